What follows belongs to an exercise in optimizing a design on an open flow for small area, a short achievable clock period and few clock cycles; a production flow would make more cautious choices. At most, simulation tests tie the RTL to the original design; equivalence was not proved. Order is by start time. A run may have started before the one above it ended, and the first run may already hold edits. Some runs may be left out. An edit can pass the tests and still lose a function that they never use. Function not checked in runs 16, 17 and 25: the RTL went through the layout flow alone. Power figures rest on the tool's default switching activity, not on a simulated workload.

--- run.sh ---
#!/bin/bash
# synth_recipe.tcl (not shown) runs the flow's synth.tcl, then flattens the netlist and writes it again
# the make line also repeats each setting of config.mk as NAME=value (left out here)
make -C /OpenROAD-flow-scripts/flow DESIGN_CONFIG=/design/flow/config.mk WORK_HOME=/design/flow/orfs CLKGATE_MAP_FILE= SYNTH_SCRIPT=/design/flow/synth_recipe.tcl finish
--- config.mk ---
export PLATFORM = sky130hd
export DESIGN_NAME = elc3_core
export DESIGN_NICKNAME = elc3_core
export VERILOG_FILES = /design/flow/design.v
export SDC_FILE = /design/flow/constraint.sdc
export NUM_CORES = 4
export LEC_CHECK = 0
export CAP_MARGIN = 20
export CORE_MARGIN = 2
export CORE_UTILIZATION = 40
export PLACE_DENSITY = 0.6
export SLEW_MARGIN = 20
--- constraint.sdc ---
create_clock -name core_clock -period 10.0 [get_ports {clk}]
set_input_delay 2.0000 -clock core_clock [delete_from_list [all_inputs] [get_ports {clk}]]
set_output_delay 2.0000 -clock core_clock [all_outputs]
set_load 0.01 [all_outputs]
--- design.v ---
module Register #(N = 16)
(
    input   logic           Clk, Reset,
    input   logic           Load,
    input   logic   [N-1:0] In,
    output  logic   [N-1:0] Out
);
    logic   [N-1:0] Next;
    always_ff @(posedge Clk) begin
        Out <= Next;
    end
    always_comb begin
        Next = Out;
        if (Reset)
            Next = {N{1'b0}};
        else if (Load)
            Next = In;
    end
endmodule
module RShiftRegister #(N = 16)
(
    input   logic           Clk, Reset,
    input   logic           Load,
    input   logic           ShiftEnable,
    input   logic           ShiftIn,
    input   logic   [N-1:0] In,
    output  logic           ShiftOut,
    output  logic   [N-1:0] Out
);
    logic   [N-1:0] Next;
    always_ff @(posedge Clk) begin
        Out <= Next;
    end
    always_comb begin
        Next = Out;
        if (Reset)
            Next = {N{1'b0}};
        else if (Load)
            Next = In;
        else if (ShiftEnable)
            Next = { ShiftIn, Out[N-1:1] };
    end
    assign ShiftOut = Out[0];
endmodule
module Mux_2to1 #(N = 16)
(
    input   logic           Select,
    input   logic   [N-1:0] In0, In1,
    output  logic   [N-1:0] Out
);
    always_comb begin
        case (Select)
            1'b0:   Out = In0;
            1'b1:   Out = In1;
        endcase
    end
endmodule
module Mux_4to1 #(N = 16)
(
    input   logic   [1:0]   Select,
    input   logic   [N-1:0] In0, In1, In2, In3,
    output  logic   [N-1:0] Out
);
    always_comb begin
        case (Select)
            2'b00:  Out = In0;
            2'b01:  Out = In1;
            2'b10:  Out = In2;
            2'b11:  Out = In3;
        endcase
    end
endmodule
module Mux_8to1 #(N = 16)
(
    input   logic   [2:0]   Select,
    input   logic   [N-1:0] In0, In1, In2, In3, In4, In5, In6, In7,
    output  logic   [N-1:0] Out
);
    always_comb begin
        case (Select)
            3'b000: Out = In0;
            3'b001: Out = In1;
            3'b010: Out = In2;
            3'b011: Out = In3;
            3'b100: Out = In4;
            3'b101: Out = In5;
            3'b110: Out = In6;
            3'b111: Out = In7;
        endcase
    end
endmodule
module DeMux_1to8 #(N = 16)
(
    input   logic   [2:0]   Select,
    input   logic   [N-1:0] In,
    output  logic   [N-1:0] Out0, Out1, Out2, Out3, Out4, Out5, Out6, Out7
);
    always_comb begin
        Out0 = {N{1'b0}};
        Out1 = {N{1'b0}};
        Out2 = {N{1'b0}};
        Out3 = {N{1'b0}};
        Out4 = {N{1'b0}};
        Out5 = {N{1'b0}};
        Out6 = {N{1'b0}};
        Out7 = {N{1'b0}};
        case (Select)
            3'b000: Out0 = In;
            3'b001: Out1 = In;
            3'b010: Out2 = In;
            3'b011: Out3 = In;
            3'b100: Out4 = In;
            3'b101: Out5 = In;
            3'b110: Out6 = In;
            3'b111: Out7 = In;
        endcase
    end
endmodule
module MuxOneHot_5to1 #(N = 16)
(
    input   logic   [4:0]   Select,
    input   logic   [N-1:0] In0, In1, In2, In3, In4,
    output  logic   [N-1:0] Out
);
    always_comb begin
        unique case (Select)
            5'b00001:   Out = In0;
            5'b00010:   Out = In1;
            5'b00100:   Out = In2;
            5'b01000:   Out = In3;
            5'b10000:   Out = In4;
            default:    Out = {N{1'b0}};
        endcase
    end
endmodule
module ALU
(
    input   logic   [1:0]   Fn,
    input   logic   [15:0]  A, B,
    output  logic   [15:0]  Out
);
    always_comb begin
        case (Fn)
            2'b00:  Out = A + B;     
            2'b01:  Out = A & B;     
            2'b10:  Out = ~A;        
            2'b11:  Out = A;         
        endcase
    end
endmodule
module RegisterFile
(
    input   logic           Clk, Reset,
    input   logic           LD_REG,              
    input   logic   [2:0]   DR, SR1, SR2,        
    input   logic   [15:0]  In,                  
    output  logic   [15:0]  SR1_Out, SR2_Out     
);
    logic           R0_Ld,  R1_Ld,  R2_Ld,  R3_Ld,  R4_Ld,  R5_Ld,  R6_Ld,  R7_Ld;
    logic   [15:0]  R0_In,  R1_In,  R2_In,  R3_In,  R4_In,  R5_In,  R6_In,  R7_In;
    logic   [15:0]  R0_Out, R1_Out, R2_Out, R3_Out, R4_Out, R5_Out, R6_Out, R7_Out;
    Register        _R0(.Clk(Clk), .Reset(Reset), .In(R0_In), .Out(R0_Out), .Load(R0_Ld));
    Register        _R1(.Clk(Clk), .Reset(Reset), .In(R1_In), .Out(R1_Out), .Load(R1_Ld));
    Register        _R2(.Clk(Clk), .Reset(Reset), .In(R2_In), .Out(R2_Out), .Load(R2_Ld));
    Register        _R3(.Clk(Clk), .Reset(Reset), .In(R3_In), .Out(R3_Out), .Load(R3_Ld));
    Register        _R4(.Clk(Clk), .Reset(Reset), .In(R4_In), .Out(R4_Out), .Load(R4_Ld));
    Register        _R5(.Clk(Clk), .Reset(Reset), .In(R5_In), .Out(R5_Out), .Load(R5_Ld));
    Register        _R6(.Clk(Clk), .Reset(Reset), .In(R6_In), .Out(R6_Out), .Load(R6_Ld));
    Register        _R7(.Clk(Clk), .Reset(Reset), .In(R7_In), .Out(R7_Out), .Load(R7_Ld));
    DeMux_1to8      _DRSelect
    (
        .In(In),
        .Out0(R0_In),
        .Out1(R1_In),
        .Out2(R2_In),
        .Out3(R3_In),
        .Out4(R4_In),
        .Out5(R5_In),
        .Out6(R6_In),
        .Out7(R7_In),
        .Select(DR)
    );
    DeMux_1to8 #(1) _LDSelect
    (
        .In(LD_REG),
        .Out0(R0_Ld),
        .Out1(R1_Ld),
        .Out2(R2_Ld),
        .Out3(R3_Ld),
        .Out4(R4_Ld),
        .Out5(R5_Ld),
        .Out6(R6_Ld),
        .Out7(R7_Ld),
        .Select(DR)
    );
    Mux_8to1        _SR1_OutMux
    (
        .In0(R0_Out),
        .In1(R1_Out),
        .In2(R2_Out),
        .In3(R3_Out),
        .In4(R4_Out),
        .In5(R5_Out),
        .In6(R6_Out),
        .In7(R7_Out),
        .Out(SR1_Out),
        .Select(SR1)
    );
    Mux_8to1        _SR2_OutMux
    (
        .In0(R0_Out),
        .In1(R1_Out),
        .In2(R2_Out),
        .In3(R3_Out),
        .In4(R4_Out),
        .In5(R5_Out),
        .In6(R6_Out),
        .In7(R7_Out),
        .Out(SR2_Out),
        .Select(SR2)
    );
endmodule
module Multiplier
(
    input   logic           Clk, Reset,
    input   logic           Run,
    input   logic   [7:0]   A, B,
    output  logic           Ready,
    output  logic   [15:0]  Out
);
    logic   [8:0]   Sum;             
    logic   [8:0]   MUL;             
    logic   [7:0]   A_Out, B_Out;    
    logic   [8:0]   A_Out_SEXT;      
    logic   [7:0]   AMUX_Out;        
    logic           A0;              
    logic           X;               
    logic           M;               
    logic           LD_A;            
    logic           LD_B;            
    logic           LD_MUL;          
    logic           LD_X;            
    logic           CLR_A;           
    logic           SH;              
    logic           AMUX;            
    logic           ADDMUX;          
    assign LD_X = M & LD_A;          
    assign AMUX = M;                 
    assign Out = { A_Out, B_Out };   
    RShiftRegister #(8) _A
    (
        .Clk(Clk),
        .Reset(Reset | CLR_A),   
        .In(AMUX_Out),
        .Out(A_Out),
        .Load(LD_A),             
        .ShiftIn(X),
        .ShiftOut(A0),
        .ShiftEnable(SH)
    );
    RShiftRegister #(8) _B
    (
        .Clk(Clk),
        .Reset(Reset),
        .In(B),
        .Out(B_Out),
        .Load(LD_B),             
        .ShiftIn(A0),
        .ShiftOut(M),
        .ShiftEnable(SH)
    );
    Register #(9)       _MUL
    (
        .Clk(Clk),
        .Reset(Reset),
        .In({ {1{A[7]}}, A }),    
        .Out(MUL),
        .Load(LD_MUL)
    );
    Register #(1)       _X
    (
        .Clk(Clk),
        .Reset(Reset | CLR_A),   
        .In(Sum[8]),
        .Out(X),
        .Load(LD_X)
    );
    Mux_2to1 #(8)       _AMUX
    (
        .In0(A_Out),
        .In1(Sum[7:0]),
        .Out(AMUX_Out),
        .Select(AMUX)
    );
    assign A_Out_SEXT = { {1{A_Out[7]}}, A_Out };    
    Mux_2to1 #(9)       _ADDMUX
    (
        .In0(A_Out_SEXT + MUL),  
        .In1(A_Out_SEXT - MUL),  
        .Out(Sum),
        .Select(ADDMUX)
    );
    logic   [3:0]   Counter, Counter_Next;
    logic           Done;
    enum logic [1:0]
    {
        Wait,
        Load,
        Multiply,
        Halt
    } State, Next_State;
    always_ff @(posedge Clk) begin
        if (Reset) begin
            Counter <= 4'h0;
            State <= Wait;
        end
        else begin
            Counter <= Counter_Next;
            State <= Next_State;
        end
    end
    always_comb begin
        Next_State = State;
        case (State)
            Wait:       Next_State = (Run) ? Load : Wait;
            Load:       Next_State = Multiply;
            Multiply:   Next_State = (Done) ? Halt : Multiply;
            Halt:       Next_State = Wait;
        endcase
    end
    always_comb begin
        CLR_A = 1'b0;
        LD_A = 1'b0;
        LD_B = 1'b0;
        LD_MUL = 1'b0;
        ADDMUX = 1'b0;
        SH = 1'b0;
        Ready = 1'b0;
        Done = 1'b0;
        Counter_Next = Counter;
        case (State)
            Wait: begin
            end
            Load: begin
                CLR_A = 1'b1;
                LD_B = 1'b1;
                LD_MUL = 1'b1;
                Counter_Next = 4'h0;
            end
            Multiply: begin
                if (Counter == 4'hE) begin
                    ADDMUX = 1'b1;
                end
                if (Counter == 4'hF) begin
                    Done = 1'b1;
                    SH = 1'b1;
                end
                else begin
                    Counter_Next = Counter + 4'h1;
                    if (Counter % 2 == 0)
                        LD_A = 1'b1;
                    else
                        SH = 1'b1;
                end
            end
            Halt: begin
                Ready = 1'b1;
            end
        endcase
    end
endmodule
module Datapath
(
    input   logic           Clk, Reset,
    input   logic   [15:0]  In,                                                   
    input   logic           LD_MAR, LD_MDR, LD_IR, LD_BEN, LD_REG, LD_CC, LD_PC,  
    input   logic           GatePC, GateMDR, GateMUL, GateALU, GateMARMUX,        
    input   logic           ADDR1MUX,                                             
    input   logic   [1:0]   ADDR2MUX, PCMUX, DRMUX, SR1MUX,                       
    input   logic           SR2MUX, MARMUX,                                       
    input   logic   [1:0]   ALUK,                                                 
    input   logic           MIO_EN,                                               
    input   logic           MUL_EN,                                               
    output  logic   [15:0]  Out,                                                  
    output  logic   [15:0]  Address,                                              
    output  logic           MUL_R,                                                
    output  logic           BEN,                                                  
    output  logic           IR_5,                                                 
	output  logic           IR_11,												  
    output  logic   [3:0]   IR_15_12,                                             
    output  logic   [15:0]  PC, IR,  
    input   logic   [15:0]  PC_In    
);
    logic   [15:0]  Bus;                                 
    logic   [3:0]   Gate;                                
    logic   [15:0]  MAR, MDR ;                    
    logic   [2:0]   SR1MUX_Out, DRMUX_Out;               
    logic   [15:0]  SR2MUX_Out;                          
    logic   [15:0]  MARMUX_Out, MDRMUX_Out, PCMUX_Out;   
    logic   [15:0]  ADDR1MUX_Out, ADDR2MUX_Out;          
    logic   [15:0]  ALU;                                 
    logic   [15:0]  MUL;                                 
    logic   [15:0]  SR1, SR2;                            
    logic           BEN_In;                              
    logic           N, Z, P;                             
    logic           N_In, Z_In, P_In;                    
    assign IR_5     = IR[5];
	assign IR_11	= IR[11];
    assign IR_15_12 = IR[15:12];
    assign Out      = MDR;                               
    assign Address  = MAR;                               
    assign N_In = Bus[15];
    assign Z_In = (Bus == 16'h0000) ? 1'b1 : 1'b0;
    assign P_In = ~N_In & ~Z_In;
    assign BEN_In = (IR[11] & N) | (IR[10] & Z) | (IR[9] & P);
    Register        _MAR
    (
        .Clk(Clk),
        .Reset(Reset),
        .In(Bus),
        .Out(MAR),
        .Load(LD_MAR)
    );
    Register        _MDR
    (
        .Clk(Clk),
        .Reset(Reset),
        .In(MDRMUX_Out),
        .Out(MDR),
        .Load(LD_MDR)
    );
    Register        _IR
    (
        .Clk(Clk),
        .Reset(Reset),
        .In(Bus),
        .Out(IR),
        .Load(LD_IR)
    );
    Register        _PC
    (
        .Clk(Clk),
        .Reset(Reset),
        .In(PCMUX_Out),
        .Out(PC),
        .Load(LD_PC)
    );
    Register #(1)   _BEN
    (
        .Clk(Clk),
        .Reset(Reset),
        .In(BEN_In),
        .Out(BEN),
        .Load(LD_BEN)
    );
    Register #(1)   _N
    (
        .Clk(Clk),
        .Reset(Reset),
        .In(N_In),
        .Out(N),
        .Load(LD_CC)
    );
    Register #(1)   _Z
    (
        .Clk(Clk),
        .Reset(Reset),
        .In(Z_In),
        .Out(Z),
        .Load(LD_CC)
    );
    Register #(1)   _P
    (
        .Clk(Clk),
        .Reset(Reset),
        .In(P_In),
        .Out(P),
        .Load(LD_CC)
    );
    RegisterFile    _GenPurposeRegs
    (
        .Clk(Clk),
        .Reset(Reset),
        .In(Bus),
        .LD_REG(LD_REG),
        .DR(DRMUX_Out),
        .SR1(SR1MUX_Out),
        .SR2(IR[2:0]),
        .SR1_Out(SR1),
        .SR2_Out(SR2)
    );
    ALU             _ALU
    (
        .A(SR1),
        .B(SR2MUX_Out),
        .Fn(ALUK),
        .Out(ALU)
    );
    Multiplier      _MUL
    (
        .Clk(Clk),
        .Reset(Reset),
        .A(SR1[7:0]),
        .B(SR2MUX_Out[7:0]),
        .Out(MUL),
        .Run(MUL_EN),
        .Ready(MUL_R)
    );
    Mux_4to1 #(3)   _DRMUX
    (
        .In0(IR[11:9]),
        .In1(3'b111),
        .In2(3'b110),
        .In3(3'b000),    
        .Out(DRMUX_Out),
        .Select(DRMUX)
    );
    Mux_4to1 #(3)   _SR1MUX
    (
        .In0(IR[11:9]),
        .In1(IR[8:6]),
        .In2(3'b110),
        .In3(3'b000),    
        .Out(SR1MUX_Out),
        .Select(SR1MUX)
    );
    Mux_2to1        _SR2MUX
    (
        .In0(SR2),
        .In1({ {11{IR[4]}}, IR[4:0] }),  
        .Out(SR2MUX_Out),
        .Select(SR2MUX)
    );
    Mux_4to1        _PCMUX
    (
        .In0(PC + 16'd1),
        .In1(Bus),
        .In2(ADDR1MUX_Out + ADDR2MUX_Out),
        .In3(PC_In),      
        .Out(PCMUX_Out),
        .Select(PCMUX)
    );
    Mux_2to1        _ADDR1MUX
    (
        .In0(PC),
        .In1(SR1),
        .Out(ADDR1MUX_Out),
        .Select(ADDR1MUX)
    );
    Mux_4to1        _ADDR2MUX
    (
        .In0(16'h0000),
        .In1({ {10{IR[ 5]}}, IR[ 5:0] }),    
        .In2({ { 7{IR[ 8]}}, IR[ 8:0] }),    
        .In3({ { 5{IR[10]}}, IR[10:0] }),    
        .Out(ADDR2MUX_Out),
        .Select(ADDR2MUX)
    );
    Mux_2to1        _MARMUX
    (
        .In0({ {8{1'b0}}, IR[7:0] }),        
        .In1(ADDR1MUX_Out + ADDR2MUX_Out),
        .Out(MARMUX_Out),
        .Select(MARMUX)
    );
    Mux_2to1        _MDRMUX
    (
        .In0(Bus),
        .In1(In),
        .Out(MDRMUX_Out),
        .Select(MIO_EN)
    );
    MuxOneHot_5to1  _GateMux
    (
        .In0(MARMUX_Out),
        .In1(ALU),
        .In2(MUL),
        .In3(MDR),
        .In4(PC),
        .Out(Bus),
        .Select({ GatePC, GateMDR, GateMUL, GateALU, GateMARMUX })
    );
endmodule
module ControlUnit
(
    input   logic           Clk, Reset,
    input   logic           Run, Continue, Step,
    input   logic           DoHalt,
    input   logic           MUL_R,
    input   logic           BEN,
    input   logic           IR_5,
    input   logic           IR_11,
    input   logic   [3:0]   IR_15_12,
    output  logic           LD_MAR, LD_MDR, LD_IR, LD_BEN, LD_REG, LD_CC, LD_PC,
    output  logic           GatePC, GateMDR, GateMUL, GateALU, GateMARMUX,
    output  logic           ADDR1MUX,
    output  logic   [1:0]   ADDR2MUX, PCMUX, DRMUX, SR1MUX,
    output  logic           SR2MUX, MARMUX,
    output  logic   [1:0]   ALUK,
    output  logic           MIO_EN, R_W,
    output  logic           MUL_EN,
    output  logic           Halted, Paused, InvalidOp,   
    output  logic   [3:0]   Opcode   
);
    assign Opcode = IR_15_12;
    assign SR2MUX = IR_5;
    enum logic [7:0]
    {
        State_00        = 8'd0,
        State_01        = 8'd1,
        State_02        = 8'd2,
        State_03        = 8'd3,
        State_04        = 8'd4,
        State_05        = 8'd5,
        State_06        = 8'd6,
        State_07        = 8'd7,
        State_09        = 8'd9,
        State_10        = 8'd10,
        State_11        = 8'd11,
        State_12        = 8'd12,
        State_13        = 8'd013,
        State_13_nR     = 8'd113,
        State_13_R      = 8'd213,
        State_14        = 8'd14,
        State_15        = 8'd15,
        State_16_nR1    = 8'd016,    
        State_16_nR2    = 8'd116,
        State_16_R      = 8'd216,    
        State_18        = 8'd18,
        State_20        = 8'd20,
        State_21        = 8'd21,
        State_22        = 8'd22,
        State_23        = 8'd23,
        State_24_nR1    = 8'd024,
        State_24_nR2    = 8'd124,
        State_24_R      = 8'd224,
        State_25_nR1    = 8'd025,
        State_25_nR2    = 8'd125,
        State_25_R      = 8'd225,
        State_26        = 8'd26,
        State_27        = 8'd27,
        State_28_nR1    = 8'd028,
        State_28_nR2    = 8'd128,
        State_28_R      = 8'd228,
        State_29_nR1    = 8'd029,
        State_29_nR2    = 8'd129,
        State_29_R      = 8'd229,
        State_30        = 8'd30,
        State_31        = 8'd31,
        State_32        = 8'd32,
        State_33_nR1    = 8'd033,
        State_33_nR2    = 8'd133,
        State_33_R      = 8'd233,
        State_35        = 8'd35,
        INVALID         = 8'd253,
        START           = 8'd254,
        HALT            = 8'd255
    } State, Next_State;
    always_ff @(posedge Clk) begin
        if (Reset || DoHalt)
            State <= HALT;
        else
            State <= Next_State;
    end
    always_comb begin
        Next_State = State;      
        case (State)
            State_18:       Next_State = State_33_nR1;
            State_33_nR1:   Next_State = State_33_nR2;
            State_33_nR2:   Next_State = State_33_R;
            State_33_R:     Next_State = State_35;
            State_35: begin
                if (Step && ~Continue)
                    Next_State = State_35;
                else
                    Next_State = State_32;
            end
            State_32: begin
                if (Step && Continue)
                    Next_State = State_32;
                else begin
                    case (Opcode)
                        4'b0000:    Next_State = State_00;       
                        4'b0001:    Next_State = State_01;       
                        4'b0010:    Next_State = State_02;       
                        4'b0011:    Next_State = State_03;       
                        4'b0100:    Next_State = State_04;       
                        4'b0101:    Next_State = State_05;       
                        4'b0110:    Next_State = State_06;       
                        4'b0111:    Next_State = State_07;       
                        4'b1001:    Next_State = State_09;       
                        4'b1010:    Next_State = State_10;       
                        4'b1011:    Next_State = State_11;       
                        4'b1100:    Next_State = State_12;       
                        4'b1101:    Next_State = State_13;       
                        4'b1110:    Next_State = State_14;       
                        4'b1111:    Next_State = State_15;       
                        default:    Next_State = INVALID;        
                    endcase
                end
            end
            State_00:       Next_State = (BEN) ? State_22 : State_18;    
            State_22:       Next_State = State_18;
            State_01:       Next_State = State_18;
            State_02:       Next_State = State_25_nR1;
            State_03:       Next_State = State_23;
            State_04:       Next_State = (IR_11) ? State_21 : State_20;  
            State_20:       Next_State = State_18;
            State_21:       Next_State = State_18;
            State_05:       Next_State = State_18;
            State_06:       Next_State = State_25_nR1;
            State_07:       Next_State = State_23;
            State_09:       Next_State = State_18;
            State_10:       Next_State = State_24_nR1;
            State_24_nR1:   Next_State = State_24_nR2;
            State_24_nR2:   Next_State = State_24_R;
            State_24_R:     Next_State = State_26;
            State_26:       Next_State = State_25_nR1;
            State_11:       Next_State = State_29_nR1;
            State_29_nR1:   Next_State = State_29_nR2;
            State_29_nR2:   Next_State = State_29_R;
            State_29_R:     Next_State = State_31;
            State_31:       Next_State = State_23;
            State_12:       Next_State = State_18;
            State_13:       Next_State = State_13_nR;
            State_13_nR:    Next_State = (MUL_R) ? State_13_R : State_13_nR;
            State_13_R:     Next_State = State_18;
            State_14:       Next_State = State_18;
            State_15:       Next_State = State_28_nR1;
            State_28_nR1:   Next_State = State_28_nR2;
            State_28_nR2:   Next_State = State_28_R;
            State_28_R:     Next_State = State_30;
            State_30:       Next_State = State_18;
            State_23:       Next_State = State_16_nR1;
            State_16_nR1:   Next_State = State_16_nR2;
            State_16_nR2:   Next_State = State_16_R;
            State_16_R:     Next_State = State_18;
            State_25_nR1:   Next_State = State_25_nR2;
            State_25_nR2:   Next_State = State_25_R;
            State_25_R:     Next_State = State_27;
            State_27:       Next_State = State_18;
            INVALID: begin
                if (Continue)
                    Next_State = HALT;
                else
                    Next_State = INVALID;
            end
            START: begin
                if (~Run)
                    Next_State = State_18;
                else
                    Next_State = START;
            end
            HALT: begin
                if (Run)
                    Next_State = START;
                else
                    Next_State = HALT;
            end
        endcase
    end
    always_comb begin
        LD_MAR      = 1'b0;
        LD_MDR      = 1'b0;
        LD_IR       = 1'b0;
        LD_BEN      = 1'b0;
        LD_REG      = 1'b0;
        LD_CC       = 1'b0;
        LD_PC       = 1'b0;
        GatePC      = 1'b0;
        GateMDR     = 1'b0;
        GateMUL     = 1'b0;
        GateALU     = 1'b0;
        GateMARMUX  = 1'b0;
        ADDR1MUX    = 1'b0;
        ADDR2MUX    = 2'b00;
        PCMUX       = 2'b00;
        DRMUX       = 2'b00;
        SR1MUX      = 2'b00;
        MARMUX      = 1'b0;
        ALUK        = 2'b00;
        MIO_EN      = 1'b0;
        R_W         = 1'b0;
        MUL_EN      = 1'b0;
        Halted      = 1'b0;
        Paused      = 1'b0;
        InvalidOp   = 1'b0;
        case (State)
            State_18: begin 
                GatePC = 1'b1;       
                LD_MAR = 1'b1;       
                PCMUX = 2'b00;       
                LD_PC = 1'b1;        
            end
            State_33_nR1:
                MIO_EN = 1'b1;       
            State_33_nR2:
                MIO_EN = 1'b1;       
            State_33_R: begin 
                MIO_EN = 1'b1;       
                LD_MDR = 1'b1;       
            end
            State_35: begin 
                GateMDR = 1'b1;      
                LD_IR = 1'b1;        
                Paused = 1'b1;
            end
            State_32:
                LD_BEN = 1'b1;       
            State_00: begin
            end
            State_22: begin
                ADDR1MUX = 1'b0;
                ADDR2MUX = 2'b10;
                PCMUX = 2'b10;
                LD_PC = 1'b1;
            end
            State_01: begin
                DRMUX = 2'b00;
                SR1MUX = 2'b01;
                ALUK = 2'b00;
                GateALU = 1'b1;
                LD_REG = 1'b1;
                LD_CC = 1'b1;
            end
            State_02: begin
                ADDR1MUX = 1'b0;
                ADDR2MUX = 2'b10;
                MARMUX = 1'b1;
                GateMARMUX = 1'b1;
                LD_MAR = 1'b1;
            end
            State_03: begin
                ADDR1MUX = 1'b0;
                ADDR2MUX = 2'b10;
                MARMUX = 1'b1;
                GateMARMUX = 1'b1;
                LD_MAR = 1'b1;
            end
            State_04: begin
                DRMUX = 2'b01;
                GatePC = 1'b1;
                LD_REG = 1'b1;
            end
            State_20: begin
                SR1MUX = 2'b01;
                ADDR1MUX = 1'b1;
                ADDR2MUX = 2'b00;
                PCMUX = 2'b10;
                LD_PC = 1'b1;
            end
            State_21: begin
                PCMUX = 2'b10;
                ADDR1MUX = 1'b0;
                ADDR2MUX = 2'b11;
                LD_PC = 1'b1;
            end
            State_05: begin
                DRMUX = 2'b00;
                SR1MUX = 2'b01;
                ALUK = 2'b01;
                GateALU = 1'b1;
                LD_REG = 1'b1;
                LD_CC = 1'b1;
            end
            State_06: begin
                SR1MUX = 2'b01;
                ADDR1MUX = 1'b1;
                ADDR2MUX = 2'b01;
                MARMUX = 1'b1;
                GateMARMUX = 1'b1;
                LD_MAR = 1'b1;
            end
            State_07: begin
                SR1MUX = 2'b01;
                ADDR1MUX = 1'b1;
                ADDR2MUX = 2'b01;
                MARMUX = 1'b1;
                GateMARMUX = 1'b1;
                LD_MAR = 1'b1;
            end
            State_09: begin
                DRMUX = 2'b00;
                SR1MUX = 2'b01;
                ALUK = 2'b10;
                GateALU = 1'b1;
                LD_REG = 1'b1;
                LD_CC = 1'b1;
            end
            State_10: begin
                ADDR1MUX = 1'b0;
                ADDR2MUX = 2'b10;
                MARMUX = 1'b1;
                GateMARMUX = 1'b1;
                LD_MAR = 1'b1;
            end
            State_24_nR1: begin
                MIO_EN = 1'b1;
            end
            State_24_nR2: begin
                MIO_EN = 1'b1;
            end
            State_24_R: begin
                MIO_EN = 1'b1;
                LD_MDR = 1'b1;
            end
            State_26: begin
                GateMDR = 1'b1;
                LD_MAR = 1'b1;
            end
            State_11: begin
                ADDR1MUX = 1'b0;
                ADDR2MUX = 2'b10;
                MARMUX = 1'b1;
                GateMARMUX = 1'b1;
                LD_MAR = 1'b1;
            end
            State_29_nR1: begin
                MIO_EN = 1'b1;
            end
            State_29_nR2: begin
                MIO_EN = 1'b1;
            end
            State_29_R: begin
                MIO_EN = 1'b1;
                LD_MDR = 1'b1;
            end
            State_31: begin
                LD_MAR = 1'b1;
                GateMDR = 1'b1;
            end
            State_12: begin
                SR1MUX = 2'b01;
                ADDR1MUX = 1'b1;
                ADDR2MUX = 2'b00;
                PCMUX = 2'b10;
                LD_PC = 1'b1;
            end
            State_13: begin
                SR1MUX = 2'b01;
                MUL_EN = 1'b1;
            end
            State_13_nR: begin
                SR1MUX = 2'b01;
            end
            State_13_R: begin
                DRMUX = 2'b00;
                GateMUL = 1'b1;
                LD_REG = 1'b1;
                LD_CC = 1'b1;
            end
            State_14: begin
                DRMUX = 2'b00;
                ADDR1MUX = 1'b0;
                ADDR2MUX = 2'b10;
                MARMUX = 1'b1;
                GateMARMUX = 1'b1;
                LD_REG = 1'b1;
                LD_CC = 1'b1;
            end
            State_15: begin
                MARMUX = 1'b0;
                GateMARMUX = 1'b1;
                LD_MAR = 1'b1;
            end
            State_28_nR1: begin
                MIO_EN = 1'b1;
                DRMUX = 2'b01;
                GatePC = 1'b1;
                LD_REG = 1'b1;
            end
            State_28_nR2: begin
                MIO_EN = 1'b1;
                DRMUX = 2'b01;
                GatePC = 1'b1;
                LD_REG = 1'b1;
            end
            State_28_R: begin
                MIO_EN = 1'b1;
                DRMUX = 2'b01;
                GatePC = 1'b1;
                LD_REG = 1'b1;
                LD_MDR = 1'b1;
            end
            State_30: begin
                GateMDR = 1'b1;
                PCMUX = 2'b01;
                LD_PC = 1'b1;
            end
            State_23: begin
                SR1MUX = 2'b00;
                ALUK = 2'b11;
                GateALU = 1'b1;
                LD_MDR = 1'b1;
            end
            State_16_nR1: begin
                MIO_EN = 1'b1;
                R_W = 1'b1;
            end
            State_16_nR2: begin
                MIO_EN = 1'b1;
                R_W = 1'b1;
            end
            State_16_R: begin
                MIO_EN = 1'b0;
                R_W = 1'b0;
            end
            State_25_nR1: begin
                MIO_EN = 1'b1;
            end
            State_25_nR2: begin
                MIO_EN = 1'b1;
            end
            State_25_R: begin
                MIO_EN = 1'b1;
                LD_MDR = 1'b1;
            end
            State_27: begin
                GateMDR = 1'b1;
                LD_REG = 1'b1;
                LD_CC = 1'b1;
            end
            INVALID:
                InvalidOp = 1'b1;
            HALT: begin
                Halted = 1'b1;
                PCMUX = 2'b11;   
                LD_PC = 1'b1;
                LD_CC = 1'b1;
            end
        endcase
    end
endmodule
module MemoryControlUnit
(
    input   logic           Clk, Reset,
    input   logic           MIO_EN,
    input   logic           R_W,
    input   logic   [15:0]  Address,
    input   logic   [15:0]  Data_FromSRAM,
    input   logic   [15:0]  Data_FromCPU,
    input   logic   [15:0]  Data_FromKeyboard,
    input   logic           Keypress,
    input   logic           DisplayReady,
    output  logic           DisplayWE,
    output  logic           Mem_CE, Mem_OE, Mem_WE,
    output  logic           Mem_LB, Mem_UB,
    output  logic           DoHalt,
    output  logic   [15:0]  Data_ToSRAM,
    output  logic   [15:0]  Data_ToCPU,
    output  logic   [15:0]  Data_ToVideo
);
    logic           LD_KBSR;
    logic           LD_DDR;
    logic           LD_DSR;
    logic           CLR_KBSR;
    logic           CLR_DSR;
    logic   [15:0]  KBDR, KBSR;
    logic   [15:0]  DDR, DSR;
    logic           DisplayWE_Out;
    assign LD_KBSR = Keypress && Data_FromKeyboard != 16'h0000;
    assign LD_DSR = DisplayReady;
    logic   [1:0]   INMUX;
    assign Data_ToSRAM = Data_FromCPU;
    assign Data_ToVideo = DDR;
    assign Mem_CE = 1'b1;
    assign Mem_LB = 1'b1;
    assign Mem_UB = 1'b1;
    always_ff @(posedge Clk) begin
        if (Reset)
            DisplayWE <= 1'b0;
        else
            DisplayWE <= DisplayWE_Out;
    end
    always_comb begin
        CLR_KBSR        = 1'b0;
        CLR_DSR         = 1'b0;
        LD_DDR          = 1'b0;
        INMUX           = 2'b00;
        Mem_OE          = 1'b0;
        Mem_WE          = 1'b0;
        DisplayWE_Out   = 1'b0;
        DoHalt          = 1'b0;
        unique case (Address)
            16'hFE00: begin
                if (MIO_EN) begin
                    INMUX = 2'b01;
                end
            end
            16'hFE02: begin
                if (MIO_EN && !R_W) begin
                    INMUX = 2'b10;
                    CLR_KBSR = 1'b1;
                end
            end
            16'hFE04: begin
                if (MIO_EN && !R_W) begin
                    INMUX = 2'b11;
                end
            end
            16'hFE06: begin
                if (MIO_EN && R_W) begin
                    LD_DDR = 1'b1;
                    CLR_DSR = 1'b1;
                    DisplayWE_Out = 1'b1;
                end
            end
            16'hFFFF: begin
                if (MIO_EN && R_W)
                    DoHalt = 1'b1;
            end
            default : begin
                if (MIO_EN) begin
                    if (R_W)
                        Mem_WE = 1'b1;
                    else begin
                        Mem_OE = 1'b1;
                        INMUX = 2'b00;
                    end
                end
            end
        endcase
    end
    Register        _KBDR
    (
        .Clk(Clk),
        .Reset(Reset),
        .In(Data_FromKeyboard),
        .Out(KBDR),
        .Load(~KBSR[15])
    );
    Register        _KBSR
    (
        .Clk(Clk),
        .Reset(Reset | CLR_KBSR),
        .In(16'h8000),
        .Out(KBSR),
        .Load(LD_KBSR)
    );
    Register        _DDR
    (
        .Clk(Clk),
        .Reset(Reset),
        .In(Data_FromCPU),
        .Out(DDR),
        .Load(LD_DDR)
    );
    Register        _DSR
    (
        .Clk(Clk),
        .Reset(Reset | CLR_DSR),
        .In(16'h8000),
        .Out(DSR),
        .Load(LD_DSR)
    );
    Mux_4to1        _INMUX
    (
        .In0(Data_FromSRAM),
        .In1(KBSR),
        .In2(KBDR),
        .In3(DSR),
        .Out(Data_ToCPU),
        .Select(INMUX)
    );
endmodule
module Synchronizer #(N = 1)
(
    input   logic           Clk,
    input   logic   [N-1:0] In,
    output  logic   [N-1:0] Out
);
    always_ff @(posedge Clk) begin
        Out <= In;
    end
endmodule
module elc3_core
(
    input   logic           clk,
    input   logic           reset,           
    input   logic           run,             
    input   logic           cont,            
    input   logic           step,            
    input   logic   [15:0]  start_pc,        
    output  logic           halted,          
    output  logic           paused,          
    output  logic           invalid_op,      
    output  logic   [15:0]  pc,              
    output  logic   [15:0]  ir,              
    output  logic   [15:0]  mem_addr,
    output  logic           mem_oe,          
    output  logic           mem_we,          
    output  logic   [15:0]  mem_wdata,
    input   logic   [15:0]  mem_rdata,
    input   logic   [7:0]   key_data,
    input   logic           key_valid,
    input   logic           disp_ready,
    output  logic           disp_we,
    output  logic   [7:0]   disp_data
);
    logic           Reset, Run, Continue, Step;
    logic           DoHalt;
    logic   [3:0]   Opcode;
    logic           LD_MAR, LD_MDR, LD_IR, LD_BEN, LD_REG, LD_CC, LD_PC;
    logic           GatePC, GateMDR, GateMUL, GateALU, GateMARMUX;
    logic           ADDR1MUX;
    logic   [1:0]   ADDR2MUX, PCMUX, DRMUX, SR1MUX;
    logic           SR2MUX, MARMUX;
    logic   [1:0]   ALUK;
    logic           MIO_EN, R_W;
    logic           MUL_EN;
    logic           MUL_R;
    logic           BEN;
    logic           IR_5;
    logic           IR_11;
    logic   [3:0]   IR_15_12;
    logic   [15:0]  Address;
    logic           Mem_CE, Mem_OE, Mem_WE, Mem_LB, Mem_UB;
    logic   [15:0]  Data_FromCPU, Data_ToCPU;
    logic   [15:0]  Data_FromSRAM, Data_ToSRAM;
    logic   [15:0]  Data_ToVideo;
    logic           DisplayWE;
    assign Step      = step;
    assign mem_addr  = Address;
    assign disp_data = Data_ToVideo[7:0];
    assign disp_we   = DisplayWE;
    Datapath dp
    (
        .Clk(clk),
        .Reset(Reset),
        .In(Data_ToCPU),
        .LD_MAR(LD_MAR), .LD_MDR(LD_MDR), .LD_IR(LD_IR), .LD_BEN(LD_BEN),
        .LD_REG(LD_REG), .LD_CC(LD_CC), .LD_PC(LD_PC),
        .GatePC(GatePC), .GateMDR(GateMDR), .GateMUL(GateMUL),
        .GateALU(GateALU), .GateMARMUX(GateMARMUX),
        .ADDR1MUX(ADDR1MUX), .ADDR2MUX(ADDR2MUX), .PCMUX(PCMUX),
        .DRMUX(DRMUX), .SR1MUX(SR1MUX), .SR2MUX(SR2MUX), .MARMUX(MARMUX),
        .ALUK(ALUK),
        .MIO_EN(MIO_EN),
        .MUL_EN(MUL_EN),
        .Out(Data_FromCPU),
        .Address(Address),
        .MUL_R(MUL_R),
        .BEN(BEN),
        .IR_5(IR_5),
        .IR_11(IR_11),
        .IR_15_12(IR_15_12),
        .PC(pc),
        .IR(ir),
        .PC_In(start_pc)
    );
    ControlUnit ctl
    (
        .Clk(clk),
        .Reset(Reset),
        .Run(Run), .Continue(Continue), .Step(Step),
        .DoHalt(DoHalt),
        .MUL_R(MUL_R),
        .BEN(BEN),
        .IR_5(IR_5),
        .IR_11(IR_11),
        .IR_15_12(IR_15_12),
        .LD_MAR(LD_MAR), .LD_MDR(LD_MDR), .LD_IR(LD_IR), .LD_BEN(LD_BEN),
        .LD_REG(LD_REG), .LD_CC(LD_CC), .LD_PC(LD_PC),
        .GatePC(GatePC), .GateMDR(GateMDR), .GateMUL(GateMUL),
        .GateALU(GateALU), .GateMARMUX(GateMARMUX),
        .ADDR1MUX(ADDR1MUX), .ADDR2MUX(ADDR2MUX), .PCMUX(PCMUX),
        .DRMUX(DRMUX), .SR1MUX(SR1MUX), .SR2MUX(SR2MUX), .MARMUX(MARMUX),
        .ALUK(ALUK),
        .MIO_EN(MIO_EN), .R_W(R_W),
        .MUL_EN(MUL_EN),
        .Halted(halted), .Paused(paused), .InvalidOp(invalid_op),
        .Opcode(Opcode)
    );
    MemoryControlUnit memCtl
    (
        .Clk(clk),
        .Reset(Reset),
        .MIO_EN(MIO_EN),
        .R_W(R_W),
        .Address(Address),
        .Data_FromSRAM(Data_FromSRAM),
        .Data_FromCPU(Data_FromCPU),
        .Data_FromKeyboard({ 8'h00, key_data }),
        .Keypress(key_valid),
        .DisplayReady(disp_ready),
        .DisplayWE(DisplayWE),
        .Mem_CE(Mem_CE), .Mem_OE(Mem_OE), .Mem_WE(Mem_WE),
        .Mem_LB(Mem_LB), .Mem_UB(Mem_UB),
        .DoHalt(DoHalt),
        .Data_ToSRAM(Data_ToSRAM),
        .Data_ToCPU(Data_ToCPU),
        .Data_ToVideo(Data_ToVideo)
    );
    logic   [15:0]  DataIn_Buffer, DataOut_Buffer;
    always_ff @(posedge clk) begin
        DataIn_Buffer  <= mem_rdata;
        DataOut_Buffer <= Data_ToSRAM;
    end
    assign Data_FromSRAM = DataIn_Buffer;
    assign mem_wdata     = DataOut_Buffer;
    Synchronizer syncReset(.Clk(clk), .In(reset), .Out(Reset));
    Synchronizer syncRun(.Clk(clk), .In(run), .Out(Run));
    Synchronizer syncContinue(.Clk(clk), .In(cont), .Out(Continue));
    Synchronizer syncOE(.Clk(clk), .In(Mem_OE), .Out(mem_oe));
    Synchronizer syncWE(.Clk(clk), .In(Mem_WE), .Out(mem_we));
endmodule
==> impl_metrics.env, run 1 <==
export IMPL_syn_avg_cell_area_um2=7.81
export IMPL_finalNetCount=2479
export IMPL_setup_viol=0
export IMPL_crit_type="reg -> reg"
export IMPL_design_area_um2=21300
export IMPL_synthFlopType="dfxtp_1"
export IMPL_post_cts_buffers=0
export IMPL_synth_edff_count=0
export IMPL_dieArea_um2=47300
export IMPL_tightest_slew_ns=1.16
export IMPL_die_y_um=217
export IMPL_ctsResizeCount=0
export IMPL_finish_utilization_pct=47.2
export IMPL_whs_ns=0.375
export IMPL_hp_class="reg -> reg"
export IMPL_power_density_nw_per_um2=178
export IMPL_pin_count=125
export IMPL_multi_input_area_um2=11500
export IMPL_pwr_share_seq_pct=36.1
export IMPL_cts_sinks=296
export IMPL_finalWorstSetupSlack_ns=2.16
export IMPL_period_needed_ns=7.84
export IMPL_area_growth_pct=17.1
export IMPL_endpoint_kind="flop"
export IMPL_crit_required_ns=10.49
export IMPL_r2r_setup_slack_ns=2.16
export IMPL_met1_usage_pct=45.3
export IMPL_vias=19040
export IMPL_fin_setup_tns_ns=0
export IMPL_ant_nets=0
export IMPL_clkLatencyLatePin_ns=0.57
export IMPL_cp_data_arrival_time_ns=8.33
export IMPL_grt_pass1_wl_um=119000
export IMPL_overflow=0
export IMPL_power_switching_mw=1.33
export IMPL_synthesis_nets=2431
export IMPL_grt_busiest_layer="met2"
export IMPL_core_region_area_um2=45200
export IMPL_portBuffers=124
export IMPL_synth_cell_types=99
export IMPL_ir_drop_mv=0.150
export IMPL_die_width_um=217
export IMPL_synthCells=2334
export IMPL_tritoncts="done"
export IMPL_clkTransAtPathRegs_ns=0.07
export IMPL_drt_iter0_drc=2301
export IMPL_drv_cap=0
export IMPL_pwr_share_clk_pct=37.2
export IMPL_hold_buffers=0
export IMPL_async_reset_ff_share_pct=0
export IMPL_comb_power_share_pct=26.8
export IMPL_cts_root_buf="clkbuf_16"
export IMPL_max_freq_mhz=127
export IMPL_placed_area_um2=20100
export IMPL_htreeDepth=2
export IMPL_n_fill_cell=4420
export IMPL_fin_cells=3009
export IMPL_grt_pass1_vias=17783
export IMPL_status="complete, no violations"
export IMPL_slew_headroom_pct=22.4
export IMPL_switching_share_pct=35.0
export IMPL_routabilityCongestion=1.02
export IMPL_cts_buffers=36
export IMPL_startpoint="ctl.State[2]$_SDFFE_PP1P_"
export IMPL_dp_cells=2944
export IMPL_grt_max_degree=98
export IMPL_drv_slew=0
export IMPL_r2r_start="ctl.State[2]$_SDFFE_PP1P_"
export IMPL_start_util_pct=40.3
export IMPL_syn_cell_area_um2=18200
export IMPL_via_per_inst=6.33
export IMPL_power_total_mw=3.79
export IMPL_dp_hpwl_um=59300
export IMPL_antenna_found_initial=0
export IMPL_place_ws_ns=2.52
export IMPL_crit_fanout=39
export IMPL_groute_usage_overall_pct=33.4
export IMPL_drc_errors=0
export IMPL_synth_seq_cells=296
export IMPL_drive_gt1_share_pct=8.18
export IMPL_clockBufferDepth=3
export IMPL_use_met2_pct=52.2
export IMPL_p_leak_nw=7.45
export IMPL_register_area_um2=5930
export IMPL_yosysSeqAreaShare_pct=32.5
export IMPL_rsz0062_at_grt="no"
export IMPL_internal_power_mw=2.46
export IMPL_grtUsageMet3_pct=5.23
export IMPL_drt_wl_total_um=80500
export IMPL_skew_ns=0.0272
export IMPL_hold_viol=0
export IMPL_placementRows=78
export IMPL_ys_warnings_count=19
export IMPL_r2r_cells=20
export IMPL_wl_per_cell_um=26.8
export IMPL_drtPass1Iterations=8
export IMPL_final_period_utilization_pct=78.4
export IMPL_setup_worst_path_start_class="flop"
==> worst max-delay path, cell delays in order (launching register included) <==
cell	delay (ns)
dfxtp_1	0.31
buf_4	0.35
or4b_1	0.84
o21ai_2	0.83
a32o_1	0.66
a221oi_1	0.23
a31oi_1	0.83
ha_1	0.38
nor2_1	0.08
o2111ai_1	0.17
a41oi_1	0.25
nand2b_1	0.25
or4_1	0.43
o22ai_2	0.24
o21ai_0	0.16
and3_1	0.17
nor4_1	0.66
a211oi_2	0.10
buf_4	0.25
or3_1	0.39
a21oi_1	0.15
==> area by class of cell <==
cell class | count | area share (%)
Multi-Input combinational cell | 1810 | 53.8
Sequential cell | 296 | 27.8
Timing Repair Buffer | 187 | 8.03
Clock buffer | 48 | 4.76
Tap cell | 600 | 3.52
Clock inverter | 16 | 1.19
Inverter | 51 | 0.897
Antenna cell | 1 | 0.0117
==> placed cells by master (no fill, tap or decap), drive strengths merged, types with 23 or more instances in the layout <==
cell           instances
a211oi               142
a21oi                143
a221oi                38
a22oi                 32
and3                  31
buf                   63
clkbuf                48
clkdlybuf4s50        124
dfxtp                296
ha                    47
inv                   53
mux2i                102
nand2                199
nand3                 66
nor2                 360
nor2b                 23
nor3                  53
o21ai                152
o22ai                 25
xnor2                 30
==> worst min path at each step <==
| stage | start | end | cells after the start | slack (ns) |
|---|---|---|---|---|
| 2_1_floorplan | dp._MDR.Out[12]$_SDFFE_PP0P_ | DataOut_Buffer[12]$_DFF_P_ | 0 | 0.35 |
| 3_3_place_gp | dp._MDR.Out[8]$_SDFFE_PP0P_ | DataOut_Buffer[8]$_DFF_P_ | 0 | 0.38 |
| 3_5_place_dp | dp._MDR.Out[8]$_SDFFE_PP0P_ | DataOut_Buffer[8]$_DFF_P_ | 0 | 0.37 |
| 4_1_cts | dp._MDR.Out[8]$_SDFFE_PP0P_ | DataOut_Buffer[8]$_DFF_P_ | 0 | 0.37 |
| 5_1_grt | dp._MDR.Out[8]$_SDFFE_PP0P_ | DataOut_Buffer[8]$_DFF_P_ | 0 | 0.38 |
| 6_report | dp._MDR.Out[8]$_SDFFE_PP0P_ | DataOut_Buffer[8]$_DFF_P_ | 0 | 0.37 |
==> metal layers <==
layer | wire [um] | vias up | share of wire (%)
li1 | - | 8738 | -
met1 | 34100 | 9190 | 42
met2 | 35800 | 933 | 44
met3 | 6800 | 179 | 8.4
met4 | 3850 | 0 | 4.8
met5 | 0 | - | 0
==> power groups by stage <==
stage / clock network, mW / logic (mW) / registers (mW)
after floorplan: 0 / 0.673 / 1.33
after detailed placement: 0 / 0.983 / 1.39
after CTS: 1.44 / 0.989 / 1.36
after global placement: 0 / 1.00 / 1.39
final: 1.41 / 1.02 / 1.37
after global routing: 1.48 / 1.10 / 1.37
==> cells in the mapped netlist (16+ instances only) <==
cell | number | area share, %
nor2_1 | 360 | 7.4
dfxtp_1 | 296 | 33
nand2_1 | 199 | 4.1
o21ai_0 | 144 | 4.0
a21oi_1 | 142 | 3.9
a211oi_1 | 141 | 5.8
clkbuf_1 | 138 | 2.8
mux2i_1 | 102 | 5.6
nand3_1 | 66 | 1.8
nor3_1 | 52 | 1.4
inv_1 | 49 | 1.0
ha_1 | 47 | 3.2
a221oi_1 | 38 | 1.8
a22oi_1 | 31 | 1.3
and3_1 | 31 | 1.1
xnor2_1 | 30 | 1.4
nor2b_1 | 23 | 0.79
o22ai_1 | 23 | 0.79
a21o_1 | 19 | 0.78
nand2b_1 | 19 | 0.65
a21boi_0 | 16 | 0.66
a31oi_1 | 16 | 0.55
==> cell families after synthesis <==
kind of cell	synth area share [%]
flops	32.5
buf+inv	5.09
xor+xnor	1.92
compound gates	29.4
fa+ha+maj	3.56
mux	6.53
simple gates	21.0
Testbench counts, summed over its fixed seeds: cycles 1,307,949.
==> inputs of run 2 (changes only) <==
--- a/design.v
+++ b/design.v
@@ -1177,17 +1177,17 @@
 (
     input   logic           clk,
-    input   logic           reset,           
-    input   logic           run,             
-    input   logic           cont,            
-    input   logic           step,            
-    input   logic   [15:0]  start_pc,        
-    output  logic           halted,          
-    output  logic           paused,          
-    output  logic           invalid_op,      
-    output  logic   [15:0]  pc,              
-    output  logic   [15:0]  ir,              
+    input   logic           reset,
+    input   logic           run,
+    input   logic           cont,
+    input   logic           step,
+    input   logic   [15:0]  start_pc,
+    output  logic           halted,
+    output  logic           paused,
+    output  logic           invalid_op,
+    output  logic   [15:0]  pc,
+    output  logic   [15:0]  ir,
     output  logic   [15:0]  mem_addr,
-    output  logic           mem_oe,          
-    output  logic           mem_we,          
+    output  logic           mem_oe,
+    output  logic           mem_we,
     output  logic   [15:0]  mem_wdata,
     input   logic   [15:0]  mem_rdata,
@@ -1198,109 +1198,227 @@
     output  logic   [7:0]   disp_data
 );
-    logic           Reset, Run, Continue, Step;
-    logic           DoHalt;
-    logic   [3:0]   Opcode;
-    logic           LD_MAR, LD_MDR, LD_IR, LD_BEN, LD_REG, LD_CC, LD_PC;
-    logic           GatePC, GateMDR, GateMUL, GateALU, GateMARMUX;
-    logic           ADDR1MUX;
-    logic   [1:0]   ADDR2MUX, PCMUX, DRMUX, SR1MUX;
-    logic           SR2MUX, MARMUX;
-    logic   [1:0]   ALUK;
-    logic           MIO_EN, R_W;
-    logic           MUL_EN;
-    logic           MUL_R;
-    logic           BEN;
-    logic           IR_5;
-    logic           IR_11;
-    logic   [3:0]   IR_15_12;
-    logic   [15:0]  Address;
-    logic           Mem_CE, Mem_OE, Mem_WE, Mem_LB, Mem_UB;
-    logic   [15:0]  Data_FromCPU, Data_ToCPU;
-    logic   [15:0]  Data_FromSRAM, Data_ToSRAM;
-    logic   [15:0]  Data_ToVideo;
-    logic           DisplayWE;
-    assign Step      = step;
-    assign mem_addr  = Address;
-    assign disp_data = Data_ToVideo[7:0];
-    assign disp_we   = DisplayWE;
-    Datapath dp
-    (
-        .Clk(clk),
-        .Reset(Reset),
-        .In(Data_ToCPU),
-        .LD_MAR(LD_MAR), .LD_MDR(LD_MDR), .LD_IR(LD_IR), .LD_BEN(LD_BEN),
-        .LD_REG(LD_REG), .LD_CC(LD_CC), .LD_PC(LD_PC),
-        .GatePC(GatePC), .GateMDR(GateMDR), .GateMUL(GateMUL),
-        .GateALU(GateALU), .GateMARMUX(GateMARMUX),
-        .ADDR1MUX(ADDR1MUX), .ADDR2MUX(ADDR2MUX), .PCMUX(PCMUX),
-        .DRMUX(DRMUX), .SR1MUX(SR1MUX), .SR2MUX(SR2MUX), .MARMUX(MARMUX),
-        .ALUK(ALUK),
-        .MIO_EN(MIO_EN),
-        .MUL_EN(MUL_EN),
-        .Out(Data_FromCPU),
-        .Address(Address),
-        .MUL_R(MUL_R),
-        .BEN(BEN),
-        .IR_5(IR_5),
-        .IR_11(IR_11),
-        .IR_15_12(IR_15_12),
-        .PC(pc),
-        .IR(ir),
-        .PC_In(start_pc)
-    );
-    ControlUnit ctl
-    (
-        .Clk(clk),
-        .Reset(Reset),
-        .Run(Run), .Continue(Continue), .Step(Step),
-        .DoHalt(DoHalt),
-        .MUL_R(MUL_R),
-        .BEN(BEN),
-        .IR_5(IR_5),
-        .IR_11(IR_11),
-        .IR_15_12(IR_15_12),
-        .LD_MAR(LD_MAR), .LD_MDR(LD_MDR), .LD_IR(LD_IR), .LD_BEN(LD_BEN),
-        .LD_REG(LD_REG), .LD_CC(LD_CC), .LD_PC(LD_PC),
-        .GatePC(GatePC), .GateMDR(GateMDR), .GateMUL(GateMUL),
-        .GateALU(GateALU), .GateMARMUX(GateMARMUX),
-        .ADDR1MUX(ADDR1MUX), .ADDR2MUX(ADDR2MUX), .PCMUX(PCMUX),
-        .DRMUX(DRMUX), .SR1MUX(SR1MUX), .SR2MUX(SR2MUX), .MARMUX(MARMUX),
-        .ALUK(ALUK),
-        .MIO_EN(MIO_EN), .R_W(R_W),
-        .MUL_EN(MUL_EN),
-        .Halted(halted), .Paused(paused), .InvalidOp(invalid_op),
-        .Opcode(Opcode)
-    );
-    MemoryControlUnit memCtl
-    (
-        .Clk(clk),
-        .Reset(Reset),
-        .MIO_EN(MIO_EN),
-        .R_W(R_W),
-        .Address(Address),
-        .Data_FromSRAM(Data_FromSRAM),
-        .Data_FromCPU(Data_FromCPU),
-        .Data_FromKeyboard({ 8'h00, key_data }),
-        .Keypress(key_valid),
-        .DisplayReady(disp_ready),
-        .DisplayWE(DisplayWE),
-        .Mem_CE(Mem_CE), .Mem_OE(Mem_OE), .Mem_WE(Mem_WE),
-        .Mem_LB(Mem_LB), .Mem_UB(Mem_UB),
-        .DoHalt(DoHalt),
-        .Data_ToSRAM(Data_ToSRAM),
-        .Data_ToCPU(Data_ToCPU),
-        .Data_ToVideo(Data_ToVideo)
-    );
-    logic   [15:0]  DataIn_Buffer, DataOut_Buffer;
+    logic s_halt, s_f, s_e, s_p, s_ml, s_ms, s_mi, s_mt, s_inv;
+    logic n_halt, n_f, n_e, n_p, n_ml, n_ms, n_mi, n_mt, n_inv;
+    logic [15:0] PC, A, IR, WD;
+    logic [7:0][15:0] R;
+    logic N, Z, P;
+    logic [2:0] pdr;         
+    logic       pst;         
+    logic       oe, we, dwe, haltf;
+    logic [1:0] rsel;        
+    logic       kbsr, dsr;
+    assign halted     = s_halt;
+    assign paused     = s_p;
+    assign invalid_op = s_inv;
+    assign pc         = PC;
+    assign ir         = IR;
+    assign mem_addr   = A;
+    assign mem_oe     = oe;
+    assign mem_we     = we;
+    assign mem_wdata  = WD;
+    assign disp_we    = dwe;
+    assign disp_data  = WD[7:0];
+    logic [15:0] mem_in;
+    always_comb begin
+        case (rsel)
+            2'd0: mem_in = mem_rdata;
+            2'd1: mem_in = {kbsr, 15'd0};
+            2'd2: mem_in = {8'd0, key_data};
+            default: mem_in = {dsr, 15'd0};
+        endcase
+    end
+    logic [3:0] op;
+    assign op = IR[15:12];
+    logic o_br, o_add, o_ld, o_st, o_jsr, o_and, o_ldr, o_str, o_rti, o_not,
+          o_ldi, o_sti, o_jmp, o_mul, o_lea, o_trap;
+    assign o_br   = op == 4'd0;
+    assign o_add  = op == 4'd1;
+    assign o_ld   = op == 4'd2;
+    assign o_st   = op == 4'd3;
+    assign o_jsr  = op == 4'd4;
+    assign o_and  = op == 4'd5;
+    assign o_ldr  = op == 4'd6;
+    assign o_str  = op == 4'd7;
+    assign o_rti  = op == 4'd8;
+    assign o_not  = op == 4'd9;
+    assign o_ldi  = op == 4'd10;
+    assign o_sti  = op == 4'd11;
+    assign o_jmp  = op == 4'd12;
+    assign o_mul  = op == 4'd13;
+    assign o_lea  = op == 4'd14;
+    assign o_trap = op == 4'd15;
+    logic [2:0]  sr2a;
+    logic [15:0] sr1, sr2, op2;
+    assign sr2a = (op[1] & op[0]) ? IR[11:9] : IR[2:0];
+    assign sr1  = R[IR[8:6]];
+    assign sr2  = R[sr2a];
+    assign op2  = IR[5] ? {{11{IR[4]}}, IR[4:0]} : sr2;
+    logic        base_sr1;
+    logic [15:0] base, offs, sum;
+    assign base_sr1 = o_add | o_ldr | o_str | o_jmp | (o_jsr & ~IR[11]);
+    always_comb begin
+        if (o_add)               offs = op2;
+        else if (o_ldr | o_str)  offs = {{10{IR[5]}}, IR[5:0]};
+        else if (o_jsr)          offs = IR[11] ? {{5{IR[10]}}, IR[10:0]} : 16'd0;
+        else if (o_jmp)          offs = 16'd0;
+        else                     offs = {{7{IR[8]}}, IR[8:0]};
+    end
+    assign base = base_sr1 ? sr1 : PC;
+    assign sum  = base + offs;
+    logic signed [7:0]  ma, mb;
+    logic signed [15:0] prod;
+    assign ma   = sr1[7:0];
+    assign mb   = op2[7:0];
+    assign prod = ma * mb;
+    logic [15:0] eres;
+    always_comb begin
+        if (o_and)                  eres = sr1 & op2;
+        else if (o_not)             eres = ~sr1;
+        else if (o_mul)             eres = prod;
+        else if (o_jsr | o_trap)    eres = PC;
+        else                        eres = sum;      
+    end
+    logic ben;
+    assign ben = (IR[11] & N) | (IR[10] & Z) | (IR[9] & P);
+    logic e_mem, e_redirect, e_wr, e_cc;
+    assign e_mem      = o_ld | o_st | o_ldr | o_str | o_ldi | o_sti;
+    assign e_redirect = (o_br & ben) | o_jmp | (o_jsr & (IR[11] | IR[8:6] != 3'd7));
+    assign e_wr       = o_add | o_and | o_not | o_mul | o_lea | o_jsr | o_trap;
+    assign e_cc       = o_add | o_and | o_not | o_mul | o_lea;
+    logic        wr_en, cc_en;
+    logic [2:0]  wr_a;
+    logic [15:0] wr_d;
+    assign wr_en = (s_e & e_wr) | s_ml;
+    assign cc_en = (s_e & e_cc) | s_ml;
+    assign wr_a  = s_ml ? pdr : ((o_jsr | o_trap) ? 3'd7 : IR[11:9]);
+    assign wr_d  = s_ml ? mem_in : eres;
+    logic [15:0] PC1;
+    assign PC1 = PC + 16'd1;
+    logic [15:0] nA, nPC;
+    logic        ld_ir, ld_pc;
+    always_comb begin
+        n_halt = 1'b0; n_f = 1'b0; n_e = 1'b0; n_p = 1'b0; n_ml = 1'b0;
+        n_ms = 1'b0; n_mi = 1'b0; n_mt = 1'b0; n_inv = 1'b0;
+        nA = A;
+        nPC = PC1;
+        ld_ir = 1'b0;
+        ld_pc = 1'b0;
+        if (s_halt) begin
+            nA = start_pc; nPC = start_pc; ld_pc = 1'b1;
+            if (run) n_f = 1'b1; else n_halt = 1'b1;
+        end
+        if (s_f) begin
+            ld_ir = 1'b1;
+            if (run) n_f = 1'b1;
+            else begin
+                nA = PC1; ld_pc = 1'b1;
+                if (step) n_p = 1'b1; else n_e = 1'b1;
+            end
+        end
+        if (s_p) begin
+            if (cont) n_e = 1'b1; else n_p = 1'b1;
+        end
+        if (s_e) begin
+            if (o_rti) n_inv = 1'b1;
+            else if (o_trap) begin
+                nA = {8'd0, IR[7:0]};
+                n_mt = 1'b1;
+            end else if (e_mem) begin
+                nA = sum;
+                ld_ir = 1'b1;
+                if (o_ldi | o_sti) n_mi = 1'b1;
+                else if (o_ld | o_ldr) n_ml = 1'b1;
+                else n_ms = 1'b1;
+            end else if (e_redirect) begin
+                nA = sum; nPC = sum; ld_pc = 1'b1;
+                n_f = 1'b1;
+            end else begin
+                nA = PC1; ld_pc = 1'b1; ld_ir = 1'b1;
+                if (step) n_p = 1'b1; else n_e = 1'b1;
+            end
+        end
+        if (s_ml) begin
+            nA = PC1; ld_pc = 1'b1;
+            if (step) n_p = 1'b1; else n_e = 1'b1;
+        end
+        if (s_ms) begin
+            if (haltf) n_halt = 1'b1;
+            else if (A == PC) begin
+                nA = PC;     
+                n_f = 1'b1;
+            end else begin
+                nA = PC1; ld_pc = 1'b1;
+                if (step) n_p = 1'b1; else n_e = 1'b1;
+            end
+        end
+        if (s_mi) begin
+            nA = mem_in;
+            if (pst) n_ms = 1'b1; else n_ml = 1'b1;
+        end
+        if (s_mt) begin
+            nA = mem_in; nPC = mem_in; ld_pc = 1'b1;
+            n_f = 1'b1;
+        end
+        if (s_inv) begin
+            if (cont) n_halt = 1'b1; else n_inv = 1'b1;
+        end
+    end
+    logic io_kbsr, io_kbdr, io_dsr, io_ddr, io_halt, io_any;
+    assign io_kbsr = nA == 16'hFE00;
+    assign io_kbdr = nA == 16'hFE02;
+    assign io_dsr  = nA == 16'hFE04;
+    assign io_ddr  = nA == 16'hFE06;
+    assign io_halt = nA == 16'hFFFF;
+    assign io_any  = io_kbsr | io_kbdr | io_dsr | io_ddr | io_halt;
+    always_ff @(posedge clk) begin
+        if (reset) begin
+            s_halt <= 1'b1; s_f <= 1'b0; s_e <= 1'b0; s_p <= 1'b0; s_ml <= 1'b0;
+            s_ms <= 1'b0; s_mi <= 1'b0; s_mt <= 1'b0; s_inv <= 1'b0;
+            we <= 1'b0; dwe <= 1'b0;
+        end else begin
+            s_halt <= n_halt; s_f <= n_f; s_e <= n_e; s_p <= n_p; s_ml <= n_ml;
+            s_ms <= n_ms; s_mi <= n_mi; s_mt <= n_mt; s_inv <= n_inv;
+            we  <= n_ms & ~io_any;
+            dwe <= n_ms & io_ddr;
+        end
+        oe    <= ~n_ms & ~io_any;
+        haltf <= io_halt;
+        rsel  <= io_kbdr ? 2'd2 : io_dsr ? 2'd3 : (io_kbsr | io_ddr | io_halt) ? 2'd1 : 2'd0;
+        A <= nA;
+        if (ld_pc) PC <= nPC;
+        if (ld_ir) IR <= mem_in;
+        if (s_e & e_mem) begin
+            pdr <= IR[11:9];
+            pst <= o_sti;
+            WD  <= sr2;
+        end
+    end
+    always_ff @(posedge clk) begin
+        if (s_halt) begin
+            N <= 1'b0; Z <= 1'b1; P <= 1'b0;
+        end else if (cc_en) begin
+            N <= wr_d[15];
+            Z <= wr_d == 16'd0;
+            P <= ~wr_d[15] & (wr_d != 16'd0);
+        end
+    end
+    logic [15:0] wr_d0;
+    assign wr_d0 = reset ? 16'd0 : wr_d;
+    genvar gi;
+    generate
+        for (gi = 0; gi < 8; gi++) begin : g_r
+            always_ff @(posedge clk)
+                if (reset | (wr_en & wr_a == gi)) R[gi] <= wr_d0;
+        end
+    endgenerate
     always_ff @(posedge clk) begin
-        DataIn_Buffer  <= mem_rdata;
-        DataOut_Buffer <= Data_ToSRAM;
+        if (reset | (s_mi | s_ml | s_mt | s_f | s_e) & rsel == 2'd2)
+            kbsr <= 1'b0;
+        else if (key_valid && key_data != 8'd0)
+            kbsr <= 1'b1;
+        if (reset | dwe)
+            dsr <= 1'b0;
+        else if (disp_ready)
+            dsr <= 1'b1;
     end
-    assign Data_FromSRAM = DataIn_Buffer;
-    assign mem_wdata     = DataOut_Buffer;
-    Synchronizer syncReset(.Clk(clk), .In(reset), .Out(Reset));
-    Synchronizer syncRun(.Clk(clk), .In(run), .Out(Run));
-    Synchronizer syncContinue(.Clk(clk), .In(cont), .Out(Continue));
-    Synchronizer syncOE(.Clk(clk), .In(Mem_OE), .Out(mem_oe));
-    Synchronizer syncWE(.Clk(clk), .In(Mem_WE), .Out(mem_we));
 endmodule
==> impl_metrics.env, run 2 <==
export IMPL_post_cts_buffers=0
export IMPL_synth_cell_types=94
export IMPL_synth_top_cells_by_count="nor2_1 (182), edfxtp_1 (180), nand2_1 (163)"
export IMPL_area_growth_pct=15.2
export IMPL_syn_avg_cell_area_um2=9.59
export IMPL_drt_wl_total_um=64100
export IMPL_setup_worst_path_start_class="flop"
export IMPL_drive_gt1_share_pct=9.66
export IMPL_diodes=0
export IMPL_synthCells=1728
export IMPL_htreeDepth=1
export IMPL_start_util_pct=40.6
export IMPL_async_reset_ff_share_pct=0
export IMPL_dp_hpwl_um=47500
export IMPL_whs_ns=0.418
export IMPL_synth_area_leaders="edfxtp_1 (33%), fa_1 (6.8%), mux4_2 (4.5%), dfxtp_1 (4.3%), nor2_1 (4.1%)"
export IMPL_drv_cap=0
export IMPL_pin_count=125
export IMPL_ir_drop_mv=0.318
export IMPL_design_area_um2=19100
export IMPL_yosysSeqAreaShare_pct=37.0
export IMPL_synthesis_nets=1876
export IMPL_placementRows=74
export IMPL_ys_warnings_count=1
export IMPL_cp_top_family="compound AO/OA/AOI/OAI gates"
export IMPL_portBuffers=124
export IMPL_cts_buffers=24
export IMPL_max_freq_mhz=117
export IMPL_power_total_mw=4.89
export IMPL_overflow=0
export IMPL_via_per_inst=6.31
export IMPL_grt_pass1_vias=14584
export IMPL_highest_layer="met4"
export IMPL_syn_cell_area_um2=16600
export IMPL_cts_sinks=216
export IMPL_p_leak_nw=7.40
export IMPL_hold_buffers=0
export IMPL_synth_edff_count=180
export IMPL_fin_setup_tns_ns=0
export IMPL_dr_wl_met2_um=27800
export IMPL_ant_nets=0
export IMPL_drtPass1Iterations=6
export IMPL_period_needed_ns=8.55
export IMPL_status="complete, no violations"
export IMPL_clockBufferDepth=3
export IMPL_endpoint_kind="flop"
export IMPL_tightest_slew_ns=1.18
export IMPL_clkTransAtPathRegs_ns=0.06
export IMPL_routabilityCongestion=0.952
export IMPL_groute_usage_overall_pct=29.3
export IMPL_cts_root_buf="clkbuf_16"
export IMPL_placed_area_um2=18300
export IMPL_crit_type="reg -> reg"
export IMPL_die_width_um=208
export IMPL_critPathSlowestCell="a21boi_1"
export IMPL_hp_class="reg -> reg"
export IMPL_cp_data_arrival_time_ns=9.00
export IMPL_mostFrequentLayoutCell="nor2_1"
export IMPL_vias=14914
export IMPL_drt_iter0_drc=1805
export IMPL_crit_required_ns=10.44
export IMPL_skew_ns=0.0172
export IMPL_grt_pass1_wl_um=95400
export IMPL_ctsResizeCount=0
export IMPL_n_fill_cell=3802
export IMPL_clkLatencyLatePin_ns=0.56
export IMPL_r2r_setup_slack_ns=1.45
export IMPL_final_cell_mix="nor2_1 (181), edfxtp_1 (180), nand2_1 (163)"
export IMPL_drc_errors=0
export IMPL_wl_per_cell_um=27.1
export IMPL_yosysTopAreaCell="edfxtp_1"
export IMPL_netlist_area_leader_share_pct=32.6
export IMPL_synth_seq_cells=216
export IMPL_finish_utilization_pct=46.8
export IMPL_power_density_nw_per_um2=256
export IMPL_die_y_um=208
export IMPL_crit_fanout=14
export IMPL_dieArea_um2=43100
export IMPL_rsz0062_at_grt="no"
export IMPL_slew_headroom_pct=20.8
export IMPL_finalNetCount=1962
export IMPL_hold_viol=0
export IMPL_setup_viol=0
export IMPL_cpPeakStageDelay_ns=0.72
export IMPL_met3_wirelength_um=6760
export IMPL_synthFlopType="edfxtp_1"
export IMPL_final_period_utilization_pct=85.5
export IMPL_antenna_found_initial=0
export IMPL_core_region_area_um2=40800
export IMPL_drv_slew=0
export IMPL_largest_register="R"
export IMPL_path_common_cell="inv_1"
export IMPL_grt_max_degree=39
export IMPL_wl_met1_um=27100
export IMPL_synth_most_common_cell="nor2_1"
export IMPL_crit_buf_inv=6
export IMPL_largest_reg_flops=128
export IMPL_tritoncts="done"
## run 2: cell count changes in the layout (fill, tap and decap cells not counted), sizes merged, moves of 70 or more
| cell | before | now |
|---|---|---|
| o21ai | 152 | 82 |
| a211oi | 142 | 28 |
| dfxtp | 296 | 36 |
| edfxtp | 0 | 180 |
| nor2 | 360 | 186 |
| inv | 53 | 129 |
## run 2: final timing paths
path                                          to  cells after the start             from
worst max-delay path              P$_SDFFE_PP0P_                     27  IR[0]$_DFFE_PP_
worst min-delay path            dsr$_SDFFE_PP0P_                      1   dwe$_SDFF_PP0_
worst max register to register    P$_SDFFE_PP0P_                     27  IR[0]$_DFFE_PP_
worst min register to register  dsr$_SDFFE_PP0P_                      1   dwe$_SDFF_PP0_
## run 2: worst reg2reg max path: stages, from the launching register on
cell	delay (ns)
edfxtp_1	0.63
a21bo_1	0.33
nand2_1	0.30
buf_4	0.32
nor2_1	0.48
o21ai_0	0.18
and3_1	0.29
a21boi_1	0.72
inv_1	0.19
fa_1	0.52
inv_1	0.06
fa_1	0.50
inv_1	0.05
fa_1	0.54
inv_1	0.06
fa_1	0.48
inv_1	0.04
ha_1	0.35
nand3_1	0.09
o22ai_1	0.29
o211ai_1	0.20
xnor2_1	0.21
a22oi_1	0.18
nor3_1	0.07
a311oi_1	0.41
nand4b_1	0.16
or4_1	0.52
a32o_1	0.29
## run 2: final cells by class
| cell class | instances | area (um^2) | share of cell area (%) |
|---|---|---|---|
| clock buffers | 33 | 654 | 3.43 |
| clock inverters | 11 | 118 | 0.616 |
| inverters | 131 | 492 | 2.58 |
| multi-input cells | 1268 | 9430 | 49.4 |
| flip-flops and latches | 216 | 6130 | 32.1 |
| well taps | 532 | 666 | 3.49 |
| repair buffers | 173 | 1610 | 8.41 |
## run 2: kinds of logic (layout without fill, tap and decap cells)
logic type | count (synthesis) | in the layout | share of synthesized area, %
simple gates | 556 | 556 | 15.6
compound gates | 427 | 427 | 17.6
buf+inv | 244 | 348 | 6.31
flops | 216 | 216 | 37.0
mux | 114 | 114 | 9.55
fa+ha+maj | 101 | 101 | 10.2
xor+xnor | 70 | 70 | 3.78
## run 2: layer usage
metal  global-route usage [%]  up-vias
met3                     5.52      170
li1                         -     6489
met2                     43.9      861
met1                     42.2     7394
met4                     10.7        0
met5                        0        -
## run 2: through the flow
stage	setup slack (ns)	cells
floorplan	3.14	1728
global placement	1.76	2319
detailed placement	1.68	2320
CTS	1.61	2364
global route	1.17	2364
finish	1.45	2364
## run 2: power by group
group / internal (mW) / switching, mW / leakage (nW)
registers: 1.17 / 0.115 / 2.09
logic: 1.04 / 1.67 / 4.94
clock network: 0.510 / 0.383 / 0.370
Testbench counts for the RTL of run 2, summed over its fixed seeds: cycles 216,384.
==> inputs of run 3 (changes only) <==
--- a/design.v
+++ b/design.v
@@ -1207,4 +1207,17 @@
     logic       oe, we, dwe, haltf;
     logic [1:0] rsel;        
+    logic io_hi, io_kbsr, io_kbdr, io_dsr, io_ddr, io_halt, io_any;
+    assign io_hi   = A[15:9] == 7'h7F;
+    assign io_kbsr = io_hi & A[8:0] == 9'h000;
+    assign io_kbdr = io_hi & A[8:0] == 9'h002;
+    assign io_dsr  = io_hi & A[8:0] == 9'h004;
+    assign io_ddr  = io_hi & A[8:0] == 9'h006;
+    assign io_halt = io_hi & A[8:0] == 9'h1FF;
+    assign io_any  = io_hi & ((A[8:3] == 6'd0 & ~A[0]) | A[8:0] == 9'h1FF);
+    assign oe    = ~s_ms & ~io_any;
+    assign we    = s_ms & ~io_any;
+    assign dwe   = s_ms & io_ddr;
+    assign haltf = io_halt;
+    assign rsel  = io_kbdr ? 2'd2 : io_dsr ? 2'd3 : (io_kbsr | io_ddr | io_halt) ? 2'd1 : 2'd0;
     logic       kbsr, dsr;
     assign halted     = s_halt;
@@ -1265,10 +1278,28 @@
     end
     assign base = base_sr1 ? sr1 : PC;
-    assign sum  = base + offs;
-    logic signed [7:0]  ma, mb;
-    logic signed [15:0] prod;
-    assign ma   = sr1[7:0];
-    assign mb   = op2[7:0];
-    assign prod = ma * mb;
+    add16 u_add (.a(base), .b(offs), .s(sum));
+    logic [1:0]  mcnt;
+    logic        mlast;
+    logic [2:0]  mdig;
+    logic        b_one, b_two, b_neg;
+    logic [9:0]  mh, mpp, mhn;
+    logic [15:0] prod;
+    assign mlast = mcnt == 2'd3;
+    always_comb begin
+        case (mcnt)
+            2'd0: mdig = {op2[1:0], 1'b0};
+            2'd1: mdig = op2[3:1];
+            2'd2: mdig = op2[5:3];
+            default: mdig = op2[7:5];
+        endcase
+    end
+    assign b_one = mdig[1] ^ mdig[0];
+    assign b_two = (mdig[2] & ~mdig[1] & ~mdig[0]) | (~mdig[2] & mdig[1] & mdig[0]);
+    assign b_neg = mdig[2] & ~(mdig[1] & mdig[0]);
+    assign mh    = (mcnt == 2'd0) ? 10'd0 : WD[15:6];
+    assign mpp   = ((b_one ? {{2{sr1[7]}}, sr1[7:0]} : 10'd0) |
+                    (b_two ? {sr1[7], sr1[7:0], 1'b0} : 10'd0)) ^ {10{b_neg}};
+    add10 u_madd (.a(mh), .b(mpp), .cin(b_neg), .s(mhn));
+    assign prod  = {mhn, WD[5:0]};
     logic [15:0] eres;
     always_comb begin
@@ -1289,10 +1320,10 @@
     logic [2:0]  wr_a;
     logic [15:0] wr_d;
-    assign wr_en = (s_e & e_wr) | s_ml;
-    assign cc_en = (s_e & e_cc) | s_ml;
+    assign wr_en = (s_e & e_wr & (~o_mul | mlast)) | s_ml;
+    assign cc_en = (s_e & e_cc & (~o_mul | mlast)) | s_ml;
     assign wr_a  = s_ml ? pdr : ((o_jsr | o_trap) ? 3'd7 : IR[11:9]);
     assign wr_d  = s_ml ? mem_in : eres;
     logic [15:0] PC1;
-    assign PC1 = PC + 16'd1;
+    inc16 u_inc (.a(PC), .s(PC1));
     logic [15:0] nA, nPC;
     logic        ld_ir, ld_pc;
@@ -1333,4 +1364,6 @@
                 nA = sum; nPC = sum; ld_pc = 1'b1;
                 n_f = 1'b1;
+            end else if (o_mul & ~mlast) begin
+                n_e = 1'b1;
             end else begin
                 nA = PC1; ld_pc = 1'b1; ld_ir = 1'b1;
@@ -1364,25 +1397,12 @@
         end
     end
-    logic io_kbsr, io_kbdr, io_dsr, io_ddr, io_halt, io_any;
-    assign io_kbsr = nA == 16'hFE00;
-    assign io_kbdr = nA == 16'hFE02;
-    assign io_dsr  = nA == 16'hFE04;
-    assign io_ddr  = nA == 16'hFE06;
-    assign io_halt = nA == 16'hFFFF;
-    assign io_any  = io_kbsr | io_kbdr | io_dsr | io_ddr | io_halt;
     always_ff @(posedge clk) begin
         if (reset) begin
             s_halt <= 1'b1; s_f <= 1'b0; s_e <= 1'b0; s_p <= 1'b0; s_ml <= 1'b0;
             s_ms <= 1'b0; s_mi <= 1'b0; s_mt <= 1'b0; s_inv <= 1'b0;
-            we <= 1'b0; dwe <= 1'b0;
         end else begin
             s_halt <= n_halt; s_f <= n_f; s_e <= n_e; s_p <= n_p; s_ml <= n_ml;
             s_ms <= n_ms; s_mi <= n_mi; s_mt <= n_mt; s_inv <= n_inv;
-            we  <= n_ms & ~io_any;
-            dwe <= n_ms & io_ddr;
         end
-        oe    <= ~n_ms & ~io_any;
-        haltf <= io_halt;
-        rsel  <= io_kbdr ? 2'd2 : io_dsr ? 2'd3 : (io_kbsr | io_ddr | io_halt) ? 2'd1 : 2'd0;
         A <= nA;
         if (ld_pc) PC <= nPC;
@@ -1391,6 +1411,10 @@
             pdr <= IR[11:9];
             pst <= o_sti;
-            WD  <= sr2;
         end
+        if (s_e & e_mem)
+            WD <= sr2;
+        else if (s_e & o_mul)
+            WD <= {mhn[9], mhn[9], mhn[9:2], mhn[1:0], WD[5:2]};
+        mcnt <= (s_e & o_mul) ? mcnt + 2'd1 : 2'd0;
     end
     always_ff @(posedge clk) begin
@@ -1423,2 +1447,50 @@
     end
 endmodule
+module add16
+(
+    input   logic   [15:0]  a, b,
+    output  logic   [15:0]  s
+);
+    logic [15:0] g0, p0, g1, p1, g2, p2, g3, p3, g4;
+    assign g0 = a & b;
+    assign p0 = a ^ b;
+    assign g1 = g0 | (p0 & {g0[14:0], 1'b0});
+    assign p1 = p0 & {p0[14:0], 1'b0};
+    assign g2 = g1 | (p1 & {g1[13:0], 2'b0});
+    assign p2 = p1 & {p1[13:0], 2'b0};
+    assign g3 = g2 | (p2 & {g2[11:0], 4'b0});
+    assign p3 = p2 & {p2[11:0], 4'b0};
+    assign g4 = g3 | (p3 & {g3[7:0], 8'b0});
+    assign s  = p0 ^ {g4[14:0], 1'b0};
+endmodule
+module add10
+(
+    input   logic   [9:0]   a, b,
+    input   logic           cin,
+    output  logic   [9:0]   s
+);
+    logic [10:0] g0, p0, g1, p1, g2, p2, g3, p3, g4;
+    assign g0 = {a & b, cin};
+    assign p0 = {a ^ b, 1'b0};
+    assign g1 = g0 | (p0 & {g0[9:0], 1'b0});
+    assign p1 = p0 & {p0[9:0], 1'b0};
+    assign g2 = g1 | (p1 & {g1[8:0], 2'b0});
+    assign p2 = p1 & {p1[8:0], 2'b0};
+    assign g3 = g2 | (p2 & {g2[6:0], 4'b0});
+    assign p3 = p2 & {p2[6:0], 4'b0};
+    assign g4 = g3 | (p3 & {g3[2:0], 8'b0});
+    assign s  = p0[10:1] ^ g4[9:0];
+endmodule
+module inc16
+(
+    input   logic   [15:0]  a,
+    output  logic   [15:0]  s
+);
+    logic [15:0] c;
+    always_comb begin
+        c[0] = 1'b1;
+        for (int i = 1; i < 16; i++)
+            c[i] = c[i-1] & a[i-1];
+    end
+    assign s = a ^ c;
+endmodule
--- a/config.mk
+++ b/config.mk
@@ -6,4 +6,5 @@
 export NUM_CORES = 4
 export LEC_CHECK = 0
+export ABC_AREA = 1
 export CAP_MARGIN = 20
 export CORE_MARGIN = 2
==> impl_metrics.env, run 3 <==
export IMPL_status="complete, no violations"
export IMPL_placementRows=71
export IMPL_synth_cell_types=55
export IMPL_n_fill_cell=3840
export IMPL_cts_root_buf="clkbuf_16"
export IMPL_routabilityCongestion=1.01
export IMPL_synth_top_cells_by_count="nand2_1 (514), inv_1 (195), a21oi_1 (181)"
export IMPL_async_reset_ff_share_pct=0
export IMPL_met3_wirelength_um=5850
export IMPL_ys_warnings_count=2
export IMPL_yosysSeqAreaShare_pct=39.9
export IMPL_p_leak_nw=7.38
export IMPL_rsz0062_at_grt="no"
export IMPL_whs_ns=0.479
export IMPL_largest_reg_flops=128
export IMPL_synth_area_leaders="edfxtp_1 (36%), nand2_1 (13%), a21oi_1 (6.0%), o21ai_0 (5.7%), nand3_1 (5.5%)"
export IMPL_wl_per_cell_um=23.2
export IMPL_cts_sinks=212
export IMPL_setup_worst_path_start_class="flop"
export IMPL_drive_gt1_share_pct=6.76
export IMPL_path_common_cell="nand2_1"
export IMPL_dp_hpwl_um=43600
export IMPL_design_area_um2=17700
export IMPL_hp_class="reg -> reg"
export IMPL_drt_iter0_drc=2146
export IMPL_cpPeakStageDelay_ns=0.58
export IMPL_final_cell_mix="nand2_1 (514), inv_1 (195), a21oi_1 (181)"
export IMPL_clkTransAtPathRegs_ns=0.06
export IMPL_power_density_nw_per_um2=182
export IMPL_syn_cell_area_um2=15100
export IMPL_core_region_area_um2=37500
export IMPL_synth_most_common_cell="nand2_1"
export IMPL_crit_fanout=54
export IMPL_portBuffers=124
export IMPL_period_needed_ns=6.29
export IMPL_pin_count=125
export IMPL_drv_cap=0
export IMPL_highest_layer="met4"
export IMPL_yosysTopAreaCell="edfxtp_1"
export IMPL_drtPass1Iterations=5
export IMPL_finalWorstSetupSlack_ns=3.71
export IMPL_area_growth_pct=16.8
export IMPL_max_freq_mhz=159
export IMPL_slew_headroom_pct=22.3
export IMPL_critPathSlowestCell="buf_4"
export IMPL_vias=15596
export IMPL_synthCells=2023
export IMPL_dp_cells=2581
export IMPL_r2r_setup_slack_ns=3.71
export IMPL_synthFlopType="edfxtp_1"
export IMPL_synth_seq_cells=212
export IMPL_cp_data_arrival_time_ns=6.59
export IMPL_wl_met1_um=25800
export IMPL_post_cts_buffers=0
export IMPL_dieArea_um2=39400
export IMPL_tightest_slew_ns=1.16
export IMPL_hold_viol=0
export IMPL_dr_wl_met2_um=27100
export IMPL_endpoint_kind="flop"
export IMPL_r2r_cells=34
export IMPL_tritoncts="done"
export IMPL_final_period_utilization_pct=62.9
export IMPL_hold_path_depth=1
export IMPL_crit_required_ns=10.30
export IMPL_die_width_um=199
export IMPL_syn_avg_cell_area_um2=7.49
export IMPL_skew_ns=0.0102
export IMPL_fin_setup_tns_ns=0
export IMPL_clkLatencyLatePin_ns=0.56
export IMPL_drv_slew=0
export IMPL_htreeDepth=1
export IMPL_synthesis_nets=2114
export IMPL_die_y_um=199
export IMPL_netlist_area_leader_share_pct=35.7
export IMPL_groute_usage_overall_pct=30.6
export IMPL_clockBufferDepth=3
export IMPL_cts_buffers=25
export IMPL_ctsResizeCount=0
export IMPL_ir_drop_mv=0.158
export IMPL_mostFrequentLayoutCell="nand2_1"
export IMPL_synth_edff_count=180
export IMPL_fin_cells=2627
export IMPL_overflow=0
export IMPL_start_util_pct=40.4
export IMPL_largest_register="R"
export IMPL_crit_type="reg -> reg"
export IMPL_diodes=0
export IMPL_grt_pass1_wl_um=90200
export IMPL_place_ws_ns=3.91
export IMPL_hold_buffers=0
export IMPL_setup_viol=0
export IMPL_grt_pass1_vias=14559
export IMPL_antenna_found_initial=0
export IMPL_drt_wl_total_um=60900
export IMPL_placed_area_um2=16800
export IMPL_grt_max_degree=55
export IMPL_drc_errors=0
export IMPL_ant_nets=0
export IMPL_finalNetCount=2188
export IMPL_via_per_inst=5.94
[run 3: cell count changes in the layout (fill, tap and decap cells not counted), moves of 55 or more]
cell,previous run,this run
fa_1,56,1
inv_1,129,195
mux2i_1,66,0
nand3_1,44,166
nand2_1,163,514
o21ai_0,81,165
a21oi_1,115,181
nor2_1,181,124
[run 3: worst paths after layout]
| check | from | end |
|---|---|---|
| hold / removal | mcnt[0]$_SDFF_PN0_ | mcnt[0]$_SDFF_PN0_ |
| setup reg to reg | IR[13]$_DFFE_PP_ | R[126]$_DFFE_PP_ |
| setup / recovery | IR[13]$_DFFE_PP_ | R[126]$_DFFE_PP_ |
| hold reg to reg | mcnt[0]$_SDFF_PN0_ | mcnt[0]$_SDFF_PN0_ |
[run 3: critical path: cells and delay by family (launching register included)]
family                   cells  cell delay, ns
AND/OR/NAND/NOR             24            3.57
buffers and inverters        7            1.15
adder cells (fa/ha/maj)      2            0.59
flip-flops                   1            0.50
AO/OA/AOI/OAI                1            0.22
[run 3: cells by family after synthesis]
family	share of synthesized area (%)
AO/OA/AOI/OAI	20.0
XOR/XNOR	2.08
adder cells (fa/ha/maj)	3.68
buffers and inverters	8.74
flip-flops	39.9
AND/OR/NAND/NOR	25.6
[run 3: layer usage]
metal	vias to the layer above	GRT usage, %
li1	7126	-
met4	0	10.3
met1	7438	43.9
met2	902	47.7
met5	-	0
met3	130	3.78
[run 3: layout make-up]
cell class | instances | area, um^2 | share of cell area (%)
Multi-Input combinational cell | 1492 | 7790 | 44.0
Inverter | 206 | 776 | 4.38
Tap cell | 511 | 639 | 3.61
Timing Repair Buffer | 160 | 1510 | 8.54
Sequential cell | 212 | 6050 | 34.2
Clock buffer | 33 | 716 | 4.05
Clock inverter | 13 | 216 | 1.22
[run 3: power breakdown]
part	switching (mW)	leakage [nW]	internal [mW]
Clock	0.393	0.451	0.636
Sequential	0.0907	2.06	1.12
Combinational	0.641	4.86	0.332
Total	1.12	7.38	2.09
[run 3: through the flow]
stage / power, mW / utilization, %
after floorplan: 1.83 / -
after global placement: 2.17 / 44.7
after detailed placement: 2.18 / 44.7
after CTS: 3.20 / 47.2
after global routing: 3.37 / 47.2
final: 3.21 / 47.2
Testbench counts for the RTL of run 3, summed over its fixed seeds: cycles 232,092.
==> inputs of run 4 (changes only) <==
--- a/design.v
+++ b/design.v
@@ -1203,4 +1203,5 @@
     logic [7:0][15:0] R;
     logic N, Z, P;
+    assign P = ~N & ~Z;
     logic [2:0] pdr;         
     logic       pst;         
@@ -1261,22 +1262,22 @@
     assign o_lea  = op == 4'd14;
     assign o_trap = op == 4'd15;
-    logic [2:0]  sr2a;
+    logic [2:0]  sr2a;       
     logic [15:0] sr1, sr2, op2;
-    assign sr2a = (op[1] & op[0]) ? IR[11:9] : IR[2:0];
     assign sr1  = R[IR[8:6]];
     assign sr2  = R[sr2a];
     assign op2  = IR[5] ? {{11{IR[4]}}, IR[4:0]} : sr2;
-    logic        base_sr1;
-    logic [15:0] base, offs, sum;
-    assign base_sr1 = o_add | o_ldr | o_str | o_jmp | (o_jsr & ~IR[11]);
-    always_comb begin
-        if (o_add)               offs = op2;
-        else if (o_ldr | o_str)  offs = {{10{IR[5]}}, IR[5:0]};
-        else if (o_jsr)          offs = IR[11] ? {{5{IR[10]}}, IR[10:0]} : 16'd0;
-        else if (o_jmp)          offs = 16'd0;
-        else                     offs = {{7{IR[8]}}, IR[8:0]};
-    end
-    assign base = base_sr1 ? sr1 : PC;
+    logic        pd_base_sr1, pd_sr2;
+    logic [15:0] base, offs, immv, sum;
+    logic [3:0]  pd_imm;     
+    assign immv = ({16{pd_imm[0]}} & {{11{IR[4]}}, IR[4:0]}) |
+                  ({16{pd_imm[1]}} & {{10{IR[5]}}, IR[5:0]}) |
+                  ({16{pd_imm[2]}} & {{7{IR[8]}}, IR[8:0]}) |
+                  ({16{pd_imm[3]}} & {{5{IR[10]}}, IR[10:0]});
+    assign offs = pd_sr2 ? sr2 : immv;
+    assign base = pd_base_sr1 ? sr1 : PC;
     add16 u_add (.a(base), .b(offs), .s(sum));
+    logic [15:0] a_xor_b, a_or_b;
+    assign a_xor_b = base ^ offs;
+    assign a_or_b  = base | offs;
     logic [1:0]  mcnt;
     logic        mlast;
@@ -1302,12 +1303,18 @@
     add10 u_madd (.a(mh), .b(mpp), .cin(b_neg), .s(mhn));
     assign prod  = {mhn, WD[5:0]};
-    logic [15:0] eres;
-    always_comb begin
-        if (o_and)                  eres = sr1 & op2;
-        else if (o_not)             eres = ~sr1;
-        else if (o_mul)             eres = prod;
-        else if (o_jsr | o_trap)    eres = PC;
-        else                        eres = sum;      
-    end
+    logic [15:0] eres, andv;
+    logic        sel_sum, sel_and, sel_not, sel_mul, sel_pc, sel_ld;
+    assign andv    = sr1 & op2;
+    assign sel_ld  = s_ml & ~reset;
+    assign sel_and = s_e & o_and & ~reset;
+    assign sel_not = s_e & o_not & ~reset;
+    assign sel_mul = s_e & o_mul & ~reset;
+    assign sel_pc  = s_e & (o_jsr | o_trap) & ~reset;
+    assign sel_sum = s_e & (o_add | o_lea) & ~reset;
+    assign eres = ({16{sel_and}} & andv) | ({16{sel_not}} & ~sr1) |
+                  ({16{sel_mul}} & prod) | ({16{sel_pc}} & PC);
+    logic z_sum, z_oth;
+    assign z_sum = &(~(a_xor_b ^ {a_or_b[14:0], 1'b0}));    
+    assign z_oth = ~|(eres | ({16{sel_ld}} & mem_in));
     logic ben;
     assign ben = (IR[11] & N) | (IR[10] & Z) | (IR[9] & P);
@@ -1323,5 +1330,5 @@
     assign cc_en = (s_e & e_cc & (~o_mul | mlast)) | s_ml;
     assign wr_a  = s_ml ? pdr : ((o_jsr | o_trap) ? 3'd7 : IR[11:9]);
-    assign wr_d  = s_ml ? mem_in : eres;
+    assign wr_d  = eres | ({16{sel_ld}} & mem_in) | ({16{sel_sum}} & sum);
     logic [15:0] PC1;
     inc16 u_inc (.a(PC), .s(PC1));
@@ -1407,5 +1414,18 @@
         A <= nA;
         if (ld_pc) PC <= nPC;
-        if (ld_ir) IR <= mem_in;
+        if (ld_ir) begin
+            IR   <= mem_in;
+            sr2a <= (mem_in[13] & mem_in[12]) ? mem_in[11:9] : mem_in[2:0];
+            pd_sr2 <= mem_in[15:12] == 4'd1 && !mem_in[5];
+            pd_imm[0] <= mem_in[15:12] == 4'd1;
+            pd_imm[1] <= mem_in[15:12] == 4'd6 || mem_in[15:12] == 4'd7;
+            pd_imm[2] <= mem_in[15:12] != 4'd1 && mem_in[15:12] != 4'd6 &&
+                         mem_in[15:12] != 4'd7 && mem_in[15:12] != 4'd4 &&
+                         mem_in[15:12] != 4'd12;
+            pd_imm[3] <= mem_in[15:12] == 4'd4 && mem_in[11];
+            pd_base_sr1 <= mem_in[15:12] == 4'd1 || mem_in[15:12] == 4'd6 ||
+                           mem_in[15:12] == 4'd7 || mem_in[15:12] == 4'd12 ||
+                           (mem_in[15:12] == 4'd4 && !mem_in[11]);
+        end
         if (s_e & e_mem) begin
             pdr <= IR[11:9];
@@ -1420,13 +1440,12 @@
     always_ff @(posedge clk) begin
         if (s_halt) begin
-            N <= 1'b0; Z <= 1'b1; P <= 1'b0;
+            N <= 1'b0; Z <= 1'b1;
         end else if (cc_en) begin
             N <= wr_d[15];
-            Z <= wr_d == 16'd0;
-            P <= ~wr_d[15] & (wr_d != 16'd0);
+            Z <= sel_sum ? z_sum : z_oth;
         end
     end
     logic [15:0] wr_d0;
-    assign wr_d0 = reset ? 16'd0 : wr_d;
+    assign wr_d0 = wr_d;     
     genvar gi;
     generate
@@ -1487,10 +1506,9 @@
     output  logic   [15:0]  s
 );
-    logic [15:0] c;
-    always_comb begin
-        c[0] = 1'b1;
-        for (int i = 1; i < 16; i++)
-            c[i] = c[i-1] & a[i-1];
-    end
-    assign s = a ^ c;
+    logic [15:0] c1, c2, c4, c8;
+    assign c1 = {a[14:0], 1'b1};
+    assign c2 = c1 & {c1[14:0], 1'b1};
+    assign c4 = c2 & {c2[13:0], 2'b11};
+    assign c8 = c4 & {c4[11:0], 4'hF};
+    assign s  = a ^ (c8 & {c8[7:0], 8'hFF});
 endmodule
==> impl_metrics.env, run 4 <==
export IMPL_hold_viol=0
export IMPL_diodes=0
export IMPL_power_density_nw_per_um2=156
export IMPL_final_cell_mix="nand2_1 (465), inv_1 (305), o21ai_0 (243)"
export IMPL_setup_worst_path_start_class="flop"
export IMPL_clockBufferDepth=3
export IMPL_slew_headroom_pct=18.4
export IMPL_wl_per_cell_um=22.3
export IMPL_syn_cell_area_um2=15700
export IMPL_skew_ns=0.0295
export IMPL_mostFrequentLayoutCell="nand2_1"
export IMPL_ir_drop_mv=0.123
export IMPL_final_period_utilization_pct=56.7
export IMPL_groute_usage_overall_pct=29.4
export IMPL_cts_root_buf="clkbuf_16"
export IMPL_htreeDepth=1
export IMPL_drv_slew=0
export IMPL_largest_register="R"
export IMPL_placementRows=72
export IMPL_routabilityCongestion=0.981
export IMPL_clkLatencyLatePin_ns=0.59
export IMPL_cts_sinks=220
export IMPL_whs_ns=0.477
export IMPL_overflow=0
export IMPL_clkTransAtPathRegs_ns=0.06
export IMPL_die_width_um=202
export IMPL_drv_cap=0
export IMPL_hold_buffers=0
export IMPL_drive_gt1_share_pct=5.45
export IMPL_largest_reg_flops=128
export IMPL_grt_pass1_wl_um=91300
export IMPL_crit_type="reg -> out"
export IMPL_endpoint_kind="output port"
export IMPL_drc_errors=0
export IMPL_core_region_area_um2=38700
export IMPL_dieArea_um2=40900
export IMPL_setup_viol=0
export IMPL_syn_avg_cell_area_um2=7.35
export IMPL_max_freq_mhz=176
export IMPL_rsz0062_at_grt="no"
export IMPL_grt_max_degree=80
export IMPL_cts_buffers=27
export IMPL_drt_iter0_drc=1850
export IMPL_antenna_found_initial=0
export IMPL_synth_edff_count=189
export IMPL_period_needed_ns=5.67
export IMPL_fin_setup_tns_ns=0
export IMPL_crit_required_ns=8.00
export IMPL_synthFlopType="edfxtp_1"
export IMPL_vias=15996
export IMPL_finalNetCount=2312
export IMPL_synthesis_nets=2233
export IMPL_place_ws_ns=4.64
export IMPL_tritoncts="done"
export IMPL_dp_hpwl_um=45500
export IMPL_synth_most_common_cell="nand2_1"
export IMPL_synth_seq_cells=220
export IMPL_yosysTopAreaCell="edfxtp_1"
export IMPL_crit_fanout=13
export IMPL_yosysSeqAreaShare_pct=40.0
export IMPL_post_cts_buffers=0
export IMPL_netlist_area_leader_share_pct=36.1
export IMPL_portBuffers=124
export IMPL_ys_warnings_count=1
export IMPL_drt_wl_total_um=61600
export IMPL_finalWorstSetupSlack_ns=4.33
export IMPL_grt_pass1_vias=14741
export IMPL_synth_area_leaders="edfxtp_1 (36%), nand2_1 (11%), o21ai_0 (8.0%), inv_1 (7.3%), nand3_1 (5.1%)"
export IMPL_synth_cell_types=54
export IMPL_p_leak_nw=7.90
export IMPL_area_growth_pct=16.1
export IMPL_start_util_pct=40.6
export IMPL_hp_class="reg -> reg"
export IMPL_die_y_um=202
export IMPL_synthCells=2140
export IMPL_via_per_inst=5.80
export IMPL_tightest_slew_ns=1.21
export IMPL_ctsResizeCount=0
export IMPL_async_reset_ff_share_pct=0
export IMPL_status="complete, no violations"
export IMPL_pin_count=125
export IMPL_cp_data_arrival_time_ns=3.67
export IMPL_ant_nets=0
export IMPL_drtPass1Iterations=6
export IMPL_synth_top_cells_by_count="nand2_1 (465), inv_1 (305), o21ai_0 (253)"
[run 4: final timing paths]
kind	start	to	slack [ns]	cells past startpoint
worst max-delay path	A[13]$_DFF_P_	mem_we	4.33	10
worst min-delay path	mcnt[0]$_SDFF_PN0_	mcnt[0]$_SDFF_PN0_	0.48	1
worst max register to register	sr2a[0]$_DFFE_PP_	R[10]$_DFFE_PP_	4.42	22
worst min register to register	mcnt[0]$_SDFF_PN0_	mcnt[0]$_SDFF_PN0_	0.48	1
[run 4: layout make-up]
| class | count | area (um^2) |
|---|---|---|
| Fill cell | 3934 | 20500 |
| Inverter | 317 | 1190 |
| Timing Repair Buffer | 157 | 1490 |
| Tap cell | 518 | 648 |
| Clock inverter | 21 | 180 |
| Clock buffer | 29 | 683 |
| Multi-Input combinational cell | 1496 | 7780 |
| Sequential cell | 220 | 6300 |
[run 4: routing by layer]
metal  vias to the layer above  global-route usage [%]  part of all wire [%]
met5                         -                       0                     0
met4                         0                    8.26                   2.6
met3                       110                    4.32                    10
met2                       925                    45.2                    44
met1                      7580                    43.0                    43
li1                       7381                       -                     -
[run 4: kinds of logic after synthesis]
group | synth area share [%]
simple gates | 23.1
compound gates | 19.7
buf+inv | 10.9
flops | 40.0
xor+xnor | 2.67
fa+ha+maj | 3.71
[run 4: power breakdown]
part | leakage [nW] | switching (mW) | total [mW] | internal (mW)
combinational | 5.32 | 0.504 | 0.761 | 0.256
clock | 0.421 | 0.421 | 0.970 | 0.549
sequential | 2.16 | 0.0584 | 1.11 | 1.05
[run 4: critical path, stage by stage, from the launching register on]
cell and delay [ns]:
dfxtp_1 0.34, inv_1 0.13, nor2_1 0.08, nand2_1 0.17, inv_1 0.09, nand2_1 0.16, inv_1 0.07, nor2_1 0.66
inv_1 0.57, nor2_1 0.24, clkdlybuf4s50_1 0.56
[run 4: per-stage QoR]
step	total power, mW	area, um^2	util (%)	std cells
after CTS	2.84	18300	47.1	2758
after global routing	2.97	18300	47.2	2758
after floorplan	1.58	15700	-	2140
after detailed placement	1.87	17400	44.9	2708
after global placement	1.87	17400	44.9	2708
final	2.84	18300	47.2	2758
Testbench counts for the RTL of run 4, summed over its fixed seeds: cycles 232,092.
==> inputs of run 5 (changes only) <==
--- a/config.mk
+++ b/config.mk
@@ -11,3 +11,5 @@
 export CORE_UTILIZATION = 40
 export PLACE_DENSITY = 0.6
+export SETUP_SLACK_MARGIN = 5
 export SLEW_MARGIN = 20
+export TNS_END_PERCENT = 100
==> impl_metrics.env, run 5 <==
export IMPL_hp_class="reg -> reg"
export IMPL_skew_ns=0.0283
export IMPL_switching_share_pct=34.7
export IMPL_synth_area_leaders="edfxtp_1 (36%), nand2_1 (11%), o21ai_0 (8.0%), inv_1 (7.3%), nand3_1 (5.1%)"
export IMPL_largest_register="R"
export IMPL_die_width_um=202
export IMPL_hold_buffers=0
export IMPL_via_per_inst=5.84
export IMPL_max_freq_mhz=207
export IMPL_wl_per_cell_um=22.5
export IMPL_drt_wl_total_um=62300
export IMPL_clockBufferDepth=3
export IMPL_drc_errors=0
export IMPL_start_util_pct=40.6
export IMPL_portBuffers=124
export IMPL_largest_reg_flops=128
export IMPL_synthCells=2140
export IMPL_syn_cell_area_um2=15700
export IMPL_overflow=0
export IMPL_async_reset_ff_share_pct=0
export IMPL_grt_pass1_wl_um=91400
export IMPL_drv_slew=0
export IMPL_crit_required_ns=8.00
export IMPL_cp_top_family="buffers and inverters"
export IMPL_period_needed_ns=4.84
export IMPL_n_fill_cell=3925
export IMPL_finalWorstSetupSlack_ns=5.16
export IMPL_critical_path_depth=10
export IMPL_cts_sinks=220
export IMPL_critPathSlowestCell="clkdlybuf4s50_1"
export IMPL_r2r_cells=26
export IMPL_cts_root_buf="clkbuf_16"
export IMPL_drive_gt1_share_pct=6.27
export IMPL_comb_power_share_pct=27.0
export IMPL_pin_count=125
export IMPL_pwr_share_clk_pct=34.0
export IMPL_synth_most_common_cell="nand2_1"
export IMPL_yosysTopAreaCell="edfxtp_1"
export IMPL_path_cells="inv_1 > nor2_1 > nand2_1 > inv_1 > nand2_1 > inv_1 > nor2_4 > clkinvlp_4 > nor2_1 > clkdlybuf4s50_1"
export IMPL_power_density_nw_per_um2=155
export IMPL_mostFrequentLayoutCell="nand2_1"
export IMPL_worstHoldEndpoint="mcnt[0]$_SDFF_PN0_"
export IMPL_synth_edff_count=189
export IMPL_cpPeakStageDelay_ns=0.55
export IMPL_routabilityCongestion=0.981
export IMPL_crit_buf_inv=5
export IMPL_path_common_cell="inv_1"
export IMPL_design_area_um2=18500
export IMPL_clkTransAtPathRegs_ns=0.06
export IMPL_fin_setup_tns_ns=0
export IMPL_final_cell_mix="nand2_1 (464), inv_1 (302), o21ai_0 (242)"
export IMPL_dp_hpwl_um=45500
export IMPL_setup_worst_path_start_class="flop"
export IMPL_yosysSeqAreaShare_pct=40.0
export IMPL_synthFlopType="edfxtp_1"
export IMPL_ys_warnings_count=1
export IMPL_drtPass1Iterations=13
export IMPL_status="complete, no violations"
export IMPL_power_switching_mw=0.991
export IMPL_synth_top_cells_by_count="nand2_1 (465), inv_1 (305), o21ai_0 (253)"
export IMPL_cp_data_arrival_time_ns=2.84
export IMPL_r2r_setup_slack_ns=5.24
export IMPL_crit_type="reg -> out"
export IMPL_cts_buffers=27
export IMPL_finalNetCount=2322
export IMPL_reg2reg_to="R[62]$_DFFE_PP_"
export IMPL_endpoint_kind="output port"
export IMPL_setup_viol=0
export IMPL_hold_path_depth=1
export IMPL_hold_viol=0
export IMPL_tritoncts="done"
export IMPL_crit_fanout=7
export IMPL_rsz0062_at_grt="yes"
export IMPL_grt_max_degree=80
export IMPL_syn_avg_cell_area_um2=7.35
export IMPL_netlist_area_leader_share_pct=36.1
export IMPL_r2r_start="sr2a[2]$_DFFE_PP_"
export IMPL_placed_area_um2=17400
export IMPL_placementRows=72
export IMPL_worstHoldStart="mcnt[0]$_SDFF_PN0_"
export IMPL_ir_drop_mv=0.124
export IMPL_internal_power_mw=1.87
export IMPL_final_period_utilization_pct=48.4
export IMPL_p_leak_nw=7.97
export IMPL_pwr_share_seq_pct=39.0
export IMPL_groute_usage_overall_pct=29.4
export IMPL_synth_seq_cells=220
export IMPL_clkLatencyLatePin_ns=0.59
export IMPL_synth_cell_types=54
export IMPL_slew_headroom_pct=14.1
export IMPL_dieArea_um2=40900
export IMPL_core_region_area_um2=38700
export IMPL_antenna_found_initial=0
export IMPL_synthesis_nets=2233
export IMPL_area_growth_pct=17.3
export IMPL_tightest_slew_ns=1.28
export IMPL_ant_nets=0
export IMPL_drv_cap=0
export IMPL_die_y_um=202
export IMPL_drt_iter0_drc=1940
export IMPL_vias=16168
export IMPL_htreeDepth=1
export IMPL_grt_pass1_vias=14715
export IMPL_place_ws_ns=4.64
## run 5: cell count changes in the layout (fill, tap and decap cells not counted), moves of 2 or more
cell	delta
a21oi_1	-2
a21oi_2	+2
buf_4	+3
buf_6	+5
clkinvlp_4	+3
inv_1	-3
inv_2	-2
inv_6	+2
## run 5: timing repair
item / 4_1_cts / 5_1_grt
setup endpoints to repair: 70 / 85
gates resized for setup: 9 / 24
setup buffers: 1 / 7
pin swaps: 0 / 3
gates cloned: 0 / 2
## run 5: final cells by class
class / instances / area (um^2) / area share, %
diodes: 1 / 2.50 / 0.0136
inverters: 317 / 1240 / 6.72
clock inverters: 21 / 180 / 0.976
clock buffers: 29 / 683 / 3.70
flip-flops and latches: 220 / 6300 / 34.1
multi-input cells: 1496 / 7800 / 42.3
well taps: 518 / 648 / 3.51
repair buffers: 167 / 1610 / 8.71
## run 5: worst reg2reg max path, cell delays in order (launching register included)
cell	delay [ns]
edfxtp_1	0.33
buf_4	0.30
clkinvlp_4	0.36
buf_4	0.27
nand3_1	0.08
nand2_1	0.12
nand2_1	0.09
nand2_1	0.08
nand2_1	0.06
o21ai_1	0.09
inv_1	0.07
ha_1	0.13
inv_1	0.09
nand2_4	0.13
clkinv_2	0.20
xor2_1	0.22
ha_1	0.38
a21oi_2	0.22
nor2_1	0.06
a211oi_1	0.25
nand2_1	0.21
nand2_1	0.13
nand3b_1	0.10
nand3_1	0.11
nand2_1	0.05
inv_1	0.08
nand2_1	0.22
## run 5: how the worst max path moves through the flow
stage / start / end / slack (ns)
after global routing: IR[7]$_DFFE_PP_ / A[11]$_DFF_P_ / 4.91
after floorplan: sr2a[0]$_DFFE_PP_ / R[111]$_DFFE_PP_ / 6.14
final: A[13]$_DFF_P_ / mem_we / 5.16
after CTS: A[13]$_DFF_P_ / mem_we / 5.01
after detailed placement: sr2a[0]$_DFFE_PP_ / R[127]$_DFFE_PP_ / 4.64
after global placement: reset / Z$_SDFFE_PP1P_ / 4.70
## run 5: cells by family (layout without fill, tap and decap cells)
logic type | Yosys count | after routing | share of synthesized area, %
simple gates | 853 | 853 | 23.1
compound gates | 549 | 549 | 19.7
buf+inv | 424 | 534 | 10.9
flops | 220 | 220 | 40.0
xor+xnor | 48 | 48 | 2.67
fa+ha+maj | 46 | 46 | 3.71
other cells | 0 | 1 | 0
## run 5: routing by layer
layer  GRT usage [%]  share of wire (%)  vias to the layer above
li1                -                  -                     7409
met1            43.1                 44                     7715
met2            45.1                 44                      931
met3            4.29                 10                      113
met4            8.29                2.6                        0
met5               0                  0                        -
## run 5: power by group through the flow
stage / Sequential, mW / Clock, mW / Combinational [mW]
final: 1.11 / 0.972 / 0.771
after global routing: 1.12 / 1.02 / 0.839
after CTS: 1.11 / 0.984 / 0.744
after detailed placement: 1.13 / 0 / 0.739
after global placement: 1.13 / 0 / 0.739
after floorplan: 1.12 / 0 / 0.462
## run 5: per-stage QoR
step	hold WS [ns]	utilization (%)	std cells	power (mW)
3_3_place_gp	0.448	44.9	2708	1.87
3_5_place_dp	0.467	44.9	2708	1.87
2_1_floorplan	0.433	-	2140	1.58
6_report	0.479	47.6	2769	2.86
5_1_grt	0.501	47.6	2768	2.98
4_1_cts	0.473	47.2	2759	2.84
==> inputs of run 6 (changes only) <==
--- a/design.v
+++ b/design.v
@@ -1262,8 +1262,14 @@
     assign o_lea  = op == 4'd14;
     assign o_trap = op == 4'd15;
-    logic [2:0]  sr2a;       
+    logic [7:0]  sr1h, sr2h;     
     logic [15:0] sr1, sr2, op2;
-    assign sr1  = R[IR[8:6]];
-    assign sr2  = R[sr2a];
+    always_comb begin
+        sr1 = 16'd0;
+        sr2 = 16'd0;
+        for (int i = 0; i < 8; i++) begin
+            sr1 = sr1 | ({16{sr1h[i]}} & R[i]);
+            sr2 = sr2 | ({16{sr2h[i]}} & R[i]);
+        end
+    end
     assign op2  = IR[5] ? {{11{IR[4]}}, IR[4:0]} : sr2;
     logic        pd_base_sr1, pd_sr2;
@@ -1314,7 +1320,17 @@
     assign eres = ({16{sel_and}} & andv) | ({16{sel_not}} & ~sr1) |
                   ({16{sel_mul}} & prod) | ({16{sel_pc}} & PC);
-    logic z_sum, z_oth;
+    logic z_sum, z_and, z_not, z_mul, z_ld, z_n;
     assign z_sum = &(~(a_xor_b ^ {a_or_b[14:0], 1'b0}));    
-    assign z_oth = ~|(eres | ({16{sel_ld}} & mem_in));
+    assign z_and = ~|andv;
+    assign z_not = &sr1;
+    assign z_mul = ~|prod;
+    assign z_ld  = ~|mem_in;
+    always_comb begin
+        if (s_ml)                   z_n = z_ld;
+        else if (o_and)             z_n = z_and;
+        else if (o_not)             z_n = z_not;
+        else if (o_mul)             z_n = z_mul;
+        else                        z_n = z_sum;
+    end
     logic ben;
     assign ben = (IR[11] & N) | (IR[10] & Z) | (IR[9] & P);
@@ -1416,5 +1432,6 @@
         if (ld_ir) begin
             IR   <= mem_in;
-            sr2a <= (mem_in[13] & mem_in[12]) ? mem_in[11:9] : mem_in[2:0];
+            sr1h <= 8'd1 << mem_in[8:6];
+            sr2h <= 8'd1 << ((mem_in[13] & mem_in[12]) ? mem_in[11:9] : mem_in[2:0]);
             pd_sr2 <= mem_in[15:12] == 4'd1 && !mem_in[5];
             pd_imm[0] <= mem_in[15:12] == 4'd1;
@@ -1443,5 +1460,5 @@
         end else if (cc_en) begin
             N <= wr_d[15];
-            Z <= sel_sum ? z_sum : z_oth;
+            Z <= z_n;
         end
     end
==> impl_metrics.env, run 6 <==
export IMPL_status="complete, no violations"
export IMPL_critPathSlowestCell="dfxtp_1"
export IMPL_placementRows=73
export IMPL_period_needed_ns=4.84
export IMPL_drc_errors=0
export IMPL_endpoint_kind="output port"
export IMPL_rsz0062_at_grt="no"
export IMPL_area_growth_pct=18.8
export IMPL_grt_busiest_layer="met2"
export IMPL_pwr_share_seq_pct=38.2
export IMPL_n_fill_cell=3868
export IMPL_synthFlopType="edfxtp_1"
export IMPL_place_ws_ns=4.43
export IMPL_clkTransAtPathRegs_ns=0.07
export IMPL_pin_count=125
export IMPL_finalNetCount=2234
export IMPL_drt_iter0_drc=1881
export IMPL_skew_ns=0.0211
export IMPL_synth_seq_cells=233
export IMPL_synth_cell_types=62
export IMPL_dieArea_um2=41400
export IMPL_groute_usage_overall_pct=31.4
export IMPL_r2r_cells=23
export IMPL_use_met2_pct=49.3
export IMPL_power_switching_mw=1.06
export IMPL_setup_viol=0
export IMPL_mostFrequentLayoutCell="nand2_1"
export IMPL_drtPass1Iterations=6
export IMPL_ant_nets=0
export IMPL_drt_wl_total_um=65800
export IMPL_start_util_pct=40.3
export IMPL_yosysTopAreaCell="edfxtp_1"
export IMPL_met1_usage_pct=41.7
export IMPL_design_area_um2=18900
export IMPL_largest_reg_flops=128
export IMPL_syn_cell_area_um2=15900
export IMPL_dp_hpwl_um=48400
export IMPL_grt_max_degree=45
export IMPL_hold_buffers=0
export IMPL_hp_class="reg -> reg"
export IMPL_ir_drop_mv=0.114
export IMPL_finalWorstSetupSlack_ns=5.16
export IMPL_cpPeakStageDelay_ns=0.55
export IMPL_max_freq_mhz=207
export IMPL_overflow=0
export IMPL_crit_required_ns=8.00
export IMPL_ys_warnings_count=1
export IMPL_p_leak_nw=8.04
export IMPL_die_y_um=203
export IMPL_clockBufferDepth=3
export IMPL_crit_fanout=9
export IMPL_drv_slew=0
export IMPL_hold_viol=0
export IMPL_final_period_utilization_pct=48.4
export IMPL_clkLatencyLatePin_ns=0.59
export IMPL_synthesis_nets=2113
export IMPL_fin_cells=2690
export IMPL_drive_gt1_share_pct=9.06
export IMPL_synthCells=2020
export IMPL_slew_headroom_pct=33.3
export IMPL_setup_worst_path_start_class="flop"
export IMPL_yosysSeqAreaShare_pct=42.0
export IMPL_cts_root_buf="clkbuf_16"
export IMPL_internal_power_mw=2.06
export IMPL_cts_buffers=28
export IMPL_whs_ns=0.477
export IMPL_pwr_share_clk_pct=35.4
export IMPL_core_region_area_um2=39500
export IMPL_placed_area_um2=17600
export IMPL_final_cell_mix="nand2_1 (497), inv_1 (263), edfxtp_1 (202)"
export IMPL_portBuffers=124
export IMPL_fin_setup_tns_ns=0
export IMPL_dp_cells=2614
export IMPL_syn_avg_cell_area_um2=7.88
export IMPL_path_common_cell="inv_1"
export IMPL_power_density_nw_per_um2=165
export IMPL_hold_path_depth=1
export IMPL_synth_top_cells_by_count="nand2_1 (497), inv_1 (265), edfxtp_1 (202)"
export IMPL_via_per_inst=5.92
export IMPL_path_cells="inv_1 > nor4_1 > nand2_1 > inv_1 > nor2_1 > buf_4 > clkinvlp_4 > a21oi_1 > clkdlybuf4s50_1"
export IMPL_drv_cap=0
export IMPL_tritoncts="done"
export IMPL_power_total_mw=3.12
export IMPL_synth_edff_count=202
export IMPL_antenna_found_initial=1
export IMPL_switching_share_pct=34.0
export IMPL_netlist_area_leader_share_pct=38.1
export IMPL_async_reset_ff_share_pct=0
export IMPL_synth_most_common_cell="nand2_1"
export IMPL_grt_pass1_vias=15059
export IMPL_crit_type="reg -> out"
export IMPL_vias=15932
export IMPL_comb_power_share_pct=26.4
export IMPL_cp_data_arrival_time_ns=2.84
export IMPL_tightest_slew_ns=1.00
export IMPL_routabilityCongestion=1.04
export IMPL_synth_area_leaders="edfxtp_1 (38%), nand2_1 (12%), inv_1 (6.3%), o21ai_0 (5.4%), dfxtp_1 (3.9%)"
export IMPL_grt_pass1_wl_um=96000
export IMPL_largest_register="R"
export IMPL_grtUsageMet3_pct=6.01
export IMPL_cts_sinks=233
export IMPL_die_width_um=203
export IMPL_wl_per_cell_um=24.5
export IMPL_htreeDepth=1
export IMPL_finish_utilization_pct=47.9
==> run 6: cell types whose count changed in the layout (fill, tap and decap cells not counted), moves of 26 or more <==
cell / delta
nand3_1: -86
inv_1: -39
a22o_1: +26
o21ai_0: -81
o21ai_1: +30
a221oi_1: +34
nand2_1: +33
a21oi_1: -62
==> run 6: final timing paths <==
path,slack [ns],to,startpoint
worst max-delay path,5.16,mem_we,A[8]$_DFF_P_
worst min-delay path,0.48,mcnt[0]$_SDFF_PN0_,mcnt[0]$_SDFF_PN0_
worst max register to register,5.26,R[28]$_DFFE_PP_,sr2h[4]$_SDFFCE_PN0P_
worst min register to register,0.48,mcnt[0]$_SDFF_PN0_,mcnt[0]$_SDFF_PN0_
==> run 6: cell families (layout without fill, tap and decap cells) <==
family	count (synthesis)	in the layout	share of synthesized area [%]
and+or+nand+nor	835	835	22.9
AOI/OAI and AO/OA	490	490	19.0
buffers and inverters	372	515	9.95
DFF	233	233	42.0
adders and majority gates	46	46	3.66
xor gates and xnor gates	44	44	2.47
other	0	2	0
==> run 6: critical path: cells and delay by family, from the launching register on <==
family,cells,cell delay [ns]
AOI/OAI and AO/OA,1,0.05
and+or+nand+nor,3,0.53
buffers and inverters,5,1.13
DFF,1,0.55
==> run 6: what timing repair did <==
| action | 4_1_cts | 5_1_grt |
|---|---|---|
| gates cloned | 0 | 0 |
| pin swaps | 0 | 3 |
| endpoints found under the setup margin | 2 | 120 |
| buffers inserted | 10 | 12 |
| endpoints found under the hold margin | 0 | 0 |
| resized for setup | 1 | 17 |
==> run 6: final cells by class <==
type	count	area, um^2	share of cell area, %
tap	525	657	3.47
multi-input combinational	1415	7750	41.0
sequential	233	6690	35.4
antenna	2	5.00	0.0265
timing repair buffer	183	1760	9.30
clock buffer	32	716	3.78
clock inverter	20	285	1.51
inverter	280	1060	5.60
==> run 6: power by group through the flow <==
stage | combinational [mW] | clock [mW] | sequential, mW
2_1_floorplan | 0.462 | 0 | 1.19
3_3_place_gp | 0.765 | 0 | 1.22
3_5_place_dp | 0.768 | 0 | 1.22
4_1_cts | 0.783 | 1.11 | 1.19
5_1_grt | 0.885 | 1.16 | 1.20
6_report | 0.823 | 1.10 | 1.19
==> run 6: metal layers <==
| metal | part of all wire [%] | wire length [um] |
|---|---|---|
| met4 | 5.4 | 3530 |
| met1 | 40 | 26000 |
| met3 | 11 | 6930 |
| met5 | 0 | 0 |
| met2 | 45 | 29300 |
Testbench counts for the RTL of run 6, summed over its fixed seeds: cycles 232,092.
==> inputs of run 7 (changes only) <==
==> flow/run.sh (new file) <==
#!/bin/bash
set -euo pipefail
export SETUP_SLACK_MARGIN=6.5
export BUFFER_PORTS_ARGS="-buffer_cell sky130_fd_sc_hd__buf_4"
bash standard.sh > standard.log 2>&1
==> standard.sh (new file) <==
#!/bin/bash
# synth_recipe.tcl (not shown) runs the flow's synth.tcl, then flattens the netlist and writes it again
# the make line also repeats each setting of config.mk as NAME=value (left out here)
make -C /OpenROAD-flow-scripts/flow DESIGN_CONFIG=/design/flow/config.mk WORK_HOME=/design/flow/orfs CLKGATE_MAP_FILE= SYNTH_SCRIPT=/design/flow/synth_recipe.tcl "${@:-finish}"
--- a/config.mk
+++ b/config.mk
@@ -11,5 +11,4 @@
 export CORE_UTILIZATION = 40
 export PLACE_DENSITY = 0.6
-export SETUP_SLACK_MARGIN = 5
 export SLEW_MARGIN = 20
 export TNS_END_PERCENT = 100
removed: run.sh
==> impl_metrics.env, run 7 <==
export IMPL_status="complete, no violations"
export IMPL_place_ws_ns=5.09
export IMPL_core_region_area_um2=39500
export IMPL_path_common_cell="nand2_1"
export IMPL_finalNetCount=2495
export IMPL_dieArea_um2=41400
export IMPL_routabilityCongestion=1.00
export IMPL_clkTransAtPathRegs_ns=0.07
export IMPL_die_y_um=203
export IMPL_die_width_um=203
export IMPL_dp_cells=2605
export IMPL_largest_reg_flops=128
export IMPL_n_fill_cell=3429
export IMPL_crit_required_ns=10.52
export IMPL_worstHoldStart="mcnt[0]$_SDFF_PN0_"
export IMPL_cts_sinks=233
export IMPL_portBuffers=124
export IMPL_crit_fanout=7
export IMPL_finalWorstSetupSlack_ns=5.76
export IMPL_mostFrequentLayoutCell="nand2_1"
export IMPL_period_needed_ns=4.24
export IMPL_power_density_nw_per_um2=152
export IMPL_final_period_utilization_pct=42.4
export IMPL_fin_cells=2950
export IMPL_hp_class="reg -> reg"
export IMPL_max_freq_mhz=236
export IMPL_crit_type="reg -> reg"
export IMPL_dp_hpwl_um=48600
export IMPL_synth_edff_count=202
export IMPL_drive_gt1_share_pct=37.9
export IMPL_via_per_inst=5.96
export IMPL_ir_drop_mv=0.109
export IMPL_yosysSeqAreaShare_pct=42.0
export IMPL_syn_cell_area_um2=15900
export IMPL_synth_cell_types=62
export IMPL_hold_buffers=0
export IMPL_cpPeakStageDelay_ns=0.52
export IMPL_vias=17581
export IMPL_yosysTopAreaCell="edfxtp_1"
export IMPL_overflow=0
export IMPL_grt_pass1_vias=16388
export IMPL_endpoint_kind="flop"
export IMPL_r2r_start="sr2h[3]$_SDFFCE_PP0P_"
export IMPL_netlist_area_leader_share_pct=38.1
export IMPL_ys_warnings_count=1
export IMPL_critPathSlowestCell="edfxtp_1"
export IMPL_placementRows=73
export IMPL_hold_viol=0
export IMPL_skew_ns=0.0158
export IMPL_syn_avg_cell_area_um2=7.88
export IMPL_fin_setup_tns_ns=0
export IMPL_drt_iter0_drc=2315
export IMPL_final_cell_mix="nand2_1 (431), buf_4 (347), inv_1 (219)"
export IMPL_cts_buffers=27
export IMPL_drv_cap=0
export IMPL_grt_pass1_wl_um=103000
export IMPL_groute_usage_overall_pct=33.8
export IMPL_wl_per_cell_um=24.9
export IMPL_grt_max_degree=44
export IMPL_startpoint="sr2h[3]$_SDFFCE_PP0P_"
export IMPL_synthesis_nets=2113
export IMPL_area_growth_pct=43.7
export IMPL_tightest_slew_ns=1.17
export IMPL_synthCells=2020
export IMPL_cts_root_buf="clkbuf_16"
export IMPL_async_reset_ff_share_pct=0
export IMPL_setup_worst_path_start_class="flop"
export IMPL_whs_ns=0.476
export IMPL_synth_area_leaders="edfxtp_1 (38%), nand2_1 (12%), inv_1 (6.3%), o21ai_0 (5.4%), dfxtp_1 (3.9%)"
export IMPL_drtPass1Iterations=6
export IMPL_finish_utilization_pct=58.0
export IMPL_antenna_found_initial=3
export IMPL_pin_count=125
export IMPL_p_leak_nw=9.84
export IMPL_synthFlopType="edfxtp_1"
export IMPL_synth_seq_cells=233
export IMPL_clkLatencyLatePin_ns=0.58
export IMPL_synth_most_common_cell="nand2_1"
export IMPL_htreeDepth=1
export IMPL_ant_nets=0
export IMPL_cp_data_arrival_time_ns=4.76
export IMPL_clockBufferDepth=3
export IMPL_drc_errors=0
export IMPL_drt_wl_total_um=73400
export IMPL_drv_slew=0
export IMPL_start_util_pct=40.3
export IMPL_tritoncts="done"
export IMPL_rsz0062_at_grt="yes"
export IMPL_synth_top_cells_by_count="nand2_1 (497), inv_1 (265), edfxtp_1 (202)"
export IMPL_slew_headroom_pct=21.7
export IMPL_setup_viol=0
export IMPL_largest_register="R"
[run 7: cell types whose count changed in the layout (fill, tap and decap cells not counted), sizes merged]
cell,change
buf,+382
bufinv,-4
clkbuf,-3
clkdlybuf4s50,-124
clkinv,-2
clkinvlp,+11
inv,-1
nor2,+1
[run 7: per-layer routing]
metal | routed length, um | global-route usage (%)
met5 | 15 | 0
met4 | 4860 | 18.7
met3 | 8690 | 7.70
met2 | 32100 | 51.7
met1 | 27800 | 44.2
[run 7: final cells by class]
cell class	instances	area [um^2]	area share [%]
Sequential cell	233	6720	29.4
Tap cell	525	657	2.87
Timing Repair inverter	3	23.8	0.104
Timing Repair Buffer	441	3780	16.5
Clock inverter	21	205	0.897
Inverter	280	1120	4.89
Multi-Input combinational cell	1416	9690	42.3
Antenna cell	2	5.00	0.0219
Clock buffer	29	683	2.99
[run 7: worst max-delay path, delay by kind of cell (launching register included)]
kind,cells,cell delay (ns)
simple gates,24,1.93
fa+ha+maj,2,0.61
compound gates,3,0.54
flops,1,0.52
buf+inv,3,0.33
xor+xnor,1,0.21
[run 7: what timing repair did]
item	CTS	global route
pin swaps	86	129
cloned	2	2
resized for setup	279	303
endpoints found under the setup margin	187	248
endpoints found under the hold margin	0	0
setup buffers	198	91
[run 7: power by group]
group | leakage [nW] | internal (mW) | total (mW) | switching (mW)
Sequential | 2.29 | 1.12 | 1.19 | 0.0675
Clock | 0.426 | 0.557 | 1.01 | 0.448
Combinational | 7.13 | 0.524 | 1.28 | 0.752
Total | 9.84 | 2.20 | 3.47 | 1.27
[run 7: path summary, 6_finish.rpt]
kind	endpoint	slack [ns]	depth (start not counted)
setup reg to reg	Z$_SDFFE_PP1P_	5.76	33
hold reg to reg	mcnt[0]$_SDFF_PN0_	0.48	1
hold / removal	mcnt[0]$_SDFF_PN0_	0.48	1
setup / recovery	Z$_SDFFE_PP1P_	5.76	33
[run 7: metrics by stage]
step           area (um^2)  total power, mW
6_report             22900             3.47
2_1_floorplan        16000             1.66
4_1_cts              20900             3.19
3_5_place_dp         17300             1.96
3_3_place_gp         17300             1.96
5_1_grt              22900             3.58
[run 7: kinds of logic after synthesis]
group / Yosys count / share of synthesized area, %
flops: 233 / 42.0
fa+ha+maj: 46 / 3.66
simple gates: 835 / 22.9
compound gates: 490 / 19.0
xor+xnor: 44 / 2.47
buf+inv: 372 / 9.95
==> inputs of run 8 (changes only) <==
--- a/design.v
+++ b/design.v
@@ -1262,14 +1262,8 @@
     assign o_lea  = op == 4'd14;
     assign o_trap = op == 4'd15;
-    logic [7:0]  sr1h, sr2h;     
+    logic [2:0]  sr2a;       
     logic [15:0] sr1, sr2, op2;
-    always_comb begin
-        sr1 = 16'd0;
-        sr2 = 16'd0;
-        for (int i = 0; i < 8; i++) begin
-            sr1 = sr1 | ({16{sr1h[i]}} & R[i]);
-            sr2 = sr2 | ({16{sr2h[i]}} & R[i]);
-        end
-    end
+    assign sr1  = R[IR[8:6]];
+    assign sr2  = R[sr2a];
     assign op2  = IR[5] ? {{11{IR[4]}}, IR[4:0]} : sr2;
     logic        pd_base_sr1, pd_sr2;
@@ -1320,17 +1314,7 @@
     assign eres = ({16{sel_and}} & andv) | ({16{sel_not}} & ~sr1) |
                   ({16{sel_mul}} & prod) | ({16{sel_pc}} & PC);
-    logic z_sum, z_and, z_not, z_mul, z_ld, z_n;
+    logic z_sum, z_oth;
     assign z_sum = &(~(a_xor_b ^ {a_or_b[14:0], 1'b0}));    
-    assign z_and = ~|andv;
-    assign z_not = &sr1;
-    assign z_mul = ~|prod;
-    assign z_ld  = ~|mem_in;
-    always_comb begin
-        if (s_ml)                   z_n = z_ld;
-        else if (o_and)             z_n = z_and;
-        else if (o_not)             z_n = z_not;
-        else if (o_mul)             z_n = z_mul;
-        else                        z_n = z_sum;
-    end
+    assign z_oth = ~|(eres | ({16{sel_ld}} & mem_in));
     logic ben;
     assign ben = (IR[11] & N) | (IR[10] & Z) | (IR[9] & P);
@@ -1432,6 +1416,5 @@
         if (ld_ir) begin
             IR   <= mem_in;
-            sr1h <= 8'd1 << mem_in[8:6];
-            sr2h <= 8'd1 << ((mem_in[13] & mem_in[12]) ? mem_in[11:9] : mem_in[2:0]);
+            sr2a <= (mem_in[13] & mem_in[12]) ? mem_in[11:9] : mem_in[2:0];
             pd_sr2 <= mem_in[15:12] == 4'd1 && !mem_in[5];
             pd_imm[0] <= mem_in[15:12] == 4'd1;
@@ -1460,5 +1443,5 @@
         end else if (cc_en) begin
             N <= wr_d[15];
-            Z <= z_n;
+            Z <= sel_sum ? z_sum : z_oth;
         end
     end
==> flow/run.sh (replaced) <==
#!/bin/bash
set -euo pipefail
export SETUP_SLACK_MARGIN=5
export BUFFER_PORTS_ARGS="-buffer_cell sky130_fd_sc_hd__buf_2"
bash standard.sh > standard.log 2>&1
==> impl_metrics.env, run 8 <==
export IMPL_status="complete, no violations"
export IMPL_grt_pass1_wl_um=90800
export IMPL_largest_reg_flops=128
export IMPL_finalNetCount=2319
export IMPL_path_common_cell="o21ai_0"
export IMPL_cts_root_buf="clkbuf_16"
export IMPL_groute_usage_overall_pct=29.4
export IMPL_synthCells=2140
export IMPL_pin_count=125
export IMPL_tightest_slew_ns=1.12
export IMPL_p_leak_nw=7.98
export IMPL_place_ws_ns=4.66
export IMPL_synth_area_leaders="edfxtp_1 (36%), nand2_1 (11%), o21ai_0 (8.0%), inv_1 (7.3%), nand3_1 (5.1%)"
export IMPL_start_util_pct=40.6
export IMPL_skew_ns=0.0189
export IMPL_period_needed_ns=4.67
export IMPL_netlist_area_leader_share_pct=36.1
export IMPL_grt_max_degree=80
export IMPL_final_period_utilization_pct=46.7
export IMPL_antenna_found_initial=0
export IMPL_fin_cells=2762
export IMPL_die_width_um=202
export IMPL_clkLatencyLatePin_ns=0.57
export IMPL_htreeDepth=1
export IMPL_pwr_share_clk_pct=34.6
export IMPL_hp_class="reg -> reg"
export IMPL_drtPass1Iterations=5
export IMPL_rsz0062_at_grt="no"
export IMPL_power_density_nw_per_um2=159
export IMPL_vias=15790
export IMPL_hold_buffers=0
export IMPL_placed_area_um2=16800
export IMPL_cts_sinks=220
export IMPL_ir_drop_mv=0.105
export IMPL_use_met2_pct=44.1
export IMPL_power_total_mw=2.82
export IMPL_drive_gt1_share_pct=11.4
export IMPL_clockBufferDepth=3
export IMPL_core_region_area_um2=38700
export IMPL_via_per_inst=5.72
export IMPL_mostFrequentLayoutCell="nand2_1"
export IMPL_synthesis_nets=2233
export IMPL_slew_headroom_pct=24.4
export IMPL_ant_nets=0
export IMPL_tritoncts="done"
export IMPL_max_freq_mhz=214
export IMPL_finalWorstSetupSlack_ns=5.33
export IMPL_yosysTopAreaCell="edfxtp_1"
export IMPL_synth_edff_count=189
export IMPL_grt_busiest_layer="met2"
export IMPL_ys_warnings_count=1
export IMPL_endpoint_kind="flop"
export IMPL_internal_power_mw=1.85
export IMPL_pwr_share_seq_pct=39.4
export IMPL_drt_iter0_drc=1699
export IMPL_clkTransAtPathRegs_ns=0.06
export IMPL_placementRows=72
export IMPL_syn_avg_cell_area_um2=7.35
export IMPL_grt_pass1_vias=14751
export IMPL_crit_required_ns=10.40
export IMPL_syn_cell_area_um2=15700
export IMPL_switching_share_pct=34.3
export IMPL_design_area_um2=17800
export IMPL_async_reset_ff_share_pct=0
export IMPL_grtUsageMet3_pct=4.00
export IMPL_drc_errors=0
export IMPL_dp_cells=2708
export IMPL_setup_viol=0
export IMPL_hold_viol=0
export IMPL_critPathSlowestCell="nor3_1"
export IMPL_met1_usage_pct=43.9
export IMPL_crit_type="reg -> reg"
export IMPL_diodes=0
export IMPL_cpPeakStageDelay_ns=0.64
export IMPL_setup_worst_path_start_class="flop"
export IMPL_largest_register="R"
export IMPL_synth_top_cells_by_count="nand2_1 (465), inv_1 (305), o21ai_0 (253)"
export IMPL_finish_utilization_pct=45.9
export IMPL_cts_buffers=27
export IMPL_fin_setup_tns_ns=0
export IMPL_comb_power_share_pct=26.0
export IMPL_drv_slew=0
export IMPL_final_cell_mix="nand2_1 (465), inv_1 (303), o21ai_0 (242)"
export IMPL_dieArea_um2=40900
export IMPL_dp_hpwl_um=45300
export IMPL_area_growth_pct=13.1
export IMPL_yosysSeqAreaShare_pct=40.0
export IMPL_whs_ns=0.480
export IMPL_n_fill_cell=3955
export IMPL_cp_data_arrival_time_ns=5.07
export IMPL_die_y_um=202
export IMPL_drv_cap=0
export IMPL_power_switching_mw=0.969
export IMPL_synth_most_common_cell="nand2_1"
export IMPL_portBuffers=124
export IMPL_drt_wl_total_um=61800
export IMPL_wl_per_cell_um=22.4
export IMPL_synth_cell_types=54
export IMPL_synthFlopType="edfxtp_1"
export IMPL_crit_fanout=5
export IMPL_synth_seq_cells=220
export IMPL_overflow=0
export IMPL_path_cells="nor2_1 > inv_1 > nor3_1 > nor2_1 > o21ai_0 > inv_1 > ha_1 > fa_1 > nand3_1 > nand2_1 > nand3_1 > o2111ai_1 > xnor2_1 > o22ai_1 > a22oi_1 > o21ai_0 > o21ai_0 > o21ai_0"
export IMPL_routabilityCongestion=0.974
==> run 8: routing by layer <==
metal / share of wire [%] / wire length (um)
met1: 46 / 28300
met2: 43 / 26500
met3: 8.3 / 5140
met4: 3.0 / 1830
met5: 0 / 0
==> run 8: area by class of cell <==
class / instances / area (um^2) / share of cell area (%)
Timing Repair Buffer: 164 / 973 / 5.47
Tap cell: 518 / 648 / 3.64
Clock inverter: 12 / 139 / 0.781
Inverter: 317 / 1230 / 6.93
Sequential cell: 220 / 6300 / 35.4
Clock buffer: 35 / 706 / 3.97
Multi-Input combinational cell: 1496 / 7790 / 43.8
==> run 8: worst paths after layout <==
kind,end,startpoint,cells past startpoint,slack (ns)
worst max-delay path,A[12]$_DFF_P_,pd_imm[3]$_DFFE_PP_,18,5.33
worst max register to register,A[12]$_DFF_P_,pd_imm[3]$_DFFE_PP_,18,5.33
worst min-delay path,mcnt[0]$_SDFF_PN0_,mcnt[0]$_SDFF_PN0_,1,0.48
worst min register to register,mcnt[0]$_SDFF_PN0_,mcnt[0]$_SDFF_PN0_,1,0.48
==> run 8: what timing repair did <==
action                                 in CTS  in global routing
gates cloned                                0                  2
resized for setup                           9                 20
setup endpoints to repair                  76                 80
endpoints found under the hold margin       0                  0
pin swaps                                   0                  1
buffers inserted                            0                  5
==> run 8: critical path: cells and delay by family (launching register included) <==
family	cells	cell delay [ns]
xor+xnor	1	0.59
simple gates	6	1.39
fa+ha+maj	2	0.71
compound gates	7	1.16
flops	1	0.40
buf+inv	2	0.24
==> run 8: cells by family (layout without fill, tap and decap cells) <==
group | after synthesis | in the layout | share of synthesized area (%)
xor+xnor | 48 | 48 | 2.67
fa+ha+maj | 46 | 46 | 3.71
buf+inv | 424 | 528 | 10.9
flops | 220 | 220 | 40.0
compound gates | 549 | 549 | 19.7
simple gates | 853 | 853 | 23.1
==> run 8: power groups by stage <==
| stage | Combinational (mW) | Sequential [mW] | Clock [mW] |
|---|---|---|---|
| after CTS | 0.711 | 1.11 | 0.984 |
| final | 0.735 | 1.11 | 0.976 |
| after global placement | 0.704 | 1.13 | 0 |
| after detailed placement | 0.706 | 1.13 | 0 |
| after floorplan | 0.462 | 1.12 | 0 |
| after global routing | 0.804 | 1.12 | 1.02 |
Testbench counts for the RTL of run 8, summed over its fixed seeds: cycles 232,092.
==> inputs of run 9 (changes only) <==
==> flow/run.sh (replaced) <==
#!/bin/bash
set -euo pipefail
export SETUP_SLACK_MARGIN=5.6
export BUFFER_PORTS_ARGS="-buffer_cell sky130_fd_sc_hd__buf_2"
bash standard.sh > standard.log 2>&1
==> impl_metrics.env, run 9 <==
export IMPL_drv_cap=0
export IMPL_fin_setup_tns_ns=0
export IMPL_internal_power_mw=1.88
export IMPL_ant_nets=0
export IMPL_cpPeakStageDelay_ns=0.47
export IMPL_area_growth_pct=16.2
export IMPL_groute_usage_overall_pct=29.6
export IMPL_via_per_inst=5.76
export IMPL_grt_max_degree=67
export IMPL_async_reset_ff_share_pct=0
export IMPL_hp_class="reg -> reg"
export IMPL_setup_worst_path_start_class="flop"
export IMPL_synth_seq_cells=220
export IMPL_clkTransAtPathRegs_ns=0.06
export IMPL_final_period_utilization_pct=44.0
export IMPL_status="complete, no violations"
export IMPL_syn_cell_area_um2=15700
export IMPL_rsz0062_at_grt="yes"
export IMPL_synth_area_leaders="edfxtp_1 (36%), nand2_1 (11%), o21ai_0 (8.0%), inv_1 (7.3%), nand3_1 (5.1%)"
export IMPL_final_cell_mix="nand2_1 (453), inv_1 (299), o21ai_0 (231)"
export IMPL_die_y_um=202
export IMPL_drt_wl_total_um=62800
export IMPL_hold_viol=0
export IMPL_period_needed_ns=4.40
export IMPL_placementRows=72
export IMPL_routabilityCongestion=0.974
export IMPL_n_fill_cell=3922
export IMPL_comb_power_share_pct=27.2
export IMPL_synthFlopType="edfxtp_1"
export IMPL_ys_warnings_count=1
export IMPL_antenna_found_initial=1
export IMPL_htreeDepth=1
export IMPL_hold_buffers=0
export IMPL_drc_errors=0
export IMPL_pin_count=125
export IMPL_vias=16024
export IMPL_p_leak_nw=8.16
export IMPL_switching_share_pct=34.5
export IMPL_slew_headroom_pct=21.6
export IMPL_synthCells=2140
export IMPL_placed_area_um2=16800
export IMPL_critPathSlowestCell="edfxtp_1"
export IMPL_design_area_um2=18300
export IMPL_yosysSeqAreaShare_pct=40.0
export IMPL_tightest_slew_ns=1.16
export IMPL_grt_pass1_wl_um=91300
export IMPL_grt_pass1_vias=14779
export IMPL_max_freq_mhz=227
export IMPL_yosysTopAreaCell="edfxtp_1"
export IMPL_mostFrequentLayoutCell="nand2_1"
export IMPL_die_width_um=202
export IMPL_synth_edff_count=189
export IMPL_clkLatencyLatePin_ns=0.57
export IMPL_pwr_share_clk_pct=34.0
export IMPL_tritoncts="done"
export IMPL_crit_required_ns=10.46
export IMPL_synthesis_nets=2233
export IMPL_cts_sinks=220
export IMPL_setup_viol=0
export IMPL_drv_slew=0
export IMPL_cts_root_buf="clkbuf_16"
export IMPL_drt_iter0_drc=1762
export IMPL_diodes=0
export IMPL_register_area_um2=6300
export IMPL_wl_per_cell_um=22.6
export IMPL_drive_gt1_share_pct=14.1
export IMPL_cp_data_arrival_time_ns=4.86
export IMPL_path_common_cell="nand2_1"
export IMPL_drtPass1Iterations=6
export IMPL_power_switching_mw=0.989
export IMPL_endpoint_kind="flop"
export IMPL_power_density_nw_per_um2=157
export IMPL_cts_buffers=27
export IMPL_skew_ns=0.0166
export IMPL_overflow=0
export IMPL_crit_fanout=25
export IMPL_dieArea_um2=40900
export IMPL_finalNetCount=2339
export IMPL_netlist_area_leader_share_pct=36.1
export IMPL_synth_top_cells_by_count="nand2_1 (465), inv_1 (305), o21ai_0 (253)"
export IMPL_pwr_share_seq_pct=38.8
export IMPL_synth_cell_types=54
export IMPL_crit_type="reg -> reg"
export IMPL_start_util_pct=40.6
export IMPL_multi_input_area_um2=7980
export IMPL_ir_drop_mv=0.115
export IMPL_syn_avg_cell_area_um2=7.35
export IMPL_clockBufferDepth=3
export IMPL_core_region_area_um2=38700
export IMPL_synth_most_common_cell="nand2_1"
export IMPL_dp_hpwl_um=45300
export IMPL_largest_reg_flops=128
export IMPL_largest_register="R"
export IMPL_portBuffers=124
[run 9: cell counts after synthesis]
Identical to the previous run, type by type.
[run 9: cells by family after synthesis]
family	synth area share, %
fa+ha+maj	3.71
simple gates	23.1
xor+xnor	2.67
buf+inv	10.9
flops	40.0
compound gates	19.7
[run 9: final timing paths]
path	start	to	slack (ns)	cells past startpoint
hold reg to reg	mcnt[0]$_SDFF_PN0_	mcnt[0]$_SDFF_PN0_	0.48	1
hold / removal	mcnt[0]$_SDFF_PN0_	mcnt[0]$_SDFF_PN0_	0.48	1
setup / recovery	sr2a[0]$_DFFE_PP_	Z$_SDFFE_PP1P_	5.60	32
setup reg to reg	sr2a[0]$_DFFE_PP_	Z$_SDFFE_PP1P_	5.60	32
[run 9: metal layers]
| metal | vias to the layer above | wire [um] | global-route usage [%] |
|---|---|---|---|
| li1 | 7444 | - | - |
| met2 | 841 | 27000 | 44.1 |
| met1 | 7616 | 28200 | 44.2 |
| met3 | 123 | 5720 | 3.98 |
| met5 | - | 0 | 0 |
| met4 | 0 | 1940 | 9.05 |
[run 9: per-stage QoR]
stage,cells,hold WS [ns],utilization [%],power [mW],worst slack (ns)
finish,2782,0.475,47.2,2.87,5.60
global route,2782,0.507,47.2,2.99,5.43
CTS,2762,0.484,46.1,2.82,5.62
detailed placement,2708,0.474,43.3,1.83,4.66
global placement,2708,0.450,43.3,1.83,4.73
floorplan,2140,0.433,-,1.58,6.14
[run 9: area by class of cell]
cell class | instances | area share [%]
clock buffers | 35 | 3.86
clock inverters | 12 | 0.760
multi-input cells | 1496 | 43.6
flip-flops and latches | 220 | 34.4
repair buffers | 183 | 6.81
well taps | 518 | 3.55
repair inverters | 1 | 0.110
inverters | 317 | 6.82
[run 9: power groups by stage]
stage | clock network [mW] | registers [mW] | logic [mW]
after floorplan | 0 | 1.12 | 0.462
after global placement | 0 | 1.13 | 0.704
after global routing | 1.02 | 1.12 | 0.851
after detailed placement | 0 | 1.13 | 0.706
after CTS | 0.984 | 1.11 | 0.724
final | 0.977 | 1.11 | 0.781
[run 9: worst max-delay path, delay by kind of cell, from the launching register on]
kind	cells	cell delay (ns)
buffers and inverters	4	0.50
xor gates and xnor gates	2	0.49
and+or+nand+nor	20	1.72
AOI/OAI and AO/OA	5	0.75
adders and majority gates	1	0.34
DFF	1	0.47
[run 9: what timing repair did]
item | in CTS | in global routing
endpoints found under the hold margin | 0 | 0
pin swaps | 2 | 11
setup endpoints to repair | 130 | 93
cloned | 2 | 5
resized for setup | 36 | 68
buffers inserted | 5 | 15
==> inputs of run 10 (changes only) <==
==> design.v: back to that of run 3 <==
==> impl_metrics.env, run 10 <==
export IMPL_tritoncts="done"
export IMPL_core_region_area_um2=37500
export IMPL_crit_type="reg -> reg"
export IMPL_routabilityCongestion=0.965
export IMPL_switching_share_pct=36.6
export IMPL_hold_viol=0
export IMPL_final_cell_mix="nand2_1 (467), inv_1 (185), edfxtp_1 (180)"
export IMPL_die_y_um=199
export IMPL_syn_cell_area_um2=15100
export IMPL_power_total_mw=3.38
export IMPL_period_needed_ns=4.79
export IMPL_final_period_utilization_pct=47.9
export IMPL_endpoint_kind="flop"
export IMPL_start_util_pct=40.4
export IMPL_finalNetCount=2307
export IMPL_slew_headroom_pct=31.1
export IMPL_cts_buffers=24
export IMPL_die_width_um=199
export IMPL_skew_ns=0.0254
export IMPL_pin_count=125
export IMPL_critPathSlowestCell="edfxtp_1"
export IMPL_htreeDepth=1
export IMPL_synthFlopType="edfxtp_1"
export IMPL_drt_wl_total_um=64700
export IMPL_diodes=0
export IMPL_ys_warnings_count=2
export IMPL_groute_usage_overall_pct=31.9
export IMPL_pwr_share_clk_pct=28.6
export IMPL_via_per_inst=5.95
export IMPL_crit_fanout=6
export IMPL_drt_iter0_drc=2052
export IMPL_synth_edff_count=180
export IMPL_netlist_area_leader_share_pct=35.7
export IMPL_placementRows=71
export IMPL_clkTransAtPathRegs_ns=0.06
export IMPL_largest_register="R"
export IMPL_grt_pass1_wl_um=93800
export IMPL_cts_sinks=212
export IMPL_synth_most_common_cell="nand2_1"
export IMPL_synthesis_nets=2114
export IMPL_internal_power_mw=2.14
export IMPL_wl_per_cell_um=23.6
export IMPL_drv_slew=0
export IMPL_drv_cap=0
export IMPL_synth_area_leaders="edfxtp_1 (36%), nand2_1 (13%), a21oi_1 (6.0%), o21ai_0 (5.7%), nand3_1 (5.5%)"
export IMPL_hold_buffers=0
export IMPL_syn_avg_cell_area_um2=7.49
export IMPL_setup_viol=0
export IMPL_power_density_nw_per_um2=176
export IMPL_yosysTopAreaCell="edfxtp_1"
export IMPL_synth_seq_cells=212
export IMPL_tightest_slew_ns=1.03
export IMPL_rsz0062_at_grt="yes"
export IMPL_drc_errors=0
export IMPL_area_growth_pct=26.6
export IMPL_vias=16330
export IMPL_pwr_share_seq_pct=35.9
export IMPL_async_reset_ff_share_pct=0
export IMPL_status="complete, no violations"
export IMPL_overflow=0
export IMPL_setup_worst_path_start_class="flop"
export IMPL_grt_pass1_vias=15085
export IMPL_p_leak_nw=8.21
export IMPL_clockBufferDepth=3
export IMPL_synth_cell_types=55
export IMPL_drtPass1Iterations=6
export IMPL_yosysSeqAreaShare_pct=39.9
export IMPL_cts_root_buf="clkbuf_16"
export IMPL_comb_power_share_pct=35.5
export IMPL_grt_max_degree=77
export IMPL_cp_data_arrival_time_ns=5.23
export IMPL_synthCells=2023
export IMPL_antenna_found_initial=2
export IMPL_dieArea_um2=39400
export IMPL_fin_setup_tns_ns=0
export IMPL_portBuffers=124
export IMPL_cpPeakStageDelay_ns=0.47
export IMPL_ant_nets=0
export IMPL_ir_drop_mv=0.131
export IMPL_fin_cells=2743
export IMPL_clkLatencyLatePin_ns=0.58
export IMPL_whs_ns=0.480
export IMPL_largest_reg_flops=128
export IMPL_dp_cells=2579
export IMPL_drive_gt1_share_pct=24.8
export IMPL_path_common_cell="nand2_1"
export IMPL_hp_class="reg -> reg"
export IMPL_crit_required_ns=10.44
export IMPL_dp_hpwl_um=43000
export IMPL_power_switching_mw=1.24
export IMPL_mostFrequentLayoutCell="nand2_1"
export IMPL_max_freq_mhz=209
export IMPL_synth_top_cells_by_count="nand2_1 (514), inv_1 (195), a21oi_1 (181)"
==> run 10: cell types whose count changed after synthesis, moves of 9 or more <==
| cell | change |
|---|---|
| inv_1 | -110 |
| o21ai_0 | -80 |
| nand2_1 | +49 |
| a21oi_1 | +32 |
| nor2_1 | -20 |
| o211ai_1 | -18 |
| clkbuf_1 | +13 |
| nand3_2 | +12 |
| a31oi_1 | +11 |
| a32o_1 | +11 |
| buf_2 | -11 |
| edfxtp_1 | -9 |
| o21ai_1 | -9 |
==> run 10: path summary, 6_finish.rpt <==
path                    start              to  slack, ns  cells past startpoint
max reg2reg  IR[12]$_DFFE_PP_  P$_SDFFE_PP0P_       5.21                     37
min reg2reg    Z$_SDFFE_PP1P_  Z$_SDFFE_PP1P_       0.48                      2
max          IR[12]$_DFFE_PP_  P$_SDFFE_PP0P_       5.21                     37
min            Z$_SDFFE_PP1P_  Z$_SDFFE_PP1P_       0.48                      2
==> run 10: power groups by stage <==
stage          Combinational, mW  Sequential, mW  Clock, mW
2_1_floorplan              0.620            1.21          0
3_3_place_gp               0.904            1.23          0
3_5_place_dp               0.910            1.23          0
4_1_cts                     1.06            1.21      0.978
5_1_grt                     1.29            1.22       1.01
6_report                    1.20            1.21      0.967
==> run 10: routing by layer <==
metal	wire [um]	GRT usage [%]
met2	28400	49.2
met1	26300	44.1
met4	2640	12.1
met3	7330	6.65
met5	12	0
==> run 10: cell families (layout without fill, tap and decap cells) <==
| family | after synthesis | count (layout) | share of synthesized area [%] |
|---|---|---|---|
| and+or+nand+nor | 898 | 902 | 25.6 |
| AOI/OAI and AO/OA | 514 | 515 | 20.0 |
| buffers and inverters | 319 | 523 | 8.74 |
| DFF | 212 | 212 | 39.9 |
| adders and majority gates | 44 | 44 | 3.68 |
| xor gates and xnor gates | 36 | 36 | 2.08 |
==> run 10: area by class of cell <==
cell class | instances | area [um^2]
Inverter | 206 | 807
Fill cell | 3641 | 18300
Clock buffer | 26 | 608
Clock inverter | 16 | 240
Sequential cell | 212 | 6050
Multi-Input combinational cell | 1497 | 8740
Tap cell | 511 | 639
Timing Repair Buffer | 275 | 2090
==> run 10: repair_timing <==
action | in CTS | in global routing
pin swaps | 45 | 67
setup endpoints to repair | 173 | 125
buffers inserted | 82 | 29
resized for setup | 145 | 115
cloned | 11 | 0
==> run 10: metrics by stage <==
step                      utilization, %  worst slack (ns)  instance area, um^2
after floorplan                        -              5.70                15100
after global placement              43.1              3.69                16100
after detailed placement            43.1              3.64                16100
after CTS                           49.3              5.29                18500
after global routing                51.2              4.99                19200
final                               51.2              5.21                19200
==> run 10: critical path: cells and delay by family, from the launching register on <==
| family | cells | cell delay [ns] |
|---|---|---|
| simple gates | 25 | 2.46 |
| fa+ha+maj | 2 | 0.57 |
| buf+inv | 7 | 0.76 |
| compound gates | 2 | 0.22 |
| flops | 1 | 0.47 |
| xor+xnor | 1 | 0.19 |
Testbench counts for the RTL of run 10, summed over its fixed seeds: cycles 232,092.
==> inputs of run 11 (changes only) <==
--- a/design.v
+++ b/design.v
@@ -1203,4 +1203,5 @@
     logic [7:0][15:0] R;
     logic N, Z, P;
+    assign P = ~N & ~Z;
     logic [2:0] pdr;         
     logic       pst;         
@@ -1261,22 +1262,22 @@
     assign o_lea  = op == 4'd14;
     assign o_trap = op == 4'd15;
-    logic [2:0]  sr2a;
+    logic [2:0]  sr2a;       
     logic [15:0] sr1, sr2, op2;
-    assign sr2a = (op[1] & op[0]) ? IR[11:9] : IR[2:0];
     assign sr1  = R[IR[8:6]];
     assign sr2  = R[sr2a];
     assign op2  = IR[5] ? {{11{IR[4]}}, IR[4:0]} : sr2;
-    logic        base_sr1;
-    logic [15:0] base, offs, sum;
-    assign base_sr1 = o_add | o_ldr | o_str | o_jmp | (o_jsr & ~IR[11]);
-    always_comb begin
-        if (o_add)               offs = op2;
-        else if (o_ldr | o_str)  offs = {{10{IR[5]}}, IR[5:0]};
-        else if (o_jsr)          offs = IR[11] ? {{5{IR[10]}}, IR[10:0]} : 16'd0;
-        else if (o_jmp)          offs = 16'd0;
-        else                     offs = {{7{IR[8]}}, IR[8:0]};
-    end
-    assign base = base_sr1 ? sr1 : PC;
+    logic        pd_base_sr1, pd_sr2;
+    logic [15:0] base, offs, immv, sum;
+    logic [3:0]  pd_imm;     
+    assign immv = ({16{pd_imm[0]}} & {{11{IR[4]}}, IR[4:0]}) |
+                  ({16{pd_imm[1]}} & {{10{IR[5]}}, IR[5:0]}) |
+                  ({16{pd_imm[2]}} & {{7{IR[8]}}, IR[8:0]}) |
+                  ({16{pd_imm[3]}} & {{5{IR[10]}}, IR[10:0]});
+    assign offs = pd_sr2 ? sr2 : immv;
+    assign base = pd_base_sr1 ? sr1 : PC;
     add16 u_add (.a(base), .b(offs), .s(sum));
+    logic [15:0] a_xor_b, a_or_b;
+    assign a_xor_b = base ^ offs;
+    assign a_or_b  = base | offs;
     logic [1:0]  mcnt;
     logic        mlast;
@@ -1302,12 +1303,18 @@
     add10 u_madd (.a(mh), .b(mpp), .cin(b_neg), .s(mhn));
     assign prod  = {mhn, WD[5:0]};
-    logic [15:0] eres;
-    always_comb begin
-        if (o_and)                  eres = sr1 & op2;
-        else if (o_not)             eres = ~sr1;
-        else if (o_mul)             eres = prod;
-        else if (o_jsr | o_trap)    eres = PC;
-        else                        eres = sum;      
-    end
+    logic [15:0] eres, andv;
+    logic        sel_sum, sel_and, sel_not, sel_mul, sel_pc, sel_ld;
+    assign andv    = sr1 & op2;
+    assign sel_ld  = s_ml & ~reset;
+    assign sel_and = s_e & o_and & ~reset;
+    assign sel_not = s_e & o_not & ~reset;
+    assign sel_mul = s_e & o_mul & ~reset;
+    assign sel_pc  = s_e & (o_jsr | o_trap) & ~reset;
+    assign sel_sum = s_e & (o_add | o_lea) & ~reset;
+    assign eres = ({16{sel_and}} & andv) | ({16{sel_not}} & ~sr1) |
+                  ({16{sel_mul}} & prod) | ({16{sel_pc}} & PC);
+    logic z_sum, z_oth;
+    assign z_sum = &(~(a_xor_b ^ {a_or_b[14:0], 1'b0}));    
+    assign z_oth = ~|(eres | ({16{sel_ld}} & mem_in));
     logic ben;
     assign ben = (IR[11] & N) | (IR[10] & Z) | (IR[9] & P);
@@ -1323,18 +1330,32 @@
     assign cc_en = (s_e & e_cc & (~o_mul | mlast)) | s_ml;
     assign wr_a  = s_ml ? pdr : ((o_jsr | o_trap) ? 3'd7 : IR[11:9]);
-    assign wr_d  = s_ml ? mem_in : eres;
+    assign wr_d  = eres | ({16{sel_ld}} & mem_in) | ({16{sel_sum}} & sum);
     logic [15:0] PC1;
     inc16 u_inc (.a(PC), .s(PC1));
     logic [15:0] nA, nPC;
+    logic refetch;
+    logic a_start, a_pc1, a_sum, a_pc, a_min, a_vect, a_hold;
+    assign refetch = A == PC;
+    assign a_start = s_halt;
+    assign a_pc1   = (s_f & ~run) | s_ml | (s_ms & ~haltf & ~refetch) |
+                     (s_e & ~o_rti & ~o_trap & ~e_mem & ~e_redirect & (~o_mul | mlast));
+    assign a_sum   = s_e & ~o_rti & ~o_trap & (e_mem | e_redirect);
+    assign a_pc    = s_ms & ~haltf & refetch;
+    assign a_min   = s_mi | s_mt;
+    assign a_vect  = s_e & o_trap;
+    assign a_hold  = ~(a_start | a_pc1 | a_sum | a_pc | a_min | a_vect);
+    assign nPC = ({16{a_start}} & start_pc) | ({16{a_pc1}} & PC1) |
+                 ({16{a_sum & e_redirect}} & sum) | ({16{s_mt}} & mem_in);
+    assign nA = ({16{a_start}} & start_pc) | ({16{a_pc1}} & PC1) | ({16{a_sum}} & sum) |
+                ({16{a_pc}} & PC) | ({16{a_min}} & mem_in) | ({16{a_vect}} & {8'd0, IR[7:0]}) |
+                ({16{a_hold}} & A);
     logic        ld_ir, ld_pc;
     always_comb begin
         n_halt = 1'b0; n_f = 1'b0; n_e = 1'b0; n_p = 1'b0; n_ml = 1'b0;
         n_ms = 1'b0; n_mi = 1'b0; n_mt = 1'b0; n_inv = 1'b0;
-        nA = A;
-        nPC = PC1;
         ld_ir = 1'b0;
         ld_pc = 1'b0;
         if (s_halt) begin
-            nA = start_pc; nPC = start_pc; ld_pc = 1'b1;
+            ld_pc = 1'b1;
             if (run) n_f = 1'b1; else n_halt = 1'b1;
         end
@@ -1343,5 +1364,5 @@
             if (run) n_f = 1'b1;
             else begin
-                nA = PC1; ld_pc = 1'b1;
+                ld_pc = 1'b1;
                 if (step) n_p = 1'b1; else n_e = 1'b1;
             end
@@ -1353,8 +1374,6 @@
             if (o_rti) n_inv = 1'b1;
             else if (o_trap) begin
-                nA = {8'd0, IR[7:0]};
                 n_mt = 1'b1;
             end else if (e_mem) begin
-                nA = sum;
                 ld_ir = 1'b1;
                 if (o_ldi | o_sti) n_mi = 1'b1;
@@ -1362,33 +1381,31 @@
                 else n_ms = 1'b1;
             end else if (e_redirect) begin
-                nA = sum; nPC = sum; ld_pc = 1'b1;
+                ld_pc = 1'b1;
                 n_f = 1'b1;
             end else if (o_mul & ~mlast) begin
                 n_e = 1'b1;
             end else begin
-                nA = PC1; ld_pc = 1'b1; ld_ir = 1'b1;
+                ld_pc = 1'b1; ld_ir = 1'b1;
                 if (step) n_p = 1'b1; else n_e = 1'b1;
             end
         end
         if (s_ml) begin
-            nA = PC1; ld_pc = 1'b1;
+            ld_pc = 1'b1;
             if (step) n_p = 1'b1; else n_e = 1'b1;
         end
         if (s_ms) begin
             if (haltf) n_halt = 1'b1;
-            else if (A == PC) begin
-                nA = PC;     
-                n_f = 1'b1;
+            else if (refetch) begin
+                n_f = 1'b1;      
             end else begin
-                nA = PC1; ld_pc = 1'b1;
+                ld_pc = 1'b1;
                 if (step) n_p = 1'b1; else n_e = 1'b1;
             end
         end
         if (s_mi) begin
-            nA = mem_in;
             if (pst) n_ms = 1'b1; else n_ml = 1'b1;
         end
         if (s_mt) begin
-            nA = mem_in; nPC = mem_in; ld_pc = 1'b1;
+            ld_pc = 1'b1;
             n_f = 1'b1;
         end
@@ -1407,5 +1424,18 @@
         A <= nA;
         if (ld_pc) PC <= nPC;
-        if (ld_ir) IR <= mem_in;
+        if (ld_ir) begin
+            IR   <= mem_in;
+            sr2a <= (mem_in[13] & mem_in[12]) ? mem_in[11:9] : mem_in[2:0];
+            pd_sr2 <= mem_in[15:12] == 4'd1 && !mem_in[5];
+            pd_imm[0] <= mem_in[15:12] == 4'd1;
+            pd_imm[1] <= mem_in[15:12] == 4'd6 || mem_in[15:12] == 4'd7;
+            pd_imm[2] <= mem_in[15:12] != 4'd1 && mem_in[15:12] != 4'd6 &&
+                         mem_in[15:12] != 4'd7 && mem_in[15:12] != 4'd4 &&
+                         mem_in[15:12] != 4'd12;
+            pd_imm[3] <= mem_in[15:12] == 4'd4 && mem_in[11];
+            pd_base_sr1 <= mem_in[15:12] == 4'd1 || mem_in[15:12] == 4'd6 ||
+                           mem_in[15:12] == 4'd7 || mem_in[15:12] == 4'd12 ||
+                           (mem_in[15:12] == 4'd4 && !mem_in[11]);
+        end
         if (s_e & e_mem) begin
             pdr <= IR[11:9];
@@ -1420,13 +1450,12 @@
     always_ff @(posedge clk) begin
         if (s_halt) begin
-            N <= 1'b0; Z <= 1'b1; P <= 1'b0;
+            N <= 1'b0; Z <= 1'b1;
         end else if (cc_en) begin
             N <= wr_d[15];
-            Z <= wr_d == 16'd0;
-            P <= ~wr_d[15] & (wr_d != 16'd0);
+            Z <= sel_sum ? z_sum : z_oth;
         end
     end
     logic [15:0] wr_d0;
-    assign wr_d0 = reset ? 16'd0 : wr_d;
+    assign wr_d0 = wr_d;     
     genvar gi;
     generate
@@ -1487,10 +1516,9 @@
     output  logic   [15:0]  s
 );
-    logic [15:0] c;
-    always_comb begin
-        c[0] = 1'b1;
-        for (int i = 1; i < 16; i++)
-            c[i] = c[i-1] & a[i-1];
-    end
-    assign s = a ^ c;
+    logic [15:0] c1, c2, c4, c8;
+    assign c1 = {a[14:0], 1'b1};
+    assign c2 = c1 & {c1[14:0], 1'b1};
+    assign c4 = c2 & {c2[13:0], 2'b11};
+    assign c8 = c4 & {c4[11:0], 4'hF};
+    assign s  = a ^ (c8 & {c8[7:0], 8'hFF});
 endmodule
==> flow/run.sh (replaced) <==
#!/bin/bash
set -euo pipefail
export SETUP_SLACK_MARGIN=6.0
export BUFFER_PORTS_ARGS="-buffer_cell sky130_fd_sc_hd__buf_2"
bash standard.sh > standard.log 2>&1
==> impl_metrics.env, run 11 <==
export IMPL_status="complete, no violations"
export IMPL_finalNetCount=2184
export IMPL_drt_wl_total_um=58900
export IMPL_portBuffers=124
export IMPL_area_growth_pct=24.3
export IMPL_drv_slew=0
export IMPL_synth_top_cells_by_count="nand2_1 (388), inv_1 (291), edfxtp_1 (189)"
export IMPL_largest_register="R"
export IMPL_power_density_nw_per_um2=155
export IMPL_synth_seq_cells=220
export IMPL_synth_fa_ha_area_share_pct=3.94
export IMPL_worstHoldEndpoint="kbsr$_SDFFE_PP0P_"
export IMPL_setup_viol=0
export IMPL_synth_cell_types=60
export IMPL_skew_ns=0.0155
export IMPL_largest_reg_flops=128
export IMPL_synth_top_family_by_area="simple AND/OR/NAND/NOR gates"
export IMPL_hold_buffers=0
export IMPL_syn_cell_area_um2=14800
export IMPL_cts_root_buf="clkbuf_16"
export IMPL_cp_data_arrival_time_ns=4.74
export IMPL_crit_type="reg -> reg"
export IMPL_synth_simple_area_share_pct=21.6
export IMPL_cts_sinks=220
export IMPL_cpPeakStageDelay_ns=0.52
export IMPL_drc_errors=0
export IMPL_tightest_slew_ns=0.991
export IMPL_power_total_mw=2.85
export IMPL_drv_cap=0
export IMPL_via_per_inst=5.84
export IMPL_start_util_pct=40.5
export IMPL_synthCells=1916
export IMPL_hold_path_depth=2
export IMPL_rsz0062_at_grt="yes"
export IMPL_clkTransAtPathRegs_ns=0.06
export IMPL_clkLatencyLatePin_ns=0.55
export IMPL_endpoint_kind="flop"
export IMPL_synth_area_leaders="edfxtp_1 (38%), nand2_1 (9.8%), inv_1 (7.4%), o21ai_0 (5.8%), a21oi_1 (5.1%)"
export IMPL_hold_viol=0
export IMPL_routabilityCongestion=0.968
export IMPL_period_needed_ns=4.25
export IMPL_placed_area_um2=15800
export IMPL_synthFlopType="edfxtp_1"
export IMPL_pin_count=125
export IMPL_groute_usage_overall_pct=29.2
export IMPL_dp_hpwl_um=39900
export IMPL_overflow=0
export IMPL_grt_max_degree=47
export IMPL_drtPass1Iterations=8
export IMPL_mostFrequentLayoutCell="nand2_1"
export IMPL_design_area_um2=18400
export IMPL_max_freq_mhz=235
export IMPL_r2r_setup_slack_ns=5.75
export IMPL_setup_worst_path_start_class="flop"
export IMPL_core_region_area_um2=36500
export IMPL_yosysSeqAreaShare_pct=42.5
export IMPL_ant_nets=0
export IMPL_slew_headroom_pct=32.2
export IMPL_crit_required_ns=10.49
export IMPL_async_reset_ff_share_pct=0
export IMPL_synth_compound_area_share_pct=18.8
export IMPL_fin_setup_tns_ns=0
export IMPL_whs_ns=0.473
export IMPL_p_leak_nw=8.11
export IMPL_netlist_area_leader_share_pct=38.3
export IMPL_final_period_utilization_pct=42.5
export IMPL_placementRows=70
export IMPL_r2r_cells=31
export IMPL_drt_iter0_drc=1829
export IMPL_synth_most_common_cell="nand2_1"
export IMPL_startpoint="sr2a[0]$_DFFE_PP_"
export IMPL_clockBufferDepth=3
export IMPL_final_cell_mix="nand2_1 (344), inv_1 (280), edfxtp_1 (189)"
export IMPL_ys_warnings_count=1
export IMPL_synth_xor_area_share_pct=2.43
export IMPL_synth_mux_area_share_pct=0
export IMPL_die_y_um=196
export IMPL_diodes=0
export IMPL_finish_utilization_pct=50.4
export IMPL_dieArea_um2=38600
export IMPL_tritoncts="done"
export IMPL_critPathSlowestCell="edfxtp_1"
export IMPL_wl_per_cell_um=22.8
export IMPL_grt_pass1_vias=13692
export IMPL_ir_drop_mv=0.120
export IMPL_reg2reg_to="Z$_SDFFE_PP1P_"
export IMPL_yosysTopAreaCell="edfxtp_1"
export IMPL_crit_fanout=19
export IMPL_hp_class="reg -> reg"
export IMPL_cts_buffers=26
export IMPL_synth_edff_count=189
export IMPL_die_width_um=196
export IMPL_vias=15072
export IMPL_synthesis_nets=2009
export IMPL_syn_avg_cell_area_um2=7.73
export IMPL_r2r_start="sr2a[0]$_DFFE_PP_"
export IMPL_path_common_cell="nand2_1"
export IMPL_grt_pass1_wl_um=84400
export IMPL_worstHoldStart="kbsr$_SDFFE_PP0P_"
export IMPL_drive_gt1_share_pct=22.8
export IMPL_htreeDepth=1
export IMPL_antenna_found_initial=0
==> run 11: cell count changes in the layout (fill, tap and decap cells not counted), moves of 9 or more <==
cell / delta
a31oi_1: -17
nand2_1: -123
o21ai_2: +10
a21oi_1: -27
buf_4: -41
edfxtp_1: +9
a32o_1: -11
nor2_1: +32
nand3_1: -9
inv_1: +95
nand3_2: -23
==> run 11: metrics by stage <==
step	instances	setup slack, ns
after floorplan	1916	6.18
after global placement	2450	4.70
after detailed placement	2450	4.56
after CTS	2537	5.98
after global routing	2579	5.51
final	2579	5.75
==> run 11: area by class of cell <==
cell class / count / area [um^2]
flip-flops and latches: 220 / 6310
inverters: 304 / 1220
repair inverters: 2 / 20.0
clock inverters: 19 / 176
fillers: 3452 / 18100
multi-input cells: 1307 / 7600
repair buffers: 230 / 1810
clock buffers: 29 / 683
well taps: 468 / 586
==> run 11: worst max-delay path, delay by kind of cell, from the launching register on <==
| kind | cells | cell delay, ns |
|---|---|---|
| fa+ha+maj | 2 | 0.59 |
| buf+inv | 5 | 0.49 |
| simple gates | 20 | 1.82 |
| compound gates | 3 | 0.56 |
| xor+xnor | 1 | 0.17 |
| flops | 1 | 0.52 |
==> run 11: routing by layer <==
metal | track usage, % | wire length, um
met5 | 0 | 0
met1 | 42.4 | 24700
met4 | 9.82 | 2420
met2 | 44.1 | 25300
met3 | 4.69 | 6550
==> run 11: cell families after synthesis <==
family,count (synthesis)
compound gates,472
simple gates,748
xor+xnor,41
flops,220
buf+inv,389
fa+ha+maj,46
==> run 11: where the power goes <==
group | leakage, nW | internal (mW) | total (mW) | switching, mW
Combinational | 5.53 | 0.279 | 0.781 | 0.502
Sequential | 2.16 | 1.05 | 1.11 | 0.0535
Clock | 0.420 | 0.568 | 0.967 | 0.399
==> run 11: what timing repair did <==
action                                  CTS  global route
gates cloned                             11             5
resized for setup                       116           130
pin swaps                                19            75
endpoints found under the setup margin  158           132
hold endpoints to repair                  0             0
setup buffers                            28            37
==> run 11: worst max path at each step <==
stage | end | slack [ns] | cells after the start
after floorplan | R[111]$_DFFE_PP_ | 6.18 | 24
after global placement | R[108]$_DFFE_PP_ | 4.70 | 27
after detailed placement | R[60]$_DFFE_PP_ | 4.56 | 27
after CTS | R[28]$_DFFE_PP_ | 5.98 | 28
after global routing | Z$_SDFFE_PP1P_ | 5.51 | 31
final | Z$_SDFFE_PP1P_ | 5.75 | 31
Testbench counts for the RTL of run 11, summed over its fixed seeds: cycles 232,092.
==> inputs of run 12 (changes only) <==
==> flow/run.sh (replaced) <==
#!/bin/bash
set -euo pipefail
export SETUP_SLACK_MARGIN=5.6
export BUFFER_PORTS_ARGS="-buffer_cell sky130_fd_sc_hd__buf_2"
bash standard.sh > standard.log 2>&1
==> impl_metrics.env, run 12 <==
export IMPL_hold_viol=0
export IMPL_wl_per_cell_um=22.5
export IMPL_yosysTopAreaCell="edfxtp_1"
export IMPL_synth_cell_types=60
export IMPL_drive_gt1_share_pct=18.2
export IMPL_start_util_pct=40.5
export IMPL_finish_utilization_pct=48.5
export IMPL_p_leak_nw=7.82
export IMPL_routabilityCongestion=0.968
export IMPL_netlist_area_leader_share_pct=38.3
export IMPL_dp_hpwl_um=39900
export IMPL_yosysSeqAreaShare_pct=42.5
export IMPL_async_reset_ff_share_pct=0
export IMPL_groute_usage_overall_pct=28.0
export IMPL_clockBufferDepth=3
export IMPL_synth_most_common_cell="nand2_1"
export IMPL_grt_max_degree=76
export IMPL_crit_required_ns=10.49
export IMPL_syn_cell_area_um2=14800
export IMPL_crit_buf_inv=2
export IMPL_hp_class="reg -> reg"
export IMPL_cpPeakStageDelay_ns=0.84
export IMPL_synth_area_leaders="edfxtp_1 (38%), nand2_1 (9.8%), inv_1 (7.4%), o21ai_0 (5.8%), a21oi_1 (5.1%)"
export IMPL_cp_top_family="compound AO/OA/AOI/OAI gates"
export IMPL_path_cells="clkbuf_16 > buf_4 > a21oi_1 > o21ai_0 > nand3_1 > nand2_2 > o21ai_0 > ha_2 > nand2_1 > o211ai_1 > a2111oi_0 > nand4_1 > nor2_1 > nand3_1 > nand2_1 > nand2_1 > nand2_1"
export IMPL_fin_setup_tns_ns=0
export IMPL_critPathSlowestCell="a2111oi_0"
export IMPL_clkLatencyLatePin_ns=0.55
export IMPL_placementRows=70
export IMPL_tightest_slew_ns=1.15
export IMPL_cts_root_buf="clkbuf_16"
export IMPL_synthesis_nets=2009
export IMPL_grt_pass1_wl_um=81100
export IMPL_vias=14727
export IMPL_drtPass1Iterations=7
export IMPL_overflow=0
export IMPL_portBuffers=124
export IMPL_die_width_um=196
export IMPL_rsz0062_at_grt="yes"
export IMPL_power_density_nw_per_um2=157
export IMPL_largest_register="R"
export IMPL_diodes=0
export IMPL_syn_avg_cell_area_um2=7.73
export IMPL_whs_ns=0.476
export IMPL_ir_drop_mv=0.120
export IMPL_slew_headroom_pct=22.2
export IMPL_antenna_found_initial=1
export IMPL_largest_reg_flops=128
export IMPL_final_period_utilization_pct=42.8
export IMPL_drt_wl_total_um=57200
export IMPL_crit_fanout=16
export IMPL_setup_viol=0
export IMPL_synth_edff_count=189
export IMPL_finalNetCount=2148
export IMPL_drt_iter0_drc=1744
export IMPL_synth_seq_cells=220
export IMPL_htreeDepth=1
export IMPL_design_area_um2=17700
export IMPL_crit_type="reg -> reg"
export IMPL_synthCells=1916
export IMPL_period_needed_ns=4.28
export IMPL_cts_buffers=26
export IMPL_drv_cap=0
export IMPL_die_y_um=196
export IMPL_mostFrequentLayoutCell="nand2_1"
export IMPL_cts_sinks=220
export IMPL_cp_data_arrival_time_ns=4.77
export IMPL_endpoint_kind="flop"
export IMPL_placed_area_um2=15800
export IMPL_max_freq_mhz=234
export IMPL_synth_top_cells_by_count="nand2_1 (388), inv_1 (291), edfxtp_1 (189)"
export IMPL_drc_errors=0
export IMPL_grt_pass1_vias=13310
export IMPL_status="complete, no violations"
export IMPL_final_cell_mix="nand2_1 (362), inv_1 (283), edfxtp_1 (189)"
export IMPL_pin_count=125
export IMPL_skew_ns=0.0136
export IMPL_synthFlopType="edfxtp_1"
export IMPL_path_common_cell="nand2_1"
export IMPL_via_per_inst=5.79
export IMPL_tritoncts="done"
export IMPL_area_growth_pct=19.7
export IMPL_drv_slew=0
export IMPL_core_region_area_um2=36500
export IMPL_ant_nets=0
export IMPL_setup_worst_path_start_class="flop"
export IMPL_ys_warnings_count=1
export IMPL_clkTransAtPathRegs_ns=0.06
export IMPL_dieArea_um2=38600
==> run 12: cell counts after synthesis <==
Identical to the previous run, type by type.
==> run 12: per-stage QoR <==
step                      total power [mW]  instances  setup slack (ns)
final                                 2.78       2543              5.72
after CTS                             2.70       2506              5.61
after floorplan                       1.51       1916              6.18
after global routing                  2.89       2543              5.55
after detailed placement              1.73       2450              4.56
after global placement                1.72       2450              4.70
==> run 12: cells by family (layout without fill, tap and decap cells) <==
kind of cell    Yosys count  in the layout  share of synthesized area, %
fa+ha+maj                46             46                          3.94
simple gates            748            749                          21.6
compound gates          472            472                          18.8
xor+xnor                 41             41                          2.43
flops                   220            220                          42.5
buf+inv                 389            547                          10.7
==> run 12: metal layers <==
metal | vias to the layer above | GRT usage [%] | wire length [um]
met5 | - | 0 | 0
met4 | 0 | 9.62 | 1990
met3 | 130 | 4.71 | 6080
met2 | 865 | 41.9 | 24600
met1 | 6962 | 40.8 | 24500
li1 | 6770 | - | -
==> run 12: worst register-to-register path, stage by stage, from the launching register on <==
cell	delay, ns
edfxtp_1	0.54
clkbuf_16	0.25
buf_4	0.19
a21oi_1	0.15
o21ai_0	0.10
nand3_1	0.09
nand2_2	0.16
o21ai_0	0.29
ha_2	0.38
nand2_1	0.14
o211ai_1	0.11
a2111oi_0	0.84
nand4_1	0.36
nor2_1	0.29
nand3_1	0.14
nand2_1	0.10
nand2_1	0.05
nand2_1	0.05
==> run 12: path summary, 6_finish.rpt <==
check | start | to | slack, ns | cells past startpoint
worst max-delay path | IR[6]$_DFFE_PP_ | Z$_SDFFE_PP1P_ | 5.72 | 17
worst min-delay path | kbsr$_SDFFE_PP0P_ | kbsr$_SDFFE_PP0P_ | 0.48 | 2
worst max register to register | IR[6]$_DFFE_PP_ | Z$_SDFFE_PP1P_ | 5.72 | 17
worst min register to register | kbsr$_SDFFE_PP0P_ | kbsr$_SDFFE_PP0P_ | 0.48 | 2
==> run 12: cell type report <==
type                            instances  area (um^2)
Timing Repair Buffer                  194         1390
Tap cell                              468          586
Clock buffer                           29          683
Fill cell                            3522        18800
Multi-Input combinational cell       1308         7360
Sequential cell                       220         6300
Clock inverter                         19          176
Inverter                              304         1230
Timing Repair inverter                  1         11.3
==> run 12: power breakdown <==
group	switching [mW]	internal (mW)
Clock	0.395	0.568
Combinational	0.475	0.236
Sequential	0.0539	1.05
==> run 12: repair_timing <==
item,CTS,global route
setup buffers,7,26
pin swaps,1,41
setup endpoints to repair,140,89
resized for setup,49,107
cloned,1,11
hold buffers,0,0
==> inputs of run 13 (changes only) <==
--- a/config.mk
+++ b/config.mk
@@ -10,4 +10,5 @@
 export CORE_MARGIN = 2
 export CORE_UTILIZATION = 40
+export CTS_BUF_LIST = sky130_fd_sc_hd__clkbuf_4
 export PLACE_DENSITY = 0.6
 export SLEW_MARGIN = 20
==> impl_metrics.env, run 13 <==
export IMPL_synth_edff_count=189
export IMPL_placementRows=70
export IMPL_crit_type="reg -> reg"
export IMPL_pwr_share_seq_pct=41.3
export IMPL_die_y_um=196
export IMPL_cts_root_buf="clkbuf_4"
export IMPL_crit_required_ns=10.46
export IMPL_fin_setup_tns_ns=0
export IMPL_register_area_um2=6300
export IMPL_place_ws_ns=4.56
export IMPL_drtPass1Iterations=6
export IMPL_grtUsageMet3_pct=5.54
export IMPL_area_growth_pct=19.2
export IMPL_whs_ns=0.474
export IMPL_power_density_nw_per_um2=152
export IMPL_mostFrequentLayoutCell="nand2_1"
export IMPL_grt_max_degree=76
export IMPL_p_leak_nw=7.87
export IMPL_synth_cell_types=60
export IMPL_yosysSeqAreaShare_pct=42.5
export IMPL_drv_cap=0
export IMPL_dp_hpwl_um=39900
export IMPL_rsz0062_at_grt="no"
export IMPL_worstHoldStart="kbsr$_SDFFE_PP0P_"
export IMPL_placed_area_um2=15800
export IMPL_tritoncts="done"
export IMPL_drc_errors=0
export IMPL_synth_seq_cells=220
export IMPL_critPathSlowestCell="edfxtp_1"
export IMPL_synth_area_leaders="edfxtp_1 (38%), nand2_1 (9.8%), inv_1 (7.4%), o21ai_0 (5.8%), a21oi_1 (5.1%)"
export IMPL_switching_share_pct=34.9
export IMPL_met1_usage_pct=41.0
export IMPL_ir_drop_mv=0.0757
export IMPL_path_common_cell="nand2_2"
export IMPL_startpoint="sr2a[0]$_DFFE_PP_"
export IMPL_finalNetCount=2183
export IMPL_r2r_cells=25
export IMPL_yosysTopAreaCell="edfxtp_1"
export IMPL_finish_utilization_pct=48.3
export IMPL_syn_avg_cell_area_um2=7.73
export IMPL_grt_pass1_vias=13700
export IMPL_finalWorstSetupSlack_ns=5.70
export IMPL_groute_usage_overall_pct=28.4
export IMPL_start_util_pct=40.5
export IMPL_largest_register="R"
export IMPL_period_needed_ns=4.30
export IMPL_grt_busiest_layer="met2"
export IMPL_ant_nets=0
export IMPL_final_cell_mix="nand2_1 (359), inv_1 (284), edfxtp_1 (189)"
export IMPL_use_met2_pct=42.7
export IMPL_final_period_utilization_pct=43.0
export IMPL_skew_ns=0.0474
export IMPL_hold_path_depth=2
export IMPL_worstHoldEndpoint="kbsr$_SDFFE_PP0P_"
export IMPL_synthesis_nets=2009
export IMPL_setup_worst_path_start_class="flop"
export IMPL_cp_top_family="simple AND/OR/NAND/NOR gates"
export IMPL_cp_data_arrival_time_ns=4.76
export IMPL_cts_buffers=60
export IMPL_power_switching_mw=0.932
export IMPL_wl_per_cell_um=22.1
export IMPL_synthCells=1916
export IMPL_synthFlopType="edfxtp_1"
export IMPL_design_area_um2=17600
export IMPL_cts_sinks=220
export IMPL_crit_fanout=11
export IMPL_die_width_um=196
export IMPL_fin_cells=2604
export IMPL_drive_gt1_share_pct=20.3
export IMPL_overflow=0
export IMPL_clockBufferDepth=3
export IMPL_async_reset_ff_share_pct=0
export IMPL_core_region_area_um2=36500
export IMPL_via_per_inst=5.76
export IMPL_ys_warnings_count=1
export IMPL_vias=14994
export IMPL_r2r_start="sr2a[0]$_DFFE_PP_"
export IMPL_dieArea_um2=38600
export IMPL_cpPeakStageDelay_ns=0.50
export IMPL_clkLatencyLatePin_ns=0.77
export IMPL_routabilityCongestion=0.968
export IMPL_max_freq_mhz=233
export IMPL_status="complete, no violations"
export IMPL_drt_wl_total_um=57600
export IMPL_multi_input_area_um2=7330
export IMPL_netlist_area_leader_share_pct=38.3
export IMPL_drt_iter0_drc=1893
export IMPL_power_total_mw=2.67
export IMPL_synth_top_cells_by_count="nand2_1 (388), inv_1 (291), edfxtp_1 (189)"
export IMPL_crit_buf_inv=4
export IMPL_setup_viol=0
export IMPL_comb_power_share_pct=26.8
export IMPL_n_fill_cell=3586
export IMPL_synth_most_common_cell="nand2_1"
export IMPL_hold_buffers=0
export IMPL_internal_power_mw=1.74
export IMPL_largest_reg_flops=128
export IMPL_slew_headroom_pct=24.5
export IMPL_grt_pass1_wl_um=82500
export IMPL_portBuffers=124
export IMPL_pwr_share_clk_pct=31.9
export IMPL_htreeDepth=2
export IMPL_dp_cells=2450
export IMPL_endpoint_kind="flop"
export IMPL_drv_slew=0
export IMPL_hold_viol=0
export IMPL_hp_class="reg -> reg"
export IMPL_reg2reg_to="R[15]$_DFFE_PP_"
export IMPL_antenna_found_initial=2
export IMPL_r2r_setup_slack_ns=5.70
export IMPL_syn_cell_area_um2=14800
export IMPL_clkTransAtPathRegs_ns=0.06
export IMPL_pin_count=125
export IMPL_tightest_slew_ns=1.12
## run 13: cell type report
type                       instances  share of cell area, %
antenna                            1                 0.0142
clock buffer                      94                   4.00
clock inverter                    13                  0.475
inverter                         304                   6.92
multi-input combinational       1308                   41.6
sequential                       220                   35.7
tap                              468                   3.32
timing repair buffer             195                   7.95
timing repair inverter             1                 0.0638
## run 13: worst min-delay path, stage by stage (launching register included)
cell and delay [ns]:
dfxtp_1 0.31, inv_1 0.05, a221oi_1 0.06
## run 13: cells by family after synthesis
family | synth area share, %
fa+ha+maj | 3.94
xor+xnor | 2.43
simple gates | 21.6
flops | 42.5
buf+inv | 10.7
compound gates | 18.8
## run 13: power by group through the flow
stage	clock, mW	combinational (mW)	sequential [mW]
2_1_floorplan	0	0.399	1.11
3_3_place_gp	0	0.603	1.12
3_5_place_dp	0	0.607	1.12
4_1_cts	0.861	0.629	1.10
5_1_grt	0.910	0.772	1.11
6_report	0.852	0.718	1.10
## run 13: worst max path at each step
stage	end	slack [ns]	cells past startpoint
6_report	R[15]$_DFFE_PP_	5.70	25
5_1_grt	R[15]$_DFFE_PP_	5.51	28
4_1_cts	Z$_SDFFE_PP1P_	5.60	32
3_5_place_dp	R[60]$_DFFE_PP_	4.56	27
3_3_place_gp	R[108]$_DFFE_PP_	4.70	27
2_1_floorplan	R[111]$_DFFE_PP_	6.18	24
## run 13: timing repair
item | in CTS | in global routing
setup endpoints to repair | 132 | 97
buffers inserted | 6 | 28
resized for setup | 53 | 98
gates cloned | 2 | 10
pin swaps | 1 | 51
## run 13: per-layer routing
metal  vias to the layer above  share of wire, %
met1                      7070                43
met3                       127                11
li1                       6886                 -
met2                       911                43
met4                         0               2.8
met5                         -                 0
==> inputs of run 14 (changes only) <==
--- a/config.mk
+++ b/config.mk
@@ -10,5 +10,5 @@
 export CORE_MARGIN = 2
 export CORE_UTILIZATION = 40
-export CTS_BUF_LIST = sky130_fd_sc_hd__clkbuf_4
+export CTS_BUF_LIST = sky130_fd_sc_hd__clkbuf_8
 export PLACE_DENSITY = 0.6
 export SLEW_MARGIN = 20
==> impl_metrics.env, run 14 <==
export IMPL_fin_cells=2558
export IMPL_routabilityCongestion=0.968
export IMPL_syn_cell_area_um2=14800
export IMPL_clkLatencyLatePin_ns=0.58
export IMPL_ant_nets=0
export IMPL_pwr_share_seq_pct=41.6
export IMPL_drt_iter0_drc=1728
export IMPL_path_cells="clkbuf_16 > buf_4 > a21oi_1 > o21ai_0 > nand3_1 > nand2_2 > o21ai_0 > ha_2 > nand2_1 > o211ai_1 > a2111oi_0 > nand4_1 > nor2_1 > nand3_1 > nand2_1 > nand2_1 > nand2_1"
export IMPL_power_density_nw_per_um2=152
export IMPL_p_leak_nw=7.77
export IMPL_die_width_um=196
export IMPL_clkTransAtPathRegs_ns=0.07
export IMPL_cts_sinks=220
export IMPL_crit_type="reg -> reg"
export IMPL_start_util_pct=40.5
export IMPL_worstHoldEndpoint="kbsr$_SDFFE_PP0P_"
export IMPL_grt_pass1_vias=13470
export IMPL_drive_gt1_share_pct=17.3
export IMPL_antenna_found_initial=1
export IMPL_rsz0062_at_grt="yes"
export IMPL_dieArea_um2=38600
export IMPL_path_common_cell="nand2_1"
export IMPL_drt_wl_total_um=56800
export IMPL_worstHoldStart="kbsr$_SDFFE_PP0P_"
export IMPL_period_needed_ns=4.28
export IMPL_synth_top_cells_by_count="nand2_1 (388), inv_1 (291), edfxtp_1 (189)"
export IMPL_die_y_um=196
export IMPL_switching_share_pct=34.4
export IMPL_yosysTopAreaCell="edfxtp_1"
export IMPL_whs_ns=0.472
export IMPL_cts_root_buf="clkbuf_8"
export IMPL_synth_edff_count=189
export IMPL_synthFlopType="edfxtp_1"
export IMPL_hold_viol=0
export IMPL_r2r_cells=17
export IMPL_area_growth_pct=18.1
export IMPL_via_per_inst=5.75
export IMPL_dp_hpwl_um=39900
export IMPL_placementRows=70
export IMPL_wl_per_cell_um=22.2
export IMPL_placed_area_um2=15800
export IMPL_drv_cap=0
export IMPL_design_area_um2=17500
export IMPL_portBuffers=124
export IMPL_diodes=0
export IMPL_core_region_area_um2=36500
export IMPL_power_switching_mw=0.914
export IMPL_cpPeakStageDelay_ns=0.85
export IMPL_hp_class="reg -> reg"
export IMPL_syn_avg_cell_area_um2=7.73
export IMPL_final_cell_mix="nand2_1 (370), inv_1 (297), edfxtp_1 (189)"
export IMPL_synth_area_leaders="edfxtp_1 (38%), nand2_1 (9.8%), inv_1 (7.4%), o21ai_0 (5.8%), a21oi_1 (5.1%)"
export IMPL_status="complete, no violations"
export IMPL_overflow=0
export IMPL_vias=14708
export IMPL_largest_reg_flops=128
export IMPL_htreeDepth=2
export IMPL_grt_max_degree=76
export IMPL_synthCells=1916
export IMPL_r2r_setup_slack_ns=5.72
export IMPL_critPathSlowestCell="a2111oi_0"
export IMPL_cp_data_arrival_time_ns=4.79
export IMPL_clockBufferDepth=3
export IMPL_grt_pass1_wl_um=81500
export IMPL_hold_buffers=0
export IMPL_mostFrequentLayoutCell="nand2_1"
export IMPL_synthesis_nets=2009
export IMPL_reg2reg_to="Z$_SDFFE_PP1P_"
export IMPL_slew_headroom_pct=25.4
export IMPL_hold_path_depth=2
export IMPL_tightest_slew_ns=1.11
export IMPL_drv_slew=0
export IMPL_synth_most_common_cell="nand2_1"
export IMPL_max_freq_mhz=234
export IMPL_internal_power_mw=1.74
export IMPL_largest_register="R"
export IMPL_pwr_share_clk_pct=31.8
export IMPL_setup_viol=0
export IMPL_endpoint_kind="flop"
export IMPL_groute_usage_overall_pct=28.2
export IMPL_ir_drop_mv=0.0828
export IMPL_async_reset_ff_share_pct=0
export IMPL_power_total_mw=2.66
export IMPL_place_ws_ns=4.56
export IMPL_crit_fanout=16
export IMPL_skew_ns=0.0264
export IMPL_finish_utilization_pct=47.9
export IMPL_drc_errors=0
export IMPL_r2r_start="IR[6]$_DFFE_PP_"
export IMPL_netlist_area_leader_share_pct=38.3
export IMPL_n_fill_cell=3541
export IMPL_comb_power_share_pct=26.6
export IMPL_crit_required_ns=10.51
export IMPL_fin_setup_tns_ns=0
export IMPL_ys_warnings_count=1
export IMPL_finalNetCount=2153
export IMPL_dp_cells=2450
export IMPL_pin_count=125
export IMPL_setup_worst_path_start_class="flop"
export IMPL_synth_seq_cells=220
export IMPL_drtPass1Iterations=5
export IMPL_synth_cell_types=60
export IMPL_final_period_utilization_pct=42.8
export IMPL_yosysSeqAreaShare_pct=42.5
export IMPL_finalWorstSetupSlack_ns=5.72
export IMPL_tritoncts="done"
export IMPL_cts_buffers=40
## run 14: power groups by stage
stage	clock network (mW)	logic (mW)	registers (mW)
3_3_place_gp	0	0.603	1.12
5_1_grt	0.900	0.761	1.11
3_5_place_dp	0	0.607	1.12
6_report	0.845	0.707	1.10
2_1_floorplan	0	0.399	1.11
4_1_cts	0.856	0.628	1.10
## run 14: cells by family after synthesis
group                      Yosys count  synth area share (%)
AOI/OAI and AO/OA                  472                  18.8
xor gates and xnor gates            41                  2.43
adders and majority gates           46                  3.94
buffers and inverters              389                  10.7
DFF                                220                  42.5
and+or+nand+nor                    748                  21.6
## run 14: how the worst max path moves through the flow
stage                                 start  cells after the start               end  slack (ns)
final                       IR[6]$_DFFE_PP_                     17    Z$_SDFFE_PP1P_        5.72
after global routing      sr2a[0]$_DFFE_PP_                     29    N$_SDFFE_PP0P_        5.54
after CTS                   IR[6]$_DFFE_PP_                     24  R[111]$_DFFE_PP_        5.61
after detailed placement  sr2a[0]$_DFFE_PP_                     27   R[60]$_DFFE_PP_        4.56
after global placement    sr2a[0]$_DFFE_PP_                     27  R[108]$_DFFE_PP_        4.70
after floorplan           sr2a[0]$_DFFE_PP_                     24  R[111]$_DFFE_PP_        6.18
## run 14: worst max-delay path, delay by kind of cell (launching register included)
family | cells | cell delay (ns)
AO/OA/AOI/OAI | 5 | 1.50
flip-flops | 1 | 0.54
AND/OR/NAND/NOR | 9 | 1.35
adder cells (fa/ha/maj) | 1 | 0.38
buffers and inverters | 2 | 0.42
## run 14: metal layers
metal,vias to the layer above,global-route usage [%],wire (um)
li1,6780,-,-
met1,6911,40.5,24300
met2,883,42.1,24200
met3,134,5.39,6260
met4,0,10.7,2000
met5,-,0,0
## run 14: area by class of cell
cell class | instances | area, um^2 | share of cell area, %
multi-input cells | 1307 | 7270 | 41.6
flip-flops and latches | 220 | 6300 | 36.0
repair buffers | 186 | 1330 | 7.60
inverters | 304 | 1230 | 7.01
clock buffers | 44 | 606 | 3.46
well taps | 468 | 586 | 3.35
clock inverters | 28 | 170 | 0.973
repair inverters | 1 | 6.26 | 0.0358
## run 14: what timing repair did
item,CTS,global route
pin swaps,1,21
endpoints found under the setup margin,132,89
setup buffers,7,20
gates resized for setup,50,80
gates cloned,1,8
==> inputs of run 15 (changes only) <==
==> flow/run.sh (replaced) <==
#!/bin/bash
set -euo pipefail
export SETUP_SLACK_MARGIN=5.3
export BUFFER_PORTS_ARGS="-buffer_cell sky130_fd_sc_hd__buf_2"
bash standard.sh > standard.log 2>&1
--- a/config.mk
+++ b/config.mk
@@ -10,5 +10,5 @@
 export CORE_MARGIN = 2
 export CORE_UTILIZATION = 40
-export CTS_BUF_LIST = sky130_fd_sc_hd__clkbuf_8
+export CTS_BUF_LIST = sky130_fd_sc_hd__clkbuf_4
 export PLACE_DENSITY = 0.6
 export SLEW_MARGIN = 20
==> impl_metrics.env, run 15 <==
export IMPL_hp_class="reg -> reg"
export IMPL_hold_buffers=0
export IMPL_rsz0062_at_grt="no"
export IMPL_synth_top_cells_by_count="nand2_1 (388), inv_1 (291), edfxtp_1 (189)"
export IMPL_portBuffers=124
export IMPL_pin_count=125
export IMPL_r2r_start="pd_sr2$_DFFE_PP_"
export IMPL_dp_hpwl_um=39900
export IMPL_syn_avg_cell_area_um2=7.73
export IMPL_cp_data_arrival_time_ns=5.04
export IMPL_synthFlopType="edfxtp_1"
export IMPL_hold_path_depth=2
export IMPL_drt_iter0_drc=1769
export IMPL_reg2reg_to="R[31]$_DFFE_PP_"
export IMPL_final_period_utilization_pct=44.8
export IMPL_crit_required_ns=10.55
export IMPL_die_width_um=196
export IMPL_p_leak_nw=7.61
export IMPL_finalNetCount=2154
export IMPL_max_freq_mhz=223
export IMPL_worstHoldStart="kbsr$_SDFFE_PP0P_"
export IMPL_worstHoldEndpoint="kbsr$_SDFFE_PP0P_"
export IMPL_finish_utilization_pct=46.5
export IMPL_syn_cell_area_um2=14800
export IMPL_drv_cap=0
export IMPL_area_growth_pct=14.7
export IMPL_async_reset_ff_share_pct=0
export IMPL_synthesis_nets=2009
export IMPL_grtUsageMet3_pct=5.72
export IMPL_drtPass1Iterations=5
export IMPL_slew_headroom_pct=27.0
export IMPL_met1_usage_pct=40.4
export IMPL_netlist_area_leader_share_pct=38.3
export IMPL_clkTransAtPathRegs_ns=0.08
export IMPL_period_needed_ns=4.48
export IMPL_synthCells=1916
export IMPL_wl_per_cell_um=21.7
export IMPL_synth_seq_cells=220
export IMPL_r2r_setup_slack_ns=5.52
export IMPL_start_util_pct=40.5
export IMPL_status="complete, no violations"
export IMPL_drive_gt1_share_pct=16.7
export IMPL_power_density_nw_per_um2=154
export IMPL_placementRows=70
export IMPL_setup_viol=0
export IMPL_htreeDepth=2
export IMPL_groute_usage_overall_pct=28.1
export IMPL_cts_root_buf="clkbuf_4"
export IMPL_drc_errors=0
export IMPL_drt_wl_total_um=55800
export IMPL_synth_edff_count=189
export IMPL_vias=14731
export IMPL_largest_register="R"
export IMPL_clkLatencyLatePin_ns=0.77
export IMPL_grt_max_degree=93
export IMPL_overflow=0
export IMPL_fin_setup_tns_ns=0
export IMPL_die_y_um=196
export IMPL_clockBufferDepth=3
export IMPL_grt_busiest_layer="met2"
export IMPL_r2r_cells=21
export IMPL_mostFrequentLayoutCell="nand2_1"
export IMPL_crit_type="reg -> reg"
export IMPL_use_met2_pct=42.0
export IMPL_tritoncts="done"
export IMPL_endpoint_kind="flop"
export IMPL_synth_area_leaders="edfxtp_1 (38%), nand2_1 (9.8%), inv_1 (7.4%), o21ai_0 (5.8%), a21oi_1 (5.1%)"
export IMPL_dieArea_um2=38600
export IMPL_setup_worst_path_start_class="flop"
export IMPL_crit_fanout=13
export IMPL_ir_drop_mv=0.0755
export IMPL_cts_sinks=220
export IMPL_via_per_inst=5.72
export IMPL_synth_most_common_cell="nand2_1"
export IMPL_largest_reg_flops=128
export IMPL_ys_warnings_count=1
export IMPL_ant_nets=0
export IMPL_grt_pass1_vias=13588
export IMPL_yosysTopAreaCell="edfxtp_1"
export IMPL_antenna_found_initial=2
export IMPL_yosysSeqAreaShare_pct=42.5
export IMPL_cts_buffers=60
export IMPL_grt_pass1_wl_um=81400
export IMPL_hold_viol=0
export IMPL_tightest_slew_ns=1.08
export IMPL_core_region_area_um2=36500
export IMPL_routabilityCongestion=0.968
export IMPL_synth_cell_types=60
export IMPL_skew_ns=0.0464
export IMPL_drv_slew=0
export IMPL_final_cell_mix="nand2_1 (380), inv_1 (286), edfxtp_1 (189)"
[run 15: cell types whose count changed in the layout (fill, tap and decap cells not counted), sizes merged]
cell / before / now
bufinv: 2 / 1
clkinvlp: 3 / 2
bufbuf: 1 / 0
buf: 179 / 164
inv: 312 / 299
clkinv: 16 / 15
diode: 0 / 1
clkbuf: 50 / 98
[run 15: power breakdown]
| group | internal, mW | switching, mW |
|---|---|---|
| Clock | 0.449 | 0.404 |
| Sequential | 1.05 | 0.0529 |
| Combinational | 0.205 | 0.449 |
[run 15: how the worst max path moves through the flow]
stage / start / end / slack, ns / cells after the start
3_5_place_dp: sr2a[0]$_DFFE_PP_ / R[60]$_DFFE_PP_ / 4.56 / 27
4_1_cts: sr2a[0]$_DFFE_PP_ / R[111]$_DFFE_PP_ / 5.31 / 26
3_3_place_gp: sr2a[0]$_DFFE_PP_ / R[108]$_DFFE_PP_ / 4.70 / 27
2_1_floorplan: sr2a[0]$_DFFE_PP_ / R[111]$_DFFE_PP_ / 6.18 / 24
6_report: pd_sr2$_DFFE_PP_ / R[31]$_DFFE_PP_ / 5.52 / 21
5_1_grt: sr2a[0]$_DFFE_PP_ / R[31]$_DFFE_PP_ / 5.30 / 26
[run 15: critical path, cell delays in order, from the launching register on]
cell and delay, ns:
edfxtp_1 0.63, a21oi_1 0.21, inv_1 0.08, a21oi_1 0.41
inv_1 0.11, a21oi_1 0.15, a21oi_1 0.08, ha_1 0.43
inv_2 0.09, nor3_1 0.20, nand2_1 0.08, o211ai_1 0.16
a21oi_1 0.12, o21ai_1 0.26, a21boi_2 0.12, o21ai_1 0.28
nand2_1 0.10, nand2_1 0.08, a21oi_1 0.09, xor2_2 0.27
nand2_1 0.14, nand2_2 0.19
[run 15: timing repair]
action	in CTS	in global routing
resized for setup	22	53
gates cloned	0	5
endpoints found under the setup margin	99	89
pin swaps	0	2
buffers inserted	3	9
[run 15: per-stage QoR]
stage                     area [um^2]  cells  setup slack, ns  power [mW]  hold slack, ns
after floorplan                 14800   1916             6.18        1.51           0.433
after global placement          15800   2450             4.70        1.72           0.445
after detailed placement        15800   2450             4.56        1.73           0.462
after CTS                       16700   2560             5.31        2.58           0.475
after global routing            17000   2575             5.30        2.73           0.515
final                           17000   2575             5.52        2.61           0.472
[run 15: cells by family after synthesis]
logic type	Yosys count	synth area share, %
AOI/OAI and AO/OA	472	18.8
buffers and inverters	389	10.7
DFF	220	42.5
xor gates and xnor gates	41	2.43
and+or+nand+nor	748	21.6
adders and majority gates	46	3.94
[run 15: layer usage]
layer	wire length (um)	share of wire [%]	vias up
met2	24200	43	856
li1	-	-	6813
met3	5880	11	113
met1	24000	43	6949
met4	1680	3.0	0
met5	0	0	-
[run 15: final cells by class]
type / instances / area [um^2]
Fill cell: 3633 / 19500
Multi-Input combinational cell: 1307 / 7040
Sequential cell: 220 / 6300
Inverter: 304 / 1200
Timing Repair Buffer: 168 / 1070
Clock buffer: 94 / 706
Tap cell: 468 / 586
Clock inverter: 13 / 83.8
Antenna cell: 1 / 2.50
==> inputs of run 16 (changes only) <==
--- a/design.v
+++ b/design.v
@@ -1200,5 +1200,6 @@
     logic s_halt, s_f, s_e, s_p, s_ml, s_ms, s_mi, s_mt, s_inv;
     logic n_halt, n_f, n_e, n_p, n_ml, n_ms, n_mi, n_mt, n_inv;
-    logic [15:0] PC, A, IR, WD;
+    logic [15:0] PC, IR, WD;     
+    logic        ud;             
     logic [7:0][15:0] R;
     logic N, Z, P;
@@ -1209,11 +1210,27 @@
     logic [1:0] rsel;        
     logic io_hi, io_kbsr, io_kbdr, io_dsr, io_ddr, io_halt, io_any;
-    assign io_hi   = A[15:9] == 7'h7F;
-    assign io_kbsr = io_hi & A[8:0] == 9'h000;
-    assign io_kbdr = io_hi & A[8:0] == 9'h002;
-    assign io_dsr  = io_hi & A[8:0] == 9'h004;
-    assign io_ddr  = io_hi & A[8:0] == 9'h006;
-    assign io_halt = io_hi & A[8:0] == 9'h1FF;
-    assign io_any  = io_hi & ((A[8:3] == 6'd0 & ~A[0]) | A[8:0] == 9'h1FF);
+    logic [15:0] A;
+    assign A = ud ? WD : PC;
+    logic [15:0] dA;             
+    logic wh, wl0, wl2, wl4, wl6, wlf, ph, pl0, pl2, pl4, pl6, plf;
+    assign wh  = WD[15:9] == 7'h7F;
+    assign wl0 = WD[8:0] == 9'h000;
+    assign wl2 = WD[8:0] == 9'h002;
+    assign wl4 = WD[8:0] == 9'h004;
+    assign wl6 = WD[8:0] == 9'h006;
+    assign wlf = WD[8:0] == 9'h1FF;
+    assign ph  = PC[15:9] == 7'h7F;
+    assign pl0 = PC[8:0] == 9'h000;
+    assign pl2 = PC[8:0] == 9'h002;
+    assign pl4 = PC[8:0] == 9'h004;
+    assign pl6 = PC[8:0] == 9'h006;
+    assign plf = PC[8:0] == 9'h1FF;
+    assign io_hi   = ud ? wh : ph;
+    assign io_kbsr = io_hi & (ud ? wl0 : pl0);
+    assign io_kbdr = io_hi & (ud ? wl2 : pl2);
+    assign io_dsr  = io_hi & (ud ? wl4 : pl4);
+    assign io_ddr  = io_hi & (ud ? wl6 : pl6);
+    assign io_halt = io_hi & (ud ? wlf : plf);
+    assign io_any  = io_kbsr | io_kbdr | io_dsr | io_ddr | io_halt;
     assign oe    = ~s_ms & ~io_any;
     assign we    = s_ms & ~io_any;
@@ -1222,4 +1239,6 @@
     assign rsel  = io_kbdr ? 2'd2 : io_dsr ? 2'd3 : (io_kbsr | io_ddr | io_halt) ? 2'd1 : 2'd0;
     logic       kbsr, dsr;
+    logic [2:0]  sr2a;       
+    logic [15:0] sr1, sr2;
     assign halted     = s_halt;
     assign paused     = s_p;
@@ -1230,7 +1249,7 @@
     assign mem_oe     = oe;
     assign mem_we     = we;
-    assign mem_wdata  = WD;
+    assign mem_wdata  = sr2;     
     assign disp_we    = dwe;
-    assign disp_data  = WD[7:0];
+    assign disp_data  = sr2[7:0];
     logic [15:0] mem_in;
     always_comb begin
@@ -1262,6 +1281,5 @@
     assign o_lea  = op == 4'd14;
     assign o_trap = op == 4'd15;
-    logic [2:0]  sr2a;       
-    logic [15:0] sr1, sr2, op2;
+    logic [15:0] op2;
     assign sr1  = R[IR[8:6]];
     assign sr2  = R[sr2a];
@@ -1333,21 +1351,23 @@
     logic [15:0] PC1;
     inc16 u_inc (.a(PC), .s(PC1));
-    logic [15:0] nA, nPC;
+    logic [15:0] nPC;
     logic refetch;
-    logic a_start, a_pc1, a_sum, a_pc, a_min, a_vect, a_hold;
-    assign refetch = A == PC;
+    logic a_start, a_pc1, a_sum;
+    assign refetch = WD == PC;
     assign a_start = s_halt;
     assign a_pc1   = (s_f & ~run) | s_ml | (s_ms & ~haltf & ~refetch) |
                      (s_e & ~o_rti & ~o_trap & ~e_mem & ~e_redirect & (~o_mul | mlast));
     assign a_sum   = s_e & ~o_rti & ~o_trap & (e_mem | e_redirect);
-    assign a_pc    = s_ms & ~haltf & refetch;
-    assign a_min   = s_mi | s_mt;
-    assign a_vect  = s_e & o_trap;
-    assign a_hold  = ~(a_start | a_pc1 | a_sum | a_pc | a_min | a_vect);
     assign nPC = ({16{a_start}} & start_pc) | ({16{a_pc1}} & PC1) |
                  ({16{a_sum & e_redirect}} & sum) | ({16{s_mt}} & mem_in);
-    assign nA = ({16{a_start}} & start_pc) | ({16{a_pc1}} & PC1) | ({16{a_sum}} & sum) |
-                ({16{a_pc}} & PC) | ({16{a_min}} & mem_in) | ({16{a_vect}} & {8'd0, IR[7:0]}) |
-                ({16{a_hold}} & A);
+    logic w_sum, w_min, w_vect, w_mul, w_ld;
+    logic [15:0] nWD;
+    assign w_sum  = s_e & e_mem;
+    assign w_vect = s_e & o_trap;
+    assign w_mul  = s_e & o_mul;
+    assign w_min  = s_mi;
+    assign w_ld   = w_sum | w_vect | w_mul | w_min;
+    assign nWD = ({16{w_sum}} & sum) | ({16{w_vect}} & {8'd0, IR[7:0]}) | ({16{w_min}} & mem_in) |
+                 ({16{w_mul}} & {mhn[9], mhn[9], mhn[9:2], mhn[1:0], WD[5:2]});
     logic        ld_ir, ld_pc;
     always_comb begin
@@ -1422,9 +1442,10 @@
             s_ms <= n_ms; s_mi <= n_mi; s_mt <= n_mt; s_inv <= n_inv;
         end
-        A <= nA;
+        if (reset) ud <= 1'b0;
+        else       ud <= n_ml | n_ms | n_mi | n_mt;
+        if (w_ld) WD <= nWD;
         if (ld_pc) PC <= nPC;
         if (ld_ir) begin
             IR   <= mem_in;
-            sr2a <= (mem_in[13] & mem_in[12]) ? mem_in[11:9] : mem_in[2:0];
             pd_sr2 <= mem_in[15:12] == 4'd1 && !mem_in[5];
             pd_imm[0] <= mem_in[15:12] == 4'd1;
@@ -1442,8 +1463,10 @@
             pst <= o_sti;
         end
-        if (s_e & e_mem)
-            WD <= sr2;
-        else if (s_e & o_mul)
-            WD <= {mhn[9], mhn[9], mhn[9:2], mhn[1:0], WD[5:2]};
+        if (s_e & (o_st | o_str | o_sti))
+            sr2a <= IR[11:9];
+        else if (s_ms)
+            sr2a <= (IR[13] & IR[12]) ? IR[11:9] : IR[2:0];
+        else if (ld_ir)
+            sr2a <= (mem_in[13] & mem_in[12]) ? mem_in[11:9] : mem_in[2:0];
         mcnt <= (s_e & o_mul) ? mcnt + 2'd1 : 2'd0;
     end
@@ -1453,5 +1476,5 @@
         end else if (cc_en) begin
             N <= wr_d[15];
-            Z <= sel_sum ? z_sum : z_oth;
+            Z <= ~|wr_d;
         end
     end
==> flow/run.sh (replaced) <==
#!/bin/bash
set -euo pipefail
export SETUP_SLACK_MARGIN=5.6
export BUFFER_PORTS_ARGS="-buffer_cell sky130_fd_sc_hd__buf_2"
bash standard.sh > standard.log 2>&1
==> impl_metrics.env, run 16 <==
export IMPL_synth_edff_count=189
export IMPL_finalNetCount=2186
export IMPL_hold_viol=0
export IMPL_placed_area_um2=15100
export IMPL_drc_errors=0
export IMPL_drv_cap=0
export IMPL_synth_top_cells_by_count="nand2_1 (406), inv_1 (249), edfxtp_1 (189)"
export IMPL_drive_gt1_share_pct=26.9
export IMPL_vias=15190
export IMPL_via_per_inst=5.81
export IMPL_largest_register="R"
export IMPL_power_density_nw_per_um2=143
export IMPL_tritoncts="done"
export IMPL_n_fill_cell=3317
export IMPL_htreeDepth=2
export IMPL_groute_usage_overall_pct=31.0
export IMPL_comb_power_share_pct=29.8
export IMPL_setup_worst_path_start_class="flop"
export IMPL_design_area_um2=18200
export IMPL_cp_data_arrival_time_ns=2.52
export IMPL_fin_setup_tns_ns=0
export IMPL_area_growth_pct=29.1
export IMPL_rsz0062_at_grt="yes"
export IMPL_power_switching_mw=0.925
export IMPL_crit_required_ns=8.00
export IMPL_clockBufferDepth=3
export IMPL_ir_drop_mv=0.0717
export IMPL_largest_reg_flops=128
export IMPL_cts_buffers=59
export IMPL_portBuffers=124
export IMPL_start_util_pct=40.7
export IMPL_dieArea_um2=36800
export IMPL_skew_ns=0.0551
export IMPL_antenna_found_initial=1
export IMPL_drtPass1Iterations=5
export IMPL_period_needed_ns=4.52
export IMPL_max_freq_mhz=221
export IMPL_hold_buffers=0
export IMPL_dp_hpwl_um=39400
export IMPL_syn_avg_cell_area_um2=7.63
export IMPL_cts_root_buf="clkbuf_4"
export IMPL_synth_most_common_cell="nand2_1"
export IMPL_async_reset_ff_share_pct=0
export IMPL_finish_utilization_pct=52.6
export IMPL_grt_pass1_vias=13835
export IMPL_placementRows=68
export IMPL_cts_sinks=205
export IMPL_netlist_area_leader_share_pct=40.3
export IMPL_path_cells="buf_12 > buf_16 > o21ai_4 > nand3_2 > nor2_4 > nand2_4 > nand2_2 > nor2_4 > nand2_8 > nor2_1 > buf_2"
export IMPL_grt_pass1_wl_um=84400
export IMPL_drt_iter0_drc=2033
export IMPL_wl_per_cell_um=22.9
export IMPL_pin_count=125
export IMPL_yosysTopAreaCell="edfxtp_1"
export IMPL_switching_share_pct=35.5
export IMPL_final_cell_mix="nand2_1 (370), inv_1 (227), edfxtp_1 (189)"
export IMPL_crit_type="reg -> out"
export IMPL_drt_wl_total_um=59800
export IMPL_setup_viol=0
export IMPL_synthesis_nets=1927
export IMPL_grt_max_degree=53
export IMPL_die_width_um=192
export IMPL_tightest_slew_ns=1.11
export IMPL_syn_cell_area_um2=14100
export IMPL_ant_nets=0
export IMPL_final_period_utilization_pct=45.2
export IMPL_clkTransAtPathRegs_ns=0.07
export IMPL_endpoint_kind="output port"
export IMPL_cpPeakStageDelay_ns=0.41
export IMPL_crit_fanout=7
export IMPL_path_common_cell="nor2_4"
export IMPL_synth_area_leaders="edfxtp_1 (40%), nand2_1 (11%), inv_1 (6.6%), o21ai_0 (5.9%), nand3_1 (5.2%)"
export IMPL_routabilityCongestion=1.02
export IMPL_ys_warnings_count=1
export IMPL_pwr_share_clk_pct=31.5
export IMPL_critPathSlowestCell="dfxtp_4"
export IMPL_status="complete, no violations"
export IMPL_clkLatencyLatePin_ns=0.83
export IMPL_p_leak_nw=7.92
export IMPL_hp_class="reg -> reg"
export IMPL_pwr_share_seq_pct=38.7
export IMPL_core_region_area_um2=34600
export IMPL_synth_cell_types=59
export IMPL_overflow=0
export IMPL_synth_seq_cells=205
export IMPL_yosysSeqAreaShare_pct=42.5
export IMPL_synthFlopType="edfxtp_1"
export IMPL_internal_power_mw=1.68
export IMPL_drv_slew=0
export IMPL_mostFrequentLayoutCell="nand2_1"
export IMPL_die_y_um=192
export IMPL_synthCells=1847
export IMPL_slew_headroom_pct=25.1
run 16: cell type report:
cell class                      instances  area (um^2)  area share (%)
Multi-Input combinational cell       1299         7470            41.1
Sequential cell                       205         6000            33.0
Timing Repair Buffer                  281         2340            12.8
Inverter                              258         1020            5.62
Clock buffer                           77          578            3.18
Tap cell                              455          569            3.13
Clock inverter                         33          198            1.09
Timing Repair inverter                  2         12.5          0.0687
Antenna cell                            4         10.0          0.0550
run 16: kinds of logic after synthesis:
family	Yosys count	share of synthesized area, %
compound gates	423	17.5
buf+inv	344	10.3
simple gates	810	24.7
fa+ha+maj	33	2.98
flops	205	42.5
xor+xnor	32	1.99
run 16: per-stage QoR:
step | hold WS, ns | instances | setup WS, ns | power [mW]
finish | 0.471 | 2614 | 5.48 | 2.61
global route | 0.476 | 2611 | 5.36 | 2.72
CTS | 0.470 | 2564 | 5.51 | 2.50
detailed placement | 0.463 | 2370 | 4.41 | 1.59
global placement | 0.451 | 2370 | 4.45 | 1.59
floorplan | 0.433 | 1847 | 6.08 | 1.39
run 16: worst paths after layout:
path / slack [ns] / endpoint / cells after the start / start
worst max-delay path: 5.48 / mem_we / 11 / ud$_SDFF_PP0_
worst min register to register: 0.47 / mcnt[0]$_SDFF_PN0_ / 1 / mcnt[0]$_SDFF_PN0_
worst min-delay path: 0.47 / mcnt[0]$_SDFF_PN0_ / 1 / mcnt[0]$_SDFF_PN0_
worst max register to register: 5.56 / Z$_SDFFE_PP1P_ / 25 / IR[6]$_DFFE_PP_
run 16: power groups by stage:
| stage | Combinational [mW] | Sequential, mW | Clock (mW) |
|---|---|---|---|
| 2_1_floorplan | 0.366 | 1.02 | 0 |
| 3_3_place_gp | 0.555 | 1.04 | 0 |
| 3_5_place_dp | 0.555 | 1.04 | 0 |
| 4_1_cts | 0.654 | 1.01 | 0.835 |
| 5_1_grt | 0.829 | 1.01 | 0.879 |
| 6_report | 0.777 | 1.01 | 0.820 |
run 16: repair_timing:
action	in CTS	in global routing
pin swaps	34	54
resized for setup	134	156
endpoints found under the setup margin	146	102
cloned	8	10
buffers inserted	76	35
run 16: critical path, delay by kind of cell, from the launching register on:
kind / cells / cell delay (ns)
AO/OA/AOI/OAI: 1 / 0.26
AND/OR/NAND/NOR: 7 / 0.63
flip-flops: 1 / 0.41
buffers and inverters: 3 / 0.43
run 16: metal layers:
layer  global-route usage [%]  vias to the layer above  part of all wire, %  wire length [um]
met1                     43.1                     7147                   41             24600
met5                        0                        -                    0                 0
li1                         -                     6863                    -                 -
met4                     12.4                        0                  4.3              2560
met3                     6.25                      196                   11              6350
met2                     47.2                      984                   44             26300
==> inputs of run 17 (changes only) <==
--- a/design.v
+++ b/design.v
@@ -1476,5 +1476,5 @@
         end else if (cc_en) begin
             N <= wr_d[15];
-            Z <= ~|wr_d;
+            Z <= sel_sum ? z_sum : z_oth;
         end
     end
--- a/config.mk
+++ b/config.mk
@@ -9,7 +9,7 @@
 export CAP_MARGIN = 20
 export CORE_MARGIN = 2
-export CORE_UTILIZATION = 40
+export CORE_UTILIZATION = 55
 export CTS_BUF_LIST = sky130_fd_sc_hd__clkbuf_4
-export PLACE_DENSITY = 0.6
+export PLACE_DENSITY = 0.72
 export SLEW_MARGIN = 20
 export TNS_END_PERCENT = 100
==> impl_metrics.env, run 17 <==
export IMPL_synthesis_nets=1995
export IMPL_area_growth_pct=22.8
export IMPL_power_total_mw=2.56
export IMPL_overflow=0
export IMPL_yosysTopAreaCell="edfxtp_1"
export IMPL_endpoint_kind="output port"
export IMPL_grt_max_degree=49
export IMPL_largest_register="R"
export IMPL_hold_buffers=0
export IMPL_power_density_nw_per_um2=143
export IMPL_drtPass1Iterations=6
export IMPL_setup_viol=0
export IMPL_portBuffers=124
export IMPL_final_cell_mix="nand2_1 (366), inv_1 (270), edfxtp_1 (189)"
export IMPL_crit_required_ns=8.00
export IMPL_period_needed_ns=4.57
export IMPL_dieArea_um2=27700
export IMPL_ir_drop_mv=0.135
export IMPL_dp_hpwl_um=37600
export IMPL_synth_mux_area_share_pct=0
export IMPL_core_region_area_um2=26000
export IMPL_pin_count=125
export IMPL_drt_wl_total_um=55100
export IMPL_synth_top_family_by_area="simple AND/OR/NAND/NOR gates"
export IMPL_slew_headroom_pct=27.5
export IMPL_synth_edff_count=189
export IMPL_cts_sinks=205
export IMPL_register_area_um2=6000
export IMPL_drive_gt1_share_pct=23.9
export IMPL_synthCells=1901
export IMPL_max_freq_mhz=219
export IMPL_cts_root_buf="clkbuf_4"
export IMPL_syn_avg_cell_area_um2=7.63
export IMPL_drt_iter0_drc=2093
export IMPL_htreeDepth=2
export IMPL_fin_cells=2482
export IMPL_ant_nets=0
export IMPL_synth_seq_cells=205
export IMPL_synth_simple_area_share_pct=22.6
export IMPL_antenna_found_initial=1
export IMPL_synth_xor_area_share_pct=2.60
export IMPL_hp_class="reg -> reg"
export IMPL_cts_buffers=56
export IMPL_die_y_um=166
export IMPL_skew_ns=0.0419
export IMPL_hold_viol=0
export IMPL_whs_ns=0.477
export IMPL_synth_cell_types=57
export IMPL_cp_data_arrival_time_ns=2.57
export IMPL_placementRows=59
export IMPL_clockBufferDepth=3
export IMPL_status="complete, no violations"
export IMPL_mostFrequentLayoutCell="nand2_1"
export IMPL_grt_pass1_vias=13859
export IMPL_drv_slew=0
export IMPL_die_width_um=166
export IMPL_synthFlopType="edfxtp_1"
export IMPL_start_util_pct=55.8
export IMPL_setup_worst_path_start_class="flop"
export IMPL_vias=15257
export IMPL_groute_usage_overall_pct=37.3
export IMPL_drc_errors=0
export IMPL_multi_input_area_um2=7660
export IMPL_tritoncts="done"
export IMPL_rsz0062_at_grt="yes"
export IMPL_tightest_slew_ns=1.08
export IMPL_p_leak_nw=7.94
export IMPL_yosysSeqAreaShare_pct=41.3
export IMPL_synth_top_cells_by_count="nand2_1 (401), inv_1 (289), edfxtp_1 (189)"
export IMPL_final_period_utilization_pct=45.7
export IMPL_netlist_area_leader_share_pct=39.1
export IMPL_design_area_um2=17800
export IMPL_placed_area_um2=15300
export IMPL_grt_pass1_wl_um=79800
export IMPL_crit_type="reg -> out"
export IMPL_drv_cap=0
export IMPL_clkTransAtPathRegs_ns=0.07
export IMPL_finalNetCount=2197
export IMPL_clkLatencyLatePin_ns=0.72
export IMPL_largest_reg_flops=128
export IMPL_crit_fanout=6
export IMPL_ys_warnings_count=1
export IMPL_synth_fa_ha_area_share_pct=4.10
export IMPL_routabilityCongestion=0.999
export IMPL_syn_cell_area_um2=14500
export IMPL_async_reset_ff_share_pct=0
export IMPL_dp_cells=2297
export IMPL_fin_setup_tns_ns=0
export IMPL_synth_area_leaders="edfxtp_1 (39%), nand2_1 (10%), inv_1 (7.5%), o21ai_0 (6.3%), nand3_1 (4.9%)"
export IMPL_synth_most_common_cell="nand2_1"
export IMPL_n_fill_cell=2201
export IMPL_synth_compound_area_share_pct=18.8
export IMPL_wl_per_cell_um=22.2
export IMPL_via_per_inst=6.15
[run 17: cell families (layout without fill, tap and decap cells)]
kind of cell | after synthesis | count (layout)
buffers and inverters | 386 | 631
AO/OA/AOI/OAI | 460 | 460
adder cells (fa/ha/maj) | 47 | 47
flip-flops | 205 | 205
XOR/XNOR | 43 | 43
AND/OR/NAND/NOR | 760 | 760
other | 0 | 1
[run 17: cell type report]
class | instances | share of cell area (%)
Antenna cell | 1 | 0.0140
Clock buffer | 73 | 3.08
Clock inverter | 28 | 1.03
Inverter | 299 | 6.74
Multi-Input combinational cell | 1310 | 43.0
Sequential cell | 205 | 33.7
Tap cell | 335 | 2.35
Timing Repair Buffer | 227 | 9.84
Timing Repair inverter | 4 | 0.316
[run 17: worst paths after layout]
check                                         from            endpoint  slack (ns)  cells after the start
worst min-delay path            mcnt[0]$_SDFF_PN0_  mcnt[0]$_SDFF_PN0_        0.48                      1
worst max register to register   sr2a[0]$_DFFE_PP_    R[111]$_DFFE_PP_        5.71                     29
worst max-delay path                 ud$_SDFF_PP0_              mem_oe        5.43                     13
worst min register to register  mcnt[0]$_SDFF_PN0_  mcnt[0]$_SDFF_PN0_        0.48                      1
[run 17: routing by layer]
layer	part of all wire, %	vias up	global-route usage (%)
met5	0	-	0
met1	40	7105	52.3
met2	44	1068	57.2
met3	11	193	6.06
li1	-	6891	-
met4	4.7	0	17.1
[run 17: critical path, stage by stage (launching register included)]
cell        delay (ns)
dfxtp_4           0.36
buf_12            0.14
clkinvlp_4        0.15
buf_6             0.13
nand2_4           0.05
nand2_4           0.09
inv_2             0.04
nor2_2            0.10
nand3_2           0.11
nor3_4            0.31
nor2_4            0.10
nand2_8           0.09
nor2_4            0.04
buf_6             0.13
[run 17: power breakdown]
| part | leakage [nW] | total, mW | internal, mW | switching (mW) |
|---|---|---|---|---|
| sequential | 2.04 | 1.01 | 0.976 | 0.0348 |
| combinational | 5.47 | 0.755 | 0.267 | 0.487 |
| clock | 0.436 | 0.790 | 0.400 | 0.391 |
[run 17: what timing repair did]
item,4_1_cts,5_1_grt
pin swaps,25,65
resized for setup,96,156
setup endpoints to repair,170,94
buffers inserted,30,39
gates cloned,4,9
[run 17: metrics by stage]
stage	setup WS, ns	util (%)
global route	5.40	68.6
global placement	4.53	59.0
floorplan	6.11	-
finish	5.43	68.6
detailed placement	4.42	59.1
CTS	5.48	64.3
==> inputs of run 18 (changes only) <==
==> design.v: back to that of run 11 <==
--- a/config.mk
+++ b/config.mk
@@ -10,5 +10,4 @@
 export CORE_MARGIN = 2
 export CORE_UTILIZATION = 55
-export CTS_BUF_LIST = sky130_fd_sc_hd__clkbuf_4
 export PLACE_DENSITY = 0.72
 export SLEW_MARGIN = 20
==> impl_metrics.env, run 18 <==
export IMPL_die_width_um=168
export IMPL_drt_wl_total_um=52900
export IMPL_core_region_area_um2=26700
export IMPL_dieArea_um2=28200
export IMPL_largest_reg_flops=128
export IMPL_status="complete, no violations"
export IMPL_cp_data_arrival_time_ns=4.77
export IMPL_drt_iter0_drc=2209
export IMPL_max_freq_mhz=232
export IMPL_htreeDepth=1
export IMPL_async_reset_ff_share_pct=0
export IMPL_area_growth_pct=15.0
export IMPL_crit_fanout=11
export IMPL_ant_nets=0
export IMPL_cts_buffers=25
export IMPL_drv_cap=0
export IMPL_pin_count=125
export IMPL_synth_most_common_cell="nand2_1"
export IMPL_worstHoldStart="mcnt[0]$_SDFF_PN0_"
export IMPL_portBuffers=124
export IMPL_crit_required_ns=10.45
export IMPL_r2r_cells=28
export IMPL_crit_type="in -> reg"
export IMPL_endpoint_kind="flop"
export IMPL_finalNetCount=2128
export IMPL_start_util_pct=55.4
export IMPL_clkLatencyLatePin_ns=0.57
export IMPL_finalWorstSetupSlack_ns=5.69
export IMPL_power_switching_mw=0.889
export IMPL_placed_area_um2=15600
export IMPL_synth_cell_types=60
export IMPL_internal_power_mw=1.75
export IMPL_diodes=0
export IMPL_switching_share_pct=33.6
export IMPL_synth_top_cells_by_count="nand2_1 (388), inv_1 (291), edfxtp_1 (189)"
export IMPL_die_y_um=168
export IMPL_multi_input_area_um2=7160
export IMPL_syn_cell_area_um2=14800
export IMPL_ir_drop_mv=0.123
export IMPL_drc_errors=0
export IMPL_synth_edff_count=189
export IMPL_final_period_utilization_pct=43.1
export IMPL_finish_utilization_pct=63.7
export IMPL_tritoncts="done"
export IMPL_cts_sinks=220
export IMPL_grt_pass1_wl_um=75800
export IMPL_yosysTopAreaCell="edfxtp_1"
export IMPL_mostFrequentLayoutCell="nand2_1"
export IMPL_clkTransAtPathRegs_ns=0.06
export IMPL_wl_per_cell_um=22.1
export IMPL_grt_pass1_vias=13127
export IMPL_syn_avg_cell_area_um2=7.73
export IMPL_synthesis_nets=2009
export IMPL_placementRows=60
export IMPL_setup_viol=0
export IMPL_design_area_um2=17000
export IMPL_pwr_share_seq_pct=41.9
export IMPL_final_cell_mix="nand2_1 (373), inv_1 (285), edfxtp_1 (189)"
export IMPL_antenna_found_initial=2
export IMPL_hold_viol=0
export IMPL_largest_register="R"
export IMPL_hold_path_depth=1
export IMPL_worstHoldEndpoint="mcnt[0]$_SDFF_PN0_"
export IMPL_drive_gt1_share_pct=15.7
export IMPL_synthCells=1916
export IMPL_fin_setup_tns_ns=0
export IMPL_synth_area_leaders="edfxtp_1 (38%), nand2_1 (9.8%), inv_1 (7.4%), o21ai_0 (5.8%), a21oi_1 (5.1%)"
export IMPL_place_ws_ns=4.59
export IMPL_vias=14862
export IMPL_grt_max_degree=93
export IMPL_rsz0062_at_grt="yes"
export IMPL_ys_warnings_count=1
export IMPL_via_per_inst=6.21
export IMPL_setup_worst_path_start_class="primary input"
export IMPL_drtPass1Iterations=6
export IMPL_groute_usage_overall_pct=35.2
export IMPL_hp_class="reg -> reg"
export IMPL_reg2reg_to="Z$_SDFFE_PP1P_"
export IMPL_synth_seq_cells=220
export IMPL_power_density_nw_per_um2=155
export IMPL_r2r_start="sr2a[2]$_DFFE_PP_"
export IMPL_p_leak_nw=7.60
export IMPL_routabilityCongestion=1.04
export IMPL_hold_buffers=0
export IMPL_drv_slew=0
export IMPL_tightest_slew_ns=1.23
export IMPL_pwr_share_clk_pct=32.9
export IMPL_register_area_um2=6300
export IMPL_n_fill_cell=2371
export IMPL_dp_hpwl_um=36600
export IMPL_skew_ns=0.0202
export IMPL_slew_headroom_pct=17.3
export IMPL_r2r_setup_slack_ns=5.73
export IMPL_cts_root_buf="clkbuf_16"
export IMPL_comb_power_share_pct=25.2
export IMPL_yosysSeqAreaShare_pct=42.5
export IMPL_power_total_mw=2.64
export IMPL_synthFlopType="edfxtp_1"
export IMPL_overflow=0
export IMPL_clockBufferDepth=3
export IMPL_period_needed_ns=4.31
export IMPL_netlist_area_leader_share_pct=38.3
run 18: cell types whose count changed in the layout (fill, tap and decap cells not counted), moves of 15 or more:
cell / delta
a21oi_1: +20
clkbuf_4: -73
dfxtp_1: +16
nor2_1: +27
clkbuf_16: +24
buf_4: -37
inv_1: +15
run 18: routing by layer:
| metal | GRT usage (%) | up-vias | wire length, um |
|---|---|---|---|
| met4 | 13.1 | 2 | 2260 |
| met5 | 0 | - | 13 |
| met3 | 7.92 | 169 | 6890 |
| li1 | - | 6726 | - |
| met1 | 49.8 | 6919 | 20800 |
| met2 | 53.0 | 1046 | 22900 |
run 18: logic make-up after synthesis:
logic type / share of synthesized area, %
adders and majority gates: 3.94
xor gates and xnor gates: 2.43
buffers and inverters: 10.7
DFF: 42.5
AOI/OAI and AO/OA: 18.8
and+or+nand+nor: 21.6
run 18: area by class of cell:
class	instances	area share, %
clock inverters	15	0.639
repair inverters	2	0.103
repair buffers	175	6.83
flip-flops and latches	220	37.0
inverters	304	7.12
multi-input cells	1307	42.0
clock buffers	31	3.81
well taps	341	2.51
run 18: repair_timing:
item                       in CTS  in global routing
gates cloned                    0                  9
pin swaps                       0                 17
gates resized for setup        36                 69
buffers inserted                4                 19
setup endpoints to repair     130                 81
run 18: worst max path at each step:
stage                      startpoint               end  slack [ns]  depth (start not counted)
finish                          reset    Z$_SDFFE_PP1P_        5.69                         23
global route        sr2a[0]$_DFFE_PP_    Z$_SDFFE_PP1P_        5.50                         31
CTS                   IR[7]$_DFFE_PP_   R[29]$_DFFE_PP_        5.61                         20
detailed placement  sr2a[0]$_DFFE_PP_  R[108]$_DFFE_PP_        4.59                         27
global placement    sr2a[0]$_DFFE_PP_  R[108]$_DFFE_PP_        4.69                         27
floorplan           sr2a[0]$_DFFE_PP_  R[111]$_DFFE_PP_        6.18                         24
run 18: critical path: stages:
cell and delay, ns:
buf_2 0.19, nor2_2 0.25, nand2_1 0.12, nor2_2 0.28, inv_1 0.23, nor2_4 0.24
inv_1 0.20, nor3b_1 0.31, nor2_1 0.10, nand2_1 0.07, nor2_1 0.04, nand2_1 0.05
nor2_1 0.07, nand3_1 0.08, nor2_1 0.05, nand2_1 0.07, nor2_1 0.06, nand3_1 0.08
nor2_1 0.05, nand2_1 0.06, nand2_1 0.06, nand2_1 0.05, nand2_1 0.04
run 18: power groups by stage:
stage                     Sequential (mW)  Combinational [mW]  Clock, mW
final                                1.11               0.666      0.869
after global routing                 1.11               0.717      0.908
after CTS                            1.10               0.599      0.867
after detailed placement             1.12               0.585          0
after global placement               1.12               0.579          0
after floorplan                      1.11               0.399          0
run 18: per-stage QoR:
step | cells | hold slack (ns)
floorplan | 1916 | 0.433
global placement | 2316 | 0.447
detailed placement | 2316 | 0.463
CTS | 2366 | 0.475
global route | 2395 | 0.485
finish | 2395 | 0.465
Testbench counts for the RTL of run 18, summed over its fixed seeds: cycles 232,092.
==> inputs of run 19 (changes only) <==
--- a/config.mk
+++ b/config.mk
@@ -9,6 +9,6 @@
 export CAP_MARGIN = 20
 export CORE_MARGIN = 2
-export CORE_UTILIZATION = 55
-export PLACE_DENSITY = 0.72
+export CORE_UTILIZATION = 70
+export PLACE_DENSITY = 0.85
 export SLEW_MARGIN = 20
 export TNS_END_PERCENT = 100
==> impl_metrics.env, run 19 <==
export IMPL_syn_avg_cell_area_um2=7.73
export IMPL_clockBufferDepth=3
export IMPL_hp_class="reg -> reg"
export IMPL_skew_ns=0.0203
export IMPL_crit_type="reg -> reg"
export IMPL_htreeDepth=1
export IMPL_path_common_cell="nand2_1"
export IMPL_placementRows=53
export IMPL_cp_data_arrival_time_ns=5.11
export IMPL_yosysTopAreaCell="edfxtp_1"
export IMPL_finalNetCount=2161
export IMPL_synth_area_leaders="edfxtp_1 (38%), nand2_1 (9.8%), inv_1 (7.4%), o21ai_0 (5.8%), a21oi_1 (5.1%)"
export IMPL_placed_area_um2=15500
export IMPL_core_region_area_um2=20900
export IMPL_synth_edff_count=189
export IMPL_setup_viol=0
export IMPL_ant_nets=0
export IMPL_grt_pass1_vias=14731
export IMPL_clkTransAtPathRegs_ns=0.07
export IMPL_rsz0062_at_grt="yes"
export IMPL_grt_max_degree=58
export IMPL_critPathSlowestCell="edfxtp_1"
export IMPL_die_y_um=149
export IMPL_die_width_um=149
export IMPL_area_growth_pct=17.5
export IMPL_clkLatencyLatePin_ns=0.55
export IMPL_cts_sinks=220
export IMPL_synthCells=1916
export IMPL_dieArea_um2=22300
export IMPL_drt_wl_total_um=60700
export IMPL_n_fill_cell=1273
export IMPL_drive_gt1_share_pct=17.9
export IMPL_async_reset_ff_share_pct=0
export IMPL_largest_register="R"
export IMPL_portBuffers=124
export IMPL_cts_root_buf="clkbuf_16"
export IMPL_tritoncts="done"
export IMPL_place_ws_ns=4.62
export IMPL_max_freq_mhz=217
export IMPL_synth_cell_types=60
export IMPL_status="complete, no violations"
export IMPL_p_leak_nw=7.82
export IMPL_cts_buffers=25
export IMPL_grt_pass1_wl_um=80800
export IMPL_syn_cell_area_um2=14800
export IMPL_power_total_mw=2.78
export IMPL_cpPeakStageDelay_ns=0.52
export IMPL_ir_drop_mv=0.216
export IMPL_endpoint_kind="flop"
export IMPL_ys_warnings_count=1
export IMPL_antenna_found_initial=0
export IMPL_drt_iter0_drc=3522
export IMPL_synth_most_common_cell="nand2_1"
export IMPL_routabilityCongestion=1.06
export IMPL_setup_worst_path_start_class="flop"
export IMPL_synth_seq_cells=220
export IMPL_power_density_nw_per_um2=160
export IMPL_finalWorstSetupSlack_ns=5.38
export IMPL_period_needed_ns=4.62
export IMPL_synth_top_cells_by_count="nand2_1 (388), inv_1 (291), edfxtp_1 (189)"
export IMPL_dp_hpwl_um=37500
export IMPL_synthFlopType="edfxtp_1"
export IMPL_crit_fanout=8
export IMPL_pin_count=125
export IMPL_tightest_slew_ns=1.43
export IMPL_overflow=0
export IMPL_mostFrequentLayoutCell="nand2_1"
export IMPL_largest_reg_flops=128
export IMPL_cp_top_family="simple AND/OR/NAND/NOR gates"
export IMPL_groute_usage_overall_pct=47.9
export IMPL_slew_headroom_pct=3.84
export IMPL_synthesis_nets=2009
export IMPL_drv_slew=0
export IMPL_drv_cap=0
export IMPL_final_period_utilization_pct=46.2
export IMPL_crit_buf_inv=3
export IMPL_yosysSeqAreaShare_pct=42.5
export IMPL_via_per_inst=7.02
export IMPL_drtPass1Iterations=10
export IMPL_hold_viol=0
export IMPL_vias=16571
export IMPL_wl_per_cell_um=25.7
export IMPL_drc_errors=0
export IMPL_start_util_pct=70.9
export IMPL_design_area_um2=17400
export IMPL_crit_required_ns=10.49
export IMPL_final_cell_mix="nand2_1 (367), inv_1 (284), edfxtp_1 (189)"
export IMPL_netlist_area_leader_share_pct=38.3
export IMPL_fin_setup_tns_ns=0
run 19: cell counts after synthesis:
No cell type changed its count.
run 19: final timing paths:
path,to,startpoint,cells past startpoint,slack [ns]
max,Z$_SDFFE_PP1P_,sr2a[0]$_DFFE_PP_,32,5.38
min,mcnt[0]$_SDFF_PN0_,mcnt[0]$_SDFF_PN0_,1,0.48
max reg2reg,Z$_SDFFE_PP1P_,sr2a[0]$_DFFE_PP_,32,5.38
min reg2reg,mcnt[0]$_SDFF_PN0_,mcnt[0]$_SDFF_PN0_,1,0.48
run 19: power breakdown:
group          total, mW  switching (mW)  internal, mW  leakage, nW
Combinational      0.746           0.502         0.244         5.28
Sequential          1.11          0.0572          1.05         2.16
Clock              0.922           0.413         0.509        0.379
Total               2.78           0.972          1.80         7.82
run 19: metal layers:
layer	up-vias	GRT usage, %	part of all wire (%)
met5	-	0	0
met4	0	27.2	9.4
met3	579	12.2	18
met2	1909	73.7	41
met1	7284	61.8	31
li1	6799	-	-
run 19: layout make-up:
cell class | count | area [um^2] | area share (%)
Multi-Input combinational cell | 1307 | 7260 | 41.7
Sequential cell | 220 | 6300 | 36.2
Inverter | 304 | 1220 | 7.00
Clock buffer | 27 | 633 | 3.64
Tap cell | 275 | 344 | 1.98
Timing Repair Buffer | 208 | 1490 | 8.54
Timing Repair inverter | 2 | 17.5 | 0.101
Antenna cell | 1 | 2.50 | 0.0144
Clock inverter | 18 | 144 | 0.827
run 19: cell families after synthesis:
group,count (synthesis),share of synthesized area [%]
simple gates,748,21.6
compound gates,472,18.8
buf+inv,389,10.7
flops,220,42.5
fa+ha+maj,46,3.94
xor+xnor,41,2.43
run 19: what timing repair did:
action / 4_1_cts / 5_1_grt
setup endpoints to repair: 131 / 79
buffers inserted: 5 / 45
hold buffers: 0 / 0
resized for setup: 44 / 90
pin swaps: 1 / 45
gates cloned: 2 / 10
run 19: through the flow:
step / instances / hold slack (ns) / util (%)
floorplan: 1916 / 0.433 / -
global placement: 2253 / 0.447 / 74.2
detailed placement: 2254 / 0.461 / 74.3
CTS: 2306 / 0.473 / 79.3
global route: 2361 / 0.499 / 83.3
finish: 2362 / 0.475 / 83.3
==> inputs of run 20 (changes only) <==
--- a/config.mk
+++ b/config.mk
@@ -9,6 +9,8 @@
 export CAP_MARGIN = 20
 export CORE_MARGIN = 2
-export CORE_UTILIZATION = 70
-export PLACE_DENSITY = 0.85
+export CORE_UTILIZATION = 55
+export CTS_CLUSTER_DIAMETER = 60
+export CTS_CLUSTER_SIZE = 32
+export PLACE_DENSITY = 0.72
 export SLEW_MARGIN = 20
 export TNS_END_PERCENT = 100
==> impl_metrics.env, run 20 <==
export IMPL_drt_wl_total_um=53400
export IMPL_pin_count=125
export IMPL_design_area_um2=17100
export IMPL_worstHoldStart="mcnt[0]$_SDFF_PN0_"
export IMPL_largest_reg_flops=128
export IMPL_diodes=0
export IMPL_fin_setup_tns_ns=0
export IMPL_yosysSeqAreaShare_pct=42.5
export IMPL_ir_drop_mv=0.117
export IMPL_via_per_inst=6.26
export IMPL_synthCells=1916
export IMPL_setup_worst_path_start_class="flop"
export IMPL_area_growth_pct=15.7
export IMPL_final_period_utilization_pct=43.7
export IMPL_antenna_found_initial=2
export IMPL_finalNetCount=2132
export IMPL_path_common_cell="nand2_1"
export IMPL_die_y_um=168
export IMPL_synth_edff_count=189
export IMPL_status="complete, no violations"
export IMPL_p_leak_nw=7.64
export IMPL_hold_buffers=0
export IMPL_core_region_area_um2=26700
export IMPL_tightest_slew_ns=1.20
export IMPL_largest_register="R"
export IMPL_vias=15005
export IMPL_clkTransAtPathRegs_ns=0.07
export IMPL_syn_avg_cell_area_um2=7.73
export IMPL_start_util_pct=55.4
export IMPL_cts_buffers=22
export IMPL_htreeDepth=1
export IMPL_grt_max_degree=93
export IMPL_tritoncts="done"
export IMPL_portBuffers=124
export IMPL_placed_area_um2=15600
export IMPL_crit_type="reg -> reg"
export IMPL_groute_usage_overall_pct=35.1
export IMPL_mostFrequentLayoutCell="nand2_1"
export IMPL_drc_errors=0
export IMPL_cp_data_arrival_time_ns=4.85
export IMPL_crit_fanout=18
export IMPL_grt_pass1_wl_um=76000
export IMPL_synthesis_nets=2009
export IMPL_drv_cap=0
export IMPL_routabilityCongestion=1.04
export IMPL_synth_top_cells_by_count="nand2_1 (388), inv_1 (291), edfxtp_1 (189)"
export IMPL_hold_viol=0
export IMPL_startpoint="sr2a[0]$_DFFE_PP_"
export IMPL_crit_required_ns=10.49
export IMPL_final_cell_mix="nand2_1 (370), inv_1 (284), edfxtp_1 (189)"
export IMPL_async_reset_ff_share_pct=0
export IMPL_slew_headroom_pct=18.9
export IMPL_cts_root_buf="clkbuf_16"
export IMPL_setup_viol=0
export IMPL_ys_warnings_count=1
export IMPL_skew_ns=0.0170
export IMPL_synthFlopType="edfxtp_1"
export IMPL_die_width_um=168
export IMPL_synth_cell_types=60
export IMPL_power_total_mw=2.65
export IMPL_drt_iter0_drc=2272
export IMPL_max_freq_mhz=229
export IMPL_drv_slew=0
export IMPL_rsz0062_at_grt="no"
export IMPL_drive_gt1_share_pct=16.6
export IMPL_grt_pass1_vias=13145
export IMPL_cts_sinks=220
export IMPL_netlist_area_leader_share_pct=38.3
export IMPL_dieArea_um2=28200
export IMPL_ant_nets=0
export IMPL_synth_seq_cells=220
export IMPL_hp_class="reg -> reg"
export IMPL_clockBufferDepth=3
export IMPL_r2r_start="sr2a[0]$_DFFE_PP_"
export IMPL_clkLatencyLatePin_ns=0.54
export IMPL_power_density_nw_per_um2=155
export IMPL_dp_hpwl_um=36600
export IMPL_synth_area_leaders="edfxtp_1 (38%), nand2_1 (9.8%), inv_1 (7.4%), o21ai_0 (5.8%), a21oi_1 (5.1%)"
export IMPL_cpPeakStageDelay_ns=0.50
export IMPL_endpoint_kind="flop"
export IMPL_synth_most_common_cell="nand2_1"
export IMPL_drtPass1Iterations=5
export IMPL_syn_cell_area_um2=14800
export IMPL_wl_per_cell_um=22.3
export IMPL_yosysTopAreaCell="edfxtp_1"
export IMPL_critPathSlowestCell="edfxtp_1"
export IMPL_period_needed_ns=4.37
export IMPL_overflow=0
export IMPL_placementRows=60
[run 20: worst paths after layout]
path                            cells past startpoint                  to  slack (ns)
worst min register to register                      1  mcnt[0]$_SDFF_PN0_        0.48
worst min-delay path                                1  mcnt[0]$_SDFF_PN0_        0.48
worst max register to register                     30      Z$_SDFFE_PP1P_        5.63
worst max-delay path                               30      Z$_SDFFE_PP1P_        5.63
[run 20: final cells by class]
class                   count  area (um^2)
multi-input cells        1307         7180
flip-flops and latches    220         6300
fillers                  2332         9590
well taps                 341          427
clock buffers              24          568
repair buffers            182         1240
inverters                 304         1210
clock inverters            16          186
repair inverters            2         17.5
[run 20: metal layers]
| metal | global-route usage (%) | vias up | part of all wire [%] |
|---|---|---|---|
| met5 | 0 | - | 0.024 |
| met4 | 12.2 | 2 | 3.9 |
| met3 | 7.59 | 162 | 13 |
| met2 | 53.6 | 1135 | 44 |
| met1 | 49.8 | 6973 | 39 |
| li1 | - | 6733 | - |
[run 20: kinds of logic (layout without fill, tap and decap cells)]
logic type	after synthesis	in the layout	share of synthesized area (%)
AOI/OAI and AO/OA	472	472	18.8
xor gates and xnor gates	41	41	2.43
adders and majority gates	46	46	3.94
buffers and inverters	389	528	10.7
DFF	220	220	42.5
and+or+nand+nor	748	748	21.6
[run 20: timing repair]
| item | CTS | global route |
|---|---|---|
| hold endpoints to repair | 0 | 0 |
| gates resized for setup | 36 | 78 |
| cloned | 0 | 11 |
| buffers inserted | 5 | 23 |
| pin swaps | 0 | 19 |
| setup endpoints to repair | 130 | 81 |
[run 20: where the power goes]
part           switching, mW  internal, mW  leakage (nW)  total (mW)
logic                  0.452         0.219          5.11       0.670
registers             0.0566          1.05          2.16        1.11
clock network          0.412         0.462         0.365       0.873
[run 20: through the flow]
stage | utilization (%) | hold WS (ns) | cells | setup slack [ns]
floorplan | - | 0.433 | 1916 | 6.18
global placement | 58.4 | 0.447 | 2316 | 4.69
detailed placement | 58.4 | 0.463 | 2316 | 4.59
CTS | 61.7 | 0.478 | 2361 | 5.59
global route | 64.1 | 0.487 | 2396 | 5.40
finish | 64.1 | 0.477 | 2396 | 5.63
[run 20: critical path, delay by kind of cell (launching register included)]
| family | cells | cell delay [ns] |
|---|---|---|
| simple gates | 17 | 1.51 |
| compound gates | 5 | 1.07 |
| buf+inv | 6 | 0.68 |
| flops | 1 | 0.50 |
| fa+ha+maj | 1 | 0.32 |
| xor+xnor | 1 | 0.24 |
==> inputs of run 21 (changes only) <==
--- a/config.mk
+++ b/config.mk
@@ -10,6 +10,5 @@
 export CORE_MARGIN = 2
 export CORE_UTILIZATION = 55
-export CTS_CLUSTER_DIAMETER = 60
-export CTS_CLUSTER_SIZE = 32
+export GPL_TIMING_DRIVEN = 1
 export PLACE_DENSITY = 0.72
 export SLEW_MARGIN = 20
==> impl_metrics.env, run 21 <==
export IMPL_synth_mux_area_share_pct=0
export IMPL_drtPass1Iterations=6
export IMPL_drt_iter0_drc=2209
export IMPL_final_period_utilization_pct=43.1
export IMPL_synth_area_leaders="edfxtp_1 (38%), nand2_1 (9.8%), inv_1 (7.4%), o21ai_0 (5.8%), a21oi_1 (5.1%)"
export IMPL_htreeDepth=1
export IMPL_drt_wl_total_um=52900
export IMPL_die_y_um=168
export IMPL_synthesis_nets=2009
export IMPL_setup_viol=0
export IMPL_grt_max_degree=93
export IMPL_slew_headroom_pct=17.3
export IMPL_cts_buffers=25
export IMPL_netlist_area_leader_share_pct=38.3
export IMPL_area_growth_pct=15.0
export IMPL_mostFrequentLayoutCell="nand2_1"
export IMPL_core_region_area_um2=26700
export IMPL_r2r_cells=28
export IMPL_synth_top_family_by_area="simple AND/OR/NAND/NOR gates"
export IMPL_synth_edff_count=189
export IMPL_hold_viol=0
export IMPL_drv_slew=0
export IMPL_skew_ns=0.0202
export IMPL_tritoncts="done"
export IMPL_synthCells=1916
export IMPL_drv_cap=0
export IMPL_syn_avg_cell_area_um2=7.73
export IMPL_overflow=0
export IMPL_clkLatencyLatePin_ns=0.57
export IMPL_ir_drop_mv=0.123
export IMPL_syn_cell_area_um2=14800
export IMPL_grt_pass1_wl_um=75800
export IMPL_antenna_found_initial=2
export IMPL_yosysSeqAreaShare_pct=42.5
export IMPL_vias=14862
export IMPL_n_fill_cell=2371
export IMPL_finalNetCount=2128
export IMPL_synth_cell_types=60
export IMPL_status="complete, no violations"
export IMPL_clkTransAtPathRegs_ns=0.06
export IMPL_reg2reg_to="Z$_SDFFE_PP1P_"
export IMPL_clockBufferDepth=3
export IMPL_placed_area_um2=15600
export IMPL_die_width_um=168
export IMPL_hold_path_depth=1
export IMPL_routabilityCongestion=1.04
export IMPL_hp_class="reg -> reg"
export IMPL_synth_compound_area_share_pct=18.8
export IMPL_max_freq_mhz=232
export IMPL_drc_errors=0
export IMPL_cts_root_buf="clkbuf_16"
export IMPL_synth_top_cells_by_count="nand2_1 (388), inv_1 (291), edfxtp_1 (189)"
export IMPL_yosysTopAreaCell="edfxtp_1"
export IMPL_dp_hpwl_um=36600
export IMPL_final_cell_mix="nand2_1 (373), inv_1 (285), edfxtp_1 (189)"
export IMPL_crit_required_ns=10.45
export IMPL_portBuffers=124
export IMPL_grt_pass1_vias=13127
export IMPL_design_area_um2=17000
export IMPL_groute_usage_overall_pct=35.2
export IMPL_crit_fanout=11
export IMPL_tightest_slew_ns=1.23
export IMPL_drive_gt1_share_pct=15.7
export IMPL_pin_count=125
export IMPL_p_leak_nw=7.60
export IMPL_cts_sinks=220
export IMPL_largest_register="R"
export IMPL_worstHoldStart="mcnt[0]$_SDFF_PN0_"
export IMPL_period_needed_ns=4.31
export IMPL_diodes=0
export IMPL_whs_ns=0.465
export IMPL_wl_per_cell_um=22.1
export IMPL_r2r_start="sr2a[2]$_DFFE_PP_"
export IMPL_dieArea_um2=28200
export IMPL_start_util_pct=55.4
export IMPL_rsz0062_at_grt="yes"
export IMPL_via_per_inst=6.21
export IMPL_ys_warnings_count=1
export IMPL_endpoint_kind="flop"
export IMPL_synthFlopType="edfxtp_1"
export IMPL_ant_nets=0
export IMPL_synth_fa_ha_area_share_pct=3.94
export IMPL_fin_setup_tns_ns=0
export IMPL_async_reset_ff_share_pct=0
export IMPL_synth_simple_area_share_pct=21.6
export IMPL_synth_most_common_cell="nand2_1"
export IMPL_power_density_nw_per_um2=155
export IMPL_synth_seq_cells=220
export IMPL_r2r_setup_slack_ns=5.73
export IMPL_worstHoldEndpoint="mcnt[0]$_SDFF_PN0_"
export IMPL_placementRows=60
export IMPL_synth_xor_area_share_pct=2.43
export IMPL_largest_reg_flops=128
export IMPL_setup_worst_path_start_class="primary input"
export IMPL_crit_type="in -> reg"
export IMPL_cp_data_arrival_time_ns=4.77
-- run 21: cell counts after synthesis --
Identical to the previous run, type by type.
-- run 21: stage by stage --
stage	setup WS, ns	util [%]	instances	power [mW]
4_1_cts	5.61	61.7	2366	2.57
5_1_grt	5.50	63.7	2395	2.74
6_report	5.69	63.7	2395	2.64
3_5_place_dp	4.59	58.4	2316	1.71
2_1_floorplan	6.18	-	1916	1.51
3_3_place_gp	4.69	58.4	2316	1.70
-- run 21: worst max path at each step --
stage | start | endpoint | slack (ns) | cells after the start
floorplan | sr2a[0]$_DFFE_PP_ | R[111]$_DFFE_PP_ | 6.18 | 24
global placement | sr2a[0]$_DFFE_PP_ | R[108]$_DFFE_PP_ | 4.69 | 27
CTS | IR[7]$_DFFE_PP_ | R[29]$_DFFE_PP_ | 5.61 | 20
detailed placement | sr2a[0]$_DFFE_PP_ | R[108]$_DFFE_PP_ | 4.59 | 27
global route | sr2a[0]$_DFFE_PP_ | Z$_SDFFE_PP1P_ | 5.50 | 31
finish | reset | Z$_SDFFE_PP1P_ | 5.69 | 23
-- run 21: where the power goes --
part	switching, mW	internal [mW]
Combinational	0.450	0.216
Clock	0.383	0.487
Sequential	0.0558	1.05
-- run 21: worst max-delay path, cell delays in order --
cell     delay, ns
buf_2         0.19
nor2_2        0.25
nand2_1       0.12
nor2_2        0.28
inv_1         0.23
nor2_4        0.24
inv_1         0.20
nor3b_1       0.31
nor2_1        0.10
nand2_1       0.07
nor2_1        0.04
nand2_1       0.05
nor2_1        0.07
nand3_1       0.08
nor2_1        0.05
nand2_1       0.07
nor2_1        0.06
nand3_1       0.08
nor2_1        0.05
nand2_1       0.06
nand2_1       0.06
nand2_1       0.05
nand2_1       0.04
-- run 21: area by class of cell --
type                            count  area (um^2)  area share (%)
Multi-Input combinational cell   1307         7160            42.0
Sequential cell                   220         6300            37.0
Inverter                          304         1210            7.12
Timing Repair Buffer              175         1160            6.83
Clock buffer                       31          648            3.81
Tap cell                          341          427            2.51
Clock inverter                     15          109           0.639
Timing Repair inverter              2         17.5           0.103
-- run 21: kinds of logic after synthesis --
family,count (synthesis)
flops,220
compound gates,472
xor+xnor,41
fa+ha+maj,46
buf+inv,389
simple gates,748
-- run 21: what timing repair did --
item / in CTS / in global routing
endpoints found under the setup margin: 130 / 81
pin swaps: 0 / 17
cloned: 0 / 9
resized for setup: 36 / 69
setup buffers: 4 / 19
endpoints found under the hold margin: 0 / 0
hold buffers: 0 / 0
-- run 21: routing by layer --
layer	GRT usage, %	wire (um)	part of all wire, %
met3	7.92	6890	13
met2	53.0	22900	43
met4	13.1	2260	4.3
met1	49.8	20800	39
met5	0	13	0.025
==> inputs of run 22 (changes only) <==
==> flow/run.sh (replaced) <==
#!/bin/bash
set -euo pipefail
export SETUP_SLACK_MARGIN=5.8
export BUFFER_PORTS_ARGS="-buffer_cell sky130_fd_sc_hd__buf_2"
bash standard.sh > standard.log 2>&1
--- a/config.mk
+++ b/config.mk
@@ -10,5 +10,4 @@
 export CORE_MARGIN = 2
 export CORE_UTILIZATION = 55
-export GPL_TIMING_DRIVEN = 1
 export PLACE_DENSITY = 0.72
 export SLEW_MARGIN = 20
==> impl_metrics.env, run 22 <==
export IMPL_cp_data_arrival_time_ns=4.65
export IMPL_final_cell_mix="nand2_1 (352), inv_1 (281), edfxtp_1 (189)"
export IMPL_drt_iter0_drc=2343
export IMPL_overflow=0
export IMPL_core_region_area_um2=26700
export IMPL_skew_ns=0.0114
export IMPL_synth_compound_area_share_pct=18.8
export IMPL_period_needed_ns=4.20
export IMPL_die_y_um=168
export IMPL_final_period_utilization_pct=42.0
export IMPL_tightest_slew_ns=1.18
export IMPL_vias=15200
export IMPL_largest_register="R"
export IMPL_p_leak_nw=7.84
export IMPL_synth_area_leaders="edfxtp_1 (38%), nand2_1 (9.8%), inv_1 (7.4%), o21ai_0 (5.8%), a21oi_1 (5.1%)"
export IMPL_yosysTopAreaCell="edfxtp_1"
export IMPL_power_density_nw_per_um2=153
export IMPL_switching_share_pct=34.0
export IMPL_dieArea_um2=28200
export IMPL_pin_count=125
export IMPL_placementRows=60
export IMPL_drt_wl_total_um=54900
export IMPL_cp_top_family="simple AND/OR/NAND/NOR gates"
export IMPL_mostFrequentLayoutCell="nand2_1"
export IMPL_crit_fanout=9
export IMPL_drtPass1Iterations=7
export IMPL_wl_per_cell_um=22.7
export IMPL_synth_top_cells_by_count="nand2_1 (388), inv_1 (291), edfxtp_1 (189)"
export IMPL_power_total_mw=2.70
export IMPL_pwr_share_seq_pct=40.9
export IMPL_routabilityCongestion=1.04
export IMPL_cts_buffers=25
export IMPL_tritoncts="done"
export IMPL_yosysSeqAreaShare_pct=42.5
export IMPL_drv_slew=0
export IMPL_diodes=0
export IMPL_slew_headroom_pct=20.8
export IMPL_drv_cap=0
export IMPL_ir_drop_mv=0.125
export IMPL_crit_type="reg -> reg"
export IMPL_clockBufferDepth=3
export IMPL_finish_utilization_pct=66.1
export IMPL_crit_buf_inv=5
export IMPL_largest_reg_flops=128
export IMPL_synth_fa_ha_area_share_pct=3.94
export IMPL_endpoint_kind="flop"
export IMPL_syn_cell_area_um2=14800
export IMPL_synth_cell_types=60
export IMPL_cpPeakStageDelay_ns=0.45
export IMPL_grt_max_degree=76
export IMPL_synth_xor_area_share_pct=2.43
export IMPL_hold_buffers=0
export IMPL_crit_required_ns=10.46
export IMPL_synth_top_family_by_area="simple AND/OR/NAND/NOR gates"
export IMPL_start_util_pct=55.4
export IMPL_die_width_um=168
export IMPL_via_per_inst=6.28
export IMPL_setup_worst_path_start_class="flop"
export IMPL_cts_root_buf="clkbuf_16"
export IMPL_ys_warnings_count=1
export IMPL_area_growth_pct=19.2
export IMPL_finalNetCount=2154
export IMPL_drive_gt1_share_pct=19.8
export IMPL_ant_nets=0
export IMPL_cts_sinks=220
export IMPL_synthesis_nets=2009
export IMPL_rsz0062_at_grt="yes"
export IMPL_synth_simple_area_share_pct=21.6
export IMPL_grt_pass1_vias=13211
export IMPL_async_reset_ff_share_pct=0
export IMPL_path_common_cell="nand2_1"
export IMPL_setup_viol=0
export IMPL_portBuffers=124
export IMPL_clkLatencyLatePin_ns=0.56
export IMPL_hp_class="reg -> reg"
export IMPL_comb_power_share_pct=26.7
export IMPL_power_switching_mw=0.919
export IMPL_synth_edff_count=189
export IMPL_netlist_area_leader_share_pct=38.3
export IMPL_synth_mux_area_share_pct=0
export IMPL_internal_power_mw=1.79
export IMPL_clkTransAtPathRegs_ns=0.06
export IMPL_synth_seq_cells=220
export IMPL_dp_hpwl_um=36600
export IMPL_htreeDepth=1
export IMPL_drc_errors=0
export IMPL_antenna_found_initial=2
export IMPL_status="complete, no violations"
export IMPL_synth_most_common_cell="nand2_1"
export IMPL_fin_setup_tns_ns=0
export IMPL_syn_avg_cell_area_um2=7.73
export IMPL_max_freq_mhz=238
export IMPL_critPathSlowestCell="edfxtp_1"
export IMPL_synthCells=1916
export IMPL_grt_pass1_wl_um=76700
export IMPL_hold_viol=0
export IMPL_synthFlopType="edfxtp_1"
export IMPL_pwr_share_clk_pct=32.3
export IMPL_groute_usage_overall_pct=35.6
-- run 22: cell types whose count changed in the layout (fill, tap and decap cells not counted), sizes merged --
cell and delta:
inv -1, nand2 +1, buf +19, clkinv +2
clkbuf +3, bufbuf +2
-- run 22: power by group through the flow --
stage,Clock [mW],Combinational [mW],Sequential (mW)
after floorplan,0,0.399,1.11
after global placement,0,0.579,1.12
after detailed placement,0,0.585,1.12
after CTS,0.867,0.616,1.10
after global routing,0.910,0.773,1.11
final,0.875,0.723,1.11
-- run 22: layout make-up --
| class | instances | area [um^2] |
|---|---|---|
| repair buffers | 199 | 1460 |
| multi-input cells | 1308 | 7460 |
| clock inverters | 15 | 109 |
| flip-flops and latches | 220 | 6300 |
| clock buffers | 31 | 648 |
| fillers | 2270 | 9070 |
| inverters | 304 | 1230 |
| repair inverters | 3 | 33.8 |
| well taps | 341 | 427 |
-- run 22: metal layers --
| layer | wire length, um | part of all wire, % | track usage, % |
|---|---|---|---|
| met5 | 13 | 0.024 | 0 |
| met3 | 7090 | 13 | 7.71 |
| met2 | 23700 | 43 | 53.8 |
| met4 | 2560 | 4.7 | 13.3 |
| met1 | 21600 | 39 | 50.6 |
-- run 22: through the flow --
| step | area [um^2] | hold WS (ns) | instances | setup slack (ns) |
|---|---|---|---|---|
| detailed placement | 15600 | 0.463 | 2316 | 4.59 |
| global placement | 15600 | 0.447 | 2316 | 4.69 |
| CTS | 16700 | 0.475 | 2374 | 5.79 |
| floorplan | 14800 | 0.433 | 1916 | 6.18 |
| global route | 17700 | 0.485 | 2421 | 5.58 |
| finish | 17700 | 0.470 | 2421 | 5.80 |
-- run 22: final timing paths --
path	slack, ns	to	cells past startpoint	from
setup / recovery	5.80	Z$_SDFFE_PP1P_	33	sr2a[0]$_DFFE_PP_
hold / removal	0.47	mcnt[0]$_SDFF_PN0_	1	mcnt[0]$_SDFF_PN0_
setup reg to reg	5.80	Z$_SDFFE_PP1P_	33	sr2a[0]$_DFFE_PP_
hold reg to reg	0.47	mcnt[0]$_SDFF_PN0_	1	mcnt[0]$_SDFF_PN0_
-- run 22: cells by family (layout without fill, tap and decap cells) --
kind of cell	after synthesis	in the layout
adders and majority gates	46	46
AOI/OAI and AO/OA	472	472
DFF	220	220
buffers and inverters	389	552
and+or+nand+nor	748	749
xor gates and xnor gates	41	41
-- run 22: what timing repair did --
item | CTS | global route
setup buffers | 9 | 32
gates cloned | 3 | 13
setup endpoints to repair | 151 | 97
pin swaps | 2 | 51
gates resized for setup | 57 | 138
-- run 22: worst reg2reg max path: cells and delay by family (launching register included) --
kind	cells	cell delay (ns)
buf+inv	5	0.55
xor+xnor	1	0.20
simple gates	22	1.75
flops	1	0.45
fa+ha+maj	2	0.55
compound gates	3	0.56
==> inputs of run 23 (changes only) <==
==> flow/run.sh (replaced) <==
#!/bin/bash
set -euo pipefail
export SETUP_SLACK_MARGIN=5.6
export BUFFER_PORTS_ARGS="-buffer_cell sky130_fd_sc_hd__buf_2"
bash standard.sh > standard.log 2>&1
--- a/config.mk
+++ b/config.mk
@@ -7,8 +7,8 @@
 export LEC_CHECK = 0
 export ABC_AREA = 1
-export CAP_MARGIN = 20
+export CAP_MARGIN = 5
 export CORE_MARGIN = 2
 export CORE_UTILIZATION = 55
 export PLACE_DENSITY = 0.72
-export SLEW_MARGIN = 20
+export SLEW_MARGIN = 5
 export TNS_END_PERCENT = 100
==> impl_metrics.env, run 23 <==
export IMPL_yosysSeqAreaShare_pct=42.5
export IMPL_cp_data_arrival_time_ns=4.75
export IMPL_grt_pass1_vias=13127
export IMPL_mostFrequentLayoutCell="nand2_1"
export IMPL_hp_class="reg -> reg"
export IMPL_antenna_found_initial=2
export IMPL_dieArea_um2=28200
export IMPL_fin_setup_tns_ns=0
export IMPL_synth_most_common_cell="nand2_1"
export IMPL_tritoncts="done"
export IMPL_synth_seq_cells=220
export IMPL_die_width_um=168
export IMPL_portBuffers=124
export IMPL_vias=14943
export IMPL_die_y_um=168
export IMPL_critPathSlowestCell="nor3b_1"
export IMPL_cts_buffers=25
export IMPL_drt_iter0_drc=2392
export IMPL_grt_pass1_wl_um=75800
export IMPL_overflow=0
export IMPL_netlist_area_leader_share_pct=38.3
export IMPL_core_region_area_um2=26700
export IMPL_async_reset_ff_share_pct=0
export IMPL_crit_fanout=11
export IMPL_synthFlopType="edfxtp_1"
export IMPL_placementRows=60
export IMPL_clkLatencyLatePin_ns=0.57
export IMPL_grt_busiest_layer="met2"
export IMPL_max_freq_mhz=233
export IMPL_diodes=0
export IMPL_path_common_cell="nand2_1"
export IMPL_hold_buffers=0
export IMPL_largest_reg_flops=128
export IMPL_synth_cell_types=60
export IMPL_drv_cap=0
export IMPL_hold_viol=0
export IMPL_syn_cell_area_um2=14800
export IMPL_htreeDepth=1
export IMPL_dp_hpwl_um=36600
export IMPL_clkTransAtPathRegs_ns=0.06
export IMPL_setup_worst_path_start_class="primary input"
export IMPL_drive_gt1_share_pct=15.6
export IMPL_crit_buf_inv=3
export IMPL_ir_drop_mv=0.122
export IMPL_crit_required_ns=10.45
export IMPL_path_cells="buf_2 > nor2_2 > nand2_1 > nor2_2 > inv_1 > nor2_4 > inv_1 > nor3b_1 > nor2_1 > nand2_1 > nor2_1 > nand2_1 > nor2_1 > nand3_1 > nor2_1 > nand2_1 > nor2_1 > nand3_1 > nor2_1 > nand2_1 > nand2_1 > nand2_1 > nand2_1"
export IMPL_drt_wl_total_um=53100
export IMPL_largest_register="R"
export IMPL_cp_top_family="simple AND/OR/NAND/NOR gates"
export IMPL_final_cell_mix="nand2_1 (373), inv_1 (285), edfxtp_1 (189)"
export IMPL_met1_usage_pct=49.8
export IMPL_power_density_nw_per_um2=155
export IMPL_drc_errors=0
export IMPL_slew_headroom_pct=12.8
export IMPL_synth_top_cells_by_count="nand2_1 (388), inv_1 (291), edfxtp_1 (189)"
export IMPL_yosysTopAreaCell="edfxtp_1"
export IMPL_final_period_utilization_pct=43.0
export IMPL_routabilityCongestion=1.04
export IMPL_area_growth_pct=14.9
export IMPL_cpPeakStageDelay_ns=0.31
export IMPL_use_met2_pct=53.0
export IMPL_rsz0062_at_grt="yes"
export IMPL_grt_max_degree=93
export IMPL_ys_warnings_count=1
export IMPL_synthesis_nets=2009
export IMPL_ant_nets=0
export IMPL_grtUsageMet3_pct=7.92
export IMPL_start_util_pct=55.4
export IMPL_drtPass1Iterations=6
export IMPL_clockBufferDepth=3
export IMPL_syn_avg_cell_area_um2=7.73
export IMPL_crit_type="in -> reg"
export IMPL_synth_area_leaders="edfxtp_1 (38%), nand2_1 (9.8%), inv_1 (7.4%), o21ai_0 (5.8%), a21oi_1 (5.1%)"
export IMPL_via_per_inst=6.24
export IMPL_period_needed_ns=4.30
export IMPL_power_total_mw=2.64
export IMPL_drv_slew=0
export IMPL_synth_edff_count=189
export IMPL_synthCells=1916
export IMPL_endpoint_kind="flop"
export IMPL_setup_viol=0
export IMPL_finalNetCount=2127
export IMPL_wl_per_cell_um=22.2
export IMPL_cts_root_buf="clkbuf_16"
export IMPL_p_leak_nw=7.60
export IMPL_cts_sinks=220
export IMPL_tightest_slew_ns=1.29
export IMPL_skew_ns=0.0188
export IMPL_pin_count=125
export IMPL_status="complete, no violations"
export IMPL_n_fill_cell=2373
export IMPL_groute_usage_overall_pct=35.2
run 23: cell counts after synthesis:
No cell type changed its count.
run 23: layer usage:
layer / part of all wire, % / routed length [um] / up-vias
met4: 4.1 / 2180 / 2
met1: 40 / 21200 / 6996
li1: - / - / 6717
met3: 12 / 6620 / 170
met2: 43 / 23000 / 1058
met5: 0.025 / 13 / -
run 23: final timing paths:
kind / startpoint / slack, ns / cells past startpoint / endpoint
setup / recovery: reset / 5.70 / 23 / Z$_SDFFE_PP1P_
hold / removal: mcnt[0]$_SDFF_PN0_ / 0.47 / 1 / mcnt[0]$_SDFF_PN0_
setup reg to reg: sr2a[2]$_DFFE_PP_ / 5.71 / 26 / Z$_SDFFE_PP1P_
hold reg to reg: mcnt[0]$_SDFF_PN0_ / 0.47 / 1 / mcnt[0]$_SDFF_PN0_
run 23: cell type report:
class                           count  area (um^2)  area share, %
Multi-Input combinational cell   1307         7160           42.1
Sequential cell                   220         6300           37.0
Inverter                          304         1210           7.12
Timing Repair Buffer              174         1150           6.76
Clock buffer                       31          648           3.81
Tap cell                          341          427           2.51
Clock inverter                     15          109          0.640
Timing Repair inverter              2         17.5          0.103
run 23: cell families (layout without fill, tap and decap cells):
kind of cell,count (synthesis),after routing,synth area share (%)
buffers and inverters,389,526,10.7
AOI/OAI and AO/OA,472,472,18.8
xor gates and xnor gates,41,41,2.43
and+or+nand+nor,748,748,21.6
adders and majority gates,46,46,3.94
DFF,220,220,42.5
run 23: per-stage QoR:
stage	worst slack (ns)	hold WS (ns)	instances	util, %	area, um^2
6_report	5.70	0.467	2394	63.7	17000
5_1_grt	5.42	0.485	2394	63.7	17000
3_5_place_dp	4.59	0.463	2316	58.4	15600
2_1_floorplan	6.18	0.433	1916	-	14800
3_3_place_gp	4.69	0.447	2316	58.4	15600
4_1_cts	5.61	0.475	2366	61.7	16500
run 23: where the power goes:
part	switching [mW]	internal [mW]	total, mW
Sequential	0.0561	1.05	1.11
Clock	0.384	0.487	0.871
Combinational	0.450	0.216	0.666
run 23: timing repair:
| item | in CTS | in global routing |
|---|---|---|
| buffers inserted | 4 | 19 |
| cloned | 0 | 9 |
| resized for setup | 36 | 69 |
| setup endpoints to repair | 130 | 81 |
| pin swaps | 0 | 17 |
==> inputs of run 24 (changes only) <==
--- a/config.mk
+++ b/config.mk
@@ -7,8 +7,8 @@
 export LEC_CHECK = 0
 export ABC_AREA = 1
-export CAP_MARGIN = 5
+export CAP_MARGIN = 20
 export CORE_MARGIN = 2
-export CORE_UTILIZATION = 55
-export PLACE_DENSITY = 0.72
-export SLEW_MARGIN = 5
+export CORE_UTILIZATION = 60
+export PLACE_DENSITY = 0.75
+export SLEW_MARGIN = 20
 export TNS_END_PERCENT = 100
==> impl_metrics.env, run 24 <==
export IMPL_die_width_um=161
export IMPL_groute_usage_overall_pct=38.9
export IMPL_r2r_start="sr2a[0]$_DFFE_PP_"
export IMPL_drv_cap=0
export IMPL_dp_hpwl_um=36900
export IMPL_fin_setup_tns_ns=0
export IMPL_switching_share_pct=34.2
export IMPL_ant_nets=0
export IMPL_synth_cell_types=60
export IMPL_drt_iter0_drc=2354
export IMPL_max_freq_mhz=232
export IMPL_drc_errors=0
export IMPL_hold_viol=0
export IMPL_finish_utilization_pct=71.6
export IMPL_yosysSeqAreaShare_pct=42.5
export IMPL_drtPass1Iterations=8
export IMPL_finalWorstSetupSlack_ns=5.68
export IMPL_crit_fanout=8
export IMPL_hold_path_depth=1
export IMPL_core_region_area_um2=24200
export IMPL_skew_ns=0.0199
export IMPL_area_growth_pct=17.3
export IMPL_synthFlopType="edfxtp_1"
export IMPL_n_fill_cell=1950
export IMPL_overflow=0
export IMPL_largest_reg_flops=128
export IMPL_ys_warnings_count=1
export IMPL_drive_gt1_share_pct=17.7
export IMPL_grt_pass1_vias=13549
export IMPL_start_util_pct=61.1
export IMPL_ir_drop_mv=0.131
export IMPL_final_period_utilization_pct=43.2
export IMPL_period_needed_ns=4.32
export IMPL_r2r_cells=35
export IMPL_cp_data_arrival_time_ns=4.80
export IMPL_slew_headroom_pct=12.4
export IMPL_crit_type="reg -> reg"
export IMPL_clockBufferDepth=3
export IMPL_r2r_setup_slack_ns=5.68
export IMPL_dieArea_um2=26000
export IMPL_place_ws_ns=4.62
export IMPL_tritoncts="done"
export IMPL_largest_register="R"
export IMPL_die_y_um=161
export IMPL_vias=15162
export IMPL_internal_power_mw=1.74
export IMPL_status="complete, no violations"
export IMPL_portBuffers=124
export IMPL_mostFrequentLayoutCell="nand2_1"
export IMPL_worstHoldStart="mcnt[0]$_SDFF_PN0_"
export IMPL_synth_top_cells_by_count="nand2_1 (388), inv_1 (291), edfxtp_1 (189)"
export IMPL_reg2reg_to="Z$_SDFFE_PP1P_"
export IMPL_power_density_nw_per_um2=152
export IMPL_cts_buffers=25
export IMPL_clkTransAtPathRegs_ns=0.06
export IMPL_startpoint="sr2a[0]$_DFFE_PP_"
export IMPL_grt_max_degree=93
export IMPL_worstHoldEndpoint="mcnt[0]$_SDFF_PN0_"
export IMPL_wl_per_cell_um=22.7
export IMPL_crit_required_ns=10.48
export IMPL_placementRows=57
export IMPL_synth_edff_count=189
export IMPL_via_per_inst=6.34
export IMPL_clkLatencyLatePin_ns=0.55
export IMPL_whs_ns=0.467
export IMPL_pwr_share_seq_pct=41.7
export IMPL_power_switching_mw=0.906
export IMPL_rsz0062_at_grt="yes"
export IMPL_syn_avg_cell_area_um2=7.73
export IMPL_async_reset_ff_share_pct=0
export IMPL_drv_slew=0
export IMPL_cts_sinks=220
export IMPL_tightest_slew_ns=1.30
export IMPL_synth_seq_cells=220
export IMPL_synthesis_nets=2009
export IMPL_synth_area_leaders="edfxtp_1 (38%), nand2_1 (9.8%), inv_1 (7.4%), o21ai_0 (5.8%), a21oi_1 (5.1%)"
export IMPL_drt_wl_total_um=54300
export IMPL_endpoint_kind="flop"
export IMPL_pwr_share_clk_pct=31.8
export IMPL_comb_power_share_pct=26.5
export IMPL_synth_most_common_cell="nand2_1"
export IMPL_setup_worst_path_start_class="flop"
export IMPL_htreeDepth=1
export IMPL_pin_count=125
export IMPL_finalNetCount=2144
export IMPL_antenna_found_initial=2
export IMPL_syn_cell_area_um2=14800
export IMPL_cts_root_buf="clkbuf_16"
export IMPL_hp_class="reg -> reg"
export IMPL_critPathSlowestCell="edfxtp_1"
export IMPL_final_cell_mix="nand2_1 (359), inv_1 (283), edfxtp_1 (189)"
export IMPL_yosysTopAreaCell="edfxtp_1"
export IMPL_cpPeakStageDelay_ns=0.47
export IMPL_setup_viol=0
export IMPL_netlist_area_leader_share_pct=38.3
export IMPL_synthCells=1916
export IMPL_path_common_cell="nand2_1"
export IMPL_grt_pass1_wl_um=77600
export IMPL_routabilityCongestion=1.05
export IMPL_p_leak_nw=7.70
==> run 24: critical path: cells and delay by family (launching register included) <==
family	cells	cell delay [ns]
flops	1	0.47
buf+inv	5	0.65
simple gates	28	2.65
fa+ha+maj	2	0.46
==> run 24: cells by family after synthesis <==
family	synth area share, %
xor gates and xnor gates	2.43
AOI/OAI and AO/OA	18.8
DFF	42.5
adders and majority gates	3.94
buffers and inverters	10.7
and+or+nand+nor	21.6
==> run 24: area by class of cell <==
class | count | area, um^2 | area share (%)
antenna | 1 | 2.50 | 0.0144
clock buffer | 29 | 641 | 3.69
clock inverter | 15 | 88.8 | 0.511
inverter | 304 | 1220 | 7.05
multi-input combinational | 1308 | 7370 | 42.4
sequential | 220 | 6300 | 36.2
tap | 324 | 405 | 2.33
timing repair buffer | 190 | 1310 | 7.53
timing repair inverter | 2 | 32.5 | 0.187
==> run 24: repair_timing <==
action,in CTS,in global routing
buffers inserted,4,32
pin swaps,1,39
gates resized for setup,36,124
setup endpoints to repair,146,72
hold buffers,0,0
cloned,0,11
==> run 24: worst max-delay path by stage <==
stage	end	slack, ns	cells past startpoint
2_1_floorplan	R[111]$_DFFE_PP_	6.18	24
3_3_place_gp	R[76]$_DFFE_PP_	4.73	27
3_5_place_dp	R[92]$_DFFE_PP_	4.62	27
4_1_cts	Z$_SDFFE_PP1P_	5.61	32
5_1_grt	N$_SDFFE_PP0P_	5.39	28
6_report	Z$_SDFFE_PP1P_	5.68	35
==> run 24: power groups by stage <==
stage / sequential, mW / clock, mW / combinational (mW)
floorplan: 1.11 / 0 / 0.399
global placement: 1.12 / 0 / 0.584
detailed placement: 1.12 / 0 / 0.592
CTS: 1.10 / 0.838 / 0.605
global route: 1.11 / 0.876 / 0.746
finish: 1.10 / 0.843 / 0.702
==> run 24: per-layer routing <==
layer  vias to the layer above  wire length [um]  GRT usage [%]
met5                         -                 0              0
met4                         0              3000           17.0
met3                       221              7770           9.58
met2                      1181             23800           60.4
met1                      7002             19700           52.2
li1                       6758                 -              -
==> run 24: stage by stage <==
step                power (mW)  area (um^2)  instances
floorplan                 1.51        14800       1916
global placement          1.70        15600       2301
detailed placement        1.71        15600       2301
CTS                       2.54        16500       2349
global route              2.73        17400       2392
finish                    2.65        17400       2393
==> inputs of run 25 (changes only) <==
--- a/design.v
+++ b/design.v
@@ -1280,27 +1280,31 @@
     assign a_xor_b = base ^ offs;
     assign a_or_b  = base | offs;
-    logic [1:0]  mcnt;
+    logic        mcnt;
     logic        mlast;
-    logic [2:0]  mdig;
-    logic        b_one, b_two, b_neg;
-    logic [9:0]  mh, mpp, mhn;
+    logic [2:0]  mdl, mdh;
+    logic        l_one, l_two, l_neg, h_one, h_two, h_neg;
+    logic [9:0]  ppl, pph;
+    logic [11:0] ma, mb, mc, ms, mcy, mx;
     logic [15:0] prod;
-    assign mlast = mcnt == 2'd3;
-    always_comb begin
-        case (mcnt)
-            2'd0: mdig = {op2[1:0], 1'b0};
-            2'd1: mdig = op2[3:1];
-            2'd2: mdig = op2[5:3];
-            default: mdig = op2[7:5];
-        endcase
-    end
-    assign b_one = mdig[1] ^ mdig[0];
-    assign b_two = (mdig[2] & ~mdig[1] & ~mdig[0]) | (~mdig[2] & mdig[1] & mdig[0]);
-    assign b_neg = mdig[2] & ~(mdig[1] & mdig[0]);
-    assign mh    = (mcnt == 2'd0) ? 10'd0 : WD[15:6];
-    assign mpp   = ((b_one ? {{2{sr1[7]}}, sr1[7:0]} : 10'd0) |
-                    (b_two ? {sr1[7], sr1[7:0], 1'b0} : 10'd0)) ^ {10{b_neg}};
-    add10 u_madd (.a(mh), .b(mpp), .cin(b_neg), .s(mhn));
-    assign prod  = {mhn, WD[5:0]};
+    assign mlast = mcnt;
+    assign mdl = mcnt ? op2[5:3] : {op2[1:0], 1'b0};
+    assign mdh = mcnt ? op2[7:5] : op2[3:1];
+    assign l_one = mdl[1] ^ mdl[0];
+    assign l_two = (mdl[2] & ~mdl[1] & ~mdl[0]) | (~mdl[2] & mdl[1] & mdl[0]);
+    assign l_neg = mdl[2] & ~(mdl[1] & mdl[0]);
+    assign h_one = mdh[1] ^ mdh[0];
+    assign h_two = (mdh[2] & ~mdh[1] & ~mdh[0]) | (~mdh[2] & mdh[1] & mdh[0]);
+    assign h_neg = mdh[2] & ~(mdh[1] & mdh[0]);
+    assign ppl = ((l_one ? {{2{sr1[7]}}, sr1[7:0]} : 10'd0) |
+                  (l_two ? {sr1[7], sr1[7:0], 1'b0} : 10'd0)) ^ {10{l_neg}};
+    assign pph = ((h_one ? {{2{sr1[7]}}, sr1[7:0]} : 10'd0) |
+                  (h_two ? {sr1[7], sr1[7:0], 1'b0} : 10'd0)) ^ {10{h_neg}};
+    assign ma  = mcnt ? {{4{WD[11]}}, WD[11:4]} : 12'd0;
+    assign mb  = {{2{ppl[9]}}, ppl};
+    assign mc  = {pph, h_neg, l_neg};
+    assign ms  = ma ^ mb ^ mc;
+    assign mcy = {(ma[10:0] & mb[10:0]) | (ma[10:0] & mc[10:0]) | (mb[10:0] & mc[10:0]), h_neg};
+    add12 u_madd (.a(ms), .b(mcy), .cin(h_neg), .s(mx));
+    assign prod  = {mx, WD[3:0]};
     logic [15:0] eres, andv;
     logic        sel_sum, sel_and, sel_not, sel_mul, sel_pc, sel_ld;
@@ -1445,6 +1449,6 @@
             WD <= sr2;
         else if (s_e & o_mul)
-            WD <= {mhn[9], mhn[9], mhn[9:2], mhn[1:0], WD[5:2]};
-        mcnt <= (s_e & o_mul) ? mcnt + 2'd1 : 2'd0;
+            WD <= {4'd0, mx};
+        mcnt <= s_e & o_mul & ~mcnt;
     end
     always_ff @(posedge clk) begin
@@ -1493,4 +1497,22 @@
     assign s  = p0 ^ {g4[14:0], 1'b0};
 endmodule
+module add12
+(
+    input   logic   [11:0]  a, b,
+    input   logic           cin,
+    output  logic   [11:0]  s
+);
+    logic [12:0] g0, p0, g1, p1, g2, p2, g3, p3, g4;
+    assign g0 = {a & b, cin};
+    assign p0 = {a ^ b, 1'b0};
+    assign g1 = g0 | (p0 & {g0[11:0], 1'b0});
+    assign p1 = p0 & {p0[11:0], 1'b0};
+    assign g2 = g1 | (p1 & {g1[10:0], 2'b0});
+    assign p2 = p1 & {p1[10:0], 2'b0};
+    assign g3 = g2 | (p2 & {g2[8:0], 4'b0});
+    assign p3 = p2 & {p2[8:0], 4'b0};
+    assign g4 = g3 | (p3 & {g3[4:0], 8'b0});
+    assign s  = p0[12:1] ^ g4[11:0];
+endmodule
 module add10
 (
--- a/config.mk
+++ b/config.mk
@@ -9,6 +9,6 @@
 export CAP_MARGIN = 20
 export CORE_MARGIN = 2
-export CORE_UTILIZATION = 60
-export PLACE_DENSITY = 0.75
+export CORE_UTILIZATION = 55
+export PLACE_DENSITY = 0.72
 export SLEW_MARGIN = 20
 export TNS_END_PERCENT = 100
==> impl_metrics.env, run 25 <==
export IMPL_status="complete, no violations"
export IMPL_worstHoldStart="kbsr$_SDFFE_PP0P_"
export IMPL_drt_iter0_drc=2256
export IMPL_rsz0062_at_grt="yes"
export IMPL_clkTransAtPathRegs_ns=0.06
export IMPL_drt_wl_total_um=56200
export IMPL_critPathSlowestCell="fa_1"
export IMPL_largest_reg_flops=128
export IMPL_reg2reg_to="Z$_SDFFE_PP1P_"
export IMPL_crit_required_ns=10.43
export IMPL_wl_per_cell_um=22.2
export IMPL_r2r_setup_slack_ns=5.12
export IMPL_synthesis_nets=2071
export IMPL_die_y_um=171
export IMPL_dp_hpwl_um=39100
export IMPL_synth_top_cells_by_count="nand2_1 (439), inv_1 (275), edfxtp_1 (189)"
export IMPL_pwr_share_seq_pct=32.0
export IMPL_cpPeakStageDelay_ns=0.60
export IMPL_yosysTopAreaCell="edfxtp_1"
export IMPL_internal_power_mw=2.18
export IMPL_drv_cap=0
export IMPL_routabilityCongestion=0.993
export IMPL_grt_max_degree=53
export IMPL_syn_cell_area_um2=15300
export IMPL_synth_seq_cells=219
export IMPL_crit_fanout=11
export IMPL_power_switching_mw=1.29
export IMPL_pwr_share_clk_pct=28.2
export IMPL_cp_data_arrival_time_ns=5.31
export IMPL_core_region_area_um2=27600
export IMPL_placementRows=61
export IMPL_switching_share_pct=37.2
export IMPL_netlist_area_leader_share_pct=37.1
export IMPL_start_util_pct=55.5
export IMPL_vias=15394
export IMPL_skew_ns=0.0259
export IMPL_setup_worst_path_start_class="flop"
export IMPL_drv_slew=0
export IMPL_yosysSeqAreaShare_pct=41.1
export IMPL_overflow=0
export IMPL_slew_headroom_pct=25.8
export IMPL_placed_area_um2=16100
export IMPL_setup_viol=0
export IMPL_comb_power_share_pct=39.9
export IMPL_antenna_found_initial=1
export IMPL_crit_type="reg -> reg"
export IMPL_crit_buf_inv=5
export IMPL_r2r_start="sr2a[0]$_DFFE_PP_"
export IMPL_cts_root_buf="clkbuf_16"
export IMPL_power_density_nw_per_um2=184
export IMPL_ys_warnings_count=1
export IMPL_fin_setup_tns_ns=0
export IMPL_p_leak_nw=8.22
export IMPL_finalNetCount=2233
export IMPL_final_cell_mix="nand2_1 (407), inv_1 (257), edfxtp_1 (189)"
export IMPL_via_per_inst=6.09
export IMPL_synthFlopType="edfxtp_1"
export IMPL_cts_buffers=25
export IMPL_async_reset_ff_share_pct=0
export IMPL_synth_most_common_cell="nand2_1"
export IMPL_whs_ns=0.482
export IMPL_design_area_um2=18900
export IMPL_dp_cells=2408
export IMPL_groute_usage_overall_pct=37.7
export IMPL_syn_avg_cell_area_um2=7.77
export IMPL_tightest_slew_ns=1.11
export IMPL_ant_nets=0
export IMPL_drc_errors=0
export IMPL_path_common_cell="nand2_1"
export IMPL_dieArea_um2=29100
export IMPL_hold_path_depth=2
export IMPL_htreeDepth=1
export IMPL_synth_cell_types=65
export IMPL_ir_drop_mv=0.205
export IMPL_synth_area_leaders="edfxtp_1 (37%), nand2_1 (11%), inv_1 (6.8%), o21ai_0 (5.8%), nand3_1 (5.5%)"
export IMPL_pin_count=125
export IMPL_largest_register="R"
export IMPL_clockBufferDepth=3
export IMPL_cts_sinks=219
export IMPL_drive_gt1_share_pct=22.2
export IMPL_final_period_utilization_pct=48.8
export IMPL_hp_class="reg -> reg"
export IMPL_fin_cells=2528
export IMPL_grt_pass1_wl_um=82500
export IMPL_tritoncts="done"
export IMPL_synthCells=1968
export IMPL_cp_top_family="simple AND/OR/NAND/NOR gates"
export IMPL_portBuffers=124
export IMPL_synth_edff_count=189
export IMPL_max_freq_mhz=205
export IMPL_endpoint_kind="flop"
export IMPL_worstHoldEndpoint="kbsr$_SDFFE_PP0P_"
export IMPL_mostFrequentLayoutCell="nand2_1"
export IMPL_period_needed_ns=4.88
export IMPL_n_fill_cell=2262
export IMPL_die_width_um=171
export IMPL_drtPass1Iterations=6
export IMPL_r2r_cells=32
export IMPL_hold_viol=0
export IMPL_power_total_mw=3.48
export IMPL_area_growth_pct=23.5
export IMPL_grt_pass1_vias=14077
export IMPL_clkLatencyLatePin_ns=0.55
run 25: metal layers:
| layer | wire length (um) | GRT usage (%) |
|---|---|---|
| met1 | 21400 | 49.1 |
| met2 | 25800 | 60.1 |
| met3 | 5790 | 6.18 |
| met4 | 3180 | 20.3 |
| met5 | 12 | 1.74 |
run 25: power groups by stage:
stage	logic, mW	registers, mW	clock network (mW)
4_1_cts	1.15	1.11	0.978
5_1_grt	1.49	1.12	1.01
3_5_place_dp	0.931	1.13	0
3_3_place_gp	0.935	1.13	0
6_report	1.39	1.11	0.979
2_1_floorplan	0.638	1.12	0
run 25: timing repair:
item	CTS	global route
cloned	6	0
resized for setup	162	132
hold buffers	0	0
setup buffers	39	27
setup endpoints to repair	113	107
hold endpoints to repair	0	0
pin swaps	56	37
run 25: final cells by class:
cell class | count | area (um^2) | area share (%)
inverter | 293 | 1180 | 6.27
multi-input combinational | 1371 | 8520 | 45.1
clock inverter | 13 | 206 | 1.09
sequential | 219 | 6280 | 33.2
timing repair buffer | 219 | 1550 | 8.21
tap | 378 | 473 | 2.51
timing repair inverter | 1 | 8.76 | 0.0464
clock buffer | 33 | 656 | 3.47
antenna | 1 | 2.50 | 0.0133
run 25: worst max-delay path by stage:
stage	startpoint	end	slack, ns	depth (start not counted)
after floorplan	sr2a[1]$_DFFE_PP_	N$_SDFFE_PP0P_	5.62	26
after global placement	sr2a[1]$_DFFE_PP_	N$_SDFFE_PP0P_	4.25	27
after detailed placement	sr2a[1]$_DFFE_PP_	N$_SDFFE_PP0P_	4.14	27
after CTS	sr2a[0]$_DFFE_PP_	R[110]$_DFFE_PP_	5.25	26
after global routing	sr2a[0]$_DFFE_PP_	Z$_SDFFE_PP1P_	4.97	32
final	sr2a[0]$_DFFE_PP_	Z$_SDFFE_PP1P_	5.12	32
run 25: through the flow:
stage / worst slack, ns / utilization (%)
2_1_floorplan: 5.62 / -
3_3_place_gp: 4.25 / 58.5
3_5_place_dp: 4.14 / 58.5
4_1_cts: 5.25 / 65.6
5_1_grt: 4.97 / 68.5
6_report: 5.12 / 68.5
run 25: cell families after synthesis:
kind of cell    after synthesis  synth area share (%)
simple gates                811                  23.2
compound gates              454                  17.2
buf+inv                     379                  10.5
flops                       219                  41.1
fa+ha+maj                    56                  5.12
xor+xnor                     49                  2.86
run 25: worst register-to-register path: cells and delay by family, from the launching register on:
| kind | cells | cell delay [ns] |
|---|---|---|
| buf+inv | 5 | 0.71 |
| flops | 1 | 0.42 |
| simple gates | 19 | 1.82 |
| fa+ha+maj | 2 | 0.83 |
| compound gates | 5 | 0.89 |
| xor+xnor | 1 | 0.12 |
==> inputs of run 26 (changes only) <==
==> design.v: back to that of run 11 <==
--- a/config.mk
+++ b/config.mk
@@ -12,3 +12,3 @@
 export PLACE_DENSITY = 0.72
 export SLEW_MARGIN = 20
-export TNS_END_PERCENT = 100
+export TNS_END_PERCENT = 25
==> impl_metrics.env, run 26 <==
export IMPL_crit_required_ns=10.45
export IMPL_setup_worst_path_start_class="primary input"
export IMPL_r2r_setup_slack_ns=5.73
export IMPL_vias=14862
export IMPL_met1_usage_pct=49.8
export IMPL_grt_busiest_layer="met2"
export IMPL_area_growth_pct=15.0
export IMPL_hold_path_depth=1
export IMPL_synth_edff_count=189
export IMPL_design_area_um2=17000
export IMPL_drv_slew=0
export IMPL_ant_nets=0
export IMPL_slew_headroom_pct=17.3
export IMPL_final_period_utilization_pct=43.1
export IMPL_clkLatencyLatePin_ns=0.57
export IMPL_critPathSlowestCell="nor3b_1"
export IMPL_mostFrequentLayoutCell="nand2_1"
export IMPL_grtUsageMet3_pct=7.92
export IMPL_finalNetCount=2128
export IMPL_worstHoldStart="mcnt[0]$_SDFF_PN0_"
export IMPL_hold_viol=0
export IMPL_dp_hpwl_um=36600
export IMPL_crit_fanout=11
export IMPL_synth_cell_types=60
export IMPL_tritoncts="done"
export IMPL_r2r_start="sr2a[2]$_DFFE_PP_"
export IMPL_synthFlopType="edfxtp_1"
export IMPL_synth_seq_cells=220
export IMPL_use_met2_pct=53.0
export IMPL_power_density_nw_per_um2=155
export IMPL_syn_cell_area_um2=14800
export IMPL_hold_buffers=0
export IMPL_clkTransAtPathRegs_ns=0.06
export IMPL_die_width_um=168
export IMPL_yosysTopAreaCell="edfxtp_1"
export IMPL_synthesis_nets=2009
export IMPL_skew_ns=0.0202
export IMPL_drtPass1Iterations=6
export IMPL_period_needed_ns=4.31
export IMPL_htreeDepth=1
export IMPL_grt_pass1_vias=13127
export IMPL_placementRows=60
export IMPL_drive_gt1_share_pct=15.7
export IMPL_hp_class="reg -> reg"
export IMPL_tightest_slew_ns=1.23
export IMPL_wl_per_cell_um=22.1
export IMPL_ys_warnings_count=1
export IMPL_dieArea_um2=28200
export IMPL_drt_wl_total_um=52900
export IMPL_setup_viol=0
export IMPL_reg2reg_to="Z$_SDFFE_PP1P_"
export IMPL_cts_sinks=220
export IMPL_diodes=0
export IMPL_largest_reg_flops=128
export IMPL_cpPeakStageDelay_ns=0.31
export IMPL_synthCells=1916
export IMPL_drv_cap=0
export IMPL_drc_errors=0
export IMPL_die_y_um=168
export IMPL_syn_avg_cell_area_um2=7.73
export IMPL_pin_count=125
export IMPL_synth_top_cells_by_count="nand2_1 (388), inv_1 (291), edfxtp_1 (189)"
export IMPL_worstHoldEndpoint="mcnt[0]$_SDFF_PN0_"
export IMPL_netlist_area_leader_share_pct=38.3
export IMPL_rsz0062_at_grt="yes"
export IMPL_crit_type="in -> reg"
export IMPL_r2r_cells=28
export IMPL_async_reset_ff_share_pct=0
export IMPL_antenna_found_initial=2
export IMPL_overflow=0
export IMPL_final_cell_mix="nand2_1 (373), inv_1 (285), edfxtp_1 (189)"
export IMPL_grt_max_degree=93
export IMPL_whs_ns=0.465
export IMPL_portBuffers=124
export IMPL_drt_iter0_drc=2209
export IMPL_status="complete, no violations"
export IMPL_cp_data_arrival_time_ns=4.77
export IMPL_path_common_cell="nand2_1"
export IMPL_routabilityCongestion=1.04
export IMPL_p_leak_nw=7.60
export IMPL_max_freq_mhz=232
export IMPL_groute_usage_overall_pct=35.2
export IMPL_n_fill_cell=2371
export IMPL_synth_most_common_cell="nand2_1"
export IMPL_cts_root_buf="clkbuf_16"
export IMPL_endpoint_kind="flop"
export IMPL_path_cells="buf_2 > nor2_2 > nand2_1 > nor2_2 > inv_1 > nor2_4 > inv_1 > nor3b_1 > nor2_1 > nand2_1 > nor2_1 > nand2_1 > nor2_1 > nand3_1 > nor2_1 > nand2_1 > nor2_1 > nand3_1 > nor2_1 > nand2_1 > nand2_1 > nand2_1 > nand2_1"
export IMPL_grt_pass1_wl_um=75800
export IMPL_yosysSeqAreaShare_pct=42.5
export IMPL_ir_drop_mv=0.123
export IMPL_fin_setup_tns_ns=0
export IMPL_via_per_inst=6.21
export IMPL_clockBufferDepth=3
export IMPL_cts_buffers=25
export IMPL_start_util_pct=55.4
export IMPL_core_region_area_um2=26700
export IMPL_synth_area_leaders="edfxtp_1 (38%), nand2_1 (9.8%), inv_1 (7.4%), o21ai_0 (5.8%), a21oi_1 (5.1%)"
export IMPL_largest_register="R"
export IMPL_placed_area_um2=15600
[run 26: cell types whose count changed in the layout (fill, tap and decap cells not counted), moves of 13 or more]
cell and change:
a21oi_1 +23, nor2_1 +41, nand3_2 -13, buf_4 -35
inv_1 +28, nand2_1 -34, nand3_4 -13
[run 26: cell families (layout without fill, tap and decap cells)]
group	count (synthesis)	count (layout)	share of synthesized area, %
flops	220	220	42.5
xor+xnor	41	41	2.43
simple gates	748	748	21.6
buf+inv	389	527	10.7
compound gates	472	472	18.8
fa+ha+maj	46	46	3.94
[run 26: critical path, delay by kind of cell]
kind	cells	cell delay, ns
simple gates	20	2.13
buf+inv	3	0.62
[run 26: final cells by class]
cell class                      count  area (um^2)  area share, %
Clock buffer                       31          648           3.81
Clock inverter                     15          109          0.639
Inverter                          304         1210           7.12
Multi-Input combinational cell   1307         7160           42.0
Sequential cell                   220         6300           37.0
Tap cell                          341          427           2.51
Timing Repair Buffer              175         1160           6.83
Timing Repair inverter              2         17.5          0.103
[run 26: worst max-delay path by stage]
stage                           start          endpoint  slack (ns)
finish                          reset    Z$_SDFFE_PP1P_        5.69
global route        sr2a[0]$_DFFE_PP_    Z$_SDFFE_PP1P_        5.50
CTS                   IR[7]$_DFFE_PP_   R[29]$_DFFE_PP_        5.61
detailed placement  sr2a[0]$_DFFE_PP_  R[108]$_DFFE_PP_        4.59
global placement    sr2a[0]$_DFFE_PP_  R[108]$_DFFE_PP_        4.69
floorplan           sr2a[0]$_DFFE_PP_  R[111]$_DFFE_PP_        6.18
[run 26: routing by layer]
| layer | routed length, um | vias up |
|---|---|---|
| met2 | 22900 | 1046 |
| met1 | 20800 | 6919 |
| met5 | 13 | - |
| met3 | 6890 | 169 |
| li1 | - | 6726 |
| met4 | 2260 | 2 |
[run 26: what timing repair did]
action	CTS	global route
gates resized for setup	36	69
setup buffers	4	19
cloned	0	9
endpoints found under the setup margin	130	81
pin swaps	0	17
[run 26: where the power goes]
| group | total, mW | internal, mW | switching [mW] |
|---|---|---|---|
| combinational | 0.666 | 0.216 | 0.450 |
| sequential | 1.11 | 1.05 | 0.0558 |
| clock | 0.869 | 0.487 | 0.383 |
| total | 2.64 | 1.75 | 0.889 |
[run 26: per-stage QoR]
step | cells | worst slack (ns) | utilization, % | total power, mW
after global placement | 2316 | 4.69 | 58.4 | 1.70
after global routing | 2395 | 5.50 | 63.7 | 2.74
after CTS | 2366 | 5.61 | 61.7 | 2.57
after floorplan | 1916 | 6.18 | - | 1.51
final | 2395 | 5.69 | 63.7 | 2.64
after detailed placement | 2316 | 4.59 | 58.4 | 1.71
Testbench counts for the RTL of run 26, summed over its fixed seeds: cycles 232,092.
==> inputs of run 27 (changes only) <==
--- a/config.mk
+++ b/config.mk
@@ -12,3 +12,3 @@
 export PLACE_DENSITY = 0.72
 export SLEW_MARGIN = 20
-export TNS_END_PERCENT = 25
+export TNS_END_PERCENT = 0
==> impl_metrics.env, run 27 <==
export IMPL_overflow=0
export IMPL_async_reset_ff_share_pct=0
export IMPL_setup_viol=0
export IMPL_vias=14884
export IMPL_final_cell_mix="nand2_1 (370), inv_1 (284), edfxtp_1 (189)"
export IMPL_p_leak_nw=7.62
export IMPL_crit_type="in -> reg"
export IMPL_synth_edff_count=189
export IMPL_ant_nets=0
export IMPL_dp_hpwl_um=36600
export IMPL_syn_avg_cell_area_um2=7.73
export IMPL_drtPass1Iterations=6
export IMPL_drive_gt1_share_pct=16.1
export IMPL_via_per_inst=6.21
export IMPL_routabilityCongestion=1.04
export IMPL_die_y_um=168
export IMPL_hold_buffers=0
export IMPL_synth_seq_cells=220
export IMPL_synthFlopType="edfxtp_1"
export IMPL_synth_top_cells_by_count="nand2_1 (388), inv_1 (291), edfxtp_1 (189)"
export IMPL_switching_share_pct=33.6
export IMPL_yosysSeqAreaShare_pct=42.5
export IMPL_max_freq_mhz=233
export IMPL_final_period_utilization_pct=42.9
export IMPL_rsz0062_at_grt="yes"
export IMPL_groute_usage_overall_pct=35.2
export IMPL_area_growth_pct=15.3
export IMPL_pin_count=125
export IMPL_synth_area_leaders="edfxtp_1 (38%), nand2_1 (9.8%), inv_1 (7.4%), o21ai_0 (5.8%), a21oi_1 (5.1%)"
export IMPL_dieArea_um2=28200
export IMPL_cts_root_buf="clkbuf_16"
export IMPL_largest_reg_flops=128
export IMPL_drv_cap=0
export IMPL_largest_register="R"
export IMPL_clockBufferDepth=3
export IMPL_tightest_slew_ns=1.25
export IMPL_crit_required_ns=10.45
export IMPL_tritoncts="done"
export IMPL_fin_cells=2396
export IMPL_antenna_found_initial=2
export IMPL_diodes=0
export IMPL_pwr_share_seq_pct=41.9
export IMPL_status="complete, no violations"
export IMPL_skew_ns=0.0226
export IMPL_start_util_pct=55.4
export IMPL_pwr_share_clk_pct=32.8
export IMPL_cts_sinks=220
export IMPL_syn_cell_area_um2=14800
export IMPL_hold_viol=0
export IMPL_setup_worst_path_start_class="primary input"
export IMPL_placed_area_um2=15600
export IMPL_synth_most_common_cell="nand2_1"
export IMPL_die_width_um=168
export IMPL_grt_pass1_wl_um=75700
export IMPL_synthesis_nets=2009
export IMPL_clkLatencyLatePin_ns=0.56
export IMPL_ir_drop_mv=0.120
export IMPL_drv_slew=0
export IMPL_clkTransAtPathRegs_ns=0.06
export IMPL_grt_pass1_vias=13126
export IMPL_power_total_mw=2.64
export IMPL_htreeDepth=1
export IMPL_comb_power_share_pct=25.2
export IMPL_synthCells=1916
export IMPL_wl_per_cell_um=22.2
export IMPL_power_switching_mw=0.886
export IMPL_dp_cells=2316
export IMPL_finalNetCount=2129
export IMPL_endpoint_kind="flop"
export IMPL_yosysTopAreaCell="edfxtp_1"
export IMPL_design_area_um2=17100
export IMPL_drc_errors=0
export IMPL_netlist_area_leader_share_pct=38.3
export IMPL_drt_iter0_drc=2142
export IMPL_fin_setup_tns_ns=0
export IMPL_period_needed_ns=4.29
export IMPL_ys_warnings_count=1
export IMPL_hp_class="reg -> reg"
export IMPL_portBuffers=124
export IMPL_cts_buffers=25
export IMPL_mostFrequentLayoutCell="nand2_1"
export IMPL_drt_wl_total_um=53300
export IMPL_crit_fanout=11
export IMPL_power_density_nw_per_um2=155
export IMPL_grt_max_degree=93
export IMPL_synth_cell_types=60
export IMPL_internal_power_mw=1.75
export IMPL_slew_headroom_pct=16.0
export IMPL_cp_data_arrival_time_ns=4.74
export IMPL_placementRows=60
export IMPL_core_region_area_um2=26700
==> run 27: cells by family after synthesis <==
kind of cell | after synthesis | synth area share [%]
AO/OA/AOI/OAI | 472 | 18.8
XOR/XNOR | 41 | 2.43
adder cells (fa/ha/maj) | 46 | 3.94
buffers and inverters | 389 | 10.7
flip-flops | 220 | 42.5
AND/OR/NAND/NOR | 748 | 21.6
==> run 27: final timing paths <==
path | startpoint | end | slack, ns | cells after the start
min reg2reg | mcnt[0]$_SDFF_PN0_ | mcnt[0]$_SDFF_PN0_ | 0.47 | 1
max reg2reg | sr2a[0]$_DFFE_PP_ | Z$_SDFFE_PP1P_ | 5.74 | 34
min | mcnt[0]$_SDFF_PN0_ | mcnt[0]$_SDFF_PN0_ | 0.47 | 1
max | reset | Z$_SDFFE_PP1P_ | 5.71 | 23
==> run 27: stage by stage <==
stage	setup slack (ns)	hold slack (ns)	util (%)
floorplan	6.18	0.433	-
detailed placement	4.59	0.463	58.4
global route	5.53	0.485	63.9
finish	5.71	0.468	63.9
CTS	5.53	0.475	61.7
global placement	4.69	0.447	58.4
==> run 27: power by group through the flow <==
stage | clock network [mW] | registers [mW] | logic [mW]
6_report | 0.867 | 1.11 | 0.666
5_1_grt | 0.908 | 1.11 | 0.718
4_1_cts | 0.867 | 1.10 | 0.598
3_5_place_dp | 0 | 1.12 | 0.585
3_3_place_gp | 0 | 1.12 | 0.579
2_1_floorplan | 0 | 1.11 | 0.399
==> run 27: final cells by class <==
type                    count  area [um^2]
clock inverters            15          109
well taps                 341          427
repair buffers            177         1180
flip-flops and latches    220         6300
fillers                  2353         9660
clock buffers              31          648
multi-input cells        1307         7190
inverters                 304         1210
repair inverters            1         11.3
==> run 27: per-layer routing <==
layer	vias up	GRT usage, %	part of all wire (%)
met5	-	0	0.024
li1	6725	-	-
met3	158	7.92	13
met1	6980	49.8	40
met4	2	13.1	3.8
met2	1019	53.0	44
==> run 27: what timing repair did <==
action | in CTS | in global routing
resized for setup | 30 | 85
pin swaps | 0 | 22
buffers inserted | 4 | 20
cloned | 0 | 9
setup endpoints to repair | 130 | 89
endpoints found under the hold margin | 0 | 0
==> run 27: worst max-delay path, stage by stage <==
cell,delay (ns)
buf_2,0.19
nor2_2,0.25
nand2_1,0.11
nor2_2,0.27
inv_1,0.23
nor2_4,0.24
inv_1,0.20
nor3b_1,0.31
nor2_1,0.10
nand2_1,0.07
nor2_1,0.04
nand2_1,0.05
nor2_1,0.07
nand3_1,0.07
nor2_1,0.05
nand2_1,0.07
nor2_1,0.07
nand3_1,0.09
nor2_1,0.05
nand2_1,0.06
nand2_1,0.05
nand2_1,0.05
nand2_1,0.04
==> inputs of run 28 (changes only) <==
--- a/config.mk
+++ b/config.mk
@@ -10,5 +10,7 @@
 export CORE_MARGIN = 2
 export CORE_UTILIZATION = 55
+export CTS_CLUSTER_DIAMETER = 100
+export CTS_CLUSTER_SIZE = 18
 export PLACE_DENSITY = 0.72
 export SLEW_MARGIN = 20
-export TNS_END_PERCENT = 0
+export TNS_END_PERCENT = 100
==> impl_metrics.env, run 28 <==
export IMPL_setup_viol=0
export IMPL_clkTransAtPathRegs_ns=0.09
export IMPL_start_util_pct=55.4
export IMPL_cts_sinks=220
export IMPL_portBuffers=124
export IMPL_critPathSlowestCell="edfxtp_1"
export IMPL_cpPeakStageDelay_ns=0.51
export IMPL_clkLatencyLatePin_ns=0.52
export IMPL_die_y_um=168
export IMPL_cts_buffers=16
export IMPL_grt_max_degree=93
export IMPL_synth_seq_cells=220
export IMPL_power_total_mw=2.46
export IMPL_core_region_area_um2=26700
export IMPL_ys_warnings_count=1
export IMPL_drtPass1Iterations=7
export IMPL_async_reset_ff_share_pct=0
export IMPL_grt_pass1_vias=12920
export IMPL_synth_top_cells_by_count="nand2_1 (388), inv_1 (291), edfxtp_1 (189)"
export IMPL_setup_worst_path_start_class="flop"
export IMPL_ir_drop_mv=0.115
export IMPL_via_per_inst=6.21
export IMPL_synthCells=1916
export IMPL_clockBufferDepth=3
export IMPL_max_freq_mhz=231
export IMPL_status="complete, no violations"
export IMPL_skew_ns=0.0294
export IMPL_vias=14815
export IMPL_pwr_share_clk_pct=27.5
export IMPL_routabilityCongestion=1.04
export IMPL_drt_wl_total_um=53100
export IMPL_dp_hpwl_um=36600
export IMPL_slew_headroom_pct=12.0
export IMPL_placementRows=60
export IMPL_power_switching_mw=0.842
export IMPL_synth_cell_types=60
export IMPL_synthFlopType="edfxtp_1"
export IMPL_rsz0062_at_grt="no"
export IMPL_comb_power_share_pct=27.5
export IMPL_largest_register="R"
export IMPL_hold_viol=0
export IMPL_period_needed_ns=4.33
export IMPL_htreeDepth=1
export IMPL_ant_nets=0
export IMPL_final_cell_mix="nand2_1 (371), inv_1 (283), edfxtp_1 (189)"
export IMPL_finalNetCount=2127
export IMPL_hp_class="reg -> reg"
export IMPL_cp_data_arrival_time_ns=4.77
export IMPL_synth_area_leaders="edfxtp_1 (38%), nand2_1 (9.8%), inv_1 (7.4%), o21ai_0 (5.8%), a21oi_1 (5.1%)"
export IMPL_endpoint_kind="flop"
export IMPL_die_width_um=168
export IMPL_p_leak_nw=7.51
export IMPL_tightest_slew_ns=1.31
export IMPL_drt_iter0_drc=2178
export IMPL_drive_gt1_share_pct=15.9
export IMPL_syn_avg_cell_area_um2=7.73
export IMPL_synth_most_common_cell="nand2_1"
export IMPL_syn_cell_area_um2=14800
export IMPL_path_common_cell="nand2_1"
export IMPL_tritoncts="done"
export IMPL_groute_usage_overall_pct=35.0
export IMPL_dieArea_um2=28200
export IMPL_cts_root_buf="clkbuf_16"
export IMPL_drv_slew=0
export IMPL_synthesis_nets=2009
export IMPL_drc_errors=0
export IMPL_final_period_utilization_pct=43.3
export IMPL_yosysTopAreaCell="edfxtp_1"
export IMPL_mostFrequentLayoutCell="nand2_1"
export IMPL_synth_edff_count=189
export IMPL_crit_required_ns=10.44
export IMPL_crit_fanout=23
export IMPL_wl_per_cell_um=22.2
export IMPL_power_density_nw_per_um2=145
export IMPL_pin_count=125
export IMPL_pwr_share_seq_pct=45.0
export IMPL_largest_reg_flops=128
export IMPL_grt_pass1_wl_um=75600
export IMPL_antenna_found_initial=2
export IMPL_netlist_area_leader_share_pct=38.3
export IMPL_switching_share_pct=34.3
export IMPL_crit_type="reg -> reg"
export IMPL_internal_power_mw=1.62
export IMPL_fin_setup_tns_ns=0
export IMPL_yosysSeqAreaShare_pct=42.5
export IMPL_area_growth_pct=14.2
export IMPL_drv_cap=0
export IMPL_overflow=0
-- run 28: cell counts after synthesis --
Identical to the previous run, type by type.
-- run 28: routing by layer --
| metal | share of wire, % | routed length, um | GRT usage [%] | vias up |
|---|---|---|---|---|
| li1 | - | - | - | 6711 |
| met1 | 39 | 20800 | 50.5 | 6878 |
| met2 | 43 | 22800 | 53.0 | 1042 |
| met3 | 13 | 6950 | 6.68 | 182 |
| met4 | 4.7 | 2510 | 12.4 | 2 |
| met5 | 0.024 | 13 | 0 | - |
-- run 28: layout make-up --
class	count	area (um^2)
Fill cell	2368	9820
Multi-Input combinational cell	1307	7210
Sequential cell	220	6300
Timing Repair Buffer	184	1250
Inverter	304	1210
Clock buffer	25	455
Tap cell	341	427
Clock inverter	3	43.8
Timing Repair inverter	1	11.3
Antenna cell	2	5.00
-- run 28: path summary, 6_finish.rpt --
path,slack (ns),to,start,depth (start not counted)
worst min register to register,0.47,mcnt[0]$_SDFF_PN0_,mcnt[0]$_SDFF_PN0_,1
worst min-delay path,0.47,mcnt[0]$_SDFF_PN0_,mcnt[0]$_SDFF_PN0_,1
worst max register to register,5.67,Z$_SDFFE_PP1P_,sr2a[0]$_DFFE_PP_,28
worst max-delay path,5.67,Z$_SDFFE_PP1P_,sr2a[0]$_DFFE_PP_,28
-- run 28: critical path: cells and delay by family, from the launching register on --
kind / cells / cell delay (ns)
XOR/XNOR: 1 / 0.23
AND/OR/NAND/NOR: 15 / 1.45
buffers and inverters: 6 / 0.79
AO/OA/AOI/OAI: 4 / 0.77
flip-flops: 1 / 0.51
adder cells (fa/ha/maj): 2 / 0.51
-- run 28: repair_timing --
| item | in CTS | in global routing |
|---|---|---|
| buffers inserted | 5 | 26 |
| resized for setup | 37 | 79 |
| gates cloned | 0 | 9 |
| pin swaps | 0 | 27 |
| hold buffers | 0 | 0 |
| endpoints found under the setup margin | 130 | 81 |
-- run 28: cell families after synthesis --
kind of cell,synth area share (%)
AOI/OAI and AO/OA,18.8
xor gates and xnor gates,2.43
adders and majority gates,3.94
buffers and inverters,10.7
DFF,42.5
and+or+nand+nor,21.6
-- run 28: metrics by stage --
stage          instance area, um^2  instances  worst slack [ns]  hold WS (ns)  utilization, %
2_1_floorplan                14800       1916              6.18         0.433               -
3_3_place_gp                 15600       2316              4.69         0.447            58.4
3_5_place_dp                 15600       2316              4.59         0.463            58.4
4_1_cts                      16200       2349              5.59         0.479            60.8
5_1_grt                      16900       2385              5.43         0.489            63.3
6_report                     16900       2387              5.67         0.470            63.3
-- run 28: power groups by stage --
| stage | logic [mW] | registers, mW | clock network (mW) |
|---|---|---|---|
| floorplan | 0.399 | 1.11 | 0 |
| CTS | 0.600 | 1.10 | 0.674 |
| global route | 0.728 | 1.11 | 0.704 |
| detailed placement | 0.585 | 1.12 | 0 |
| finish | 0.676 | 1.11 | 0.677 |
| global placement | 0.579 | 1.12 | 0 |
==> inputs of run 29 (changes only) <==
--- a/config.mk
+++ b/config.mk
@@ -10,6 +10,6 @@
 export CORE_MARGIN = 2
 export CORE_UTILIZATION = 55
-export CTS_CLUSTER_DIAMETER = 100
-export CTS_CLUSTER_SIZE = 18
+export CTS_CLUSTER_DIAMETER = 80
+export CTS_CLUSTER_SIZE = 24
 export PLACE_DENSITY = 0.72
 export SLEW_MARGIN = 20
==> impl_metrics.env, run 29 <==
export IMPL_slew_headroom_pct=18.4
export IMPL_synth_area_leaders="edfxtp_1 (38%), nand2_1 (9.8%), inv_1 (7.4%), o21ai_0 (5.8%), a21oi_1 (5.1%)"
export IMPL_finalNetCount=2122
export IMPL_design_area_um2=16800
export IMPL_syn_cell_area_um2=14800
export IMPL_drv_cap=0
export IMPL_fin_setup_tns_ns=0
export IMPL_cts_root_buf="clkbuf_16"
export IMPL_max_freq_mhz=234
export IMPL_tightest_slew_ns=1.21
export IMPL_crit_type="reg -> reg"
export IMPL_hold_path_depth=1
export IMPL_n_fill_cell=2370
export IMPL_status="complete, no violations"
export IMPL_fin_cells=2378
export IMPL_area_growth_pct=13.6
export IMPL_largest_register="R"
export IMPL_r2r_cells=33
export IMPL_dp_hpwl_um=36600
export IMPL_synth_top_cells_by_count="nand2_1 (388), inv_1 (291), edfxtp_1 (189)"
export IMPL_drive_gt1_share_pct=15.9
export IMPL_crit_required_ns=10.41
export IMPL_period_needed_ns=4.27
export IMPL_dp_cells=2316
export IMPL_grt_max_degree=93
export IMPL_grt_pass1_wl_um=75300
export IMPL_synthesis_nets=2009
export IMPL_r2r_start="sr2a[0]$_DFFE_PP_"
export IMPL_pin_count=125
export IMPL_antenna_found_initial=2
export IMPL_async_reset_ff_share_pct=0
export IMPL_setup_worst_path_start_class="flop"
export IMPL_power_density_nw_per_um2=142
export IMPL_clockBufferDepth=3
export IMPL_cp_data_arrival_time_ns=4.68
export IMPL_placementRows=60
export IMPL_yosysSeqAreaShare_pct=42.5
export IMPL_die_width_um=168
export IMPL_setup_viol=0
export IMPL_drt_wl_total_um=52900
export IMPL_via_per_inst=6.24
export IMPL_ys_warnings_count=1
export IMPL_hold_viol=0
export IMPL_critPathSlowestCell="edfxtp_1"
export IMPL_tritoncts="done"
export IMPL_clkLatencyLatePin_ns=0.50
export IMPL_netlist_area_leader_share_pct=38.3
export IMPL_groute_usage_overall_pct=34.9
export IMPL_skew_ns=0.0247
export IMPL_ir_drop_mv=0.0861
export IMPL_grtUsageMet3_pct=6.93
export IMPL_worstHoldEndpoint="mcnt[0]$_SDFF_PN0_"
export IMPL_synth_edff_count=189
export IMPL_p_leak_nw=7.47
export IMPL_worstHoldStart="mcnt[0]$_SDFF_PN0_"
export IMPL_power_total_mw=2.39
export IMPL_largest_reg_flops=128
export IMPL_portBuffers=124
export IMPL_cpPeakStageDelay_ns=0.51
export IMPL_synth_cell_types=60
export IMPL_syn_avg_cell_area_um2=7.73
export IMPL_final_period_utilization_pct=42.7
export IMPL_drtPass1Iterations=6
export IMPL_dieArea_um2=28200
export IMPL_grt_busiest_layer="met2"
export IMPL_ant_nets=0
export IMPL_r2r_setup_slack_ns=5.73
export IMPL_vias=14849
export IMPL_finish_utilization_pct=62.9
export IMPL_endpoint_kind="flop"
export IMPL_cts_buffers=14
export IMPL_routabilityCongestion=1.04
export IMPL_rsz0062_at_grt="yes"
export IMPL_diodes=0
export IMPL_path_common_cell="nand2_1"
export IMPL_wl_per_cell_um=22.2
export IMPL_synth_seq_cells=220
export IMPL_placed_area_um2=15600
export IMPL_mostFrequentLayoutCell="nand2_1"
export IMPL_grt_pass1_vias=12961
export IMPL_synth_most_common_cell="nand2_1"
export IMPL_drt_iter0_drc=2176
export IMPL_cts_sinks=220
export IMPL_drv_slew=0
export IMPL_synthFlopType="edfxtp_1"
export IMPL_core_region_area_um2=26700
export IMPL_overflow=0
export IMPL_yosysTopAreaCell="edfxtp_1"
export IMPL_use_met2_pct=53.3
export IMPL_hp_class="reg -> reg"
export IMPL_met1_usage_pct=49.9
export IMPL_final_cell_mix="nand2_1 (370), inv_1 (283), edfxtp_1 (189)"
export IMPL_htreeDepth=1
export IMPL_die_y_um=168
export IMPL_drc_errors=0
export IMPL_start_util_pct=55.4
export IMPL_reg2reg_to="Z$_SDFFE_PP1P_"
export IMPL_synthCells=1916
export IMPL_clkTransAtPathRegs_ns=0.09
export IMPL_crit_fanout=18
run 29: report_power, final:
group          internal [mW]  switching, mW  leakage, nW
Sequential              1.05         0.0565         2.16
Combinational          0.222          0.454         5.10
Clock                  0.283          0.322        0.209
Total                   1.55          0.833         7.47
run 29: through the flow:
stage          setup slack, ns  hold slack [ns]
3_3_place_gp              4.69            0.447
4_1_cts                   5.61            0.478
6_report                  5.73            0.485
2_1_floorplan             6.18            0.433
3_5_place_dp              4.59            0.463
5_1_grt                   5.51            0.488
run 29: routing by layer:
| metal | vias to the layer above | routed length (um) |
|---|---|---|
| li1 | 6703 | - |
| met5 | - | 13 |
| met1 | 6930 | 21200 |
| met4 | 2 | 2160 |
| met2 | 1048 | 22900 |
| met3 | 166 | 6650 |
run 29: worst max path at each step:
| stage | startpoint | endpoint |
|---|---|---|
| global route | sr2a[0]$_DFFE_PP_ | R[44]$_DFFE_PP_ |
| finish | sr2a[0]$_DFFE_PP_ | Z$_SDFFE_PP1P_ |
| detailed placement | sr2a[0]$_DFFE_PP_ | R[108]$_DFFE_PP_ |
| global placement | sr2a[0]$_DFFE_PP_ | R[108]$_DFFE_PP_ |
| CTS | IR[6]$_DFFE_PP_ | R[31]$_DFFE_PP_ |
| floorplan | sr2a[0]$_DFFE_PP_ | R[111]$_DFFE_PP_ |
run 29: kinds of logic after synthesis:
family / count (synthesis) / share of synthesized area (%)
flip-flops: 220 / 42.5
buffers and inverters: 389 / 10.7
AO/OA/AOI/OAI: 472 / 18.8
adder cells (fa/ha/maj): 46 / 3.94
AND/OR/NAND/NOR: 748 / 21.6
XOR/XNOR: 41 / 2.43
run 29: area by class of cell:
class	count	area, um^2	area share [%]
clock buffers	19	390	2.32
clock inverters	5	43.8	0.260
inverters	304	1210	7.22
multi-input cells	1307	7220	42.9
flip-flops and latches	220	6300	37.4
well taps	341	427	2.54
repair buffers	180	1210	7.19
repair inverters	2	17.5	0.104
run 29: repair_timing:
item / in CTS / in global routing
gates cloned: 0 / 9
endpoints found under the setup margin: 130 / 89
hold buffers: 0 / 0
setup buffers: 5 / 24
gates resized for setup: 34 / 87
pin swaps: 0 / 21
run 29: worst max-delay path: cells and delay by family (launching register included):
kind / cells / cell delay (ns)
AOI/OAI and AO/OA: 3 / 0.55
xor gates and xnor gates: 1 / 0.20
adders and majority gates: 1 / 0.31
buffers and inverters: 5 / 0.60
DFF: 1 / 0.51
and+or+nand+nor: 23 / 1.97
==> inputs of run 30 (changes only) <==
--- a/config.mk
+++ b/config.mk
@@ -10,6 +10,6 @@
 export CORE_MARGIN = 2
 export CORE_UTILIZATION = 55
-export CTS_CLUSTER_DIAMETER = 80
-export CTS_CLUSTER_SIZE = 24
+export CTS_CLUSTER_DIAMETER = 90
+export CTS_CLUSTER_SIZE = 28
 export PLACE_DENSITY = 0.72
 export SLEW_MARGIN = 20
==> impl_metrics.env, run 30 <==
export IMPL_clockBufferDepth=3
export IMPL_cts_sinks=220
export IMPL_async_reset_ff_share_pct=0
export IMPL_status="complete, no violations"
export IMPL_clkTransAtPathRegs_ns=0.11
export IMPL_largest_register="R"
export IMPL_pin_count=125
export IMPL_tightest_slew_ns=1.27
export IMPL_synth_edff_count=189
export IMPL_syn_cell_area_um2=14800
export IMPL_crit_buf_inv=3
export IMPL_pwr_share_seq_pct=46.2
export IMPL_mostFrequentLayoutCell="nand2_1"
export IMPL_dp_hpwl_um=36600
export IMPL_endpoint_kind="flop"
export IMPL_yosysTopAreaCell="edfxtp_1"
export IMPL_via_per_inst=6.23
export IMPL_hp_class="reg -> reg"
export IMPL_tritoncts="done"
export IMPL_slew_headroom_pct=14.5
export IMPL_grt_pass1_vias=13030
export IMPL_placed_area_um2=15600
export IMPL_dp_cells=2316
export IMPL_area_growth_pct=13.7
export IMPL_path_cells="buf_2 > nor2_2 > nand2_1 > nor2_2 > inv_1 > nor2_4 > inv_1 > nor3b_1 > nor2_1 > nand2_1 > nor2_1 > nand2_1 > nor2_1 > nand3_1 > nor2_1 > nand2_1 > nor2_1 > nand3_1 > nor2_1 > nand2_1 > nand2_1 > nand2_1 > nand2_1"
export IMPL_cpPeakStageDelay_ns=0.31
export IMPL_max_freq_mhz=230
export IMPL_path_common_cell="nand2_1"
export IMPL_finalWorstSetupSlack_ns=5.65
export IMPL_crit_fanout=11
export IMPL_clkLatencyLatePin_ns=0.51
export IMPL_placementRows=60
export IMPL_synthesis_nets=2009
export IMPL_design_area_um2=16800
export IMPL_drtPass1Iterations=9
export IMPL_switching_share_pct=35.3
export IMPL_synth_seq_cells=220
export IMPL_cts_root_buf="clkbuf_16"
export IMPL_n_fill_cell=2371
export IMPL_portBuffers=124
export IMPL_largest_reg_flops=128
export IMPL_p_leak_nw=7.50
export IMPL_comb_power_share_pct=28.1
export IMPL_place_ws_ns=4.59
export IMPL_setup_worst_path_start_class="primary input"
export IMPL_routabilityCongestion=1.04
export IMPL_synthFlopType="edfxtp_1"
export IMPL_worstHoldStart="mcnt[0]$_SDFF_PN0_"
export IMPL_drv_cap=0
export IMPL_period_needed_ns=4.35
export IMPL_antenna_found_initial=2
export IMPL_syn_avg_cell_area_um2=7.73
export IMPL_power_switching_mw=0.845
export IMPL_ant_nets=0
export IMPL_final_cell_mix="nand2_1 (370), inv_1 (285), edfxtp_1 (189)"
export IMPL_start_util_pct=55.4
export IMPL_die_y_um=168
export IMPL_synth_most_common_cell="nand2_1"
export IMPL_hold_viol=0
export IMPL_drc_errors=0
export IMPL_die_width_um=168
export IMPL_vias=14817
export IMPL_groute_usage_overall_pct=34.9
export IMPL_yosysSeqAreaShare_pct=42.5
export IMPL_hold_buffers=0
export IMPL_netlist_area_leader_share_pct=38.3
export IMPL_dieArea_um2=28200
export IMPL_cp_top_family="simple AND/OR/NAND/NOR gates"
export IMPL_skew_ns=0.0381
export IMPL_startpoint="reset"
export IMPL_synthCells=1916
export IMPL_drive_gt1_share_pct=15.9
export IMPL_synth_area_leaders="edfxtp_1 (38%), nand2_1 (9.8%), inv_1 (7.4%), o21ai_0 (5.8%), a21oi_1 (5.1%)"
export IMPL_drv_slew=0
export IMPL_rsz0062_at_grt="yes"
export IMPL_cp_data_arrival_time_ns=4.75
export IMPL_diodes=0
export IMPL_critPathSlowestCell="nor3b_1"
export IMPL_power_density_nw_per_um2=142
export IMPL_r2r_start="sr2a[0]$_DFFE_PP_"
export IMPL_setup_viol=0
export IMPL_pwr_share_clk_pct=25.7
export IMPL_core_region_area_um2=26700
export IMPL_ir_drop_mv=0.139
export IMPL_synth_top_cells_by_count="nand2_1 (388), inv_1 (291), edfxtp_1 (189)"
export IMPL_crit_type="in -> reg"
export IMPL_fin_cells=2379
export IMPL_grt_pass1_wl_um=75300
export IMPL_ys_warnings_count=1
export IMPL_crit_required_ns=10.40
export IMPL_synth_cell_types=60
export IMPL_final_period_utilization_pct=43.5
export IMPL_drt_iter0_drc=2458
export IMPL_overflow=0
export IMPL_finalNetCount=2126
export IMPL_wl_per_cell_um=22.3
export IMPL_whs_ns=0.476
export IMPL_drt_wl_total_um=53100
export IMPL_internal_power_mw=1.55
export IMPL_cts_buffers=13
export IMPL_htreeDepth=1
export IMPL_fin_setup_tns_ns=0
export IMPL_grt_max_degree=93
## run 30: layout make-up
| type | instances | area [um^2] | area share [%] |
|---|---|---|---|
| multi-input combinational | 1307 | 7180 | 42.7 |
| sequential | 220 | 6300 | 37.4 |
| timing repair buffer | 186 | 1270 | 7.57 |
| inverter | 304 | 1220 | 7.23 |
| tap | 341 | 427 | 2.53 |
| clock buffer | 14 | 329 | 1.95 |
| clock inverter | 6 | 96.3 | 0.572 |
| timing repair inverter | 1 | 11.3 | 0.0669 |
## run 30: final timing paths
check / endpoint / slack (ns) / cells past startpoint
worst max register to register: Z$_SDFFE_PP1P_ / 5.71 / 33
worst min register to register: mcnt[0]$_SDFF_PN0_ / 0.48 / 1
worst max-delay path: Z$_SDFFE_PP1P_ / 5.65 / 23
worst min-delay path: mcnt[0]$_SDFF_PN0_ / 0.48 / 1
## run 30: kinds of logic after synthesis
kind of cell / Yosys count / share of synthesized area, %
adders and majority gates: 46 / 3.94
DFF: 220 / 42.5
and+or+nand+nor: 748 / 21.6
AOI/OAI and AO/OA: 472 / 18.8
buffers and inverters: 389 / 10.7
xor gates and xnor gates: 41 / 2.43
## run 30: power by group through the flow
stage / logic, mW / clock network, mW / registers (mW)
2_1_floorplan: 0.399 / 0 / 1.11
3_3_place_gp: 0.579 / 0 / 1.12
3_5_place_dp: 0.585 / 0 / 1.12
4_1_cts: 0.599 / 0.613 / 1.10
5_1_grt: 0.726 / 0.643 / 1.11
6_report: 0.674 / 0.617 / 1.11
## run 30: repair_timing
action,CTS,global route
cloned,0,10
resized for setup,38,80
buffers inserted,4,28
pin swaps,0,21
endpoints found under the setup margin,130,81
## run 30: layer usage
metal,vias up,share of wire (%),routed length [um],track usage (%)
li1,6710,-,-,-
met1,6881,39,20700,49.4
met2,1066,44,23100,53.4
met3,158,13,7130,7.40
met4,2,4.0,2110,11.9
met5,-,0.024,13,0
## run 30: worst reg2reg max path, delay by kind of cell, from the launching register on
family | cells | cell delay, ns
buffers and inverters | 5 | 0.60
XOR/XNOR | 1 | 0.16
AO/OA/AOI/OAI | 4 | 0.76
adder cells (fa/ha/maj) | 1 | 0.31
AND/OR/NAND/NOR | 22 | 1.89
flip-flops | 1 | 0.52
## run 30: metrics by stage
stage,util (%),power [mW]
after CTS,60.5,2.31
after global placement,58.4,1.70
after detailed placement,58.4,1.71
after floorplan,-,1.51
after global routing,63.0,2.48
final,63.0,2.40

[what the ideal ports hide]
Ports are ideal in the flow. The routed layouts listed here were re-timed in OpenROAD. Step 1, drivers: a clkbuf_16 drives clk and a buf_2 each remaining input, both assumed. Step 2 moves the port delays by t, midway between the first and last clock arrival at a register: inputs arrive t later, outputs are due t later. That takes back most of the time a late clock gives input paths. a / b / c = no drivers / after step 1 / after step 2; a / b = the first two.
run | t, ns | setup slack, ns | latest minus earliest clock arrival (ns) | worst slew at a driven data input, ns
run 1 | 0.611 | 2.157 / 2.157 / 2.157 | 0.027 / 0.027 | 0.05
run 2 | 0.605 | 1.445 / 1.445 / 1.445 | 0.017 / 0.017 | 0.05
run 3 | 0.615 | 3.713 / 3.713 / 3.713 | 0.010 / 0.010 | 0.06
run 4 | 0.623 | 4.333 / 4.282 / 4.415 | 0.030 / 0.030 | 0.06
run 5 | 0.622 | 5.160 / 5.108 / 4.587 | 0.028 / 0.028 | 0.06
run 6 | 0.637 | 5.157 / 5.100 / 4.692 | 0.021 / 0.021 | 0.04
run 7 | 0.635 | 5.765 / 5.765 / 5.659 | 0.016 / 0.016 | 0.05
run 8 | 0.607 | 5.325 / 5.295 / 4.847 | 0.019 / 0.019 | 0.06
run 9 | 0.611 | 5.603 / 5.603 / 5.179 | 0.016 / 0.016 | 0.06
run 10 | 0.618 | 5.207 / 5.207 / 5.207 | 0.025 / 0.026 | 0.04
run 11 | 0.601 | 5.752 / 5.752 / 5.236 | 0.016 / 0.015 | 0.05
run 12 | 0.604 | 5.721 / 5.721 / 5.311 | 0.013 / 0.014 | 0.05
run 13 | 0.791 | 5.702 / 5.687 / 5.069 | 0.047 / 0.047 | 0.05
run 14 | 0.620 | 5.722 / 5.722 / 5.235 | 0.026 / 0.026 | 0.05
run 15 | 0.793 | 5.519 / 5.519 / 5.039 | 0.047 / 0.046 | 0.05
run 16 | 0.851 | 5.476 / 5.428 / 4.741 | 0.055 / 0.055 | 0.07
run 17 | 0.751 | 5.427 / 5.379 / 5.074 | 0.042 / 0.042 | 0.08
run 18 | 0.613 | 5.687 / 5.723 / 5.110 | 0.020 / 0.020 | 0.05
run 19 | 0.590 | 5.384 / 5.384 / 5.024 | 0.020 / 0.020 | 0.05
run 20 | 0.587 | 5.634 / 5.634 / 5.176 | 0.017 / 0.017 | 0.05
run 21 | 0.613 | 5.687 / 5.723 / 5.110 | 0.020 / 0.020 | 0.05
run 22 | 0.613 | 5.803 / 5.803 / 5.342 | 0.011 / 0.012 | 0.05
run 23 | 0.613 | 5.702 / 5.712 / 5.125 | 0.019 / 0.019 | 0.05
run 24 | 0.592 | 5.684 / 5.684 / 5.201 | 0.020 / 0.020 | 0.04
run 25 | 0.595 | 5.124 / 5.124 / 5.124 | 0.027 / 0.026 | 0.03
run 26 | 0.613 | 5.687 / 5.723 / 5.110 | 0.020 / 0.020 | 0.05
run 27 | 0.607 | 5.710 / 5.741 / 5.139 | 0.023 / 0.022 | 0.05
run 28 | 0.552 | 5.671 / 5.671 / 5.224 | 0.030 / 0.029 | 0.05
run 29 | 0.544 | 5.729 / 5.729 / 5.255 | 0.025 / 0.025 | 0.05
run 30 | 0.540 | 5.653 / 5.687 / 5.147 | 0.038 / 0.038 | 0.05
After both steps setup and hold are still met in every run listed. The setup slack of run 16, which loses most, moves by -0.048 ns with the drivers and by -0.735 ns with both steps.
